This design comes from an exercise in tuning for small area, a short achievable clock period and few clock cycles per item on the open sky130 flow, not from production work.
RTL that was checked went through simulation tests only; none was proved equivalent to the original.
The runs stand in the order in which they began. Some may have run side by side, so a run need not build on the results above it, and the first need not be the original design.
The series may have gaps, and a smaller design here may also do less where the tests do not look.
The RTL of run 2 was laid out without a check of its function.
The clock port is modelled as an ideal driver, which makes a skipped or thinned clock tree look cheaper than it is; a real chip needs a root buffer or a tree.
Power is estimated from default activity; no workload was simulated.

==> design/flow/design.v <==
`default_nettype none
module shift_add_multiplier_unit #(
    parameter OPERAND_WIDTH = 16
) (
    input logic i_clk,
    input logic i_reset,
    input logic i_operands_valid,
    input logic [OPERAND_WIDTH-1:0] i_operand_a,
    input logic [OPERAND_WIDTH-1:0] i_operand_b,
    output logic o_result_valid,
    output logic [OPERAND_WIDTH*2-1:0] o_result
);
    logic [$clog2(OPERAND_WIDTH):0] counter;
    logic [OPERAND_WIDTH*2-1:0] operand_a;
    logic [OPERAND_WIDTH-2:0] operand_b;
    logic [OPERAND_WIDTH*2-1:0] result;
    logic [OPERAND_WIDTH*2-2:0] accumulator;
    assign result = accumulator + ((operand_b[0]) ? operand_a : 0);
    always_ff @(posedge i_clk) begin
        if (i_reset) begin
            counter <= 0;
            operand_a <= 0;
            operand_b <= 0;
            accumulator <= 0;
        end else if ((counter == 0 || counter == OPERAND_WIDTH-1) && i_operands_valid) begin
            accumulator <= (i_operand_b[0]) ? i_operand_a : 0;
            operand_a <= { { (OPERAND_WIDTH-1){ 1'b0 } }, i_operand_a, 1'b0 };
            operand_b <= { 1'b0, i_operand_b[OPERAND_WIDTH-1:1] };
            counter <= 1;
        end else if (counter != 0) begin
            accumulator <= result;
            operand_a <= { operand_a[OPERAND_WIDTH*2-2:0], 1'b0};
            operand_b <= { 1'b0, operand_b[OPERAND_WIDTH-2:1] };
            counter <= (counter == OPERAND_WIDTH-1) ? 0 : counter + 1;
        end
    end
    assign o_result_valid = (counter == OPERAND_WIDTH-1);
    assign o_result = result;
endmodule
module shift_add_multiplier #(
    parameter OPERAND_WIDTH = 16
) (
    input logic i_clk,
    input logic i_reset,
    input logic i_operands_valid,
    input logic [OPERAND_WIDTH-1:0] i_operand_a,
    input logic [OPERAND_WIDTH-1:0] i_operand_b,
    output logic o_result_valid,
    output logic [OPERAND_WIDTH*2-1:0] o_result
);
    logic [$clog2(OPERAND_WIDTH):0] counter;
    logic [OPERAND_WIDTH-2:0] in_valid_vector;
    logic [OPERAND_WIDTH-2:0] out_valid_vector;
    logic [OPERAND_WIDTH*2-1:0] result_vector[OPERAND_WIDTH-2:0];
    logic result_valid;
    logic [OPERAND_WIDTH*2-1:0] result;
    always_ff @(posedge i_clk) begin
        if (i_reset) begin
            counter <= 0;
            result_valid <= 1'b0;
            result <= 0;
        end else begin
            counter <= (counter == OPERAND_WIDTH-2) ? 0 : counter + 1;
            result_valid <= |out_valid_vector;
            result <= result_vector[counter];
        end
    end
    always_comb begin
        for (int i = 0; i < OPERAND_WIDTH-1; i++) begin
            in_valid_vector[i] = i_operands_valid && counter == i;
        end
    end
    genvar k;
    generate
    for (k = 0; k < OPERAND_WIDTH - 1; k++) begin : g_units
        shift_add_multiplier_unit #(
            .OPERAND_WIDTH(OPERAND_WIDTH)
        ) unit (
            .i_clk(i_clk),
            .i_reset(i_reset),
            .i_operands_valid(in_valid_vector[k]),
            .i_operand_a(i_operand_a),
            .i_operand_b(i_operand_b),
            .o_result_valid(out_valid_vector[k]),
            .o_result(result_vector[k])
        );
    end
    endgenerate
    assign o_result_valid = result_valid;
    assign o_result = result;
endmodule
==> design/flow/run.sh <==
#!/bin/bash
# synth_recipe.tcl (not shown) runs the flow's synth.tcl, then flattens the netlist and writes it again
# the make line also repeats each setting of config.mk as NAME=value (left out here)
make -C /OpenROAD-flow-scripts/flow DESIGN_CONFIG=/design/flow/config.mk WORK_HOME=/design/flow/orfs CLKGATE_MAP_FILE= SYNTH_SCRIPT=/design/flow/synth_recipe.tcl finish
==> design/flow/config.mk <==
export PLATFORM = sky130hd
export DESIGN_NAME = shift_add_multiplier
export DESIGN_NICKNAME = shift_add_multiplier
export VERILOG_FILES = /design/flow/design.v
export SDC_FILE = /design/flow/constraint.sdc
export NUM_CORES = 4
export LEC_CHECK = 0
export CAP_MARGIN = 20
export CORE_MARGIN = 2
export CORE_UTILIZATION = 40
export SLEW_MARGIN = 20
==> design/flow/constraint.sdc <==
create_clock -name core_clock -period 5.5 [get_ports {i_clk}]
set_input_delay 1.1000 -clock core_clock [delete_from_list [all_inputs] [get_ports {i_clk}]]
set_output_delay 1.1000 -clock core_clock [all_outputs]
set_load 0.01 [all_outputs]
==> impl_metrics.json, run 1 <==
{
  "status": "no timing/DRC/antenna violations",
  "synth_area_leaders": "dfxtp_1 33%, nand2_1 7.8%, ha_1 7.8%",
  "dr.pass1.iters": 12,
  "fin_crit_sh": 0.9813,
  "core.rowCount": 162,
  "cts.sinks": 1268,
  "nNetsFinal": 10518,
  "antenna_found_initial": 20,
  "syn_area_sq_mm": 0.07810,
  "finalClockSkew_ns": 0.05511,
  "min_period_ns": 5.397,
  "ios": 68,
  "crit_buf_inv": 0,
  "multi_input_area_sq_mm": 0.04967,
  "grt_max_degree": 167,
  "combPwrFrac": 0.256,
  "max_freq_mhz": 185.3,
  "end_kind": "register",
  "critPathMaxStageDelay_ns": 0.79,
  "cts-root-buf": "clkbuf_16",
  "grt_pass1_wl_um": 511800,
  "dieArea_sq_mm": 0.1988,
  "crit_type": "reg2reg",
  "cts_buffer_depth": 3,
  "gp_congestion": 1.118,
  "vdd_ir_drop_max_mv": 0.2664,
  "holdPathStages": 2,
  "hold_start": "g_units[13].unit.operand_a[30]",
  "area_growth_pct": 11.98,
  "seqCellArea_sq_mm": 0.02539,
  "setup-violations-final": 0,
  "r2r_start": "g_units[11].unit.operand_b[0]",
  "p_sw_frac": 0.3658,
  "core_sq_mm": 0.1944,
  "cap_violations": 0,
  "p_leak_uw": 0.03358,
  "whs_ns": 0.4429,
  "dp.final_hpwl_um": 267800,
  "ys_types": 94,
  "routedWlPerCell_um": 28.18,
  "slowest_stage": "a221oi_1",
  "initial_core_util": 0.4018,
  "crit_chain": "and2_1 > ha_1 > a21oi_1 > a211oi_1 > nor3_1 > a31oi_1 > nor2b_1 > xnor2_1 > a221o_1 > a221oi_1 > nand4_1 > a221oi_1 > a221oi_1",
  "switchingPower_uw": 10680,
  "synth_edf_count": 0,
  "synthArstFlopShare": 0,
  "yosysTopAreaCell": "dfxtp_1",
  "hp-class": "reg2reg",
  "worstMarginPinSlew_ns": 1.329,
  "viasPerCell": 6.289,
  "numCtsBuffers": 155,
  "grt_overflow": 0,
  "dieHeight_um": 445.9,
  "yosysWarnings": 3,
  "fill_cells": 19301,
  "min_to": "g_units[13].unit.operand_a[31]",
  "ff2ff_setup_slack_ns": 0.10,
  "synth_top_area_share": 0.3250,
  "p_seq_frac": 0.361,
  "yosys_register_bits": 1268,
  "clk_pin_slew_ns": 0.07,
  "wl_met1_um": 150000,
  "clk_latency_ns": 0.85,
  "critPathMaxFanout": 25,
  "crit_top_cell": "a221oi_1",
  "cts_tree": "done",
  "powerDensity_mw_per_mm2": 333.7,
  "slew_headroom": 0.1049,
  "remaining_drc_errors": 0,
  "setup_tns_ns": 0,
  "drt_iter0_markers": 10539,
  "synth_nets": 10754,
  "layout-drive-gt1-share": 0.07043,
  "dr_wl_met2_um": 145000,
  "cp_top_family": "compound AO/OA/AOI/OAI gates",
  "reg2reg_depth": 13,
  "syn_inst": 10220,
  "seq_area_frac_synth": 0.3250,
  "route.met3.wl_um": 32200,
  "vias": 79629,
  "track_usage": 0.3456,
  "rsz0062_at_grt": "false",
  "wl_um": 356800,
  "die_w_um": 445.9,
  "htreeDepth": 4,
  "drv_slew": 0,
  "synthFlopType": "dfxtp_1",
  "intPower_uw": 18510,
  "grt_pass1_vias": 72172,
  "hold_violations": 0,
  "ant_nets": 0,
  "syn-mean-instance-area_sq_um": 7.642,
  "ctsHoldBuffers": 0,
  "crit_required_ns": 6.18,
  "clock_power_share": 0.383,
  "highest-signal-layer": "met5",
  "cp.arrival_ns": 6.08,
  "crit_path_start_kind": "register",
  "portBuffers": 67,
  "r2r-end": "result[20]"
}
[logic make-up (layout without fill, tap and decap cells)]
group,after synthesis,in the layout,share of synthesized area
flip-flops,1268,1268,0.3250
buffers and inverters,926,816,0.04475
AO/OA/AOI/OAI,2939,2939,0.2593
AND/OR/NAND/NOR,4123,4123,0.2368
adder cells (fa/ha/maj),499,499,0.08139
multiplexers,35,35,0.004534
other,0,10,0
XOR/XNOR,430,430,0.04822
[flip-flops by register name (all words and copies together), names as in the netlist]
name and flops:
g_units.unit.operand_b 225, g_units.unit.counter 75, counter 5, result_valid 1
g_units.unit.accumulator 465, result 32, g_units.unit.operand_a 465
[final cells by class]
| type | count | area share |
|---|---|---|
| multi-input cells | 8026 | 0.5679 |
| flip-flops and latches | 1268 | 0.2903 |
| clock buffers | 217 | 0.05153 |
| well taps | 2542 | 0.03637 |
| repair buffers | 374 | 0.03588 |
| clock inverters | 66 | 0.01096 |
| inverters | 159 | 0.006824 |
| diodes | 10 | 0.0002861 |
[power by group through the flow]
stage / clock (uW) / combinational, uW / sequential (uW)
after global placement: 0 / 7090 / 10700
after detailed placement: 0 / 7220 / 10700
final: 11200 / 7460 / 10500
after global routing: 11700 / 7940 / 10600
after CTS: 11300 / 7230 / 10500
after floorplan: 0 / 4490 / 10500
[per-layer routing]
| metal | up-vias | track usage |
|---|---|---|
| met5 | - | 0 |
| met4 | 12 | 0.2483 |
| met3 | 812 | 0.07560 |
| met2 | 3851 | 0.4921 |
| met1 | 38438 | 0.4585 |
| li1 | 36516 | - |
[worst register-to-register path, cell delays in order, from the launching register on]
cell	delay, ns
dfxtp_2	0.62
and2_1	0.21
ha_1	0.28
a21oi_1	0.31
a211oi_1	0.14
nor3_1	0.69
a31oi_1	0.22
nor2b_1	0.40
xnor2_1	0.15
a221o_1	0.44
a221oi_1	0.79
nand4_1	0.45
a221oi_1	0.37
a221oi_1	0.15
[Yosys cell counts (49+ instances only)]
master and count:
o211ai_1 49, a31oi_1 249, a221oi_1 82, nand3_1 351, and2_1 508, clkbuf_1 698
o21ai_0 282, xnor2_1 272, inv_1 158, a222oi_1 230, a311oi_1 177, a21oi_1 808
a21o_1 167, buf_1 58, nand4_1 90, a22oi_1 311, a211oi_1 111, dfxtp_1 1268
ha_1 484, o21bai_1 68, nand2_1 1615, xor2_1 158, nor2_1 1107, o21a_1 62
and3_1 65, nor3_1 158
[how the worst max path moves through the flow]
stage | cells after the start | from | slack [ns] | end
finish | 13 | g_units[11].unit.operand_b[0] | 0.10 | result[20]
global route | 15 | g_units[10].unit.operand_b[0] | 0.03 | result[30]
CTS | 13 | g_units[11].unit.operand_b[0] | 0.17 | result[20]
detailed placement | 13 | g_units[11].unit.operand_b[0] | 0.19 | result[20]
global placement | 15 | g_units[10].unit.operand_b[0] | 0.14 | result[30]
floorplan | 15 | g_units[7].unit.operand_b[0] | 1.63 | result[29]
[cell usage in the layout, fill, tap and decap left out, types with 110 or more instances in the layout]
cell type,n
nor2_1,1096
nand3_1,345
a222oi_1,230
clkbuf_16,159
nor3_1,148
inv_1,157
a22oi_1,311
nand2_1,1614
ha_1,484
buf_4,292
o21ai_0,279
a21o_1,167
a311oi_1,177
a211oi_1,110
dfxtp_1,1267
a21oi_1,794
a31oi_1,249
xnor2_1,272
and2_1,507
xor2_1,158
[metrics by stage]
stage          total power, uW    util  instances  setup slack [ns]  area [sq um]
2_1_floorplan            15020       -      10220             1.630         78100
3_3_place_gp             17790  0.4215      12369            0.1386         81930
3_5_place_dp             17940  0.4215      12369            0.1937         81940
4_1_cts                  29070  0.4497      12652            0.1668         87410
5_1_grt                  30220  0.4498      12653           0.02839         87440
6_report                 29190  0.4499      12662            0.1031         87460
[repair_timing]
item / in CTS / in global routing
resized for setup: 0 / 2
buffers inserted: 0 / 0
hold endpoints to repair: 0 / 0
setup endpoints to repair: 0 / 2
Testbench counts, summed over its fixed seeds: cycles 40,064, items 40,000.
==> run 2, diff against run 1 <==
==> design/flow/design.v (replaced) <==
`default_nettype none
module shift_add_multiplier #(
    parameter OPERAND_WIDTH = 16
) (
    input logic i_clk,
    input logic i_reset,
    input logic i_operands_valid,
    input logic [OPERAND_WIDTH-1:0] i_operand_a,
    input logic [OPERAND_WIDTH-1:0] i_operand_b,
    output logic o_result_valid,
    output logic [OPERAND_WIDTH*2-1:0] o_result
);
  logic [16:0] bx;
  assign bx = {i_operand_b, 1'b0};
  logic [7:0] neg_d, one_d, two_d;
  always_comb begin
    for (int i = 0; i < 8; i++) begin
      neg_d[i] = bx[2*i+2];
      one_d[i] = bx[2*i+1] ^ bx[2*i];
      two_d[i] = (bx[2*i+2] & ~bx[2*i+1] & ~bx[2*i]) | (~bx[2*i+2] & bx[2*i+1] & bx[2*i]);
    end
  end
  logic [15:0] a_q;
  logic [7:0] neg_q, one_q, two_q;
  logic b15_q;
  logic v0_q, v1_q, v2_q;
  logic [62:0] m_d, m_q;
  logic [31:0] p_d, p_q;
  always_ff @(posedge i_clk) begin
    a_q <= i_operand_a;
    neg_q <= neg_d;
    one_q <= one_d;
    two_q <= two_d;
    b15_q <= i_operand_b[15];
    m_q <= m_d;
    p_q <= p_d;
  end
  always_ff @(posedge i_clk) begin
    if (i_reset) begin
      v0_q <= 1'b0;
      v1_q <= 1'b0;
      v2_q <= 1'b0;
    end else begin
      v0_q <= i_operands_valid;
      v1_q <= v0_q;
      v2_q <= v1_q;
    end
  end
  logic pp0_0_1;
  logic pp0_1_2;
  logic pp0_2_3;
  logic pp0_3_4;
  logic pp0_4_5;
  logic pp0_5_6;
  logic pp0_6_7;
  logic pp0_7_8;
  logic pp0_8_9;
  logic pp0_9_10;
  logic pp0_10_11;
  logic pp0_11_12;
  logic pp0_12_13;
  logic pp0_13_14;
  logic pp0_14_15;
  logic pp0_15_16;
  logic pp0_16_17;
  logic ns0_18;
  logic pp1_0_19;
  logic pp1_1_20;
  logic pp1_2_21;
  logic pp1_3_22;
  logic pp1_4_23;
  logic pp1_5_24;
  logic pp1_6_25;
  logic pp1_7_26;
  logic pp1_8_27;
  logic pp1_9_28;
  logic pp1_10_29;
  logic pp1_11_30;
  logic pp1_12_31;
  logic pp1_13_32;
  logic pp1_14_33;
  logic pp1_15_34;
  logic pp1_16_35;
  logic ns1_36;
  logic pp2_0_37;
  logic pp2_1_38;
  logic pp2_2_39;
  logic pp2_3_40;
  logic pp2_4_41;
  logic pp2_5_42;
  logic pp2_6_43;
  logic pp2_7_44;
  logic pp2_8_45;
  logic pp2_9_46;
  logic pp2_10_47;
  logic pp2_11_48;
  logic pp2_12_49;
  logic pp2_13_50;
  logic pp2_14_51;
  logic pp2_15_52;
  logic pp2_16_53;
  logic ns2_54;
  logic pp3_0_55;
  logic pp3_1_56;
  logic pp3_2_57;
  logic pp3_3_58;
  logic pp3_4_59;
  logic pp3_5_60;
  logic pp3_6_61;
  logic pp3_7_62;
  logic pp3_8_63;
  logic pp3_9_64;
  logic pp3_10_65;
  logic pp3_11_66;
  logic pp3_12_67;
  logic pp3_13_68;
  logic pp3_14_69;
  logic pp3_15_70;
  logic pp3_16_71;
  logic ns3_72;
  logic pp4_0_73;
  logic pp4_1_74;
  logic pp4_2_75;
  logic pp4_3_76;
  logic pp4_4_77;
  logic pp4_5_78;
  logic pp4_6_79;
  logic pp4_7_80;
  logic pp4_8_81;
  logic pp4_9_82;
  logic pp4_10_83;
  logic pp4_11_84;
  logic pp4_12_85;
  logic pp4_13_86;
  logic pp4_14_87;
  logic pp4_15_88;
  logic pp4_16_89;
  logic ns4_90;
  logic pp5_0_91;
  logic pp5_1_92;
  logic pp5_2_93;
  logic pp5_3_94;
  logic pp5_4_95;
  logic pp5_5_96;
  logic pp5_6_97;
  logic pp5_7_98;
  logic pp5_8_99;
  logic pp5_9_100;
  logic pp5_10_101;
  logic pp5_11_102;
  logic pp5_12_103;
  logic pp5_13_104;
  logic pp5_14_105;
  logic pp5_15_106;
  logic pp5_16_107;
  logic ns5_108;
  logic pp6_0_109;
  logic pp6_1_110;
  logic pp6_2_111;
  logic pp6_3_112;
  logic pp6_4_113;
  logic pp6_5_114;
  logic pp6_6_115;
  logic pp6_7_116;
  logic pp6_8_117;
  logic pp6_9_118;
  logic pp6_10_119;
  logic pp6_11_120;
  logic pp6_12_121;
  logic pp6_13_122;
  logic pp6_14_123;
  logic pp6_15_124;
  logic pp6_16_125;
  logic ns6_126;
  logic pp7_0_127;
  logic pp7_1_128;
  logic pp7_2_129;
  logic pp7_3_130;
  logic pp7_4_131;
  logic pp7_5_132;
  logic pp7_6_133;
  logic pp7_7_134;
  logic pp7_8_135;
  logic pp7_9_136;
  logic pp7_10_137;
  logic pp7_11_138;
  logic pp7_12_139;
  logic pp7_13_140;
  logic pp7_14_141;
  logic pp7_15_142;
  logic pp7_16_143;
  logic ns7_144;
  logic pp8_0_145;
  logic pp8_1_146;
  logic pp8_2_147;
  logic pp8_3_148;
  logic pp8_4_149;
  logic pp8_5_150;
  logic pp8_6_151;
  logic pp8_7_152;
  logic pp8_8_153;
  logic pp8_9_154;
  logic pp8_10_155;
  logic pp8_11_156;
  logic pp8_12_157;
  logic pp8_13_158;
  logic pp8_14_159;
  logic pp8_15_160;
  logic s10_161;
  logic c10_162;
  logic s11_163;
  logic c11_164;
  logic s12_165;
  logic c12_166;
  logic s12_167;
  logic c12_168;
  logic s13_169;
  logic c13_170;
  logic s13_171;
  logic c13_172;
  logic s14_173;
  logic c14_174;
  logic s14_175;
  logic c14_176;
  logic s14_177;
  logic c14_178;
  logic s15_179;
  logic c15_180;
  logic s15_181;
  logic c15_182;
  logic s15_183;
  logic c15_184;
  logic s16_185;
  logic c16_186;
  logic s16_187;
  logic c16_188;
  logic s16_189;
  logic c16_190;
  logic s17_191;
  logic c17_192;
  logic s17_193;
  logic c17_194;
  logic s17_195;
  logic c17_196;
  logic s18_197;
  logic c18_198;
  logic s18_199;
  logic c18_200;
  logic s18_201;
  logic c18_202;
  logic s19_203;
  logic c19_204;
  logic s19_205;
  logic c19_206;
  logic s19_207;
  logic c19_208;
  logic s20_209;
  logic c20_210;
  logic s20_211;
  logic c20_212;
  logic s20_213;
  logic c20_214;
  logic s21_215;
  logic c21_216;
  logic s21_217;
  logic c21_218;
  logic s22_219;
  logic c22_220;
  logic s22_221;
  logic c22_222;
  logic s23_223;
  logic c23_224;
  logic s24_225;
  logic c24_226;
  logic s6_227;
  logic c6_228;
  logic s7_229;
  logic c7_230;
  logic s8_231;
  logic c8_232;
  logic s8_233;
  logic c8_234;
  logic s9_235;
  logic c9_236;
  logic s9_237;
  logic c9_238;
  logic s10_239;
  logic c10_240;
  logic s10_241;
  logic c10_242;
  logic s11_243;
  logic c11_244;
  logic s11_245;
  logic c11_246;
  logic s12_247;
  logic c12_248;
  logic s12_249;
  logic c12_250;
  logic s13_251;
  logic c13_252;
  logic s13_253;
  logic c13_254;
  logic s14_255;
  logic c14_256;
  logic s14_257;
  logic c14_258;
  logic s15_259;
  logic c15_260;
  logic s15_261;
  logic c15_262;
  logic s16_263;
  logic c16_264;
  logic s16_265;
  logic c16_266;
  logic s17_267;
  logic c17_268;
  logic s17_269;
  logic c17_270;
  logic s18_271;
  logic c18_272;
  logic s18_273;
  logic c18_274;
  logic s19_275;
  logic c19_276;
  logic s19_277;
  logic c19_278;
  logic s20_279;
  logic c20_280;
  logic s20_281;
  logic c20_282;
  logic s21_283;
  logic c21_284;
  logic s21_285;
  logic c21_286;
  logic s22_287;
  logic c22_288;
  logic s22_289;
  logic c22_290;
  logic s23_291;
  logic c23_292;
  logic s23_293;
  logic c23_294;
  logic s24_295;
  logic c24_296;
  logic s24_297;
  logic c24_298;
  logic s25_299;
  logic c25_300;
  logic s25_301;
  logic c25_302;
  logic s26_303;
  logic c26_304;
  logic s26_305;
  logic c26_306;
  logic s27_307;
  logic c27_308;
  logic s28_309;
  logic c28_310;
  logic s4_311;
  logic c4_312;
  logic s5_313;
  logic c5_314;
  logic s6_315;
  logic c6_316;
  logic s7_317;
  logic c7_318;
  logic s8_319;
  logic c8_320;
  logic s9_321;
  logic c9_322;
  logic s10_323;
  logic c10_324;
  logic s11_325;
  logic c11_326;
  logic s12_327;
  logic c12_328;
  logic s13_329;
  logic c13_330;
  logic s14_331;
  logic c14_332;
  logic s15_333;
  logic c15_334;
  logic s16_335;
  logic c16_336;
  logic s17_337;
  logic c17_338;
  logic s18_339;
  logic c18_340;
  logic s19_341;
  logic c19_342;
  logic s20_343;
  logic c20_344;
  logic s21_345;
  logic c21_346;
  logic s22_347;
  logic c22_348;
  logic s23_349;
  logic c23_350;
  logic s24_351;
  logic c24_352;
  logic s25_353;
  logic c25_354;
  logic s26_355;
  logic c26_356;
  logic s27_357;
  logic c27_358;
  logic s28_359;
  logic c28_360;
  logic s29_361;
  logic c29_362;
  logic s30_363;
  logic c30_364;
  logic s2_365;
  logic c2_366;
  logic s3_367;
  logic c3_368;
  logic s4_369;
  logic c4_370;
  logic s5_371;
  logic c5_372;
  logic s6_373;
  logic c6_374;
  logic s7_375;
  logic c7_376;
  logic s8_377;
  logic c8_378;
  logic s9_379;
  logic c9_380;
  logic s10_381;
  logic c10_382;
  logic s11_383;
  logic c11_384;
  logic s12_385;
  logic c12_386;
  logic s13_387;
  logic c13_388;
  logic s14_389;
  logic c14_390;
  logic s15_391;
  logic c15_392;
  logic s16_393;
  logic c16_394;
  logic s17_395;
  logic c17_396;
  logic s18_397;
  logic c18_398;
  logic s19_399;
  logic c19_400;
  logic s20_401;
  logic c20_402;
  logic s21_403;
  logic c21_404;
  logic s22_405;
  logic c22_406;
  logic s23_407;
  logic c23_408;
  logic s24_409;
  logic c24_410;
  logic s25_411;
  logic c25_412;
  logic s26_413;
  logic c26_414;
  logic s27_415;
  logic c27_416;
  logic s28_417;
  logic c28_418;
  logic s29_419;
  logic c29_420;
  logic s30_421;
  logic c30_422;
  logic s31_423;
  logic c31_424;
  assign pp0_0_1 = ((one_q[0] & a_q[0])) ^ neg_q[0];
  assign pp0_1_2 = ((one_q[0] & a_q[1]) | (two_q[0] & a_q[0])) ^ neg_q[0];
  assign pp0_2_3 = ((one_q[0] & a_q[2]) | (two_q[0] & a_q[1])) ^ neg_q[0];
  assign pp0_3_4 = ((one_q[0] & a_q[3]) | (two_q[0] & a_q[2])) ^ neg_q[0];
  assign pp0_4_5 = ((one_q[0] & a_q[4]) | (two_q[0] & a_q[3])) ^ neg_q[0];
  assign pp0_5_6 = ((one_q[0] & a_q[5]) | (two_q[0] & a_q[4])) ^ neg_q[0];
  assign pp0_6_7 = ((one_q[0] & a_q[6]) | (two_q[0] & a_q[5])) ^ neg_q[0];
  assign pp0_7_8 = ((one_q[0] & a_q[7]) | (two_q[0] & a_q[6])) ^ neg_q[0];
  assign pp0_8_9 = ((one_q[0] & a_q[8]) | (two_q[0] & a_q[7])) ^ neg_q[0];
  assign pp0_9_10 = ((one_q[0] & a_q[9]) | (two_q[0] & a_q[8])) ^ neg_q[0];
  assign pp0_10_11 = ((one_q[0] & a_q[10]) | (two_q[0] & a_q[9])) ^ neg_q[0];
  assign pp0_11_12 = ((one_q[0] & a_q[11]) | (two_q[0] & a_q[10])) ^ neg_q[0];
  assign pp0_12_13 = ((one_q[0] & a_q[12]) | (two_q[0] & a_q[11])) ^ neg_q[0];
  assign pp0_13_14 = ((one_q[0] & a_q[13]) | (two_q[0] & a_q[12])) ^ neg_q[0];
  assign pp0_14_15 = ((one_q[0] & a_q[14]) | (two_q[0] & a_q[13])) ^ neg_q[0];
  assign pp0_15_16 = ((one_q[0] & a_q[15]) | (two_q[0] & a_q[14])) ^ neg_q[0];
  assign pp0_16_17 = ((two_q[0] & a_q[15])) ^ neg_q[0];
  assign ns0_18 = ~neg_q[0];
  assign pp1_0_19 = ((one_q[1] & a_q[0])) ^ neg_q[1];
  assign pp1_1_20 = ((one_q[1] & a_q[1]) | (two_q[1] & a_q[0])) ^ neg_q[1];
  assign pp1_2_21 = ((one_q[1] & a_q[2]) | (two_q[1] & a_q[1])) ^ neg_q[1];
  assign pp1_3_22 = ((one_q[1] & a_q[3]) | (two_q[1] & a_q[2])) ^ neg_q[1];
  assign pp1_4_23 = ((one_q[1] & a_q[4]) | (two_q[1] & a_q[3])) ^ neg_q[1];
  assign pp1_5_24 = ((one_q[1] & a_q[5]) | (two_q[1] & a_q[4])) ^ neg_q[1];
  assign pp1_6_25 = ((one_q[1] & a_q[6]) | (two_q[1] & a_q[5])) ^ neg_q[1];
  assign pp1_7_26 = ((one_q[1] & a_q[7]) | (two_q[1] & a_q[6])) ^ neg_q[1];
  assign pp1_8_27 = ((one_q[1] & a_q[8]) | (two_q[1] & a_q[7])) ^ neg_q[1];
  assign pp1_9_28 = ((one_q[1] & a_q[9]) | (two_q[1] & a_q[8])) ^ neg_q[1];
  assign pp1_10_29 = ((one_q[1] & a_q[10]) | (two_q[1] & a_q[9])) ^ neg_q[1];
  assign pp1_11_30 = ((one_q[1] & a_q[11]) | (two_q[1] & a_q[10])) ^ neg_q[1];
  assign pp1_12_31 = ((one_q[1] & a_q[12]) | (two_q[1] & a_q[11])) ^ neg_q[1];
  assign pp1_13_32 = ((one_q[1] & a_q[13]) | (two_q[1] & a_q[12])) ^ neg_q[1];
  assign pp1_14_33 = ((one_q[1] & a_q[14]) | (two_q[1] & a_q[13])) ^ neg_q[1];
  assign pp1_15_34 = ((one_q[1] & a_q[15]) | (two_q[1] & a_q[14])) ^ neg_q[1];
  assign pp1_16_35 = ((two_q[1] & a_q[15])) ^ neg_q[1];
  assign ns1_36 = ~neg_q[1];
  assign pp2_0_37 = ((one_q[2] & a_q[0])) ^ neg_q[2];
  assign pp2_1_38 = ((one_q[2] & a_q[1]) | (two_q[2] & a_q[0])) ^ neg_q[2];
  assign pp2_2_39 = ((one_q[2] & a_q[2]) | (two_q[2] & a_q[1])) ^ neg_q[2];
  assign pp2_3_40 = ((one_q[2] & a_q[3]) | (two_q[2] & a_q[2])) ^ neg_q[2];
  assign pp2_4_41 = ((one_q[2] & a_q[4]) | (two_q[2] & a_q[3])) ^ neg_q[2];
  assign pp2_5_42 = ((one_q[2] & a_q[5]) | (two_q[2] & a_q[4])) ^ neg_q[2];
  assign pp2_6_43 = ((one_q[2] & a_q[6]) | (two_q[2] & a_q[5])) ^ neg_q[2];
  assign pp2_7_44 = ((one_q[2] & a_q[7]) | (two_q[2] & a_q[6])) ^ neg_q[2];
  assign pp2_8_45 = ((one_q[2] & a_q[8]) | (two_q[2] & a_q[7])) ^ neg_q[2];
  assign pp2_9_46 = ((one_q[2] & a_q[9]) | (two_q[2] & a_q[8])) ^ neg_q[2];
  assign pp2_10_47 = ((one_q[2] & a_q[10]) | (two_q[2] & a_q[9])) ^ neg_q[2];
  assign pp2_11_48 = ((one_q[2] & a_q[11]) | (two_q[2] & a_q[10])) ^ neg_q[2];
  assign pp2_12_49 = ((one_q[2] & a_q[12]) | (two_q[2] & a_q[11])) ^ neg_q[2];
  assign pp2_13_50 = ((one_q[2] & a_q[13]) | (two_q[2] & a_q[12])) ^ neg_q[2];
  assign pp2_14_51 = ((one_q[2] & a_q[14]) | (two_q[2] & a_q[13])) ^ neg_q[2];
  assign pp2_15_52 = ((one_q[2] & a_q[15]) | (two_q[2] & a_q[14])) ^ neg_q[2];
  assign pp2_16_53 = ((two_q[2] & a_q[15])) ^ neg_q[2];
  assign ns2_54 = ~neg_q[2];
  assign pp3_0_55 = ((one_q[3] & a_q[0])) ^ neg_q[3];
  assign pp3_1_56 = ((one_q[3] & a_q[1]) | (two_q[3] & a_q[0])) ^ neg_q[3];
  assign pp3_2_57 = ((one_q[3] & a_q[2]) | (two_q[3] & a_q[1])) ^ neg_q[3];
  assign pp3_3_58 = ((one_q[3] & a_q[3]) | (two_q[3] & a_q[2])) ^ neg_q[3];
  assign pp3_4_59 = ((one_q[3] & a_q[4]) | (two_q[3] & a_q[3])) ^ neg_q[3];
  assign pp3_5_60 = ((one_q[3] & a_q[5]) | (two_q[3] & a_q[4])) ^ neg_q[3];
  assign pp3_6_61 = ((one_q[3] & a_q[6]) | (two_q[3] & a_q[5])) ^ neg_q[3];
  assign pp3_7_62 = ((one_q[3] & a_q[7]) | (two_q[3] & a_q[6])) ^ neg_q[3];
  assign pp3_8_63 = ((one_q[3] & a_q[8]) | (two_q[3] & a_q[7])) ^ neg_q[3];
  assign pp3_9_64 = ((one_q[3] & a_q[9]) | (two_q[3] & a_q[8])) ^ neg_q[3];
  assign pp3_10_65 = ((one_q[3] & a_q[10]) | (two_q[3] & a_q[9])) ^ neg_q[3];
  assign pp3_11_66 = ((one_q[3] & a_q[11]) | (two_q[3] & a_q[10])) ^ neg_q[3];
  assign pp3_12_67 = ((one_q[3] & a_q[12]) | (two_q[3] & a_q[11])) ^ neg_q[3];
  assign pp3_13_68 = ((one_q[3] & a_q[13]) | (two_q[3] & a_q[12])) ^ neg_q[3];
  assign pp3_14_69 = ((one_q[3] & a_q[14]) | (two_q[3] & a_q[13])) ^ neg_q[3];
  assign pp3_15_70 = ((one_q[3] & a_q[15]) | (two_q[3] & a_q[14])) ^ neg_q[3];
  assign pp3_16_71 = ((two_q[3] & a_q[15])) ^ neg_q[3];
  assign ns3_72 = ~neg_q[3];
  assign pp4_0_73 = ((one_q[4] & a_q[0])) ^ neg_q[4];
  assign pp4_1_74 = ((one_q[4] & a_q[1]) | (two_q[4] & a_q[0])) ^ neg_q[4];
  assign pp4_2_75 = ((one_q[4] & a_q[2]) | (two_q[4] & a_q[1])) ^ neg_q[4];
  assign pp4_3_76 = ((one_q[4] & a_q[3]) | (two_q[4] & a_q[2])) ^ neg_q[4];
  assign pp4_4_77 = ((one_q[4] & a_q[4]) | (two_q[4] & a_q[3])) ^ neg_q[4];
  assign pp4_5_78 = ((one_q[4] & a_q[5]) | (two_q[4] & a_q[4])) ^ neg_q[4];
  assign pp4_6_79 = ((one_q[4] & a_q[6]) | (two_q[4] & a_q[5])) ^ neg_q[4];
  assign pp4_7_80 = ((one_q[4] & a_q[7]) | (two_q[4] & a_q[6])) ^ neg_q[4];
  assign pp4_8_81 = ((one_q[4] & a_q[8]) | (two_q[4] & a_q[7])) ^ neg_q[4];
  assign pp4_9_82 = ((one_q[4] & a_q[9]) | (two_q[4] & a_q[8])) ^ neg_q[4];
  assign pp4_10_83 = ((one_q[4] & a_q[10]) | (two_q[4] & a_q[9])) ^ neg_q[4];
  assign pp4_11_84 = ((one_q[4] & a_q[11]) | (two_q[4] & a_q[10])) ^ neg_q[4];
  assign pp4_12_85 = ((one_q[4] & a_q[12]) | (two_q[4] & a_q[11])) ^ neg_q[4];
  assign pp4_13_86 = ((one_q[4] & a_q[13]) | (two_q[4] & a_q[12])) ^ neg_q[4];
  assign pp4_14_87 = ((one_q[4] & a_q[14]) | (two_q[4] & a_q[13])) ^ neg_q[4];
  assign pp4_15_88 = ((one_q[4] & a_q[15]) | (two_q[4] & a_q[14])) ^ neg_q[4];
  assign pp4_16_89 = ((two_q[4] & a_q[15])) ^ neg_q[4];
  assign ns4_90 = ~neg_q[4];
  assign pp5_0_91 = ((one_q[5] & a_q[0])) ^ neg_q[5];
  assign pp5_1_92 = ((one_q[5] & a_q[1]) | (two_q[5] & a_q[0])) ^ neg_q[5];
  assign pp5_2_93 = ((one_q[5] & a_q[2]) | (two_q[5] & a_q[1])) ^ neg_q[5];
  assign pp5_3_94 = ((one_q[5] & a_q[3]) | (two_q[5] & a_q[2])) ^ neg_q[5];
  assign pp5_4_95 = ((one_q[5] & a_q[4]) | (two_q[5] & a_q[3])) ^ neg_q[5];
  assign pp5_5_96 = ((one_q[5] & a_q[5]) | (two_q[5] & a_q[4])) ^ neg_q[5];
  assign pp5_6_97 = ((one_q[5] & a_q[6]) | (two_q[5] & a_q[5])) ^ neg_q[5];
  assign pp5_7_98 = ((one_q[5] & a_q[7]) | (two_q[5] & a_q[6])) ^ neg_q[5];
  assign pp5_8_99 = ((one_q[5] & a_q[8]) | (two_q[5] & a_q[7])) ^ neg_q[5];
  assign pp5_9_100 = ((one_q[5] & a_q[9]) | (two_q[5] & a_q[8])) ^ neg_q[5];
  assign pp5_10_101 = ((one_q[5] & a_q[10]) | (two_q[5] & a_q[9])) ^ neg_q[5];
  assign pp5_11_102 = ((one_q[5] & a_q[11]) | (two_q[5] & a_q[10])) ^ neg_q[5];
  assign pp5_12_103 = ((one_q[5] & a_q[12]) | (two_q[5] & a_q[11])) ^ neg_q[5];
  assign pp5_13_104 = ((one_q[5] & a_q[13]) | (two_q[5] & a_q[12])) ^ neg_q[5];
  assign pp5_14_105 = ((one_q[5] & a_q[14]) | (two_q[5] & a_q[13])) ^ neg_q[5];
  assign pp5_15_106 = ((one_q[5] & a_q[15]) | (two_q[5] & a_q[14])) ^ neg_q[5];
  assign pp5_16_107 = ((two_q[5] & a_q[15])) ^ neg_q[5];
  assign ns5_108 = ~neg_q[5];
  assign pp6_0_109 = ((one_q[6] & a_q[0])) ^ neg_q[6];
  assign pp6_1_110 = ((one_q[6] & a_q[1]) | (two_q[6] & a_q[0])) ^ neg_q[6];
  assign pp6_2_111 = ((one_q[6] & a_q[2]) | (two_q[6] & a_q[1])) ^ neg_q[6];
  assign pp6_3_112 = ((one_q[6] & a_q[3]) | (two_q[6] & a_q[2])) ^ neg_q[6];
  assign pp6_4_113 = ((one_q[6] & a_q[4]) | (two_q[6] & a_q[3])) ^ neg_q[6];
  assign pp6_5_114 = ((one_q[6] & a_q[5]) | (two_q[6] & a_q[4])) ^ neg_q[6];
  assign pp6_6_115 = ((one_q[6] & a_q[6]) | (two_q[6] & a_q[5])) ^ neg_q[6];
  assign pp6_7_116 = ((one_q[6] & a_q[7]) | (two_q[6] & a_q[6])) ^ neg_q[6];
  assign pp6_8_117 = ((one_q[6] & a_q[8]) | (two_q[6] & a_q[7])) ^ neg_q[6];
  assign pp6_9_118 = ((one_q[6] & a_q[9]) | (two_q[6] & a_q[8])) ^ neg_q[6];
  assign pp6_10_119 = ((one_q[6] & a_q[10]) | (two_q[6] & a_q[9])) ^ neg_q[6];
  assign pp6_11_120 = ((one_q[6] & a_q[11]) | (two_q[6] & a_q[10])) ^ neg_q[6];
  assign pp6_12_121 = ((one_q[6] & a_q[12]) | (two_q[6] & a_q[11])) ^ neg_q[6];
  assign pp6_13_122 = ((one_q[6] & a_q[13]) | (two_q[6] & a_q[12])) ^ neg_q[6];
  assign pp6_14_123 = ((one_q[6] & a_q[14]) | (two_q[6] & a_q[13])) ^ neg_q[6];
  assign pp6_15_124 = ((one_q[6] & a_q[15]) | (two_q[6] & a_q[14])) ^ neg_q[6];
  assign pp6_16_125 = ((two_q[6] & a_q[15])) ^ neg_q[6];
  assign ns6_126 = ~neg_q[6];
  assign pp7_0_127 = ((one_q[7] & a_q[0])) ^ neg_q[7];
  assign pp7_1_128 = ((one_q[7] & a_q[1]) | (two_q[7] & a_q[0])) ^ neg_q[7];
  assign pp7_2_129 = ((one_q[7] & a_q[2]) | (two_q[7] & a_q[1])) ^ neg_q[7];
  assign pp7_3_130 = ((one_q[7] & a_q[3]) | (two_q[7] & a_q[2])) ^ neg_q[7];
  assign pp7_4_131 = ((one_q[7] & a_q[4]) | (two_q[7] & a_q[3])) ^ neg_q[7];
  assign pp7_5_132 = ((one_q[7] & a_q[5]) | (two_q[7] & a_q[4])) ^ neg_q[7];
  assign pp7_6_133 = ((one_q[7] & a_q[6]) | (two_q[7] & a_q[5])) ^ neg_q[7];
  assign pp7_7_134 = ((one_q[7] & a_q[7]) | (two_q[7] & a_q[6])) ^ neg_q[7];
  assign pp7_8_135 = ((one_q[7] & a_q[8]) | (two_q[7] & a_q[7])) ^ neg_q[7];
  assign pp7_9_136 = ((one_q[7] & a_q[9]) | (two_q[7] & a_q[8])) ^ neg_q[7];
  assign pp7_10_137 = ((one_q[7] & a_q[10]) | (two_q[7] & a_q[9])) ^ neg_q[7];
  assign pp7_11_138 = ((one_q[7] & a_q[11]) | (two_q[7] & a_q[10])) ^ neg_q[7];
  assign pp7_12_139 = ((one_q[7] & a_q[12]) | (two_q[7] & a_q[11])) ^ neg_q[7];
  assign pp7_13_140 = ((one_q[7] & a_q[13]) | (two_q[7] & a_q[12])) ^ neg_q[7];
  assign pp7_14_141 = ((one_q[7] & a_q[14]) | (two_q[7] & a_q[13])) ^ neg_q[7];
  assign pp7_15_142 = ((one_q[7] & a_q[15]) | (two_q[7] & a_q[14])) ^ neg_q[7];
  assign pp7_16_143 = ((two_q[7] & a_q[15])) ^ neg_q[7];
  assign ns7_144 = ~neg_q[7];
  assign pp8_0_145 = a_q[0] & b15_q;
  assign pp8_1_146 = a_q[1] & b15_q;
  assign pp8_2_147 = a_q[2] & b15_q;
  assign pp8_3_148 = a_q[3] & b15_q;
  assign pp8_4_149 = a_q[4] & b15_q;
  assign pp8_5_150 = a_q[5] & b15_q;
  assign pp8_6_151 = a_q[6] & b15_q;
  assign pp8_7_152 = a_q[7] & b15_q;
  assign pp8_8_153 = a_q[8] & b15_q;
  assign pp8_9_154 = a_q[9] & b15_q;
  assign pp8_10_155 = a_q[10] & b15_q;
  assign pp8_11_156 = a_q[11] & b15_q;
  assign pp8_12_157 = a_q[12] & b15_q;
  assign pp8_13_158 = a_q[13] & b15_q;
  assign pp8_14_159 = a_q[14] & b15_q;
  assign pp8_15_160 = a_q[15] & b15_q;
  assign s10_161 = pp0_10_11 ^ pp1_8_27;
  assign c10_162 = pp0_10_11 & pp1_8_27;
  assign s11_163 = pp0_11_12 ^ pp1_9_28;
  assign c11_164 = pp0_11_12 & pp1_9_28;
  assign s12_165 = pp0_12_13 ^ pp1_10_29 ^ pp2_8_45;
  assign c12_166 = (pp0_12_13 & pp1_10_29) | (pp0_12_13 & pp2_8_45) | (pp1_10_29 & pp2_8_45);
  assign s12_167 = pp3_6_61 ^ pp4_4_77;
  assign c12_168 = pp3_6_61 & pp4_4_77;
  assign s13_169 = pp0_13_14 ^ pp1_11_30 ^ pp2_9_46;
  assign c13_170 = (pp0_13_14 & pp1_11_30) | (pp0_13_14 & pp2_9_46) | (pp1_11_30 & pp2_9_46);
  assign s13_171 = pp3_7_62 ^ pp4_5_78;
  assign c13_172 = pp3_7_62 & pp4_5_78;
  assign s14_173 = pp0_14_15 ^ pp1_12_31 ^ pp2_10_47;
  assign c14_174 = (pp0_14_15 & pp1_12_31) | (pp0_14_15 & pp2_10_47) | (pp1_12_31 & pp2_10_47);
  assign s14_175 = pp3_8_63 ^ pp4_6_79 ^ pp5_4_95;
  assign c14_176 = (pp3_8_63 & pp4_6_79) | (pp3_8_63 & pp5_4_95) | (pp4_6_79 & pp5_4_95);
  assign s14_177 = pp6_2_111 ^ pp7_0_127;
  assign c14_178 = pp6_2_111 & pp7_0_127;
  assign s15_179 = pp0_15_16 ^ pp1_13_32 ^ pp2_11_48;
  assign c15_180 = (pp0_15_16 & pp1_13_32) | (pp0_15_16 & pp2_11_48) | (pp1_13_32 & pp2_11_48);
  assign s15_181 = pp3_9_64 ^ pp4_7_80 ^ pp5_5_96;
  assign c15_182 = (pp3_9_64 & pp4_7_80) | (pp3_9_64 & pp5_5_96) | (pp4_7_80 & pp5_5_96);
  assign s15_183 = pp6_3_112 ^ pp7_1_128;
  assign c15_184 = pp6_3_112 & pp7_1_128;
  assign s16_185 = pp0_16_17 ^ pp1_14_33 ^ pp2_12_49;
  assign c16_186 = (pp0_16_17 & pp1_14_33) | (pp0_16_17 & pp2_12_49) | (pp1_14_33 & pp2_12_49);
  assign s16_187 = pp3_10_65 ^ pp4_8_81 ^ pp5_6_97;
  assign c16_188 = (pp3_10_65 & pp4_8_81) | (pp3_10_65 & pp5_6_97) | (pp4_8_81 & pp5_6_97);
  assign s16_189 = pp6_4_113 ^ pp7_2_129 ^ pp8_0_145;
  assign c16_190 = (pp6_4_113 & pp7_2_129) | (pp6_4_113 & pp8_0_145) | (pp7_2_129 & pp8_0_145);
  assign s17_191 = neg_q[0] ^ pp1_15_34 ^ pp2_13_50;
  assign c17_192 = (neg_q[0] & pp1_15_34) | (neg_q[0] & pp2_13_50) | (pp1_15_34 & pp2_13_50);
  assign s17_193 = pp3_11_66 ^ pp4_9_82 ^ pp5_7_98;
  assign c17_194 = (pp3_11_66 & pp4_9_82) | (pp3_11_66 & pp5_7_98) | (pp4_9_82 & pp5_7_98);
  assign s17_195 = pp6_5_114 ^ pp7_3_130 ^ pp8_1_146;
  assign c17_196 = (pp6_5_114 & pp7_3_130) | (pp6_5_114 & pp8_1_146) | (pp7_3_130 & pp8_1_146);
  assign s18_197 = neg_q[0] ^ pp1_16_35 ^ pp2_14_51;
  assign c18_198 = (neg_q[0] & pp1_16_35) | (neg_q[0] & pp2_14_51) | (pp1_16_35 & pp2_14_51);
  assign s18_199 = pp3_12_67 ^ pp4_10_83 ^ pp5_8_99;
  assign c18_200 = (pp3_12_67 & pp4_10_83) | (pp3_12_67 & pp5_8_99) | (pp4_10_83 & pp5_8_99);
  assign s18_201 = pp6_6_115 ^ pp7_4_131 ^ pp8_2_147;
  assign c18_202 = (pp6_6_115 & pp7_4_131) | (pp6_6_115 & pp8_2_147) | (pp7_4_131 & pp8_2_147);
  assign s19_203 = ns0_18 ^ ns1_36 ^ pp2_15_52;
  assign c19_204 = (ns0_18 & ns1_36) | (ns0_18 & pp2_15_52) | (ns1_36 & pp2_15_52);
  assign s19_205 = pp3_13_68 ^ pp4_11_84 ^ pp5_9_100;
  assign c19_206 = (pp3_13_68 & pp4_11_84) | (pp3_13_68 & pp5_9_100) | (pp4_11_84 & pp5_9_100);
  assign s19_207 = pp6_7_116 ^ pp7_5_132 ^ pp8_3_148;
  assign c19_208 = (pp6_7_116 & pp7_5_132) | (pp6_7_116 & pp8_3_148) | (pp7_5_132 & pp8_3_148);
  assign s20_209 = 1'b1 ^ pp2_16_53 ^ pp3_14_69;
  assign c20_210 = (1'b1 & pp2_16_53) | (1'b1 & pp3_14_69) | (pp2_16_53 & pp3_14_69);
  assign s20_211 = pp4_12_85 ^ pp5_10_101 ^ pp6_8_117;
  assign c20_212 = (pp4_12_85 & pp5_10_101) | (pp4_12_85 & pp6_8_117) | (pp5_10_101 & pp6_8_117);
  assign s20_213 = pp7_6_133 ^ pp8_4_149;
  assign c20_214 = pp7_6_133 & pp8_4_149;
  assign s21_215 = ns2_54 ^ pp3_15_70 ^ pp4_13_86;
  assign c21_216 = (ns2_54 & pp3_15_70) | (ns2_54 & pp4_13_86) | (pp3_15_70 & pp4_13_86);
  assign s21_217 = pp5_11_102 ^ pp6_9_118 ^ pp7_7_134;
  assign c21_218 = (pp5_11_102 & pp6_9_118) | (pp5_11_102 & pp7_7_134) | (pp6_9_118 & pp7_7_134);
  assign s22_219 = 1'b1 ^ pp3_16_71 ^ pp4_14_87;
  assign c22_220 = (1'b1 & pp3_16_71) | (1'b1 & pp4_14_87) | (pp3_16_71 & pp4_14_87);
  assign s22_221 = pp5_12_103 ^ pp6_10_119;
  assign c22_222 = pp5_12_103 & pp6_10_119;
  assign s23_223 = ns3_72 ^ pp4_15_88 ^ pp5_13_104;
  assign c23_224 = (ns3_72 & pp4_15_88) | (ns3_72 & pp5_13_104) | (pp4_15_88 & pp5_13_104);
  assign s24_225 = 1'b1 ^ pp4_16_89;
  assign c24_226 = 1'b1 & pp4_16_89;
  assign s6_227 = pp0_6_7 ^ pp1_4_23;
  assign c6_228 = pp0_6_7 & pp1_4_23;
  assign s7_229 = pp0_7_8 ^ pp1_5_24;
  assign c7_230 = pp0_7_8 & pp1_5_24;
  assign s8_231 = pp0_8_9 ^ pp1_6_25 ^ pp2_4_41;
  assign c8_232 = (pp0_8_9 & pp1_6_25) | (pp0_8_9 & pp2_4_41) | (pp1_6_25 & pp2_4_41);
  assign s8_233 = pp3_2_57 ^ pp4_0_73;
  assign c8_234 = pp3_2_57 & pp4_0_73;
  assign s9_235 = pp0_9_10 ^ pp1_7_26 ^ pp2_5_42;
  assign c9_236 = (pp0_9_10 & pp1_7_26) | (pp0_9_10 & pp2_5_42) | (pp1_7_26 & pp2_5_42);
  assign s9_237 = pp3_3_58 ^ pp4_1_74;
  assign c9_238 = pp3_3_58 & pp4_1_74;
  assign s10_239 = s10_161 ^ pp2_6_43 ^ pp3_4_59;
  assign c10_240 = (s10_161 & pp2_6_43) | (s10_161 & pp3_4_59) | (pp2_6_43 & pp3_4_59);
  assign s10_241 = pp4_2_75 ^ pp5_0_91 ^ neg_q[5];
  assign c10_242 = (pp4_2_75 & pp5_0_91) | (pp4_2_75 & neg_q[5]) | (pp5_0_91 & neg_q[5]);
  assign s11_243 = s11_163 ^ pp2_7_44 ^ pp3_5_60;
  assign c11_244 = (s11_163 & pp2_7_44) | (s11_163 & pp3_5_60) | (pp2_7_44 & pp3_5_60);
  assign s11_245 = pp4_3_76 ^ pp5_1_92 ^ c10_162;
  assign c11_246 = (pp4_3_76 & pp5_1_92) | (pp4_3_76 & c10_162) | (pp5_1_92 & c10_162);
  assign s12_247 = s12_165 ^ s12_167 ^ pp5_2_93;
  assign c12_248 = (s12_165 & s12_167) | (s12_165 & pp5_2_93) | (s12_167 & pp5_2_93);
  assign s12_249 = pp6_0_109 ^ neg_q[6] ^ c11_164;
  assign c12_250 = (pp6_0_109 & neg_q[6]) | (pp6_0_109 & c11_164) | (neg_q[6] & c11_164);
  assign s13_251 = s13_169 ^ s13_171 ^ pp5_3_94;
  assign c13_252 = (s13_169 & s13_171) | (s13_169 & pp5_3_94) | (s13_171 & pp5_3_94);
  assign s13_253 = pp6_1_110 ^ c12_166 ^ c12_168;
  assign c13_254 = (pp6_1_110 & c12_166) | (pp6_1_110 & c12_168) | (c12_166 & c12_168);
  assign s14_255 = s14_173 ^ s14_175 ^ s14_177;
  assign c14_256 = (s14_173 & s14_175) | (s14_173 & s14_177) | (s14_175 & s14_177);
  assign s14_257 = neg_q[7] ^ c13_170 ^ c13_172;
  assign c14_258 = (neg_q[7] & c13_170) | (neg_q[7] & c13_172) | (c13_170 & c13_172);
  assign s15_259 = s15_179 ^ s15_181 ^ s15_183;
  assign c15_260 = (s15_179 & s15_181) | (s15_179 & s15_183) | (s15_181 & s15_183);
  assign s15_261 = c14_174 ^ c14_176 ^ c14_178;
  assign c15_262 = (c14_174 & c14_176) | (c14_174 & c14_178) | (c14_176 & c14_178);
  assign s16_263 = s16_185 ^ s16_187 ^ s16_189;
  assign c16_264 = (s16_185 & s16_187) | (s16_185 & s16_189) | (s16_187 & s16_189);
  assign s16_265 = c15_180 ^ c15_182 ^ c15_184;
  assign c16_266 = (c15_180 & c15_182) | (c15_180 & c15_184) | (c15_182 & c15_184);
  assign s17_267 = s17_191 ^ s17_193 ^ s17_195;
  assign c17_268 = (s17_191 & s17_193) | (s17_191 & s17_195) | (s17_193 & s17_195);
  assign s17_269 = c16_186 ^ c16_188 ^ c16_190;
  assign c17_270 = (c16_186 & c16_188) | (c16_186 & c16_190) | (c16_188 & c16_190);
  assign s18_271 = s18_197 ^ s18_199 ^ s18_201;
  assign c18_272 = (s18_197 & s18_199) | (s18_197 & s18_201) | (s18_199 & s18_201);
  assign s18_273 = c17_192 ^ c17_194 ^ c17_196;
  assign c18_274 = (c17_192 & c17_194) | (c17_192 & c17_196) | (c17_194 & c17_196);
  assign s19_275 = s19_203 ^ s19_205 ^ s19_207;
  assign c19_276 = (s19_203 & s19_205) | (s19_203 & s19_207) | (s19_205 & s19_207);
  assign s19_277 = c18_198 ^ c18_200 ^ c18_202;
  assign c19_278 = (c18_198 & c18_200) | (c18_198 & c18_202) | (c18_200 & c18_202);
  assign s20_279 = s20_209 ^ s20_211 ^ s20_213;
  assign c20_280 = (s20_209 & s20_211) | (s20_209 & s20_213) | (s20_211 & s20_213);
  assign s20_281 = c19_204 ^ c19_206 ^ c19_208;
  assign c20_282 = (c19_204 & c19_206) | (c19_204 & c19_208) | (c19_206 & c19_208);
  assign s21_283 = s21_215 ^ s21_217 ^ pp8_5_150;
  assign c21_284 = (s21_215 & s21_217) | (s21_215 & pp8_5_150) | (s21_217 & pp8_5_150);
  assign s21_285 = c20_210 ^ c20_212 ^ c20_214;
  assign c21_286 = (c20_210 & c20_212) | (c20_210 & c20_214) | (c20_212 & c20_214);
  assign s22_287 = s22_219 ^ s22_221 ^ pp7_8_135;
  assign c22_288 = (s22_219 & s22_221) | (s22_219 & pp7_8_135) | (s22_221 & pp7_8_135);
  assign s22_289 = pp8_6_151 ^ c21_216 ^ c21_218;
  assign c22_290 = (pp8_6_151 & c21_216) | (pp8_6_151 & c21_218) | (c21_216 & c21_218);
  assign s23_291 = s23_223 ^ pp6_11_120 ^ pp7_9_136;
  assign c23_292 = (s23_223 & pp6_11_120) | (s23_223 & pp7_9_136) | (pp6_11_120 & pp7_9_136);
  assign s23_293 = pp8_7_152 ^ c22_220 ^ c22_222;
  assign c23_294 = (pp8_7_152 & c22_220) | (pp8_7_152 & c22_222) | (c22_220 & c22_222);
  assign s24_295 = s24_225 ^ pp5_14_105 ^ pp6_12_121;
  assign c24_296 = (s24_225 & pp5_14_105) | (s24_225 & pp6_12_121) | (pp5_14_105 & pp6_12_121);
  assign s24_297 = pp7_10_137 ^ pp8_8_153 ^ c23_224;
  assign c24_298 = (pp7_10_137 & pp8_8_153) | (pp7_10_137 & c23_224) | (pp8_8_153 & c23_224);
  assign s25_299 = ns4_90 ^ pp5_15_106 ^ pp6_13_122;
  assign c25_300 = (ns4_90 & pp5_15_106) | (ns4_90 & pp6_13_122) | (pp5_15_106 & pp6_13_122);
  assign s25_301 = pp7_11_138 ^ pp8_9_154 ^ c24_226;
  assign c25_302 = (pp7_11_138 & pp8_9_154) | (pp7_11_138 & c24_226) | (pp8_9_154 & c24_226);
  assign s26_303 = 1'b1 ^ pp5_16_107 ^ pp6_14_123;
  assign c26_304 = (1'b1 & pp5_16_107) | (1'b1 & pp6_14_123) | (pp5_16_107 & pp6_14_123);
  assign s26_305 = pp7_12_139 ^ pp8_10_155;
  assign c26_306 = pp7_12_139 & pp8_10_155;
  assign s27_307 = ns5_108 ^ pp6_15_124 ^ pp7_13_140;
  assign c27_308 = (ns5_108 & pp6_15_124) | (ns5_108 & pp7_13_140) | (pp6_15_124 & pp7_13_140);
  assign s28_309 = 1'b1 ^ pp6_16_125;
  assign c28_310 = 1'b1 & pp6_16_125;
  assign s4_311 = pp0_4_5 ^ pp1_2_21;
  assign c4_312 = pp0_4_5 & pp1_2_21;
  assign s5_313 = pp0_5_6 ^ pp1_3_22;
  assign c5_314 = pp0_5_6 & pp1_3_22;
  assign s6_315 = s6_227 ^ pp2_2_39 ^ pp3_0_55;
  assign c6_316 = (s6_227 & pp2_2_39) | (s6_227 & pp3_0_55) | (pp2_2_39 & pp3_0_55);
  assign s7_317 = s7_229 ^ pp2_3_40 ^ pp3_1_56;
  assign c7_318 = (s7_229 & pp2_3_40) | (s7_229 & pp3_1_56) | (pp2_3_40 & pp3_1_56);
  assign s8_319 = s8_231 ^ s8_233 ^ neg_q[4];
  assign c8_320 = (s8_231 & s8_233) | (s8_231 & neg_q[4]) | (s8_233 & neg_q[4]);
  assign s9_321 = s9_235 ^ s9_237 ^ c8_232;
  assign c9_322 = (s9_235 & s9_237) | (s9_235 & c8_232) | (s9_237 & c8_232);
  assign s10_323 = s10_239 ^ s10_241 ^ c9_236;
  assign c10_324 = (s10_239 & s10_241) | (s10_239 & c9_236) | (s10_241 & c9_236);
  assign s11_325 = s11_243 ^ s11_245 ^ c10_240;
  assign c11_326 = (s11_243 & s11_245) | (s11_243 & c10_240) | (s11_245 & c10_240);
  assign s12_327 = s12_247 ^ s12_249 ^ c11_244;
  assign c12_328 = (s12_247 & s12_249) | (s12_247 & c11_244) | (s12_249 & c11_244);
  assign s13_329 = s13_251 ^ s13_253 ^ c12_248;
  assign c13_330 = (s13_251 & s13_253) | (s13_251 & c12_248) | (s13_253 & c12_248);
  assign s14_331 = s14_255 ^ s14_257 ^ c13_252;
  assign c14_332 = (s14_255 & s14_257) | (s14_255 & c13_252) | (s14_257 & c13_252);
  assign s15_333 = s15_259 ^ s15_261 ^ c14_256;
  assign c15_334 = (s15_259 & s15_261) | (s15_259 & c14_256) | (s15_261 & c14_256);
  assign s16_335 = s16_263 ^ s16_265 ^ c15_260;
  assign c16_336 = (s16_263 & s16_265) | (s16_263 & c15_260) | (s16_265 & c15_260);
  assign s17_337 = s17_267 ^ s17_269 ^ c16_264;
  assign c17_338 = (s17_267 & s17_269) | (s17_267 & c16_264) | (s17_269 & c16_264);
  assign s18_339 = s18_271 ^ s18_273 ^ c17_268;
  assign c18_340 = (s18_271 & s18_273) | (s18_271 & c17_268) | (s18_273 & c17_268);
  assign s19_341 = s19_275 ^ s19_277 ^ c18_272;
  assign c19_342 = (s19_275 & s19_277) | (s19_275 & c18_272) | (s19_277 & c18_272);
  assign s20_343 = s20_279 ^ s20_281 ^ c19_276;
  assign c20_344 = (s20_279 & s20_281) | (s20_279 & c19_276) | (s20_281 & c19_276);
  assign s21_345 = s21_283 ^ s21_285 ^ c20_280;
  assign c21_346 = (s21_283 & s21_285) | (s21_283 & c20_280) | (s21_285 & c20_280);
  assign s22_347 = s22_287 ^ s22_289 ^ c21_284;
  assign c22_348 = (s22_287 & s22_289) | (s22_287 & c21_284) | (s22_289 & c21_284);
  assign s23_349 = s23_291 ^ s23_293 ^ c22_288;
  assign c23_350 = (s23_291 & s23_293) | (s23_291 & c22_288) | (s23_293 & c22_288);
  assign s24_351 = s24_295 ^ s24_297 ^ c23_292;
  assign c24_352 = (s24_295 & s24_297) | (s24_295 & c23_292) | (s24_297 & c23_292);
  assign s25_353 = s25_299 ^ s25_301 ^ c24_296;
  assign c25_354 = (s25_299 & s25_301) | (s25_299 & c24_296) | (s25_301 & c24_296);
  assign s26_355 = s26_303 ^ s26_305 ^ c25_300;
  assign c26_356 = (s26_303 & s26_305) | (s26_303 & c25_300) | (s26_305 & c25_300);
  assign s27_357 = s27_307 ^ pp8_11_156 ^ c26_304;
  assign c27_358 = (s27_307 & pp8_11_156) | (s27_307 & c26_304) | (pp8_11_156 & c26_304);
  assign s28_359 = s28_309 ^ pp7_14_141 ^ pp8_12_157;
  assign c28_360 = (s28_309 & pp7_14_141) | (s28_309 & pp8_12_157) | (pp7_14_141 & pp8_12_157);
  assign s29_361 = ns6_126 ^ pp7_15_142 ^ pp8_13_158;
  assign c29_362 = (ns6_126 & pp7_15_142) | (ns6_126 & pp8_13_158) | (pp7_15_142 & pp8_13_158);
  assign s30_363 = 1'b1 ^ pp7_16_143;
  assign c30_364 = 1'b1 & pp7_16_143;
  assign s2_365 = pp0_2_3 ^ pp1_0_19;
  assign c2_366 = pp0_2_3 & pp1_0_19;
  assign s3_367 = pp0_3_4 ^ pp1_1_20;
  assign c3_368 = pp0_3_4 & pp1_1_20;
  assign s4_369 = s4_311 ^ pp2_0_37 ^ neg_q[2];
  assign c4_370 = (s4_311 & pp2_0_37) | (s4_311 & neg_q[2]) | (pp2_0_37 & neg_q[2]);
  assign s5_371 = s5_313 ^ pp2_1_38 ^ c4_312;
  assign c5_372 = (s5_313 & pp2_1_38) | (s5_313 & c4_312) | (pp2_1_38 & c4_312);
  assign s6_373 = s6_315 ^ neg_q[3] ^ c5_314;
  assign c6_374 = (s6_315 & neg_q[3]) | (s6_315 & c5_314) | (neg_q[3] & c5_314);
  assign s7_375 = s7_317 ^ c6_228 ^ c6_316;
  assign c7_376 = (s7_317 & c6_228) | (s7_317 & c6_316) | (c6_228 & c6_316);
  assign s8_377 = s8_319 ^ c7_230 ^ c7_318;
  assign c8_378 = (s8_319 & c7_230) | (s8_319 & c7_318) | (c7_230 & c7_318);
  assign s9_379 = s9_321 ^ c8_234 ^ c8_320;
  assign c9_380 = (s9_321 & c8_234) | (s9_321 & c8_320) | (c8_234 & c8_320);
  assign s10_381 = s10_323 ^ c9_238 ^ c9_322;
  assign c10_382 = (s10_323 & c9_238) | (s10_323 & c9_322) | (c9_238 & c9_322);
  assign s11_383 = s11_325 ^ c10_242 ^ c10_324;
  assign c11_384 = (s11_325 & c10_242) | (s11_325 & c10_324) | (c10_242 & c10_324);
  assign s12_385 = s12_327 ^ c11_246 ^ c11_326;
  assign c12_386 = (s12_327 & c11_246) | (s12_327 & c11_326) | (c11_246 & c11_326);
  assign s13_387 = s13_329 ^ c12_250 ^ c12_328;
  assign c13_388 = (s13_329 & c12_250) | (s13_329 & c12_328) | (c12_250 & c12_328);
  assign s14_389 = s14_331 ^ c13_254 ^ c13_330;
  assign c14_390 = (s14_331 & c13_254) | (s14_331 & c13_330) | (c13_254 & c13_330);
  assign s15_391 = s15_333 ^ c14_258 ^ c14_332;
  assign c15_392 = (s15_333 & c14_258) | (s15_333 & c14_332) | (c14_258 & c14_332);
  assign s16_393 = s16_335 ^ c15_262 ^ c15_334;
  assign c16_394 = (s16_335 & c15_262) | (s16_335 & c15_334) | (c15_262 & c15_334);
  assign s17_395 = s17_337 ^ c16_266 ^ c16_336;
  assign c17_396 = (s17_337 & c16_266) | (s17_337 & c16_336) | (c16_266 & c16_336);
  assign s18_397 = s18_339 ^ c17_270 ^ c17_338;
  assign c18_398 = (s18_339 & c17_270) | (s18_339 & c17_338) | (c17_270 & c17_338);
  assign s19_399 = s19_341 ^ c18_274 ^ c18_340;
  assign c19_400 = (s19_341 & c18_274) | (s19_341 & c18_340) | (c18_274 & c18_340);
  assign s20_401 = s20_343 ^ c19_278 ^ c19_342;
  assign c20_402 = (s20_343 & c19_278) | (s20_343 & c19_342) | (c19_278 & c19_342);
  assign s21_403 = s21_345 ^ c20_282 ^ c20_344;
  assign c21_404 = (s21_345 & c20_282) | (s21_345 & c20_344) | (c20_282 & c20_344);
  assign s22_405 = s22_347 ^ c21_286 ^ c21_346;
  assign c22_406 = (s22_347 & c21_286) | (s22_347 & c21_346) | (c21_286 & c21_346);
  assign s23_407 = s23_349 ^ c22_290 ^ c22_348;
  assign c23_408 = (s23_349 & c22_290) | (s23_349 & c22_348) | (c22_290 & c22_348);
  assign s24_409 = s24_351 ^ c23_294 ^ c23_350;
  assign c24_410 = (s24_351 & c23_294) | (s24_351 & c23_350) | (c23_294 & c23_350);
  assign s25_411 = s25_353 ^ c24_298 ^ c24_352;
  assign c25_412 = (s25_353 & c24_298) | (s25_353 & c24_352) | (c24_298 & c24_352);
  assign s26_413 = s26_355 ^ c25_302 ^ c25_354;
  assign c26_414 = (s26_355 & c25_302) | (s26_355 & c25_354) | (c25_302 & c25_354);
  assign s27_415 = s27_357 ^ c26_306 ^ c26_356;
  assign c27_416 = (s27_357 & c26_306) | (s27_357 & c26_356) | (c26_306 & c26_356);
  assign s28_417 = s28_359 ^ c27_308 ^ c27_358;
  assign c28_418 = (s28_359 & c27_308) | (s28_359 & c27_358) | (c27_308 & c27_358);
  assign s29_419 = s29_361 ^ c28_310 ^ c28_360;
  assign c29_420 = (s29_361 & c28_310) | (s29_361 & c28_360) | (c28_310 & c28_360);
  assign s30_421 = s30_363 ^ pp8_14_159 ^ c29_362;
  assign c30_422 = (s30_363 & pp8_14_159) | (s30_363 & c29_362) | (pp8_14_159 & c29_362);
  assign s31_423 = ns7_144 ^ pp8_15_160 ^ c30_364;
  assign c31_424 = (ns7_144 & pp8_15_160) | (ns7_144 & c30_364) | (pp8_15_160 & c30_364);
  assign m_d[0] = pp0_0_1;
  assign m_d[1] = neg_q[0];
  assign m_d[2] = pp0_1_2;
  assign m_d[3] = s2_365;
  assign m_d[4] = neg_q[1];
  assign m_d[5] = s3_367;
  assign m_d[6] = c2_366;
  assign m_d[7] = s4_369;
  assign m_d[8] = c3_368;
  assign m_d[9] = s5_371;
  assign m_d[10] = c4_370;
  assign m_d[11] = s6_373;
  assign m_d[12] = c5_372;
  assign m_d[13] = s7_375;
  assign m_d[14] = c6_374;
  assign m_d[15] = s8_377;
  assign m_d[16] = c7_376;
  assign m_d[17] = s9_379;
  assign m_d[18] = c8_378;
  assign m_d[19] = s10_381;
  assign m_d[20] = c9_380;
  assign m_d[21] = s11_383;
  assign m_d[22] = c10_382;
  assign m_d[23] = s12_385;
  assign m_d[24] = c11_384;
  assign m_d[25] = s13_387;
  assign m_d[26] = c12_386;
  assign m_d[27] = s14_389;
  assign m_d[28] = c13_388;
  assign m_d[29] = s15_391;
  assign m_d[30] = c14_390;
  assign m_d[31] = s16_393;
  assign m_d[32] = c15_392;
  assign m_d[33] = s17_395;
  assign m_d[34] = c16_394;
  assign m_d[35] = s18_397;
  assign m_d[36] = c17_396;
  assign m_d[37] = s19_399;
  assign m_d[38] = c18_398;
  assign m_d[39] = s20_401;
  assign m_d[40] = c19_400;
  assign m_d[41] = s21_403;
  assign m_d[42] = c20_402;
  assign m_d[43] = s22_405;
  assign m_d[44] = c21_404;
  assign m_d[45] = s23_407;
  assign m_d[46] = c22_406;
  assign m_d[47] = s24_409;
  assign m_d[48] = c23_408;
  assign m_d[49] = s25_411;
  assign m_d[50] = c24_410;
  assign m_d[51] = s26_413;
  assign m_d[52] = c25_412;
  assign m_d[53] = s27_415;
  assign m_d[54] = c26_414;
  assign m_d[55] = s28_417;
  assign m_d[56] = c27_416;
  assign m_d[57] = s29_419;
  assign m_d[58] = c28_418;
  assign m_d[59] = s30_421;
  assign m_d[60] = c29_420;
  assign m_d[61] = s31_423;
  assign m_d[62] = c30_422;
  logic [31:0] rx, ry;
  assign rx[0] = m_q[0];
  assign ry[0] = m_q[1];
  assign rx[1] = m_q[2];
  assign ry[1] = 1'b0;
  assign rx[2] = m_q[3];
  assign ry[2] = m_q[4];
  assign rx[3] = m_q[5];
  assign ry[3] = m_q[6];
  assign rx[4] = m_q[7];
  assign ry[4] = m_q[8];
  assign rx[5] = m_q[9];
  assign ry[5] = m_q[10];
  assign rx[6] = m_q[11];
  assign ry[6] = m_q[12];
  assign rx[7] = m_q[13];
  assign ry[7] = m_q[14];
  assign rx[8] = m_q[15];
  assign ry[8] = m_q[16];
  assign rx[9] = m_q[17];
  assign ry[9] = m_q[18];
  assign rx[10] = m_q[19];
  assign ry[10] = m_q[20];
  assign rx[11] = m_q[21];
  assign ry[11] = m_q[22];
  assign rx[12] = m_q[23];
  assign ry[12] = m_q[24];
  assign rx[13] = m_q[25];
  assign ry[13] = m_q[26];
  assign rx[14] = m_q[27];
  assign ry[14] = m_q[28];
  assign rx[15] = m_q[29];
  assign ry[15] = m_q[30];
  assign rx[16] = m_q[31];
  assign ry[16] = m_q[32];
  assign rx[17] = m_q[33];
  assign ry[17] = m_q[34];
  assign rx[18] = m_q[35];
  assign ry[18] = m_q[36];
  assign rx[19] = m_q[37];
  assign ry[19] = m_q[38];
  assign rx[20] = m_q[39];
  assign ry[20] = m_q[40];
  assign rx[21] = m_q[41];
  assign ry[21] = m_q[42];
  assign rx[22] = m_q[43];
  assign ry[22] = m_q[44];
  assign rx[23] = m_q[45];
  assign ry[23] = m_q[46];
  assign rx[24] = m_q[47];
  assign ry[24] = m_q[48];
  assign rx[25] = m_q[49];
  assign ry[25] = m_q[50];
  assign rx[26] = m_q[51];
  assign ry[26] = m_q[52];
  assign rx[27] = m_q[53];
  assign ry[27] = m_q[54];
  assign rx[28] = m_q[55];
  assign ry[28] = m_q[56];
  assign rx[29] = m_q[57];
  assign ry[29] = m_q[58];
  assign rx[30] = m_q[59];
  assign ry[30] = m_q[60];
  assign rx[31] = m_q[61];
  assign ry[31] = m_q[62];
  assign p_d = rx + ry;
  assign o_result = p_q;
  assign o_result_valid = v2_q;
endmodule
--- a/design/flow/config.mk
+++ b/design/flow/config.mk
@@ -5,7 +5,10 @@
 export SDC_FILE = /design/flow/constraint.sdc
 export NUM_CORES = 4
 export LEC_CHECK = 0
+export ABC_CLOCK_PERIOD_IN_PS = 2400
 export CAP_MARGIN = 20
 export CORE_MARGIN = 2
-export CORE_UTILIZATION = 40
+export CORE_UTILIZATION = 60
+export PLACE_DENSITY = 0.7
+export SETUP_SLACK_MARGIN = 3.1
 export SLEW_MARGIN = 20
==> impl_metrics.json, run 2 <==
{
  "status": "no timing/DRC/antenna violations",
  "r2r_start": "a_q[8]",
  "ant_nets": 0,
  "numCtsBuffers": 17,
  "nNetsFinal": 1296,
  "crit_chain": "buf_6 > a22oi_2 > xor2_2 > fa_2 > inv_2 > fa_2 > fa_1 > fa_2",
  "end_kind": "register",
  "top_register": "m_q",
  "htreeDepth": 4,
  "holdPathStages": 1,
  "ys_top_cells_by_count": "138 x dfxtp_1, 128 x xnor2_1, 120 x a22oi_1",
  "layout_commonest_cell": "xnor2_1",
  "remaining_drc_errors": 0,
  "dr.pass1.iters": 5,
  "min_to": "v2_q",
  "fin_util": 0.7698,
  "powerDensity_mw_per_mm2": 547.9,
  "ios": 68,
  "cts-root-buf": "clkbuf_16",
  "clk_pin_slew_ns": 0.06,
  "cts.sinks": 138,
  "routedWlPerCell_um": 19.46,
  "viasPerCell": 5.781,
  "layout_common_cells": "121 x xnor2_1, 100 x dfxtp_1, 93 x inv_1, 79 x fa_1",
  "dieHeight_um": 133.2,
  "setup-violations-final": 0,
  "rsz0062_at_grt": "true",
  "slowest_stage": "fa_2",
  "layout-drive-gt1-share": 0.2594,
  "hp-class": "reg2reg",
  "wl_um": 26030,
  "syn_inst": 1025,
  "grt_pass1_wl_um": 40390,
  "min_period_ns": 3.061,
  "ys_types": 54,
  "crit_required_ns": 5.86,
  "grt_max_degree": 25,
  "clk_latency_ns": 0.42,
  "grt_overflow": 0,
  "cp.arrival_ns": 3.43,
  "yosysTopAreaCell": "dfxtp_1",
  "largestRegisters": "m_q x63, p_q x32, a_q x16",
  "synthFlopType": "dfxtp_1",
  "cts_tree": "done",
  "setup_tns_ns": 0,
  "cap_violations": 0,
  "worstMarginPinSlew_ns": 0.5115,
  "core.rowCount": 47,
  "drt_iter0_markers": 790,
  "placed_cells_incl_taps": 1224,
  "fin_area_sq_mm": 0.01267,
  "vias": 7735,
  "crit_type": "reg2reg",
  "cts_buffer_depth": 2,
  "core_sq_mm": 0.01647,
  "synth_nets": 1216,
  "slew_headroom": 0.6502,
  "gp_congestion": 0.9001,
  "dp.final_hpwl_um": 16830,
  "p_leak_uw": 0.005144,
  "synth.most_common_cell": "dfxtp_1",
  "dieArea_sq_mm": 0.01775,
  "ctsHoldBuffers": 0,
  "largest_register_ffs": 63,
  "critPathMaxFanout": 6,
  "yosys_register_bits": 138,
  "syn_area_sq_mm": 0.01002,
  "yosysWarnings": 1,
  "hold_violations": 0,
  "critPathMaxStageDelay_ns": 0.57,
  "ff2ff_setup_slack_ns": 2.44,
  "synth_top_area_share": 0.2757,
  "initial_core_util": 0.6085,
  "synth_edf_count": 0,
  "area_growth_pct": 26.50,
  "placed_cell_area_sq_mm": 0.01091,
  "crit_top_cell": "fa_2",
  "antenna_found_initial": 0,
  "r2r-end": "m_q[37]",
  "synth_area_leaders": "dfxtp_1 28%, fa_1 21%, xnor2_1 11%",
  "vdd_ir_drop_max_mv": 0.2851,
  "reg2reg_depth": 8,
  "insertedDiodeCount": 0,
  "track_usage": 0.2930,
  "hold_start": "v1_q",
  "crit_path_start_kind": "register",
  "final_cells": 1338,
  "max_freq_mhz": 326.7,
  "portBuffers": 67,
  "die_w_um": 133.2,
  "seq_area_frac_synth": 0.2757,
  "grt_pass1_vias": 7468,
  "finalClockSkew_ns": 0.006913,
  "fin_crit_sh": 0.5566,
  "drv_slew": 0,
  "syn-mean-instance-area_sq_um": 9.775,
  "synthArstFlopShare": 0
}
[run 2: cell types whose count changed after synthesis, sizes merged, moves of 230 or more]
| cell | delta |
|---|---|
| a21oi | -780 |
| dfxtp | -1130 |
| clkbuf | -608 |
| nand3 | -343 |
| nand2 | -1565 |
| ha | -433 |
| and2 | -505 |
| o21ai | -287 |
| a222oi | -230 |
| a31oi | -244 |
| nor2 | -1087 |
[run 2: routing by layer]
layer / routed length (um) / GRT usage
met5: 0 / 0
met1: 11360 / 0.4182
met2: 11700 / 0.4427
met4: 570 / 0.07683
met3: 2396 / 0.08295
[run 2: logic make-up (layout without fill, tap and decap cells)]
kind of cell | after synthesis | count (layout) | share of synthesized area
compound gates | 231 | 231 | 0.1608
buf+inv | 198 | 291 | 0.07430
xor+xnor | 172 | 172 | 0.1504
fa+ha+maj | 156 | 156 | 0.2735
flops | 138 | 138 | 0.2757
simple gates | 127 | 127 | 0.06219
mux | 3 | 3 | 0.003122
[run 2: area by class of cell]
| type | instances | area (sq um) |
|---|---|---|
| multi-input combinational | 689 | 7109 |
| fill | 1132 | 3791 |
| sequential | 138 | 2903 |
| timing repair buffer | 152 | 1428 |
| clock buffer | 19 | 432.9 |
| inverter | 107 | 406.6 |
| tap | 220 | 275.3 |
| clock inverter | 13 | 120.1 |
[run 2: where the power goes]
group          switching (uW)  internal [uW]  leakage, uW  total (uW)
Clock                     447            625     0.000269        1070
Combinational            2320           1950      0.00370        4270
Sequential                178           1420      0.00118        1600
Total                    2940           4000      0.00514        6940
[run 2: how the worst max path moves through the flow]
| stage | slack (ns) | to | start |
|---|---|---|---|
| 6_report | 2.44 | m_q[37] | a_q[8] |
| 5_1_grt | 2.38 | m_q[25] | a_q[9] |
| 3_3_place_gp | 1.97 | m_q[25] | neg_q[0] |
| 3_5_place_dp | 1.90 | m_q[23] | neg_q[0] |
| 2_1_floorplan | 2.47 | m_q[25] | two_q[2] |
| 4_1_cts | 2.50 | m_q[45] | a_q[12] |
[run 2: repair_timing]
action                                  4_1_cts  5_1_grt
endpoints found under the setup margin       60       59
buffers inserted                             59       23
resized for setup                           117       65
pin swaps                                     8       35
[run 2: through the flow]
| stage | setup slack (ns) | hold slack, ns | total power, uW |
|---|---|---|---|
| 2_1_floorplan | 2.473 | 0.3290 | 4492 |
| 3_3_place_gp | 1.969 | 0.4180 | 5428 |
| 3_5_place_dp | 1.903 | 0.4310 | 5549 |
| 4_1_cts | 2.499 | 0.4460 | 6758 |
| 5_1_grt | 2.385 | 0.4587 | 7557 |
| 6_report | 2.439 | 0.4408 | 6944 |
[run 2: critical path, delay by kind of cell, from the launching register on]
kind,cells,cell delay (ns)
flops,1,0.37
fa+ha+maj,4,2.08
xor+xnor,1,0.14
compound gates,1,0.22
buf+inv,2,0.19
==> run 3, diff against run 2 <==
==> design/flow/design.v (replaced) <==
`default_nettype none
module shift_add_multiplier #(
    parameter OPERAND_WIDTH = 16
) (
    input logic i_clk,
    input logic i_reset,
    input logic i_operands_valid,
    input logic [OPERAND_WIDTH-1:0] i_operand_a,
    input logic [OPERAND_WIDTH-1:0] i_operand_b,
    output logic o_result_valid,
    output logic [OPERAND_WIDTH*2-1:0] o_result
);
  logic [16:0] bx;
  assign bx = {i_operand_b, 1'b0};
  logic [7:0] neg_d, one_d, two_d;
  always_comb begin
    for (int i = 0; i < 8; i++) begin
      neg_d[i] = bx[2*i+2];
      one_d[i] = bx[2*i+1] ^ bx[2*i];
      two_d[i] = (bx[2*i+2] & ~bx[2*i+1] & ~bx[2*i]) | (~bx[2*i+2] & bx[2*i+1] & bx[2*i]);
    end
  end
  logic [15:0] a_q;
  logic [7:0] neg_q, one_q, two_q;
  logic b15_q;
  logic v0_q, v1_q, v2_q;
  logic [91:0] m_d, m_q;
  logic [31:0] p_d, p_q;
  always_ff @(posedge i_clk) begin
    a_q <= i_operand_a;
    neg_q <= neg_d;
    one_q <= one_d;
    two_q <= two_d;
    b15_q <= i_operand_b[15];
    m_q <= m_d;
    p_q <= p_d;
  end
  always_ff @(posedge i_clk) begin
    if (i_reset) begin
      v0_q <= 1'b0;
      v1_q <= 1'b0;
      v2_q <= 1'b0;
    end else begin
      v0_q <= i_operands_valid;
      v1_q <= v0_q;
      v2_q <= v1_q;
    end
  end
  logic pp0_0_1;
  logic pp0_1_2;
  logic pp0_2_3;
  logic pp0_3_4;
  logic pp0_4_5;
  logic pp0_5_6;
  logic pp0_6_7;
  logic pp0_7_8;
  logic pp0_8_9;
  logic pp0_9_10;
  logic pp0_10_11;
  logic pp0_11_12;
  logic pp0_12_13;
  logic pp0_13_14;
  logic pp0_14_15;
  logic pp0_15_16;
  logic pp0_16_17;
  logic ns0_18;
  logic pp1_0_19;
  logic pp1_1_20;
  logic pp1_2_21;
  logic pp1_3_22;
  logic pp1_4_23;
  logic pp1_5_24;
  logic pp1_6_25;
  logic pp1_7_26;
  logic pp1_8_27;
  logic pp1_9_28;
  logic pp1_10_29;
  logic pp1_11_30;
  logic pp1_12_31;
  logic pp1_13_32;
  logic pp1_14_33;
  logic pp1_15_34;
  logic pp1_16_35;
  logic ns1_36;
  logic pp2_0_37;
  logic pp2_1_38;
  logic pp2_2_39;
  logic pp2_3_40;
  logic pp2_4_41;
  logic pp2_5_42;
  logic pp2_6_43;
  logic pp2_7_44;
  logic pp2_8_45;
  logic pp2_9_46;
  logic pp2_10_47;
  logic pp2_11_48;
  logic pp2_12_49;
  logic pp2_13_50;
  logic pp2_14_51;
  logic pp2_15_52;
  logic pp2_16_53;
  logic ns2_54;
  logic pp3_0_55;
  logic pp3_1_56;
  logic pp3_2_57;
  logic pp3_3_58;
  logic pp3_4_59;
  logic pp3_5_60;
  logic pp3_6_61;
  logic pp3_7_62;
  logic pp3_8_63;
  logic pp3_9_64;
  logic pp3_10_65;
  logic pp3_11_66;
  logic pp3_12_67;
  logic pp3_13_68;
  logic pp3_14_69;
  logic pp3_15_70;
  logic pp3_16_71;
  logic ns3_72;
  logic pp4_0_73;
  logic pp4_1_74;
  logic pp4_2_75;
  logic pp4_3_76;
  logic pp4_4_77;
  logic pp4_5_78;
  logic pp4_6_79;
  logic pp4_7_80;
  logic pp4_8_81;
  logic pp4_9_82;
  logic pp4_10_83;
  logic pp4_11_84;
  logic pp4_12_85;
  logic pp4_13_86;
  logic pp4_14_87;
  logic pp4_15_88;
  logic pp4_16_89;
  logic ns4_90;
  logic pp5_0_91;
  logic pp5_1_92;
  logic pp5_2_93;
  logic pp5_3_94;
  logic pp5_4_95;
  logic pp5_5_96;
  logic pp5_6_97;
  logic pp5_7_98;
  logic pp5_8_99;
  logic pp5_9_100;
  logic pp5_10_101;
  logic pp5_11_102;
  logic pp5_12_103;
  logic pp5_13_104;
  logic pp5_14_105;
  logic pp5_15_106;
  logic pp5_16_107;
  logic ns5_108;
  logic pp6_0_109;
  logic pp6_1_110;
  logic pp6_2_111;
  logic pp6_3_112;
  logic pp6_4_113;
  logic pp6_5_114;
  logic pp6_6_115;
  logic pp6_7_116;
  logic pp6_8_117;
  logic pp6_9_118;
  logic pp6_10_119;
  logic pp6_11_120;
  logic pp6_12_121;
  logic pp6_13_122;
  logic pp6_14_123;
  logic pp6_15_124;
  logic pp6_16_125;
  logic ns6_126;
  logic pp7_0_127;
  logic pp7_1_128;
  logic pp7_2_129;
  logic pp7_3_130;
  logic pp7_4_131;
  logic pp7_5_132;
  logic pp7_6_133;
  logic pp7_7_134;
  logic pp7_8_135;
  logic pp7_9_136;
  logic pp7_10_137;
  logic pp7_11_138;
  logic pp7_12_139;
  logic pp7_13_140;
  logic pp7_14_141;
  logic pp7_15_142;
  logic pp7_16_143;
  logic ns7_144;
  logic pp8_0_145;
  logic pp8_1_146;
  logic pp8_2_147;
  logic pp8_3_148;
  logic pp8_4_149;
  logic pp8_5_150;
  logic pp8_6_151;
  logic pp8_7_152;
  logic pp8_8_153;
  logic pp8_9_154;
  logic pp8_10_155;
  logic pp8_11_156;
  logic pp8_12_157;
  logic pp8_13_158;
  logic pp8_14_159;
  logic pp8_15_160;
  logic hs4_161;
  logic hc4_162;
  logic hs5_163;
  logic hc5_164;
  logic fs6_165;
  logic fc6_166;
  logic hs6_167;
  logic hc6_168;
  logic fs7_169;
  logic fc7_170;
  logic hs7_171;
  logic hc7_172;
  logic fs8_173;
  logic fc8_174;
  logic fs8_175;
  logic fc8_176;
  logic hs8_177;
  logic hc8_178;
  logic fs9_179;
  logic fc9_180;
  logic fs9_181;
  logic fc9_182;
  logic hs9_183;
  logic hc9_184;
  logic fs10_185;
  logic fc10_186;
  logic fs10_187;
  logic fc10_188;
  logic fs10_189;
  logic fc10_190;
  logic hs10_191;
  logic hc10_192;
  logic fs11_193;
  logic fc11_194;
  logic fs11_195;
  logic fc11_196;
  logic fs11_197;
  logic fc11_198;
  logic hs11_199;
  logic hc11_200;
  logic fs12_201;
  logic fc12_202;
  logic fs12_203;
  logic fc12_204;
  logic fs12_205;
  logic fc12_206;
  logic fs12_207;
  logic fc12_208;
  logic hs12_209;
  logic hc12_210;
  logic fs13_211;
  logic fc13_212;
  logic fs13_213;
  logic fc13_214;
  logic fs13_215;
  logic fc13_216;
  logic fs13_217;
  logic fc13_218;
  logic hs13_219;
  logic hc13_220;
  logic fs14_221;
  logic fc14_222;
  logic fs14_223;
  logic fc14_224;
  logic fs14_225;
  logic fc14_226;
  logic fs14_227;
  logic fc14_228;
  logic fs14_229;
  logic fc14_230;
  logic hs14_231;
  logic hc14_232;
  logic fs15_233;
  logic fc15_234;
  logic fs15_235;
  logic fc15_236;
  logic fs15_237;
  logic fc15_238;
  logic fs15_239;
  logic fc15_240;
  logic fs15_241;
  logic fc15_242;
  logic hs15_243;
  logic hc15_244;
  logic fs16_245;
  logic fc16_246;
  logic fs16_247;
  logic fc16_248;
  logic fs16_249;
  logic fc16_250;
  logic fs16_251;
  logic fc16_252;
  logic fs16_253;
  logic fc16_254;
  logic fs16_255;
  logic fc16_256;
  logic fs17_257;
  logic fc17_258;
  logic fs17_259;
  logic fc17_260;
  logic fs17_261;
  logic fc17_262;
  logic fs17_263;
  logic fc17_264;
  logic fs17_265;
  logic fc17_266;
  logic fs17_267;
  logic fc17_268;
  logic fs18_269;
  logic fc18_270;
  logic fs18_271;
  logic fc18_272;
  logic fs18_273;
  logic fc18_274;
  logic fs18_275;
  logic fc18_276;
  logic fs18_277;
  logic fc18_278;
  logic fs18_279;
  logic fc18_280;
  logic fs19_281;
  logic fc19_282;
  logic fs19_283;
  logic fc19_284;
  logic fs19_285;
  logic fc19_286;
  logic fs19_287;
  logic fc19_288;
  logic fs19_289;
  logic fc19_290;
  logic fs19_291;
  logic fc19_292;
  logic fs20_293;
  logic fc20_294;
  logic fs20_295;
  logic fc20_296;
  logic fs20_297;
  logic fc20_298;
  logic fs20_299;
  logic fc20_300;
  logic fs20_301;
  logic fc20_302;
  logic hs20_303;
  logic hc20_304;
  logic fs21_305;
  logic fc21_306;
  logic fs21_307;
  logic fc21_308;
  logic fs21_309;
  logic fc21_310;
  logic fs21_311;
  logic fc21_312;
  logic fs21_313;
  logic fc21_314;
  logic fs22_315;
  logic fc22_316;
  logic fs22_317;
  logic fc22_318;
  logic fs22_319;
  logic fc22_320;
  logic fs22_321;
  logic fc22_322;
  logic hs22_323;
  logic hc22_324;
  logic fs23_325;
  logic fc23_326;
  logic fs23_327;
  logic fc23_328;
  logic fs23_329;
  logic fc23_330;
  logic fs23_331;
  logic fc23_332;
  logic fs24_333;
  logic fc24_334;
  logic fs24_335;
  logic fc24_336;
  logic fs24_337;
  logic fc24_338;
  logic hs24_339;
  logic hc24_340;
  logic fs25_341;
  logic fc25_342;
  logic fs25_343;
  logic fc25_344;
  logic fs25_345;
  logic fc25_346;
  logic fs26_347;
  logic fc26_348;
  logic fs26_349;
  logic fc26_350;
  logic hs26_351;
  logic hc26_352;
  logic fs27_353;
  logic fc27_354;
  logic fs27_355;
  logic fc27_356;
  logic fs28_357;
  logic fc28_358;
  logic hs28_359;
  logic hc28_360;
  logic fs29_361;
  logic fc29_362;
  logic hs30_363;
  logic hc30_364;
  logic hs2_365;
  logic hc2_366;
  logic hs3_367;
  logic hc3_368;
  logic fs4_369;
  logic fc4_370;
  logic fs5_371;
  logic fc5_372;
  logic fs6_373;
  logic fc6_374;
  logic fs7_375;
  logic fc7_376;
  logic fs8_377;
  logic fc8_378;
  logic fs9_379;
  logic fc9_380;
  logic fs10_381;
  logic fc10_382;
  logic fs11_383;
  logic fc11_384;
  logic fs12_385;
  logic fc12_386;
  logic fs13_387;
  logic fc13_388;
  logic fs14_389;
  logic fc14_390;
  logic fs15_391;
  logic fc15_392;
  logic fs16_393;
  logic fc16_394;
  logic fs17_395;
  logic fc17_396;
  logic fs18_397;
  logic fc18_398;
  logic fs19_399;
  logic fc19_400;
  logic fs20_401;
  logic fc20_402;
  logic fs21_403;
  logic fc21_404;
  logic fs22_405;
  logic fc22_406;
  logic fs23_407;
  logic fc23_408;
  logic fs24_409;
  logic fc24_410;
  logic fs25_411;
  logic fc25_412;
  logic fs26_413;
  logic fc26_414;
  logic fs27_415;
  logic fc27_416;
  logic fs28_417;
  logic fc28_418;
  logic fs29_419;
  logic fc29_420;
  logic fs30_421;
  logic fc30_422;
  logic fs31_423;
  logic fc31_424;
  logic fx_425;
  logic fx_426;
  logic fx_427;
  logic fx_428;
  logic fx_429;
  logic fx_430;
  logic fx_431;
  logic fx_432;
  logic fx_433;
  logic fx_434;
  logic fx_435;
  logic fx_436;
  logic fx_437;
  logic fx_438;
  logic fx_439;
  logic fx_440;
  logic fx_441;
  logic fx_442;
  logic fx_443;
  logic fx_444;
  logic fx_445;
  logic fx_446;
  logic fx_447;
  logic fx_448;
  logic fx_449;
  logic fx_450;
  logic fx_451;
  logic fx_452;
  logic fx_453;
  logic fx_454;
  logic fx_455;
  logic fx_456;
  logic fx_457;
  logic fx_458;
  logic fx_459;
  logic fx_460;
  logic fx_461;
  logic fx_462;
  logic fx_463;
  logic fx_464;
  logic fx_465;
  logic fx_466;
  logic fx_467;
  logic fx_468;
  logic fx_469;
  logic fx_470;
  logic fx_471;
  logic fx_472;
  logic fx_473;
  logic fx_474;
  logic fx_475;
  logic fx_476;
  logic fx_477;
  logic fx_478;
  logic fx_479;
  logic fx_480;
  logic fx_481;
  logic fx_482;
  logic fx_483;
  logic fx_484;
  logic fx_485;
  logic fx_486;
  logic fx_487;
  logic fx_488;
  logic fx_489;
  logic fx_490;
  logic fx_491;
  logic fx_492;
  logic fx_493;
  logic fx_494;
  logic fx_495;
  logic fx_496;
  logic fx_497;
  logic fx_498;
  logic fx_499;
  assign pp0_0_1 = ((one_q[0] & a_q[0])) ^ neg_q[0];
  assign pp0_1_2 = ((one_q[0] & a_q[1]) | (two_q[0] & a_q[0])) ^ neg_q[0];
  assign pp0_2_3 = ((one_q[0] & a_q[2]) | (two_q[0] & a_q[1])) ^ neg_q[0];
  assign pp0_3_4 = ((one_q[0] & a_q[3]) | (two_q[0] & a_q[2])) ^ neg_q[0];
  assign pp0_4_5 = ((one_q[0] & a_q[4]) | (two_q[0] & a_q[3])) ^ neg_q[0];
  assign pp0_5_6 = ((one_q[0] & a_q[5]) | (two_q[0] & a_q[4])) ^ neg_q[0];
  assign pp0_6_7 = ((one_q[0] & a_q[6]) | (two_q[0] & a_q[5])) ^ neg_q[0];
  assign pp0_7_8 = ((one_q[0] & a_q[7]) | (two_q[0] & a_q[6])) ^ neg_q[0];
  assign pp0_8_9 = ((one_q[0] & a_q[8]) | (two_q[0] & a_q[7])) ^ neg_q[0];
  assign pp0_9_10 = ((one_q[0] & a_q[9]) | (two_q[0] & a_q[8])) ^ neg_q[0];
  assign pp0_10_11 = ((one_q[0] & a_q[10]) | (two_q[0] & a_q[9])) ^ neg_q[0];
  assign pp0_11_12 = ((one_q[0] & a_q[11]) | (two_q[0] & a_q[10])) ^ neg_q[0];
  assign pp0_12_13 = ((one_q[0] & a_q[12]) | (two_q[0] & a_q[11])) ^ neg_q[0];
  assign pp0_13_14 = ((one_q[0] & a_q[13]) | (two_q[0] & a_q[12])) ^ neg_q[0];
  assign pp0_14_15 = ((one_q[0] & a_q[14]) | (two_q[0] & a_q[13])) ^ neg_q[0];
  assign pp0_15_16 = ((one_q[0] & a_q[15]) | (two_q[0] & a_q[14])) ^ neg_q[0];
  assign pp0_16_17 = ((two_q[0] & a_q[15])) ^ neg_q[0];
  assign ns0_18 = ~neg_q[0];
  assign pp1_0_19 = ((one_q[1] & a_q[0])) ^ neg_q[1];
  assign pp1_1_20 = ((one_q[1] & a_q[1]) | (two_q[1] & a_q[0])) ^ neg_q[1];
  assign pp1_2_21 = ((one_q[1] & a_q[2]) | (two_q[1] & a_q[1])) ^ neg_q[1];
  assign pp1_3_22 = ((one_q[1] & a_q[3]) | (two_q[1] & a_q[2])) ^ neg_q[1];
  assign pp1_4_23 = ((one_q[1] & a_q[4]) | (two_q[1] & a_q[3])) ^ neg_q[1];
  assign pp1_5_24 = ((one_q[1] & a_q[5]) | (two_q[1] & a_q[4])) ^ neg_q[1];
  assign pp1_6_25 = ((one_q[1] & a_q[6]) | (two_q[1] & a_q[5])) ^ neg_q[1];
  assign pp1_7_26 = ((one_q[1] & a_q[7]) | (two_q[1] & a_q[6])) ^ neg_q[1];
  assign pp1_8_27 = ((one_q[1] & a_q[8]) | (two_q[1] & a_q[7])) ^ neg_q[1];
  assign pp1_9_28 = ((one_q[1] & a_q[9]) | (two_q[1] & a_q[8])) ^ neg_q[1];
  assign pp1_10_29 = ((one_q[1] & a_q[10]) | (two_q[1] & a_q[9])) ^ neg_q[1];
  assign pp1_11_30 = ((one_q[1] & a_q[11]) | (two_q[1] & a_q[10])) ^ neg_q[1];
  assign pp1_12_31 = ((one_q[1] & a_q[12]) | (two_q[1] & a_q[11])) ^ neg_q[1];
  assign pp1_13_32 = ((one_q[1] & a_q[13]) | (two_q[1] & a_q[12])) ^ neg_q[1];
  assign pp1_14_33 = ((one_q[1] & a_q[14]) | (two_q[1] & a_q[13])) ^ neg_q[1];
  assign pp1_15_34 = ((one_q[1] & a_q[15]) | (two_q[1] & a_q[14])) ^ neg_q[1];
  assign pp1_16_35 = ((two_q[1] & a_q[15])) ^ neg_q[1];
  assign ns1_36 = ~neg_q[1];
  assign pp2_0_37 = ((one_q[2] & a_q[0])) ^ neg_q[2];
  assign pp2_1_38 = ((one_q[2] & a_q[1]) | (two_q[2] & a_q[0])) ^ neg_q[2];
  assign pp2_2_39 = ((one_q[2] & a_q[2]) | (two_q[2] & a_q[1])) ^ neg_q[2];
  assign pp2_3_40 = ((one_q[2] & a_q[3]) | (two_q[2] & a_q[2])) ^ neg_q[2];
  assign pp2_4_41 = ((one_q[2] & a_q[4]) | (two_q[2] & a_q[3])) ^ neg_q[2];
  assign pp2_5_42 = ((one_q[2] & a_q[5]) | (two_q[2] & a_q[4])) ^ neg_q[2];
  assign pp2_6_43 = ((one_q[2] & a_q[6]) | (two_q[2] & a_q[5])) ^ neg_q[2];
  assign pp2_7_44 = ((one_q[2] & a_q[7]) | (two_q[2] & a_q[6])) ^ neg_q[2];
  assign pp2_8_45 = ((one_q[2] & a_q[8]) | (two_q[2] & a_q[7])) ^ neg_q[2];
  assign pp2_9_46 = ((one_q[2] & a_q[9]) | (two_q[2] & a_q[8])) ^ neg_q[2];
  assign pp2_10_47 = ((one_q[2] & a_q[10]) | (two_q[2] & a_q[9])) ^ neg_q[2];
  assign pp2_11_48 = ((one_q[2] & a_q[11]) | (two_q[2] & a_q[10])) ^ neg_q[2];
  assign pp2_12_49 = ((one_q[2] & a_q[12]) | (two_q[2] & a_q[11])) ^ neg_q[2];
  assign pp2_13_50 = ((one_q[2] & a_q[13]) | (two_q[2] & a_q[12])) ^ neg_q[2];
  assign pp2_14_51 = ((one_q[2] & a_q[14]) | (two_q[2] & a_q[13])) ^ neg_q[2];
  assign pp2_15_52 = ((one_q[2] & a_q[15]) | (two_q[2] & a_q[14])) ^ neg_q[2];
  assign pp2_16_53 = ((two_q[2] & a_q[15])) ^ neg_q[2];
  assign ns2_54 = ~neg_q[2];
  assign pp3_0_55 = ((one_q[3] & a_q[0])) ^ neg_q[3];
  assign pp3_1_56 = ((one_q[3] & a_q[1]) | (two_q[3] & a_q[0])) ^ neg_q[3];
  assign pp3_2_57 = ((one_q[3] & a_q[2]) | (two_q[3] & a_q[1])) ^ neg_q[3];
  assign pp3_3_58 = ((one_q[3] & a_q[3]) | (two_q[3] & a_q[2])) ^ neg_q[3];
  assign pp3_4_59 = ((one_q[3] & a_q[4]) | (two_q[3] & a_q[3])) ^ neg_q[3];
  assign pp3_5_60 = ((one_q[3] & a_q[5]) | (two_q[3] & a_q[4])) ^ neg_q[3];
  assign pp3_6_61 = ((one_q[3] & a_q[6]) | (two_q[3] & a_q[5])) ^ neg_q[3];
  assign pp3_7_62 = ((one_q[3] & a_q[7]) | (two_q[3] & a_q[6])) ^ neg_q[3];
  assign pp3_8_63 = ((one_q[3] & a_q[8]) | (two_q[3] & a_q[7])) ^ neg_q[3];
  assign pp3_9_64 = ((one_q[3] & a_q[9]) | (two_q[3] & a_q[8])) ^ neg_q[3];
  assign pp3_10_65 = ((one_q[3] & a_q[10]) | (two_q[3] & a_q[9])) ^ neg_q[3];
  assign pp3_11_66 = ((one_q[3] & a_q[11]) | (two_q[3] & a_q[10])) ^ neg_q[3];
  assign pp3_12_67 = ((one_q[3] & a_q[12]) | (two_q[3] & a_q[11])) ^ neg_q[3];
  assign pp3_13_68 = ((one_q[3] & a_q[13]) | (two_q[3] & a_q[12])) ^ neg_q[3];
  assign pp3_14_69 = ((one_q[3] & a_q[14]) | (two_q[3] & a_q[13])) ^ neg_q[3];
  assign pp3_15_70 = ((one_q[3] & a_q[15]) | (two_q[3] & a_q[14])) ^ neg_q[3];
  assign pp3_16_71 = ((two_q[3] & a_q[15])) ^ neg_q[3];
  assign ns3_72 = ~neg_q[3];
  assign pp4_0_73 = ((one_q[4] & a_q[0])) ^ neg_q[4];
  assign pp4_1_74 = ((one_q[4] & a_q[1]) | (two_q[4] & a_q[0])) ^ neg_q[4];
  assign pp4_2_75 = ((one_q[4] & a_q[2]) | (two_q[4] & a_q[1])) ^ neg_q[4];
  assign pp4_3_76 = ((one_q[4] & a_q[3]) | (two_q[4] & a_q[2])) ^ neg_q[4];
  assign pp4_4_77 = ((one_q[4] & a_q[4]) | (two_q[4] & a_q[3])) ^ neg_q[4];
  assign pp4_5_78 = ((one_q[4] & a_q[5]) | (two_q[4] & a_q[4])) ^ neg_q[4];
  assign pp4_6_79 = ((one_q[4] & a_q[6]) | (two_q[4] & a_q[5])) ^ neg_q[4];
  assign pp4_7_80 = ((one_q[4] & a_q[7]) | (two_q[4] & a_q[6])) ^ neg_q[4];
  assign pp4_8_81 = ((one_q[4] & a_q[8]) | (two_q[4] & a_q[7])) ^ neg_q[4];
  assign pp4_9_82 = ((one_q[4] & a_q[9]) | (two_q[4] & a_q[8])) ^ neg_q[4];
  assign pp4_10_83 = ((one_q[4] & a_q[10]) | (two_q[4] & a_q[9])) ^ neg_q[4];
  assign pp4_11_84 = ((one_q[4] & a_q[11]) | (two_q[4] & a_q[10])) ^ neg_q[4];
  assign pp4_12_85 = ((one_q[4] & a_q[12]) | (two_q[4] & a_q[11])) ^ neg_q[4];
  assign pp4_13_86 = ((one_q[4] & a_q[13]) | (two_q[4] & a_q[12])) ^ neg_q[4];
  assign pp4_14_87 = ((one_q[4] & a_q[14]) | (two_q[4] & a_q[13])) ^ neg_q[4];
  assign pp4_15_88 = ((one_q[4] & a_q[15]) | (two_q[4] & a_q[14])) ^ neg_q[4];
  assign pp4_16_89 = ((two_q[4] & a_q[15])) ^ neg_q[4];
  assign ns4_90 = ~neg_q[4];
  assign pp5_0_91 = ((one_q[5] & a_q[0])) ^ neg_q[5];
  assign pp5_1_92 = ((one_q[5] & a_q[1]) | (two_q[5] & a_q[0])) ^ neg_q[5];
  assign pp5_2_93 = ((one_q[5] & a_q[2]) | (two_q[5] & a_q[1])) ^ neg_q[5];
  assign pp5_3_94 = ((one_q[5] & a_q[3]) | (two_q[5] & a_q[2])) ^ neg_q[5];
  assign pp5_4_95 = ((one_q[5] & a_q[4]) | (two_q[5] & a_q[3])) ^ neg_q[5];
  assign pp5_5_96 = ((one_q[5] & a_q[5]) | (two_q[5] & a_q[4])) ^ neg_q[5];
  assign pp5_6_97 = ((one_q[5] & a_q[6]) | (two_q[5] & a_q[5])) ^ neg_q[5];
  assign pp5_7_98 = ((one_q[5] & a_q[7]) | (two_q[5] & a_q[6])) ^ neg_q[5];
  assign pp5_8_99 = ((one_q[5] & a_q[8]) | (two_q[5] & a_q[7])) ^ neg_q[5];
  assign pp5_9_100 = ((one_q[5] & a_q[9]) | (two_q[5] & a_q[8])) ^ neg_q[5];
  assign pp5_10_101 = ((one_q[5] & a_q[10]) | (two_q[5] & a_q[9])) ^ neg_q[5];
  assign pp5_11_102 = ((one_q[5] & a_q[11]) | (two_q[5] & a_q[10])) ^ neg_q[5];
  assign pp5_12_103 = ((one_q[5] & a_q[12]) | (two_q[5] & a_q[11])) ^ neg_q[5];
  assign pp5_13_104 = ((one_q[5] & a_q[13]) | (two_q[5] & a_q[12])) ^ neg_q[5];
  assign pp5_14_105 = ((one_q[5] & a_q[14]) | (two_q[5] & a_q[13])) ^ neg_q[5];
  assign pp5_15_106 = ((one_q[5] & a_q[15]) | (two_q[5] & a_q[14])) ^ neg_q[5];
  assign pp5_16_107 = ((two_q[5] & a_q[15])) ^ neg_q[5];
  assign ns5_108 = ~neg_q[5];
  assign pp6_0_109 = ((one_q[6] & a_q[0])) ^ neg_q[6];
  assign pp6_1_110 = ((one_q[6] & a_q[1]) | (two_q[6] & a_q[0])) ^ neg_q[6];
  assign pp6_2_111 = ((one_q[6] & a_q[2]) | (two_q[6] & a_q[1])) ^ neg_q[6];
  assign pp6_3_112 = ((one_q[6] & a_q[3]) | (two_q[6] & a_q[2])) ^ neg_q[6];
  assign pp6_4_113 = ((one_q[6] & a_q[4]) | (two_q[6] & a_q[3])) ^ neg_q[6];
  assign pp6_5_114 = ((one_q[6] & a_q[5]) | (two_q[6] & a_q[4])) ^ neg_q[6];
  assign pp6_6_115 = ((one_q[6] & a_q[6]) | (two_q[6] & a_q[5])) ^ neg_q[6];
  assign pp6_7_116 = ((one_q[6] & a_q[7]) | (two_q[6] & a_q[6])) ^ neg_q[6];
  assign pp6_8_117 = ((one_q[6] & a_q[8]) | (two_q[6] & a_q[7])) ^ neg_q[6];
  assign pp6_9_118 = ((one_q[6] & a_q[9]) | (two_q[6] & a_q[8])) ^ neg_q[6];
  assign pp6_10_119 = ((one_q[6] & a_q[10]) | (two_q[6] & a_q[9])) ^ neg_q[6];
  assign pp6_11_120 = ((one_q[6] & a_q[11]) | (two_q[6] & a_q[10])) ^ neg_q[6];
  assign pp6_12_121 = ((one_q[6] & a_q[12]) | (two_q[6] & a_q[11])) ^ neg_q[6];
  assign pp6_13_122 = ((one_q[6] & a_q[13]) | (two_q[6] & a_q[12])) ^ neg_q[6];
  assign pp6_14_123 = ((one_q[6] & a_q[14]) | (two_q[6] & a_q[13])) ^ neg_q[6];
  assign pp6_15_124 = ((one_q[6] & a_q[15]) | (two_q[6] & a_q[14])) ^ neg_q[6];
  assign pp6_16_125 = ((two_q[6] & a_q[15])) ^ neg_q[6];
  assign ns6_126 = ~neg_q[6];
  assign pp7_0_127 = ((one_q[7] & a_q[0])) ^ neg_q[7];
  assign pp7_1_128 = ((one_q[7] & a_q[1]) | (two_q[7] & a_q[0])) ^ neg_q[7];
  assign pp7_2_129 = ((one_q[7] & a_q[2]) | (two_q[7] & a_q[1])) ^ neg_q[7];
  assign pp7_3_130 = ((one_q[7] & a_q[3]) | (two_q[7] & a_q[2])) ^ neg_q[7];
  assign pp7_4_131 = ((one_q[7] & a_q[4]) | (two_q[7] & a_q[3])) ^ neg_q[7];
  assign pp7_5_132 = ((one_q[7] & a_q[5]) | (two_q[7] & a_q[4])) ^ neg_q[7];
  assign pp7_6_133 = ((one_q[7] & a_q[6]) | (two_q[7] & a_q[5])) ^ neg_q[7];
  assign pp7_7_134 = ((one_q[7] & a_q[7]) | (two_q[7] & a_q[6])) ^ neg_q[7];
  assign pp7_8_135 = ((one_q[7] & a_q[8]) | (two_q[7] & a_q[7])) ^ neg_q[7];
  assign pp7_9_136 = ((one_q[7] & a_q[9]) | (two_q[7] & a_q[8])) ^ neg_q[7];
  assign pp7_10_137 = ((one_q[7] & a_q[10]) | (two_q[7] & a_q[9])) ^ neg_q[7];
  assign pp7_11_138 = ((one_q[7] & a_q[11]) | (two_q[7] & a_q[10])) ^ neg_q[7];
  assign pp7_12_139 = ((one_q[7] & a_q[12]) | (two_q[7] & a_q[11])) ^ neg_q[7];
  assign pp7_13_140 = ((one_q[7] & a_q[13]) | (two_q[7] & a_q[12])) ^ neg_q[7];
  assign pp7_14_141 = ((one_q[7] & a_q[14]) | (two_q[7] & a_q[13])) ^ neg_q[7];
  assign pp7_15_142 = ((one_q[7] & a_q[15]) | (two_q[7] & a_q[14])) ^ neg_q[7];
  assign pp7_16_143 = ((two_q[7] & a_q[15])) ^ neg_q[7];
  assign ns7_144 = ~neg_q[7];
  assign pp8_0_145 = a_q[0] & b15_q;
  assign pp8_1_146 = a_q[1] & b15_q;
  assign pp8_2_147 = a_q[2] & b15_q;
  assign pp8_3_148 = a_q[3] & b15_q;
  assign pp8_4_149 = a_q[4] & b15_q;
  assign pp8_5_150 = a_q[5] & b15_q;
  assign pp8_6_151 = a_q[6] & b15_q;
  assign pp8_7_152 = a_q[7] & b15_q;
  assign pp8_8_153 = a_q[8] & b15_q;
  assign pp8_9_154 = a_q[9] & b15_q;
  assign pp8_10_155 = a_q[10] & b15_q;
  assign pp8_11_156 = a_q[11] & b15_q;
  assign pp8_12_157 = a_q[12] & b15_q;
  assign pp8_13_158 = a_q[13] & b15_q;
  assign pp8_14_159 = a_q[14] & b15_q;
  assign pp8_15_160 = a_q[15] & b15_q;
  assign hs4_161 = neg_q[2] ^ pp0_4_5;
  assign hc4_162 = neg_q[2] & pp0_4_5;
  assign hs5_163 = pp0_5_6 ^ pp1_3_22;
  assign hc5_164 = pp0_5_6 & pp1_3_22;
  assign fs6_165 = neg_q[3] ^ pp0_6_7 ^ pp1_4_23;
  assign fc6_166 = (neg_q[3] & pp0_6_7) | (neg_q[3] & pp1_4_23) | (pp0_6_7 & pp1_4_23);
  assign hs6_167 = pp2_2_39 ^ pp3_0_55;
  assign hc6_168 = pp2_2_39 & pp3_0_55;
  assign fs7_169 = pp0_7_8 ^ pp1_5_24 ^ pp2_3_40;
  assign fc7_170 = (pp0_7_8 & pp1_5_24) | (pp0_7_8 & pp2_3_40) | (pp1_5_24 & pp2_3_40);
  assign hs7_171 = pp3_1_56 ^ hc6_168;
  assign hc7_172 = pp3_1_56 & hc6_168;
  assign fs8_173 = neg_q[4] ^ pp0_8_9 ^ pp1_6_25;
  assign fc8_174 = (neg_q[4] & pp0_8_9) | (neg_q[4] & pp1_6_25) | (pp0_8_9 & pp1_6_25);
  assign fs8_175 = pp2_4_41 ^ pp3_2_57 ^ pp4_0_73;
  assign fc8_176 = (pp2_4_41 & pp3_2_57) | (pp2_4_41 & pp4_0_73) | (pp3_2_57 & pp4_0_73);
  assign hs8_177 = fs8_173 ^ fs8_175;
  assign hc8_178 = fs8_173 & fs8_175;
  assign fs9_179 = pp0_9_10 ^ pp1_7_26 ^ pp2_5_42;
  assign fc9_180 = (pp0_9_10 & pp1_7_26) | (pp0_9_10 & pp2_5_42) | (pp1_7_26 & pp2_5_42);
  assign fx_425 = pp3_3_58 ^ pp4_1_74;
  assign fs9_181 = fx_425 ^ fs9_179;
  assign fc9_182 = fx_425 ? fs9_179 : pp3_3_58;
  assign hs9_183 = fc8_174 ^ fc8_176;
  assign hc9_184 = fc8_174 & fc8_176;
  assign fs10_185 = neg_q[5] ^ pp0_10_11 ^ pp1_8_27;
  assign fc10_186 = (neg_q[5] & pp0_10_11) | (neg_q[5] & pp1_8_27) | (pp0_10_11 & pp1_8_27);
  assign fs10_187 = pp2_6_43 ^ pp3_4_59 ^ pp4_2_75;
  assign fc10_188 = (pp2_6_43 & pp3_4_59) | (pp2_6_43 & pp4_2_75) | (pp3_4_59 & pp4_2_75);
  assign fs10_189 = pp5_0_91 ^ fs10_185 ^ fs10_187;
  assign fc10_190 = (pp5_0_91 & fs10_185) | (pp5_0_91 & fs10_187) | (fs10_185 & fs10_187);
  assign hs10_191 = fc9_180 ^ fc9_182;
  assign hc10_192 = fc9_180 & fc9_182;
  assign fx_426 = pp0_11_12 ^ pp1_9_28;
  assign fs11_193 = fx_426 ^ pp2_7_44;
  assign fc11_194 = fx_426 ? pp2_7_44 : pp0_11_12;
  assign fx_427 = pp3_5_60 ^ pp4_3_76;
  assign fs11_195 = fx_427 ^ pp5_1_92;
  assign fc11_196 = fx_427 ? pp5_1_92 : pp3_5_60;
  assign fx_428 = fs11_193 ^ fs11_195;
  assign fs11_197 = fx_428 ^ fc10_186;
  assign fc11_198 = fx_428 ? fc10_186 : fs11_193;
  assign hs11_199 = fc10_188 ^ fs11_197;
  assign hc11_200 = fc10_188 & fs11_197;
  assign fx_429 = neg_q[6] ^ pp0_12_13;
  assign fs12_201 = fx_429 ^ pp1_10_29;
  assign fc12_202 = fx_429 ? pp1_10_29 : neg_q[6];
  assign fs12_203 = pp2_8_45 ^ pp3_6_61 ^ pp4_4_77;
  assign fc12_204 = (pp2_8_45 & pp3_6_61) | (pp2_8_45 & pp4_4_77) | (pp3_6_61 & pp4_4_77);
  assign fx_430 = pp5_2_93 ^ pp6_0_109;
  assign fs12_205 = fx_430 ^ fs12_201;
  assign fc12_206 = fx_430 ? fs12_201 : pp5_2_93;
  assign fs12_207 = fs12_203 ^ fc11_194 ^ fc11_196;
  assign fc12_208 = (fs12_203 & fc11_194) | (fs12_203 & fc11_196) | (fc11_194 & fc11_196);
  assign hs12_209 = fs12_205 ^ fc11_198;
  assign hc12_210 = fs12_205 & fc11_198;
  assign fx_431 = pp0_13_14 ^ pp1_11_30;
  assign fs13_211 = fx_431 ^ pp2_9_46;
  assign fc13_212 = fx_431 ? pp2_9_46 : pp0_13_14;
  assign fs13_213 = pp3_7_62 ^ pp4_5_78 ^ pp5_3_94;
  assign fc13_214 = (pp3_7_62 & pp4_5_78) | (pp3_7_62 & pp5_3_94) | (pp4_5_78 & pp5_3_94);
  assign fx_432 = pp6_1_110 ^ fs13_211;
  assign fs13_215 = fx_432 ^ fs13_213;
  assign fc13_216 = fx_432 ? fs13_213 : pp6_1_110;
  assign fx_433 = fc12_202 ^ fc12_204;
  assign fs13_217 = fx_433 ^ fc12_206;
  assign fc13_218 = fx_433 ? fc12_206 : fc12_202;
  assign hs13_219 = fs13_215 ^ fs13_217;
  assign hc13_220 = fs13_215 & fs13_217;
  assign fx_434 = neg_q[7] ^ pp0_14_15;
  assign fs14_221 = fx_434 ^ pp1_12_31;
  assign fc14_222 = fx_434 ? pp1_12_31 : neg_q[7];
  assign fx_435 = pp2_10_47 ^ pp3_8_63;
  assign fs14_223 = fx_435 ^ pp4_6_79;
  assign fc14_224 = fx_435 ? pp4_6_79 : pp2_10_47;
  assign fs14_225 = pp5_4_95 ^ pp6_2_111 ^ pp7_0_127;
  assign fc14_226 = (pp5_4_95 & pp6_2_111) | (pp5_4_95 & pp7_0_127) | (pp6_2_111 & pp7_0_127);
  assign fx_436 = fs14_221 ^ fs14_223;
  assign fs14_227 = fx_436 ^ fs14_225;
  assign fc14_228 = fx_436 ? fs14_225 : fs14_221;
  assign fx_437 = fc13_212 ^ fc13_214;
  assign fs14_229 = fx_437 ^ fs14_227;
  assign fc14_230 = fx_437 ? fs14_227 : fc13_212;
  assign hs14_231 = fc13_216 ^ fc13_218;
  assign hc14_232 = fc13_216 & fc13_218;
  assign fx_438 = pp0_15_16 ^ pp1_13_32;
  assign fs15_233 = fx_438 ^ pp2_11_48;
  assign fc15_234 = fx_438 ? pp2_11_48 : pp0_15_16;
  assign fs15_235 = pp3_9_64 ^ pp4_7_80 ^ pp5_5_96;
  assign fc15_236 = (pp3_9_64 & pp4_7_80) | (pp3_9_64 & pp5_5_96) | (pp4_7_80 & pp5_5_96);
  assign fx_439 = pp6_3_112 ^ pp7_1_128;
  assign fs15_237 = fx_439 ^ fs15_233;
  assign fc15_238 = fx_439 ? fs15_233 : pp6_3_112;
  assign fx_440 = fs15_235 ^ fc14_222;
  assign fs15_239 = fx_440 ^ fc14_224;
  assign fc15_240 = fx_440 ? fc14_224 : fs15_235;
  assign fx_441 = fc14_226 ^ fs15_237;
  assign fs15_241 = fx_441 ^ fc14_228;
  assign fc15_242 = fx_441 ? fc14_228 : fc14_226;
  assign hs15_243 = fs15_239 ^ fc14_230;
  assign hc15_244 = fs15_239 & fc14_230;
  assign fx_442 = pp8_0_145 ^ pp0_16_17;
  assign fs16_245 = fx_442 ^ pp1_14_33;
  assign fc16_246 = fx_442 ? pp1_14_33 : pp8_0_145;
  assign fx_443 = pp2_12_49 ^ pp3_10_65;
  assign fs16_247 = fx_443 ^ pp4_8_81;
  assign fc16_248 = fx_443 ? pp4_8_81 : pp2_12_49;
  assign fs16_249 = pp5_6_97 ^ pp6_4_113 ^ pp7_2_129;
  assign fc16_250 = (pp5_6_97 & pp6_4_113) | (pp5_6_97 & pp7_2_129) | (pp6_4_113 & pp7_2_129);
  assign fx_444 = fs16_245 ^ fs16_247;
  assign fs16_251 = fx_444 ^ fs16_249;
  assign fc16_252 = fx_444 ? fs16_249 : fs16_245;
  assign fx_445 = fc15_234 ^ fc15_236;
  assign fs16_253 = fx_445 ^ fc15_238;
  assign fc16_254 = fx_445 ? fc15_238 : fc15_234;
  assign fx_446 = fs16_251 ^ fs16_253;
  assign fs16_255 = fx_446 ^ fc15_240;
  assign fc16_256 = fx_446 ? fc15_240 : fs16_251;
  assign fx_447 = neg_q[0] ^ pp8_1_146;
  assign fs17_257 = fx_447 ^ pp1_15_34;
  assign fc17_258 = fx_447 ? pp1_15_34 : neg_q[0];
  assign fx_448 = pp2_13_50 ^ pp3_11_66;
  assign fs17_259 = fx_448 ^ pp4_9_82;
  assign fc17_260 = fx_448 ? pp4_9_82 : pp2_13_50;
  assign fs17_261 = pp5_7_98 ^ pp6_5_114 ^ pp7_3_130;
  assign fc17_262 = (pp5_7_98 & pp6_5_114) | (pp5_7_98 & pp7_3_130) | (pp6_5_114 & pp7_3_130);
  assign fx_449 = fs17_257 ^ fs17_259;
  assign fs17_263 = fx_449 ^ fs17_261;
  assign fc17_264 = fx_449 ? fs17_261 : fs17_257;
  assign fs17_265 = fc16_246 ^ fc16_248 ^ fc16_250;
  assign fc17_266 = (fc16_246 & fc16_248) | (fc16_246 & fc16_250) | (fc16_248 & fc16_250);
  assign fx_450 = fs17_263 ^ fc16_252;
  assign fs17_267 = fx_450 ^ fs17_265;
  assign fc17_268 = fx_450 ? fs17_265 : fs17_263;
  assign fx_451 = neg_q[0] ^ pp8_2_147;
  assign fs18_269 = fx_451 ^ pp1_16_35;
  assign fc18_270 = fx_451 ? pp1_16_35 : neg_q[0];
  assign fs18_271 = pp2_14_51 ^ pp3_12_67 ^ pp4_10_83;
  assign fc18_272 = (pp2_14_51 & pp3_12_67) | (pp2_14_51 & pp4_10_83) | (pp3_12_67 & pp4_10_83);
  assign fs18_273 = pp5_8_99 ^ pp6_6_115 ^ pp7_4_131;
  assign fc18_274 = (pp5_8_99 & pp6_6_115) | (pp5_8_99 & pp7_4_131) | (pp6_6_115 & pp7_4_131);
  assign fx_452 = fs18_269 ^ fc17_258;
  assign fs18_275 = fx_452 ^ fs18_271;
  assign fc18_276 = fx_452 ? fs18_271 : fs18_269;
  assign fs18_277 = fs18_273 ^ fc17_260 ^ fc17_262;
  assign fc18_278 = (fs18_273 & fc17_260) | (fs18_273 & fc17_262) | (fc17_260 & fc17_262);
  assign fx_453 = fs18_275 ^ fc17_264;
  assign fs18_279 = fx_453 ^ fs18_277;
  assign fc18_280 = fx_453 ? fs18_277 : fs18_275;
  assign fs19_281 = ns0_18 ^ ns1_36 ^ pp8_3_148;
  assign fc19_282 = (ns0_18 & ns1_36) | (ns0_18 & pp8_3_148) | (ns1_36 & pp8_3_148);
  assign fs19_283 = pp2_15_52 ^ pp3_13_68 ^ pp4_11_84;
  assign fc19_284 = (pp2_15_52 & pp3_13_68) | (pp2_15_52 & pp4_11_84) | (pp3_13_68 & pp4_11_84);
  assign fx_454 = pp5_9_100 ^ pp6_7_116;
  assign fs19_285 = fx_454 ^ pp7_5_132;
  assign fc19_286 = fx_454 ? pp7_5_132 : pp5_9_100;
  assign fx_455 = fs19_281 ^ fc18_270;
  assign fs19_287 = fx_455 ^ fs19_283;
  assign fc19_288 = fx_455 ? fs19_283 : fs19_281;
  assign fs19_289 = fs19_285 ^ fc18_272 ^ fc18_274;
  assign fc19_290 = (fs19_285 & fc18_272) | (fs19_285 & fc18_274) | (fc18_272 & fc18_274);
  assign fx_456 = fs19_287 ^ fc18_276;
  assign fs19_291 = fx_456 ^ fs19_289;
  assign fc19_292 = fx_456 ? fs19_289 : fs19_287;
  assign fx_457 = 1'b1 ^ pp8_4_149;
  assign fs20_293 = fx_457 ^ pp2_16_53;
  assign fc20_294 = fx_457 ? pp2_16_53 : 1'b1;
  assign fx_458 = pp3_14_69 ^ pp4_12_85;
  assign fs20_295 = fx_458 ^ pp5_10_101;
  assign fc20_296 = fx_458 ? pp5_10_101 : pp3_14_69;
  assign fx_459 = pp6_8_117 ^ pp7_6_133;
  assign fs20_297 = fx_459 ^ fc19_282;
  assign fc20_298 = fx_459 ? fc19_282 : pp6_8_117;
  assign fx_460 = fs20_293 ^ fs20_295;
  assign fs20_299 = fx_460 ^ fs20_297;
  assign fc20_300 = fx_460 ? fs20_297 : fs20_293;
  assign fs20_301 = fc19_284 ^ fc19_286 ^ fs20_299;
  assign fc20_302 = (fc19_284 & fc19_286) | (fc19_284 & fs20_299) | (fc19_286 & fs20_299);
  assign hs20_303 = fc19_288 ^ fc19_290;
  assign hc20_304 = fc19_288 & fc19_290;
  assign fx_461 = ns2_54 ^ pp8_5_150;
  assign fs21_305 = fx_461 ^ pp3_15_70;
  assign fc21_306 = fx_461 ? pp3_15_70 : ns2_54;
  assign fs21_307 = pp4_13_86 ^ pp5_11_102 ^ pp6_9_118;
  assign fc21_308 = (pp4_13_86 & pp5_11_102) | (pp4_13_86 & pp6_9_118) | (pp5_11_102 & pp6_9_118);
  assign fx_462 = pp7_7_134 ^ fs21_305;
  assign fs21_309 = fx_462 ^ fc20_294;
  assign fc21_310 = fx_462 ? fc20_294 : pp7_7_134;
  assign fx_463 = fs21_307 ^ fc20_296;
  assign fs21_311 = fx_463 ^ fc20_298;
  assign fc21_312 = fx_463 ? fc20_298 : fs21_307;
  assign fx_464 = fs21_309 ^ fc20_300;
  assign fs21_313 = fx_464 ^ fs21_311;
  assign fc21_314 = fx_464 ? fs21_311 : fs21_309;
  assign fx_465 = 1'b1 ^ pp8_6_151;
  assign fs22_315 = fx_465 ^ pp3_16_71;
  assign fc22_316 = fx_465 ? pp3_16_71 : 1'b1;
  assign fs22_317 = pp4_14_87 ^ pp5_12_103 ^ pp6_10_119;
  assign fc22_318 = (pp4_14_87 & pp5_12_103) | (pp4_14_87 & pp6_10_119) | (pp5_12_103 & pp6_10_119);
  assign fx_466 = pp7_8_135 ^ fs22_315;
  assign fs22_319 = fx_466 ^ fc21_306;
  assign fc22_320 = fx_466 ? fc21_306 : pp7_8_135;
  assign fx_467 = fs22_317 ^ fc21_308;
  assign fs22_321 = fx_467 ^ fs22_319;
  assign fc22_322 = fx_467 ? fs22_319 : fs22_317;
  assign hs22_323 = fc21_310 ^ fs22_321;
  assign hc22_324 = fc21_310 & fs22_321;
  assign fs23_325 = ns3_72 ^ pp8_7_152 ^ pp4_15_88;
  assign fc23_326 = (ns3_72 & pp8_7_152) | (ns3_72 & pp4_15_88) | (pp8_7_152 & pp4_15_88);
  assign fs23_327 = pp5_13_104 ^ pp6_11_120 ^ pp7_9_136;
  assign fc23_328 = (pp5_13_104 & pp6_11_120) | (pp5_13_104 & pp7_9_136) | (pp6_11_120 & pp7_9_136);
  assign fs23_329 = fs23_325 ^ fc22_316 ^ fs23_327;
  assign fc23_330 = (fs23_325 & fc22_316) | (fs23_325 & fs23_327) | (fc22_316 & fs23_327);
  assign fx_468 = fc22_318 ^ fc22_320;
  assign fs23_331 = fx_468 ^ fs23_329;
  assign fc23_332 = fx_468 ? fs23_329 : fc22_318;
  assign fs24_333 = 1'b1 ^ pp8_8_153 ^ pp4_16_89;
  assign fc24_334 = (1'b1 & pp8_8_153) | (1'b1 & pp4_16_89) | (pp8_8_153 & pp4_16_89);
  assign fs24_335 = pp5_14_105 ^ pp6_12_121 ^ pp7_10_137;
  assign fc24_336 = (pp5_14_105 & pp6_12_121) | (pp5_14_105 & pp7_10_137) | (pp6_12_121 & pp7_10_137);
  assign fx_469 = fs24_333 ^ fc23_326;
  assign fs24_337 = fx_469 ^ fs24_335;
  assign fc24_338 = fx_469 ? fs24_335 : fs24_333;
  assign hs24_339 = fc23_328 ^ fs24_337;
  assign hc24_340 = fc23_328 & fs24_337;
  assign fs25_341 = ns4_90 ^ pp8_9_154 ^ pp5_15_106;
  assign fc25_342 = (ns4_90 & pp8_9_154) | (ns4_90 & pp5_15_106) | (pp8_9_154 & pp5_15_106);
  assign fs25_343 = pp6_13_122 ^ pp7_11_138 ^ fs25_341;
  assign fc25_344 = (pp6_13_122 & pp7_11_138) | (pp6_13_122 & fs25_341) | (pp7_11_138 & fs25_341);
  assign fx_470 = fc24_334 ^ fc24_336;
  assign fs25_345 = fx_470 ^ fs25_343;
  assign fc25_346 = fx_470 ? fs25_343 : fc24_334;
  assign fs26_347 = 1'b1 ^ pp8_10_155 ^ pp5_16_107;
  assign fc26_348 = (1'b1 & pp8_10_155) | (1'b1 & pp5_16_107) | (pp8_10_155 & pp5_16_107);
  assign fx_471 = pp6_14_123 ^ pp7_12_139;
  assign fs26_349 = fx_471 ^ fs26_347;
  assign fc26_350 = fx_471 ? fs26_347 : pp6_14_123;
  assign hs26_351 = fc25_342 ^ fs26_349;
  assign hc26_352 = fc25_342 & fs26_349;
  assign fs27_353 = ns5_108 ^ pp8_11_156 ^ pp6_15_124;
  assign fc27_354 = (ns5_108 & pp8_11_156) | (ns5_108 & pp6_15_124) | (pp8_11_156 & pp6_15_124);
  assign fs27_355 = pp7_13_140 ^ fs27_353 ^ fc26_348;
  assign fc27_356 = (pp7_13_140 & fs27_353) | (pp7_13_140 & fc26_348) | (fs27_353 & fc26_348);
  assign fs28_357 = 1'b1 ^ pp8_12_157 ^ pp6_16_125;
  assign fc28_358 = (1'b1 & pp8_12_157) | (1'b1 & pp6_16_125) | (pp8_12_157 & pp6_16_125);
  assign hs28_359 = pp7_14_141 ^ fs28_357;
  assign hc28_360 = pp7_14_141 & fs28_357;
  assign fs29_361 = ns6_126 ^ pp8_13_158 ^ pp7_15_142;
  assign fc29_362 = (ns6_126 & pp8_13_158) | (ns6_126 & pp7_15_142) | (pp8_13_158 & pp7_15_142);
  assign hs30_363 = 1'b1 ^ pp8_14_159;
  assign hc30_364 = 1'b1 & pp8_14_159;
  assign m_d[0] = pp0_0_1;   
  assign m_d[1] = neg_q[0];   
  assign m_d[2] = pp0_1_2;   
  assign m_d[3] = pp0_2_3;   
  assign m_d[4] = pp1_0_19;   
  assign m_d[5] = neg_q[1];   
  assign m_d[6] = pp0_3_4;   
  assign m_d[7] = pp1_1_20;   
  assign m_d[8] = pp1_2_21;   
  assign m_d[9] = pp2_0_37;   
  assign m_d[10] = hs4_161;   
  assign m_d[11] = pp2_1_38;   
  assign m_d[12] = hc4_162;   
  assign m_d[13] = hs5_163;   
  assign m_d[14] = hc5_164;   
  assign m_d[15] = fs6_165;   
  assign m_d[16] = hs6_167;   
  assign m_d[17] = fs7_169;   
  assign m_d[18] = fc6_166;   
  assign m_d[19] = hs7_171;   
  assign m_d[20] = fc7_170;   
  assign m_d[21] = hc7_172;   
  assign m_d[22] = hs8_177;   
  assign m_d[23] = fs9_181;   
  assign m_d[24] = hc8_178;   
  assign m_d[25] = hs9_183;   
  assign m_d[26] = hc9_184;   
  assign m_d[27] = fs10_189;   
  assign m_d[28] = hs10_191;   
  assign m_d[29] = fc10_190;   
  assign m_d[30] = hc10_192;   
  assign m_d[31] = hs11_199;   
  assign m_d[32] = fs12_207;   
  assign m_d[33] = hc11_200;   
  assign m_d[34] = hs12_209;   
  assign m_d[35] = fc12_208;   
  assign m_d[36] = hc12_210;   
  assign m_d[37] = hs13_219;   
  assign m_d[38] = fs14_229;   
  assign m_d[39] = hc13_220;   
  assign m_d[40] = hs14_231;   
  assign m_d[41] = fs15_241;   
  assign m_d[42] = hc14_232;   
  assign m_d[43] = hs15_243;   
  assign m_d[44] = fc15_242;   
  assign m_d[45] = hc15_244;   
  assign m_d[46] = fs16_255;   
  assign m_d[47] = fc16_254;   
  assign m_d[48] = fc16_256;   
  assign m_d[49] = fs17_267;   
  assign m_d[50] = fc17_266;   
  assign m_d[51] = fc17_268;   
  assign m_d[52] = fs18_279;   
  assign m_d[53] = fc18_278;   
  assign m_d[54] = fc18_280;   
  assign m_d[55] = fs19_291;   
  assign m_d[56] = fs20_301;   
  assign m_d[57] = fc19_292;   
  assign m_d[58] = hs20_303;   
  assign m_d[59] = fc20_302;   
  assign m_d[60] = hc20_304;   
  assign m_d[61] = fs21_313;   
  assign m_d[62] = fc21_312;   
  assign m_d[63] = fc21_314;   
  assign m_d[64] = hs22_323;   
  assign m_d[65] = fc22_322;   
  assign m_d[66] = hc22_324;   
  assign m_d[67] = fs23_331;   
  assign m_d[68] = fc23_330;   
  assign m_d[69] = fc23_332;   
  assign m_d[70] = hs24_339;   
  assign m_d[71] = fc24_338;   
  assign m_d[72] = hc24_340;   
  assign m_d[73] = fs25_345;   
  assign m_d[74] = fc25_344;   
  assign m_d[75] = fc25_346;   
  assign m_d[76] = hs26_351;   
  assign m_d[77] = fc26_350;   
  assign m_d[78] = hc26_352;   
  assign m_d[79] = fs27_355;   
  assign m_d[80] = fc27_354;   
  assign m_d[81] = fc27_356;   
  assign m_d[82] = hs28_359;   
  assign m_d[83] = fc28_358;   
  assign m_d[84] = hc28_360;   
  assign m_d[85] = fs29_361;   
  assign m_d[86] = pp7_16_143;   
  assign m_d[87] = fc29_362;   
  assign m_d[88] = hs30_363;   
  assign m_d[89] = ns7_144;   
  assign m_d[90] = pp8_15_160;   
  assign m_d[91] = hc30_364;   
  logic [31:0] rx, ry;
  assign hs2_365 = m_q[3] ^ m_q[4];
  assign hc2_366 = m_q[3] & m_q[4];
  assign hs3_367 = m_q[6] ^ m_q[7];
  assign hc3_368 = m_q[6] & m_q[7];
  assign fx_472 = m_q[8] ^ m_q[9];
  assign fs4_369 = fx_472 ^ m_q[10];
  assign fc4_370 = fx_472 ? m_q[10] : m_q[8];
  assign fx_473 = m_q[11] ^ m_q[12];
  assign fs5_371 = fx_473 ^ m_q[13];
  assign fc5_372 = fx_473 ? m_q[13] : m_q[11];
  assign fx_474 = m_q[14] ^ m_q[15];
  assign fs6_373 = fx_474 ^ m_q[16];
  assign fc6_374 = fx_474 ? m_q[16] : m_q[14];
  assign fx_475 = m_q[17] ^ m_q[18];
  assign fs7_375 = fx_475 ^ m_q[19];
  assign fc7_376 = fx_475 ? m_q[19] : m_q[17];
  assign fx_476 = m_q[20] ^ m_q[21];
  assign fs8_377 = fx_476 ^ m_q[22];
  assign fc8_378 = fx_476 ? m_q[22] : m_q[20];
  assign fx_477 = m_q[23] ^ m_q[24];
  assign fs9_379 = fx_477 ^ m_q[25];
  assign fc9_380 = fx_477 ? m_q[25] : m_q[23];
  assign fx_478 = m_q[26] ^ m_q[27];
  assign fs10_381 = fx_478 ^ m_q[28];
  assign fc10_382 = fx_478 ? m_q[28] : m_q[26];
  assign fx_479 = m_q[29] ^ m_q[30];
  assign fs11_383 = fx_479 ^ m_q[31];
  assign fc11_384 = fx_479 ? m_q[31] : m_q[29];
  assign fx_480 = m_q[32] ^ m_q[33];
  assign fs12_385 = fx_480 ^ m_q[34];
  assign fc12_386 = fx_480 ? m_q[34] : m_q[32];
  assign fx_481 = m_q[35] ^ m_q[36];
  assign fs13_387 = fx_481 ^ m_q[37];
  assign fc13_388 = fx_481 ? m_q[37] : m_q[35];
  assign fx_482 = m_q[38] ^ m_q[39];
  assign fs14_389 = fx_482 ^ m_q[40];
  assign fc14_390 = fx_482 ? m_q[40] : m_q[38];
  assign fx_483 = m_q[41] ^ m_q[42];
  assign fs15_391 = fx_483 ^ m_q[43];
  assign fc15_392 = fx_483 ? m_q[43] : m_q[41];
  assign fx_484 = m_q[44] ^ m_q[45];
  assign fs16_393 = fx_484 ^ m_q[46];
  assign fc16_394 = fx_484 ? m_q[46] : m_q[44];
  assign fx_485 = m_q[47] ^ m_q[48];
  assign fs17_395 = fx_485 ^ m_q[49];
  assign fc17_396 = fx_485 ? m_q[49] : m_q[47];
  assign fx_486 = m_q[50] ^ m_q[51];
  assign fs18_397 = fx_486 ^ m_q[52];
  assign fc18_398 = fx_486 ? m_q[52] : m_q[50];
  assign fx_487 = m_q[53] ^ m_q[54];
  assign fs19_399 = fx_487 ^ m_q[55];
  assign fc19_400 = fx_487 ? m_q[55] : m_q[53];
  assign fx_488 = m_q[56] ^ m_q[57];
  assign fs20_401 = fx_488 ^ m_q[58];
  assign fc20_402 = fx_488 ? m_q[58] : m_q[56];
  assign fx_489 = m_q[59] ^ m_q[60];
  assign fs21_403 = fx_489 ^ m_q[61];
  assign fc21_404 = fx_489 ? m_q[61] : m_q[59];
  assign fx_490 = m_q[62] ^ m_q[63];
  assign fs22_405 = fx_490 ^ m_q[64];
  assign fc22_406 = fx_490 ? m_q[64] : m_q[62];
  assign fx_491 = m_q[65] ^ m_q[66];
  assign fs23_407 = fx_491 ^ m_q[67];
  assign fc23_408 = fx_491 ? m_q[67] : m_q[65];
  assign fx_492 = m_q[68] ^ m_q[69];
  assign fs24_409 = fx_492 ^ m_q[70];
  assign fc24_410 = fx_492 ? m_q[70] : m_q[68];
  assign fx_493 = m_q[71] ^ m_q[72];
  assign fs25_411 = fx_493 ^ m_q[73];
  assign fc25_412 = fx_493 ? m_q[73] : m_q[71];
  assign fx_494 = m_q[74] ^ m_q[75];
  assign fs26_413 = fx_494 ^ m_q[76];
  assign fc26_414 = fx_494 ? m_q[76] : m_q[74];
  assign fx_495 = m_q[77] ^ m_q[78];
  assign fs27_415 = fx_495 ^ m_q[79];
  assign fc27_416 = fx_495 ? m_q[79] : m_q[77];
  assign fx_496 = m_q[80] ^ m_q[81];
  assign fs28_417 = fx_496 ^ m_q[82];
  assign fc28_418 = fx_496 ? m_q[82] : m_q[80];
  assign fx_497 = m_q[83] ^ m_q[84];
  assign fs29_419 = fx_497 ^ m_q[85];
  assign fc29_420 = fx_497 ? m_q[85] : m_q[83];
  assign fx_498 = m_q[86] ^ m_q[87];
  assign fs30_421 = fx_498 ^ m_q[88];
  assign fc30_422 = fx_498 ? m_q[88] : m_q[86];
  assign fx_499 = m_q[89] ^ m_q[90];
  assign fs31_423 = fx_499 ^ m_q[91];
  assign fc31_424 = fx_499 ? m_q[91] : m_q[89];
  assign rx[0] = m_q[0];
  assign ry[0] = m_q[1];
  assign rx[1] = m_q[2];
  assign ry[1] = 1'b0;
  assign rx[2] = m_q[5];
  assign ry[2] = hs2_365;
  assign rx[3] = hc2_366;
  assign ry[3] = hs3_367;
  assign rx[4] = hc3_368;
  assign ry[4] = fs4_369;
  assign rx[5] = fc4_370;
  assign ry[5] = fs5_371;
  assign rx[6] = fc5_372;
  assign ry[6] = fs6_373;
  assign rx[7] = fc6_374;
  assign ry[7] = fs7_375;
  assign rx[8] = fc7_376;
  assign ry[8] = fs8_377;
  assign rx[9] = fc8_378;
  assign ry[9] = fs9_379;
  assign rx[10] = fc9_380;
  assign ry[10] = fs10_381;
  assign rx[11] = fc10_382;
  assign ry[11] = fs11_383;
  assign rx[12] = fc11_384;
  assign ry[12] = fs12_385;
  assign rx[13] = fc12_386;
  assign ry[13] = fs13_387;
  assign rx[14] = fc13_388;
  assign ry[14] = fs14_389;
  assign rx[15] = fc14_390;
  assign ry[15] = fs15_391;
  assign rx[16] = fc15_392;
  assign ry[16] = fs16_393;
  assign rx[17] = fc16_394;
  assign ry[17] = fs17_395;
  assign rx[18] = fc17_396;
  assign ry[18] = fs18_397;
  assign rx[19] = fc18_398;
  assign ry[19] = fs19_399;
  assign rx[20] = fc19_400;
  assign ry[20] = fs20_401;
  assign rx[21] = fc20_402;
  assign ry[21] = fs21_403;
  assign rx[22] = fc21_404;
  assign ry[22] = fs22_405;
  assign rx[23] = fc22_406;
  assign ry[23] = fs23_407;
  assign rx[24] = fc23_408;
  assign ry[24] = fs24_409;
  assign rx[25] = fc24_410;
  assign ry[25] = fs25_411;
  assign rx[26] = fc25_412;
  assign ry[26] = fs26_413;
  assign rx[27] = fc26_414;
  assign ry[27] = fs27_415;
  assign rx[28] = fc27_416;
  assign ry[28] = fs28_417;
  assign rx[29] = fc28_418;
  assign ry[29] = fs29_419;
  assign rx[30] = fc29_420;
  assign ry[30] = fs30_421;
  assign rx[31] = fc30_422;
  assign ry[31] = fs31_423;
  assign p_d = rx + ry;
  assign o_result = p_q;
  assign o_result_valid = v2_q;
endmodule
--- a/design/flow/config.mk
+++ b/design/flow/config.mk
@@ -5,10 +5,10 @@
 export SDC_FILE = /design/flow/constraint.sdc
 export NUM_CORES = 4
 export LEC_CHECK = 0
-export ABC_CLOCK_PERIOD_IN_PS = 2400
+export ABC_CLOCK_PERIOD_IN_PS = 2200
 export CAP_MARGIN = 20
 export CORE_MARGIN = 2
 export CORE_UTILIZATION = 60
 export PLACE_DENSITY = 0.7
-export SETUP_SLACK_MARGIN = 3.1
+export SETUP_SLACK_MARGIN = 3.3
 export SLEW_MARGIN = 20
==> impl_metrics.json, run 3 <==
{
  "holdPathStages": 1,
  "finalClockSkew_ns": 0.01563,
  "yosysTopAreaCell": "dfxtp_1",
  "ctsHoldBuffers": 0,
  "synth.most_common_cell": "xnor2_1",
  "area_growth_pct": 37.55,
  "syn_inst": 1177,
  "powerDensity_mw_per_mm2": 693.5,
  "pre_cts_ws_ns": 2.623,
  "vdd_ir_drop_max_mv": 0.3356,
  "ys_types": 73,
  "largest_register_ffs": 92,
  "crit_path_start_kind": "register",
  "p_leak_uw": 0.006271,
  "synthArstFlopShare": 0,
  "drv_slew": 0,
  "numCtsBuffers": 17,
  "yosysWarnings": 1,
  "status": "no timing/DRC/antenna violations",
  "hp-class": "reg2reg",
  "grt_pass1_wl_um": 46640,
  "setup_tns_ns": 0,
  "startpoint": "m_q[10]",
  "seq_area_frac_synth": 0.2952,
  "synth_area_leaders": "dfxtp_1 30%, xnor2_1 20%, a22oi_1 7.6%",
  "cts.sinks": 167,
  "core_sq_mm": 0.01864,
  "syn-mean-instance-area_sq_um": 9.623,
  "viasPerCell": 6.336,
  "ios": 68,
  "min_period_ns": 2.581,
  "wl_um": 37980,
  "portBuffers": 67,
  "cp.arrival_ns": 2.89,
  "dp.final_hpwl_um": 18910,
  "fin_crit_sh": 0.4693,
  "drt_iter0_markers": 1235,
  "rsz0062_at_grt": "true",
  "cts_buffer_depth": 2,
  "slew_headroom": 0.5899,
  "track_usage": 0.2989,
  "r2r-end": "p_q[29]",
  "grt_overflow": 0,
  "hold_start": "v1_q",
  "cts-root-buf": "clkbuf_16",
  "finalWorstSetupSlack_ns": 2.919,
  "clk_latency_ns": 0.44,
  "yosys_register_bits": 167,
  "remaining_drc_errors": 0,
  "nNetsFinal": 1481,
  "initial_core_util": 0.6075,
  "die_w_um": 141.4,
  "gp_congestion": 0.9047,
  "largestRegisters": "m_q x92, p_q x32, a_q x16",
  "crit_type": "reg2reg",
  "r2r_start": "m_q[10]",
  "end_kind": "register",
  "hold_violations": 0,
  "min_to": "v2_q",
  "synth_edf_count": 0,
  "grt_max_degree": 22,
  "htreeDepth": 4,
  "grt_pass1_vias": 8859,
  "layout_common_cells": "195 x xnor2_1, 146 x buf_4, 119 x dfxtp_1, 69 x xnor2_2, 61 x a22oi_1",
  "ff2ff_setup_slack_ns": 2.92,
  "reg2reg_depth": 10,
  "layout_commonest_cell": "xnor2_1",
  "dr.pass1.iters": 6,
  "slowest_stage": "a2111oi_4",
  "setup-violations-final": 0,
  "syn_area_sq_mm": 0.01133,
  "fin_util": 0.8356,
  "power.total_uw": 10800,
  "dieHeight_um": 141.4,
  "routedWlPerCell_um": 23.68,
  "critPathMaxStageDelay_ns": 0.39,
  "insertedDiodeCount": 0,
  "crit_required_ns": 5.81,
  "ant_nets": 0,
  "synth_top_area_share": 0.2952,
  "clk_pin_slew_ns": 0.07,
  "crit_chain": "xnor2_2 > xnor2_1 > ha_2 > or3_4 > o221ai_4 > a21oi_4 > or2_4 > a2111oi_4 > o21bai_1 > xor2_1",
  "cap_violations": 0,
  "synthFlopType": "dfxtp_1",
  "cts_tree": "done",
  "dieArea_sq_mm": 0.01999,
  "max_freq_mhz": 387.5,
  "ys_top_cells_by_count": "264 x xnor2_1, 167 x dfxtp_1, 115 x a22oi_1",
  "worstMarginPinSlew_ns": 0.6088,
  "critPathMaxFanout": 3,
  "synth_nets": 1301,
  "antenna_found_initial": 0,
  "vias": 10163,
  "core.rowCount": 50,
  "layout-drive-gt1-share": 0.3810,
  "top_register": "m_q"
}
[run 3: changes by cell type after synthesis, sizes merged, moves of 29 or more]
cell	previous run	this run
maj3	0	57
xnor2	128	266
fa	105	34
buf	1	39
clkbuf	90	50
dfxtp	138	167
inv	107	49
[run 3: report_power, final]
part / total, uW / internal [uW] / switching (uW) / leakage [uW]
registers: 1980 / 1690 / 296 / 0.00142
logic: 7620 / 3800 / 3830 / 0.00456
clock network: 1200 / 665 / 532 / 0.000292
[run 3: how the worst max path moves through the flow]
stage	slack [ns]	end
2_1_floorplan	3.12	p_q[30]
3_3_place_gp	2.66	m_q[43]
3_5_place_dp	2.62	m_q[43]
4_1_cts	2.94	p_q[29]
5_1_grt	2.85	p_q[30]
6_report	2.92	p_q[29]
[run 3: worst max-delay path: cells and delay by family (launching register included)]
family / cells / cell delay [ns]
simple gates: 2 / 0.63
compound gates: 4 / 0.86
flops: 1 / 0.34
xor+xnor: 3 / 0.43
fa+ha+maj: 1 / 0.20
[run 3: logic make-up after synthesis]
group / count (synthesis) / share of synthesized area
XOR/XNOR: 316 / 0.2482
flip-flops: 167 / 0.2952
multiplexers: 1 / 0.0009942
AO/OA/AOI/OAI: 256 / 0.1639
adder cells (fa/ha/maj): 146 / 0.1720
AND/OR/NAND/NOR: 153 / 0.06827
buffers and inverters: 138 / 0.05137
[run 3: timing repair]
action	4_1_cts	5_1_grt
setup buffers	96	83
gates resized for setup	195	192
pin swaps	56	138
setup endpoints to repair	112	59
cloned	0	0
[run 3: per-layer routing]
metal,track usage,wire [um],vias up
met5,0,0,-
met4,0.1200,2603,0
met3,0.06817,4082,279
met2,0.4693,16760,765
met1,0.4007,14540,4709
li1,-,-,4410
[run 3: through the flow]
stage          cells  cell area [sq um]  hold WS, ns
6_report        1604              15580       0.4401
5_1_grt         1604              15580       0.4551
4_1_cts         1521              14000       0.4444
3_5_place_dp    1393              12130       0.4288
3_3_place_gp    1393              12130       0.4171
2_1_floorplan   1177              11880       0.3639
[run 3: final cells by class]
class                      count  area [sq um]
tap                          234         292.8
clock inverter                12         130.1
timing repair buffer         250          2220
fill                         956          3064
sequential                   167          3496
multi-input combinational    872          8795
inverter                      49         188.9
clock buffer                  20         456.7
Testbench counts for the RTL of run 3, summed over its fixed seeds: cycles 40,012, items 40,000.
==> run 4, diff against run 3 <==
--- a/design/flow/config.mk
+++ b/design/flow/config.mk
@@ -12,3 +12,4 @@
 export PLACE_DENSITY = 0.7
 export SETUP_SLACK_MARGIN = 3.3
 export SLEW_MARGIN = 20
+export TNS_END_PERCENT = 0
==> impl_metrics.json, run 4 <==
{
  "grt_pass1_wl_um": 42690,
  "cts.sinks": 167,
  "holdPathStages": 1,
  "layout-drive-gt1-share": 0.1439,
  "insertedDiodeCount": 0,
  "synth_area_leaders": "dfxtp_1 30%, xnor2_1 20%, a22oi_1 7.6%",
  "grt_pass1_vias": 8131,
  "setup_tns_ns": 0,
  "vdd_ir_drop_max_mv": 0.3102,
  "power.total_uw": 9568,
  "dieArea_sq_mm": 0.01999,
  "r2r_start": "m_q[23]",
  "synth_nets": 1301,
  "hold_start": "m_q[1]",
  "max_freq_mhz": 389.4,
  "ys_types": 73,
  "ant_nets": 0,
  "cap_violations": 0,
  "htreeDepth": 4,
  "min_to": "p_q[0]",
  "wl_um": 26540,
  "core_sq_mm": 0.01864,
  "largest_register_ffs": 92,
  "viasPerCell": 5.892,
  "grt_overflow": 0,
  "nNetsFinal": 1313,
  "crit_required_ns": 5.82,
  "remaining_drc_errors": 0,
  "area_growth_pct": 14.69,
  "synth_edf_count": 0,
  "syn_area_sq_mm": 0.01133,
  "core.rowCount": 50,
  "ys_top_cells_by_count": "264 x xnor2_1, 167 x dfxtp_1, 115 x a22oi_1",
  "clk_pin_slew_ns": 0.07,
  "hold_violations": 0,
  "cts_tree": "done",
  "ios": 68,
  "reg2reg_depth": 11,
  "finalClockSkew_ns": 0.008920,
  "cts_buffer_depth": 2,
  "end_kind": "register",
  "yosysTopAreaCell": "dfxtp_1",
  "track_usage": 0.2726,
  "synth.most_common_cell": "xnor2_1",
  "dieHeight_um": 141.4,
  "hp-class": "reg2reg",
  "cp.arrival_ns": 2.89,
  "setup-violations-final": 0,
  "drv_slew": 0,
  "seq_area_frac_synth": 0.2952,
  "status": "no timing/DRC/antenna violations",
  "layout_commonest_cell": "xnor2_1",
  "largestRegisters": "m_q x92, p_q x32, a_q x16",
  "syn_inst": 1177,
  "slew_headroom": 0.6701,
  "gp_congestion": 0.8951,
  "crit_type": "reg2reg",
  "worstMarginPinSlew_ns": 0.4913,
  "p_leak_uw": 0.004937,
  "fin_crit_sh": 0.4669,
  "final_cells": 1436,
  "top_register": "m_q",
  "min_period_ns": 2.568,
  "powerDensity_mw_per_mm2": 736.5,
  "crit_path_start_kind": "register",
  "numCtsBuffers": 17,
  "clk_latency_ns": 0.43,
  "synthArstFlopShare": 0,
  "synth_top_area_share": 0.2952,
  "fill_cells": 1482,
  "syn-mean-instance-area_sq_um": 9.623,
  "r2r-end": "p_q[22]",
  "yosys_register_bits": 167,
  "routedWlPerCell_um": 18.48,
  "drt_iter0_markers": 671,
  "ff2ff_setup_slack_ns": 2.93,
  "dp.final_hpwl_um": 18630,
  "portBuffers": 67,
  "grt_max_degree": 26,
  "yosysWarnings": 1,
  "dr.pass1.iters": 6,
  "critPathMaxFanout": 6,
  "vias": 8461,
  "synthFlopType": "dfxtp_1",
  "rsz0062_at_grt": "true",
  "initial_core_util": 0.6075,
  "cts-root-buf": "clkbuf_16",
  "layout_common_cells": "255 x xnor2_1, 126 x dfxtp_1, 110 x a22oi_1, 67 x clkdlybuf4s50_1, 58 x nand2_1",
  "die_w_um": 141.4,
  "placed_cells_incl_taps": 1395,
  "antenna_found_initial": 0
}
run 4: cell counts after synthesis:
No cell type changed its count.
run 4: how the worst max path moves through the flow:
stage                     startpoint       to  slack (ns)  cells past startpoint
after floorplan              m_q[27]  p_q[14]        3.12                     10
final                        m_q[23]  p_q[22]        2.93                     11
after global routing          m_q[3]  p_q[22]        2.84                     11
after global placement       m_q[40]  p_q[30]        2.69                      9
after CTS                    m_q[28]  p_q[30]        2.93                     11
after detailed placement    neg_q[6]  m_q[57]        2.65                      7
run 4: report_power, final:
| group | switching (uW) | leakage, uW | total, uW | internal (uW) |
|---|---|---|---|---|
| clock | 529 | 0.000285 | 1160 | 632 |
| sequential | 321 | 0.00141 | 2020 | 1690 |
| combinational | 3260 | 0.00324 | 6390 | 3130 |
| total | 4110 | 0.00494 | 9570 | 5460 |
run 4: final cells by class:
type / count / area, sq um / share of cell area
tap: 234 / 292.8 / 0.02254
inverter: 49 / 188.9 / 0.01454
clock buffer: 21 / 470.5 / 0.03622
clock inverter: 11 / 108.9 / 0.008380
multi-input combinational: 872 / 7741 / 0.5959
sequential: 167 / 3397 / 0.2615
timing repair buffer: 82 / 790.8 / 0.06087
run 4: cell families after synthesis:
kind of cell / after synthesis / share of synthesized area
compound gates: 256 / 0.1639
xor+xnor: 316 / 0.2482
fa+ha+maj: 146 / 0.1720
buf+inv: 138 / 0.05137
flops: 167 / 0.2952
mux: 1 / 0.0009942
simple gates: 153 / 0.06827
run 4: through the flow:
stage | util | area [sq um] | hold WS (ns) | setup WS (ns)
2_1_floorplan | - | 11630 | 0.3687 | 3.123
4_1_cts | 0.6891 | 12850 | 0.4482 | 2.929
3_3_place_gp | 0.6464 | 12050 | 0.4203 | 2.693
3_5_place_dp | 0.6464 | 12050 | 0.4291 | 2.645
6_report | 0.6968 | 12990 | 0.4492 | 2.932
5_1_grt | 0.6968 | 12990 | 0.4590 | 2.842
run 4: timing repair:
item | 4_1_cts | 5_1_grt
hold endpoints to repair | 0 | 0
gates cloned | 0 | 0
endpoints found under the setup margin | 106 | 98
gates resized for setup | 60 | 29
hold buffers | 0 | 0
setup buffers | 7 | 2
pin swaps | 16 | 18
run 4: worst max-delay path, stage by stage (launching register included):
cell and delay, ns:
dfxtp_1 0.34, maj3_2 0.35, ha_4 0.25, and4_4 0.20, o2bb2ai_4 0.12, or2_4 0.28, a221oi_4 0.26, buf_6 0.16
o21a_1 0.15, nand2b_1 0.10, buf_4 0.15, xnor2_1 0.11
run 4: per-layer routing:
metal | track usage | vias to the layer above | routed length, um
li1 | - | 4057 | -
met1 | 0.4027 | 3997 | 12400
met2 | 0.3975 | 363 | 11540
met3 | 0.05602 | 44 | 2077
met4 | 0.09000 | 0 | 516
met5 | 0 | - | 0
==> run 5, diff against run 4 <==
--- a/design/flow/config.mk
+++ b/design/flow/config.mk
@@ -10,6 +10,4 @@
 export CORE_MARGIN = 2
 export CORE_UTILIZATION = 60
 export PLACE_DENSITY = 0.7
-export SETUP_SLACK_MARGIN = 3.3
 export SLEW_MARGIN = 20
-export TNS_END_PERCENT = 0
==> impl_metrics.json, run 5 <==
{
  "synth_edf_count": 0,
  "crit_type": "reg2reg",
  "grt_pass1_vias": 7775,
  "end_kind": "register",
  "hp-class": "reg2reg",
  "dr_wl_met2_um": 11280,
  "htreeDepth": 4,
  "wl_met1_um": 12300,
  "cap_violations": 0,
  "synthArstFlopShare": 0,
  "fill_cells": 1504,
  "routedWlPerCell_um": 18.29,
  "synth_nets": 1301,
  "vias": 8395,
  "p_sw_frac": 0.4278,
  "dieHeight_um": 141.4,
  "clock_power_share": 0.140,
  "switchingPower_uw": 3821,
  "placed_cell_area_sq_mm": 0.01193,
  "powerDensity_mw_per_mm2": 711.0,
  "die_w_um": 141.4,
  "intPower_uw": 5111,
  "crit_path_start_kind": "register",
  "gp_congestion": 0.9019,
  "seqCellArea_sq_mm": 0.003343,
  "power.total_uw": 8931,
  "slowest_stage": "dfxtp_1",
  "clk_pin_slew_ns": 0.07,
  "fin_area_sq_mm": 0.01256,
  "vdd_ir_drop_max_mv": 0.3348,
  "setup-violations-final": 0,
  "top_register": "m_q",
  "dieArea_sq_mm": 0.01999,
  "ys_top_cells_by_count": "264 x xnor2_1, 167 x dfxtp_1, 115 x a22oi_1",
  "grt_pass1_wl_um": 41370,
  "cts-resized-gates": 0,
  "yosys_register_bits": 167,
  "core_sq_mm": 0.01864,
  "rsz0062_at_grt": "false",
  "yosysTopAreaCell": "dfxtp_1",
  "largestRegisters": "m_q x92, p_q x32, a_q x16",
  "largest_register_ffs": 92,
  "layout-drive-gt1-share": 0.05956,
  "crit_required_ns": 5.83,
  "synth_top_area_share": 0.2952,
  "fin_crit_sh": 0.5479,
  "critPathMaxFanout": 20,
  "layout_commonest_cell": "xnor2_1",
  "synth_area_leaders": "dfxtp_1 30%, xnor2_1 20%, a22oi_1 7.6%",
  "dp.final_hpwl_um": 18210,
  "cts_tree": "done",
  "p_seq_frac": 0.224,
  "viasPerCell": 5.887,
  "antenna_found_initial": 0,
  "insertedDiodeCount": 0,
  "route.met3.wl_um": 2012,
  "dr.pass1.iters": 5,
  "yosysWarnings": 1,
  "min_period_ns": 3.013,
  "crit_chain": "buf_4 > nand2_1 > fa_1 > xnor2_1 > nor2_1 > nand2b_1 > xnor2_1 > fa_1 > inv_1",
  "ctsHoldBuffers": 0,
  "worstMarginPinSlew_ns": 0.8920,
  "cp.arrival_ns": 3.35,
  "drv_slew": 0,
  "area_growth_pct": 10.91,
  "initial_core_util": 0.6075,
  "drt_iter0_markers": 685,
  "syn-mean-instance-area_sq_um": 9.623,
  "crit_buf_inv": 2,
  "core.rowCount": 50,
  "cts_setup_buffers": 0,
  "cts-root-buf": "clkbuf_16",
  "status": "no timing/DRC/antenna violations",
  "grt_max_degree": 26,
  "hold_violations": 0,
  "syn_area_sq_mm": 0.01133,
  "p_leak_uw": 0.004828,
  "numCtsBuffers": 17,
  "critPathMaxStageDelay_ns": 0.90,
  "nNetsFinal": 1303,
  "grt_overflow": 0,
  "holdPathStages": 1,
  "ios": 68,
  "combPwrFrac": 0.636,
  "layout_common_cells": "264 x xnor2_1, 167 x dfxtp_1, 115 x a22oi_1, 67 x clkdlybuf4s50_1, 59 x nand2_1",
  "finalClockSkew_ns": 0.008599,
  "slew_headroom": 0.4045,
  "portBuffers": 67,
  "synthFlopType": "dfxtp_1",
  "ant_nets": 0,
  "remaining_drc_errors": 0,
  "worst-path-stages": 9,
  "highest-signal-layer": "met4",
  "max_freq_mhz": 331.9,
  "syn_inst": 1177,
  "setup_tns_ns": 0,
  "reg2reg_depth": 9,
  "synth.most_common_cell": "xnor2_1",
  "seq_area_frac_synth": 0.2952,
  "cp_top_family": "adder cells",
  "track_usage": 0.2643,
  "wl_um": 26080,
  "cts.sinks": 167,
  "clk_latency_ns": 0.44,
  "ys_types": 73,
  "cts_buffer_depth": 2,
  "multi_input_area_sq_mm": 0.007401
}
[run 5: cell types whose count changed in the layout (fill, tap and decap cells not counted), moves of 5 or more]
| cell | delta |
|---|---|
| dfxtp_1 | +41 |
| dfxtp_2 | -40 |
| ha_1 | +12 |
| xnor2_1 | +9 |
| xnor2_2 | -9 |
| buf_4 | -8 |
| ha_2 | -7 |
| maj3_1 | +6 |
| maj3_2 | -6 |
| a22oi_1 | +5 |
| a22oi_2 | -5 |
| ha_4 | -5 |
[run 5: metrics by stage]
| stage | utilization | hold WS (ns) | setup WS, ns | std cells |
|---|---|---|---|---|
| after CTS | 0.6738 | 0.4448 | 2.480 | 1426 |
| final | 0.6738 | 0.4438 | 2.487 | 1426 |
| after floorplan | - | 0.3687 | 2.635 | 1177 |
| after detailed placement | 0.6401 | 0.4282 | 2.485 | 1394 |
| after global placement | 0.6401 | 0.4282 | 2.553 | 1394 |
| after global routing | 0.6738 | 0.4476 | 2.338 | 1426 |
[run 5: cell type report]
cell class / count / area share
repair buffers: 72 / 0.05637
clock buffers: 20 / 0.03715
clock inverters: 12 / 0.01285
flip-flops and latches: 167 / 0.2661
multi-input cells: 872 / 0.5891
inverters: 49 / 0.01504
well taps: 234 / 0.02331
[run 5: cell families (layout without fill, tap and decap cells)]
logic type / Yosys count / count (layout) / share of synthesized area
xor+xnor: 316 / 316 / 0.2482
compound gates: 256 / 256 / 0.1639
flops: 167 / 167 / 0.2952
simple gates: 153 / 153 / 0.06827
fa+ha+maj: 146 / 146 / 0.1720
buf+inv: 138 / 153 / 0.05137
mux: 1 / 1 / 0.0009942
[run 5: worst paths after layout]
kind | start | endpoint | slack, ns
setup reg to reg | neg_q[7] | m_q[56] | 2.49
hold reg to reg | v1_q | v2_q | 0.44
setup / recovery | neg_q[7] | m_q[56] | 2.49
hold / removal | v1_q | v2_q | 0.44
[run 5: worst register-to-register path, delay by kind of cell, from the launching register on]
kind                     cells  cell delay [ns]
adder cells (fa/ha/maj)      2             0.95
AND/OR/NAND/NOR              3             0.34
flip-flops                   1             0.90
XOR/XNOR                     2             0.36
buffers and inverters        2             0.38
[run 5: layer usage]
metal / global-route usage / vias up
met1: 0.3866 / 3954
met3: 0.04657 / 44
met4: 0.09158 / 0
met2: 0.3935 / 362
li1: - / 4035
met5: 0 / -
[run 5: power by group through the flow]
| stage | clock, uW | sequential (uW) | combinational (uW) |
|---|---|---|---|
| after floorplan | 0 | 1950 | 4430 |
| after global placement | 0 | 2010 | 5560 |
| after detailed placement | 0 | 2020 | 5610 |
| after CTS | 1270 | 2000 | 5640 |
| after global routing | 1320 | 2040 | 6280 |
| final | 1250 | 2000 | 5680 |
==> run 6, diff against run 5 <==
==> design/flow/design.v (replaced) <==
`default_nettype none
module shift_add_multiplier #(
    parameter OPERAND_WIDTH = 16
) (
    input logic i_clk,
    input logic i_reset,
    input logic i_operands_valid,
    input logic [OPERAND_WIDTH-1:0] i_operand_a,
    input logic [OPERAND_WIDTH-1:0] i_operand_b,
    output logic o_result_valid,
    output logic [OPERAND_WIDTH*2-1:0] o_result
);
  logic [16:0] bx;
  assign bx = {i_operand_b, 1'b0};
  logic [7:0] neg_d, one_d, two_d;
  always_comb begin
    for (int i = 0; i < 8; i++) begin
      neg_d[i] = bx[2*i+2];
      one_d[i] = bx[2*i+1] ^ bx[2*i];
      two_d[i] = (bx[2*i+2] & ~bx[2*i+1] & ~bx[2*i]) | (~bx[2*i+2] & bx[2*i+1] & bx[2*i]);
    end
  end
  logic [15:0] a_q;
  logic [7:0] neg_q, one_q, two_q;
  logic b15_q;
  logic v0_q, v1_q, v2_q;
  logic [70:0] m_d, m_q;
  logic [31:0] p_d, p_q;
  always_ff @(posedge i_clk) begin
    a_q <= i_operand_a;
    neg_q <= neg_d;
    one_q <= one_d;
    two_q <= two_d;
    b15_q <= i_operand_b[15];
    m_q <= m_d;
    p_q <= p_d;
  end
  always_ff @(posedge i_clk) begin
    if (i_reset) begin
      v0_q <= 1'b0;
      v1_q <= 1'b0;
      v2_q <= 1'b0;
    end else begin
      v0_q <= i_operands_valid;
      v1_q <= v0_q;
      v2_q <= v1_q;
    end
  end
  logic pp0_0_1;
  logic pp0_1_2;
  logic pp0_2_3;
  logic pp0_3_4;
  logic pp0_4_5;
  logic pp0_5_6;
  logic pp0_6_7;
  logic pp0_7_8;
  logic pp0_8_9;
  logic pp0_9_10;
  logic pp0_10_11;
  logic pp0_11_12;
  logic pp0_12_13;
  logic pp0_13_14;
  logic pp0_14_15;
  logic pp0_15_16;
  logic pp0_16_17;
  logic ns0_18;
  logic pp1_0_19;
  logic pp1_1_20;
  logic pp1_2_21;
  logic pp1_3_22;
  logic pp1_4_23;
  logic pp1_5_24;
  logic pp1_6_25;
  logic pp1_7_26;
  logic pp1_8_27;
  logic pp1_9_28;
  logic pp1_10_29;
  logic pp1_11_30;
  logic pp1_12_31;
  logic pp1_13_32;
  logic pp1_14_33;
  logic pp1_15_34;
  logic pp1_16_35;
  logic ns1_36;
  logic pp2_0_37;
  logic pp2_1_38;
  logic pp2_2_39;
  logic pp2_3_40;
  logic pp2_4_41;
  logic pp2_5_42;
  logic pp2_6_43;
  logic pp2_7_44;
  logic pp2_8_45;
  logic pp2_9_46;
  logic pp2_10_47;
  logic pp2_11_48;
  logic pp2_12_49;
  logic pp2_13_50;
  logic pp2_14_51;
  logic pp2_15_52;
  logic pp2_16_53;
  logic ns2_54;
  logic pp3_0_55;
  logic pp3_1_56;
  logic pp3_2_57;
  logic pp3_3_58;
  logic pp3_4_59;
  logic pp3_5_60;
  logic pp3_6_61;
  logic pp3_7_62;
  logic pp3_8_63;
  logic pp3_9_64;
  logic pp3_10_65;
  logic pp3_11_66;
  logic pp3_12_67;
  logic pp3_13_68;
  logic pp3_14_69;
  logic pp3_15_70;
  logic pp3_16_71;
  logic ns3_72;
  logic pp4_0_73;
  logic pp4_1_74;
  logic pp4_2_75;
  logic pp4_3_76;
  logic pp4_4_77;
  logic pp4_5_78;
  logic pp4_6_79;
  logic pp4_7_80;
  logic pp4_8_81;
  logic pp4_9_82;
  logic pp4_10_83;
  logic pp4_11_84;
  logic pp4_12_85;
  logic pp4_13_86;
  logic pp4_14_87;
  logic pp4_15_88;
  logic pp4_16_89;
  logic ns4_90;
  logic pp5_0_91;
  logic pp5_1_92;
  logic pp5_2_93;
  logic pp5_3_94;
  logic pp5_4_95;
  logic pp5_5_96;
  logic pp5_6_97;
  logic pp5_7_98;
  logic pp5_8_99;
  logic pp5_9_100;
  logic pp5_10_101;
  logic pp5_11_102;
  logic pp5_12_103;
  logic pp5_13_104;
  logic pp5_14_105;
  logic pp5_15_106;
  logic pp5_16_107;
  logic ns5_108;
  logic pp6_0_109;
  logic pp6_1_110;
  logic pp6_2_111;
  logic pp6_3_112;
  logic pp6_4_113;
  logic pp6_5_114;
  logic pp6_6_115;
  logic pp6_7_116;
  logic pp6_8_117;
  logic pp6_9_118;
  logic pp6_10_119;
  logic pp6_11_120;
  logic pp6_12_121;
  logic pp6_13_122;
  logic pp6_14_123;
  logic pp6_15_124;
  logic pp6_16_125;
  logic ns6_126;
  logic pp7_0_127;
  logic pp7_1_128;
  logic pp7_2_129;
  logic pp7_3_130;
  logic pp7_4_131;
  logic pp7_5_132;
  logic pp7_6_133;
  logic pp7_7_134;
  logic pp7_8_135;
  logic pp7_9_136;
  logic pp7_10_137;
  logic pp7_11_138;
  logic pp7_12_139;
  logic pp7_13_140;
  logic pp7_14_141;
  logic pp7_15_142;
  logic pp7_16_143;
  logic ns7_144;
  logic pp8_0_145;
  logic pp8_1_146;
  logic pp8_2_147;
  logic pp8_3_148;
  logic pp8_4_149;
  logic pp8_5_150;
  logic pp8_6_151;
  logic pp8_7_152;
  logic pp8_8_153;
  logic pp8_9_154;
  logic pp8_10_155;
  logic pp8_11_156;
  logic pp8_12_157;
  logic pp8_13_158;
  logic pp8_14_159;
  logic pp8_15_160;
  logic hs2_161;
  logic hc2_162;
  logic hs3_163;
  logic hc3_164;
  logic fs4_165;
  logic fc4_166;
  logic hs4_167;
  logic hc4_168;
  logic fs5_169;
  logic fc5_170;
  logic hs5_171;
  logic hc5_172;
  logic fs6_173;
  logic fc6_174;
  logic fs6_175;
  logic fc6_176;
  logic hs6_177;
  logic hc6_178;
  logic fs7_179;
  logic fc7_180;
  logic fs7_181;
  logic fc7_182;
  logic hs7_183;
  logic hc7_184;
  logic fs8_185;
  logic fc8_186;
  logic fs8_187;
  logic fc8_188;
  logic fs8_189;
  logic fc8_190;
  logic hs8_191;
  logic hc8_192;
  logic fs9_193;
  logic fc9_194;
  logic fs9_195;
  logic fc9_196;
  logic fs9_197;
  logic fc9_198;
  logic hs9_199;
  logic hc9_200;
  logic fs10_201;
  logic fc10_202;
  logic fs10_203;
  logic fc10_204;
  logic fs10_205;
  logic fc10_206;
  logic fs10_207;
  logic fc10_208;
  logic hs10_209;
  logic hc10_210;
  logic fs11_211;
  logic fc11_212;
  logic fs11_213;
  logic fc11_214;
  logic fs11_215;
  logic fc11_216;
  logic fs11_217;
  logic fc11_218;
  logic fs12_221;
  logic fc12_222;
  logic fs12_223;
  logic fc12_224;
  logic fs12_225;
  logic fc12_226;
  logic fs12_227;
  logic fc12_228;
  logic fs12_229;
  logic fc12_230;
  logic fs13_231;
  logic fc13_232;
  logic fs13_233;
  logic fc13_234;
  logic fs13_235;
  logic fc13_236;
  logic fs13_237;
  logic fc13_238;
  logic fs13_239;
  logic fc13_240;
  logic fs14_241;
  logic fc14_242;
  logic fs14_243;
  logic fc14_244;
  logic fs14_245;
  logic fc14_246;
  logic fs14_247;
  logic fc14_248;
  logic fs14_249;
  logic fc14_250;
  logic fs14_251;
  logic fc14_252;
  logic fs15_253;
  logic fc15_254;
  logic fs15_255;
  logic fc15_256;
  logic fs15_257;
  logic fc15_258;
  logic fs15_259;
  logic fc15_260;
  logic fs15_261;
  logic fc15_262;
  logic fs16_265;
  logic fc16_266;
  logic fs16_267;
  logic fc16_268;
  logic fs16_269;
  logic fc16_270;
  logic fs16_271;
  logic fc16_272;
  logic fs16_273;
  logic fc16_274;
  logic fs16_275;
  logic fc16_276;
  logic fs17_277;
  logic fc17_278;
  logic fs17_279;
  logic fc17_280;
  logic fs17_281;
  logic fc17_282;
  logic fs17_283;
  logic fc17_284;
  logic fs17_285;
  logic fc17_286;
  logic fs17_287;
  logic fc17_288;
  logic fs18_291;
  logic fc18_292;
  logic fs18_293;
  logic fc18_294;
  logic fs18_295;
  logic fc18_296;
  logic fs18_297;
  logic fc18_298;
  logic fs18_299;
  logic fc18_300;
  logic fs18_301;
  logic fc18_302;
  logic fs19_305;
  logic fc19_306;
  logic fs19_307;
  logic fc19_308;
  logic fs19_309;
  logic fc19_310;
  logic fs19_311;
  logic fc19_312;
  logic fs19_313;
  logic fc19_314;
  logic fs19_315;
  logic fc19_316;
  logic fs20_319;
  logic fc20_320;
  logic fs20_321;
  logic fc20_322;
  logic fs20_323;
  logic fc20_324;
  logic fs20_325;
  logic fc20_326;
  logic fs20_327;
  logic fc20_328;
  logic fs20_329;
  logic fc20_330;
  logic fs21_331;
  logic fc21_332;
  logic fs21_333;
  logic fc21_334;
  logic fs21_335;
  logic fc21_336;
  logic fs21_337;
  logic fc21_338;
  logic fs21_339;
  logic fc21_340;
  logic fs22_343;
  logic fc22_344;
  logic fs22_345;
  logic fc22_346;
  logic fs22_347;
  logic fc22_348;
  logic fs22_349;
  logic fc22_350;
  logic fs22_351;
  logic fc22_352;
  logic fs23_353;
  logic fc23_354;
  logic fs23_355;
  logic fc23_356;
  logic fs23_357;
  logic fc23_358;
  logic fs23_359;
  logic fc23_360;
  logic fs24_363;
  logic fc24_364;
  logic fs24_365;
  logic fc24_366;
  logic fs24_367;
  logic fc24_368;
  logic fs24_369;
  logic fc24_370;
  logic fs25_371;
  logic fc25_372;
  logic fs25_373;
  logic fc25_374;
  logic fs25_375;
  logic fc25_376;
  logic hs25_377;
  logic hc25_378;
  logic fs26_379;
  logic fc26_380;
  logic fs26_381;
  logic fc26_382;
  logic fs26_383;
  logic fc26_384;
  logic hs26_385;
  logic hc26_386;
  logic fs27_387;
  logic fc27_388;
  logic fs27_389;
  logic fc27_390;
  logic fs27_391;
  logic fc27_392;
  logic fs28_393;
  logic fc28_394;
  logic fs28_395;
  logic fc28_396;
  logic hs28_397;
  logic hc28_398;
  logic fs29_399;
  logic fc29_400;
  logic fs29_401;
  logic fc29_402;
  logic fs30_403;
  logic fc30_404;
  logic hs30_405;
  logic hc30_406;
  logic fs31_407;
  logic fc31_408;
  logic hs11_409;
  logic hc11_410;
  logic hs12_411;
  logic hc12_412;
  logic hs13_413;
  logic hc13_414;
  logic hs14_415;
  logic hc14_416;
  logic fs15_417;
  logic fc15_418;
  logic hs15_419;
  logic hc15_420;
  logic fs16_421;
  logic fc16_422;
  logic fs17_423;
  logic fc17_424;
  logic fs18_425;
  logic fc18_426;
  logic fs19_427;
  logic fc19_428;
  logic hs20_429;
  logic hc20_430;
  logic fs21_431;
  logic fc21_432;
  logic hs22_433;
  logic hc22_434;
  logic fs23_435;
  logic fc23_436;
  logic hs24_437;
  logic hc24_438;
  logic hs25_439;
  logic hc25_440;
  logic hs26_441;
  logic hc26_442;
  logic hs27_443;
  logic hc27_444;
  logic hs28_445;
  logic hc28_446;
  logic hs29_447;
  logic hc29_448;
  logic hs30_449;
  logic hc30_450;
  logic hs31_451;
  logic hc31_452;
  logic fx_453;
  logic fx_454;
  logic fx_455;
  logic fx_456;
  logic fx_457;
  logic fx_458;
  logic fx_459;
  logic fx_460;
  logic fx_461;
  logic fx_462;
  logic fx_463;
  logic fx_464;
  logic fx_465;
  logic fx_466;
  logic fx_467;
  logic fx_468;
  logic fx_469;
  logic fx_470;
  logic fx_471;
  logic fx_472;
  logic fx_473;
  logic fx_474;
  logic fx_475;
  logic fx_476;
  logic fx_477;
  logic fx_478;
  logic fx_479;
  logic fx_480;
  logic fx_481;
  logic fx_482;
  logic fx_483;
  logic fx_484;
  logic fx_485;
  logic fx_486;
  logic fx_487;
  logic fx_488;
  logic fx_489;
  logic fx_490;
  logic fx_491;
  logic fx_492;
  logic fx_493;
  logic fx_494;
  logic fx_495;
  logic fx_496;
  logic fx_497;
  logic fx_498;
  logic fx_499;
  logic fx_500;
  logic fx_501;
  logic fx_502;
  logic fx_503;
  logic fx_504;
  logic fx_505;
  logic fx_506;
  logic fx_507;
  logic fx_508;
  logic fx_509;
  logic fx_510;
  logic fx_511;
  logic fx_512;
  logic fx_513;
  logic fx_514;
  logic fx_515;
  logic fx_516;
  logic fx_517;
  logic fx_518;
  logic fx_519;
  logic fx_520;
  logic fx_521;
  logic fx_522;
  logic fx_523;
  logic fx_524;
  logic fx_525;
  logic fx_526;
  assign pp0_0_1 = ((one_q[0] & a_q[0])) ^ neg_q[0];
  assign pp0_1_2 = ((one_q[0] & a_q[1]) | (two_q[0] & a_q[0])) ^ neg_q[0];
  assign pp0_2_3 = ((one_q[0] & a_q[2]) | (two_q[0] & a_q[1])) ^ neg_q[0];
  assign pp0_3_4 = ((one_q[0] & a_q[3]) | (two_q[0] & a_q[2])) ^ neg_q[0];
  assign pp0_4_5 = ((one_q[0] & a_q[4]) | (two_q[0] & a_q[3])) ^ neg_q[0];
  assign pp0_5_6 = ((one_q[0] & a_q[5]) | (two_q[0] & a_q[4])) ^ neg_q[0];
  assign pp0_6_7 = ((one_q[0] & a_q[6]) | (two_q[0] & a_q[5])) ^ neg_q[0];
  assign pp0_7_8 = ((one_q[0] & a_q[7]) | (two_q[0] & a_q[6])) ^ neg_q[0];
  assign pp0_8_9 = ((one_q[0] & a_q[8]) | (two_q[0] & a_q[7])) ^ neg_q[0];
  assign pp0_9_10 = ((one_q[0] & a_q[9]) | (two_q[0] & a_q[8])) ^ neg_q[0];
  assign pp0_10_11 = ((one_q[0] & a_q[10]) | (two_q[0] & a_q[9])) ^ neg_q[0];
  assign pp0_11_12 = ((one_q[0] & a_q[11]) | (two_q[0] & a_q[10])) ^ neg_q[0];
  assign pp0_12_13 = ((one_q[0] & a_q[12]) | (two_q[0] & a_q[11])) ^ neg_q[0];
  assign pp0_13_14 = ((one_q[0] & a_q[13]) | (two_q[0] & a_q[12])) ^ neg_q[0];
  assign pp0_14_15 = ((one_q[0] & a_q[14]) | (two_q[0] & a_q[13])) ^ neg_q[0];
  assign pp0_15_16 = ((one_q[0] & a_q[15]) | (two_q[0] & a_q[14])) ^ neg_q[0];
  assign pp0_16_17 = ((two_q[0] & a_q[15])) ^ neg_q[0];
  assign ns0_18 = ~neg_q[0];
  assign pp1_0_19 = ((one_q[1] & a_q[0])) ^ neg_q[1];
  assign pp1_1_20 = ((one_q[1] & a_q[1]) | (two_q[1] & a_q[0])) ^ neg_q[1];
  assign pp1_2_21 = ((one_q[1] & a_q[2]) | (two_q[1] & a_q[1])) ^ neg_q[1];
  assign pp1_3_22 = ((one_q[1] & a_q[3]) | (two_q[1] & a_q[2])) ^ neg_q[1];
  assign pp1_4_23 = ((one_q[1] & a_q[4]) | (two_q[1] & a_q[3])) ^ neg_q[1];
  assign pp1_5_24 = ((one_q[1] & a_q[5]) | (two_q[1] & a_q[4])) ^ neg_q[1];
  assign pp1_6_25 = ((one_q[1] & a_q[6]) | (two_q[1] & a_q[5])) ^ neg_q[1];
  assign pp1_7_26 = ((one_q[1] & a_q[7]) | (two_q[1] & a_q[6])) ^ neg_q[1];
  assign pp1_8_27 = ((one_q[1] & a_q[8]) | (two_q[1] & a_q[7])) ^ neg_q[1];
  assign pp1_9_28 = ((one_q[1] & a_q[9]) | (two_q[1] & a_q[8])) ^ neg_q[1];
  assign pp1_10_29 = ((one_q[1] & a_q[10]) | (two_q[1] & a_q[9])) ^ neg_q[1];
  assign pp1_11_30 = ((one_q[1] & a_q[11]) | (two_q[1] & a_q[10])) ^ neg_q[1];
  assign pp1_12_31 = ((one_q[1] & a_q[12]) | (two_q[1] & a_q[11])) ^ neg_q[1];
  assign pp1_13_32 = ((one_q[1] & a_q[13]) | (two_q[1] & a_q[12])) ^ neg_q[1];
  assign pp1_14_33 = ((one_q[1] & a_q[14]) | (two_q[1] & a_q[13])) ^ neg_q[1];
  assign pp1_15_34 = ((one_q[1] & a_q[15]) | (two_q[1] & a_q[14])) ^ neg_q[1];
  assign pp1_16_35 = ((two_q[1] & a_q[15])) ^ neg_q[1];
  assign ns1_36 = ~neg_q[1];
  assign pp2_0_37 = ((one_q[2] & a_q[0])) ^ neg_q[2];
  assign pp2_1_38 = ((one_q[2] & a_q[1]) | (two_q[2] & a_q[0])) ^ neg_q[2];
  assign pp2_2_39 = ((one_q[2] & a_q[2]) | (two_q[2] & a_q[1])) ^ neg_q[2];
  assign pp2_3_40 = ((one_q[2] & a_q[3]) | (two_q[2] & a_q[2])) ^ neg_q[2];
  assign pp2_4_41 = ((one_q[2] & a_q[4]) | (two_q[2] & a_q[3])) ^ neg_q[2];
  assign pp2_5_42 = ((one_q[2] & a_q[5]) | (two_q[2] & a_q[4])) ^ neg_q[2];
  assign pp2_6_43 = ((one_q[2] & a_q[6]) | (two_q[2] & a_q[5])) ^ neg_q[2];
  assign pp2_7_44 = ((one_q[2] & a_q[7]) | (two_q[2] & a_q[6])) ^ neg_q[2];
  assign pp2_8_45 = ((one_q[2] & a_q[8]) | (two_q[2] & a_q[7])) ^ neg_q[2];
  assign pp2_9_46 = ((one_q[2] & a_q[9]) | (two_q[2] & a_q[8])) ^ neg_q[2];
  assign pp2_10_47 = ((one_q[2] & a_q[10]) | (two_q[2] & a_q[9])) ^ neg_q[2];
  assign pp2_11_48 = ((one_q[2] & a_q[11]) | (two_q[2] & a_q[10])) ^ neg_q[2];
  assign pp2_12_49 = ((one_q[2] & a_q[12]) | (two_q[2] & a_q[11])) ^ neg_q[2];
  assign pp2_13_50 = ((one_q[2] & a_q[13]) | (two_q[2] & a_q[12])) ^ neg_q[2];
  assign pp2_14_51 = ((one_q[2] & a_q[14]) | (two_q[2] & a_q[13])) ^ neg_q[2];
  assign pp2_15_52 = ((one_q[2] & a_q[15]) | (two_q[2] & a_q[14])) ^ neg_q[2];
  assign pp2_16_53 = ((two_q[2] & a_q[15])) ^ neg_q[2];
  assign ns2_54 = ~neg_q[2];
  assign pp3_0_55 = ((one_q[3] & a_q[0])) ^ neg_q[3];
  assign pp3_1_56 = ((one_q[3] & a_q[1]) | (two_q[3] & a_q[0])) ^ neg_q[3];
  assign pp3_2_57 = ((one_q[3] & a_q[2]) | (two_q[3] & a_q[1])) ^ neg_q[3];
  assign pp3_3_58 = ((one_q[3] & a_q[3]) | (two_q[3] & a_q[2])) ^ neg_q[3];
  assign pp3_4_59 = ((one_q[3] & a_q[4]) | (two_q[3] & a_q[3])) ^ neg_q[3];
  assign pp3_5_60 = ((one_q[3] & a_q[5]) | (two_q[3] & a_q[4])) ^ neg_q[3];
  assign pp3_6_61 = ((one_q[3] & a_q[6]) | (two_q[3] & a_q[5])) ^ neg_q[3];
  assign pp3_7_62 = ((one_q[3] & a_q[7]) | (two_q[3] & a_q[6])) ^ neg_q[3];
  assign pp3_8_63 = ((one_q[3] & a_q[8]) | (two_q[3] & a_q[7])) ^ neg_q[3];
  assign pp3_9_64 = ((one_q[3] & a_q[9]) | (two_q[3] & a_q[8])) ^ neg_q[3];
  assign pp3_10_65 = ((one_q[3] & a_q[10]) | (two_q[3] & a_q[9])) ^ neg_q[3];
  assign pp3_11_66 = ((one_q[3] & a_q[11]) | (two_q[3] & a_q[10])) ^ neg_q[3];
  assign pp3_12_67 = ((one_q[3] & a_q[12]) | (two_q[3] & a_q[11])) ^ neg_q[3];
  assign pp3_13_68 = ((one_q[3] & a_q[13]) | (two_q[3] & a_q[12])) ^ neg_q[3];
  assign pp3_14_69 = ((one_q[3] & a_q[14]) | (two_q[3] & a_q[13])) ^ neg_q[3];
  assign pp3_15_70 = ((one_q[3] & a_q[15]) | (two_q[3] & a_q[14])) ^ neg_q[3];
  assign pp3_16_71 = ((two_q[3] & a_q[15])) ^ neg_q[3];
  assign ns3_72 = ~neg_q[3];
  assign pp4_0_73 = ((one_q[4] & a_q[0])) ^ neg_q[4];
  assign pp4_1_74 = ((one_q[4] & a_q[1]) | (two_q[4] & a_q[0])) ^ neg_q[4];
  assign pp4_2_75 = ((one_q[4] & a_q[2]) | (two_q[4] & a_q[1])) ^ neg_q[4];
  assign pp4_3_76 = ((one_q[4] & a_q[3]) | (two_q[4] & a_q[2])) ^ neg_q[4];
  assign pp4_4_77 = ((one_q[4] & a_q[4]) | (two_q[4] & a_q[3])) ^ neg_q[4];
  assign pp4_5_78 = ((one_q[4] & a_q[5]) | (two_q[4] & a_q[4])) ^ neg_q[4];
  assign pp4_6_79 = ((one_q[4] & a_q[6]) | (two_q[4] & a_q[5])) ^ neg_q[4];
  assign pp4_7_80 = ((one_q[4] & a_q[7]) | (two_q[4] & a_q[6])) ^ neg_q[4];
  assign pp4_8_81 = ((one_q[4] & a_q[8]) | (two_q[4] & a_q[7])) ^ neg_q[4];
  assign pp4_9_82 = ((one_q[4] & a_q[9]) | (two_q[4] & a_q[8])) ^ neg_q[4];
  assign pp4_10_83 = ((one_q[4] & a_q[10]) | (two_q[4] & a_q[9])) ^ neg_q[4];
  assign pp4_11_84 = ((one_q[4] & a_q[11]) | (two_q[4] & a_q[10])) ^ neg_q[4];
  assign pp4_12_85 = ((one_q[4] & a_q[12]) | (two_q[4] & a_q[11])) ^ neg_q[4];
  assign pp4_13_86 = ((one_q[4] & a_q[13]) | (two_q[4] & a_q[12])) ^ neg_q[4];
  assign pp4_14_87 = ((one_q[4] & a_q[14]) | (two_q[4] & a_q[13])) ^ neg_q[4];
  assign pp4_15_88 = ((one_q[4] & a_q[15]) | (two_q[4] & a_q[14])) ^ neg_q[4];
  assign pp4_16_89 = ((two_q[4] & a_q[15])) ^ neg_q[4];
  assign ns4_90 = ~neg_q[4];
  assign pp5_0_91 = ((one_q[5] & a_q[0])) ^ neg_q[5];
  assign pp5_1_92 = ((one_q[5] & a_q[1]) | (two_q[5] & a_q[0])) ^ neg_q[5];
  assign pp5_2_93 = ((one_q[5] & a_q[2]) | (two_q[5] & a_q[1])) ^ neg_q[5];
  assign pp5_3_94 = ((one_q[5] & a_q[3]) | (two_q[5] & a_q[2])) ^ neg_q[5];
  assign pp5_4_95 = ((one_q[5] & a_q[4]) | (two_q[5] & a_q[3])) ^ neg_q[5];
  assign pp5_5_96 = ((one_q[5] & a_q[5]) | (two_q[5] & a_q[4])) ^ neg_q[5];
  assign pp5_6_97 = ((one_q[5] & a_q[6]) | (two_q[5] & a_q[5])) ^ neg_q[5];
  assign pp5_7_98 = ((one_q[5] & a_q[7]) | (two_q[5] & a_q[6])) ^ neg_q[5];
  assign pp5_8_99 = ((one_q[5] & a_q[8]) | (two_q[5] & a_q[7])) ^ neg_q[5];
  assign pp5_9_100 = ((one_q[5] & a_q[9]) | (two_q[5] & a_q[8])) ^ neg_q[5];
  assign pp5_10_101 = ((one_q[5] & a_q[10]) | (two_q[5] & a_q[9])) ^ neg_q[5];
  assign pp5_11_102 = ((one_q[5] & a_q[11]) | (two_q[5] & a_q[10])) ^ neg_q[5];
  assign pp5_12_103 = ((one_q[5] & a_q[12]) | (two_q[5] & a_q[11])) ^ neg_q[5];
  assign pp5_13_104 = ((one_q[5] & a_q[13]) | (two_q[5] & a_q[12])) ^ neg_q[5];
  assign pp5_14_105 = ((one_q[5] & a_q[14]) | (two_q[5] & a_q[13])) ^ neg_q[5];
  assign pp5_15_106 = ((one_q[5] & a_q[15]) | (two_q[5] & a_q[14])) ^ neg_q[5];
  assign pp5_16_107 = ((two_q[5] & a_q[15])) ^ neg_q[5];
  assign ns5_108 = ~neg_q[5];
  assign pp6_0_109 = ((one_q[6] & a_q[0])) ^ neg_q[6];
  assign pp6_1_110 = ((one_q[6] & a_q[1]) | (two_q[6] & a_q[0])) ^ neg_q[6];
  assign pp6_2_111 = ((one_q[6] & a_q[2]) | (two_q[6] & a_q[1])) ^ neg_q[6];
  assign pp6_3_112 = ((one_q[6] & a_q[3]) | (two_q[6] & a_q[2])) ^ neg_q[6];
  assign pp6_4_113 = ((one_q[6] & a_q[4]) | (two_q[6] & a_q[3])) ^ neg_q[6];
  assign pp6_5_114 = ((one_q[6] & a_q[5]) | (two_q[6] & a_q[4])) ^ neg_q[6];
  assign pp6_6_115 = ((one_q[6] & a_q[6]) | (two_q[6] & a_q[5])) ^ neg_q[6];
  assign pp6_7_116 = ((one_q[6] & a_q[7]) | (two_q[6] & a_q[6])) ^ neg_q[6];
  assign pp6_8_117 = ((one_q[6] & a_q[8]) | (two_q[6] & a_q[7])) ^ neg_q[6];
  assign pp6_9_118 = ((one_q[6] & a_q[9]) | (two_q[6] & a_q[8])) ^ neg_q[6];
  assign pp6_10_119 = ((one_q[6] & a_q[10]) | (two_q[6] & a_q[9])) ^ neg_q[6];
  assign pp6_11_120 = ((one_q[6] & a_q[11]) | (two_q[6] & a_q[10])) ^ neg_q[6];
  assign pp6_12_121 = ((one_q[6] & a_q[12]) | (two_q[6] & a_q[11])) ^ neg_q[6];
  assign pp6_13_122 = ((one_q[6] & a_q[13]) | (two_q[6] & a_q[12])) ^ neg_q[6];
  assign pp6_14_123 = ((one_q[6] & a_q[14]) | (two_q[6] & a_q[13])) ^ neg_q[6];
  assign pp6_15_124 = ((one_q[6] & a_q[15]) | (two_q[6] & a_q[14])) ^ neg_q[6];
  assign pp6_16_125 = ((two_q[6] & a_q[15])) ^ neg_q[6];
  assign ns6_126 = ~neg_q[6];
  assign pp7_0_127 = ((one_q[7] & a_q[0])) ^ neg_q[7];
  assign pp7_1_128 = ((one_q[7] & a_q[1]) | (two_q[7] & a_q[0])) ^ neg_q[7];
  assign pp7_2_129 = ((one_q[7] & a_q[2]) | (two_q[7] & a_q[1])) ^ neg_q[7];
  assign pp7_3_130 = ((one_q[7] & a_q[3]) | (two_q[7] & a_q[2])) ^ neg_q[7];
  assign pp7_4_131 = ((one_q[7] & a_q[4]) | (two_q[7] & a_q[3])) ^ neg_q[7];
  assign pp7_5_132 = ((one_q[7] & a_q[5]) | (two_q[7] & a_q[4])) ^ neg_q[7];
  assign pp7_6_133 = ((one_q[7] & a_q[6]) | (two_q[7] & a_q[5])) ^ neg_q[7];
  assign pp7_7_134 = ((one_q[7] & a_q[7]) | (two_q[7] & a_q[6])) ^ neg_q[7];
  assign pp7_8_135 = ((one_q[7] & a_q[8]) | (two_q[7] & a_q[7])) ^ neg_q[7];
  assign pp7_9_136 = ((one_q[7] & a_q[9]) | (two_q[7] & a_q[8])) ^ neg_q[7];
  assign pp7_10_137 = ((one_q[7] & a_q[10]) | (two_q[7] & a_q[9])) ^ neg_q[7];
  assign pp7_11_138 = ((one_q[7] & a_q[11]) | (two_q[7] & a_q[10])) ^ neg_q[7];
  assign pp7_12_139 = ((one_q[7] & a_q[12]) | (two_q[7] & a_q[11])) ^ neg_q[7];
  assign pp7_13_140 = ((one_q[7] & a_q[13]) | (two_q[7] & a_q[12])) ^ neg_q[7];
  assign pp7_14_141 = ((one_q[7] & a_q[14]) | (two_q[7] & a_q[13])) ^ neg_q[7];
  assign pp7_15_142 = ((one_q[7] & a_q[15]) | (two_q[7] & a_q[14])) ^ neg_q[7];
  assign pp7_16_143 = ((two_q[7] & a_q[15])) ^ neg_q[7];
  assign ns7_144 = ~neg_q[7];
  assign pp8_0_145 = a_q[0] & b15_q;
  assign pp8_1_146 = a_q[1] & b15_q;
  assign pp8_2_147 = a_q[2] & b15_q;
  assign pp8_3_148 = a_q[3] & b15_q;
  assign pp8_4_149 = a_q[4] & b15_q;
  assign pp8_5_150 = a_q[5] & b15_q;
  assign pp8_6_151 = a_q[6] & b15_q;
  assign pp8_7_152 = a_q[7] & b15_q;
  assign pp8_8_153 = a_q[8] & b15_q;
  assign pp8_9_154 = a_q[9] & b15_q;
  assign pp8_10_155 = a_q[10] & b15_q;
  assign pp8_11_156 = a_q[11] & b15_q;
  assign pp8_12_157 = a_q[12] & b15_q;
  assign pp8_13_158 = a_q[13] & b15_q;
  assign pp8_14_159 = a_q[14] & b15_q;
  assign pp8_15_160 = a_q[15] & b15_q;
  assign hs2_161 = neg_q[1] ^ pp0_2_3;
  assign hc2_162 = neg_q[1] & pp0_2_3;
  assign hs3_163 = pp0_3_4 ^ pp1_1_20;
  assign hc3_164 = pp0_3_4 & pp1_1_20;
  assign fs4_165 = neg_q[2] ^ pp0_4_5 ^ pp1_2_21;
  assign fc4_166 = (neg_q[2] & pp0_4_5) | (neg_q[2] & pp1_2_21) | (pp0_4_5 & pp1_2_21);
  assign hs4_167 = pp2_0_37 ^ hc3_164;
  assign hc4_168 = pp2_0_37 & hc3_164;
  assign fs5_169 = pp0_5_6 ^ pp1_3_22 ^ pp2_1_38;
  assign fc5_170 = (pp0_5_6 & pp1_3_22) | (pp0_5_6 & pp2_1_38) | (pp1_3_22 & pp2_1_38);
  assign hs5_171 = fs5_169 ^ fc4_166;
  assign hc5_172 = fs5_169 & fc4_166;
  assign fs6_173 = neg_q[3] ^ pp0_6_7 ^ pp1_4_23;
  assign fc6_174 = (neg_q[3] & pp0_6_7) | (neg_q[3] & pp1_4_23) | (pp0_6_7 & pp1_4_23);
  assign fx_453 = pp2_2_39 ^ pp3_0_55;
  assign fs6_175 = fx_453 ^ fs6_173;
  assign fc6_176 = fx_453 ? fs6_173 : pp2_2_39;
  assign hs6_177 = fc5_170 ^ fs6_175;
  assign hc6_178 = fc5_170 & fs6_175;
  assign fs7_179 = pp0_7_8 ^ pp1_5_24 ^ pp2_3_40;
  assign fc7_180 = (pp0_7_8 & pp1_5_24) | (pp0_7_8 & pp2_3_40) | (pp1_5_24 & pp2_3_40);
  assign fx_454 = pp3_1_56 ^ fs7_179;
  assign fs7_181 = fx_454 ^ fc6_174;
  assign fc7_182 = fx_454 ? fc6_174 : pp3_1_56;
  assign hs7_183 = fc6_176 ^ fs7_181;
  assign hc7_184 = fc6_176 & fs7_181;
  assign fs8_185 = neg_q[4] ^ pp0_8_9 ^ pp1_6_25;
  assign fc8_186 = (neg_q[4] & pp0_8_9) | (neg_q[4] & pp1_6_25) | (pp0_8_9 & pp1_6_25);
  assign fs8_187 = pp2_4_41 ^ pp3_2_57 ^ pp4_0_73;
  assign fc8_188 = (pp2_4_41 & pp3_2_57) | (pp2_4_41 & pp4_0_73) | (pp3_2_57 & pp4_0_73);
  assign fx_455 = fs8_185 ^ fs8_187;
  assign fs8_189 = fx_455 ^ fc7_180;
  assign fc8_190 = fx_455 ? fc7_180 : fs8_185;
  assign hs8_191 = fs8_189 ^ fc7_182;
  assign hc8_192 = fs8_189 & fc7_182;
  assign fx_456 = pp0_9_10 ^ pp1_7_26;
  assign fs9_193 = fx_456 ^ pp2_5_42;
  assign fc9_194 = fx_456 ? pp2_5_42 : pp0_9_10;
  assign fx_457 = pp3_3_58 ^ pp4_1_74;
  assign fs9_195 = fx_457 ^ fs9_193;
  assign fc9_196 = fx_457 ? fs9_193 : pp3_3_58;
  assign fx_458 = fc8_186 ^ fc8_188;
  assign fs9_197 = fx_458 ^ fs9_195;
  assign fc9_198 = fx_458 ? fs9_195 : fc8_186;
  assign hs9_199 = fc8_190 ^ fs9_197;
  assign hc9_200 = fc8_190 & fs9_197;
  assign fx_459 = neg_q[5] ^ pp0_10_11;
  assign fs10_201 = fx_459 ^ pp1_8_27;
  assign fc10_202 = fx_459 ? pp1_8_27 : neg_q[5];
  assign fs10_203 = pp2_6_43 ^ pp3_4_59 ^ pp4_2_75;
  assign fc10_204 = (pp2_6_43 & pp3_4_59) | (pp2_6_43 & pp4_2_75) | (pp3_4_59 & pp4_2_75);
  assign fx_460 = pp5_0_91 ^ fs10_201;
  assign fs10_205 = fx_460 ^ fs10_203;
  assign fc10_206 = fx_460 ? fs10_203 : pp5_0_91;
  assign fx_461 = fc9_194 ^ fc9_196;
  assign fs10_207 = fx_461 ^ fs10_205;
  assign fc10_208 = fx_461 ? fs10_205 : fc9_194;
  assign hs10_209 = fc9_198 ^ fs10_207;
  assign hc10_210 = fc9_198 & fs10_207;
  assign fx_462 = pp0_11_12 ^ pp1_9_28;
  assign fs11_211 = fx_462 ^ pp2_7_44;
  assign fc11_212 = fx_462 ? pp2_7_44 : pp0_11_12;
  assign fx_463 = pp3_5_60 ^ pp4_3_76;
  assign fs11_213 = fx_463 ^ pp5_1_92;
  assign fc11_214 = fx_463 ? pp5_1_92 : pp3_5_60;
  assign fx_464 = fs11_211 ^ fs11_213;
  assign fs11_215 = fx_464 ^ fc10_202;
  assign fc11_216 = fx_464 ? fc10_202 : fs11_211;
  assign fx_465 = fc10_204 ^ fs11_215;
  assign fs11_217 = fx_465 ^ fc10_206;
  assign fc11_218 = fx_465 ? fc10_206 : fc10_204;
  assign fx_466 = neg_q[6] ^ pp0_12_13;
  assign fs12_221 = fx_466 ^ pp1_10_29;
  assign fc12_222 = fx_466 ? pp1_10_29 : neg_q[6];
  assign fx_467 = pp2_8_45 ^ pp3_6_61;
  assign fs12_223 = fx_467 ^ pp4_4_77;
  assign fc12_224 = fx_467 ? pp4_4_77 : pp2_8_45;
  assign fx_468 = pp5_2_93 ^ pp6_0_109;
  assign fs12_225 = fx_468 ^ fs12_221;
  assign fc12_226 = fx_468 ? fs12_221 : pp5_2_93;
  assign fs12_227 = fs12_223 ^ fc11_212 ^ fc11_214;
  assign fc12_228 = (fs12_223 & fc11_212) | (fs12_223 & fc11_214) | (fc11_212 & fc11_214);
  assign fx_469 = fs12_225 ^ fc11_216;
  assign fs12_229 = fx_469 ^ fs12_227;
  assign fc12_230 = fx_469 ? fs12_227 : fs12_225;
  assign fx_470 = pp0_13_14 ^ pp1_11_30;
  assign fs13_231 = fx_470 ^ pp2_9_46;
  assign fc13_232 = fx_470 ? pp2_9_46 : pp0_13_14;
  assign fs13_233 = pp3_7_62 ^ pp4_5_78 ^ pp5_3_94;
  assign fc13_234 = (pp3_7_62 & pp4_5_78) | (pp3_7_62 & pp5_3_94) | (pp4_5_78 & pp5_3_94);
  assign fx_471 = pp6_1_110 ^ fs13_231;
  assign fs13_235 = fx_471 ^ fs13_233;
  assign fc13_236 = fx_471 ? fs13_233 : pp6_1_110;
  assign fx_472 = fc12_222 ^ fc12_224;
  assign fs13_237 = fx_472 ^ fc12_226;
  assign fc13_238 = fx_472 ? fc12_226 : fc12_222;
  assign fx_473 = fs13_235 ^ fs13_237;
  assign fs13_239 = fx_473 ^ fc12_228;
  assign fc13_240 = fx_473 ? fc12_228 : fs13_235;
  assign fs14_241 = neg_q[7] ^ pp0_14_15 ^ pp1_12_31;
  assign fc14_242 = (neg_q[7] & pp0_14_15) | (neg_q[7] & pp1_12_31) | (pp0_14_15 & pp1_12_31);
  assign fs14_243 = pp2_10_47 ^ pp3_8_63 ^ pp4_6_79;
  assign fc14_244 = (pp2_10_47 & pp3_8_63) | (pp2_10_47 & pp4_6_79) | (pp3_8_63 & pp4_6_79);
  assign fs14_245 = pp5_4_95 ^ pp6_2_111 ^ pp7_0_127;
  assign fc14_246 = (pp5_4_95 & pp6_2_111) | (pp5_4_95 & pp7_0_127) | (pp6_2_111 & pp7_0_127);
  assign fx_474 = fs14_241 ^ fs14_243;
  assign fs14_247 = fx_474 ^ fs14_245;
  assign fc14_248 = fx_474 ? fs14_245 : fs14_241;
  assign fx_475 = fc13_232 ^ fc13_234;
  assign fs14_249 = fx_475 ^ fs14_247;
  assign fc14_250 = fx_475 ? fs14_247 : fc13_232;
  assign fx_476 = fc13_236 ^ fc13_238;
  assign fs14_251 = fx_476 ^ fs14_249;
  assign fc14_252 = fx_476 ? fs14_249 : fc13_236;
  assign fx_477 = pp0_15_16 ^ pp1_13_32;
  assign fs15_253 = fx_477 ^ pp2_11_48;
  assign fc15_254 = fx_477 ? pp2_11_48 : pp0_15_16;
  assign fs15_255 = pp3_9_64 ^ pp4_7_80 ^ pp5_5_96;
  assign fc15_256 = (pp3_9_64 & pp4_7_80) | (pp3_9_64 & pp5_5_96) | (pp4_7_80 & pp5_5_96);
  assign fx_478 = pp6_3_112 ^ pp7_1_128;
  assign fs15_257 = fx_478 ^ fs15_253;
  assign fc15_258 = fx_478 ? fs15_253 : pp6_3_112;
  assign fs15_259 = fs15_255 ^ fc14_242 ^ fc14_244;
  assign fc15_260 = (fs15_255 & fc14_242) | (fs15_255 & fc14_244) | (fc14_242 & fc14_244);
  assign fx_479 = fc14_246 ^ fs15_257;
  assign fs15_261 = fx_479 ^ fc14_248;
  assign fc15_262 = fx_479 ? fc14_248 : fc14_246;
  assign fx_480 = pp8_0_145 ^ pp0_16_17;
  assign fs16_265 = fx_480 ^ pp1_14_33;
  assign fc16_266 = fx_480 ? pp1_14_33 : pp8_0_145;
  assign fx_481 = pp2_12_49 ^ pp3_10_65;
  assign fs16_267 = fx_481 ^ pp4_8_81;
  assign fc16_268 = fx_481 ? pp4_8_81 : pp2_12_49;
  assign fs16_269 = pp5_6_97 ^ pp6_4_113 ^ pp7_2_129;
  assign fc16_270 = (pp5_6_97 & pp6_4_113) | (pp5_6_97 & pp7_2_129) | (pp6_4_113 & pp7_2_129);
  assign fx_482 = fs16_265 ^ fs16_267;
  assign fs16_271 = fx_482 ^ fs16_269;
  assign fc16_272 = fx_482 ? fs16_269 : fs16_265;
  assign fx_483 = fc15_254 ^ fc15_256;
  assign fs16_273 = fx_483 ^ fc15_258;
  assign fc16_274 = fx_483 ? fc15_258 : fc15_254;
  assign fx_484 = fs16_271 ^ fs16_273;
  assign fs16_275 = fx_484 ^ fc15_260;
  assign fc16_276 = fx_484 ? fc15_260 : fs16_271;
  assign fx_485 = neg_q[0] ^ pp8_1_146;
  assign fs17_277 = fx_485 ^ pp1_15_34;
  assign fc17_278 = fx_485 ? pp1_15_34 : neg_q[0];
  assign fx_486 = pp2_13_50 ^ pp3_11_66;
  assign fs17_279 = fx_486 ^ pp4_9_82;
  assign fc17_280 = fx_486 ? pp4_9_82 : pp2_13_50;
  assign fs17_281 = pp5_7_98 ^ pp6_5_114 ^ pp7_3_130;
  assign fc17_282 = (pp5_7_98 & pp6_5_114) | (pp5_7_98 & pp7_3_130) | (pp6_5_114 & pp7_3_130);
  assign fx_487 = fs17_277 ^ fs17_279;
  assign fs17_283 = fx_487 ^ fs17_281;
  assign fc17_284 = fx_487 ? fs17_281 : fs17_277;
  assign fs17_285 = fc16_266 ^ fc16_268 ^ fc16_270;
  assign fc17_286 = (fc16_266 & fc16_268) | (fc16_266 & fc16_270) | (fc16_268 & fc16_270);
  assign fx_488 = fs17_283 ^ fc16_272;
  assign fs17_287 = fx_488 ^ fs17_285;
  assign fc17_288 = fx_488 ? fs17_285 : fs17_283;
  assign fx_489 = neg_q[0] ^ pp8_2_147;
  assign fs18_291 = fx_489 ^ pp1_16_35;
  assign fc18_292 = fx_489 ? pp1_16_35 : neg_q[0];
  assign fx_490 = pp2_14_51 ^ pp3_12_67;
  assign fs18_293 = fx_490 ^ pp4_10_83;
  assign fc18_294 = fx_490 ? pp4_10_83 : pp2_14_51;
  assign fs18_295 = pp5_8_99 ^ pp6_6_115 ^ pp7_4_131;
  assign fc18_296 = (pp5_8_99 & pp6_6_115) | (pp5_8_99 & pp7_4_131) | (pp6_6_115 & pp7_4_131);
  assign fx_491 = fs18_291 ^ fc17_278;
  assign fs18_297 = fx_491 ^ fs18_293;
  assign fc18_298 = fx_491 ? fs18_293 : fs18_291;
  assign fs18_299 = fs18_295 ^ fc17_280 ^ fc17_282;
  assign fc18_300 = (fs18_295 & fc17_280) | (fs18_295 & fc17_282) | (fc17_280 & fc17_282);
  assign fx_492 = fs18_297 ^ fc17_284;
  assign fs18_301 = fx_492 ^ fs18_299;
  assign fc18_302 = fx_492 ? fs18_299 : fs18_297;
  assign fx_493 = ns0_18 ^ ns1_36;
  assign fs19_305 = fx_493 ^ pp8_3_148;
  assign fc19_306 = fx_493 ? pp8_3_148 : ns0_18;
  assign fs19_307 = pp2_15_52 ^ pp3_13_68 ^ pp4_11_84;
  assign fc19_308 = (pp2_15_52 & pp3_13_68) | (pp2_15_52 & pp4_11_84) | (pp3_13_68 & pp4_11_84);
  assign fx_494 = pp5_9_100 ^ pp6_7_116;
  assign fs19_309 = fx_494 ^ pp7_5_132;
  assign fc19_310 = fx_494 ? pp7_5_132 : pp5_9_100;
  assign fx_495 = fs19_305 ^ fc18_292;
  assign fs19_311 = fx_495 ^ fs19_307;
  assign fc19_312 = fx_495 ? fs19_307 : fs19_305;
  assign fx_496 = fs19_309 ^ fc18_294;
  assign fs19_313 = fx_496 ^ fc18_296;
  assign fc19_314 = fx_496 ? fc18_296 : fs19_309;
  assign fx_497 = fs19_311 ^ fc18_298;
  assign fs19_315 = fx_497 ^ fs19_313;
  assign fc19_316 = fx_497 ? fs19_313 : fs19_311;
  assign fx_498 = 1'b1 ^ pp8_4_149;
  assign fs20_319 = fx_498 ^ pp2_16_53;
  assign fc20_320 = fx_498 ? pp2_16_53 : 1'b1;
  assign fx_499 = pp3_14_69 ^ pp4_12_85;
  assign fs20_321 = fx_499 ^ pp5_10_101;
  assign fc20_322 = fx_499 ? pp5_10_101 : pp3_14_69;
  assign fx_500 = pp6_8_117 ^ pp7_6_133;
  assign fs20_323 = fx_500 ^ fc19_306;
  assign fc20_324 = fx_500 ? fc19_306 : pp6_8_117;
  assign fs20_325 = fs20_319 ^ fs20_321 ^ fs20_323;
  assign fc20_326 = (fs20_319 & fs20_321) | (fs20_319 & fs20_323) | (fs20_321 & fs20_323);
  assign fx_501 = fc19_308 ^ fc19_310;
  assign fs20_327 = fx_501 ^ fs20_325;
  assign fc20_328 = fx_501 ? fs20_325 : fc19_308;
  assign fx_502 = fc19_312 ^ fc19_314;
  assign fs20_329 = fx_502 ^ fs20_327;
  assign fc20_330 = fx_502 ? fs20_327 : fc19_312;
  assign fx_503 = ns2_54 ^ pp8_5_150;
  assign fs21_331 = fx_503 ^ pp3_15_70;
  assign fc21_332 = fx_503 ? pp3_15_70 : ns2_54;
  assign fs21_333 = pp4_13_86 ^ pp5_11_102 ^ pp6_9_118;
  assign fc21_334 = (pp4_13_86 & pp5_11_102) | (pp4_13_86 & pp6_9_118) | (pp5_11_102 & pp6_9_118);
  assign fx_504 = pp7_7_134 ^ fs21_331;
  assign fs21_335 = fx_504 ^ fc20_320;
  assign fc21_336 = fx_504 ? fc20_320 : pp7_7_134;
  assign fs21_337 = fs21_333 ^ fc20_322 ^ fc20_324;
  assign fc21_338 = (fs21_333 & fc20_322) | (fs21_333 & fc20_324) | (fc20_322 & fc20_324);
  assign fx_505 = fs21_335 ^ fc20_326;
  assign fs21_339 = fx_505 ^ fs21_337;
  assign fc21_340 = fx_505 ? fs21_337 : fs21_335;
  assign fx_506 = 1'b1 ^ pp8_6_151;
  assign fs22_343 = fx_506 ^ pp3_16_71;
  assign fc22_344 = fx_506 ? pp3_16_71 : 1'b1;
  assign fx_507 = pp4_14_87 ^ pp5_12_103;
  assign fs22_345 = fx_507 ^ pp6_10_119;
  assign fc22_346 = fx_507 ? pp6_10_119 : pp4_14_87;
  assign fx_508 = pp7_8_135 ^ fs22_343;
  assign fs22_347 = fx_508 ^ fc21_332;
  assign fc22_348 = fx_508 ? fc21_332 : pp7_8_135;
  assign fx_509 = fs22_345 ^ fc21_334;
  assign fs22_349 = fx_509 ^ fs22_347;
  assign fc22_350 = fx_509 ? fs22_347 : fs22_345;
  assign fx_510 = fc21_336 ^ fs22_349;
  assign fs22_351 = fx_510 ^ fc21_338;
  assign fc22_352 = fx_510 ? fc21_338 : fc21_336;
  assign fs23_353 = ns3_72 ^ pp8_7_152 ^ pp4_15_88;
  assign fc23_354 = (ns3_72 & pp8_7_152) | (ns3_72 & pp4_15_88) | (pp8_7_152 & pp4_15_88);
  assign fs23_355 = pp5_13_104 ^ pp6_11_120 ^ pp7_9_136;
  assign fc23_356 = (pp5_13_104 & pp6_11_120) | (pp5_13_104 & pp7_9_136) | (pp6_11_120 & pp7_9_136);
  assign fs23_357 = fs23_353 ^ fc22_344 ^ fs23_355;
  assign fc23_358 = (fs23_353 & fc22_344) | (fs23_353 & fs23_355) | (fc22_344 & fs23_355);
  assign fx_511 = fc22_346 ^ fc22_348;
  assign fs23_359 = fx_511 ^ fs23_357;
  assign fc23_360 = fx_511 ? fs23_357 : fc22_346;
  assign fx_512 = 1'b1 ^ pp8_8_153;
  assign fs24_363 = fx_512 ^ pp4_16_89;
  assign fc24_364 = fx_512 ? pp4_16_89 : 1'b1;
  assign fs24_365 = pp5_14_105 ^ pp6_12_121 ^ pp7_10_137;
  assign fc24_366 = (pp5_14_105 & pp6_12_121) | (pp5_14_105 & pp7_10_137) | (pp6_12_121 & pp7_10_137);
  assign fx_513 = fs24_363 ^ fc23_354;
  assign fs24_367 = fx_513 ^ fs24_365;
  assign fc24_368 = fx_513 ? fs24_365 : fs24_363;
  assign fx_514 = fc23_356 ^ fs24_367;
  assign fs24_369 = fx_514 ^ fc23_358;
  assign fc24_370 = fx_514 ? fc23_358 : fc23_356;
  assign fs25_371 = ns4_90 ^ pp8_9_154 ^ pp5_15_106;
  assign fc25_372 = (ns4_90 & pp8_9_154) | (ns4_90 & pp5_15_106) | (pp8_9_154 & pp5_15_106);
  assign fx_515 = pp6_13_122 ^ pp7_11_138;
  assign fs25_373 = fx_515 ^ fs25_371;
  assign fc25_374 = fx_515 ? fs25_371 : pp6_13_122;
  assign fx_516 = fc24_364 ^ fc24_366;
  assign fs25_375 = fx_516 ^ fs25_373;
  assign fc25_376 = fx_516 ? fs25_373 : fc24_364;
  assign hs25_377 = fc24_368 ^ fs25_375;
  assign hc25_378 = fc24_368 & fs25_375;
  assign fx_517 = 1'b1 ^ pp8_10_155;
  assign fs26_379 = fx_517 ^ pp5_16_107;
  assign fc26_380 = fx_517 ? pp5_16_107 : 1'b1;
  assign fx_518 = pp6_14_123 ^ pp7_12_139;
  assign fs26_381 = fx_518 ^ fs26_379;
  assign fc26_382 = fx_518 ? fs26_379 : pp6_14_123;
  assign fx_519 = fc25_372 ^ fs26_381;
  assign fs26_383 = fx_519 ^ fc25_374;
  assign fc26_384 = fx_519 ? fc25_374 : fc25_372;
  assign hs26_385 = fs26_383 ^ fc25_376;
  assign hc26_386 = fs26_383 & fc25_376;
  assign fx_520 = ns5_108 ^ pp8_11_156;
  assign fs27_387 = fx_520 ^ pp6_15_124;
  assign fc27_388 = fx_520 ? pp6_15_124 : ns5_108;
  assign fx_521 = pp7_13_140 ^ fs27_387;
  assign fs27_389 = fx_521 ^ fc26_380;
  assign fc27_390 = fx_521 ? fc26_380 : pp7_13_140;
  assign fx_522 = fc26_382 ^ fs27_389;
  assign fs27_391 = fx_522 ^ fc26_384;
  assign fc27_392 = fx_522 ? fc26_384 : fc26_382;
  assign fs28_393 = 1'b1 ^ pp8_12_157 ^ pp6_16_125;
  assign fc28_394 = (1'b1 & pp8_12_157) | (1'b1 & pp6_16_125) | (pp8_12_157 & pp6_16_125);
  assign fx_523 = pp7_14_141 ^ fs28_393;
  assign fs28_395 = fx_523 ^ fc27_388;
  assign fc28_396 = fx_523 ? fc27_388 : pp7_14_141;
  assign hs28_397 = fs28_395 ^ fc27_390;
  assign hc28_398 = fs28_395 & fc27_390;
  assign fs29_399 = ns6_126 ^ pp8_13_158 ^ pp7_15_142;
  assign fc29_400 = (ns6_126 & pp8_13_158) | (ns6_126 & pp7_15_142) | (pp8_13_158 & pp7_15_142);
  assign fx_524 = fs29_399 ^ fc28_394;
  assign fs29_401 = fx_524 ^ fc28_396;
  assign fc29_402 = fx_524 ? fc28_396 : fs29_399;
  assign fs30_403 = 1'b1 ^ pp8_14_159 ^ pp7_16_143;
  assign fc30_404 = (1'b1 & pp8_14_159) | (1'b1 & pp7_16_143) | (pp8_14_159 & pp7_16_143);
  assign hs30_405 = fs30_403 ^ fc29_400;
  assign hc30_406 = fs30_403 & fc29_400;
  assign fs31_407 = ns7_144 ^ pp8_15_160 ^ fc30_404;
  assign fc31_408 = (ns7_144 & pp8_15_160) | (ns7_144 & fc30_404) | (pp8_15_160 & fc30_404);
  assign m_d[0] = pp0_0_1;   
  assign m_d[1] = neg_q[0];   
  assign m_d[2] = pp0_1_2;   
  assign m_d[3] = pp1_0_19;   
  assign m_d[4] = hs2_161;   
  assign m_d[5] = hc2_162;   
  assign m_d[6] = hs3_163;   
  assign m_d[7] = fs4_165;   
  assign m_d[8] = hs4_167;   
  assign m_d[9] = hc4_168;   
  assign m_d[10] = hs5_171;   
  assign m_d[11] = hc5_172;   
  assign m_d[12] = hs6_177;   
  assign m_d[13] = hc6_178;   
  assign m_d[14] = hs7_183;   
  assign m_d[15] = hc7_184;   
  assign m_d[16] = hs8_191;   
  assign m_d[17] = hc8_192;   
  assign m_d[18] = hs9_199;   
  assign m_d[19] = hc9_200;   
  assign m_d[20] = hs10_209;   
  assign m_d[21] = hc10_210;   
  assign m_d[22] = fc10_208;   
  assign m_d[23] = fs11_217;   
  assign m_d[24] = fc11_218;   
  assign m_d[25] = fs12_229;   
  assign m_d[26] = fc12_230;   
  assign m_d[27] = fs13_239;   
  assign m_d[28] = fc13_240;   
  assign m_d[29] = fs14_251;   
  assign m_d[30] = fc14_252;   
  assign m_d[31] = fs15_259;   
  assign m_d[32] = fc14_250;   
  assign m_d[33] = fs15_261;   
  assign m_d[34] = fc15_262;   
  assign m_d[35] = fs16_275;   
  assign m_d[36] = fc16_276;   
  assign m_d[37] = fc16_274;   
  assign m_d[38] = fs17_287;   
  assign m_d[39] = fc17_288;   
  assign m_d[40] = fc17_286;   
  assign m_d[41] = fs18_301;   
  assign m_d[42] = fc18_302;   
  assign m_d[43] = fc18_300;   
  assign m_d[44] = fs19_315;   
  assign m_d[45] = fc19_316;   
  assign m_d[46] = fs20_329;   
  assign m_d[47] = fc20_330;   
  assign m_d[48] = fc20_328;   
  assign m_d[49] = fs21_339;   
  assign m_d[50] = fc21_340;   
  assign m_d[51] = fs22_351;   
  assign m_d[52] = fc22_352;   
  assign m_d[53] = fc22_350;   
  assign m_d[54] = fs23_359;   
  assign m_d[55] = fc23_360;   
  assign m_d[56] = fs24_369;   
  assign m_d[57] = fc24_370;   
  assign m_d[58] = hs25_377;   
  assign m_d[59] = hc25_378;   
  assign m_d[60] = hs26_385;   
  assign m_d[61] = hc26_386;   
  assign m_d[62] = fs27_391;   
  assign m_d[63] = fc27_392;   
  assign m_d[64] = hs28_397;   
  assign m_d[65] = hc28_398;   
  assign m_d[66] = fs29_401;   
  assign m_d[67] = fc29_402;   
  assign m_d[68] = hs30_405;   
  assign m_d[69] = hc30_406;   
  assign m_d[70] = fs31_407;   
  logic [31:0] rx, ry;
  assign hs11_409 = m_q[21] ^ m_q[22];
  assign hc11_410 = m_q[21] & m_q[22];
  assign hs12_411 = m_q[24] ^ m_q[25];
  assign hc12_412 = m_q[24] & m_q[25];
  assign hs13_413 = m_q[26] ^ m_q[27];
  assign hc13_414 = m_q[26] & m_q[27];
  assign hs14_415 = m_q[28] ^ m_q[29];
  assign hc14_416 = m_q[28] & m_q[29];
  assign fx_525 = m_q[30] ^ m_q[31];
  assign fs15_417 = fx_525 ^ m_q[32];
  assign fc15_418 = fx_525 ? m_q[32] : m_q[30];
  assign hs15_419 = m_q[33] ^ hc14_416;
  assign hc15_420 = m_q[33] & hc14_416;
  assign fx_526 = m_q[34] ^ m_q[35];
  assign fs16_421 = fx_526 ^ fc15_418;
  assign fc16_422 = fx_526 ? fc15_418 : m_q[34];
  assign fs17_423 = m_q[36] ^ m_q[37] ^ m_q[38];
  assign fc17_424 = (m_q[36] & m_q[37]) | (m_q[36] & m_q[38]) | (m_q[37] & m_q[38]);
  assign fs18_425 = m_q[39] ^ m_q[40] ^ m_q[41];
  assign fc18_426 = (m_q[39] & m_q[40]) | (m_q[39] & m_q[41]) | (m_q[40] & m_q[41]);
  assign fs19_427 = m_q[42] ^ m_q[43] ^ m_q[44];
  assign fc19_428 = (m_q[42] & m_q[43]) | (m_q[42] & m_q[44]) | (m_q[43] & m_q[44]);
  assign hs20_429 = m_q[45] ^ m_q[46];
  assign hc20_430 = m_q[45] & m_q[46];
  assign fs21_431 = m_q[47] ^ m_q[48] ^ m_q[49];
  assign fc21_432 = (m_q[47] & m_q[48]) | (m_q[47] & m_q[49]) | (m_q[48] & m_q[49]);
  assign hs22_433 = m_q[50] ^ m_q[51];
  assign hc22_434 = m_q[50] & m_q[51];
  assign fs23_435 = m_q[52] ^ m_q[53] ^ m_q[54];
  assign fc23_436 = (m_q[52] & m_q[53]) | (m_q[52] & m_q[54]) | (m_q[53] & m_q[54]);
  assign hs24_437 = m_q[55] ^ m_q[56];
  assign hc24_438 = m_q[55] & m_q[56];
  assign hs25_439 = m_q[57] ^ m_q[58];
  assign hc25_440 = m_q[57] & m_q[58];
  assign hs26_441 = m_q[59] ^ m_q[60];
  assign hc26_442 = m_q[59] & m_q[60];
  assign hs27_443 = m_q[61] ^ m_q[62];
  assign hc27_444 = m_q[61] & m_q[62];
  assign hs28_445 = m_q[63] ^ m_q[64];
  assign hc28_446 = m_q[63] & m_q[64];
  assign hs29_447 = m_q[65] ^ m_q[66];
  assign hc29_448 = m_q[65] & m_q[66];
  assign hs30_449 = m_q[67] ^ m_q[68];
  assign hc30_450 = m_q[67] & m_q[68];
  assign hs31_451 = m_q[69] ^ m_q[70];
  assign hc31_452 = m_q[69] & m_q[70];
  assign rx[0] = m_q[0];
  assign ry[0] = m_q[1];
  assign rx[1] = m_q[2];
  assign ry[1] = 1'b0;
  assign rx[2] = m_q[3];
  assign ry[2] = m_q[4];
  assign rx[3] = m_q[5];
  assign ry[3] = m_q[6];
  assign rx[4] = m_q[7];
  assign ry[4] = m_q[8];
  assign rx[5] = m_q[9];
  assign ry[5] = m_q[10];
  assign rx[6] = m_q[11];
  assign ry[6] = m_q[12];
  assign rx[7] = m_q[13];
  assign ry[7] = m_q[14];
  assign rx[8] = m_q[15];
  assign ry[8] = m_q[16];
  assign rx[9] = m_q[17];
  assign ry[9] = m_q[18];
  assign rx[10] = m_q[19];
  assign ry[10] = m_q[20];
  assign rx[11] = m_q[23];
  assign ry[11] = hs11_409;
  assign rx[12] = hc11_410;
  assign ry[12] = hs12_411;
  assign rx[13] = hc12_412;
  assign ry[13] = hs13_413;
  assign rx[14] = hc13_414;
  assign ry[14] = hs14_415;
  assign rx[15] = fs15_417;
  assign ry[15] = hs15_419;
  assign rx[16] = hc15_420;
  assign ry[16] = fs16_421;
  assign rx[17] = fc16_422;
  assign ry[17] = fs17_423;
  assign rx[18] = fc17_424;
  assign ry[18] = fs18_425;
  assign rx[19] = fc18_426;
  assign ry[19] = fs19_427;
  assign rx[20] = fc19_428;
  assign ry[20] = hs20_429;
  assign rx[21] = hc20_430;
  assign ry[21] = fs21_431;
  assign rx[22] = fc21_432;
  assign ry[22] = hs22_433;
  assign rx[23] = hc22_434;
  assign ry[23] = fs23_435;
  assign rx[24] = fc23_436;
  assign ry[24] = hs24_437;
  assign rx[25] = hc24_438;
  assign ry[25] = hs25_439;
  assign rx[26] = hc25_440;
  assign ry[26] = hs26_441;
  assign rx[27] = hc26_442;
  assign ry[27] = hs27_443;
  assign rx[28] = hc27_444;
  assign ry[28] = hs28_445;
  assign rx[29] = hc28_446;
  assign ry[29] = hs29_447;
  assign rx[30] = hc29_448;
  assign ry[30] = hs30_449;
  assign rx[31] = hc30_450;
  assign ry[31] = hs31_451;
  assign p_d = rx + ry;
  assign o_result = p_q;
  assign o_result_valid = v2_q;
endmodule
--- a/design/flow/config.mk
+++ b/design/flow/config.mk
@@ -5,9 +5,10 @@
 export SDC_FILE = /design/flow/constraint.sdc
 export NUM_CORES = 4
 export LEC_CHECK = 0
-export ABC_CLOCK_PERIOD_IN_PS = 2200
 export CAP_MARGIN = 20
 export CORE_MARGIN = 2
 export CORE_UTILIZATION = 60
 export PLACE_DENSITY = 0.7
+export SETUP_SLACK_MARGIN = 3.3
 export SLEW_MARGIN = 20
+export TNS_END_PERCENT = 0
==> impl_metrics.json, run 6 <==
{
  "wl_um": 24710,
  "clk_latency_ns": 0.43,
  "cts_buffer_depth": 2,
  "yosysTopAreaCell": "dfxtp_1",
  "insertedDiodeCount": 0,
  "remaining_drc_errors": 0,
  "ys_types": 64,
  "end_kind": "register",
  "synth_top_area_share": 0.2677,
  "finalClockSkew_ns": 0.01652,
  "cap_violations": 0,
  "core.rowCount": 49,
  "largest_register_ffs": 71,
  "drt_iter0_markers": 564,
  "layout_commonest_cell": "xnor2_1",
  "max_freq_mhz": 358.0,
  "final_cells": 1417,
  "area_growth_pct": 12.28,
  "portBuffers": 67,
  "synth.most_common_cell": "xnor2_1",
  "syn_inst": 1172,
  "initial_core_util": 0.6099,
  "startpoint": "m_q[31]",
  "synth_edf_count": 0,
  "ctsHoldBuffers": 0,
  "p_seq_frac": 0.214,
  "viasPerCell": 5.808,
  "hold_violations": 0,
  "rsz0062_at_grt": "true",
  "vdd_ir_drop_max_mv": 0.4469,
  "r2r_start": "m_q[31]",
  "critPathMaxFanout": 6,
  "r2r-end": "p_q[29]",
  "track_usage": 0.2634,
  "ys_top_cells_by_count": "233 x xnor2_1, 146 x dfxtp_1, 115 x a22oi_1",
  "crit_required_ns": 5.83,
  "placed_cell_area_sq_mm": 0.01149,
  "combPwrFrac": 0.641,
  "p_sw_frac": 0.4319,
  "die_w_um": 138.9,
  "grt_max_degree": 22,
  "syn_area_sq_mm": 0.01092,
  "synthFlopType": "dfxtp_1",
  "syn-mean-instance-area_sq_um": 9.317,
  "pre_cts_ws_ns": 2.311,
  "fill_cells": 1441,
  "fin_area_sq_mm": 0.01226,
  "hp-class": "reg2reg",
  "antenna_found_initial": 0,
  "placed_cells_incl_taps": 1383,
  "hold_start": "m_q[1]",
  "holdPathStages": 1,
  "vias": 8230,
  "min_period_ns": 2.793,
  "seq_area_frac_synth": 0.2677,
  "core_sq_mm": 0.01790,
  "drv_slew": 0,
  "min_to": "p_q[0]",
  "routedWlPerCell_um": 17.44,
  "largestRegisters": "m_q x71, p_q x32, a_q x16",
  "switchingPower_uw": 3525,
  "finalWorstSetupSlack_ns": 2.707,
  "setup_tns_ns": 0,
  "crit_path_start_kind": "register",
  "worstMarginPinSlew_ns": 0.7041,
  "ff2ff_setup_slack_ns": 2.71,
  "yosysWarnings": 1,
  "reg2reg_depth": 8,
  "gp_congestion": 0.9069,
  "powerDensity_mw_per_mm2": 665.7,
  "htreeDepth": 4,
  "clock_power_share": 0.145,
  "synth_nets": 1305,
  "nNetsFinal": 1308,
  "synth_area_leaders": "dfxtp_1 27%, xnor2_1 19%, a22oi_1 7.9%",
  "cts.sinks": 146,
  "clk_pin_slew_ns": 0.07,
  "cp.arrival_ns": 3.13,
  "status": "no timing/DRC/antenna violations",
  "dp.final_hpwl_um": 18170,
  "grt_pass1_wl_um": 41080,
  "layout_common_cells": "233 x xnor2_1, 115 x a22oi_1, 111 x dfxtp_1, 67 x nand2_1, 67 x clkdlybuf4s50_1",
  "p_leak_uw": 0.004711,
  "numCtsBuffers": 17,
  "ant_nets": 0,
  "layout-drive-gt1-share": 0.09428,
  "ios": 68,
  "top_register": "m_q",
  "setup-violations-final": 0,
  "yosys_register_bits": 146,
  "grt_overflow": 0,
  "slew_headroom": 0.5300,
  "synthArstFlopShare": 0,
  "cts_tree": "done",
  "dieHeight_um": 138.9,
  "dieArea_sq_mm": 0.01929,
  "dr.pass1.iters": 6,
  "fin_crit_sh": 0.5078,
  "intPower_uw": 4637,
  "crit_type": "reg2reg",
  "grt_pass1_vias": 8018,
  "cts-root-buf": "clkbuf_16"
}
run 6: final cells by class:
type,instances,area (sq um),area share
sequential,146,2997,0.2444
tap,229,286.5,0.02337
multi-input combinational,888,7483,0.6104
inverter,51,191.4,0.01561
clock inverter,14,165.2,0.01347
timing repair buffer,71,708.2,0.05776
clock buffer,18,429.2,0.03500
run 6: per-layer routing:
layer | up-vias | wire length [um] | track usage
met4 | 0 | 548 | 0.1031
li1 | 4046 | - | -
met5 | - | 0 | 0
met1 | 3827 | 11820 | 0.3801
met2 | 318 | 10740 | 0.3969
met3 | 39 | 1589 | 0.04144
run 6: cells by family after synthesis:
| kind of cell | share of synthesized area |
|---|---|
| xor gates and xnor gates | 0.2440 |
| AOI/OAI and AO/OA | 0.1718 |
| and+or+nand+nor | 0.07414 |
| adders and majority gates | 0.1828 |
| DFF | 0.2677 |
| buffers and inverters | 0.05695 |
| muxes | 0.002750 |
run 6: what timing repair did:
item,in CTS,in global routing
gates resized for setup,42,20
setup buffers,2,0
setup endpoints to repair,108,110
pin swaps,3,4
run 6: how the worst max path moves through the flow:
stage               to
2_1_floorplan  m_q[62]
3_3_place_gp   m_q[62]
3_5_place_dp   m_q[62]
4_1_cts        p_q[29]
5_1_grt        p_q[31]
6_report       p_q[29]
run 6: power groups by stage:
stage / combinational [uW] / clock [uW] / sequential, uW
after floorplan: 3950 / 0 / 1700
after global placement: 4930 / 0 / 1760
after detailed placement: 4970 / 0 / 1770
after CTS: 5140 / 1200 / 1750
after global routing: 5800 / 1250 / 1790
final: 5230 / 1180 / 1750
run 6: metrics by stage:
| step | total power (uW) | hold slack, ns | util |
|---|---|---|---|
| after global placement | 6696 | 0.4261 | 0.6418 |
| after global routing | 8834 | 0.4618 | 0.6849 |
| after floorplan | 5651 | 0.3258 | - |
| after CTS | 8093 | 0.4511 | 0.6810 |
| final | 8162 | 0.4443 | 0.6849 |
| after detailed placement | 6743 | 0.4357 | 0.6418 |
run 6: critical path: stages (launching register included):
cell,delay (ns)
dfxtp_1,0.32
maj3_2,0.33
maj3_2,0.32
ha_4,0.30
nand2_1,0.06
or3_4,0.41
or4_4,0.51
o21a_1,0.23
o311ai_2,0.22
Testbench counts for the RTL of run 6, summed over its fixed seeds: cycles 40,012, items 40,000.
==> run 7, diff against run 6 <==
==> design/flow/flow/run.sh (new file) <==
#!/bin/bash
# Own layout flow: the standard flow (standard.sh, unchanged synthesis and
# steps), with the port buffers made of sky130_fd_sc_hd__buf_2 cells instead of
# the delay cells buffer_ports picks by default.
set -euo pipefail
bash standard.sh "BUFFER_PORTS_ARGS=-buffer_cell sky130_fd_sc_hd__buf_2" finish > standard_flow.log 2>&1
==> design/flow/standard.sh (new file) <==
#!/bin/bash
# synth_recipe.tcl (not shown) runs the flow's synth.tcl, then flattens the netlist and writes it again
# the make line also repeats each setting of config.mk as NAME=value (left out here)
make -C /OpenROAD-flow-scripts/flow DESIGN_CONFIG=/design/flow/config.mk WORK_HOME=/design/flow/orfs CLKGATE_MAP_FILE= SYNTH_SCRIPT=/design/flow/synth_recipe.tcl "${@:-finish}"
removed: design/flow/run.sh
==> impl_metrics.json, run 7 <==
{
  "status": "no timing/DRC/antenna violations",
  "end_kind": "register",
  "ys_types": 64,
  "cts_buffer_depth": 2,
  "core_sq_mm": 0.01790,
  "fill_cells": 1447,
  "critPathMaxFanout": 3,
  "worstMarginPinSlew_ns": 0.7366,
  "seqCellArea_sq_mm": 0.003000,
  "ys_top_cells_by_count": "233 x xnor2_1, 146 x dfxtp_1, 115 x a22oi_1",
  "cts-root-buf": "clkbuf_16",
  "grt_pass1_wl_um": 41240,
  "gp_congestion": 0.9004,
  "clk_pin_slew_ns": 0.06,
  "synth_top_area_share": 0.2677,
  "htreeDepth": 4,
  "multi_input_area_sq_mm": 0.007551,
  "ant_nets": 0,
  "cap_violations": 0,
  "layout-drive-gt1-share": 0.1685,
  "dieHeight_um": 138.9,
  "p_leak_uw": 0.004795,
  "grt_overflow": 0,
  "syn_area_sq_mm": 0.01092,
  "synthArstFlopShare": 0,
  "largestRegisters": "m_q x71, p_q x32, a_q x16",
  "dr.pass1.iters": 6,
  "clk_latency_ns": 0.44,
  "crit_type": "reg2reg",
  "syn-mean-instance-area_sq_um": 9.317,
  "dieArea_sq_mm": 0.01929,
  "synth_edf_count": 0,
  "rsz0062_at_grt": "true",
  "yosysWarnings": 1,
  "layout_commonest_cell": "xnor2_1",
  "crit_path_start_kind": "register",
  "track_usage": 0.2687,
  "synthFlopType": "dfxtp_1",
  "hp-class": "reg2reg",
  "core.rowCount": 49,
  "initial_core_util": 0.6099,
  "cts.sinks": 146,
  "powerDensity_mw_per_mm2": 690.9,
  "yosysTopAreaCell": "dfxtp_1",
  "numCtsBuffers": 17,
  "cp.arrival_ns": 3.13,
  "portBuffers": 67,
  "antenna_found_initial": 0,
  "slew_headroom": 0.5054,
  "vias": 8483,
  "crit_required_ns": 5.82,
  "wl_um": 25620,
  "whs_ns": 0.4435,
  "min_period_ns": 2.812,
  "grt_max_degree": 22,
  "largest_register_ffs": 71,
  "setup_tns_ns": 0,
  "ios": 68,
  "max_freq_mhz": 355.7,
  "drt_iter0_markers": 760,
  "routedWlPerCell_um": 17.94,
  "vdd_ir_drop_max_mv": 0.5970,
  "nNetsFinal": 1319,
  "drv_slew": 0,
  "setup-violations-final": 0,
  "syn_inst": 1172,
  "yosys_register_bits": 146,
  "synth_nets": 1305,
  "cts_tree": "done",
  "dp.final_hpwl_um": 18330,
  "insertedDiodeCount": 0,
  "viasPerCell": 5.940,
  "top_register": "m_q",
  "layout_common_cells": "231 x xnor2_1, 115 x a22oi_1, 106 x dfxtp_1, 67 x buf_2, 66 x nand2_1",
  "power.total_uw": 8360,
  "synth.most_common_cell": "xnor2_1",
  "grt_pass1_vias": 8060,
  "fin_util": 0.6759,
  "remaining_drc_errors": 0,
  "area_growth_pct": 10.82,
  "fin_crit_sh": 0.5112,
  "die_w_um": 138.9,
  "synth_area_leaders": "dfxtp_1 27%, xnor2_1 19%, a22oi_1 7.9%",
  "ctsHoldBuffers": 0,
  "seq_area_frac_synth": 0.2677,
  "hold_violations": 0,
  "placed_cells_incl_taps": 1383,
  "final_cells": 1428,
  "finalClockSkew_ns": 0.01284
}
run 7: cell count changes in the layout (fill, tap and decap cells not counted), sizes merged:
cell / before / now
clkinv: 1 / 3
clkinvlp: 3 / 2
buf: 4 / 82
inv: 59 / 56
clkdlybuf4s50: 67 / 0
clkbuf: 18 / 20
run 7: final timing paths:
| check | to | depth (start not counted) | slack, ns | start |
|---|---|---|---|---|
| max | p_q[27] | 9 | 2.69 | m_q[31] |
| min | v1_q | 1 | 0.44 | v0_q |
| max reg2reg | p_q[27] | 9 | 2.69 | m_q[31] |
| min reg2reg | v1_q | 1 | 0.44 | v0_q |
run 7: repair_timing:
item                                    CTS  global route
setup buffers                             7             6
gates resized for setup                  47            29
pin swaps                                 7             7
endpoints found under the setup margin   76            77
run 7: layer usage:
| metal | part of all wire | up-vias | GRT usage |
|---|---|---|---|
| met4 | 0.023 | 0 | 0.09835 |
| li1 | - | 4070 | - |
| met1 | 0.46 | 3979 | 0.3824 |
| met2 | 0.44 | 384 | 0.3956 |
| met5 | 0 | - | 0 |
| met3 | 0.077 | 50 | 0.06768 |
run 7: per-stage QoR:
stage	worst slack (ns)	instance area, sq um
2_1_floorplan	2.753	11000
3_3_place_gp	2.410	11150
3_5_place_dp	2.280	11150
4_1_cts	2.674	11940
5_1_grt	2.617	12100
6_report	2.688	12100
run 7: critical path, stage by stage (launching register included):
cell     delay, ns
dfxtp_2       0.33
maj3_2        0.32
maj3_2        0.33
ha_4          0.30
nand2_2       0.05
or3_4         0.39
or4_4         0.52
o21a_1        0.22
buf_4         0.14
xnor2_1       0.11
run 7: cell families after synthesis:
group / after synthesis / share of synthesized area
AOI/OAI and AO/OA: 266 / 0.1718
buffers and inverters: 138 / 0.05695
adders and majority gates: 149 / 0.1828
muxes: 3 / 0.002750
xor gates and xnor gates: 300 / 0.2440
DFF: 146 / 0.2677
and+or+nand+nor: 170 / 0.07414
run 7: area by class of cell:
cell class / count / share of cell area
clock buffer: 20 / 0.03774
clock inverter: 12 / 0.01210
inverter: 51 / 0.01582
multi-input combinational: 888 / 0.6240
sequential: 146 / 0.2480
tap: 229 / 0.02368
timing repair buffer: 82 / 0.03867
run 7: where the power goes:
part	internal (uW)	switching, uW
Sequential	1510	238
Combinational	2520	2890
Clock	703	493
Total	4740	3620
==> run 8, diff against run 7 <==
--- a/design/flow/design.v
+++ b/design/flow/design.v
@@ -1206,7 +1206,428 @@
   assign ry[30] = hs30_449;
   assign rx[31] = hc30_450;
   assign ry[31] = hs31_451;
-  assign p_d = rx + ry;
+  logic [31:0] ag, ap;
+  assign ag = rx & ry;
+  assign ap = rx ^ ry;
+  logic pg1_1, pp1_1;
+  assign pg1_1 = ag[1] | (ap[1] & ag[0]);
+  assign pp1_1 = ap[1] & ap[0];
+  logic pg1_2, pp1_2;
+  assign pg1_2 = ag[2] | (ap[2] & ag[1]);
+  assign pp1_2 = ap[2] & ap[1];
+  logic pg1_3, pp1_3;
+  assign pg1_3 = ag[3] | (ap[3] & ag[2]);
+  assign pp1_3 = ap[3] & ap[2];
+  logic pg1_4, pp1_4;
+  assign pg1_4 = ag[4] | (ap[4] & ag[3]);
+  assign pp1_4 = ap[4] & ap[3];
+  logic pg1_5, pp1_5;
+  assign pg1_5 = ag[5] | (ap[5] & ag[4]);
+  assign pp1_5 = ap[5] & ap[4];
+  logic pg1_6, pp1_6;
+  assign pg1_6 = ag[6] | (ap[6] & ag[5]);
+  assign pp1_6 = ap[6] & ap[5];
+  logic pg1_7, pp1_7;
+  assign pg1_7 = ag[7] | (ap[7] & ag[6]);
+  assign pp1_7 = ap[7] & ap[6];
+  logic pg1_8, pp1_8;
+  assign pg1_8 = ag[8] | (ap[8] & ag[7]);
+  assign pp1_8 = ap[8] & ap[7];
+  logic pg1_9, pp1_9;
+  assign pg1_9 = ag[9] | (ap[9] & ag[8]);
+  assign pp1_9 = ap[9] & ap[8];
+  logic pg1_10, pp1_10;
+  assign pg1_10 = ag[10] | (ap[10] & ag[9]);
+  assign pp1_10 = ap[10] & ap[9];
+  logic pg1_11, pp1_11;
+  assign pg1_11 = ag[11] | (ap[11] & ag[10]);
+  assign pp1_11 = ap[11] & ap[10];
+  logic pg1_12, pp1_12;
+  assign pg1_12 = ag[12] | (ap[12] & ag[11]);
+  assign pp1_12 = ap[12] & ap[11];
+  logic pg1_13, pp1_13;
+  assign pg1_13 = ag[13] | (ap[13] & ag[12]);
+  assign pp1_13 = ap[13] & ap[12];
+  logic pg1_14, pp1_14;
+  assign pg1_14 = ag[14] | (ap[14] & ag[13]);
+  assign pp1_14 = ap[14] & ap[13];
+  logic pg1_15, pp1_15;
+  assign pg1_15 = ag[15] | (ap[15] & ag[14]);
+  assign pp1_15 = ap[15] & ap[14];
+  logic pg1_16, pp1_16;
+  assign pg1_16 = ag[16] | (ap[16] & ag[15]);
+  assign pp1_16 = ap[16] & ap[15];
+  logic pg1_17, pp1_17;
+  assign pg1_17 = ag[17] | (ap[17] & ag[16]);
+  assign pp1_17 = ap[17] & ap[16];
+  logic pg1_18, pp1_18;
+  assign pg1_18 = ag[18] | (ap[18] & ag[17]);
+  assign pp1_18 = ap[18] & ap[17];
+  logic pg1_19, pp1_19;
+  assign pg1_19 = ag[19] | (ap[19] & ag[18]);
+  assign pp1_19 = ap[19] & ap[18];
+  logic pg1_20, pp1_20;
+  assign pg1_20 = ag[20] | (ap[20] & ag[19]);
+  assign pp1_20 = ap[20] & ap[19];
+  logic pg1_21, pp1_21;
+  assign pg1_21 = ag[21] | (ap[21] & ag[20]);
+  assign pp1_21 = ap[21] & ap[20];
+  logic pg1_22, pp1_22;
+  assign pg1_22 = ag[22] | (ap[22] & ag[21]);
+  assign pp1_22 = ap[22] & ap[21];
+  logic pg1_23, pp1_23;
+  assign pg1_23 = ag[23] | (ap[23] & ag[22]);
+  assign pp1_23 = ap[23] & ap[22];
+  logic pg1_24, pp1_24;
+  assign pg1_24 = ag[24] | (ap[24] & ag[23]);
+  assign pp1_24 = ap[24] & ap[23];
+  logic pg1_25, pp1_25;
+  assign pg1_25 = ag[25] | (ap[25] & ag[24]);
+  assign pp1_25 = ap[25] & ap[24];
+  logic pg1_26, pp1_26;
+  assign pg1_26 = ag[26] | (ap[26] & ag[25]);
+  assign pp1_26 = ap[26] & ap[25];
+  logic pg1_27, pp1_27;
+  assign pg1_27 = ag[27] | (ap[27] & ag[26]);
+  assign pp1_27 = ap[27] & ap[26];
+  logic pg1_28, pp1_28;
+  assign pg1_28 = ag[28] | (ap[28] & ag[27]);
+  assign pp1_28 = ap[28] & ap[27];
+  logic pg1_29, pp1_29;
+  assign pg1_29 = ag[29] | (ap[29] & ag[28]);
+  assign pp1_29 = ap[29] & ap[28];
+  logic pg1_30, pp1_30;
+  assign pg1_30 = ag[30] | (ap[30] & ag[29]);
+  assign pp1_30 = ap[30] & ap[29];
+  logic pg1_31, pp1_31;
+  assign pg1_31 = ag[31] | (ap[31] & ag[30]);
+  assign pp1_31 = ap[31] & ap[30];
+  logic pg2_2, pp2_2;
+  assign pg2_2 = pg1_2 | (pp1_2 & ag[0]);
+  assign pp2_2 = pp1_2 & ap[0];
+  logic pg2_3, pp2_3;
+  assign pg2_3 = pg1_3 | (pp1_3 & pg1_1);
+  assign pp2_3 = pp1_3 & pp1_1;
+  logic pg2_4, pp2_4;
+  assign pg2_4 = pg1_4 | (pp1_4 & pg1_2);
+  assign pp2_4 = pp1_4 & pp1_2;
+  logic pg2_5, pp2_5;
+  assign pg2_5 = pg1_5 | (pp1_5 & pg1_3);
+  assign pp2_5 = pp1_5 & pp1_3;
+  logic pg2_6, pp2_6;
+  assign pg2_6 = pg1_6 | (pp1_6 & pg1_4);
+  assign pp2_6 = pp1_6 & pp1_4;
+  logic pg2_7, pp2_7;
+  assign pg2_7 = pg1_7 | (pp1_7 & pg1_5);
+  assign pp2_7 = pp1_7 & pp1_5;
+  logic pg2_8, pp2_8;
+  assign pg2_8 = pg1_8 | (pp1_8 & pg1_6);
+  assign pp2_8 = pp1_8 & pp1_6;
+  logic pg2_9, pp2_9;
+  assign pg2_9 = pg1_9 | (pp1_9 & pg1_7);
+  assign pp2_9 = pp1_9 & pp1_7;
+  logic pg2_10, pp2_10;
+  assign pg2_10 = pg1_10 | (pp1_10 & pg1_8);
+  assign pp2_10 = pp1_10 & pp1_8;
+  logic pg2_11, pp2_11;
+  assign pg2_11 = pg1_11 | (pp1_11 & pg1_9);
+  assign pp2_11 = pp1_11 & pp1_9;
+  logic pg2_12, pp2_12;
+  assign pg2_12 = pg1_12 | (pp1_12 & pg1_10);
+  assign pp2_12 = pp1_12 & pp1_10;
+  logic pg2_13, pp2_13;
+  assign pg2_13 = pg1_13 | (pp1_13 & pg1_11);
+  assign pp2_13 = pp1_13 & pp1_11;
+  logic pg2_14, pp2_14;
+  assign pg2_14 = pg1_14 | (pp1_14 & pg1_12);
+  assign pp2_14 = pp1_14 & pp1_12;
+  logic pg2_15, pp2_15;
+  assign pg2_15 = pg1_15 | (pp1_15 & pg1_13);
+  assign pp2_15 = pp1_15 & pp1_13;
+  logic pg2_16, pp2_16;
+  assign pg2_16 = pg1_16 | (pp1_16 & pg1_14);
+  assign pp2_16 = pp1_16 & pp1_14;
+  logic pg2_17, pp2_17;
+  assign pg2_17 = pg1_17 | (pp1_17 & pg1_15);
+  assign pp2_17 = pp1_17 & pp1_15;
+  logic pg2_18, pp2_18;
+  assign pg2_18 = pg1_18 | (pp1_18 & pg1_16);
+  assign pp2_18 = pp1_18 & pp1_16;
+  logic pg2_19, pp2_19;
+  assign pg2_19 = pg1_19 | (pp1_19 & pg1_17);
+  assign pp2_19 = pp1_19 & pp1_17;
+  logic pg2_20, pp2_20;
+  assign pg2_20 = pg1_20 | (pp1_20 & pg1_18);
+  assign pp2_20 = pp1_20 & pp1_18;
+  logic pg2_21, pp2_21;
+  assign pg2_21 = pg1_21 | (pp1_21 & pg1_19);
+  assign pp2_21 = pp1_21 & pp1_19;
+  logic pg2_22, pp2_22;
+  assign pg2_22 = pg1_22 | (pp1_22 & pg1_20);
+  assign pp2_22 = pp1_22 & pp1_20;
+  logic pg2_23, pp2_23;
+  assign pg2_23 = pg1_23 | (pp1_23 & pg1_21);
+  assign pp2_23 = pp1_23 & pp1_21;
+  logic pg2_24, pp2_24;
+  assign pg2_24 = pg1_24 | (pp1_24 & pg1_22);
+  assign pp2_24 = pp1_24 & pp1_22;
+  logic pg2_25, pp2_25;
+  assign pg2_25 = pg1_25 | (pp1_25 & pg1_23);
+  assign pp2_25 = pp1_25 & pp1_23;
+  logic pg2_26, pp2_26;
+  assign pg2_26 = pg1_26 | (pp1_26 & pg1_24);
+  assign pp2_26 = pp1_26 & pp1_24;
+  logic pg2_27, pp2_27;
+  assign pg2_27 = pg1_27 | (pp1_27 & pg1_25);
+  assign pp2_27 = pp1_27 & pp1_25;
+  logic pg2_28, pp2_28;
+  assign pg2_28 = pg1_28 | (pp1_28 & pg1_26);
+  assign pp2_28 = pp1_28 & pp1_26;
+  logic pg2_29, pp2_29;
+  assign pg2_29 = pg1_29 | (pp1_29 & pg1_27);
+  assign pp2_29 = pp1_29 & pp1_27;
+  logic pg2_30, pp2_30;
+  assign pg2_30 = pg1_30 | (pp1_30 & pg1_28);
+  assign pp2_30 = pp1_30 & pp1_28;
+  logic pg2_31, pp2_31;
+  assign pg2_31 = pg1_31 | (pp1_31 & pg1_29);
+  assign pp2_31 = pp1_31 & pp1_29;
+  logic pg3_4, pp3_4;
+  assign pg3_4 = pg2_4 | (pp2_4 & ag[0]);
+  assign pp3_4 = pp2_4 & ap[0];
+  logic pg3_5, pp3_5;
+  assign pg3_5 = pg2_5 | (pp2_5 & pg1_1);
+  assign pp3_5 = pp2_5 & pp1_1;
+  logic pg3_6, pp3_6;
+  assign pg3_6 = pg2_6 | (pp2_6 & pg2_2);
+  assign pp3_6 = pp2_6 & pp2_2;
+  logic pg3_7, pp3_7;
+  assign pg3_7 = pg2_7 | (pp2_7 & pg2_3);
+  assign pp3_7 = pp2_7 & pp2_3;
+  logic pg3_8, pp3_8;
+  assign pg3_8 = pg2_8 | (pp2_8 & pg2_4);
+  assign pp3_8 = pp2_8 & pp2_4;
+  logic pg3_9, pp3_9;
+  assign pg3_9 = pg2_9 | (pp2_9 & pg2_5);
+  assign pp3_9 = pp2_9 & pp2_5;
+  logic pg3_10, pp3_10;
+  assign pg3_10 = pg2_10 | (pp2_10 & pg2_6);
+  assign pp3_10 = pp2_10 & pp2_6;
+  logic pg3_11, pp3_11;
+  assign pg3_11 = pg2_11 | (pp2_11 & pg2_7);
+  assign pp3_11 = pp2_11 & pp2_7;
+  logic pg3_12, pp3_12;
+  assign pg3_12 = pg2_12 | (pp2_12 & pg2_8);
+  assign pp3_12 = pp2_12 & pp2_8;
+  logic pg3_13, pp3_13;
+  assign pg3_13 = pg2_13 | (pp2_13 & pg2_9);
+  assign pp3_13 = pp2_13 & pp2_9;
+  logic pg3_14, pp3_14;
+  assign pg3_14 = pg2_14 | (pp2_14 & pg2_10);
+  assign pp3_14 = pp2_14 & pp2_10;
+  logic pg3_15, pp3_15;
+  assign pg3_15 = pg2_15 | (pp2_15 & pg2_11);
+  assign pp3_15 = pp2_15 & pp2_11;
+  logic pg3_16, pp3_16;
+  assign pg3_16 = pg2_16 | (pp2_16 & pg2_12);
+  assign pp3_16 = pp2_16 & pp2_12;
+  logic pg3_17, pp3_17;
+  assign pg3_17 = pg2_17 | (pp2_17 & pg2_13);
+  assign pp3_17 = pp2_17 & pp2_13;
+  logic pg3_18, pp3_18;
+  assign pg3_18 = pg2_18 | (pp2_18 & pg2_14);
+  assign pp3_18 = pp2_18 & pp2_14;
+  logic pg3_19, pp3_19;
+  assign pg3_19 = pg2_19 | (pp2_19 & pg2_15);
+  assign pp3_19 = pp2_19 & pp2_15;
+  logic pg3_20, pp3_20;
+  assign pg3_20 = pg2_20 | (pp2_20 & pg2_16);
+  assign pp3_20 = pp2_20 & pp2_16;
+  logic pg3_21, pp3_21;
+  assign pg3_21 = pg2_21 | (pp2_21 & pg2_17);
+  assign pp3_21 = pp2_21 & pp2_17;
+  logic pg3_22, pp3_22;
+  assign pg3_22 = pg2_22 | (pp2_22 & pg2_18);
+  assign pp3_22 = pp2_22 & pp2_18;
+  logic pg3_23, pp3_23;
+  assign pg3_23 = pg2_23 | (pp2_23 & pg2_19);
+  assign pp3_23 = pp2_23 & pp2_19;
+  logic pg3_24, pp3_24;
+  assign pg3_24 = pg2_24 | (pp2_24 & pg2_20);
+  assign pp3_24 = pp2_24 & pp2_20;
+  logic pg3_25, pp3_25;
+  assign pg3_25 = pg2_25 | (pp2_25 & pg2_21);
+  assign pp3_25 = pp2_25 & pp2_21;
+  logic pg3_26, pp3_26;
+  assign pg3_26 = pg2_26 | (pp2_26 & pg2_22);
+  assign pp3_26 = pp2_26 & pp2_22;
+  logic pg3_27, pp3_27;
+  assign pg3_27 = pg2_27 | (pp2_27 & pg2_23);
+  assign pp3_27 = pp2_27 & pp2_23;
+  logic pg3_28, pp3_28;
+  assign pg3_28 = pg2_28 | (pp2_28 & pg2_24);
+  assign pp3_28 = pp2_28 & pp2_24;
+  logic pg3_29, pp3_29;
+  assign pg3_29 = pg2_29 | (pp2_29 & pg2_25);
+  assign pp3_29 = pp2_29 & pp2_25;
+  logic pg3_30, pp3_30;
+  assign pg3_30 = pg2_30 | (pp2_30 & pg2_26);
+  assign pp3_30 = pp2_30 & pp2_26;
+  logic pg3_31, pp3_31;
+  assign pg3_31 = pg2_31 | (pp2_31 & pg2_27);
+  assign pp3_31 = pp2_31 & pp2_27;
+  logic pg4_8, pp4_8;
+  assign pg4_8 = pg3_8 | (pp3_8 & ag[0]);
+  assign pp4_8 = pp3_8 & ap[0];
+  logic pg4_9, pp4_9;
+  assign pg4_9 = pg3_9 | (pp3_9 & pg1_1);
+  assign pp4_9 = pp3_9 & pp1_1;
+  logic pg4_10, pp4_10;
+  assign pg4_10 = pg3_10 | (pp3_10 & pg2_2);
+  assign pp4_10 = pp3_10 & pp2_2;
+  logic pg4_11, pp4_11;
+  assign pg4_11 = pg3_11 | (pp3_11 & pg2_3);
+  assign pp4_11 = pp3_11 & pp2_3;
+  logic pg4_12, pp4_12;
+  assign pg4_12 = pg3_12 | (pp3_12 & pg3_4);
+  assign pp4_12 = pp3_12 & pp3_4;
+  logic pg4_13, pp4_13;
+  assign pg4_13 = pg3_13 | (pp3_13 & pg3_5);
+  assign pp4_13 = pp3_13 & pp3_5;
+  logic pg4_14, pp4_14;
+  assign pg4_14 = pg3_14 | (pp3_14 & pg3_6);
+  assign pp4_14 = pp3_14 & pp3_6;
+  logic pg4_15, pp4_15;
+  assign pg4_15 = pg3_15 | (pp3_15 & pg3_7);
+  assign pp4_15 = pp3_15 & pp3_7;
+  logic pg4_16, pp4_16;
+  assign pg4_16 = pg3_16 | (pp3_16 & pg3_8);
+  assign pp4_16 = pp3_16 & pp3_8;
+  logic pg4_17, pp4_17;
+  assign pg4_17 = pg3_17 | (pp3_17 & pg3_9);
+  assign pp4_17 = pp3_17 & pp3_9;
+  logic pg4_18, pp4_18;
+  assign pg4_18 = pg3_18 | (pp3_18 & pg3_10);
+  assign pp4_18 = pp3_18 & pp3_10;
+  logic pg4_19, pp4_19;
+  assign pg4_19 = pg3_19 | (pp3_19 & pg3_11);
+  assign pp4_19 = pp3_19 & pp3_11;
+  logic pg4_20, pp4_20;
+  assign pg4_20 = pg3_20 | (pp3_20 & pg3_12);
+  assign pp4_20 = pp3_20 & pp3_12;
+  logic pg4_21, pp4_21;
+  assign pg4_21 = pg3_21 | (pp3_21 & pg3_13);
+  assign pp4_21 = pp3_21 & pp3_13;
+  logic pg4_22, pp4_22;
+  assign pg4_22 = pg3_22 | (pp3_22 & pg3_14);
+  assign pp4_22 = pp3_22 & pp3_14;
+  logic pg4_23, pp4_23;
+  assign pg4_23 = pg3_23 | (pp3_23 & pg3_15);
+  assign pp4_23 = pp3_23 & pp3_15;
+  logic pg4_24, pp4_24;
+  assign pg4_24 = pg3_24 | (pp3_24 & pg3_16);
+  assign pp4_24 = pp3_24 & pp3_16;
+  logic pg4_25, pp4_25;
+  assign pg4_25 = pg3_25 | (pp3_25 & pg3_17);
+  assign pp4_25 = pp3_25 & pp3_17;
+  logic pg4_26, pp4_26;
+  assign pg4_26 = pg3_26 | (pp3_26 & pg3_18);
+  assign pp4_26 = pp3_26 & pp3_18;
+  logic pg4_27, pp4_27;
+  assign pg4_27 = pg3_27 | (pp3_27 & pg3_19);
+  assign pp4_27 = pp3_27 & pp3_19;
+  logic pg4_28, pp4_28;
+  assign pg4_28 = pg3_28 | (pp3_28 & pg3_20);
+  assign pp4_28 = pp3_28 & pp3_20;
+  logic pg4_29, pp4_29;
+  assign pg4_29 = pg3_29 | (pp3_29 & pg3_21);
+  assign pp4_29 = pp3_29 & pp3_21;
+  logic pg4_30, pp4_30;
+  assign pg4_30 = pg3_30 | (pp3_30 & pg3_22);
+  assign pp4_30 = pp3_30 & pp3_22;
+  logic pg4_31, pp4_31;
+  assign pg4_31 = pg3_31 | (pp3_31 & pg3_23);
+  assign pp4_31 = pp3_31 & pp3_23;
+  logic pg5_16, pp5_16;
+  assign pg5_16 = pg4_16 | (pp4_16 & ag[0]);
+  assign pp5_16 = pp4_16 & ap[0];
+  logic pg5_17, pp5_17;
+  assign pg5_17 = pg4_17 | (pp4_17 & pg1_1);
+  assign pp5_17 = pp4_17 & pp1_1;
+  logic pg5_18, pp5_18;
+  assign pg5_18 = pg4_18 | (pp4_18 & pg2_2);
+  assign pp5_18 = pp4_18 & pp2_2;
+  logic pg5_19, pp5_19;
+  assign pg5_19 = pg4_19 | (pp4_19 & pg2_3);
+  assign pp5_19 = pp4_19 & pp2_3;
+  logic pg5_20, pp5_20;
+  assign pg5_20 = pg4_20 | (pp4_20 & pg3_4);
+  assign pp5_20 = pp4_20 & pp3_4;
+  logic pg5_21, pp5_21;
+  assign pg5_21 = pg4_21 | (pp4_21 & pg3_5);
+  assign pp5_21 = pp4_21 & pp3_5;
+  logic pg5_22, pp5_22;
+  assign pg5_22 = pg4_22 | (pp4_22 & pg3_6);
+  assign pp5_22 = pp4_22 & pp3_6;
+  logic pg5_23, pp5_23;
+  assign pg5_23 = pg4_23 | (pp4_23 & pg3_7);
+  assign pp5_23 = pp4_23 & pp3_7;
+  logic pg5_24, pp5_24;
+  assign pg5_24 = pg4_24 | (pp4_24 & pg4_8);
+  assign pp5_24 = pp4_24 & pp4_8;
+  logic pg5_25, pp5_25;
+  assign pg5_25 = pg4_25 | (pp4_25 & pg4_9);
+  assign pp5_25 = pp4_25 & pp4_9;
+  logic pg5_26, pp5_26;
+  assign pg5_26 = pg4_26 | (pp4_26 & pg4_10);
+  assign pp5_26 = pp4_26 & pp4_10;
+  logic pg5_27, pp5_27;
+  assign pg5_27 = pg4_27 | (pp4_27 & pg4_11);
+  assign pp5_27 = pp4_27 & pp4_11;
+  logic pg5_28, pp5_28;
+  assign pg5_28 = pg4_28 | (pp4_28 & pg4_12);
+  assign pp5_28 = pp4_28 & pp4_12;
+  logic pg5_29, pp5_29;
+  assign pg5_29 = pg4_29 | (pp4_29 & pg4_13);
+  assign pp5_29 = pp4_29 & pp4_13;
+  logic pg5_30, pp5_30;
+  assign pg5_30 = pg4_30 | (pp4_30 & pg4_14);
+  assign pp5_30 = pp4_30 & pp4_14;
+  logic pg5_31, pp5_31;
+  assign pg5_31 = pg4_31 | (pp4_31 & pg4_15);
+  assign pp5_31 = pp4_31 & pp4_15;
+  assign p_d[0] = ap[0];
+  assign p_d[1] = ap[1] ^ ag[0];
+  assign p_d[2] = ap[2] ^ pg1_1;
+  assign p_d[3] = ap[3] ^ pg2_2;
+  assign p_d[4] = ap[4] ^ pg2_3;
+  assign p_d[5] = ap[5] ^ pg3_4;
+  assign p_d[6] = ap[6] ^ pg3_5;
+  assign p_d[7] = ap[7] ^ pg3_6;
+  assign p_d[8] = ap[8] ^ pg3_7;
+  assign p_d[9] = ap[9] ^ pg4_8;
+  assign p_d[10] = ap[10] ^ pg4_9;
+  assign p_d[11] = ap[11] ^ pg4_10;
+  assign p_d[12] = ap[12] ^ pg4_11;
+  assign p_d[13] = ap[13] ^ pg4_12;
+  assign p_d[14] = ap[14] ^ pg4_13;
+  assign p_d[15] = ap[15] ^ pg4_14;
+  assign p_d[16] = ap[16] ^ pg4_15;
+  assign p_d[17] = ap[17] ^ pg5_16;
+  assign p_d[18] = ap[18] ^ pg5_17;
+  assign p_d[19] = ap[19] ^ pg5_18;
+  assign p_d[20] = ap[20] ^ pg5_19;
+  assign p_d[21] = ap[21] ^ pg5_20;
+  assign p_d[22] = ap[22] ^ pg5_21;
+  assign p_d[23] = ap[23] ^ pg5_22;
+  assign p_d[24] = ap[24] ^ pg5_23;
+  assign p_d[25] = ap[25] ^ pg5_24;
+  assign p_d[26] = ap[26] ^ pg5_25;
+  assign p_d[27] = ap[27] ^ pg5_26;
+  assign p_d[28] = ap[28] ^ pg5_27;
+  assign p_d[29] = ap[29] ^ pg5_28;
+  assign p_d[30] = ap[30] ^ pg5_29;
+  assign p_d[31] = ap[31] ^ pg5_30;
   assign o_result = p_q;
   assign o_result_valid = v2_q;
 endmodule
==> design/flow/flow/run.sh (replaced) <==
#!/bin/bash
# Own layout flow: the standard flow (standard.sh: the standard synthesis
# and ORFS steps unchanged) with these settings:
#  - port buffers are sky130_fd_sc_hd__buf_2 cells instead of the delay cells
#    buffer_ports picks by default;
#  - clock tree: clkbuf_8 buffers and no dummy load cells;
#  - after clock tree synthesis, flow/post_cts.tcl downsizes cells where that
#    leaves the worst setup slack unchanged (area recovery, same logic).
# standard.sh's full output goes to standard_flow.log; ORFS keeps each step's
# log under orfs/logs/.
set -euo pipefail
here=$(pwd)
bash standard.sh \
  "BUFFER_PORTS_ARGS=-buffer_cell sky130_fd_sc_hd__buf_2" \
  "CTS_ARGS=-sink_clustering_enable -repair_clock_nets -dont_use_dummy_load -buf_list sky130_fd_sc_hd__clkbuf_8" \
  "POST_CTS_TCL=$here/flow/post_cts.tcl" \
  finish > standard_flow.log 2>&1
==> design/flow/flow/post_cts.tcl (new file) <==
# POST_CTS hook: area recovery by downsizing cells whose smaller drive
# strength leaves the worst slack unchanged (see sizer.tcl).
source [file join [file dirname [info script]] sizer.tcl]
set sz_period [get_property [lindex [all_clocks] 0] period]
estimate_parasitics -placement
puts "sizer start: period [format %.3f [expr {$sz_period - [sz_wns]}]] area [format %.0f [sz_area]]"
sz_down 0.05
check_placement -verbose
puts "sizer end: period [format %.3f [expr {$sz_period - [sz_wns]}]] area [format %.0f [sz_area]]"
==> design/flow/flow/sizer.tcl (new file) <==

proc sz_base {name} {
  regsub {_[0-9]+$} $name "" b
  return $b
}

proc sz_wns {} {
  return [expr {[sta::worst_slack_cmd max] * 1e9}]
}

# replace_cell drops the parasitics of the nets on the cell; estimate them again
proc sz_swap {iname cell} {
  replace_cell $iname $cell
  estimate_parasitics -placement
}

proc sz_area {} {
  return [expr {[rsz::design_area] * 1e12}]
}

# families: base name -> list of lib cell names
global sz_fam sz_area_of
set sz_fam [dict create]
set sz_area_of [dict create]
foreach lc [get_lib_cells *] {
  set n [get_name $lc]
  if {![string match sky130_fd_sc_hd__* $n]} { continue }
  if {[string match *lpflow* $n] || [string match *probe* $n]} { continue }
  dict lappend sz_fam [sz_base $n] $n
  dict set sz_area_of $n [get_property $lc area]
}

proc sz_alts {inst} {
  global sz_fam
  if {[string match clk* [get_full_name $inst]]} { return {} }
  set cur [get_property $inst ref_name]
  set b [sz_base $cur]
  if {![dict exists $sz_fam $b]} { return {} }
  if {[string match *clkbuf* $b] || [string match *clkinv* $b] || [string match *tap* $b] || [string match *fill* $b] || [string match *conb* $b]} { return {} }
  set r {}
  foreach n [dict get $sz_fam $b] { if {$n ne $cur} { lappend r $n } }
  return $r
}

proc sz_cost {period} {
  return [expr {[sz_area] * $period}]
}

proc sz_path_insts {pe} {
  set r {}
  foreach p [get_property $pe points] {
    set pin [get_property $p pin]
    if {[get_property $pin direction] ne "output"} { continue }
    set c [get_cells -quiet -of_objects $pin]
    if {$c eq ""} { continue }
    lappend r [get_full_name $c]
  }
  return [lsort -unique $r]
}

proc sz_endpoint_slack {ep} {
  set pe [find_timing_paths -to $ep -group_path_count 1]
  return [get_property $pe slack]
}

# upsizing along the worst path
proc sz_up {clk_period max_moves} {
  global sz_area_of
  set moves {}
  set best_cost [sz_cost [expr {$clk_period - [sz_wns]}]]
  set best_n 0
  set stall 0
  for {set it 0} {$it < $max_moves} {incr it} {
    set wns [sz_wns]
    set pe [find_timing_paths -group_path_count 1 -sort_by_slack]
    set ep [get_full_name [get_property $pe endpoint]]
    set eps [get_property $pe slack]
    set best {}
    set best_gain 0.0
    foreach iname [sz_path_insts $pe] {
      set inst [get_cells $iname]
      set cur [get_property $inst ref_name]
      foreach alt [sz_alts $inst] {
        sz_swap $iname $alt
        set nw [sz_wns]
        if {$nw >= $wns - 1e-4} {
          set ns [sz_endpoint_slack [get_pins $ep]]
          set da [expr {[dict get $sz_area_of $alt] - [dict get $sz_area_of $cur]}]
          set gain [expr {($ns - $eps) / (abs($da) + 1.0)}]
          if {$ns > $eps + 0.001 && $gain > $best_gain} {
            set best_gain $gain
            set best [list $iname $cur $alt]
          }
        }
        sz_swap $iname $cur
      }
    }
    if {$best eq {}} { break }
    sz_swap [lindex $best 0] [lindex $best 2]
    lappend moves $best
    set c [sz_cost [expr {$clk_period - [sz_wns]}]]
    if {$c < $best_cost - 1e-6} {
      set best_cost $c
      set best_n [llength $moves]
    }
  }
  # undo the moves after the best point
  for {set i [expr {[llength $moves] - 1}]} {$i >= $best_n} {incr i -1} {
    set m [lindex $moves $i]
    sz_swap [lindex $m 0] [lindex $m 1]
  }
  puts "sizer up: [llength $moves] moves tried, kept $best_n, period [format %.3f [expr {$clk_period - [sz_wns]}]] area [format %.0f [sz_area]]"
}

# downsizing cells whose change leaves the worst slack as it is
proc sz_through_slack {iname} {
  set pins [get_pins -quiet -of_objects [get_cells $iname] -filter "direction==output"]
  if {$pins eq ""} { return 1e9 }
  set pe [find_timing_paths -through $pins -group_path_count 1]
  if {$pe eq ""} { return 1e9 }
  return [get_property $pe slack]
}

proc sz_down {{guard 0.05}} {
  global sz_area_of
  set wns [sz_wns]
  set n 0
  set insts {}
  foreach inst [get_cells *] {
    if {[sz_alts $inst] eq {}} { continue }
    lappend insts [get_full_name $inst]
  }
  foreach iname $insts {
    set inst [get_cells $iname]
    set cur [get_property $inst ref_name]
    set ca [dict get $sz_area_of $cur]
    # smaller alternatives, smallest first
    set cands {}
    foreach alt [sz_alts $inst] {
      set a [dict get $sz_area_of $alt]
      if {$a < $ca} { lappend cands [list $a $alt] }
    }
    foreach c [lsort -real -index 0 $cands] {
      set alt [lindex $c 1]
      sz_swap $iname $alt
      if {[sz_wns] >= $wns - 1e-4 && [sz_through_slack $iname] >= $wns + $guard} {
        incr n
        break
      }
      sz_swap $iname $cur
    }
  }
  puts "sizer down: $n cells downsized, area [format %.0f [sz_area]]"
}
==> impl_metrics.json, run 8 <==
{
  "status": "no timing/DRC/antenna violations",
  "synth_area_leaders": "dfxtp_1 27%, xnor2_1 20%, a22oi_1 8.5%",
  "clk_pin_slew_ns": 0.08,
  "layout_commonest_cell": "xnor2_1",
  "r2r_start": "m_q[31]",
  "switchingPower_uw": 3177,
  "dieArea_sq_mm": 0.01905,
  "seq_area_frac_synth": 0.2712,
  "gp_congestion": 0.9324,
  "dr.pass1.iters": 6,
  "finalWorstSetupSlack_ns": 2.853,
  "clock_power_share": 0.088,
  "largest_register_ffs": 71,
  "cp.arrival_ns": 2.99,
  "area_growth_pct": 7.257,
  "layout-drive-gt1-share": 0.1014,
  "powerDensity_mw_per_mm2": 623.9,
  "crit_path_start_kind": "register",
  "p_sw_frac": 0.4406,
  "dieHeight_um": 138.0,
  "crit_top_cell": "maj3_2",
  "dp.final_hpwl_um": 17380,
  "top_register": "m_q",
  "hold_start": "v0_q",
  "remaining_drc_errors": 0,
  "synth_top_area_share": 0.2712,
  "routedWlPerCell_um": 16.85,
  "drv_slew": 0,
  "intPower_uw": 4033,
  "finalClockSkew_ns": 0.02369,
  "syn_inst": 1166,
  "syn-mean-instance-area_sq_um": 9.241,
  "clk_latency_ns": 0.46,
  "synth.most_common_cell": "xnor2_1",
  "synth_edf_count": 0,
  "grt_overflow": 0,
  "yosysTopAreaCell": "dfxtp_1",
  "wl_um": 23800,
  "min_period_ns": 2.647,
  "placed_cell_area_sq_mm": 0.01104,
  "drt_iter0_markers": 699,
  "synthFlopType": "dfxtp_1",
  "yosys.area_share.simple": 0.07977,
  "fin_area_sq_mm": 0.01156,
  "track_usage": 0.2531,
  "syn_area_sq_mm": 0.01078,
  "synth_xor_area_frac": 0.2494,
  "synthMuxAreaShare": 0.003832,
  "synth_nets": 1299,
  "combPwrFrac": 0.673,
  "worstMarginPinSlew_ns": 0.6389,
  "reg2reg_depth": 11,
  "insertedDiodeCount": 0,
  "end_kind": "register",
  "grt_max_degree": 27,
  "synth_top_family_by_area": "XOR/XNOR gates",
  "antenna_found_initial": 0,
  "setup-violations-final": 0,
  "layout_common_cells": "239 x xnor2_1, 123 x a22oi_1, 108 x dfxtp_1, 73 x nand2_1, 69 x buf_1",
  "p_leak_uw": 0.004397,
  "rsz0062_at_grt": "true",
  "r2r-end": "p_q[30]",
  "yosys_register_bits": 146,
  "crit_chain": "maj3_2 > maj3_2 > ha_4 > a21oi_2 > nand2_1 > nor2_2 > o21ai_2 > o311a_1 > or2_1 > a311oi_2 > xnor2_1",
  "slowest_stage": "maj3_2",
  "min_to": "v1_q",
  "max_freq_mhz": 377.8,
  "core.rowCount": 49,
  "ios": 68,
  "die_w_um": 138.0,
  "critPathMaxStageDelay_ns": 0.33,
  "grt_pass1_vias": 7555,
  "p_seq_frac": 0.240,
  "synthAdderAreaFrac": 0.1795,
  "nNetsFinal": 1318,
  "vdd_ir_drop_max_mv": 0.4904,
  "pre_cts_ws_ns": 2.447,
  "cts.sinks": 146,
  "cts_tree": "done",
  "vias": 8103,
  "ys_types": 65,
  "hold_violations": 0,
  "critPathMaxFanout": 7,
  "holdPathStages": 1,
  "synthArstFlopShare": 0,
  "whs_ns": 0.4425,
  "synth_compound_area_frac": 0.1614,
  "ff2ff_setup_slack_ns": 2.85,
  "yosysWarnings": 1,
  "portBuffers": 67,
  "cap_violations": 0,
  "setup_tns_ns": 0,
  "grt_pass1_wl_um": 39540,
  "fin_crit_sh": 0.4813,
  "viasPerCell": 5.739,
  "crit_required_ns": 5.84,
  "hp-class": "reg2reg",
  "ant_nets": 0,
  "largestRegisters": "m_q x71, p_q x32, a_q x16",
  "initial_core_util": 0.6061,
  "slew_headroom": 0.5710,
  "crit_type": "reg2reg",
  "ys_top_cells_by_count": "243 x xnor2_1, 146 x dfxtp_1, 122 x a22oi_1",
  "core_sq_mm": 0.01778
}
[run 8: kinds of logic after synthesis]
kind of cell	Yosys count
mux	4
buf+inv	133
flops	146
simple gates	185
compound gates	249
xor+xnor	306
fa+ha+maj	143
[run 8: stage by stage]
stage               power (uW)  instances    util
floorplan                 5584       1166       -
global placement          6267       1380  0.6209
detailed placement        6350       1380  0.6209
global route              7923       1412  0.6500
finish                    7210       1412  0.6500
[run 8: worst max-delay path, delay by kind of cell (launching register included)]
| family | cells | cell delay [ns] |
|---|---|---|
| adder cells (fa/ha/maj) | 3 | 0.92 |
| AO/OA/AOI/OAI | 4 | 0.78 |
| AND/OR/NAND/NOR | 3 | 0.44 |
| flip-flops | 1 | 0.32 |
| XOR/XNOR | 1 | 0.10 |
[run 8: layout make-up]
cell class | instances | area (sq um)
inverter | 46 | 172.7
timing repair buffer | 87 | 410.4
fill | 1534 | 6222
clock buffer | 17 | 234.0
tap | 229 | 286.5
multi-input combinational | 887 | 7413
sequential | 146 | 3040
[run 8: routing by layer]
layer / routed length [um] / share of wire / GRT usage / up-vias
li1: - / - / - / 3995
met1: 11310 / 0.48 / 0.3777 / 3747
met2: 10200 / 0.43 / 0.3718 / 337
met3: 2034 / 0.085 / 0.05577 / 24
met4: 261 / 0.011 / 0.06391 / 0
met5: 0 / 0 / 0 / -
[run 8: power groups by stage]
stage                     registers (uW)  clock network, uW  logic [uW]
after global placement              1750                  0        4520
after floorplan                     1700                  0        3880
final                               1730                631        4850
after global routing                1770                696        5460
after detailed placement            1760                  0        4590
[run 8: worst max path at each step]
| stage | startpoint | end | slack (ns) |
|---|---|---|---|
| after detailed placement | a_q[15] | m_q[62] | 2.45 |
| after global placement | a_q[15] | m_q[62] | 2.51 |
| after global routing | m_q[31] | p_q[28] | 2.75 |
| after floorplan | m_q[30] | p_q[30] | 2.79 |
| final | m_q[31] | p_q[30] | 2.85 |
Testbench counts for the RTL of run 8, summed over its fixed seeds: cycles 40,012, items 40,000.
==> run 9, diff against run 8 <==
==> design/flow/design.v: back to that of run 3 <==
--- a/design/flow/config.mk
+++ b/design/flow/config.mk
@@ -5,10 +5,11 @@
 export SDC_FILE = /design/flow/constraint.sdc
 export NUM_CORES = 4
 export LEC_CHECK = 0
+export ABC_AREA = 1
 export CAP_MARGIN = 20
 export CORE_MARGIN = 2
 export CORE_UTILIZATION = 60
 export PLACE_DENSITY = 0.7
-export SETUP_SLACK_MARGIN = 3.3
+export SETUP_SLACK_MARGIN = 3.5
 export SLEW_MARGIN = 20
 export TNS_END_PERCENT = 0
==> impl_metrics.json, run 9 <==
{
  "dieHeight_um": 143.4,
  "cap_violations": 0,
  "critPathMaxFanout": 8,
  "insertedDiodeCount": 0,
  "fin_crit_sh": 0.4320,
  "ys_top_cells_by_count": "437 x nand2_1, 178 x inv_1, 167 x dfxtp_1",
  "antenna_found_initial": 0,
  "crit_required_ns": 5.85,
  "portBuffers": 67,
  "finalClockSkew_ns": 0.03598,
  "synth_top_area_share": 0.2866,
  "drt_iter0_markers": 1083,
  "vias": 11076,
  "syn_inst": 1606,
  "critPathMaxStageDelay_ns": 0.48,
  "synth_edf_count": 0,
  "synth_nets": 1730,
  "die_w_um": 143.4,
  "fill_cells": 1744,
  "initial_core_util": 0.6054,
  "synthFlopType": "dfxtp_1",
  "r2r-end": "m_q[67]",
  "crit_type": "reg2reg",
  "track_usage": 0.3418,
  "gp_congestion": 1.034,
  "dr.pass1.iters": 7,
  "cts.sinks": 167,
  "ff2ff_setup_slack_ns": 3.12,
  "wl_um": 34530,
  "dp.final_hpwl_um": 25120,
  "setup-violations-final": 0,
  "remaining_drc_errors": 0,
  "synthMuxAreaShare": 0.006757,
  "crit_buf_inv": 3,
  "ios": 68,
  "setup_tns_ns": 0,
  "synthArstFlopShare": 0,
  "powerDensity_mw_per_mm2": 579.7,
  "rsz0062_at_grt": "true",
  "drv_slew": 0,
  "layout-drive-gt1-share": 0.1434,
  "min_to": "v1_q",
  "ys_types": 43,
  "ant_nets": 0,
  "layout_commonest_cell": "nand2_1",
  "cts_tree": "done",
  "cp_top_family": "adder cells",
  "seq_area_frac_synth": 0.2866,
  "clk_latency_ns": 0.47,
  "min_period_ns": 2.376,
  "hold_violations": 0,
  "cp.arrival_ns": 2.72,
  "power.total_uw": 7666,
  "whs_ns": 0.4124,
  "max_freq_mhz": 420.9,
  "syn-mean-instance-area_sq_um": 7.264,
  "synth_top_family_by_area": "simple AND/OR/NAND/NOR gates",
  "crit_top_cell": "fa_1",
  "dieArea_sq_mm": 0.02058,
  "layout_common_cells": "429 x nand2_1, 157 x inv_1, 154 x xor2_1, 134 x dfxtp_1",
  "yosysWarnings": 1,
  "synth.most_common_cell": "nand2_1",
  "largest_register_ffs": 92,
  "crit_path_start_kind": "register",
  "nNetsFinal": 1834,
  "synth_compound_area_frac": 0.1274,
  "grt_overflow": 0,
  "routedWlPerCell_um": 17.50,
  "worstMarginPinSlew_ns": 0.4219,
  "viasPerCell": 5.614,
  "vdd_ir_drop_max_mv": 0.3577,
  "end_kind": "register",
  "crit_chain": "clkinvlp_4 > buf_4 > o22ai_2 > xor2_1 > fa_1 > inv_1 > fa_1 > nand3_1 > nand2_1",
  "startpoint": "two_q[4]",
  "yosysTopAreaCell": "dfxtp_1",
  "p_leak_uw": 0.006405,
  "synth_area_leaders": "dfxtp_1 29%, nand2_1 14%, xor2_1 12%",
  "syn_area_sq_mm": 0.01167,
  "yosys_register_bits": 167,
  "clk_pin_slew_ns": 0.11,
  "top_register": "m_q",
  "largestRegisters": "m_q x92, p_q x32, a_q x16",
  "yosys.area_share.simple": 0.2312,
  "status": "no timing/DRC/antenna violations",
  "slowest_stage": "fa_1",
  "area_growth_pct": 13.35,
  "reg2reg_depth": 9,
  "core_sq_mm": 0.01927,
  "grt_pass1_wl_um": 53820,
  "core.rowCount": 51,
  "hp-class": "reg2reg",
  "grt_pass1_vias": 10331,
  "synth_xor_area_frac": 0.1410,
  "r2r_start": "two_q[4]",
  "synthAdderAreaFrac": 0.1216,
  "slew_headroom": 0.7187,
  "hold_start": "v0_q",
  "grt_max_degree": 22,
  "holdPathStages": 2
}
## run 9: changes by cell type after synthesis, moves of 40 or more
cell	previous run	this run
xor2_1	62	164
a22oi_1	122	0
nand3_1	11	85
nor2_1	47	87
nand2_1	73	437
xnor2_1	243	22
o22ai_1	2	107
inv_1	40	178
## run 9: layout make-up
cell class / count / area [sq um] / area share
multi-input combinational: 1193 / 7776 / 0.5880
sequential: 167 / 3425 / 0.2590
inverter: 199 / 830.8 / 0.06283
timing repair buffer: 132 / 626.9 / 0.04740
tap: 265 / 331.6 / 0.02507
clock buffer: 17 / 234.0 / 0.01769
## run 9: logic make-up (layout without fill, tap and decap cells)
| group | Yosys count | after routing |
|---|---|---|
| AO/OA/AOI/OAI | 244 | 244 |
| XOR/XNOR | 187 | 187 |
| adder cells (fa/ha/maj) | 94 | 94 |
| AND/OR/NAND/NOR | 661 | 661 |
| flip-flops | 167 | 167 |
| buffers and inverters | 246 | 348 |
| multiplexers | 7 | 7 |
## run 9: power by group
part           switching (uW)  total, uW  internal [uW]
combinational            3190       5100           1910
clock                     411        685            274
sequential                221       1880           1660
## run 9: worst max path at each step
stage                     slack [ns]  cells after the start  endpoint
after detailed placement        2.54                     10   m_q[56]
final                           3.12                      9   m_q[67]
after global routing            3.06                      8   m_q[67]
after floorplan                 3.38                     10   m_q[52]
after global placement          2.67                     10   m_q[56]
## run 9: tightest hold or removal path: cells and delay by family, from the launching register on
family        cells  cell delay (ns)
buf+inv           1             0.04
flops             1             0.31
simple gates      1             0.03
## run 9: layer usage
layer | share of wire | global-route usage | vias up | routed length, um
met5 | 0 | 0 | - | 0
met4 | 0.063 | 0.1981 | 0 | 2191
met3 | 0.089 | 0.08431 | 170 | 3084
met2 | 0.44 | 0.5401 | 575 | 15140
met1 | 0.41 | 0.4248 | 4929 | 14120
li1 | - | - | 5402 | -
## run 9: per-stage QoR
step,std cells,utilization,instance area (sq um),setup slack [ns]
3_5_place_dp,1893,0.6323,12180,2.545
2_1_floorplan,1606,-,11910,3.381
6_report,1973,0.6862,13220,3.124
5_1_grt,1973,0.6862,13220,3.061
3_3_place_gp,1893,0.6323,12180,2.668
Testbench counts for the RTL of run 9, summed over its fixed seeds: cycles 40,012, items 40,000.
==> run 10, diff against run 9 <==
--- a/design/flow/design.v
+++ b/design/flow/design.v
@@ -493,58 +493,6 @@
   logic fx_445;
   logic fx_446;
   logic fx_447;
-  logic fx_448;
-  logic fx_449;
-  logic fx_450;
-  logic fx_451;
-  logic fx_452;
-  logic fx_453;
-  logic fx_454;
-  logic fx_455;
-  logic fx_456;
-  logic fx_457;
-  logic fx_458;
-  logic fx_459;
-  logic fx_460;
-  logic fx_461;
-  logic fx_462;
-  logic fx_463;
-  logic fx_464;
-  logic fx_465;
-  logic fx_466;
-  logic fx_467;
-  logic fx_468;
-  logic fx_469;
-  logic fx_470;
-  logic fx_471;
-  logic fx_472;
-  logic fx_473;
-  logic fx_474;
-  logic fx_475;
-  logic fx_476;
-  logic fx_477;
-  logic fx_478;
-  logic fx_479;
-  logic fx_480;
-  logic fx_481;
-  logic fx_482;
-  logic fx_483;
-  logic fx_484;
-  logic fx_485;
-  logic fx_486;
-  logic fx_487;
-  logic fx_488;
-  logic fx_489;
-  logic fx_490;
-  logic fx_491;
-  logic fx_492;
-  logic fx_493;
-  logic fx_494;
-  logic fx_495;
-  logic fx_496;
-  logic fx_497;
-  logic fx_498;
-  logic fx_499;
   assign pp0_0_1 = ((one_q[0] & a_q[0])) ^ neg_q[0];
   assign pp0_1_2 = ((one_q[0] & a_q[1]) | (two_q[0] & a_q[0])) ^ neg_q[0];
   assign pp0_2_3 = ((one_q[0] & a_q[2]) | (two_q[0] & a_q[1])) ^ neg_q[0];
@@ -725,9 +673,8 @@
   assign hc8_178 = fs8_173 & fs8_175;
   assign fs9_179 = pp0_9_10 ^ pp1_7_26 ^ pp2_5_42;
   assign fc9_180 = (pp0_9_10 & pp1_7_26) | (pp0_9_10 & pp2_5_42) | (pp1_7_26 & pp2_5_42);
-  assign fx_425 = pp3_3_58 ^ pp4_1_74;
-  assign fs9_181 = fx_425 ^ fs9_179;
-  assign fc9_182 = fx_425 ? fs9_179 : pp3_3_58;
+  assign fs9_181 = pp3_3_58 ^ pp4_1_74 ^ fs9_179;
+  assign fc9_182 = (pp3_3_58 & pp4_1_74) | (pp3_3_58 & fs9_179) | (pp4_1_74 & fs9_179);
   assign hs9_183 = fc8_174 ^ fc8_176;
   assign hc9_184 = fc8_174 & fc8_176;
   assign fs10_185 = neg_q[5] ^ pp0_10_11 ^ pp1_8_27;
@@ -738,178 +685,157 @@
   assign fc10_190 = (pp5_0_91 & fs10_185) | (pp5_0_91 & fs10_187) | (fs10_185 & fs10_187);
   assign hs10_191 = fc9_180 ^ fc9_182;
   assign hc10_192 = fc9_180 & fc9_182;
-  assign fx_426 = pp0_11_12 ^ pp1_9_28;
-  assign fs11_193 = fx_426 ^ pp2_7_44;
-  assign fc11_194 = fx_426 ? pp2_7_44 : pp0_11_12;
-  assign fx_427 = pp3_5_60 ^ pp4_3_76;
-  assign fs11_195 = fx_427 ^ pp5_1_92;
-  assign fc11_196 = fx_427 ? pp5_1_92 : pp3_5_60;
-  assign fx_428 = fs11_193 ^ fs11_195;
-  assign fs11_197 = fx_428 ^ fc10_186;
-  assign fc11_198 = fx_428 ? fc10_186 : fs11_193;
+  assign fs11_193 = pp0_11_12 ^ pp1_9_28 ^ pp2_7_44;
+  assign fc11_194 = (pp0_11_12 & pp1_9_28) | (pp0_11_12 & pp2_7_44) | (pp1_9_28 & pp2_7_44);
+  assign fs11_195 = pp3_5_60 ^ pp4_3_76 ^ pp5_1_92;
+  assign fc11_196 = (pp3_5_60 & pp4_3_76) | (pp3_5_60 & pp5_1_92) | (pp4_3_76 & pp5_1_92);
+  assign fs11_197 = fs11_193 ^ fs11_195 ^ fc10_186;
+  assign fc11_198 = (fs11_193 & fs11_195) | (fs11_193 & fc10_186) | (fs11_195 & fc10_186);
   assign hs11_199 = fc10_188 ^ fs11_197;
   assign hc11_200 = fc10_188 & fs11_197;
-  assign fx_429 = neg_q[6] ^ pp0_12_13;
-  assign fs12_201 = fx_429 ^ pp1_10_29;
-  assign fc12_202 = fx_429 ? pp1_10_29 : neg_q[6];
+  assign fs12_201 = neg_q[6] ^ pp0_12_13 ^ pp1_10_29;
+  assign fc12_202 = (neg_q[6] & pp0_12_13) | (neg_q[6] & pp1_10_29) | (pp0_12_13 & pp1_10_29);
   assign fs12_203 = pp2_8_45 ^ pp3_6_61 ^ pp4_4_77;
   assign fc12_204 = (pp2_8_45 & pp3_6_61) | (pp2_8_45 & pp4_4_77) | (pp3_6_61 & pp4_4_77);
-  assign fx_430 = pp5_2_93 ^ pp6_0_109;
-  assign fs12_205 = fx_430 ^ fs12_201;
-  assign fc12_206 = fx_430 ? fs12_201 : pp5_2_93;
+  assign fx_425 = pp5_2_93 ^ pp6_0_109;
+  assign fs12_205 = fx_425 ^ fs12_201;
+  assign fc12_206 = fx_425 ? fs12_201 : pp5_2_93;
   assign fs12_207 = fs12_203 ^ fc11_194 ^ fc11_196;
   assign fc12_208 = (fs12_203 & fc11_194) | (fs12_203 & fc11_196) | (fc11_194 & fc11_196);
   assign hs12_209 = fs12_205 ^ fc11_198;
   assign hc12_210 = fs12_205 & fc11_198;
-  assign fx_431 = pp0_13_14 ^ pp1_11_30;
-  assign fs13_211 = fx_431 ^ pp2_9_46;
-  assign fc13_212 = fx_431 ? pp2_9_46 : pp0_13_14;
+  assign fs13_211 = pp0_13_14 ^ pp1_11_30 ^ pp2_9_46;
+  assign fc13_212 = (pp0_13_14 & pp1_11_30) | (pp0_13_14 & pp2_9_46) | (pp1_11_30 & pp2_9_46);
   assign fs13_213 = pp3_7_62 ^ pp4_5_78 ^ pp5_3_94;
   assign fc13_214 = (pp3_7_62 & pp4_5_78) | (pp3_7_62 & pp5_3_94) | (pp4_5_78 & pp5_3_94);
-  assign fx_432 = pp6_1_110 ^ fs13_211;
-  assign fs13_215 = fx_432 ^ fs13_213;
-  assign fc13_216 = fx_432 ? fs13_213 : pp6_1_110;
-  assign fx_433 = fc12_202 ^ fc12_204;
-  assign fs13_217 = fx_433 ^ fc12_206;
-  assign fc13_218 = fx_433 ? fc12_206 : fc12_202;
+  assign fs13_215 = pp6_1_110 ^ fs13_211 ^ fs13_213;
+  assign fc13_216 = (pp6_1_110 & fs13_211) | (pp6_1_110 & fs13_213) | (fs13_211 & fs13_213);
+  assign fx_426 = fc12_202 ^ fc12_204;
+  assign fs13_217 = fx_426 ^ fc12_206;
+  assign fc13_218 = fx_426 ? fc12_206 : fc12_202;
   assign hs13_219 = fs13_215 ^ fs13_217;
   assign hc13_220 = fs13_215 & fs13_217;
-  assign fx_434 = neg_q[7] ^ pp0_14_15;
-  assign fs14_221 = fx_434 ^ pp1_12_31;
-  assign fc14_222 = fx_434 ? pp1_12_31 : neg_q[7];
-  assign fx_435 = pp2_10_47 ^ pp3_8_63;
-  assign fs14_223 = fx_435 ^ pp4_6_79;
-  assign fc14_224 = fx_435 ? pp4_6_79 : pp2_10_47;
+  assign fs14_221 = neg_q[7] ^ pp0_14_15 ^ pp1_12_31;
+  assign fc14_222 = (neg_q[7] & pp0_14_15) | (neg_q[7] & pp1_12_31) | (pp0_14_15 & pp1_12_31);
+  assign fs14_223 = pp2_10_47 ^ pp3_8_63 ^ pp4_6_79;
+  assign fc14_224 = (pp2_10_47 & pp3_8_63) | (pp2_10_47 & pp4_6_79) | (pp3_8_63 & pp4_6_79);
   assign fs14_225 = pp5_4_95 ^ pp6_2_111 ^ pp7_0_127;
   assign fc14_226 = (pp5_4_95 & pp6_2_111) | (pp5_4_95 & pp7_0_127) | (pp6_2_111 & pp7_0_127);
-  assign fx_436 = fs14_221 ^ fs14_223;
-  assign fs14_227 = fx_436 ^ fs14_225;
-  assign fc14_228 = fx_436 ? fs14_225 : fs14_221;
-  assign fx_437 = fc13_212 ^ fc13_214;
-  assign fs14_229 = fx_437 ^ fs14_227;
-  assign fc14_230 = fx_437 ? fs14_227 : fc13_212;
+  assign fx_427 = fs14_221 ^ fs14_223;
+  assign fs14_227 = fx_427 ^ fs14_225;
+  assign fc14_228 = fx_427 ? fs14_225 : fs14_221;
+  assign fx_428 = fc13_212 ^ fc13_214;
+  assign fs14_229 = fx_428 ^ fs14_227;
+  assign fc14_230 = fx_428 ? fs14_227 : fc13_212;
   assign hs14_231 = fc13_216 ^ fc13_218;
   assign hc14_232 = fc13_216 & fc13_218;
-  assign fx_438 = pp0_15_16 ^ pp1_13_32;
-  assign fs15_233 = fx_438 ^ pp2_11_48;
-  assign fc15_234 = fx_438 ? pp2_11_48 : pp0_15_16;
+  assign fs15_233 = pp0_15_16 ^ pp1_13_32 ^ pp2_11_48;
+  assign fc15_234 = (pp0_15_16 & pp1_13_32) | (pp0_15_16 & pp2_11_48) | (pp1_13_32 & pp2_11_48);
   assign fs15_235 = pp3_9_64 ^ pp4_7_80 ^ pp5_5_96;
   assign fc15_236 = (pp3_9_64 & pp4_7_80) | (pp3_9_64 & pp5_5_96) | (pp4_7_80 & pp5_5_96);
-  assign fx_439 = pp6_3_112 ^ pp7_1_128;
-  assign fs15_237 = fx_439 ^ fs15_233;
-  assign fc15_238 = fx_439 ? fs15_233 : pp6_3_112;
-  assign fx_440 = fs15_235 ^ fc14_222;
-  assign fs15_239 = fx_440 ^ fc14_224;
-  assign fc15_240 = fx_440 ? fc14_224 : fs15_235;
-  assign fx_441 = fc14_226 ^ fs15_237;
-  assign fs15_241 = fx_441 ^ fc14_228;
-  assign fc15_242 = fx_441 ? fc14_228 : fc14_226;
+  assign fx_429 = pp6_3_112 ^ pp7_1_128;
+  assign fs15_237 = fx_429 ^ fs15_233;
+  assign fc15_238 = fx_429 ? fs15_233 : pp6_3_112;
+  assign fs15_239 = fs15_235 ^ fc14_222 ^ fc14_224;
+  assign fc15_240 = (fs15_235 & fc14_222) | (fs15_235 & fc14_224) | (fc14_222 & fc14_224);
+  assign fx_430 = fc14_226 ^ fs15_237;
+  assign fs15_241 = fx_430 ^ fc14_228;
+  assign fc15_242 = fx_430 ? fc14_228 : fc14_226;
   assign hs15_243 = fs15_239 ^ fc14_230;
   assign hc15_244 = fs15_239 & fc14_230;
-  assign fx_442 = pp8_0_145 ^ pp0_16_17;
-  assign fs16_245 = fx_442 ^ pp1_14_33;
-  assign fc16_246 = fx_442 ? pp1_14_33 : pp8_0_145;
-  assign fx_443 = pp2_12_49 ^ pp3_10_65;
-  assign fs16_247 = fx_443 ^ pp4_8_81;
-  assign fc16_248 = fx_443 ? pp4_8_81 : pp2_12_49;
+  assign fs16_245 = pp8_0_145 ^ pp0_16_17 ^ pp1_14_33;
+  assign fc16_246 = (pp8_0_145 & pp0_16_17) | (pp8_0_145 & pp1_14_33) | (pp0_16_17 & pp1_14_33);
+  assign fs16_247 = pp2_12_49 ^ pp3_10_65 ^ pp4_8_81;
+  assign fc16_248 = (pp2_12_49 & pp3_10_65) | (pp2_12_49 & pp4_8_81) | (pp3_10_65 & pp4_8_81);
   assign fs16_249 = pp5_6_97 ^ pp6_4_113 ^ pp7_2_129;
   assign fc16_250 = (pp5_6_97 & pp6_4_113) | (pp5_6_97 & pp7_2_129) | (pp6_4_113 & pp7_2_129);
-  assign fx_444 = fs16_245 ^ fs16_247;
-  assign fs16_251 = fx_444 ^ fs16_249;
-  assign fc16_252 = fx_444 ? fs16_249 : fs16_245;
-  assign fx_445 = fc15_234 ^ fc15_236;
-  assign fs16_253 = fx_445 ^ fc15_238;
-  assign fc16_254 = fx_445 ? fc15_238 : fc15_234;
-  assign fx_446 = fs16_251 ^ fs16_253;
-  assign fs16_255 = fx_446 ^ fc15_240;
-  assign fc16_256 = fx_446 ? fc15_240 : fs16_251;
-  assign fx_447 = neg_q[0] ^ pp8_1_146;
-  assign fs17_257 = fx_447 ^ pp1_15_34;
-  assign fc17_258 = fx_447 ? pp1_15_34 : neg_q[0];
-  assign fx_448 = pp2_13_50 ^ pp3_11_66;
-  assign fs17_259 = fx_448 ^ pp4_9_82;
-  assign fc17_260 = fx_448 ? pp4_9_82 : pp2_13_50;
+  assign fx_431 = fs16_245 ^ fs16_247;
+  assign fs16_251 = fx_431 ^ fs16_249;
+  assign fc16_252 = fx_431 ? fs16_249 : fs16_245;
+  assign fx_432 = fc15_234 ^ fc15_236;
+  assign fs16_253 = fx_432 ^ fc15_238;
+  assign fc16_254 = fx_432 ? fc15_238 : fc15_234;
+  assign fx_433 = fs16_251 ^ fs16_253;
+  assign fs16_255 = fx_433 ^ fc15_240;
+  assign fc16_256 = fx_433 ? fc15_240 : fs16_251;
+  assign fs17_257 = neg_q[0] ^ pp8_1_146 ^ pp1_15_34;
+  assign fc17_258 = (neg_q[0] & pp8_1_146) | (neg_q[0] & pp1_15_34) | (pp8_1_146 & pp1_15_34);
+  assign fs17_259 = pp2_13_50 ^ pp3_11_66 ^ pp4_9_82;
+  assign fc17_260 = (pp2_13_50 & pp3_11_66) | (pp2_13_50 & pp4_9_82) | (pp3_11_66 & pp4_9_82);
   assign fs17_261 = pp5_7_98 ^ pp6_5_114 ^ pp7_3_130;
   assign fc17_262 = (pp5_7_98 & pp6_5_114) | (pp5_7_98 & pp7_3_130) | (pp6_5_114 & pp7_3_130);
-  assign fx_449 = fs17_257 ^ fs17_259;
-  assign fs17_263 = fx_449 ^ fs17_261;
-  assign fc17_264 = fx_449 ? fs17_261 : fs17_257;
+  assign fx_434 = fs17_257 ^ fs17_259;
+  assign fs17_263 = fx_434 ^ fs17_261;
+  assign fc17_264 = fx_434 ? fs17_261 : fs17_257;
   assign fs17_265 = fc16_246 ^ fc16_248 ^ fc16_250;
   assign fc17_266 = (fc16_246 & fc16_248) | (fc16_246 & fc16_250) | (fc16_248 & fc16_250);
-  assign fx_450 = fs17_263 ^ fc16_252;
-  assign fs17_267 = fx_450 ^ fs17_265;
-  assign fc17_268 = fx_450 ? fs17_265 : fs17_263;
-  assign fx_451 = neg_q[0] ^ pp8_2_147;
-  assign fs18_269 = fx_451 ^ pp1_16_35;
-  assign fc18_270 = fx_451 ? pp1_16_35 : neg_q[0];
+  assign fx_435 = fs17_263 ^ fc16_252;
+  assign fs17_267 = fx_435 ^ fs17_265;
+  assign fc17_268 = fx_435 ? fs17_265 : fs17_263;
+  assign fs18_269 = neg_q[0] ^ pp8_2_147 ^ pp1_16_35;
+  assign fc18_270 = (neg_q[0] & pp8_2_147) | (neg_q[0] & pp1_16_35) | (pp8_2_147 & pp1_16_35);
   assign fs18_271 = pp2_14_51 ^ pp3_12_67 ^ pp4_10_83;
   assign fc18_272 = (pp2_14_51 & pp3_12_67) | (pp2_14_51 & pp4_10_83) | (pp3_12_67 & pp4_10_83);
   assign fs18_273 = pp5_8_99 ^ pp6_6_115 ^ pp7_4_131;
   assign fc18_274 = (pp5_8_99 & pp6_6_115) | (pp5_8_99 & pp7_4_131) | (pp6_6_115 & pp7_4_131);
-  assign fx_452 = fs18_269 ^ fc17_258;
-  assign fs18_275 = fx_452 ^ fs18_271;
-  assign fc18_276 = fx_452 ? fs18_271 : fs18_269;
+  assign fx_436 = fs18_269 ^ fc17_258;
+  assign fs18_275 = fx_436 ^ fs18_271;
+  assign fc18_276 = fx_436 ? fs18_271 : fs18_269;
   assign fs18_277 = fs18_273 ^ fc17_260 ^ fc17_262;
   assign fc18_278 = (fs18_273 & fc17_260) | (fs18_273 & fc17_262) | (fc17_260 & fc17_262);
-  assign fx_453 = fs18_275 ^ fc17_264;
-  assign fs18_279 = fx_453 ^ fs18_277;
-  assign fc18_280 = fx_453 ? fs18_277 : fs18_275;
+  assign fx_437 = fs18_275 ^ fc17_264;
+  assign fs18_279 = fx_437 ^ fs18_277;
+  assign fc18_280 = fx_437 ? fs18_277 : fs18_275;
   assign fs19_281 = ns0_18 ^ ns1_36 ^ pp8_3_148;
   assign fc19_282 = (ns0_18 & ns1_36) | (ns0_18 & pp8_3_148) | (ns1_36 & pp8_3_148);
   assign fs19_283 = pp2_15_52 ^ pp3_13_68 ^ pp4_11_84;
   assign fc19_284 = (pp2_15_52 & pp3_13_68) | (pp2_15_52 & pp4_11_84) | (pp3_13_68 & pp4_11_84);
-  assign fx_454 = pp5_9_100 ^ pp6_7_116;
-  assign fs19_285 = fx_454 ^ pp7_5_132;
-  assign fc19_286 = fx_454 ? pp7_5_132 : pp5_9_100;
-  assign fx_455 = fs19_281 ^ fc18_270;
-  assign fs19_287 = fx_455 ^ fs19_283;
-  assign fc19_288 = fx_455 ? fs19_283 : fs19_281;
+  assign fs19_285 = pp5_9_100 ^ pp6_7_116 ^ pp7_5_132;
+  assign fc19_286 = (pp5_9_100 & pp6_7_116) | (pp5_9_100 & pp7_5_132) | (pp6_7_116 & pp7_5_132);
+  assign fx_438 = fs19_281 ^ fc18_270;
+  assign fs19_287 = fx_438 ^ fs19_283;
+  assign fc19_288 = fx_438 ? fs19_283 : fs19_281;
   assign fs19_289 = fs19_285 ^ fc18_272 ^ fc18_274;
   assign fc19_290 = (fs19_285 & fc18_272) | (fs19_285 & fc18_274) | (fc18_272 & fc18_274);
-  assign fx_456 = fs19_287 ^ fc18_276;
-  assign fs19_291 = fx_456 ^ fs19_289;
-  assign fc19_292 = fx_456 ? fs19_289 : fs19_287;
-  assign fx_457 = 1'b1 ^ pp8_4_149;
-  assign fs20_293 = fx_457 ^ pp2_16_53;
-  assign fc20_294 = fx_457 ? pp2_16_53 : 1'b1;
-  assign fx_458 = pp3_14_69 ^ pp4_12_85;
-  assign fs20_295 = fx_458 ^ pp5_10_101;
-  assign fc20_296 = fx_458 ? pp5_10_101 : pp3_14_69;
-  assign fx_459 = pp6_8_117 ^ pp7_6_133;
-  assign fs20_297 = fx_459 ^ fc19_282;
-  assign fc20_298 = fx_459 ? fc19_282 : pp6_8_117;
-  assign fx_460 = fs20_293 ^ fs20_295;
-  assign fs20_299 = fx_460 ^ fs20_297;
-  assign fc20_300 = fx_460 ? fs20_297 : fs20_293;
-  assign fs20_301 = fc19_284 ^ fc19_286 ^ fs20_299;
-  assign fc20_302 = (fc19_284 & fc19_286) | (fc19_284 & fs20_299) | (fc19_286 & fs20_299);
+  assign fx_439 = fs19_287 ^ fc18_276;
+  assign fs19_291 = fx_439 ^ fs19_289;
+  assign fc19_292 = fx_439 ? fs19_289 : fs19_287;
+  assign fs20_293 = 1'b1 ^ pp8_4_149 ^ pp2_16_53;
+  assign fc20_294 = (1'b1 & pp8_4_149) | (1'b1 & pp2_16_53) | (pp8_4_149 & pp2_16_53);
+  assign fs20_295 = pp3_14_69 ^ pp4_12_85 ^ pp5_10_101;
+  assign fc20_296 = (pp3_14_69 & pp4_12_85) | (pp3_14_69 & pp5_10_101) | (pp4_12_85 & pp5_10_101);
+  assign fx_440 = pp6_8_117 ^ pp7_6_133;
+  assign fs20_297 = fx_440 ^ fc19_282;
+  assign fc20_298 = fx_440 ? fc19_282 : pp6_8_117;
+  assign fs20_299 = fs20_293 ^ fs20_295 ^ fs20_297;
+  assign fc20_300 = (fs20_293 & fs20_295) | (fs20_293 & fs20_297) | (fs20_295 & fs20_297);
+  assign fx_441 = fc19_284 ^ fc19_286;
+  assign fs20_301 = fx_441 ^ fs20_299;
+  assign fc20_302 = fx_441 ? fs20_299 : fc19_284;
   assign hs20_303 = fc19_288 ^ fc19_290;
   assign hc20_304 = fc19_288 & fc19_290;
-  assign fx_461 = ns2_54 ^ pp8_5_150;
-  assign fs21_305 = fx_461 ^ pp3_15_70;
-  assign fc21_306 = fx_461 ? pp3_15_70 : ns2_54;
+  assign fs21_305 = ns2_54 ^ pp8_5_150 ^ pp3_15_70;
+  assign fc21_306 = (ns2_54 & pp8_5_150) | (ns2_54 & pp3_15_70) | (pp8_5_150 & pp3_15_70);
   assign fs21_307 = pp4_13_86 ^ pp5_11_102 ^ pp6_9_118;
   assign fc21_308 = (pp4_13_86 & pp5_11_102) | (pp4_13_86 & pp6_9_118) | (pp5_11_102 & pp6_9_118);
-  assign fx_462 = pp7_7_134 ^ fs21_305;
-  assign fs21_309 = fx_462 ^ fc20_294;
-  assign fc21_310 = fx_462 ? fc20_294 : pp7_7_134;
-  assign fx_463 = fs21_307 ^ fc20_296;
-  assign fs21_311 = fx_463 ^ fc20_298;
-  assign fc21_312 = fx_463 ? fc20_298 : fs21_307;
-  assign fx_464 = fs21_309 ^ fc20_300;
-  assign fs21_313 = fx_464 ^ fs21_311;
-  assign fc21_314 = fx_464 ? fs21_311 : fs21_309;
-  assign fx_465 = 1'b1 ^ pp8_6_151;
-  assign fs22_315 = fx_465 ^ pp3_16_71;
-  assign fc22_316 = fx_465 ? pp3_16_71 : 1'b1;
+  assign fx_442 = pp7_7_134 ^ fs21_305;
+  assign fs21_309 = fx_442 ^ fc20_294;
+  assign fc21_310 = fx_442 ? fc20_294 : pp7_7_134;
+  assign fs21_311 = fs21_307 ^ fc20_296 ^ fc20_298;
+  assign fc21_312 = (fs21_307 & fc20_296) | (fs21_307 & fc20_298) | (fc20_296 & fc20_298);
+  assign fx_443 = fs21_309 ^ fc20_300;
+  assign fs21_313 = fx_443 ^ fs21_311;
+  assign fc21_314 = fx_443 ? fs21_311 : fs21_309;
+  assign fs22_315 = 1'b1 ^ pp8_6_151 ^ pp3_16_71;
+  assign fc22_316 = (1'b1 & pp8_6_151) | (1'b1 & pp3_16_71) | (pp8_6_151 & pp3_16_71);
   assign fs22_317 = pp4_14_87 ^ pp5_12_103 ^ pp6_10_119;
   assign fc22_318 = (pp4_14_87 & pp5_12_103) | (pp4_14_87 & pp6_10_119) | (pp5_12_103 & pp6_10_119);
-  assign fx_466 = pp7_8_135 ^ fs22_315;
-  assign fs22_319 = fx_466 ^ fc21_306;
-  assign fc22_320 = fx_466 ? fc21_306 : pp7_8_135;
-  assign fx_467 = fs22_317 ^ fc21_308;
-  assign fs22_321 = fx_467 ^ fs22_319;
-  assign fc22_322 = fx_467 ? fs22_319 : fs22_317;
+  assign fx_444 = pp7_8_135 ^ fs22_315;
+  assign fs22_319 = fx_444 ^ fc21_306;
+  assign fc22_320 = fx_444 ? fc21_306 : pp7_8_135;
+  assign fx_445 = fs22_317 ^ fc21_308;
+  assign fs22_321 = fx_445 ^ fs22_319;
+  assign fc22_322 = fx_445 ? fs22_319 : fs22_317;
   assign hs22_323 = fc21_310 ^ fs22_321;
   assign hc22_324 = fc21_310 & fs22_321;
   assign fs23_325 = ns3_72 ^ pp8_7_152 ^ pp4_15_88;
@@ -918,30 +844,28 @@
   assign fc23_328 = (pp5_13_104 & pp6_11_120) | (pp5_13_104 & pp7_9_136) | (pp6_11_120 & pp7_9_136);
   assign fs23_329 = fs23_325 ^ fc22_316 ^ fs23_327;
   assign fc23_330 = (fs23_325 & fc22_316) | (fs23_325 & fs23_327) | (fc22_316 & fs23_327);
-  assign fx_468 = fc22_318 ^ fc22_320;
-  assign fs23_331 = fx_468 ^ fs23_329;
-  assign fc23_332 = fx_468 ? fs23_329 : fc22_318;
+  assign fx_446 = fc22_318 ^ fc22_320;
+  assign fs23_331 = fx_446 ^ fs23_329;
+  assign fc23_332 = fx_446 ? fs23_329 : fc22_318;
   assign fs24_333 = 1'b1 ^ pp8_8_153 ^ pp4_16_89;
   assign fc24_334 = (1'b1 & pp8_8_153) | (1'b1 & pp4_16_89) | (pp8_8_153 & pp4_16_89);
   assign fs24_335 = pp5_14_105 ^ pp6_12_121 ^ pp7_10_137;
   assign fc24_336 = (pp5_14_105 & pp6_12_121) | (pp5_14_105 & pp7_10_137) | (pp6_12_121 & pp7_10_137);
-  assign fx_469 = fs24_333 ^ fc23_326;
-  assign fs24_337 = fx_469 ^ fs24_335;
-  assign fc24_338 = fx_469 ? fs24_335 : fs24_333;
+  assign fs24_337 = fs24_333 ^ fc23_326 ^ fs24_335;
+  assign fc24_338 = (fs24_333 & fc23_326) | (fs24_333 & fs24_335) | (fc23_326 & fs24_335);
   assign hs24_339 = fc23_328 ^ fs24_337;
   assign hc24_340 = fc23_328 & fs24_337;
   assign fs25_341 = ns4_90 ^ pp8_9_154 ^ pp5_15_106;
   assign fc25_342 = (ns4_90 & pp8_9_154) | (ns4_90 & pp5_15_106) | (pp8_9_154 & pp5_15_106);
   assign fs25_343 = pp6_13_122 ^ pp7_11_138 ^ fs25_341;
   assign fc25_344 = (pp6_13_122 & pp7_11_138) | (pp6_13_122 & fs25_341) | (pp7_11_138 & fs25_341);
-  assign fx_470 = fc24_334 ^ fc24_336;
-  assign fs25_345 = fx_470 ^ fs25_343;
-  assign fc25_346 = fx_470 ? fs25_343 : fc24_334;
+  assign fx_447 = fc24_334 ^ fc24_336;
+  assign fs25_345 = fx_447 ^ fs25_343;
+  assign fc25_346 = fx_447 ? fs25_343 : fc24_334;
   assign fs26_347 = 1'b1 ^ pp8_10_155 ^ pp5_16_107;
   assign fc26_348 = (1'b1 & pp8_10_155) | (1'b1 & pp5_16_107) | (pp8_10_155 & pp5_16_107);
-  assign fx_471 = pp6_14_123 ^ pp7_12_139;
-  assign fs26_349 = fx_471 ^ fs26_347;
-  assign fc26_350 = fx_471 ? fs26_347 : pp6_14_123;
+  assign fs26_349 = pp6_14_123 ^ pp7_12_139 ^ fs26_347;
+  assign fc26_350 = (pp6_14_123 & pp7_12_139) | (pp6_14_123 & fs26_347) | (pp7_12_139 & fs26_347);
   assign hs26_351 = fc25_342 ^ fs26_349;
   assign hc26_352 = fc25_342 & fs26_349;
   assign fs27_353 = ns5_108 ^ pp8_11_156 ^ pp6_15_124;
@@ -1053,90 +977,62 @@
   assign hc2_366 = m_q[3] & m_q[4];
   assign hs3_367 = m_q[6] ^ m_q[7];
   assign hc3_368 = m_q[6] & m_q[7];
-  assign fx_472 = m_q[8] ^ m_q[9];
-  assign fs4_369 = fx_472 ^ m_q[10];
-  assign fc4_370 = fx_472 ? m_q[10] : m_q[8];
-  assign fx_473 = m_q[11] ^ m_q[12];
-  assign fs5_371 = fx_473 ^ m_q[13];
-  assign fc5_372 = fx_473 ? m_q[13] : m_q[11];
-  assign fx_474 = m_q[14] ^ m_q[15];
-  assign fs6_373 = fx_474 ^ m_q[16];
-  assign fc6_374 = fx_474 ? m_q[16] : m_q[14];
-  assign fx_475 = m_q[17] ^ m_q[18];
-  assign fs7_375 = fx_475 ^ m_q[19];
-  assign fc7_376 = fx_475 ? m_q[19] : m_q[17];
-  assign fx_476 = m_q[20] ^ m_q[21];
-  assign fs8_377 = fx_476 ^ m_q[22];
-  assign fc8_378 = fx_476 ? m_q[22] : m_q[20];
-  assign fx_477 = m_q[23] ^ m_q[24];
-  assign fs9_379 = fx_477 ^ m_q[25];
-  assign fc9_380 = fx_477 ? m_q[25] : m_q[23];
-  assign fx_478 = m_q[26] ^ m_q[27];
-  assign fs10_381 = fx_478 ^ m_q[28];
-  assign fc10_382 = fx_478 ? m_q[28] : m_q[26];
-  assign fx_479 = m_q[29] ^ m_q[30];
-  assign fs11_383 = fx_479 ^ m_q[31];
-  assign fc11_384 = fx_479 ? m_q[31] : m_q[29];
-  assign fx_480 = m_q[32] ^ m_q[33];
-  assign fs12_385 = fx_480 ^ m_q[34];
-  assign fc12_386 = fx_480 ? m_q[34] : m_q[32];
-  assign fx_481 = m_q[35] ^ m_q[36];
-  assign fs13_387 = fx_481 ^ m_q[37];
-  assign fc13_388 = fx_481 ? m_q[37] : m_q[35];
-  assign fx_482 = m_q[38] ^ m_q[39];
-  assign fs14_389 = fx_482 ^ m_q[40];
-  assign fc14_390 = fx_482 ? m_q[40] : m_q[38];
-  assign fx_483 = m_q[41] ^ m_q[42];
-  assign fs15_391 = fx_483 ^ m_q[43];
-  assign fc15_392 = fx_483 ? m_q[43] : m_q[41];
-  assign fx_484 = m_q[44] ^ m_q[45];
-  assign fs16_393 = fx_484 ^ m_q[46];
-  assign fc16_394 = fx_484 ? m_q[46] : m_q[44];
-  assign fx_485 = m_q[47] ^ m_q[48];
-  assign fs17_395 = fx_485 ^ m_q[49];
-  assign fc17_396 = fx_485 ? m_q[49] : m_q[47];
-  assign fx_486 = m_q[50] ^ m_q[51];
-  assign fs18_397 = fx_486 ^ m_q[52];
-  assign fc18_398 = fx_486 ? m_q[52] : m_q[50];
-  assign fx_487 = m_q[53] ^ m_q[54];
-  assign fs19_399 = fx_487 ^ m_q[55];
-  assign fc19_400 = fx_487 ? m_q[55] : m_q[53];
-  assign fx_488 = m_q[56] ^ m_q[57];
-  assign fs20_401 = fx_488 ^ m_q[58];
-  assign fc20_402 = fx_488 ? m_q[58] : m_q[56];
-  assign fx_489 = m_q[59] ^ m_q[60];
-  assign fs21_403 = fx_489 ^ m_q[61];
-  assign fc21_404 = fx_489 ? m_q[61] : m_q[59];
-  assign fx_490 = m_q[62] ^ m_q[63];
-  assign fs22_405 = fx_490 ^ m_q[64];
-  assign fc22_406 = fx_490 ? m_q[64] : m_q[62];
-  assign fx_491 = m_q[65] ^ m_q[66];
-  assign fs23_407 = fx_491 ^ m_q[67];
-  assign fc23_408 = fx_491 ? m_q[67] : m_q[65];
-  assign fx_492 = m_q[68] ^ m_q[69];
-  assign fs24_409 = fx_492 ^ m_q[70];
-  assign fc24_410 = fx_492 ? m_q[70] : m_q[68];
-  assign fx_493 = m_q[71] ^ m_q[72];
-  assign fs25_411 = fx_493 ^ m_q[73];
-  assign fc25_412 = fx_493 ? m_q[73] : m_q[71];
-  assign fx_494 = m_q[74] ^ m_q[75];
-  assign fs26_413 = fx_494 ^ m_q[76];
-  assign fc26_414 = fx_494 ? m_q[76] : m_q[74];
-  assign fx_495 = m_q[77] ^ m_q[78];
-  assign fs27_415 = fx_495 ^ m_q[79];
-  assign fc27_416 = fx_495 ? m_q[79] : m_q[77];
-  assign fx_496 = m_q[80] ^ m_q[81];
-  assign fs28_417 = fx_496 ^ m_q[82];
-  assign fc28_418 = fx_496 ? m_q[82] : m_q[80];
-  assign fx_497 = m_q[83] ^ m_q[84];
-  assign fs29_419 = fx_497 ^ m_q[85];
-  assign fc29_420 = fx_497 ? m_q[85] : m_q[83];
-  assign fx_498 = m_q[86] ^ m_q[87];
-  assign fs30_421 = fx_498 ^ m_q[88];
-  assign fc30_422 = fx_498 ? m_q[88] : m_q[86];
-  assign fx_499 = m_q[89] ^ m_q[90];
-  assign fs31_423 = fx_499 ^ m_q[91];
-  assign fc31_424 = fx_499 ? m_q[91] : m_q[89];
+  assign fs4_369 = m_q[8] ^ m_q[9] ^ m_q[10];
+  assign fc4_370 = (m_q[8] & m_q[9]) | (m_q[8] & m_q[10]) | (m_q[9] & m_q[10]);
+  assign fs5_371 = m_q[11] ^ m_q[12] ^ m_q[13];
+  assign fc5_372 = (m_q[11] & m_q[12]) | (m_q[11] & m_q[13]) | (m_q[12] & m_q[13]);
+  assign fs6_373 = m_q[14] ^ m_q[15] ^ m_q[16];
+  assign fc6_374 = (m_q[14] & m_q[15]) | (m_q[14] & m_q[16]) | (m_q[15] & m_q[16]);
+  assign fs7_375 = m_q[17] ^ m_q[18] ^ m_q[19];
+  assign fc7_376 = (m_q[17] & m_q[18]) | (m_q[17] & m_q[19]) | (m_q[18] & m_q[19]);
+  assign fs8_377 = m_q[20] ^ m_q[21] ^ m_q[22];
+  assign fc8_378 = (m_q[20] & m_q[21]) | (m_q[20] & m_q[22]) | (m_q[21] & m_q[22]);
+  assign fs9_379 = m_q[23] ^ m_q[24] ^ m_q[25];
+  assign fc9_380 = (m_q[23] & m_q[24]) | (m_q[23] & m_q[25]) | (m_q[24] & m_q[25]);
+  assign fs10_381 = m_q[26] ^ m_q[27] ^ m_q[28];
+  assign fc10_382 = (m_q[26] & m_q[27]) | (m_q[26] & m_q[28]) | (m_q[27] & m_q[28]);
+  assign fs11_383 = m_q[29] ^ m_q[30] ^ m_q[31];
+  assign fc11_384 = (m_q[29] & m_q[30]) | (m_q[29] & m_q[31]) | (m_q[30] & m_q[31]);
+  assign fs12_385 = m_q[32] ^ m_q[33] ^ m_q[34];
+  assign fc12_386 = (m_q[32] & m_q[33]) | (m_q[32] & m_q[34]) | (m_q[33] & m_q[34]);
+  assign fs13_387 = m_q[35] ^ m_q[36] ^ m_q[37];
+  assign fc13_388 = (m_q[35] & m_q[36]) | (m_q[35] & m_q[37]) | (m_q[36] & m_q[37]);
+  assign fs14_389 = m_q[38] ^ m_q[39] ^ m_q[40];
+  assign fc14_390 = (m_q[38] & m_q[39]) | (m_q[38] & m_q[40]) | (m_q[39] & m_q[40]);
+  assign fs15_391 = m_q[41] ^ m_q[42] ^ m_q[43];
+  assign fc15_392 = (m_q[41] & m_q[42]) | (m_q[41] & m_q[43]) | (m_q[42] & m_q[43]);
+  assign fs16_393 = m_q[44] ^ m_q[45] ^ m_q[46];
+  assign fc16_394 = (m_q[44] & m_q[45]) | (m_q[44] & m_q[46]) | (m_q[45] & m_q[46]);
+  assign fs17_395 = m_q[47] ^ m_q[48] ^ m_q[49];
+  assign fc17_396 = (m_q[47] & m_q[48]) | (m_q[47] & m_q[49]) | (m_q[48] & m_q[49]);
+  assign fs18_397 = m_q[50] ^ m_q[51] ^ m_q[52];
+  assign fc18_398 = (m_q[50] & m_q[51]) | (m_q[50] & m_q[52]) | (m_q[51] & m_q[52]);
+  assign fs19_399 = m_q[53] ^ m_q[54] ^ m_q[55];
+  assign fc19_400 = (m_q[53] & m_q[54]) | (m_q[53] & m_q[55]) | (m_q[54] & m_q[55]);
+  assign fs20_401 = m_q[56] ^ m_q[57] ^ m_q[58];
+  assign fc20_402 = (m_q[56] & m_q[57]) | (m_q[56] & m_q[58]) | (m_q[57] & m_q[58]);
+  assign fs21_403 = m_q[59] ^ m_q[60] ^ m_q[61];
+  assign fc21_404 = (m_q[59] & m_q[60]) | (m_q[59] & m_q[61]) | (m_q[60] & m_q[61]);
+  assign fs22_405 = m_q[62] ^ m_q[63] ^ m_q[64];
+  assign fc22_406 = (m_q[62] & m_q[63]) | (m_q[62] & m_q[64]) | (m_q[63] & m_q[64]);
+  assign fs23_407 = m_q[65] ^ m_q[66] ^ m_q[67];
+  assign fc23_408 = (m_q[65] & m_q[66]) | (m_q[65] & m_q[67]) | (m_q[66] & m_q[67]);
+  assign fs24_409 = m_q[68] ^ m_q[69] ^ m_q[70];
+  assign fc24_410 = (m_q[68] & m_q[69]) | (m_q[68] & m_q[70]) | (m_q[69] & m_q[70]);
+  assign fs25_411 = m_q[71] ^ m_q[72] ^ m_q[73];
+  assign fc25_412 = (m_q[71] & m_q[72]) | (m_q[71] & m_q[73]) | (m_q[72] & m_q[73]);
+  assign fs26_413 = m_q[74] ^ m_q[75] ^ m_q[76];
+  assign fc26_414 = (m_q[74] & m_q[75]) | (m_q[74] & m_q[76]) | (m_q[75] & m_q[76]);
+  assign fs27_415 = m_q[77] ^ m_q[78] ^ m_q[79];
+  assign fc27_416 = (m_q[77] & m_q[78]) | (m_q[77] & m_q[79]) | (m_q[78] & m_q[79]);
+  assign fs28_417 = m_q[80] ^ m_q[81] ^ m_q[82];
+  assign fc28_418 = (m_q[80] & m_q[81]) | (m_q[80] & m_q[82]) | (m_q[81] & m_q[82]);
+  assign fs29_419 = m_q[83] ^ m_q[84] ^ m_q[85];
+  assign fc29_420 = (m_q[83] & m_q[84]) | (m_q[83] & m_q[85]) | (m_q[84] & m_q[85]);
+  assign fs30_421 = m_q[86] ^ m_q[87] ^ m_q[88];
+  assign fc30_422 = (m_q[86] & m_q[87]) | (m_q[86] & m_q[88]) | (m_q[87] & m_q[88]);
+  assign fs31_423 = m_q[89] ^ m_q[90] ^ m_q[91];
+  assign fc31_424 = (m_q[89] & m_q[90]) | (m_q[89] & m_q[91]) | (m_q[90] & m_q[91]);
   assign rx[0] = m_q[0];
   assign ry[0] = m_q[1];
   assign rx[1] = m_q[2];
==> impl_metrics.json, run 10 <==
{
  "r2r-end": "m_q[43]",
  "yosysWarnings": 1,
  "clk_latency_ns": 0.46,
  "antenna_found_initial": 0,
  "synth_edf_count": 0,
  "ys_types": 43,
  "fin_crit_sh": 0.4470,
  "finalClockSkew_ns": 0.03056,
  "synth.most_common_cell": "nand2_1",
  "crit_chain": "clkinvlp_4 > o22ai_4 > xor2_2 > fa_1 > nor2_1 > inv_1 > nand2_2 > xor2_2 > inv_1 > nor2_1 > a21oi_1 > ha_1",
  "status": "no timing/DRC/antenna violations",
  "seq_area_frac_synth": 0.3054,
  "largest_register_ffs": 92,
  "yosysTopAreaCell": "dfxtp_1",
  "core_sq_mm": 0.01790,
  "clk_pin_slew_ns": 0.08,
  "clock_power_share": 0.087,
  "yosys_register_bits": 167,
  "crit_buf_inv": 3,
  "dp.final_hpwl_um": 20910,
  "setup_tns_ns": 0,
  "layout-drive-gt1-share": 0.1132,
  "slowest_stage": "fa_1",
  "p_seq_frac": 0.247,
  "worstMarginPinSlew_ns": 0.5988,
  "ios": 68,
  "top_register": "m_q",
  "syn_area_sq_mm": 0.01095,
  "ant_nets": 0,
  "fill_cells": 1549,
  "vias": 8951,
  "track_usage": 0.3013,
  "combPwrFrac": 0.666,
  "syn_inst": 1273,
  "synth_nets": 1446,
  "drv_slew": 0,
  "min_period_ns": 2.458,
  "placed_cell_area_sq_mm": 0.01155,
  "wl_um": 28610,
  "insertedDiodeCount": 0,
  "setup-violations-final": 0,
  "pre_cts_ws_ns": 2.467,
  "max_freq_mhz": 406.8,
  "synth_area_leaders": "dfxtp_1 31%, fa_1 15%, xor2_1 13%",
  "remaining_drc_errors": 0,
  "switchingPower_uw": 3747,
  "dr.pass1.iters": 6,
  "cts_tree": "done",
  "r2r_start": "two_q[2]",
  "hold_start": "v0_q",
  "grt_max_degree": 28,
  "crit_path_start_kind": "register",
  "grt_overflow": 0,
  "critPathMaxStageDelay_ns": 0.60,
  "critPathMaxFanout": 7,
  "nNetsFinal": 1527,
  "cp.arrival_ns": 2.80,
  "grt_pass1_wl_um": 45240,
  "grt_pass1_vias": 8679,
  "syn-mean-instance-area_sq_um": 8.598,
  "viasPerCell": 5.662,
  "dieHeight_um": 139.1,
  "cap_violations": 0,
  "drt_iter0_markers": 768,
  "area_growth_pct": 9.808,
  "p_sw_frac": 0.4986,
  "powerDensity_mw_per_mm2": 625.2,
  "synthFlopType": "dfxtp_1",
  "cp_top_family": "adder cells",
  "hp-class": "reg2reg",
  "layout_common_cells": "226 x nand2_1, 153 x xor2_1, 147 x dfxtp_1, 118 x inv_1, 99 x o22ai_1",
  "rsz0062_at_grt": "true",
  "end_kind": "register",
  "fin_util": 0.6714,
  "synthArstFlopShare": 0,
  "dieArea_sq_mm": 0.01934,
  "crit_required_ns": 5.84,
  "fin_area_sq_mm": 0.01202,
  "p_leak_uw": 0.005614,
  "portBuffers": 67,
  "initial_core_util": 0.6114,
  "layout_commonest_cell": "nand2_1",
  "vdd_ir_drop_max_mv": 0.4757,
  "finalWorstSetupSlack_ns": 3.042,
  "min_to": "v1_q",
  "hold_violations": 0,
  "cts.sinks": 167,
  "intPower_uw": 3768,
  "holdPathStages": 2,
  "synth_top_area_share": 0.3054,
  "routedWlPerCell_um": 18.09,
  "ff2ff_setup_slack_ns": 3.04,
  "core.rowCount": 49,
  "gp_congestion": 0.9691,
  "crit_type": "reg2reg",
  "whs_ns": 0.4088,
  "reg2reg_depth": 12,
  "die_w_um": 139.1,
  "largestRegisters": "m_q x92, p_q x32, a_q x16",
  "ys_top_cells_by_count": "215 x nand2_1, 167 x dfxtp_1, 162 x xor2_1",
  "slew_headroom": 0.6008
}
[run 10: cell types whose count changed after synthesis, moves of 18 or more]
cell,previous run,this run
nand2_1,437,215
fa_1,34,83
nand3_1,85,48
inv_1,178,145
nor2_1,87,66
nor3_1,24,6
[run 10: worst register-to-register path, stage by stage, from the launching register on]
cell and delay [ns]:
dfxtp_2 0.36, clkinvlp_4 0.21, o22ai_4 0.20, xor2_2 0.11
fa_1 0.60, nor2_1 0.06, inv_1 0.07, nand2_2 0.07
xor2_2 0.21, inv_1 0.06, nor2_1 0.08, a21oi_1 0.05
ha_1 0.27
[run 10: area by class of cell]
cell class / count / area (sq um) / share of cell area
clock buffer: 17 / 234.0 / 0.01947
inverter: 159 / 686.9 / 0.05715
multi-input combinational: 900 / 6915 / 0.5754
sequential: 167 / 3388 / 0.2819
tap: 229 / 286.5 / 0.02384
timing repair buffer: 107 / 495.5 / 0.04122
timing repair inverter: 2 / 12.51 / 0.001041
[run 10: kinds of logic after synthesis]
family | after synthesis | synth area share
xor gates and xnor gates | 170 | 0.1367
adders and majority gates | 138 | 0.2147
DFF | 167 | 0.3054
AOI/OAI and AO/OA | 210 | 0.1161
buffers and inverters | 206 | 0.07282
muxes | 7 | 0.007202
and+or+nand+nor | 375 | 0.1470
[run 10: worst max path at each step]
stage / startpoint / cells past startpoint / to / slack (ns)
detailed placement: neg_q[4] / 6 / m_q[31] / 2.47
finish: two_q[2] / 12 / m_q[43] / 3.04
floorplan: one_q[5] / 9 / m_q[37] / 3.24
global route: two_q[2] / 12 / m_q[43] / 2.92
global placement: neg_q[4] / 6 / m_q[31] / 2.57
[run 10: routing by layer]
| metal | share of wire | GRT usage | routed length, um | vias up |
|---|---|---|---|---|
| li1 | - | - | - | 4268 |
| met1 | 0.42 | 0.3931 | 11980 | 4118 |
| met2 | 0.45 | 0.4773 | 12800 | 468 |
| met3 | 0.088 | 0.06872 | 2525 | 97 |
| met4 | 0.046 | 0.1446 | 1305 | 0 |
| met5 | 0 | 0 | 0 | - |
[run 10: stage by stage]
step | cells | power, uW
floorplan | 1273 | 5602
global placement | 1523 | 6775
detailed placement | 1523 | 6847
global route | 1581 | 8224
finish | 1581 | 7515
[run 10: power by group through the flow]
stage	Sequential [uW]	Clock (uW)	Combinational [uW]
final	1850	657	5000
after global routing	1900	711	5620
after detailed placement	1890	0	4960
after global placement	1870	0	4900
after floorplan	1900	0	3700
Testbench counts for the RTL of run 10, summed over its fixed seeds: cycles 40,012, items 40,000.
==> run 11, diff against run 10 <==
==> design/flow/flow/run.sh (replaced) <==
#!/bin/bash
# Own layout flow: the standard flow (standard.sh: the standard synthesis
# and ORFS steps unchanged) with these settings:
#  - port buffers are sky130_fd_sc_hd__buf_2 cells instead of the delay cells
#    buffer_ports picks by default;
#  - clock tree: clkbuf_8 buffers and no dummy load cells;
set -euo pipefail
here=$(pwd)
bash standard.sh \
  "BUFFER_PORTS_ARGS=-buffer_cell sky130_fd_sc_hd__buf_2" \
  "CTS_ARGS=-sink_clustering_enable -repair_clock_nets -dont_use_dummy_load -buf_list sky130_fd_sc_hd__clkbuf_8" \
  "POST_CTS_TCL=$here/flow/post_cts.tcl" \
  "POST_GLOBAL_ROUTE_TCL=$here/flow/post_grt.tcl" \
  finish > standard_flow.log 2>&1
==> design/flow/flow/post_cts.tcl (replaced) <==
source [file join [file dirname [info script]] sizer.tcl]
set sz_period [get_property [lindex [all_clocks] 0] period]
estimate_parasitics -placement
puts "sizer start: period [format %.3f [expr {$sz_period - [sz_wns]}]] area [format %.0f [sz_area]]"
sz_up $sz_period 60
sz_down 0.05
detailed_placement
check_placement -verbose
estimate_parasitics -placement
puts "sizer end: period [format %.3f [expr {$sz_period - [sz_wns]}]] area [format %.0f [sz_area]]"
==> design/flow/flow/post_grt.tcl (new file) <==
source [file join [file dirname [info script]] sizer.tcl]
global sz_par
set sz_par -global_routing
set sz_period [get_property [lindex [all_clocks] 0] period]
estimate_parasitics -global_routing
puts "sizer start: period [format %.3f [expr {$sz_period - [sz_wns]}]] area [format %.0f [sz_area]]"
global_route -start_incremental
sz_up $sz_period 40
sz_down 0.05
detailed_placement
global_route -end_incremental
check_placement -verbose
estimate_parasitics -global_routing
puts "sizer end: period [format %.3f [expr {$sz_period - [sz_wns]}]] area [format %.0f [sz_area]]"
--- a/design/flow/flow/sizer.tcl
+++ b/design/flow/flow/sizer.tcl
@@ -1,3 +1,5 @@
+
+global sz_fam sz_area_of sz_par
 
 proc sz_base {name} {
   regsub {_[0-9]+$} $name "" b
@@ -9,9 +11,11 @@
 }
 
 # replace_cell drops the parasitics of the nets on the cell; estimate them again
+set sz_par -placement
 proc sz_swap {iname cell} {
+  global sz_par
   replace_cell $iname $cell
-  estimate_parasitics -placement
+  estimate_parasitics $sz_par
 }
 
 proc sz_area {} {
@@ -19,7 +23,6 @@
 }
 
 # families: base name -> list of lib cell names
-global sz_fam sz_area_of
 set sz_fam [dict create]
 set sz_area_of [dict create]
 foreach lc [get_lib_cells *] {
==> impl_metrics.json, run 11 <==
{
  "status": "no timing/DRC/antenna violations",
  "cts_tree": "done",
  "cp.arrival_ns": 2.78,
  "reg2reg_depth": 9,
  "dr.pass1.iters": 5,
  "r2r_start": "m_q[23]",
  "track_usage": 0.3021,
  "clock_power_share": 0.086,
  "layout_commonest_cell": "nand2_1",
  "end_kind": "register",
  "r2r-end": "p_q[29]",
  "crit_required_ns": 5.86,
  "p_leak_uw": 0.005614,
  "synthArstFlopShare": 0,
  "dieHeight_um": 139.1,
  "drt_iter0_markers": 785,
  "vdd_ir_drop_max_mv": 0.4782,
  "synth_top_area_share": 0.3054,
  "crit_type": "reg2reg",
  "p_seq_frac": 0.243,
  "setup-violations-final": 0,
  "ios": 68,
  "core.rowCount": 49,
  "crit_path_start_kind": "register",
  "ff2ff_setup_slack_ns": 3.08,
  "antenna_found_initial": 0,
  "setup_tns_ns": 0,
  "dieArea_sq_mm": 0.01934,
  "min_period_ns": 2.416,
  "hold_start": "v0_q",
  "synth_area_leaders": "dfxtp_1 31%, fa_1 15%, xor2_1 13%",
  "synth_edf_count": 0,
  "seq_area_frac_synth": 0.3054,
  "largest_register_ffs": 92,
  "ys_top_cells_by_count": "215 x nand2_1, 167 x dfxtp_1, 162 x xor2_1",
  "synth_nets": 1446,
  "cts.sinks": 167,
  "routedWlPerCell_um": 18.18,
  "powerDensity_mw_per_mm2": 629.8,
  "placed_cell_area_sq_mm": 0.01155,
  "ant_nets": 0,
  "synth.most_common_cell": "nand2_1",
  "hp-class": "reg2reg",
  "grt_overflow": 0,
  "fin_util": 0.6774,
  "grt_pass1_vias": 8688,
  "grt_pass1_wl_um": 45340,
  "clk_latency_ns": 0.47,
  "whs_ns": 0.4088,
  "yosysTopAreaCell": "dfxtp_1",
  "holdPathStages": 2,
  "largestRegisters": "m_q x92, p_q x32, a_q x16",
  "vias": 8994,
  "fin_crit_sh": 0.4393,
  "ys_types": 43,
  "slew_headroom": 0.7249,
  "die_w_um": 139.1,
  "layout-drive-gt1-share": 0.1393,
  "max_freq_mhz": 413.8,
  "layout_common_cells": "222 x nand2_1, 153 x xor2_1, 142 x dfxtp_1, 108 x inv_1, 95 x o22ai_1",
  "syn_inst": 1273,
  "remaining_drc_errors": 0,
  "gp_congestion": 0.9691,
  "yosysWarnings": 1,
  "syn_area_sq_mm": 0.01095,
  "critPathMaxFanout": 5,
  "fin_area_sq_mm": 0.01213,
  "drv_slew": 0,
  "synthFlopType": "dfxtp_1",
  "clk_pin_slew_ns": 0.10,
  "viasPerCell": 5.696,
  "wl_um": 28710,
  "p_sw_frac": 0.4996,
  "nNetsFinal": 1525,
  "combPwrFrac": 0.671,
  "initial_core_util": 0.6114,
  "finalClockSkew_ns": 0.02931,
  "portBuffers": 67,
  "yosys_register_bits": 167,
  "area_growth_pct": 10.79,
  "dp.final_hpwl_um": 20910,
  "top_register": "m_q",
  "insertedDiodeCount": 0,
  "core_sq_mm": 0.01790,
  "hold_violations": 0,
  "grt_max_degree": 28,
  "worstMarginPinSlew_ns": 0.4113,
  "syn-mean-instance-area_sq_um": 8.598,
  "min_to": "v1_q",
  "intPower_uw": 3822,
  "switchingPower_uw": 3816,
  "cap_violations": 0
}
[run 11: worst max-delay path by stage]
stage,from,to
after floorplan,one_q[5],m_q[37]
final,m_q[23],p_q[29]
after global placement,neg_q[4],m_q[31]
after detailed placement,neg_q[4],m_q[31]
[run 11: per-stage QoR]
stage | total power [uW] | worst slack [ns] | std cells
6_report | 7638 | 3.084 | 1579
2_1_floorplan | 5602 | 3.239 | 1273
3_3_place_gp | 6775 | 2.571 | 1523
3_5_place_dp | 6847 | 2.467 | 1523
[run 11: kinds of logic (layout without fill, tap and decap cells)]
| family | count (synthesis) | after routing | synth area share |
|---|---|---|---|
| and+or+nand+nor | 375 | 375 | 0.1470 |
| AOI/OAI and AO/OA | 210 | 210 | 0.1161 |
| buffers and inverters | 206 | 283 | 0.07282 |
| xor gates and xnor gates | 170 | 170 | 0.1367 |
| DFF | 167 | 167 | 0.3054 |
| adders and majority gates | 138 | 138 | 0.2147 |
| muxes | 7 | 7 | 0.007202 |
[run 11: cell type report]
cell class	count	area (sq um)
Clock buffer	17	234.0
Fill cell	1537	5776
Inverter	159	691.9
Multi-Input combinational cell	900	7020
Sequential cell	167	3400
Tap cell	229	286.5
Timing Repair Buffer	105	479.2
Timing Repair inverter	2	15.01
[run 11: worst max-delay path: stages (launching register included)]
cell and delay (ns):
dfxtp_1 0.34, fa_1 0.48, ha_1 0.40, nand2_2 0.11, nor2_1 0.28, nand2_1 0.12
o21ai_2 0.28, nand2_1 0.15, nand3_1 0.09, nand2_1 0.05
[run 11: routing by layer]
metal	global-route usage	vias up	wire length (um)
li1	-	4266	-
met1	0.3918	4166	11870
met4	0.1414	0	1334
met5	0	-	0
met2	0.4846	462	12880
met3	0.06664	100	2627
[run 11: power groups by stage]
stage	Clock [uW]	Combinational, uW	Sequential (uW)
2_1_floorplan	0	3700	1900
3_3_place_gp	0	4900	1870
3_5_place_dp	0	4960	1890
6_report	656	5120	1860
==> run 12, diff against run 11 <==
--- a/design/flow/flow/run.sh
+++ b/design/flow/flow/run.sh
@@ -4,6 +4,10 @@
 #  - port buffers are sky130_fd_sc_hd__buf_2 cells instead of the delay cells
 #    buffer_ports picks by default;
 #  - clock tree: clkbuf_8 buffers and no dummy load cells;
+#  - after global routing (flow/post_grt.tcl): gate sizing again with
+#    global-route parasitics.
+# standard.sh's full output goes to standard_flow.log; ORFS keeps each step's
+# log under orfs/logs/.
 set -euo pipefail
 here=$(pwd)
 bash standard.sh \
--- a/design/flow/flow/post_cts.tcl
+++ b/design/flow/flow/post_cts.tcl
@@ -1,5 +1,11 @@
+source [file join [file dirname [info script]] skew.tcl]
 source [file join [file dirname [info script]] sizer.tcl]
 set sz_period [get_property [lindex [all_clocks] 0] period]
+estimate_parasitics -placement
+puts "skew start: period [format %.3f [expr {$sz_period - [sz_wns]}]]"
+sk_apply {a_q* neg_q* one_q* two_q* b15_q* v0_q*} {p_q* v2_q*} sky130_fd_sc_hd__clkbuf_2
+sk_cleanup
+detailed_placement
 estimate_parasitics -placement
 puts "sizer start: period [format %.3f [expr {$sz_period - [sz_wns]}]] area [format %.0f [sz_area]]"
 sz_up $sz_period 60
--- a/design/flow/flow/sizer.tcl
+++ b/design/flow/flow/sizer.tcl
@@ -62,7 +62,9 @@
 }
 
 proc sz_endpoint_slack {ep} {
-  set pe [find_timing_paths -to $ep -group_path_count 1]
+  set obj [get_ports -quiet $ep]
+  if {$obj eq ""} { set obj [get_pins $ep] }
+  set pe [find_timing_paths -to $obj -group_path_count 1]
   return [get_property $pe slack]
 }
 
@@ -87,7 +89,7 @@
         sz_swap $iname $alt
         set nw [sz_wns]
         if {$nw >= $wns - 1e-4} {
-          set ns [sz_endpoint_slack [get_pins $ep]]
+          set ns [sz_endpoint_slack $ep]
           set da [expr {[dict get $sz_area_of $alt] - [dict get $sz_area_of $cur]}]
           set gain [expr {($ns - $eps) / (abs($da) + 1.0)}]
           if {$ns > $eps + 0.001 && $gain > $best_gain} {
==> design/flow/flow/skew.tcl (new file) <==
# Clock skew between pipeline stages (after clock tree synthesis).
# The input registers (the stage before the partial products) get their clock
# earlier, from buffers driven by the clock port, and the output registers get
# theirs later, through a delay cell: this moves time from the input paths and
# output paths, which have slack to spare, to the register-to-register stages.

proc sk_centroid {insts} {
  set sx 0; set sy 0; set n 0
  foreach i $insts {
    set loc [$i getLocation]
    set sx [expr {$sx + [lindex $loc 0]}]
    set sy [expr {$sy + [lindex $loc 1]}]
    incr n
  }
  return [list [expr {$sx / $n}] [expr {$sy / $n}]]
}

proc sk_flops {patterns} {
  set block [ord::get_db_block]
  set r {}
  foreach inst [$block getInsts] {
    set n [$inst getName]
    foreach p $patterns {
      if {[string match $p $n]} { lappend r $inst; break }
    }
  }
  return $r
}

# drive the CLK pins of insts from a new buffer (cell) whose input is net src
proc sk_rehang {insts src cell name} {
  set block [ord::get_db_block]
  set master [[ord::get_db] findMaster $cell]
  set buf [odb::dbInst_create $block $master $name]
  set net [odb::dbNet_create $block ${name}_net]
  $net setSigType CLOCK
  [$buf findITerm A] connect $src
  [$buf findITerm X] connect $net
  foreach i $insts {
    set it [$i findITerm CLK]
    $it disconnect
    $it connect $net
  }
  set c [sk_centroid $insts]
  $buf setLocation [lindex $c 0] [lindex $c 1]
  $buf setPlacementStatus PLACED
  return $buf
}

proc sk_apply {early_patterns late_patterns late_delay_cell} {
  set block [ord::get_db_block]
  set pnet [$block findNet i_clk]
  # the root clock buffer and its output net
  set root [[lindex [$pnet getITerms] 0] getInst]
  foreach it [$root getITerms] { if {[$it isOutputSignal]} { set rnet [$it getNet] } }
  # early: two buffers on the clock port, each for half the input registers
  set early [sk_flops $early_patterns]
  set early [lsort -command {apply {{a b} {expr {[lindex [$a getLocation] 0] - [lindex [$b getLocation] 0]}}}} $early]
  set h [expr {[llength $early] / 2}]
  sk_rehang [lrange $early 0 [expr {$h - 1}]] $pnet sky130_fd_sc_hd__clkbuf_16 clkskew_early_0
  sk_rehang [lrange $early $h end] $pnet sky130_fd_sc_hd__clkbuf_16 clkskew_early_1
  # late: root net -> delay cell -> two buffers -> output registers
  if {$late_delay_cell ne ""} {
    set master [[ord::get_db] findMaster $late_delay_cell]
    set d [odb::dbInst_create $block $master clkskew_late_d]
    set dnet [odb::dbNet_create $block clkskew_late_d_net]
    $dnet setSigType CLOCK
    [$d findITerm A] connect $rnet
    [$d findITerm X] connect $dnet
    set late [sk_flops $late_patterns]
    set late [lsort -command {apply {{a b} {expr {[lindex [$a getLocation] 0] - [lindex [$b getLocation] 0]}}}} $late]
    set h [expr {[llength $late] / 2}]
    sk_rehang [lrange $late 0 [expr {$h - 1}]] $dnet sky130_fd_sc_hd__clkbuf_16 clkskew_late_0
    sk_rehang [lrange $late $h end] $dnet sky130_fd_sc_hd__clkbuf_16 clkskew_late_1
    set c [sk_centroid $late]
    $d setLocation [lindex $c 0] [lindex $c 1]
    $d setPlacementStatus PLACED
  }
  global_connect
}

# remove clock buffers left without loads
proc sk_cleanup {} {
  set block [ord::get_db_block]
  foreach inst [$block getInsts] {
    if {![string match clkbuf_* [$inst getName]]} { continue }
    foreach it [$inst getITerms] {
      if {[$it isOutputSignal]} {
        set net [$it getNet]
        if {$net eq "NULL" || $net eq ""} { continue }
        set loads 0
        foreach x [$net getITerms] { if {[$x isInputSignal]} { incr loads } }
        if {$loads == 0} {
          puts "skew: removing [$inst getName] (no loads)"
          odb::dbInst_destroy $inst
          odb::dbNet_destroy $net
        }
      }
    }
  }
}
==> impl_metrics.json, run 12 <==
{
  "syn_inst": 1273,
  "synth_edf_count": 0,
  "seqCellArea_sq_mm": 0.003392,
  "synth.most_common_cell": "nand2_1",
  "synth_top_area_share": 0.3054,
  "initial_core_util": 0.6114,
  "synthFlopType": "dfxtp_1",
  "clk_pin_slew_ns": 0.11,
  "vias": 8975,
  "ys_types": 43,
  "worstMarginPinSlew_ns": 0.4272,
  "synth_area_leaders": "dfxtp_1 31%, fa_1 15%, xor2_1 13%",
  "gp_congestion": 0.9691,
  "crit_path_start_kind": "register",
  "slowest_stage": "dfxtp_2",
  "dp.final_hpwl_um": 20910,
  "remaining_drc_errors": 0,
  "syn-mean-instance-area_sq_um": 8.598,
  "ios": 68,
  "synth_nets": 1446,
  "cp_top_family": "flip-flops",
  "slew_headroom": 0.7142,
  "portBuffers": 67,
  "crit_buf_inv": 1,
  "yosys_register_bits": 167,
  "critPathMaxStageDelay_ns": 0.31,
  "largestRegisters": "m_q x92, p_q x32, a_q x16",
  "crit_chain": "buf_2",
  "vdd_ir_drop_max_mv": 0.6016,
  "hold_violations": 0,
  "track_usage": 0.3071,
  "top_register": "m_q",
  "dr.pass1.iters": 5,
  "layout-drive-gt1-share": 0.1697,
  "drt_iter0_markers": 863,
  "finalWorstSetupSlack_ns": 3.313,
  "wl_um": 29240,
  "grt_pass1_wl_um": 45880,
  "critPathMaxFanout": 1,
  "end_kind": "output pin",
  "viasPerCell": 5.645,
  "fin_crit_sh": 0.3977,
  "layout_common_cells": "222 x nand2_1, 151 x xor2_1, 142 x dfxtp_1, 116 x inv_1, 99 x o22ai_1",
  "grt_max_degree": 28,
  "dieArea_sq_mm": 0.01934,
  "hp-class": "reg2reg",
  "drv_slew": 0,
  "seq_area_frac_synth": 0.3054,
  "min_period_ns": 2.187,
  "yosysWarnings": 1,
  "finalClockSkew_ns": 0.3349,
  "power.total_uw": 8069,
  "ff2ff_setup_slack_ns": 3.34,
  "core.rowCount": 49,
  "yosysTopAreaCell": "dfxtp_1",
  "grt_overflow": 0,
  "area_growth_pct": 12.81,
  "clk_latency_ns": 0.48,
  "routedWlPerCell_um": 18.39,
  "multi_input_area_sq_mm": 0.007108,
  "ant_nets": 0,
  "nNetsFinal": 1536,
  "setup-violations-final": 0,
  "powerDensity_mw_per_mm2": 653.4,
  "largest_register_ffs": 92,
  "dieHeight_um": 139.1,
  "synthArstFlopShare": 0,
  "fin_util": 0.6898,
  "pre_cts_ws_ns": 2.467,
  "crit_required_ns": 4.40,
  "insertedDiodeCount": 0,
  "p_leak_uw": 0.005758,
  "cap_violations": 0,
  "fill_cells": 1505,
  "antenna_found_initial": 0,
  "crit_type": "reg2out",
  "die_w_um": 139.1,
  "cp.arrival_ns": 1.09,
  "ys_top_cells_by_count": "215 x nand2_1, 167 x dfxtp_1, 162 x xor2_1",
  "grt_pass1_vias": 8790,
  "max_freq_mhz": 457.2,
  "cts.sinks": 167,
  "core_sq_mm": 0.01790,
  "setup_tns_ns": 0,
  "layout_commonest_cell": "nand2_1",
  "status": "no timing/DRC/antenna violations",
  "whs_ns": 0.1630,
  "syn_area_sq_mm": 0.01095
}
## run 12: cell counts after synthesis
No cell type changed its count.
## run 12: area by class of cell, without the clock buffers
type / instances / area share
timing repair buffer: 112 / 0.04327
inverter: 159 / 0.05563
sequential: 167 / 0.2747
tap: 229 / 0.02320
multi-input combinational: 900 / 0.5756
timing repair inverter: 2 / 0.001216
buffer: 5 / 0.008512
## run 12: metrics by stage
stage                     instances  area [sq um]
after floorplan                1273         11420
after global placement         1523         11550
after detailed placement       1523         11550
final                          1590         12350
## run 12: worst paths after layout
| kind | from | endpoint | depth (start not counted) |
|---|---|---|---|
| worst min register to register | v0_q | v1_q | 2 |
| worst max-delay path | p_q[0] | o_result[0] | 1 |
| worst min-delay path | v0_q | v1_q | 2 |
| worst max register to register | two_q[1] | m_q[31] | 8 |
## run 12: cells by family (layout without fill, tap and decap cells)
logic type / count (synthesis) / count (layout) / share of synthesized area
adders and majority gates: 138 / 138 / 0.2147
buffers and inverters: 206 / 294 / 0.07282
DFF: 167 / 167 / 0.3054
muxes: 7 / 7 / 0.007202
AOI/OAI and AO/OA: 210 / 210 / 0.1161
and+or+nand+nor: 375 / 375 / 0.1470
xor gates and xnor gates: 170 / 170 / 0.1367
## run 12: layer usage
| layer | part of all wire | wire, um | global-route usage |
|---|---|---|---|
| met5 | 0 | 0 | 0 |
| met4 | 0.042 | 1221 | 0.1398 |
| met3 | 0.082 | 2394 | 0.06733 |
| met2 | 0.46 | 13360 | 0.5009 |
| met1 | 0.42 | 12260 | 0.3931 |
## run 12: power breakdown
group / internal, uW / switching (uW) / leakage (uW)
logic: 2040 / 3370 / 0.00418
registers: 1670 / 186 / 0.00141
clock network: 387 / 428 / 0.000168

-- afterwards: timing with drivers on the ports --
In the flow no input, the clock included, has a driving cell. The finished layouts below were timed again as built, in two steps.
Step 1: set_driving_cell puts a clkbuf_16 on i_clk and a buf_2 on each other input, an assumption about the parent block.
Step 2, shift: input delay + t, output delay - t, t = (earliest + latest rising clock arrival at the registers) / 2. This alone moves slack from input paths to output paths.
Three values: no drivers, after step 1, after step 2; two values: the first two.
| run | t (ns) | setup WS [ns] | latest minus earliest clock arrival (ns) | cell pins on the clock port's net |
|---|---|---|---|---|
| run 1 | 0.911 | 0.103 / 0.103 / 0.103 | 0.056 / 0.056 | 1 |
| run 2 | 0.468 | 2.439 / 2.439 / 2.439 | 0.007 / 0.007 | 1 |
| run 3 | 0.479 | 2.919 / 2.919 / 2.919 | 0.015 / 0.016 | 1 |
| run 4 | 0.472 | 2.932 / 2.932 / 2.932 | 0.009 / 0.009 | 1 |
| run 5 | 0.477 | 2.487 / 2.487 / 2.487 | 0.008 / 0.008 | 1 |
| run 6 | 0.472 | 2.707 / 2.707 / 2.707 | 0.016 / 0.017 | 1 |
| run 7 | 0.476 | 2.688 / 2.688 / 2.688 | 0.013 / 0.013 | 1 |
| run 8 | 0.487 | 2.853 / 2.853 / 2.853 | 0.024 / 0.024 | 1 |
| run 9 | 0.498 | 3.124 / 3.124 / 3.124 | 0.040 / 0.040 | 1 |
| run 10 | 0.490 | 3.042 / 3.042 / 3.042 | 0.038 / 0.038 | 1 |
| run 11 | 0.497 | 3.084 / 3.084 / 3.084 | 0.036 / 0.037 | 1 |
| run 12 | 0.460 | 3.313 / 3.245 / 3.344 | 0.505 / 0.505 | 3 |
In run 12 the clock reaches the registers at very different times; t lies between them, and the last value is a rough guide only.
